From an optimization exercise on the open Yosys and OpenROAD flow, aimed at small area and a short achievable clock period; shortcuts taken in it are not production practice. In this exercise RTL edits were held to simulation tests only and were not proved equivalent to the original. Order is by start time. A run may have started before the one above it ended, and the first run may already hold edits. Not every run is shown, and edits may drop behaviour that the tests do not exercise. Power is estimated from default activity; no workload was simulated.

==> flow/design.v <==
module TwistPE #(
     parameter INPUT_WIDTH_p  = 8
    ,parameter WEIGHT_WIDTH_p = 8
    ,parameter OUTPUT_WIDTH_p = 32      
)(
     input  logic                              clk_i
    ,input  logic                              reset_i
    ,input  logic signed [WEIGHT_WIDTH_p-1:0]  in_weight_i
    ,output logic signed [WEIGHT_WIDTH_p-1:0]  out_weight_o
    ,input  logic                              in_lock_i
    ,output logic                              out_lock_o
    ,input  logic signed [INPUT_WIDTH_p-1:0]   in_ifmap_i
    ,output logic signed [INPUT_WIDTH_p-1:0]   out_ifmap_o
    ,input  logic signed [OUTPUT_WIDTH_p-1:0]  in_psum_i
    ,output logic signed [OUTPUT_WIDTH_p-1:0]  out_psum_o
    ,input  logic                              in_propagate_i
    ,output logic                              out_propagate_o
    ,input  logic                              in_valid_i
);
    logic signed [INPUT_WIDTH_p-1:0]  buffer1_r;
    logic signed [INPUT_WIDTH_p-1:0]  buffer2_r;
    logic signed [WEIGHT_WIDTH_p-1:0] pass_reg_r;
    logic                             lock_delayed_r;
    logic                             prop_delayed_r;
    logic lock_rise;
    assign lock_rise = in_lock_i & ~lock_delayed_r;
    logic signed [INPUT_WIDTH_p-1:0] weight_sel;
    assign weight_sel = (in_propagate_i == 1'b0) ? buffer1_r
                                                 : buffer2_r;
    logic signed [OUTPUT_WIDTH_p:0] mac_full;
    assign mac_full = in_psum_i + (in_ifmap_i * weight_sel);
    logic signed [OUTPUT_WIDTH_p-1:0] mac_result;
    always_comb begin
        if (mac_full < $signed({2'b11, {(OUTPUT_WIDTH_p-1){1'b0}}}))       
            mac_result = {1'b1, {(OUTPUT_WIDTH_p-1){1'b0}}};       
        else if (mac_full > $signed({2'b00, {(OUTPUT_WIDTH_p-1){1'b1}}}))  
            mac_result = {1'b0, {(OUTPUT_WIDTH_p-1){1'b1}}};       
        else
            mac_result = mac_full[OUTPUT_WIDTH_p-1:0];
    end
    assign out_ifmap_o     = in_ifmap_i;                                   
    assign out_psum_o      = in_valid_i ? mac_result : in_psum_i;          
    assign out_weight_o    = pass_reg_r;                                   
    assign out_lock_o      = lock_delayed_r;                               
    assign out_propagate_o = prop_delayed_r;                               
    always_ff @(posedge clk_i) begin
        if (reset_i) begin
            buffer1_r      <= '0;
            buffer2_r      <= '0;
            pass_reg_r     <= '0;
            lock_delayed_r <= 1'b0;
            prop_delayed_r <= 1'b0;
        end
        else if (in_valid_i) begin
            pass_reg_r <= in_weight_i;
            lock_delayed_r <= in_lock_i;
            prop_delayed_r <= in_propagate_i;
            if (lock_rise) begin
                if (in_propagate_i == 1'b0)
                    buffer2_r <= in_weight_i;                              
                else
                    buffer1_r <= in_weight_i;                              
            end
        end
    end
endmodule
module TwistMesh #(
     parameter N_p            = 4                                          
    ,parameter INPUT_WIDTH_p  = 8
    ,parameter WEIGHT_WIDTH_p = 8
    ,parameter OUTPUT_WIDTH_p = 32      
)(
     input  logic                              clk_i
    ,input  logic                              reset_i
    ,input  logic [N_p-1:0][WEIGHT_WIDTH_p-1:0] in_weight_i
    ,input  logic [N_p-1:0]                     in_lock_i
    ,input  logic [N_p-1:0][INPUT_WIDTH_p-1:0]  in_ifmap_i
    ,input  logic [N_p-1:0][OUTPUT_WIDTH_p-1:0] in_psum_i
    ,input  logic                              in_propagate_i
    ,input  logic                              in_valid_i
    ,input  logic                              in_last_i
    ,output logic [N_p-1:0][OUTPUT_WIDTH_p-1:0] out_psum_o
    ,output logic                              out_valid_o
    ,output logic                              out_last_o
);
    logic [N_p-1:0][N_p-1:0][WEIGHT_WIDTH_p-1:0] pe_in_weight;
    logic [N_p-1:0][N_p-1:0][WEIGHT_WIDTH_p-1:0] pe_out_weight;
    logic [N_p-1:0][N_p-1:0] pe_in_lock;
    logic [N_p-1:0][N_p-1:0] pe_out_lock;
    logic [N_p-1:0][N_p-1:0][INPUT_WIDTH_p-1:0] pe_in_ifmap;
    logic [N_p-1:0][N_p-1:0][INPUT_WIDTH_p-1:0] pe_out_ifmap;
    logic [N_p-1:0][N_p-1:0][OUTPUT_WIDTH_p-1:0] pe_in_psum;
    logic [N_p-1:0][N_p-1:0][OUTPUT_WIDTH_p-1:0] pe_out_psum;
    logic [N_p-1:0][N_p-1:0] pe_in_prop;
    logic [N_p-1:0][N_p-1:0] pe_out_prop;
    logic [N_p-1:0] col_valid_r;
    assign col_valid_r[0] = in_valid_i;
    for (genvar c = 1; c < N_p; c++) begin : gen_valid_pipe
        always_ff @(posedge clk_i) begin
            if (reset_i)
                col_valid_r[c] <= 1'b0;
            else
                col_valid_r[c] <= col_valid_r[c-1];
        end
    end
    logic [N_p-1:0] col_last_r;
    assign col_last_r[0] = in_last_i;
    for (genvar c = 1; c < N_p; c++) begin : gen_last_pipe
        always_ff @(posedge clk_i) begin
            if (reset_i)
                col_last_r[c] <= 1'b0;
            else
                col_last_r[c] <= col_last_r[c-1];
        end
    end
    for (genvar r = 0; r < N_p; r++) begin : gen_row
        for (genvar c = 0; c < N_p; c++) begin : gen_col
            TwistPE #(
                 .INPUT_WIDTH_p  (INPUT_WIDTH_p)
                ,.WEIGHT_WIDTH_p (WEIGHT_WIDTH_p)
                ,.OUTPUT_WIDTH_p (OUTPUT_WIDTH_p)
            ) u_pe (
                 .clk_i           (clk_i)
                ,.reset_i         (reset_i)
                ,.in_weight_i     (pe_in_weight [r][c])
                ,.out_weight_o    (pe_out_weight[r][c])
                ,.in_lock_i       (pe_in_lock   [r][c])
                ,.out_lock_o      (pe_out_lock  [r][c])
                ,.in_ifmap_i      (pe_in_ifmap  [r][c])
                ,.out_ifmap_o     (pe_out_ifmap [r][c])
                ,.in_psum_i       (pe_in_psum   [r][c])
                ,.out_psum_o      (pe_out_psum  [r][c])
                ,.in_propagate_i  (pe_in_prop   [r][c])
                ,.out_propagate_o (pe_out_prop  [r][c])
                ,.in_valid_i      (col_valid_r[c])                         
            );
        end
    end
    for (genvar r = 0; r < N_p; r++) begin : gen_weight_col0
        assign pe_in_weight[r][0] = in_weight_i[r];                        
    end
    for (genvar r = 0; r < N_p; r++) begin : gen_weight_horiz
        for (genvar c = 1; c < N_p; c++) begin : gen_weight_c
            assign pe_in_weight[r][c] = pe_out_weight[r][c-1];             
        end
    end
    for (genvar r = 0; r < N_p; r++) begin : gen_lock_col0
        assign pe_in_lock[r][0] = in_lock_i[r];                            
    end
    for (genvar r = 0; r < N_p; r++) begin : gen_lock_diag
        for (genvar c = 1; c < N_p; c++) begin : gen_lock_c
            assign pe_in_lock[r][c] = pe_out_lock[(r+1)%N_p][c-1];         
        end
    end
    for (genvar r = 0; r < N_p; r++) begin : gen_ifmap_col0
        assign pe_in_ifmap[r][0] = in_ifmap_i[r];                          
    end
    for (genvar r = 0; r < N_p; r++) begin : gen_ifmap_diag
        for (genvar c = 1; c < N_p; c++) begin : gen_ifmap_c
            always_ff @(posedge clk_i) begin
                if (col_valid_r[c-1])                                      
                    pe_in_ifmap[r][c] <= pe_out_ifmap[(r+1)%N_p][c-1];     
            end
        end
    end
    for (genvar r = 0; r < N_p; r++) begin : gen_psum_col0
        assign pe_in_psum[r][0] = in_psum_i[r];                            
    end
    for (genvar r = 0; r < N_p; r++) begin : gen_psum_horiz
        for (genvar c = 1; c < N_p; c++) begin : gen_psum_c
            always_ff @(posedge clk_i) begin
                if (col_valid_r[c-1])                                      
                    pe_in_psum[r][c] <= pe_out_psum[r][c-1];               
            end
        end
    end
    for (genvar r = 0; r < N_p; r++) begin : gen_prop_col0
        assign pe_in_prop[r][0] = in_propagate_i;                          
    end
    for (genvar r = 0; r < N_p; r++) begin : gen_prop_chain
        for (genvar c = 1; c < N_p; c++) begin : gen_prop_c
            assign pe_in_prop[r][c] = pe_out_prop[r][c-1];                 
        end
    end
    for (genvar r = 0; r < N_p; r++) begin : gen_output
        assign out_psum_o[r] = pe_out_psum[r][N_p-1];
    end
    assign out_valid_o = col_valid_r[N_p-1];
    assign out_last_o  = col_last_r[N_p-1];
endmodule
module twist_mesh_top #(
     parameter N_p = 4
)(
     input  logic                clk_i
    ,input  logic                reset_i
    ,input  logic [N_p*8-1:0]    in_weight_i
    ,input  logic [N_p-1:0]      in_lock_i
    ,input  logic [N_p*8-1:0]    in_ifmap_i
    ,input  logic [N_p*32-1:0]   in_psum_i
    ,input  logic                in_propagate_i
    ,input  logic                in_valid_i
    ,input  logic                in_last_i
    ,output logic [N_p*32-1:0]   out_psum_o
    ,output logic                out_valid_o
    ,output logic                out_last_o
);
    TwistMesh #(
         .N_p           (N_p)
        ,.INPUT_WIDTH_p (8)
        ,.WEIGHT_WIDTH_p(8)
        ,.OUTPUT_WIDTH_p(32)
    ) u_mesh (
         .clk_i          (clk_i)
        ,.reset_i        (reset_i)
        ,.in_weight_i    (in_weight_i)
        ,.in_lock_i      (in_lock_i)
        ,.in_ifmap_i     (in_ifmap_i)
        ,.in_psum_i      (in_psum_i)
        ,.in_propagate_i (in_propagate_i)
        ,.in_valid_i     (in_valid_i)
        ,.in_last_i      (in_last_i)
        ,.out_psum_o     (out_psum_o)
        ,.out_valid_o    (out_valid_o)
        ,.out_last_o     (out_last_o)
    );
endmodule
==> flow/run.sh <==
#!/bin/bash
# synth_recipe.tcl (not shown) runs the flow's synth.tcl, then flattens the netlist and writes it again
# the make line also repeats each setting of config.mk as NAME=value (left out here)
make -C /OpenROAD-flow-scripts/flow DESIGN_CONFIG=/design/flow/config.mk WORK_HOME=/design/flow/orfs CLKGATE_MAP_FILE= SYNTH_SCRIPT=/design/flow/synth_recipe.tcl finish
==> flow/config.mk <==
export PLATFORM = sky130hd
export DESIGN_NAME = twist_mesh_top
export DESIGN_NICKNAME = twist_mesh_top
export VERILOG_FILES = /design/flow/design.v
export SDC_FILE = /design/flow/constraint.sdc
export NUM_CORES = 4
export LEC_CHECK = 0
export CAP_MARGIN = 20
export CORE_MARGIN = 2
export CORE_UTILIZATION = 40
export SLEW_MARGIN = 20
==> flow/constraint.sdc <==
create_clock -name core_clock -period 11.0 [get_ports {clk_i}]
set_input_delay 2.2000 -clock core_clock [delete_from_list [all_inputs] [get_ports {clk_i}]]
set_output_delay 2.2000 -clock core_clock [all_outputs]
set_load 0.01 [all_outputs]
==> results of run 1 <==
==> critical path: stages (launching register included) <==
cell and delay (ns):
dfxtp_4 0.48, buf_6 0.27, mux2i_1 0.23, buf_4 0.20, nand2b_1 0.24, fa_1 0.55, fa_2 0.77, clkinvlp_4 0.14
buf_4 0.21, fa_1 0.52, fa_1 0.43, ha_1 0.29, ha_1 0.41, nand4_1 0.27, nor4_1 0.33, o2bb2ai_1 0.24
o221ai_1 0.24, a31o_2 0.26, xnor2_2 0.14, buf_4 0.24, maj3_1 0.34, mux2_2 0.28, clkdlybuf4s50_1 0.48
==> cell usage after synthesis, types with 171 or more instances <==
library cell | number | area, µm²
fa_1 | 2240 | 44840
inv_1 | 1935 | 7263
ha_1 | 1152 | 14410
nand2_1 | 1021 | 3832
a21oi_1 | 791 | 3959
nor2_1 | 490 | 1839
edfxtp_1 | 480 | 14410
nor2b_1 | 469 | 2934
o21ai_0 | 378 | 1892
dfxtp_1 | 377 | 7547
xnor2_1 | 312 | 2733
a21o_1 | 231 | 1734
mux2i_1 | 225 | 2252
clkbuf_1 | 218 | 818.3
xor2_1 | 171 | 1498
==> metrics by stage <==
step / cell area [µm²] / hold WS [ns] / setup WS, ns / utilization, %
detailed placement: 130800 / 0.4297 / 0.5879 / 43.13
CTS: 134500 / 0.4417 / 0.01581 / 44.35
floorplan: 122200 / 0.4138 / 1.178 / -
global placement: 130800 / 0.4205 / 0.6377 / 43.13
finish: 134600 / 0.4391 / 0.4742 / 44.39
global route: 134600 / 0.4607 / 0.01879 / 44.39
==> worst paths after layout <==
kind	slack, ns	end	depth (start not counted)	startpoint
setup / recovery	0.47	out_psum_o[12]	22	flop
hold / removal	0.44	u_mesh.col_last_r[2]	1	u_mesh.col_last_r[1]
setup reg to reg	1.72	u_mesh.pe_in_psum[106]	21	flop
hold reg to reg	0.44	u_mesh.col_last_r[2]	1	u_mesh.col_last_r[1]
==> logic make-up after synthesis <==
family | Yosys count | share of synthesized area, %
muxes | 281 | 2.359
adders and majority gates | 3498 | 49.40
buffers and inverters | 2179 | 6.722
xor gates and xnor gates | 484 | 3.476
AOI/OAI and AO/OA | 2005 | 9.952
DFF | 857 | 17.97
and+or+nand+nor | 2599 | 10.12
==> state kept, by name, summed over array words and instances (netlist names) <==
signal	count
u_mesh.pe_in_psum	384
u_mesh.gen_row.gen_col.u_pe.buffer1_r	128
u_mesh.gen_row.gen_col.u_pe.buffer2_r	128
u_mesh.gen_row.gen_col.u_pe.pass_reg_r	96
u_mesh.pe_in_ifmap	96
u_mesh.gen_row.gen_col.u_pe.lock_delayed_r	16
u_mesh.col_last_r	3
u_mesh.col_valid_r	3
u_mesh.gen_row.gen_col.u_pe.prop_delayed_r	3
==> what timing repair did <==
item                                   CTS  global route
gates resized for setup                 11            19
pin swaps                                0             2
endpoints found under the hold margin    0             0
setup endpoints to repair               74           114
buffers inserted                        15             1
gates cloned                             0             2
==> cell type report <==
cell class | instances | area (µm²)
tap | 3978 | 4977
inverter | 1936 | 7293
fill | 28850 | 168700
multi-input combinational | 8869 | 92180
sequential | 857 | 21980
clock inverter | 58 | 744.5
antenna | 17 | 42.54
timing repair buffer | 502 | 4639
clock buffer | 130 | 2784
==> layout by cell type (no fill, tap or decap), types with 225 or more instances in the layout <==
master           netlist  layout
o21ai_0              378     377
mux2i_1              225     225
a21oi_1              791     791
inv_1               1935    1928
ha_1                1152    1152
clkdlybuf4s50_1        0     327
xnor2_1              312     305
dfxtp_1              377     371
nand2_1             1021    1021
nor2b_1              469     469
nor2_1               490     490
fa_1                2240    2237
a21o_1               231     231
edfxtp_1             480     480
==> power breakdown <==
part	switching (µW)	internal (µW)	leakage, µW
clock	1460	2070	0.00173
combinational	3120	2220	0.0544
sequential	384	3970	0.00756
total	4960	8260	0.0637
==> metal layers <==
layer	wire length [µm]	vias to the layer above	share of wire, %	track usage, %
met3	18470	290	6.0	2.724
li1	-	39510	-	-
met1	150900	41570	49	30.75
met4	6790	34	2.2	4.246
met2	133400	1887	43	30.59
met5	202	-	0.065	0
==> impl_results.md, run 1 <==
- Yosys warns: 2
- Core Area: 303300 µm²
- TNS Setup: 0 ns
- Total Die Area: 309900 µm²
- Tmin final: 10.53 ns
- Initial antenna violation count: 45
- Cells after Synth: 11.90k
- Top Ports: 331
- First-pass DRT Iterations: 5
- Worst-margin pin slew: 1.242 ns
- Hold_buf cts: 0
- Max Fclk: 0.09500 GHz
- Share of layout cells above drive strength 1: 4.347%
- Leak: 0.06366 µW
- # nets final: 15.86k
- RSZ-0062 raised after global routing: false
- Avg WL per Cell: 18.95 µm
- GRT overflow: 0
- Final Max Tran Viols: 0
- Post-Place Cells: 16.12k
- Worst setup EP type: primary output
- Crit path kind: reg -> out
- Vias in the first global route: 85.04k
- Post-synth top flop: edfxtp_1
- Seq/Total Area, Yosys: 17.97%
- Post-Syn Area: 122200 µm²
- Req. time, crit path: 8.80 ns
- Vias post-DR: 83.29k
- Worst setup SP type: flop
- Final Skew: 0.05513 ns
- PortBufs: 330
- DRC Markers: 0
- Synth async-reset ratio: 0%
- First-pass GRT wire length: 491.9 mm
- Tot GR Track Use: 20.24%
- DRT Wirelength: 309.7 mm
- Num CTS Buffers: 99
- Outcome: finished clean
- Synth unique cells: 86
- CP arrival: 8.33 ns
- PD cells: 98.17 nW/µm²
- Root Buffer: clkbuf_16
- Die height: 556.7 µm
- Hpwl dp: 262.2 mm
- Hold Vio Cnt, Final: 0
- Synth Area per Inst: 10.26 µm²
- Finished Layout Cells: 16.35k
- Max FO, Critical Path: 31
- Total chip power: 13220 µW
- Post-DRT Antenna Nets: 0
- Largest net degree at the start of global routing: 177
- Initial DRC Count: 5734
- Vias per cell: 5.095
- Maximum vdd ir drop: 0.0001349 V
- EDFF count, synth: 480
- CTS tree: yes
- Initial core utilization: 40.29%
- # H-tree levels: 3
- Syn Nets: 15.50k
- Placement row count: 202
- Gpl congestion: 0.9288
- Max transition margin: 17.23%
- Clock Latency Late Sink: 0.76 ns
- Deepest clock path buffer count: 3
- CTS sink count: 857
- Fin crit share: 95.69%
- Count of state elements after synthesis: 857
- Area Growth Syn to Fin: 10.20%
- Die Width: 556.7 µm
- Final number of setup-violating endpoints: 0
- Clock slew seen by the registers of the worst setup and hold paths: 0.06 ns
- HP Class: reg -> reg
- Max-cap viol count: 0
==> inputs of run 2 (changes only) <==
==> flow/design.v (replaced) <==
module TwistPE (
     input  logic               clk_i
    ,input  logic               reset_i
    ,input  logic signed [7:0]  in_weight_i
    ,input  logic               in_rise_i       
    ,input  logic signed [7:0]  in_ifmap_i
    ,input  logic        [31:0] in_psum_i
    ,output logic        [31:0] out_psum_o
    ,input  logic               in_propagate_i
    ,input  logic               in_valid_i
);
    logic signed [7:0] buffer1_r, buffer2_r;
    always_ff @(posedge clk_i) begin
        if (reset_i) begin
            buffer1_r <= '0;
            buffer2_r <= '0;
        end else if (in_valid_i & in_rise_i) begin
            if (in_propagate_i) buffer1_r <= in_weight_i;
            else                buffer2_r <= in_weight_i;
        end
    end
    logic signed [7:0] weight_sel;
    assign weight_sel = in_propagate_i ? buffer2_r : buffer1_r;
    TwistMac u_mac (
         .a_i (in_ifmap_i)
        ,.w_i (weight_sel)
        ,.s_i (in_psum_i)
        ,.o_o (out_psum_o)
    );
endmodule
module TwistMac (
    input  logic [7:0]  a_i
   ,input  logic [7:0]  w_i
   ,input  logic [31:0] s_i
   ,output logic [31:0] o_o
);
    wire n0, n1, n2, n3, n4, n5, n6, n7, n8, n9, n10, n11, n12, n13, n14, n15;
    wire n16, n17, n18, n19, n20, n21, n22, n23, n24, n25, n26, n27, n28, n29, n30, n31;
    wire n32, n33, n34, n35, n36, n37, n38, n39, n40, n41, n42, n43, n44, n45, n46, n47;
    wire n48, n49, n50, n51, n52, n53, n54, n55, n56, n57, n58, n59, n60, n61, n62, n63;
    wire n64, n65, n66, n67, n68, n69, n70, n71, n72, n73, n74, n75, n76, n77, n78, n79;
    wire n80, n81, n82, n83, n84, n85, n86, n87, n88, n89, n90, n91, n92, n93, n94, n95;
    wire n96, n97, n98, n99, n100, n101, n102, n103, n104, n105, n106, n107, n108, n109, n110, n111;
    wire n112, n113, n114, n115, n116, n117, n118, n119, n120, n121, n122, n123, n124, n125, n126, n127;
    wire n128, n129, n130, n131, n132, n133, n134, n135, n136, n137, n138, n139, n140, n141, n142, n143;
    wire n144, n145, n146, n147, n148, n149, n150, n151, n152, n153, n154, n155, n156, n157, n158, n159;
    wire n160, n161, n162, n163, n164, n165, n166, n167, n168, n169, n170, n171, n172, n173, n174, n175;
    wire n176, n177, n178, n179, n180, n181, n182, n183, n184, n185, n186, n187, n188, n189, n190, n191;
    wire n192, n193, n194, n195, n196, n197, n198, n199, n200, n201, n202, n203, n204, n205, n206, n207;
    wire n208, n209, n210, n211, n212, n213, n214, n215, n216, n217, n218, n219, n220, n221, n222, n223;
    wire n224, n225, n226, n227, n228, n229, n230, n231, n232, n233, n234, n235, n236, n237, n238, n239;
    wire n240, n241, n242, n243, n244, n245, n246, n247, n248, n249, n250, n251, n252, n253, n254, n255;
    wire n256, n257, n258, n259, n260, n261, n262, n263, n264, n265, n266, n267, n268, n269, n270, n271;
    wire n272, n273, n274, n275, n276, n277, n278, n279, n280, n281, n282, n283, n284;
    assign n0 = (a_i[0] & w_i[5]) ^ (a_i[1] & w_i[4]);
    assign n1 = (a_i[0] & w_i[5]) & (a_i[1] & w_i[4]);
    assign n2 = (a_i[0] & w_i[6]) ^ (a_i[1] & w_i[5]) ^ (a_i[2] & w_i[4]);
    assign n3 = ((a_i[0] & w_i[6]) & (a_i[1] & w_i[5])) | ((a_i[0] & w_i[6]) & (a_i[2] & w_i[4])) | ((a_i[1] & w_i[5]) & (a_i[2] & w_i[4]));
    assign n4 = (a_i[3] & w_i[3]) ^ (a_i[4] & w_i[2]);
    assign n5 = (a_i[3] & w_i[3]) & (a_i[4] & w_i[2]);
    assign n6 = ~(a_i[0] & w_i[7]) ^ (a_i[1] & w_i[6]) ^ (a_i[2] & w_i[5]);
    assign n7 = (~(a_i[0] & w_i[7]) & (a_i[1] & w_i[6])) | (~(a_i[0] & w_i[7]) & (a_i[2] & w_i[5])) | ((a_i[1] & w_i[6]) & (a_i[2] & w_i[5]));
    assign n8 = (a_i[3] & w_i[4]) ^ (a_i[4] & w_i[3]) ^ (a_i[5] & w_i[2]);
    assign n9 = ((a_i[3] & w_i[4]) & (a_i[4] & w_i[3])) | ((a_i[3] & w_i[4]) & (a_i[5] & w_i[2])) | ((a_i[4] & w_i[3]) & (a_i[5] & w_i[2]));
    assign n10 = (a_i[6] & w_i[1]) ^ ~(a_i[7] & w_i[0]);
    assign n11 = (a_i[6] & w_i[1]) & ~(a_i[7] & w_i[0]);
    assign n12 = ~(a_i[1] & w_i[7]) ^ (a_i[2] & w_i[6]) ^ (a_i[3] & w_i[5]);
    assign n13 = (~(a_i[1] & w_i[7]) & (a_i[2] & w_i[6])) | (~(a_i[1] & w_i[7]) & (a_i[3] & w_i[5])) | ((a_i[2] & w_i[6]) & (a_i[3] & w_i[5]));
    assign n14 = (a_i[4] & w_i[4]) ^ (a_i[5] & w_i[3]) ^ (a_i[6] & w_i[2]);
    assign n15 = ((a_i[4] & w_i[4]) & (a_i[5] & w_i[3])) | ((a_i[4] & w_i[4]) & (a_i[6] & w_i[2])) | ((a_i[5] & w_i[3]) & (a_i[6] & w_i[2]));
    assign n16 = ~(a_i[7] & w_i[1]) ^ s_i[8] ^ 1'b1;
    assign n17 = (~(a_i[7] & w_i[1]) & s_i[8]) | (~(a_i[7] & w_i[1]) & 1'b1) | (s_i[8] & 1'b1);
    assign n18 = ~(a_i[2] & w_i[7]) ^ (a_i[3] & w_i[6]) ^ (a_i[4] & w_i[5]);
    assign n19 = (~(a_i[2] & w_i[7]) & (a_i[3] & w_i[6])) | (~(a_i[2] & w_i[7]) & (a_i[4] & w_i[5])) | ((a_i[3] & w_i[6]) & (a_i[4] & w_i[5]));
    assign n20 = (a_i[5] & w_i[4]) ^ (a_i[6] & w_i[3]) ^ ~(a_i[7] & w_i[2]);
    assign n21 = ((a_i[5] & w_i[4]) & (a_i[6] & w_i[3])) | ((a_i[5] & w_i[4]) & ~(a_i[7] & w_i[2])) | ((a_i[6] & w_i[3]) & ~(a_i[7] & w_i[2]));
    assign n22 = ~(a_i[3] & w_i[7]) ^ (a_i[4] & w_i[6]) ^ (a_i[5] & w_i[5]);
    assign n23 = (~(a_i[3] & w_i[7]) & (a_i[4] & w_i[6])) | (~(a_i[3] & w_i[7]) & (a_i[5] & w_i[5])) | ((a_i[4] & w_i[6]) & (a_i[5] & w_i[5]));
    assign n24 = (a_i[0] & w_i[3]) ^ (a_i[1] & w_i[2]);
    assign n25 = (a_i[0] & w_i[3]) & (a_i[1] & w_i[2]);
    assign n26 = (a_i[0] & w_i[4]) ^ (a_i[1] & w_i[3]) ^ (a_i[2] & w_i[2]);
    assign n27 = ((a_i[0] & w_i[4]) & (a_i[1] & w_i[3])) | ((a_i[0] & w_i[4]) & (a_i[2] & w_i[2])) | ((a_i[1] & w_i[3]) & (a_i[2] & w_i[2]));
    assign n28 = (a_i[3] & w_i[1]) ^ (a_i[4] & w_i[0]);
    assign n29 = (a_i[3] & w_i[1]) & (a_i[4] & w_i[0]);
    assign n30 = (a_i[2] & w_i[3]) ^ (a_i[3] & w_i[2]) ^ (a_i[4] & w_i[1]);
    assign n31 = ((a_i[2] & w_i[3]) & (a_i[3] & w_i[2])) | ((a_i[2] & w_i[3]) & (a_i[4] & w_i[1])) | ((a_i[3] & w_i[2]) & (a_i[4] & w_i[1]));
    assign n32 = (a_i[5] & w_i[0]) ^ s_i[5] ^ n0;
    assign n33 = ((a_i[5] & w_i[0]) & s_i[5]) | ((a_i[5] & w_i[0]) & n0) | (s_i[5] & n0);
    assign n34 = (a_i[5] & w_i[1]) ^ (a_i[6] & w_i[0]) ^ s_i[6];
    assign n35 = ((a_i[5] & w_i[1]) & (a_i[6] & w_i[0])) | ((a_i[5] & w_i[1]) & s_i[6]) | ((a_i[6] & w_i[0]) & s_i[6]);
    assign n36 = n1 ^ n2 ^ n4;
    assign n37 = (n1 & n2) | (n1 & n4) | (n2 & n4);
    assign n38 = s_i[7] ^ n3 ^ n5;
    assign n39 = (s_i[7] & n3) | (s_i[7] & n5) | (n3 & n5);
    assign n40 = n6 ^ n8 ^ n10;
    assign n41 = (n6 & n8) | (n6 & n10) | (n8 & n10);
    assign n42 = n7 ^ n9 ^ n11;
    assign n43 = (n7 & n9) | (n7 & n11) | (n9 & n11);
    assign n44 = n12 ^ n14 ^ n16;
    assign n45 = (n12 & n14) | (n12 & n16) | (n14 & n16);
    assign n46 = s_i[9] ^ n13 ^ n15;
    assign n47 = (s_i[9] & n13) | (s_i[9] & n15) | (n13 & n15);
    assign n48 = n17 ^ n18 ^ n20;
    assign n49 = (n17 & n18) | (n17 & n20) | (n18 & n20);
    assign n50 = (a_i[6] & w_i[4]) ^ ~(a_i[7] & w_i[3]) ^ s_i[10];
    assign n51 = ((a_i[6] & w_i[4]) & ~(a_i[7] & w_i[3])) | ((a_i[6] & w_i[4]) & s_i[10]) | (~(a_i[7] & w_i[3]) & s_i[10]);
    assign n52 = n19 ^ n21 ^ n22;
    assign n53 = (n19 & n21) | (n19 & n22) | (n21 & n22);
    assign n54 = ~(a_i[4] & w_i[7]) ^ (a_i[5] & w_i[6]) ^ (a_i[6] & w_i[5]);
    assign n55 = (~(a_i[4] & w_i[7]) & (a_i[5] & w_i[6])) | (~(a_i[4] & w_i[7]) & (a_i[6] & w_i[5])) | ((a_i[5] & w_i[6]) & (a_i[6] & w_i[5]));
    assign n56 = ~(a_i[7] & w_i[4]) ^ s_i[11] ^ n23;
    assign n57 = (~(a_i[7] & w_i[4]) & s_i[11]) | (~(a_i[7] & w_i[4]) & n23) | (s_i[11] & n23);
    assign n58 = ~(a_i[5] & w_i[7]) ^ (a_i[6] & w_i[6]) ^ ~(a_i[7] & w_i[5]);
    assign n59 = (~(a_i[5] & w_i[7]) & (a_i[6] & w_i[6])) | (~(a_i[5] & w_i[7]) & ~(a_i[7] & w_i[5])) | ((a_i[6] & w_i[6]) & ~(a_i[7] & w_i[5]));
    assign n60 = (a_i[0] & w_i[2]) ^ (a_i[1] & w_i[1]);
    assign n61 = (a_i[0] & w_i[2]) & (a_i[1] & w_i[1]);
    assign n62 = (a_i[2] & w_i[1]) ^ (a_i[3] & w_i[0]) ^ s_i[3];
    assign n63 = ((a_i[2] & w_i[1]) & (a_i[3] & w_i[0])) | ((a_i[2] & w_i[1]) & s_i[3]) | ((a_i[3] & w_i[0]) & s_i[3]);
    assign n64 = s_i[4] ^ n25 ^ n26;
    assign n65 = (s_i[4] & n25) | (s_i[4] & n26) | (n25 & n26);
    assign n66 = n27 ^ n29 ^ n30;
    assign n67 = (n27 & n29) | (n27 & n30) | (n29 & n30);
    assign n68 = n31 ^ n33 ^ n34;
    assign n69 = (n31 & n33) | (n31 & n34) | (n33 & n34);
    assign n70 = n35 ^ n37 ^ n38;
    assign n71 = (n35 & n37) | (n35 & n38) | (n37 & n38);
    assign n72 = n39 ^ n41 ^ n42;
    assign n73 = (n39 & n41) | (n39 & n42) | (n41 & n42);
    assign n74 = n43 ^ n45 ^ n46;
    assign n75 = (n43 & n45) | (n43 & n46) | (n45 & n46);
    assign n76 = n47 ^ n49 ^ n50;
    assign n77 = (n47 & n49) | (n47 & n50) | (n49 & n50);
    assign n78 = n51 ^ n53 ^ n54;
    assign n79 = (n51 & n53) | (n51 & n54) | (n53 & n54);
    assign n80 = s_i[12] ^ n55 ^ n57;
    assign n81 = (s_i[12] & n55) | (s_i[12] & n57) | (n55 & n57);
    assign n82 = ~(a_i[6] & w_i[7]) ^ ~(a_i[7] & w_i[6]) ^ s_i[13];
    assign n83 = (~(a_i[6] & w_i[7]) & ~(a_i[7] & w_i[6])) | (~(a_i[6] & w_i[7]) & s_i[13]) | (~(a_i[7] & w_i[6]) & s_i[13]);
    assign n84 = (a_i[0] & w_i[1]) ^ (a_i[1] & w_i[0]);
    assign n85 = (a_i[0] & w_i[1]) & (a_i[1] & w_i[0]);
    assign n86 = (a_i[2] & w_i[0]) ^ s_i[2] ^ n60;
    assign n87 = ((a_i[2] & w_i[0]) & s_i[2]) | ((a_i[2] & w_i[0]) & n60) | (s_i[2] & n60);
    assign n88 = n24 ^ n61 ^ n62;
    assign n89 = (n24 & n61) | (n24 & n62) | (n61 & n62);
    assign n90 = n28 ^ n63 ^ n64;
    assign n91 = (n28 & n63) | (n28 & n64) | (n63 & n64);
    assign n92 = n32 ^ n65 ^ n66;
    assign n93 = (n32 & n65) | (n32 & n66) | (n65 & n66);
    assign n94 = n36 ^ n67 ^ n68;
    assign n95 = (n36 & n67) | (n36 & n68) | (n67 & n68);
    assign n96 = n40 ^ n69 ^ n70;
    assign n97 = (n40 & n69) | (n40 & n70) | (n69 & n70);
    assign n98 = n44 ^ n71 ^ n72;
    assign n99 = (n44 & n71) | (n44 & n72) | (n71 & n72);
    assign n100 = n48 ^ n73 ^ n74;
    assign n101 = (n48 & n73) | (n48 & n74) | (n73 & n74);
    assign n102 = n52 ^ n75 ^ n76;
    assign n103 = (n52 & n75) | (n52 & n76) | (n75 & n76);
    assign n104 = n56 ^ n77 ^ n78;
    assign n105 = (n56 & n77) | (n56 & n78) | (n77 & n78);
    assign n106 = n58 ^ n79 ^ n80;
    assign n107 = (n58 & n79) | (n58 & n80) | (n79 & n80);
    assign n108 = n59 ^ n81 ^ n82;
    assign n109 = (n59 & n81) | (n59 & n82) | (n81 & n82);
    assign n110 = (a_i[7] & w_i[7]) ^ s_i[14] ^ n83;
    assign n111 = ((a_i[7] & w_i[7]) & s_i[14]) | ((a_i[7] & w_i[7]) & n83) | (s_i[14] & n83);
    assign n112 = s_i[15] ^ 1'b1;
    assign n113 = s_i[15] & 1'b1;
    assign n114 = (a_i[0] & w_i[0]) & s_i[0];
    assign n115 = s_i[1] & n84;
    assign n116 = n85 & n86;
    assign n117 = n87 & n88;
    assign n118 = n89 & n90;
    assign n119 = n91 & n92;
    assign n120 = n93 & n94;
    assign n121 = n95 & n96;
    assign n122 = n97 & n98;
    assign n123 = n99 & n100;
    assign n124 = n101 & n102;
    assign n125 = n103 & n104;
    assign n126 = n105 & n106;
    assign n127 = n107 & n108;
    assign n128 = n109 & n110;
    assign n129 = n111 & n112;
    assign n130 = n113 & 1'b0;
    assign n131 = 1'b0 & 1'b0;
    assign n132 = (a_i[0] & w_i[0]) ^ s_i[0];
    assign n133 = s_i[1] ^ n84;
    assign n134 = n85 ^ n86;
    assign n135 = n87 ^ n88;
    assign n136 = n89 ^ n90;
    assign n137 = n91 ^ n92;
    assign n138 = n93 ^ n94;
    assign n139 = n95 ^ n96;
    assign n140 = n97 ^ n98;
    assign n141 = n99 ^ n100;
    assign n142 = n101 ^ n102;
    assign n143 = n103 ^ n104;
    assign n144 = n105 ^ n106;
    assign n145 = n107 ^ n108;
    assign n146 = n109 ^ n110;
    assign n147 = n111 ^ n112;
    assign n148 = n113 ^ 1'b0;
    assign n149 = 1'b0 ^ 1'b0;
    assign n150 = n115 | (n133 & n114);
    assign n151 = n133 & n132;
    assign n152 = n116 | (n134 & n115);
    assign n153 = n134 & n133;
    assign n154 = n117 | (n135 & n116);
    assign n155 = n135 & n134;
    assign n156 = n118 | (n136 & n117);
    assign n157 = n136 & n135;
    assign n158 = n119 | (n137 & n118);
    assign n159 = n137 & n136;
    assign n160 = n120 | (n138 & n119);
    assign n161 = n138 & n137;
    assign n162 = n121 | (n139 & n120);
    assign n163 = n139 & n138;
    assign n164 = n122 | (n140 & n121);
    assign n165 = n140 & n139;
    assign n166 = n123 | (n141 & n122);
    assign n167 = n141 & n140;
    assign n168 = n124 | (n142 & n123);
    assign n169 = n142 & n141;
    assign n170 = n125 | (n143 & n124);
    assign n171 = n143 & n142;
    assign n172 = n126 | (n144 & n125);
    assign n173 = n144 & n143;
    assign n174 = n127 | (n145 & n126);
    assign n175 = n145 & n144;
    assign n176 = n128 | (n146 & n127);
    assign n177 = n146 & n145;
    assign n178 = n129 | (n147 & n128);
    assign n179 = n147 & n146;
    assign n180 = n130 | (n148 & n129);
    assign n181 = n148 & n147;
    assign n182 = n131 | (n149 & n130);
    assign n183 = n149 & n148;
    assign n184 = n152 | (n153 & n114);
    assign n185 = n153 & n132;
    assign n186 = n154 | (n155 & n150);
    assign n187 = n155 & n151;
    assign n188 = n156 | (n157 & n152);
    assign n189 = n157 & n153;
    assign n190 = n158 | (n159 & n154);
    assign n191 = n159 & n155;
    assign n192 = n160 | (n161 & n156);
    assign n193 = n161 & n157;
    assign n194 = n162 | (n163 & n158);
    assign n195 = n163 & n159;
    assign n196 = n164 | (n165 & n160);
    assign n197 = n165 & n161;
    assign n198 = n166 | (n167 & n162);
    assign n199 = n167 & n163;
    assign n200 = n168 | (n169 & n164);
    assign n201 = n169 & n165;
    assign n202 = n170 | (n171 & n166);
    assign n203 = n171 & n167;
    assign n204 = n172 | (n173 & n168);
    assign n205 = n173 & n169;
    assign n206 = n174 | (n175 & n170);
    assign n207 = n175 & n171;
    assign n208 = n176 | (n177 & n172);
    assign n209 = n177 & n173;
    assign n210 = n178 | (n179 & n174);
    assign n211 = n179 & n175;
    assign n212 = n180 | (n181 & n176);
    assign n213 = n181 & n177;
    assign n214 = n182 | (n183 & n178);
    assign n215 = n183 & n179;
    assign n216 = n188 | (n189 & n114);
    assign n217 = n189 & n132;
    assign n218 = n190 | (n191 & n150);
    assign n219 = n191 & n151;
    assign n220 = n192 | (n193 & n184);
    assign n221 = n193 & n185;
    assign n222 = n194 | (n195 & n186);
    assign n223 = n195 & n187;
    assign n224 = n196 | (n197 & n188);
    assign n225 = n197 & n189;
    assign n226 = n198 | (n199 & n190);
    assign n227 = n199 & n191;
    assign n228 = n200 | (n201 & n192);
    assign n229 = n201 & n193;
    assign n230 = n202 | (n203 & n194);
    assign n231 = n203 & n195;
    assign n232 = n204 | (n205 & n196);
    assign n233 = n205 & n197;
    assign n234 = n206 | (n207 & n198);
    assign n235 = n207 & n199;
    assign n236 = n208 | (n209 & n200);
    assign n237 = n209 & n201;
    assign n238 = n210 | (n211 & n202);
    assign n239 = n211 & n203;
    assign n240 = n212 | (n213 & n204);
    assign n241 = n213 & n205;
    assign n242 = n214 | (n215 & n206);
    assign n243 = n215 & n207;
    assign n244 = n224 | (n225 & n114);
    assign n245 = n225 & n132;
    assign n246 = n226 | (n227 & n150);
    assign n247 = n227 & n151;
    assign n248 = n228 | (n229 & n184);
    assign n249 = n229 & n185;
    assign n250 = n230 | (n231 & n186);
    assign n251 = n231 & n187;
    assign n252 = n232 | (n233 & n216);
    assign n253 = n233 & n217;
    assign n254 = n234 | (n235 & n218);
    assign n255 = n235 & n219;
    assign n256 = n236 | (n237 & n220);
    assign n257 = n237 & n221;
    assign n258 = n238 | (n239 & n222);
    assign n259 = n239 & n223;
    assign n260 = n240 | (n241 & n224);
    assign n261 = n241 & n225;
    assign n262 = n242 | (n243 & n226);
    assign n263 = n243 & n227;
    assign n264 = n260 | (n261 & n114);
    assign n265 = n261 & n132;
    assign n266 = n262 | (n263 & n150);
    assign n267 = n263 & n151;
    assign n268 = n133 ^ n114;
    assign n269 = n134 ^ n150;
    assign n270 = n135 ^ n184;
    assign n271 = n136 ^ n186;
    assign n272 = n137 ^ n216;
    assign n273 = n138 ^ n218;
    assign n274 = n139 ^ n220;
    assign n275 = n140 ^ n222;
    assign n276 = n141 ^ n244;
    assign n277 = n142 ^ n246;
    assign n278 = n143 ^ n248;
    assign n279 = n144 ^ n250;
    assign n280 = n145 ^ n252;
    assign n281 = n146 ^ n254;
    assign n282 = n147 ^ n256;
    assign n283 = n148 ^ n258;
    assign n284 = n149 ^ n264;
    wire [17:0] t = {n284, n283, n282, n281, n280, n279, n278, n277, n276, n275, n274, n273, n272, n271, n270, n269, n268, n132};
    wire inc = t[17];
    wire dec = ~t[17] & ~t[16];
    wire [15:0] ones, zeros;
    assign ones[0] = 1'b1;
    assign zeros[0] = 1'b1;
    assign ones[1] = ones[0] & s_i[16];
    assign zeros[1] = zeros[0] & ~s_i[16];
    assign ones[2] = ones[1] & s_i[17];
    assign zeros[2] = zeros[1] & ~s_i[17];
    assign ones[3] = ones[2] & s_i[18];
    assign zeros[3] = zeros[2] & ~s_i[18];
    assign ones[4] = ones[3] & s_i[19];
    assign zeros[4] = zeros[3] & ~s_i[19];
    assign ones[5] = ones[4] & s_i[20];
    assign zeros[5] = zeros[4] & ~s_i[20];
    assign ones[6] = ones[5] & s_i[21];
    assign zeros[6] = zeros[5] & ~s_i[21];
    assign ones[7] = ones[6] & s_i[22];
    assign zeros[7] = zeros[6] & ~s_i[22];
    assign ones[8] = ones[7] & s_i[23];
    assign zeros[8] = zeros[7] & ~s_i[23];
    assign ones[9] = ones[8] & s_i[24];
    assign zeros[9] = zeros[8] & ~s_i[24];
    assign ones[10] = ones[9] & s_i[25];
    assign zeros[10] = zeros[9] & ~s_i[25];
    assign ones[11] = ones[10] & s_i[26];
    assign zeros[11] = zeros[10] & ~s_i[26];
    assign ones[12] = ones[11] & s_i[27];
    assign zeros[12] = zeros[11] & ~s_i[27];
    assign ones[13] = ones[12] & s_i[28];
    assign zeros[13] = zeros[12] & ~s_i[28];
    assign ones[14] = ones[13] & s_i[29];
    assign zeros[14] = zeros[13] & ~s_i[29];
    assign ones[15] = ones[14] & s_i[30];
    assign zeros[15] = zeros[14] & ~s_i[30];
    wire [15:0] hi = s_i[31:16] ^ (({16{inc}} & ones) | ({16{dec}} & zeros));
    wire pos_ovf = inc & ones[15] & ~s_i[31];
    wire neg_ovf = dec & zeros[15] & s_i[31];
    assign o_o = pos_ovf ? 32'h7fff_ffff : neg_ovf ? 32'h8000_0000 : {hi, t[15:0]};
endmodule
module TwistMesh #(
     parameter N_p = 4
)(
     input  logic                    clk_i
    ,input  logic                    reset_i
    ,input  logic [N_p-1:0][7:0]     in_weight_i
    ,input  logic [N_p-1:0]          in_lock_i
    ,input  logic [N_p-1:0][7:0]     in_ifmap_i
    ,input  logic [N_p-1:0][31:0]    in_psum_i
    ,input  logic                    in_propagate_i
    ,input  logic                    in_valid_i
    ,input  logic                    in_last_i
    ,output logic [N_p-1:0][31:0]    out_psum_o
    ,output logic                    out_valid_o
    ,output logic                    out_last_o
);
    logic [N_p-1:1] valid_r, last_r;
    always_ff @(posedge clk_i) begin
        if (reset_i) begin
            valid_r <= '0;
            last_r  <= '0;
        end else begin
            valid_r <= {valid_r[N_p-2:1], in_valid_i};
            last_r  <= {last_r[N_p-2:1],  in_last_i};
        end
    end
    logic [N_p-1:0] col_valid;
    assign col_valid = {valid_r, in_valid_i};
    logic [N_p-1:0] lock_hist_r;
    always_ff @(posedge clk_i) begin
        if (reset_i)         lock_hist_r <= '0;
        else if (in_valid_i) lock_hist_r <= in_lock_i;
    end
    logic [N_p-1:1][N_p-1:0] rise_r;     
    logic [N_p-1:0][N_p-1:0] rise;
    assign rise = {rise_r, in_lock_i & ~lock_hist_r};
    always_ff @(posedge clk_i) rise_r <= rise[N_p-2:0];
    logic [N_p-1:1] prop_r;
    logic [N_p-1:0] prop;
    assign prop = {prop_r, in_propagate_i};
    always_ff @(posedge clk_i) prop_r <= prop[N_p-2:0];
    logic [N_p-1:0][N_p-1:1][7:0]  weight_r;    
    logic [N_p-1:0][N_p-1:1][7:0]  ifmap_r;
    logic [N_p-1:0][N_p-1:1][31:0] psum_r;
    logic [N_p-1:0][N_p-1:0][7:0]  weight;
    logic [N_p-1:0][N_p-1:0][7:0]  ifmap;
    logic [N_p-1:0][N_p-1:0][31:0] psum_in;
    logic [N_p-1:0][N_p-1:0][31:0] psum_out;
    for (genvar r = 0; r < N_p; r++) begin : g_row
        assign weight[r]  = {weight_r[r], in_weight_i[r]};
        assign ifmap[r]   = {ifmap_r[r],  in_ifmap_i[r]};
        assign psum_in[r] = {psum_r[r],   in_psum_i[r]};
        for (genvar c = 1; c < N_p; c++) begin : g_pipe
            always_ff @(posedge clk_i) begin
                weight_r[r][c] <= weight[r][c-1];
                ifmap_r[r][c]  <= ifmap[(r+1)%N_p][c-1];
                psum_r[r][c]   <= psum_out[r][c-1];
            end
        end
        for (genvar c = 0; c < N_p; c++) begin : g_col
            TwistPE u_pe (
                 .clk_i          (clk_i)
                ,.reset_i        (reset_i)
                ,.in_weight_i    (weight[r][c])
                ,.in_rise_i      (rise[c][(r+c)%N_p])
                ,.in_ifmap_i     (ifmap[r][c])
                ,.in_psum_i      (psum_in[r][c])
                ,.out_psum_o     (psum_out[r][c])
                ,.in_propagate_i (prop[c])
                ,.in_valid_i     (col_valid[c])
            );
        end
        assign out_psum_o[r] = psum_out[r][N_p-1];
    end
    assign out_valid_o = valid_r[N_p-1];
    assign out_last_o  = last_r[N_p-1];
endmodule
module twist_mesh_top #(
     parameter N_p = 4
)(
     input  logic                clk_i
    ,input  logic                reset_i
    ,input  logic [N_p*8-1:0]    in_weight_i
    ,input  logic [N_p-1:0]      in_lock_i
    ,input  logic [N_p*8-1:0]    in_ifmap_i
    ,input  logic [N_p*32-1:0]   in_psum_i
    ,input  logic                in_propagate_i
    ,input  logic                in_valid_i
    ,input  logic                in_last_i
    ,output logic [N_p*32-1:0]   out_psum_o
    ,output logic                out_valid_o
    ,output logic                out_last_o
);
    TwistMesh #(.N_p(N_p)) u_mesh (
         .clk_i          (clk_i)
        ,.reset_i        (reset_i)
        ,.in_weight_i    (in_weight_i)
        ,.in_lock_i      (in_lock_i)
        ,.in_ifmap_i     (in_ifmap_i)
        ,.in_psum_i      (in_psum_i)
        ,.in_propagate_i (in_propagate_i)
        ,.in_valid_i     (in_valid_i)
        ,.in_last_i      (in_last_i)
        ,.out_psum_o     (out_psum_o)
        ,.out_valid_o    (out_valid_o)
        ,.out_last_o     (out_last_o)
    );
endmodule
==> run 2 against run 1 <==
Still clean on timing, DRC and antenna. Sequential power down 2%. Combinational power up 110%. Via count down 31%. Critical path type unchanged. Critical endpoint is now out_psum_o[18]. Largest cell class unchanged. Largest power group unchanged.
==> impl_results.md, run 2 <==
- Outcome: finished clean
- CTS tree: yes
- Post-DRT Antenna Nets: 0 (unchanged)
- Cell internal pwr: 10730 µW (+30%)
- Most frequent cells in the layout: nand2_1 (1039), inv_1 (899), dfxtp_1 (855)
- Synth Area per Inst: 8.773 µm² (-15%)
- Gpl congestion: 0.8869 (-4.5%)
- Filler Cells Inserted: 17.15k (-41%)
- Max FO, Critical Path: 28 (-9.7%)
- Clock Latency Late Sink: 0.71 ns (-0.05 ns)
- Share of layout cells above drive strength 1: 4.438% (+0.091 points)
- Initial core utilization: 40.38% (+0.097 points)
- DP Area: 76850 µm² (-41%)
- CP max-delay cell: dfxtp_2
- Avg WL per Cell: 18.88 µm (-0.34%)
- Synth async-reset ratio: 0% (unchanged)
- Max Fclk: 0.09741 GHz (+2.5%)
- Worst reg-to-reg setup slack: 3.22 ns (+1.50 ns)
- Worst path most repeated cell: fa_1
- Hold_buf cts: 0 (unchanged)
- Num CTS Buffers: 95 (-4.0%)
- DRC Markers: 0 (unchanged)
- Cell area after layout: 80230 µm² (-40%)
- Req. time, crit path: 8.80 ns (about the same)
- Metal3 WL: 12.77 mm (-31%)
- Post-synth top flop: dfxtp_1
- WL met2: 90.45 mm (-32%)
- Hold Vio Cnt, Final: 0 (unchanged)
- Root Buffer: clkbuf_16
- Dominant cells by area after synthesis: dfxtp_1 (24%), fa_1 (22%), ha_1 (7.0%)
- Synth top cells by count: nand2_1 (1039), inv_1 (899), dfxtp_1 (857), fa_1 (784), o21ai_0 (452)
- Initial DRC Count: 3862 (-33%)
- TNS Setup: 0 ns (unchanged)
- Placement row count: 154 (-24%)
- Maximum vdd ir drop: 0.0002666 V (+98%)
- # nets final: 9735 (-39%)
- Clock slew seen by the registers of the worst setup and hold paths: 0.06 ns (about the same)
- Yosys top cell area share: 24.07% (-13 points)
- Worst-margin pin slew: 1.114 ns (-0.1280 ns)
- Vias post-DR: 57.36k (-31%)
- # resized after CTS: 0 (-11)
- PD cells: 237.7 nW/µm² (+140%)
- RSZ-0062 raised after global routing: false
- Vias per cell: 5.323 (+4.5%)
- EDFF count, synth: 0 (-100%)
- Leak: 0.03540 µW (-44%)
- Largest Register: u_mesh.psum_r
- Highest metal used: met4
- Syn Nets: 9509 (-39%)
- Reg power frac: 22.3% (-11 points)
- Crit path kind: reg -> out
- Area Growth Syn to Fin: 12.57%
- Fin crit share: 93.33% (-2.4 points)
- Reg-to-reg endpoint: u_mesh.psum_r[87]
- WHS Path Cells: 0 (-1)
- Commonest non-fill, non-tap cell in the layout: nand2_1
- Count of state elements after synthesis: 857 (unchanged)
- Clock power frac: 17.7% (-9.0 points)
- Most numerous cell in the Yosys netlist: nand2_1
- Largest net degree at the start of global routing: 102 (-42%)
- Deepest clock path buffer count: 3 (unchanged)
- Seq/Total Area, Yosys: 24.07% (+6.1 points)
- Post-Place Cells: 10.59k (-34%)
- Combinational group share of total power: 60.0% (+20 points)
- Die Width: 426.1 µm (-23%)
- Post-Syn Area: 71270 µm² (-42%)
- Final number of setup-violating endpoints: 0 (unchanged)
- Yosys warns: 2 (unchanged)
- Die height: 426.1 µm (-23%)
- Finished Layout Cells: 10.78k (-34%)
- Max incr delay on CP: 0.90 ns (+0.13 ns)
- Initial antenna violation count: 34 (-24%)
- Cells after Synth: 8124 (-32%)
- First-pass DRT Iterations: 5 (unchanged)
- Max reg flops: 384 (unchanged)
- Sw power: 8339 µW (+68%)
- Tot GR Track Use: 22.23% (+2.0 points)
- Total Die Area: 181600 µm² (-41%)
- Worst Hold End: u_mesh.weight_r[81]
- R2r worst-path depth: 18 (-14%)
- DRT Wirelength: 203.5 mm (-34%)
- HP Class: reg -> reg
- Largest regs: u_mesh.psum_r: 384 flops, u_mesh.g_row.g_col.u_pe.buffer1_r: 128 flops, u_mesh.g_row.g_col.u_pe.buffer2_r: 128 flops
- Core Area: 176500 µm² (-42%)
- Vias in the first global route: 56.96k (-33%)
- CTS sink count: 857 (unchanged)
- Metal-1 WL: 95.41 mm (-37%)
- Worst setup EP type: primary output
- CP cell instances: mux2_2, and2_1, fa_1, inv_1, fa_1, fa_1, fa_1, ha_1, nand2_1, o21ai_0, nor2_1, a21oi_1, a41o_1, nor4b_1, and3_1, nand2_1, and3_1, o21ai_0, clkdlybuf4s50_1
- Max-cap viol count: 0 (unchanged)
- First-pass GRT wire length: 320.8 mm (-35%)
- Yosys top cell by area: dfxtp_1
- Final Max Tran Viols: 0 (unchanged)
- Post-Route Utilization: 45.46% (+1.1 points)
- Worst setup SP type: flop
- CP arrival: 8.07 ns (-0.26 ns)
- Post-CTS Setup Inserts: 0 (-15)
- Critical R2R Launch: u_mesh.prop_r[2]
- Hpwl dp: 165.0 mm (-37%)
- Min-delay src: u_mesh.weight_r[73]
- Synth unique cells: 92 (+7.0%)
- GRT overflow: 0 (unchanged)
- Top Ports: 331 (unchanged)
- Switch share: 43.73% (+6.2 points)
- Final Skew: 0.02345 ns (-0.03169 ns)
- # H-tree levels: 3 (unchanged)
- Tmin final: 10.27 ns (-0.2600 ns)
- Max transition margin: 25.66% (+8.4 points)
- PortBufs: 330 (unchanged)
- Crit. Startpoint: u_mesh.prop_r[3]
==> run 2: changes by cell type after synthesis, moves of 297 or more <==
| cell | delta |
|---|---|
| inv_1 | -1036 |
| fa_1 | -1456 |
| a21oi_1 | -368 |
| dfxtp_1 | +480 |
| ha_1 | -752 |
| edfxtp_1 | -480 |
| nor2b_1 | -297 |
==> run 2: layout make-up <==
| cell class | instances | area [µm²] | area share (%) |
|---|---|---|---|
| Multi-Input combinational cell | 6140 | 49910 | 62.21 |
| Sequential cell | 857 | 17160 | 21.39 |
| Timing Repair Buffer | 357 | 3518 | 4.385 |
| Inverter | 899 | 3374 | 4.206 |
| Tap cell | 2340 | 2928 | 3.649 |
| Clock buffer | 120 | 2623 | 3.269 |
| Clock inverter | 54 | 694.4 | 0.8655 |
| Antenna cell | 10 | 25.02 | 0.03119 |
==> run 2: worst max-delay path by stage <==
stage,to,cells after the start
after global routing,out_psum_o[18],19
after floorplan,out_psum_o[122],21
final,out_psum_o[18],19
after CTS,out_psum_o[99],18
after detailed placement,out_psum_o[99],19
after global placement,out_psum_o[104],19
==> run 2: per-stage QoR <==
step | worst slack [ns] | total power (µW) | hold WS [ns]
floorplan | 2.569 | 11820 | 0.3290
detailed placement | 1.212 | 15700 | 0.3869
finish | 0.7342 | 19070 | 0.4124
CTS | 0.4399 | 19140 | 0.3896
global route | 0.1164 | 20670 | 0.4019
global placement | 1.463 | 15550 | 0.3762
==> run 2: power by group through the flow <==
stage / clock [µW] / sequential, µW / combinational [µW]
3_3_place_gp: 0 / 4290 / 11300
4_1_cts: 3450 / 4240 / 11500
3_5_place_dp: 0 / 4310 / 11400
6_report: 3380 / 4250 / 11400
5_1_grt: 3560 / 4310 / 12800
2_1_floorplan: 0 / 4000 / 7820
==> run 2: cells by family (layout without fill, tap and decap cells) <==
logic type / count (synthesis) / in the layout / synth area share (%)
AO/OA/AOI/OAI: 1418 / 1418 / 12.08
XOR/XNOR: 335 / 335 / 4.117
adder cells (fa/ha/maj): 1184 / 1184 / 29.04
buffers and inverters: 1127 / 1430 / 5.981
flip-flops: 857 / 857 / 24.07
multiplexers: 358 / 358 / 5.251
other: 0 / 10 / 0
AND/OR/NAND/NOR: 2845 / 2845 / 19.46
==> run 2: worst max-delay path, delay by kind of cell, from the launching register on <==
kind | cells | cell delay, ns
adder cells (fa/ha/maj) | 5 | 2.30
AO/OA/AOI/OAI | 4 | 1.05
flip-flops | 1 | 0.90
AND/OR/NAND/NOR | 7 | 1.97
multiplexers | 1 | 0.50
buffers and inverters | 2 | 0.62
==> run 2: metal layers <==
metal / track usage [%] / vias to the layer above
met3: 2.798 / 224
met2: 34.82 / 1564
li1: - / 27370
met4: 6.042 / 0
met5: 0 / -
met1: 32.16 / 28210
==> inputs of run 3 (changes only) <==
==> flow/design.v (replaced) <==
module TwistPE (
     input  logic       clk_i
    ,input  logic       reset_i
    ,input  logic [7:0] in_weight_i
    ,input  logic       in_load_i         
    ,input  logic       in_prop_i         
    ,input  logic       in_prop_next_i    
    ,output logic [7:0] weight_o          
    ,output logic [7:0] weight_next_o     
);
    logic [7:0] a_r, b_r, b_load;
    logic       swap;
    assign b_load = in_load_i ? in_weight_i : b_r;
    assign swap   = in_prop_i ^ in_prop_next_i;
    assign weight_o      = a_r;
    assign weight_next_o = swap ? b_load : a_r;
    always_ff @(posedge clk_i) begin
        if (reset_i) begin
            a_r <= '0;
            b_r <= '0;
        end else begin
            a_r <= swap ? b_load : a_r;
            b_r <= swap ? a_r    : b_load;
        end
    end
endmodule
module TwTree0 (
     input  logic [7:0]  a_i
    ,input  logic [7:0]  w_i
    ,input  logic [15:0] s_i
    ,output logic [17:0] x_o
    ,output logic [17:0] y_o
);
    wire n0, n1, n2, n3, n4, n5, n6, n7, n8, n9, n10, n11, n12, n13, n14, n15;
    wire n16, n17, n18, n19, n20, n21, n22, n23, n24, n25, n26, n27, n28, n29, n30, n31;
    wire n32, n33, n34, n35, n36, n37, n38, n39, n40, n41, n42, n43, n44, n45, n46, n47;
    wire n48, n49, n50, n51, n52, n53, n54, n55, n56, n57, n58, n59, n60, n61, n62, n63;
    wire n64, n65, n66, n67, n68, n69, n70, n71, n72, n73, n74, n75, n76, n77, n78, n79;
    wire n80, n81, n82, n83, n84, n85, n86, n87, n88, n89, n90, n91, n92, n93, n94, n95;
    wire n96, n97, n98, n99, n100, n101, n102, n103, n104, n105, n106, n107, n108, n109, n110, n111;
    wire n112, n113;
    assign n0 = s_i[1] ^ (a_i[0] & w_i[1]);
    assign n1 = s_i[1] & (a_i[0] & w_i[1]);
    assign n2 = s_i[2] ^ (a_i[0] & w_i[2]) ^ (a_i[1] & w_i[1]);
    assign n3 = (s_i[2] & (a_i[0] & w_i[2])) | (s_i[2] & (a_i[1] & w_i[1])) | ((a_i[0] & w_i[2]) & (a_i[1] & w_i[1]));
    assign n4 = (a_i[2] & w_i[0]) ^ n1;
    assign n5 = (a_i[2] & w_i[0]) & n1;
    assign n6 = s_i[3] ^ (a_i[0] & w_i[3]) ^ (a_i[1] & w_i[2]);
    assign n7 = (s_i[3] & (a_i[0] & w_i[3])) | (s_i[3] & (a_i[1] & w_i[2])) | ((a_i[0] & w_i[3]) & (a_i[1] & w_i[2]));
    assign n8 = (a_i[2] & w_i[1]) ^ (a_i[3] & w_i[0]) ^ n5;
    assign n9 = ((a_i[2] & w_i[1]) & (a_i[3] & w_i[0])) | ((a_i[2] & w_i[1]) & n5) | ((a_i[3] & w_i[0]) & n5);
    assign n10 = n3 ^ n6;
    assign n11 = n3 & n6;
    assign n12 = s_i[4] ^ (a_i[0] & w_i[4]) ^ (a_i[1] & w_i[3]);
    assign n13 = (s_i[4] & (a_i[0] & w_i[4])) | (s_i[4] & (a_i[1] & w_i[3])) | ((a_i[0] & w_i[4]) & (a_i[1] & w_i[3]));
    assign n14 = (a_i[2] & w_i[2]) ^ (a_i[3] & w_i[1]) ^ (a_i[4] & w_i[0]);
    assign n15 = ((a_i[2] & w_i[2]) & (a_i[3] & w_i[1])) | ((a_i[2] & w_i[2]) & (a_i[4] & w_i[0])) | ((a_i[3] & w_i[1]) & (a_i[4] & w_i[0]));
    assign n16 = n7 ^ n12 ^ n14;
    assign n17 = (n7 & n12) | (n7 & n14) | (n12 & n14);
    assign n18 = n11 ^ n9;
    assign n19 = n11 & n9;
    assign n20 = s_i[5] ^ (a_i[0] & w_i[5]) ^ (a_i[1] & w_i[4]);
    assign n21 = (s_i[5] & (a_i[0] & w_i[5])) | (s_i[5] & (a_i[1] & w_i[4])) | ((a_i[0] & w_i[5]) & (a_i[1] & w_i[4]));
    assign n22 = (a_i[2] & w_i[3]) ^ (a_i[3] & w_i[2]) ^ (a_i[4] & w_i[1]);
    assign n23 = ((a_i[2] & w_i[3]) & (a_i[3] & w_i[2])) | ((a_i[2] & w_i[3]) & (a_i[4] & w_i[1])) | ((a_i[3] & w_i[2]) & (a_i[4] & w_i[1]));
    assign n24 = (a_i[5] & w_i[0]) ^ n13 ^ n15;
    assign n25 = ((a_i[5] & w_i[0]) & n13) | ((a_i[5] & w_i[0]) & n15) | (n13 & n15);
    assign n26 = n20 ^ n22 ^ n17;
    assign n27 = (n20 & n22) | (n20 & n17) | (n22 & n17);
    assign n28 = n24 ^ n19;
    assign n29 = n24 & n19;
    assign n30 = s_i[6] ^ (a_i[0] & w_i[6]) ^ (a_i[1] & w_i[5]);
    assign n31 = (s_i[6] & (a_i[0] & w_i[6])) | (s_i[6] & (a_i[1] & w_i[5])) | ((a_i[0] & w_i[6]) & (a_i[1] & w_i[5]));
    assign n32 = (a_i[2] & w_i[4]) ^ (a_i[3] & w_i[3]) ^ (a_i[4] & w_i[2]);
    assign n33 = ((a_i[2] & w_i[4]) & (a_i[3] & w_i[3])) | ((a_i[2] & w_i[4]) & (a_i[4] & w_i[2])) | ((a_i[3] & w_i[3]) & (a_i[4] & w_i[2]));
    assign n34 = (a_i[5] & w_i[1]) ^ (a_i[6] & w_i[0]) ^ n21;
    assign n35 = ((a_i[5] & w_i[1]) & (a_i[6] & w_i[0])) | ((a_i[5] & w_i[1]) & n21) | ((a_i[6] & w_i[0]) & n21);
    assign n36 = n23 ^ n30 ^ n32;
    assign n37 = (n23 & n30) | (n23 & n32) | (n30 & n32);
    assign n38 = n25 ^ n34 ^ n36;
    assign n39 = (n25 & n34) | (n25 & n36) | (n34 & n36);
    assign n40 = n29 ^ n27;
    assign n41 = n29 & n27;
    assign n42 = s_i[7] ^ (a_i[1] & w_i[6]) ^ (a_i[2] & w_i[5]);
    assign n43 = (s_i[7] & (a_i[1] & w_i[6])) | (s_i[7] & (a_i[2] & w_i[5])) | ((a_i[1] & w_i[6]) & (a_i[2] & w_i[5]));
    assign n44 = (a_i[3] & w_i[4]) ^ (a_i[4] & w_i[3]) ^ (a_i[5] & w_i[2]);
    assign n45 = ((a_i[3] & w_i[4]) & (a_i[4] & w_i[3])) | ((a_i[3] & w_i[4]) & (a_i[5] & w_i[2])) | ((a_i[4] & w_i[3]) & (a_i[5] & w_i[2]));
    assign n46 = (a_i[6] & w_i[1]) ^ ~(a_i[0] & w_i[7]) ^ ~(a_i[7] & w_i[0]);
    assign n47 = ((a_i[6] & w_i[1]) & ~(a_i[0] & w_i[7])) | ((a_i[6] & w_i[1]) & ~(a_i[7] & w_i[0])) | (~(a_i[0] & w_i[7]) & ~(a_i[7] & w_i[0]));
    assign n48 = n31 ^ n33 ^ n42;
    assign n49 = (n31 & n33) | (n31 & n42) | (n33 & n42);
    assign n50 = n44 ^ n46 ^ n35;
    assign n51 = (n44 & n46) | (n44 & n35) | (n46 & n35);
    assign n52 = n37 ^ n48 ^ n50;
    assign n53 = (n37 & n48) | (n37 & n50) | (n48 & n50);
    assign n54 = n39 ^ n41;
    assign n55 = n39 & n41;
    assign n56 = 1'b1 ^ s_i[8] ^ (a_i[2] & w_i[6]);
    assign n57 = (1'b1 & s_i[8]) | (1'b1 & (a_i[2] & w_i[6])) | (s_i[8] & (a_i[2] & w_i[6]));
    assign n58 = (a_i[3] & w_i[5]) ^ (a_i[4] & w_i[4]) ^ (a_i[5] & w_i[3]);
    assign n59 = ((a_i[3] & w_i[5]) & (a_i[4] & w_i[4])) | ((a_i[3] & w_i[5]) & (a_i[5] & w_i[3])) | ((a_i[4] & w_i[4]) & (a_i[5] & w_i[3]));
    assign n60 = (a_i[6] & w_i[2]) ^ ~(a_i[1] & w_i[7]) ^ ~(a_i[7] & w_i[1]);
    assign n61 = ((a_i[6] & w_i[2]) & ~(a_i[1] & w_i[7])) | ((a_i[6] & w_i[2]) & ~(a_i[7] & w_i[1])) | (~(a_i[1] & w_i[7]) & ~(a_i[7] & w_i[1]));
    assign n62 = n43 ^ n45 ^ n47;
    assign n63 = (n43 & n45) | (n43 & n47) | (n45 & n47);
    assign n64 = n56 ^ n58 ^ n60;
    assign n65 = (n56 & n58) | (n56 & n60) | (n58 & n60);
    assign n66 = n49 ^ n62 ^ n64;
    assign n67 = (n49 & n62) | (n49 & n64) | (n62 & n64);
    assign n68 = n51 ^ n66 ^ n53;
    assign n69 = (n51 & n66) | (n51 & n53) | (n66 & n53);
    assign n70 = s_i[9] ^ (a_i[3] & w_i[6]) ^ (a_i[4] & w_i[5]);
    assign n71 = (s_i[9] & (a_i[3] & w_i[6])) | (s_i[9] & (a_i[4] & w_i[5])) | ((a_i[3] & w_i[6]) & (a_i[4] & w_i[5]));
    assign n72 = (a_i[5] & w_i[4]) ^ (a_i[6] & w_i[3]) ^ ~(a_i[2] & w_i[7]);
    assign n73 = ((a_i[5] & w_i[4]) & (a_i[6] & w_i[3])) | ((a_i[5] & w_i[4]) & ~(a_i[2] & w_i[7])) | ((a_i[6] & w_i[3]) & ~(a_i[2] & w_i[7]));
    assign n74 = ~(a_i[7] & w_i[2]) ^ n57 ^ n59;
    assign n75 = (~(a_i[7] & w_i[2]) & n57) | (~(a_i[7] & w_i[2]) & n59) | (n57 & n59);
    assign n76 = n61 ^ n70 ^ n72;
    assign n77 = (n61 & n70) | (n61 & n72) | (n70 & n72);
    assign n78 = n63 ^ n65 ^ n74;
    assign n79 = (n63 & n65) | (n63 & n74) | (n65 & n74);
    assign n80 = n76 ^ n67 ^ n78;
    assign n81 = (n76 & n67) | (n76 & n78) | (n67 & n78);
    assign n82 = s_i[10] ^ (a_i[4] & w_i[6]) ^ (a_i[5] & w_i[5]);
    assign n83 = (s_i[10] & (a_i[4] & w_i[6])) | (s_i[10] & (a_i[5] & w_i[5])) | ((a_i[4] & w_i[6]) & (a_i[5] & w_i[5]));
    assign n84 = (a_i[6] & w_i[4]) ^ ~(a_i[3] & w_i[7]) ^ ~(a_i[7] & w_i[3]);
    assign n85 = ((a_i[6] & w_i[4]) & ~(a_i[3] & w_i[7])) | ((a_i[6] & w_i[4]) & ~(a_i[7] & w_i[3])) | (~(a_i[3] & w_i[7]) & ~(a_i[7] & w_i[3]));
    assign n86 = n71 ^ n73 ^ n82;
    assign n87 = (n71 & n73) | (n71 & n82) | (n73 & n82);
    assign n88 = n84 ^ n75 ^ n77;
    assign n89 = (n84 & n75) | (n84 & n77) | (n75 & n77);
    assign n90 = n86 ^ n79 ^ n88;
    assign n91 = (n86 & n79) | (n86 & n88) | (n79 & n88);
    assign n92 = s_i[11] ^ (a_i[5] & w_i[6]) ^ (a_i[6] & w_i[5]);
    assign n93 = (s_i[11] & (a_i[5] & w_i[6])) | (s_i[11] & (a_i[6] & w_i[5])) | ((a_i[5] & w_i[6]) & (a_i[6] & w_i[5]));
    assign n94 = ~(a_i[4] & w_i[7]) ^ ~(a_i[7] & w_i[4]) ^ n83;
    assign n95 = (~(a_i[4] & w_i[7]) & ~(a_i[7] & w_i[4])) | (~(a_i[4] & w_i[7]) & n83) | (~(a_i[7] & w_i[4]) & n83);
    assign n96 = n85 ^ n92 ^ n87;
    assign n97 = (n85 & n92) | (n85 & n87) | (n92 & n87);
    assign n98 = n94 ^ n89 ^ n96;
    assign n99 = (n94 & n89) | (n94 & n96) | (n89 & n96);
    assign n100 = s_i[12] ^ (a_i[6] & w_i[6]) ^ ~(a_i[5] & w_i[7]);
    assign n101 = (s_i[12] & (a_i[6] & w_i[6])) | (s_i[12] & ~(a_i[5] & w_i[7])) | ((a_i[6] & w_i[6]) & ~(a_i[5] & w_i[7]));
    assign n102 = ~(a_i[7] & w_i[5]) ^ n93 ^ n100;
    assign n103 = (~(a_i[7] & w_i[5]) & n93) | (~(a_i[7] & w_i[5]) & n100) | (n93 & n100);
    assign n104 = n95 ^ n102 ^ n97;
    assign n105 = (n95 & n102) | (n95 & n97) | (n102 & n97);
    assign n106 = s_i[13] ^ ~(a_i[6] & w_i[7]) ^ ~(a_i[7] & w_i[6]);
    assign n107 = (s_i[13] & ~(a_i[6] & w_i[7])) | (s_i[13] & ~(a_i[7] & w_i[6])) | (~(a_i[6] & w_i[7]) & ~(a_i[7] & w_i[6]));
    assign n108 = n101 ^ n106 ^ n103;
    assign n109 = (n101 & n106) | (n101 & n103) | (n106 & n103);
    assign n110 = s_i[14] ^ (a_i[7] & w_i[7]) ^ n107;
    assign n111 = (s_i[14] & (a_i[7] & w_i[7])) | (s_i[14] & n107) | ((a_i[7] & w_i[7]) & n107);
    assign n112 = 1'b1 ^ s_i[15] ^ n111;
    assign n113 = (1'b1 & s_i[15]) | (1'b1 & n111) | (s_i[15] & n111);
    assign x_o = {1'b0, n113, n112, n110, n108, n104, n91, n81, n80, n55, n52, n38, n28, n16, n10, n2, (a_i[1] & w_i[0]), s_i[0]};
    assign y_o = {1'b0, 1'b0, 1'b0, n109, n105, n99, n98, n90, n69, n68, n54, n40, n26, n18, n8, n4, n0, (a_i[0] & w_i[0])};
endmodule
module TwMerge (
     input  logic [7:0]  a_i
    ,input  logic [7:0]  w_i
    ,input  logic [17:0] xi_i
    ,input  logic [17:0] yi_i
    ,input  logic [15:0] hi_i
    ,output logic [17:0] x_o
    ,output logic [17:0] y_o
);
    wire pos, neg, sat;
    wire [17:0] xs, ys;
    wire n0, n1, n2, n3, n4, n5, n6, n7, n8, n9, n10, n11, n12, n13, n14, n15;
    wire n16, n17, n18, n19, n20, n21, n22, n23, n24, n25, n26, n27, n28, n29, n30, n31;
    wire n32, n33, n34, n35, n36, n37, n38, n39, n40, n41, n42, n43, n44, n45, n46, n47;
    wire n48, n49, n50, n51, n52, n53, n54, n55, n56, n57, n58, n59, n60, n61, n62, n63;
    wire n64, n65, n66, n67, n68, n69, n70, n71, n72, n73, n74, n75, n76, n77, n78, n79;
    wire n80, n81, n82, n83, n84, n85, n86, n87, n88, n89, n90, n91, n92, n93, n94, n95;
    wire n96, n97, n98, n99, n100, n101, n102, n103, n104, n105, n106, n107, n108, n109, n110, n111;
    wire n112, n113, n114, n115, n116, n117, n118, n119, n120, n121, n122, n123, n124, n125, n126, n127;
    wire n128, n129, n130, n131, n132, n133, n134, n135, n136, n137, n138, n139, n140, n141, n142, n143;
    wire n144, n145, n146, n147, n148, n149, n150, n151, n152, n153, n154, n155, n156, n157, n158, n159;
    wire n160, n161, n162, n163, n164, n165, n166, n167, n168, n169, n170, n171, n172, n173, n174, n175;
    wire n176, n177, n178, n179, n180, n181, n182, n183, n184, n185, n186, n187, n188, n189, n190, n191;
    wire n192, n193, n194, n195, n196, n197, n198, n199, n200, n201, n202, n203, n204, n205, n206, n207;
    wire n208, n209, n210, n211, n212, n213, n214, n215, n216, n217, n218, n219, n220, n221, n222, n223;
    wire n224, n225, n226, n227, n228, n229, n230, n231, n232, n233, n234, n235, n236, n237, n238, n239;
    wire n240, n241, n242, n243, n244, n245, n246, n247, n248, n249, n250, n251, n252, n253, n254, n255;
    wire n256, n257, n258, n259, n260, n261, n262, n263, n264, n265, n266, n267, n268, n269, n270, n271;
    wire n272, n273, n274, n275, n276, n277, n278, n279, n280, n281, n282, n283, n284, n285, n286, n287;
    wire n288, n289, n290, n291, n292, n293, n294, n295, n296, n297, n298, n299, n300, n301, n302, n303;
    wire n304, n305, n306, n307, n308, n309, n310, n311, n312, n313, n314, n315, n316, n317, n318, n319;
    wire n320;
    assign n0 = xi_i[0] & yi_i[0];
    assign n1 = xi_i[1] & yi_i[1];
    assign n2 = xi_i[2] & yi_i[2];
    assign n3 = xi_i[3] & yi_i[3];
    assign n4 = xi_i[4] & yi_i[4];
    assign n5 = xi_i[5] & yi_i[5];
    assign n6 = xi_i[6] & yi_i[6];
    assign n7 = xi_i[7] & yi_i[7];
    assign n8 = xi_i[8] & yi_i[8];
    assign n9 = xi_i[9] & yi_i[9];
    assign n10 = xi_i[10] & yi_i[10];
    assign n11 = xi_i[11] & yi_i[11];
    assign n12 = xi_i[12] & yi_i[12];
    assign n13 = xi_i[13] & yi_i[13];
    assign n14 = xi_i[14] & yi_i[14];
    assign n15 = xi_i[15] & yi_i[15];
    assign n16 = xi_i[16] & yi_i[16];
    assign n17 = xi_i[17] & yi_i[17];
    assign n18 = xi_i[0] ^ yi_i[0];
    assign n19 = xi_i[1] ^ yi_i[1];
    assign n20 = xi_i[2] ^ yi_i[2];
    assign n21 = xi_i[3] ^ yi_i[3];
    assign n22 = xi_i[4] ^ yi_i[4];
    assign n23 = xi_i[5] ^ yi_i[5];
    assign n24 = xi_i[6] ^ yi_i[6];
    assign n25 = xi_i[7] ^ yi_i[7];
    assign n26 = xi_i[8] ^ yi_i[8];
    assign n27 = xi_i[9] ^ yi_i[9];
    assign n28 = xi_i[10] ^ yi_i[10];
    assign n29 = xi_i[11] ^ yi_i[11];
    assign n30 = xi_i[12] ^ yi_i[12];
    assign n31 = xi_i[13] ^ yi_i[13];
    assign n32 = xi_i[14] ^ yi_i[14];
    assign n33 = xi_i[15] ^ yi_i[15];
    assign n34 = xi_i[16] ^ yi_i[16];
    assign n35 = xi_i[17] ^ yi_i[17];
    assign n36 = n1 | (n19 & n0);
    assign n37 = n19 & n18;
    assign n38 = n2 | (n20 & n1);
    assign n39 = n20 & n19;
    assign n40 = n3 | (n21 & n2);
    assign n41 = n21 & n20;
    assign n42 = n4 | (n22 & n3);
    assign n43 = n22 & n21;
    assign n44 = n5 | (n23 & n4);
    assign n45 = n23 & n22;
    assign n46 = n6 | (n24 & n5);
    assign n47 = n24 & n23;
    assign n48 = n7 | (n25 & n6);
    assign n49 = n25 & n24;
    assign n50 = n8 | (n26 & n7);
    assign n51 = n26 & n25;
    assign n52 = n9 | (n27 & n8);
    assign n53 = n27 & n26;
    assign n54 = n10 | (n28 & n9);
    assign n55 = n28 & n27;
    assign n56 = n11 | (n29 & n10);
    assign n57 = n29 & n28;
    assign n58 = n12 | (n30 & n11);
    assign n59 = n30 & n29;
    assign n60 = n13 | (n31 & n12);
    assign n61 = n31 & n30;
    assign n62 = n14 | (n32 & n13);
    assign n63 = n32 & n31;
    assign n64 = n15 | (n33 & n14);
    assign n65 = n33 & n32;
    assign n66 = n16 | (n34 & n15);
    assign n67 = n34 & n33;
    assign n68 = n17 | (n35 & n16);
    assign n69 = n35 & n34;
    assign n70 = n38 | (n39 & n0);
    assign n71 = n39 & n18;
    assign n72 = n40 | (n41 & n36);
    assign n73 = n41 & n37;
    assign n74 = n42 | (n43 & n38);
    assign n75 = n43 & n39;
    assign n76 = n44 | (n45 & n40);
    assign n77 = n45 & n41;
    assign n78 = n46 | (n47 & n42);
    assign n79 = n47 & n43;
    assign n80 = n48 | (n49 & n44);
    assign n81 = n49 & n45;
    assign n82 = n50 | (n51 & n46);
    assign n83 = n51 & n47;
    assign n84 = n52 | (n53 & n48);
    assign n85 = n53 & n49;
    assign n86 = n54 | (n55 & n50);
    assign n87 = n55 & n51;
    assign n88 = n56 | (n57 & n52);
    assign n89 = n57 & n53;
    assign n90 = n58 | (n59 & n54);
    assign n91 = n59 & n55;
    assign n92 = n60 | (n61 & n56);
    assign n93 = n61 & n57;
    assign n94 = n62 | (n63 & n58);
    assign n95 = n63 & n59;
    assign n96 = n64 | (n65 & n60);
    assign n97 = n65 & n61;
    assign n98 = n66 | (n67 & n62);
    assign n99 = n67 & n63;
    assign n100 = n68 | (n69 & n64);
    assign n101 = n69 & n65;
    assign n102 = n74 | (n75 & n0);
    assign n103 = n75 & n18;
    assign n104 = n76 | (n77 & n36);
    assign n105 = n77 & n37;
    assign n106 = n78 | (n79 & n70);
    assign n107 = n79 & n71;
    assign n108 = n80 | (n81 & n72);
    assign n109 = n81 & n73;
    assign n110 = n82 | (n83 & n74);
    assign n111 = n83 & n75;
    assign n112 = n84 | (n85 & n76);
    assign n113 = n85 & n77;
    assign n114 = n86 | (n87 & n78);
    assign n115 = n87 & n79;
    assign n116 = n88 | (n89 & n80);
    assign n117 = n89 & n81;
    assign n118 = n90 | (n91 & n82);
    assign n119 = n91 & n83;
    assign n120 = n92 | (n93 & n84);
    assign n121 = n93 & n85;
    assign n122 = n94 | (n95 & n86);
    assign n123 = n95 & n87;
    assign n124 = n96 | (n97 & n88);
    assign n125 = n97 & n89;
    assign n126 = n98 | (n99 & n90);
    assign n127 = n99 & n91;
    assign n128 = n100 | (n101 & n92);
    assign n129 = n101 & n93;
    assign n130 = n110 | (n111 & n0);
    assign n131 = n111 & n18;
    assign n132 = n112 | (n113 & n36);
    assign n133 = n113 & n37;
    assign n134 = n114 | (n115 & n70);
    assign n135 = n115 & n71;
    assign n136 = n116 | (n117 & n72);
    assign n137 = n117 & n73;
    assign n138 = n118 | (n119 & n102);
    assign n139 = n119 & n103;
    assign n140 = n120 | (n121 & n104);
    assign n141 = n121 & n105;
    assign n142 = n122 | (n123 & n106);
    assign n143 = n123 & n107;
    assign n144 = n124 | (n125 & n108);
    assign n145 = n125 & n109;
    assign n146 = n126 | (n127 & n110);
    assign n147 = n127 & n111;
    assign n148 = n128 | (n129 & n112);
    assign n149 = n129 & n113;
    assign n150 = n146 | (n147 & n0);
    assign n151 = n147 & n18;
    assign n152 = n148 | (n149 & n36);
    assign n153 = n149 & n37;
    assign n154 = n19 ^ n0;
    assign n155 = n20 ^ n36;
    assign n156 = n21 ^ n70;
    assign n157 = n22 ^ n72;
    assign n158 = n23 ^ n102;
    assign n159 = n24 ^ n104;
    assign n160 = n25 ^ n106;
    assign n161 = n26 ^ n108;
    assign n162 = n27 ^ n130;
    assign n163 = n28 ^ n132;
    assign n164 = n29 ^ n134;
    assign n165 = n30 ^ n136;
    assign n166 = n31 ^ n138;
    assign n167 = n32 ^ n140;
    assign n168 = n33 ^ n142;
    assign n169 = n34 ^ n144;
    assign n170 = n35 ^ n150;
    assign pos = n170 & (hi_i == 16'h7fff);
    assign neg = ~n170 & ~n169 & (hi_i == 16'h8000);
    assign sat = pos | neg;
    assign xs = sat ? {1'b0, 1'b1, {16{pos}}} : xi_i;
    assign ys = sat ? 18'd0 : yi_i;
    assign n171 = (a_i[0] & w_i[0]) ^ xs[0];
    assign n172 = (a_i[0] & w_i[0]) & xs[0];
    assign n173 = (a_i[0] & w_i[1]) ^ (a_i[1] & w_i[0]) ^ xs[1];
    assign n174 = ((a_i[0] & w_i[1]) & (a_i[1] & w_i[0])) | ((a_i[0] & w_i[1]) & xs[1]) | ((a_i[1] & w_i[0]) & xs[1]);
    assign n175 = ys[1] ^ n172;
    assign n176 = ys[1] & n172;
    assign n177 = (a_i[0] & w_i[2]) ^ (a_i[1] & w_i[1]) ^ (a_i[2] & w_i[0]);
    assign n178 = ((a_i[0] & w_i[2]) & (a_i[1] & w_i[1])) | ((a_i[0] & w_i[2]) & (a_i[2] & w_i[0])) | ((a_i[1] & w_i[1]) & (a_i[2] & w_i[0]));
    assign n179 = n177 ^ xs[2] ^ ys[2];
    assign n180 = (n177 & xs[2]) | (n177 & ys[2]) | (xs[2] & ys[2]);
    assign n181 = n174 ^ n176;
    assign n182 = n174 & n176;
    assign n183 = (a_i[0] & w_i[3]) ^ (a_i[1] & w_i[2]) ^ (a_i[2] & w_i[1]);
    assign n184 = ((a_i[0] & w_i[3]) & (a_i[1] & w_i[2])) | ((a_i[0] & w_i[3]) & (a_i[2] & w_i[1])) | ((a_i[1] & w_i[2]) & (a_i[2] & w_i[1]));
    assign n185 = (a_i[3] & w_i[0]) ^ n178 ^ n183;
    assign n186 = ((a_i[3] & w_i[0]) & n178) | ((a_i[3] & w_i[0]) & n183) | (n178 & n183);
    assign n187 = n185 ^ xs[3] ^ ys[3];
    assign n188 = (n185 & xs[3]) | (n185 & ys[3]) | (xs[3] & ys[3]);
    assign n189 = n180 ^ n187;
    assign n190 = n180 & n187;
    assign n191 = (a_i[0] & w_i[4]) ^ (a_i[1] & w_i[3]) ^ (a_i[2] & w_i[2]);
    assign n192 = ((a_i[0] & w_i[4]) & (a_i[1] & w_i[3])) | ((a_i[0] & w_i[4]) & (a_i[2] & w_i[2])) | ((a_i[1] & w_i[3]) & (a_i[2] & w_i[2]));
    assign n193 = (a_i[3] & w_i[1]) ^ (a_i[4] & w_i[0]) ^ n184;
    assign n194 = ((a_i[3] & w_i[1]) & (a_i[4] & w_i[0])) | ((a_i[3] & w_i[1]) & n184) | ((a_i[4] & w_i[0]) & n184);
    assign n195 = n191 ^ n186 ^ n193;
    assign n196 = (n191 & n186) | (n191 & n193) | (n186 & n193);
    assign n197 = n195 ^ xs[4] ^ ys[4];
    assign n198 = (n195 & xs[4]) | (n195 & ys[4]) | (xs[4] & ys[4]);
    assign n199 = n188 ^ n197;
    assign n200 = n188 & n197;
    assign n201 = (a_i[0] & w_i[5]) ^ (a_i[1] & w_i[4]) ^ (a_i[2] & w_i[3]);
    assign n202 = ((a_i[0] & w_i[5]) & (a_i[1] & w_i[4])) | ((a_i[0] & w_i[5]) & (a_i[2] & w_i[3])) | ((a_i[1] & w_i[4]) & (a_i[2] & w_i[3]));
    assign n203 = (a_i[3] & w_i[2]) ^ (a_i[4] & w_i[1]) ^ (a_i[5] & w_i[0]);
    assign n204 = ((a_i[3] & w_i[2]) & (a_i[4] & w_i[1])) | ((a_i[3] & w_i[2]) & (a_i[5] & w_i[0])) | ((a_i[4] & w_i[1]) & (a_i[5] & w_i[0]));
    assign n205 = n192 ^ n201 ^ n203;
    assign n206 = (n192 & n201) | (n192 & n203) | (n201 & n203);
    assign n207 = n194 ^ n205 ^ n196;
    assign n208 = (n194 & n205) | (n194 & n196) | (n205 & n196);
    assign n209 = n207 ^ xs[5] ^ ys[5];
    assign n210 = (n207 & xs[5]) | (n207 & ys[5]) | (xs[5] & ys[5]);
    assign n211 = n198 ^ n209;
    assign n212 = n198 & n209;
    assign n213 = (a_i[0] & w_i[6]) ^ (a_i[1] & w_i[5]) ^ (a_i[2] & w_i[4]);
    assign n214 = ((a_i[0] & w_i[6]) & (a_i[1] & w_i[5])) | ((a_i[0] & w_i[6]) & (a_i[2] & w_i[4])) | ((a_i[1] & w_i[5]) & (a_i[2] & w_i[4]));
    assign n215 = (a_i[3] & w_i[3]) ^ (a_i[4] & w_i[2]) ^ (a_i[5] & w_i[1]);
    assign n216 = ((a_i[3] & w_i[3]) & (a_i[4] & w_i[2])) | ((a_i[3] & w_i[3]) & (a_i[5] & w_i[1])) | ((a_i[4] & w_i[2]) & (a_i[5] & w_i[1]));
    assign n217 = (a_i[6] & w_i[0]) ^ n202 ^ n204;
    assign n218 = ((a_i[6] & w_i[0]) & n202) | ((a_i[6] & w_i[0]) & n204) | (n202 & n204);
    assign n219 = n213 ^ n215 ^ n206;
    assign n220 = (n213 & n215) | (n213 & n206) | (n215 & n206);
    assign n221 = n217 ^ n219 ^ n208;
    assign n222 = (n217 & n219) | (n217 & n208) | (n219 & n208);
    assign n223 = xs[6] ^ ys[6] ^ n221;
    assign n224 = (xs[6] & ys[6]) | (xs[6] & n221) | (ys[6] & n221);
    assign n225 = n210 ^ n212;
    assign n226 = n210 & n212;
    assign n227 = (a_i[1] & w_i[6]) ^ (a_i[2] & w_i[5]) ^ (a_i[3] & w_i[4]);
    assign n228 = ((a_i[1] & w_i[6]) & (a_i[2] & w_i[5])) | ((a_i[1] & w_i[6]) & (a_i[3] & w_i[4])) | ((a_i[2] & w_i[5]) & (a_i[3] & w_i[4]));
    assign n229 = (a_i[4] & w_i[3]) ^ (a_i[5] & w_i[2]) ^ (a_i[6] & w_i[1]);
    assign n230 = ((a_i[4] & w_i[3]) & (a_i[5] & w_i[2])) | ((a_i[4] & w_i[3]) & (a_i[6] & w_i[1])) | ((a_i[5] & w_i[2]) & (a_i[6] & w_i[1]));
    assign n231 = ~(a_i[0] & w_i[7]) ^ ~(a_i[7] & w_i[0]) ^ n214;
    assign n232 = (~(a_i[0] & w_i[7]) & ~(a_i[7] & w_i[0])) | (~(a_i[0] & w_i[7]) & n214) | (~(a_i[7] & w_i[0]) & n214);
    assign n233 = n216 ^ n227 ^ n229;
    assign n234 = (n216 & n227) | (n216 & n229) | (n227 & n229);
    assign n235 = n218 ^ n231 ^ n233;
    assign n236 = (n218 & n231) | (n218 & n233) | (n231 & n233);
    assign n237 = n220 ^ n235 ^ xs[7];
    assign n238 = (n220 & n235) | (n220 & xs[7]) | (n235 & xs[7]);
    assign n239 = ys[7] ^ n222 ^ n237;
    assign n240 = (ys[7] & n222) | (ys[7] & n237) | (n222 & n237);
    assign n241 = n224 ^ n226;
    assign n242 = n224 & n226;
    assign n243 = 1'b1 ^ (a_i[2] & w_i[6]) ^ (a_i[3] & w_i[5]);
    assign n244 = (1'b1 & (a_i[2] & w_i[6])) | (1'b1 & (a_i[3] & w_i[5])) | ((a_i[2] & w_i[6]) & (a_i[3] & w_i[5]));
    assign n245 = (a_i[4] & w_i[4]) ^ (a_i[5] & w_i[3]) ^ (a_i[6] & w_i[2]);
    assign n246 = ((a_i[4] & w_i[4]) & (a_i[5] & w_i[3])) | ((a_i[4] & w_i[4]) & (a_i[6] & w_i[2])) | ((a_i[5] & w_i[3]) & (a_i[6] & w_i[2]));
    assign n247 = ~(a_i[1] & w_i[7]) ^ ~(a_i[7] & w_i[1]) ^ n228;
    assign n248 = (~(a_i[1] & w_i[7]) & ~(a_i[7] & w_i[1])) | (~(a_i[1] & w_i[7]) & n228) | (~(a_i[7] & w_i[1]) & n228);
    assign n249 = n230 ^ n243 ^ n245;
    assign n250 = (n230 & n243) | (n230 & n245) | (n243 & n245);
    assign n251 = n232 ^ n234 ^ n247;
    assign n252 = (n232 & n234) | (n232 & n247) | (n234 & n247);
    assign n253 = n249 ^ n236 ^ n251;
    assign n254 = (n249 & n236) | (n249 & n251) | (n236 & n251);
    assign n255 = n253 ^ xs[8] ^ ys[8];
    assign n256 = (n253 & xs[8]) | (n253 & ys[8]) | (xs[8] & ys[8]);
    assign n257 = n238 ^ n255 ^ n240;
    assign n258 = (n238 & n255) | (n238 & n240) | (n255 & n240);
    assign n259 = (a_i[3] & w_i[6]) ^ (a_i[4] & w_i[5]) ^ (a_i[5] & w_i[4]);
    assign n260 = ((a_i[3] & w_i[6]) & (a_i[4] & w_i[5])) | ((a_i[3] & w_i[6]) & (a_i[5] & w_i[4])) | ((a_i[4] & w_i[5]) & (a_i[5] & w_i[4]));
    assign n261 = (a_i[6] & w_i[3]) ^ ~(a_i[2] & w_i[7]) ^ ~(a_i[7] & w_i[2]);
    assign n262 = ((a_i[6] & w_i[3]) & ~(a_i[2] & w_i[7])) | ((a_i[6] & w_i[3]) & ~(a_i[7] & w_i[2])) | (~(a_i[2] & w_i[7]) & ~(a_i[7] & w_i[2]));
    assign n263 = n244 ^ n246 ^ n259;
    assign n264 = (n244 & n246) | (n244 & n259) | (n246 & n259);
    assign n265 = n261 ^ n248 ^ n250;
    assign n266 = (n261 & n248) | (n261 & n250) | (n248 & n250);
    assign n267 = n263 ^ n252 ^ n265;
    assign n268 = (n263 & n252) | (n263 & n265) | (n252 & n265);
    assign n269 = n254 ^ n267 ^ xs[9];
    assign n270 = (n254 & n267) | (n254 & xs[9]) | (n267 & xs[9]);
    assign n271 = ys[9] ^ n256 ^ n269;
    assign n272 = (ys[9] & n256) | (ys[9] & n269) | (n256 & n269);
    assign n273 = (a_i[4] & w_i[6]) ^ (a_i[5] & w_i[5]) ^ (a_i[6] & w_i[4]);
    assign n274 = ((a_i[4] & w_i[6]) & (a_i[5] & w_i[5])) | ((a_i[4] & w_i[6]) & (a_i[6] & w_i[4])) | ((a_i[5] & w_i[5]) & (a_i[6] & w_i[4]));
    assign n275 = ~(a_i[3] & w_i[7]) ^ ~(a_i[7] & w_i[3]) ^ n260;
    assign n276 = (~(a_i[3] & w_i[7]) & ~(a_i[7] & w_i[3])) | (~(a_i[3] & w_i[7]) & n260) | (~(a_i[7] & w_i[3]) & n260);
    assign n277 = n262 ^ n273 ^ n264;
    assign n278 = (n262 & n273) | (n262 & n264) | (n273 & n264);
    assign n279 = n275 ^ n266 ^ n277;
    assign n280 = (n275 & n266) | (n275 & n277) | (n266 & n277);
    assign n281 = n268 ^ n279 ^ xs[10];
    assign n282 = (n268 & n279) | (n268 & xs[10]) | (n279 & xs[10]);
    assign n283 = ys[10] ^ n270 ^ n281;
    assign n284 = (ys[10] & n270) | (ys[10] & n281) | (n270 & n281);
    assign n285 = (a_i[5] & w_i[6]) ^ (a_i[6] & w_i[5]) ^ ~(a_i[4] & w_i[7]);
    assign n286 = ((a_i[5] & w_i[6]) & (a_i[6] & w_i[5])) | ((a_i[5] & w_i[6]) & ~(a_i[4] & w_i[7])) | ((a_i[6] & w_i[5]) & ~(a_i[4] & w_i[7]));
    assign n287 = ~(a_i[7] & w_i[4]) ^ n274 ^ n285;
    assign n288 = (~(a_i[7] & w_i[4]) & n274) | (~(a_i[7] & w_i[4]) & n285) | (n274 & n285);
    assign n289 = n276 ^ n287 ^ n278;
    assign n290 = (n276 & n287) | (n276 & n278) | (n287 & n278);
    assign n291 = n289 ^ n280 ^ xs[11];
    assign n292 = (n289 & n280) | (n289 & xs[11]) | (n280 & xs[11]);
    assign n293 = ys[11] ^ n282 ^ n291;
    assign n294 = (ys[11] & n282) | (ys[11] & n291) | (n282 & n291);
    assign n295 = (a_i[6] & w_i[6]) ^ ~(a_i[5] & w_i[7]) ^ ~(a_i[7] & w_i[5]);
    assign n296 = ((a_i[6] & w_i[6]) & ~(a_i[5] & w_i[7])) | ((a_i[6] & w_i[6]) & ~(a_i[7] & w_i[5])) | (~(a_i[5] & w_i[7]) & ~(a_i[7] & w_i[5]));
    assign n297 = n286 ^ n295 ^ n288;
    assign n298 = (n286 & n295) | (n286 & n288) | (n295 & n288);
    assign n299 = n297 ^ n290 ^ xs[12];
    assign n300 = (n297 & n290) | (n297 & xs[12]) | (n290 & xs[12]);
    assign n301 = ys[12] ^ n292 ^ n299;
    assign n302 = (ys[12] & n292) | (ys[12] & n299) | (n292 & n299);
    assign n303 = ~(a_i[6] & w_i[7]) ^ ~(a_i[7] & w_i[6]) ^ n296;
    assign n304 = (~(a_i[6] & w_i[7]) & ~(a_i[7] & w_i[6])) | (~(a_i[6] & w_i[7]) & n296) | (~(a_i[7] & w_i[6]) & n296);
    assign n305 = n303 ^ n298 ^ xs[13];
    assign n306 = (n303 & n298) | (n303 & xs[13]) | (n298 & xs[13]);
    assign n307 = ys[13] ^ n300 ^ n305;
    assign n308 = (ys[13] & n300) | (ys[13] & n305) | (n300 & n305);
    assign n309 = (a_i[7] & w_i[7]) ^ n304 ^ xs[14];
    assign n310 = ((a_i[7] & w_i[7]) & n304) | ((a_i[7] & w_i[7]) & xs[14]) | (n304 & xs[14]);
    assign n311 = ys[14] ^ n306 ^ n309;
    assign n312 = (ys[14] & n306) | (ys[14] & n309) | (n306 & n309);
    assign n313 = 1'b1 ^ xs[15] ^ ys[15];
    assign n314 = (1'b1 & xs[15]) | (1'b1 & ys[15]) | (xs[15] & ys[15]);
    assign n315 = n310 ^ n313;
    assign n316 = n310 & n313;
    assign n317 = xs[16] ^ ys[16] ^ n314;
    assign n318 = (xs[16] & ys[16]) | (xs[16] & n314) | (ys[16] & n314);
    assign n319 = xs[17] ^ ys[17];
    assign n320 = xs[17] & ys[17];
    assign x_o = {n319, n316, n315, n308, n302, n294, n284, n272, n271, n242, n239, n223, n200, n190, n182, n179, n173, ys[0]};
    assign y_o = {n318, n317, n312, n311, n307, n301, n293, n283, n258, n257, n241, n225, n211, n199, n189, n181, n175, n171};
endmodule
module TwFin (
     input  logic [17:0] x_i
    ,input  logic [17:0] y_i
    ,input  logic [15:0] hi_i
    ,output logic [31:0] o_o
);
    wire n0, n1, n2, n3, n4, n5, n6, n7, n8, n9, n10, n11, n12, n13, n14, n15;
    wire n16, n17, n18, n19, n20, n21, n22, n23, n24, n25, n26, n27, n28, n29, n30, n31;
    wire n32, n33, n34, n35, n36, n37, n38, n39, n40, n41, n42, n43, n44, n45, n46, n47;
    wire n48, n49, n50, n51, n52, n53, n54, n55, n56, n57, n58, n59, n60, n61, n62, n63;
    wire n64, n65, n66, n67, n68, n69, n70, n71, n72, n73, n74, n75, n76, n77, n78, n79;
    wire n80, n81, n82, n83, n84, n85, n86, n87, n88, n89, n90, n91, n92, n93, n94, n95;
    wire n96, n97, n98, n99, n100, n101, n102, n103, n104, n105, n106, n107, n108, n109, n110, n111;
    wire n112, n113, n114, n115, n116, n117, n118, n119, n120, n121, n122, n123, n124, n125, n126, n127;
    wire n128, n129, n130, n131, n132, n133, n134, n135, n136, n137, n138, n139, n140, n141, n142, n143;
    wire n144, n145, n146, n147, n148, n149, n150, n151, n152, n153, n154, n155, n156, n157, n158, n159;
    wire n160, n161, n162, n163, n164, n165, n166, n167, n168, n169, n170;
    assign n0 = x_i[0] & y_i[0];
    assign n1 = x_i[1] & y_i[1];
    assign n2 = x_i[2] & y_i[2];
    assign n3 = x_i[3] & y_i[3];
    assign n4 = x_i[4] & y_i[4];
    assign n5 = x_i[5] & y_i[5];
    assign n6 = x_i[6] & y_i[6];
    assign n7 = x_i[7] & y_i[7];
    assign n8 = x_i[8] & y_i[8];
    assign n9 = x_i[9] & y_i[9];
    assign n10 = x_i[10] & y_i[10];
    assign n11 = x_i[11] & y_i[11];
    assign n12 = x_i[12] & y_i[12];
    assign n13 = x_i[13] & y_i[13];
    assign n14 = x_i[14] & y_i[14];
    assign n15 = x_i[15] & y_i[15];
    assign n16 = x_i[16] & y_i[16];
    assign n17 = x_i[17] & y_i[17];
    assign n18 = x_i[0] ^ y_i[0];
    assign n19 = x_i[1] ^ y_i[1];
    assign n20 = x_i[2] ^ y_i[2];
    assign n21 = x_i[3] ^ y_i[3];
    assign n22 = x_i[4] ^ y_i[4];
    assign n23 = x_i[5] ^ y_i[5];
    assign n24 = x_i[6] ^ y_i[6];
    assign n25 = x_i[7] ^ y_i[7];
    assign n26 = x_i[8] ^ y_i[8];
    assign n27 = x_i[9] ^ y_i[9];
    assign n28 = x_i[10] ^ y_i[10];
    assign n29 = x_i[11] ^ y_i[11];
    assign n30 = x_i[12] ^ y_i[12];
    assign n31 = x_i[13] ^ y_i[13];
    assign n32 = x_i[14] ^ y_i[14];
    assign n33 = x_i[15] ^ y_i[15];
    assign n34 = x_i[16] ^ y_i[16];
    assign n35 = x_i[17] ^ y_i[17];
    assign n36 = n1 | (n19 & n0);
    assign n37 = n19 & n18;
    assign n38 = n2 | (n20 & n1);
    assign n39 = n20 & n19;
    assign n40 = n3 | (n21 & n2);
    assign n41 = n21 & n20;
    assign n42 = n4 | (n22 & n3);
    assign n43 = n22 & n21;
    assign n44 = n5 | (n23 & n4);
    assign n45 = n23 & n22;
    assign n46 = n6 | (n24 & n5);
    assign n47 = n24 & n23;
    assign n48 = n7 | (n25 & n6);
    assign n49 = n25 & n24;
    assign n50 = n8 | (n26 & n7);
    assign n51 = n26 & n25;
    assign n52 = n9 | (n27 & n8);
    assign n53 = n27 & n26;
    assign n54 = n10 | (n28 & n9);
    assign n55 = n28 & n27;
    assign n56 = n11 | (n29 & n10);
    assign n57 = n29 & n28;
    assign n58 = n12 | (n30 & n11);
    assign n59 = n30 & n29;
    assign n60 = n13 | (n31 & n12);
    assign n61 = n31 & n30;
    assign n62 = n14 | (n32 & n13);
    assign n63 = n32 & n31;
    assign n64 = n15 | (n33 & n14);
    assign n65 = n33 & n32;
    assign n66 = n16 | (n34 & n15);
    assign n67 = n34 & n33;
    assign n68 = n17 | (n35 & n16);
    assign n69 = n35 & n34;
    assign n70 = n38 | (n39 & n0);
    assign n71 = n39 & n18;
    assign n72 = n40 | (n41 & n36);
    assign n73 = n41 & n37;
    assign n74 = n42 | (n43 & n38);
    assign n75 = n43 & n39;
    assign n76 = n44 | (n45 & n40);
    assign n77 = n45 & n41;
    assign n78 = n46 | (n47 & n42);
    assign n79 = n47 & n43;
    assign n80 = n48 | (n49 & n44);
    assign n81 = n49 & n45;
    assign n82 = n50 | (n51 & n46);
    assign n83 = n51 & n47;
    assign n84 = n52 | (n53 & n48);
    assign n85 = n53 & n49;
    assign n86 = n54 | (n55 & n50);
    assign n87 = n55 & n51;
    assign n88 = n56 | (n57 & n52);
    assign n89 = n57 & n53;
    assign n90 = n58 | (n59 & n54);
    assign n91 = n59 & n55;
    assign n92 = n60 | (n61 & n56);
    assign n93 = n61 & n57;
    assign n94 = n62 | (n63 & n58);
    assign n95 = n63 & n59;
    assign n96 = n64 | (n65 & n60);
    assign n97 = n65 & n61;
    assign n98 = n66 | (n67 & n62);
    assign n99 = n67 & n63;
    assign n100 = n68 | (n69 & n64);
    assign n101 = n69 & n65;
    assign n102 = n74 | (n75 & n0);
    assign n103 = n75 & n18;
    assign n104 = n76 | (n77 & n36);
    assign n105 = n77 & n37;
    assign n106 = n78 | (n79 & n70);
    assign n107 = n79 & n71;
    assign n108 = n80 | (n81 & n72);
    assign n109 = n81 & n73;
    assign n110 = n82 | (n83 & n74);
    assign n111 = n83 & n75;
    assign n112 = n84 | (n85 & n76);
    assign n113 = n85 & n77;
    assign n114 = n86 | (n87 & n78);
    assign n115 = n87 & n79;
    assign n116 = n88 | (n89 & n80);
    assign n117 = n89 & n81;
    assign n118 = n90 | (n91 & n82);
    assign n119 = n91 & n83;
    assign n120 = n92 | (n93 & n84);
    assign n121 = n93 & n85;
    assign n122 = n94 | (n95 & n86);
    assign n123 = n95 & n87;
    assign n124 = n96 | (n97 & n88);
    assign n125 = n97 & n89;
    assign n126 = n98 | (n99 & n90);
    assign n127 = n99 & n91;
    assign n128 = n100 | (n101 & n92);
    assign n129 = n101 & n93;
    assign n130 = n110 | (n111 & n0);
    assign n131 = n111 & n18;
    assign n132 = n112 | (n113 & n36);
    assign n133 = n113 & n37;
    assign n134 = n114 | (n115 & n70);
    assign n135 = n115 & n71;
    assign n136 = n116 | (n117 & n72);
    assign n137 = n117 & n73;
    assign n138 = n118 | (n119 & n102);
    assign n139 = n119 & n103;
    assign n140 = n120 | (n121 & n104);
    assign n141 = n121 & n105;
    assign n142 = n122 | (n123 & n106);
    assign n143 = n123 & n107;
    assign n144 = n124 | (n125 & n108);
    assign n145 = n125 & n109;
    assign n146 = n126 | (n127 & n110);
    assign n147 = n127 & n111;
    assign n148 = n128 | (n129 & n112);
    assign n149 = n129 & n113;
    assign n150 = n146 | (n147 & n0);
    assign n151 = n147 & n18;
    assign n152 = n148 | (n149 & n36);
    assign n153 = n149 & n37;
    assign n154 = n19 ^ n0;
    assign n155 = n20 ^ n36;
    assign n156 = n21 ^ n70;
    assign n157 = n22 ^ n72;
    assign n158 = n23 ^ n102;
    assign n159 = n24 ^ n104;
    assign n160 = n25 ^ n106;
    assign n161 = n26 ^ n108;
    assign n162 = n27 ^ n130;
    assign n163 = n28 ^ n132;
    assign n164 = n29 ^ n134;
    assign n165 = n30 ^ n136;
    assign n166 = n31 ^ n138;
    assign n167 = n32 ^ n140;
    assign n168 = n33 ^ n142;
    assign n169 = n34 ^ n144;
    assign n170 = n35 ^ n150;
    wire [17:0] t = {n170, n169, n168, n167, n166, n165, n164, n163, n162, n161, n160, n159, n158, n157, n156, n155, n154, n18};
    wire inc = t[17] & t[16];
    wire dec = ~t[17];
    wire [15:0] ones, zeros;
    assign ones[0] = 1'b1;
    assign zeros[0] = 1'b1;
    assign ones[1] = ones[0] & hi_i[0];
    assign zeros[1] = zeros[0] & ~hi_i[0];
    assign ones[2] = ones[1] & hi_i[1];
    assign zeros[2] = zeros[1] & ~hi_i[1];
    assign ones[3] = ones[2] & hi_i[2];
    assign zeros[3] = zeros[2] & ~hi_i[2];
    assign ones[4] = ones[3] & hi_i[3];
    assign zeros[4] = zeros[3] & ~hi_i[3];
    assign ones[5] = ones[4] & hi_i[4];
    assign zeros[5] = zeros[4] & ~hi_i[4];
    assign ones[6] = ones[5] & hi_i[5];
    assign zeros[6] = zeros[5] & ~hi_i[5];
    assign ones[7] = ones[6] & hi_i[6];
    assign zeros[7] = zeros[6] & ~hi_i[6];
    assign ones[8] = ones[7] & hi_i[7];
    assign zeros[8] = zeros[7] & ~hi_i[7];
    assign ones[9] = ones[8] & hi_i[8];
    assign zeros[9] = zeros[8] & ~hi_i[8];
    assign ones[10] = ones[9] & hi_i[9];
    assign zeros[10] = zeros[9] & ~hi_i[9];
    assign ones[11] = ones[10] & hi_i[10];
    assign zeros[11] = zeros[10] & ~hi_i[10];
    assign ones[12] = ones[11] & hi_i[11];
    assign zeros[12] = zeros[11] & ~hi_i[11];
    assign ones[13] = ones[12] & hi_i[12];
    assign zeros[13] = zeros[12] & ~hi_i[12];
    assign ones[14] = ones[13] & hi_i[13];
    assign zeros[14] = zeros[13] & ~hi_i[13];
    assign ones[15] = ones[14] & hi_i[14];
    assign zeros[15] = zeros[14] & ~hi_i[14];
    wire [15:0] hi = hi_i ^ (({16{inc}} & ones) | ({16{dec}} & zeros));
    wire pos_ovf = inc & ones[15] & ~hi_i[15];
    wire neg_ovf = dec & zeros[15] & hi_i[15];
    assign o_o = pos_ovf ? 32'h7fff_ffff : neg_ovf ? 32'h8000_0000 : {hi, t[15:0]};
endmodule
module TwistMesh #(
     parameter N_p = 4
)(
     input  logic                    clk_i
    ,input  logic                    reset_i
    ,input  logic [N_p-1:0][7:0]     in_weight_i
    ,input  logic [N_p-1:0]          in_lock_i
    ,input  logic [N_p-1:0][7:0]     in_ifmap_i
    ,input  logic [N_p-1:0][31:0]    in_psum_i
    ,input  logic                    in_propagate_i
    ,input  logic                    in_valid_i
    ,input  logic                    in_last_i
    ,output logic [N_p-1:0][31:0]    out_psum_o
    ,output logic                    out_valid_o
    ,output logic                    out_last_o
);
    logic [N_p-1:1] valid_r, last_r;
    always_ff @(posedge clk_i) begin
        if (reset_i) begin
            valid_r <= '0;
            last_r  <= '0;
        end else begin
            valid_r <= {valid_r[N_p-2:1], in_valid_i};
            last_r  <= {last_r[N_p-2:1],  in_last_i};
        end
    end
    logic [N_p-1:0] col_valid;
    assign col_valid = {valid_r, in_valid_i};
    logic [N_p-1:0] lock_hist_r;
    always_ff @(posedge clk_i) begin
        if (reset_i)         lock_hist_r <= '0;
        else if (in_valid_i) lock_hist_r <= in_lock_i;
    end
    logic [N_p-1:1][N_p-1:0] rise_r;     
    logic [N_p-1:0][N_p-1:0] rise;
    assign rise = {rise_r, in_lock_i & ~lock_hist_r};
    always_ff @(posedge clk_i) rise_r <= rise[N_p-2:0];
    logic [N_p-1:1] prop_r;
    logic [N_p-1:0] prop;
    assign prop = {prop_r, in_propagate_i};
    always_ff @(posedge clk_i) prop_r <= prop[N_p-2:0];
    logic [N_p-1:0][N_p-1:1][7:0] weight_r;    
    logic [N_p-1:0][N_p-1:0][7:0] weight;
    logic [N_p-1:0][2:1][7:0]     ifmap_r;     
    for (genvar r = 0; r < N_p; r++) begin : g_pipe
        assign weight[r] = {weight_r[r], in_weight_i[r]};
        always_ff @(posedge clk_i) begin
            weight_r[r]   <= weight[r][N_p-2:0];
            ifmap_r[r][1] <= in_ifmap_i[(r+1)%N_p];
            ifmap_r[r][2] <= ifmap_r[(r+1)%N_p][1];
        end
    end
    logic [N_p-1:0][7:0] buf1_r, buf2_r, w0;
    for (genvar r = 0; r < N_p; r++) begin : g_col0
        always_ff @(posedge clk_i) begin
            if (reset_i) begin
                buf1_r[r] <= '0;
                buf2_r[r] <= '0;
            end else if (in_valid_i & rise[0][r]) begin
                if (in_propagate_i) buf1_r[r] <= in_weight_i[r];
                else                buf2_r[r] <= in_weight_i[r];
            end
        end
        assign w0[r] = in_propagate_i ? buf2_r[r] : buf1_r[r];
    end
    logic [N_p-1:0][N_p-1:1][7:0] w_act, w_nxt;
    for (genvar r = 0; r < N_p; r++) begin : g_row
        for (genvar c = 1; c < N_p; c++) begin : g_col
            TwistPE u_pe (
                 .clk_i          (clk_i)
                ,.reset_i        (reset_i)
                ,.in_weight_i    (weight[r][c])
                ,.in_load_i      (col_valid[c] & rise[c][(r+c)%N_p])
                ,.in_prop_i      (prop[c])
                ,.in_prop_next_i (prop[c-1])
                ,.weight_o       (w_act[r][c])
                ,.weight_next_o  (w_nxt[r][c])
            );
        end
    end
    for (genvar r = 0; r < N_p; r++) begin : g_psum
        logic [17:0] x0, y0, x0_r, y0_r;
        logic [15:0] h0_r;
        TwTree0 u_t0 (.a_i(in_ifmap_i[r]), .w_i(w0[r]), .s_i(in_psum_i[r][15:0]), .x_o(x0), .y_o(y0));
        always_ff @(posedge clk_i) begin
            x0_r <= x0;
            y0_r <= y0;
            h0_r <= in_psum_i[r][31:16];
        end
        logic [17:0] x1, y1;
        logic [31:0] o1, o1_r;
        TwMerge u_m1 (.a_i(ifmap_r[r][1]), .w_i(w_act[r][1]), .xi_i(x0_r), .yi_i(y0_r), .hi_i(h0_r), .x_o(x1), .y_o(y1));
        TwFin   u_f1 (.x_i(x1), .y_i(y1), .hi_i(h0_r), .o_o(o1));
        always_ff @(posedge clk_i) o1_r <= o1;
        logic [17:0] x2, y2, x3, y3, x3_r, y3_r;
        logic [15:0] h3_r;
        TwTree0 u_t2 (.a_i(ifmap_r[r][2]), .w_i(w_act[r][2]), .s_i(o1_r[15:0]), .x_o(x2), .y_o(y2));
        TwMerge u_m3 (.a_i(ifmap_r[(r+1)%N_p][2]), .w_i(w_nxt[r][3]), .xi_i(x2), .yi_i(y2), .hi_i(o1_r[31:16]), .x_o(x3), .y_o(y3));
        always_ff @(posedge clk_i) begin
            x3_r <= x3;
            y3_r <= y3;
            h3_r <= o1_r[31:16];
        end
        TwFin   u_f3 (.x_i(x3_r), .y_i(y3_r), .hi_i(h3_r), .o_o(out_psum_o[r]));
    end
    assign out_valid_o = valid_r[N_p-1];
    assign out_last_o  = last_r[N_p-1];
endmodule
module twist_mesh_top #(
     parameter N_p = 4
)(
     input  logic                clk_i
    ,input  logic                reset_i
    ,input  logic [N_p*8-1:0]    in_weight_i
    ,input  logic [N_p-1:0]      in_lock_i
    ,input  logic [N_p*8-1:0]    in_ifmap_i
    ,input  logic [N_p*32-1:0]   in_psum_i
    ,input  logic                in_propagate_i
    ,input  logic                in_valid_i
    ,input  logic                in_last_i
    ,output logic [N_p*32-1:0]   out_psum_o
    ,output logic                out_valid_o
    ,output logic                out_last_o
);
    TwistMesh #(.N_p(N_p)) u_mesh (
         .clk_i          (clk_i)
        ,.reset_i        (reset_i)
        ,.in_weight_i    (in_weight_i)
        ,.in_lock_i      (in_lock_i)
        ,.in_ifmap_i     (in_ifmap_i)
        ,.in_psum_i      (in_psum_i)
        ,.in_propagate_i (in_propagate_i)
        ,.in_valid_i     (in_valid_i)
        ,.in_last_i      (in_last_i)
        ,.out_psum_o     (out_psum_o)
        ,.out_valid_o    (out_valid_o)
        ,.out_last_o     (out_last_o)
    );
endmodule
==> run 3 against run 2 <==
Combinational power up 14%. Non-clock buffer count up 12. Critical path type is now reg -> reg. Count of clock-buffer cells in the layout up 16. Final cell count down 6.0%. Worst setup slack better by 2.4 ns. Clock power up 11%. First-iteration DRC count down 15%. Sequential power up 14%. Hold slack worse by 0.062 ns.
==> impl_results.md, run 3 <==
- Hold_buf cts: 0 (unchanged)
- Clock slew seen by the registers of the worst setup and hold paths: 0.06 ns (about the same)
- # H-tree levels: 3 (unchanged)
- Dominant cells by area after synthesis: dfxtp_1 (28%), fa_1 (25%), ha_1 (7.3%)
- Final Skew: 0.05239 ns (+0.02894 ns)
- Filler Cells Inserted: 16.86k (-1.7%)
- Post-synth top flop: dfxtp_1
- Crit path max-delay family: simple AND/OR/NAND/NOR gates
- Tot GR Track Use: 21.75% (-0.48 points)
- CTS tree: yes
- Reg-to-reg endpoint: u_mesh.g_psum[2].o1_r[21]
- Yosys warns: 2 (unchanged)
- Crit. Startpoint: u_mesh.g_psum[2].h0_r[0]
- Sw power: 9455 µW (+13%)
- HP Class: reg -> reg
- Outcome: finished clean
- Max incr delay on CP: 0.78 ns (-0.12 ns)
- Combinational group share of total power: 60.2% (+0.2 points)
- Vias per cell: 5.168 (-2.9%)
- Hpwl dp: 157.6 mm (-4.5%)
- Synth Area per Inst: 9.345 µm² (+6.5%)
- Share of layout cells above drive strength 1: 3.895% (-0.54 points)
- Initial core utilization: 40.31% (-0.067 points)
- First-pass DRT Iterations: 6 (+1)
- Worst Setup EP: u_mesh.g_psum[2].o1_r[21]
- Cells after Synth: 7515 (-7.5%)
- Leak: 0.03580 µW (+1.1%)
- Most frequent cells in the layout: inv_1 (983), dfxtp_1 (965), fa_1 (888)
- Count of state elements after synthesis: 965 (+13%)
- Pre-CTS WS: 2.954 ns (+1.742 ns)
- Root Buffer: clkbuf_16
- Fin crit share: 71.15% (-22 points)
- Initial DRC Count: 3266 (-15%)
- Largest net degree at the start of global routing: 98 (-3.9%)
- Max reg flops: 128 (-67%)
- PortBufs: 330 (unchanged)
- Final number of setup-violating endpoints: 0 (unchanged)
- Deepest clock path buffer count: 3 (unchanged)
- PD cells: 272.2 nW/µm² (+15%)
- Die height: 423.0 µm (-0.73%)
- Req. time, crit path: 11.57 ns (+2.77 ns)
- EDFF count, synth: 0 (unchanged)
- # nets final: 9217 (-5.3%)
- RSZ-0062 raised after global routing: false
- Top Ports: 331 (unchanged)
- Reg power frac: 22.4% (about the same)
- CP max-delay cell: or3_1
- TNS Setup: 0 ns (unchanged)
- Stages on the worst setup path: 22 (+3)
- Yosys top cell by area: dfxtp_1
- Tmin final: 7.827 ns (-2.439 ns)
- GRT overflow: 0 (unchanged)
- First-pass GRT wire length: 307.4 mm (-4.2%)
- Placement row count: 153 (-0.65%)
- Max-cap viol count: 0 (unchanged)
- Synth top cells by count: inv_1 (983), dfxtp_1 (965), fa_1 (888), nand2_1 (786), and2_1 (562)
- Clock power frac: 17.3% (-0.4 points)
- Hold Vio Cnt, Final: 0 (unchanged)
- Synth async-reset ratio: 0% (unchanged)
- Area Growth Syn to Fin: 13.27%
- Initial antenna violation count: 15 (-56%)
- Cell area after layout: 79550 µm² (-0.86%)
- DRC Markers: 0 (unchanged)
- Critical R2R Launch: u_mesh.g_psum[2].h0_r[0]
- Avg WL per Cell: 19.31 µm (+2.3%)
- Seq/Total Area, Yosys: 27.51% (+3.4 points)
- CP bufs+invs: 1 (-1)
- Post-Syn Area: 70230 µm² (-1.5%)
- Core Area: 174200 µm² (-1.3%)
- CP cell instances: or3_4, or3_4, or3_1, or3_4, nor4_4, nand4b_4, or3_1, a21oi_1, fa_1, inv_1, fa_1, fa_1, ha_1, and3_1, a31oi_1, o21ai_0, a41o_1, a311o_1, xnor2_1, nor2_1, nand2_1, o21ai_0
- Worst setup EP type: flop
- Num CTS Buffers: 105 (+11%)
- Maximum vdd ir drop: 0.0001947 V (-27%)
- Cell internal pwr: 12200 µW (+14%)
- Syn Nets: 9016 (-5.2%)
- Vias post-DR: 52.36k (-8.7%)
- Crit path kind: reg -> reg
- Gpl congestion: 0.9058 (+2.1%)
- Commonest non-fill, non-tap cell in the layout: inv_1
- Max Fclk: 0.1278 GHz (+31%)
- DRT Wirelength: 195.7 mm (-3.8%)
- CTS sink count: 965 (+13%)
- Worst-margin pin slew: 1.210 ns (+0.09689 ns)
- Clock Latency Late Sink: 0.76 ns (+0.05 ns)
- Die Width: 423.0 µm (-0.73%)
- R2r worst-path depth: 22 (+4)
- Post-DRT Antenna Nets: 0 (unchanged)
- Final Max Tran Viols: 0 (unchanged)
- Synth unique cells: 80 (-13%)
- Worst reg-to-reg setup slack: 3.17 ns (-0.05 ns)
- # resized after CTS: 0 (unchanged)
- Post-CTS Setup Inserts: 0 (unchanged)
- Largest Register: u_mesh.g_psum.o1_r
- Total Die Area: 178900 µm² (-1.4%)
- Post-Place Cells: 9933 (-6.2%)
- Yosys top cell area share: 27.51% (+3.4 points)
- Worst setup SP type: flop
- Setup ws final: 3.173 ns (+2.439 ns)
- Most numerous cell in the Yosys netlist: inv_1
- DP Area: 75800 µm² (-1.4%)
- CP arrival: 8.40 ns (+0.33 ns)
- Switch share: 43.66% (-0.070 points)
- Finished Layout Cells: 10.13k (-6.0%)
- Max transition margin: 16.99% (-8.7 points)
- Max FO, Critical Path: 33 (+18%)
- Vias in the first global route: 53.82k (-5.5%)
run 3: cell families (layout without fill, tap and decap cells):
kind of cell | Yosys count | after routing | synth area share [%]
flops | 965 | 965 | 27.51
other cells | 0 | 3 | 0
compound gates | 1205 | 1205 | 11.03
fa+ha+maj | 1300 | 1300 | 32.65
simple gates | 2472 | 2472 | 17.78
mux | 163 | 163 | 2.371
xor+xnor | 152 | 152 | 1.896
buf+inv | 1258 | 1547 | 6.759
run 3: how the worst min path moves through the flow:
stage / startpoint / endpoint / slack [ns] / cells past startpoint
finish: u_mesh.weight_r[56] / u_mesh.weight_r[64] / 0.35 / 0
global route: u_mesh.weight_r[58] / u_mesh.weight_r[66] / 0.36 / 0
CTS: u_mesh.weight_r[56] / u_mesh.weight_r[64] / 0.35 / 0
detailed placement: u_mesh.weight_r[56] / u_mesh.weight_r[64] / 0.34 / 0
global placement: u_mesh.weight_r[29] / u_mesh.weight_r[37] / 0.33 / 0
floorplan: u_mesh.ifmap_r[19] / u_mesh.ifmap_r[11] / 0.33 / 0
run 3: worst reg2reg max path: cells and delay by family (launching register included):
kind | cells | cell delay, ns
adders and majority gates | 4 | 1.32
AOI/OAI and AO/OA | 6 | 1.44
xor gates and xnor gates | 1 | 0.59
buffers and inverters | 1 | 0.05
DFF | 1 | 0.40
and+or+nand+nor | 10 | 3.88
run 3: per-stage QoR:
| step | total power, µW | hold WS [ns] | util (%) |
|---|---|---|---|
| after CTS | 21860 | 0.3518 | 45.64 |
| final | 21660 | 0.3507 | 45.66 |
| after global placement | 17790 | 0.3334 | 43.51 |
| after detailed placement | 18000 | 0.3392 | 43.51 |
| after floorplan | 13730 | 0.3290 | - |
| after global routing | 23820 | 0.3620 | 45.66 |
run 3: cell type report:
class                   count  area, µm²  share of cell area, %
repair buffers            369       3598                  4.524
diodes                      3      7.507               0.009438
well taps                2325       2909                  3.657
inverters                 983       3690                  4.639
flip-flops and latches    965      19320                  24.29
multi-input cells        5292      46310                  58.22
clock inverters            59      850.8                  1.070
clock buffers             136       2864                  3.600
run 3: power groups by stage:
| stage | Sequential [µW] | Combinational [µW] | Clock, µW |
|---|---|---|---|
| 2_1_floorplan | 4610 | 9120 | 0 |
| 3_3_place_gp | 4910 | 12900 | 0 |
| 3_5_place_dp | 4920 | 13100 | 0 |
| 4_1_cts | 4850 | 13200 | 3850 |
| 5_1_grt | 4920 | 14900 | 3990 |
| 6_report | 4860 | 13000 | 3760 |
run 3: per-layer routing:
metal	vias to the layer above	global-route usage, %	share of wire (%)
li1	24920	-	-
met2	1198	36.62	48
met4	14	6.109	2.5
met3	234	2.662	4.9
met5	-	0	0.044
met1	26000	29.38	45
==> inputs of run 4 (changes only) <==
==> flow/design.v (replaced) <==
module TwistPE (
     input  logic       clk_i
    ,input  logic       reset_i
    ,input  logic [7:0] in_weight_i
    ,input  logic       in_load_i         
    ,input  logic       in_prop_i         
    ,input  logic       in_prop_next_i    
    ,output logic [7:0] weight_o          
    ,output logic [7:0] weight_next_o     
);
    logic [7:0] a_r, b_r, b_load;
    logic       swap;
    assign b_load = in_load_i ? in_weight_i : b_r;
    assign swap   = in_prop_i ^ in_prop_next_i;
    assign weight_o      = a_r;
    assign weight_next_o = swap ? b_load : a_r;
    always_ff @(posedge clk_i) begin
        if (reset_i) begin
            a_r <= '0;
            b_r <= '0;
        end else begin
            a_r <= swap ? b_load : a_r;
            b_r <= swap ? a_r    : b_load;
        end
    end
endmodule
module TwTree0 (
     input  logic [7:0]  a_i
    ,input  logic [7:0]  w_i
    ,input  logic [15:0] s_i
    ,output logic [17:0] x_o
    ,output logic [17:0] y_o
);
    wire n0, n1, n2, n3, n4, n5, n6, n7, n8, n9, n10, n11, n12, n13, n14, n15;
    wire n16, n17, n18, n19, n20, n21, n22, n23, n24, n25, n26, n27, n28, n29, n30, n31;
    wire n32, n33, n34, n35, n36, n37, n38, n39, n40, n41, n42, n43, n44, n45, n46, n47;
    wire n48, n49, n50, n51, n52, n53, n54, n55, n56, n57, n58, n59, n60, n61, n62, n63;
    wire n64, n65, n66, n67, n68, n69, n70, n71, n72, n73, n74, n75, n76, n77, n78, n79;
    wire n80, n81, n82, n83, n84, n85, n86, n87, n88, n89, n90, n91, n92, n93, n94, n95;
    wire n96, n97, n98, n99, n100, n101, n102, n103, n104, n105, n106, n107, n108, n109, n110, n111;
    wire n112, n113;
    assign n0 = s_i[5] ^ (a_i[0] & w_i[5]);
    assign n1 = s_i[5] & (a_i[0] & w_i[5]);
    assign n2 = s_i[6] ^ (a_i[0] & w_i[6]) ^ (a_i[1] & w_i[5]);
    assign n3 = (s_i[6] & (a_i[0] & w_i[6])) | (s_i[6] & (a_i[1] & w_i[5])) | ((a_i[0] & w_i[6]) & (a_i[1] & w_i[5]));
    assign n4 = (a_i[2] & w_i[4]) ^ (a_i[3] & w_i[3]);
    assign n5 = (a_i[2] & w_i[4]) & (a_i[3] & w_i[3]);
    assign n6 = s_i[7] ^ ~(a_i[0] & w_i[7]) ^ (a_i[1] & w_i[6]);
    assign n7 = (s_i[7] & ~(a_i[0] & w_i[7])) | (s_i[7] & (a_i[1] & w_i[6])) | (~(a_i[0] & w_i[7]) & (a_i[1] & w_i[6]));
    assign n8 = (a_i[2] & w_i[5]) ^ (a_i[3] & w_i[4]) ^ (a_i[4] & w_i[3]);
    assign n9 = ((a_i[2] & w_i[5]) & (a_i[3] & w_i[4])) | ((a_i[2] & w_i[5]) & (a_i[4] & w_i[3])) | ((a_i[3] & w_i[4]) & (a_i[4] & w_i[3]));
    assign n10 = (a_i[5] & w_i[2]) ^ (a_i[6] & w_i[1]);
    assign n11 = (a_i[5] & w_i[2]) & (a_i[6] & w_i[1]);
    assign n12 = 1'b1 ^ s_i[8] ^ ~(a_i[1] & w_i[7]);
    assign n13 = (1'b1 & s_i[8]) | (1'b1 & ~(a_i[1] & w_i[7])) | (s_i[8] & ~(a_i[1] & w_i[7]));
    assign n14 = (a_i[2] & w_i[6]) ^ (a_i[3] & w_i[5]) ^ (a_i[4] & w_i[4]);
    assign n15 = ((a_i[2] & w_i[6]) & (a_i[3] & w_i[5])) | ((a_i[2] & w_i[6]) & (a_i[4] & w_i[4])) | ((a_i[3] & w_i[5]) & (a_i[4] & w_i[4]));
    assign n16 = (a_i[5] & w_i[3]) ^ (a_i[6] & w_i[2]) ^ ~(a_i[7] & w_i[1]);
    assign n17 = ((a_i[5] & w_i[3]) & (a_i[6] & w_i[2])) | ((a_i[5] & w_i[3]) & ~(a_i[7] & w_i[1])) | ((a_i[6] & w_i[2]) & ~(a_i[7] & w_i[1]));
    assign n18 = s_i[9] ^ ~(a_i[2] & w_i[7]) ^ (a_i[3] & w_i[6]);
    assign n19 = (s_i[9] & ~(a_i[2] & w_i[7])) | (s_i[9] & (a_i[3] & w_i[6])) | (~(a_i[2] & w_i[7]) & (a_i[3] & w_i[6]));
    assign n20 = (a_i[4] & w_i[5]) ^ (a_i[5] & w_i[4]) ^ (a_i[6] & w_i[3]);
    assign n21 = ((a_i[4] & w_i[5]) & (a_i[5] & w_i[4])) | ((a_i[4] & w_i[5]) & (a_i[6] & w_i[3])) | ((a_i[5] & w_i[4]) & (a_i[6] & w_i[3]));
    assign n22 = s_i[10] ^ ~(a_i[3] & w_i[7]) ^ (a_i[4] & w_i[6]);
    assign n23 = (s_i[10] & ~(a_i[3] & w_i[7])) | (s_i[10] & (a_i[4] & w_i[6])) | (~(a_i[3] & w_i[7]) & (a_i[4] & w_i[6]));
    assign n24 = s_i[3] ^ (a_i[0] & w_i[3]);
    assign n25 = s_i[3] & (a_i[0] & w_i[3]);
    assign n26 = s_i[4] ^ (a_i[0] & w_i[4]) ^ (a_i[1] & w_i[3]);
    assign n27 = (s_i[4] & (a_i[0] & w_i[4])) | (s_i[4] & (a_i[1] & w_i[3])) | ((a_i[0] & w_i[4]) & (a_i[1] & w_i[3]));
    assign n28 = (a_i[2] & w_i[2]) ^ (a_i[3] & w_i[1]);
    assign n29 = (a_i[2] & w_i[2]) & (a_i[3] & w_i[1]);
    assign n30 = (a_i[1] & w_i[4]) ^ (a_i[2] & w_i[3]) ^ (a_i[3] & w_i[2]);
    assign n31 = ((a_i[1] & w_i[4]) & (a_i[2] & w_i[3])) | ((a_i[1] & w_i[4]) & (a_i[3] & w_i[2])) | ((a_i[2] & w_i[3]) & (a_i[3] & w_i[2]));
    assign n32 = (a_i[4] & w_i[1]) ^ (a_i[5] & w_i[0]) ^ n0;
    assign n33 = ((a_i[4] & w_i[1]) & (a_i[5] & w_i[0])) | ((a_i[4] & w_i[1]) & n0) | ((a_i[5] & w_i[0]) & n0);
    assign n34 = (a_i[4] & w_i[2]) ^ (a_i[5] & w_i[1]) ^ (a_i[6] & w_i[0]);
    assign n35 = ((a_i[4] & w_i[2]) & (a_i[5] & w_i[1])) | ((a_i[4] & w_i[2]) & (a_i[6] & w_i[0])) | ((a_i[5] & w_i[1]) & (a_i[6] & w_i[0]));
    assign n36 = n1 ^ n2 ^ n4;
    assign n37 = (n1 & n2) | (n1 & n4) | (n2 & n4);
    assign n38 = ~(a_i[7] & w_i[0]) ^ n3 ^ n5;
    assign n39 = (~(a_i[7] & w_i[0]) & n3) | (~(a_i[7] & w_i[0]) & n5) | (n3 & n5);
    assign n40 = n6 ^ n8 ^ n10;
    assign n41 = (n6 & n8) | (n6 & n10) | (n8 & n10);
    assign n42 = n7 ^ n9 ^ n11;
    assign n43 = (n7 & n9) | (n7 & n11) | (n9 & n11);
    assign n44 = n12 ^ n14 ^ n16;
    assign n45 = (n12 & n14) | (n12 & n16) | (n14 & n16);
    assign n46 = ~(a_i[7] & w_i[2]) ^ n13 ^ n15;
    assign n47 = (~(a_i[7] & w_i[2]) & n13) | (~(a_i[7] & w_i[2]) & n15) | (n13 & n15);
    assign n48 = n17 ^ n18 ^ n20;
    assign n49 = (n17 & n18) | (n17 & n20) | (n18 & n20);
    assign n50 = (a_i[5] & w_i[5]) ^ (a_i[6] & w_i[4]) ^ ~(a_i[7] & w_i[3]);
    assign n51 = ((a_i[5] & w_i[5]) & (a_i[6] & w_i[4])) | ((a_i[5] & w_i[5]) & ~(a_i[7] & w_i[3])) | ((a_i[6] & w_i[4]) & ~(a_i[7] & w_i[3]));
    assign n52 = n19 ^ n21 ^ n22;
    assign n53 = (n19 & n21) | (n19 & n22) | (n21 & n22);
    assign n54 = s_i[11] ^ ~(a_i[4] & w_i[7]) ^ (a_i[5] & w_i[6]);
    assign n55 = (s_i[11] & ~(a_i[4] & w_i[7])) | (s_i[11] & (a_i[5] & w_i[6])) | (~(a_i[4] & w_i[7]) & (a_i[5] & w_i[6]));
    assign n56 = (a_i[6] & w_i[5]) ^ ~(a_i[7] & w_i[4]) ^ n23;
    assign n57 = ((a_i[6] & w_i[5]) & ~(a_i[7] & w_i[4])) | ((a_i[6] & w_i[5]) & n23) | (~(a_i[7] & w_i[4]) & n23);
    assign n58 = s_i[12] ^ ~(a_i[5] & w_i[7]) ^ (a_i[6] & w_i[6]);
    assign n59 = (s_i[12] & ~(a_i[5] & w_i[7])) | (s_i[12] & (a_i[6] & w_i[6])) | (~(a_i[5] & w_i[7]) & (a_i[6] & w_i[6]));
    assign n60 = s_i[2] ^ (a_i[0] & w_i[2]);
    assign n61 = s_i[2] & (a_i[0] & w_i[2]);
    assign n62 = (a_i[1] & w_i[2]) ^ (a_i[2] & w_i[1]) ^ (a_i[3] & w_i[0]);
    assign n63 = ((a_i[1] & w_i[2]) & (a_i[2] & w_i[1])) | ((a_i[1] & w_i[2]) & (a_i[3] & w_i[0])) | ((a_i[2] & w_i[1]) & (a_i[3] & w_i[0]));
    assign n64 = (a_i[4] & w_i[0]) ^ n25 ^ n26;
    assign n65 = ((a_i[4] & w_i[0]) & n25) | ((a_i[4] & w_i[0]) & n26) | (n25 & n26);
    assign n66 = n27 ^ n29 ^ n30;
    assign n67 = (n27 & n29) | (n27 & n30) | (n29 & n30);
    assign n68 = n31 ^ n33 ^ n34;
    assign n69 = (n31 & n33) | (n31 & n34) | (n33 & n34);
    assign n70 = n35 ^ n37 ^ n38;
    assign n71 = (n35 & n37) | (n35 & n38) | (n37 & n38);
    assign n72 = n39 ^ n41 ^ n42;
    assign n73 = (n39 & n41) | (n39 & n42) | (n41 & n42);
    assign n74 = n43 ^ n45 ^ n46;
    assign n75 = (n43 & n45) | (n43 & n46) | (n45 & n46);
    assign n76 = n47 ^ n49 ^ n50;
    assign n77 = (n47 & n49) | (n47 & n50) | (n49 & n50);
    assign n78 = n51 ^ n53 ^ n54;
    assign n79 = (n51 & n53) | (n51 & n54) | (n53 & n54);
    assign n80 = ~(a_i[7] & w_i[5]) ^ n55 ^ n57;
    assign n81 = (~(a_i[7] & w_i[5]) & n55) | (~(a_i[7] & w_i[5]) & n57) | (n55 & n57);
    assign n82 = s_i[13] ^ ~(a_i[6] & w_i[7]) ^ ~(a_i[7] & w_i[6]);
    assign n83 = (s_i[13] & ~(a_i[6] & w_i[7])) | (s_i[13] & ~(a_i[7] & w_i[6])) | (~(a_i[6] & w_i[7]) & ~(a_i[7] & w_i[6]));
    assign n84 = s_i[1] ^ (a_i[0] & w_i[1]);
    assign n85 = s_i[1] & (a_i[0] & w_i[1]);
    assign n86 = (a_i[1] & w_i[1]) ^ (a_i[2] & w_i[0]) ^ n60;
    assign n87 = ((a_i[1] & w_i[1]) & (a_i[2] & w_i[0])) | ((a_i[1] & w_i[1]) & n60) | ((a_i[2] & w_i[0]) & n60);
    assign n88 = n24 ^ n61 ^ n62;
    assign n89 = (n24 & n61) | (n24 & n62) | (n61 & n62);
    assign n90 = n28 ^ n63 ^ n64;
    assign n91 = (n28 & n63) | (n28 & n64) | (n63 & n64);
    assign n92 = n32 ^ n65 ^ n66;
    assign n93 = (n32 & n65) | (n32 & n66) | (n65 & n66);
    assign n94 = n36 ^ n67 ^ n68;
    assign n95 = (n36 & n67) | (n36 & n68) | (n67 & n68);
    assign n96 = n40 ^ n69 ^ n70;
    assign n97 = (n40 & n69) | (n40 & n70) | (n69 & n70);
    assign n98 = n44 ^ n71 ^ n72;
    assign n99 = (n44 & n71) | (n44 & n72) | (n71 & n72);
    assign n100 = n48 ^ n73 ^ n74;
    assign n101 = (n48 & n73) | (n48 & n74) | (n73 & n74);
    assign n102 = n52 ^ n75 ^ n76;
    assign n103 = (n52 & n75) | (n52 & n76) | (n75 & n76);
    assign n104 = n56 ^ n77 ^ n78;
    assign n105 = (n56 & n77) | (n56 & n78) | (n77 & n78);
    assign n106 = n58 ^ n79 ^ n80;
    assign n107 = (n58 & n79) | (n58 & n80) | (n79 & n80);
    assign n108 = n59 ^ n81 ^ n82;
    assign n109 = (n59 & n81) | (n59 & n82) | (n81 & n82);
    assign n110 = s_i[14] ^ (a_i[7] & w_i[7]) ^ n83;
    assign n111 = (s_i[14] & (a_i[7] & w_i[7])) | (s_i[14] & n83) | ((a_i[7] & w_i[7]) & n83);
    assign n112 = 1'b1 ^ s_i[15];
    assign n113 = 1'b1 & s_i[15];
    assign x_o = {1'b0, n113, n111, n109, n107, n105, n103, n101, n99, n97, n95, n93, n91, n89, n87, n85, (a_i[1] & w_i[0]), s_i[0]};
    assign y_o = {1'b0, 1'b0, n112, n110, n108, n106, n104, n102, n100, n98, n96, n94, n92, n90, n88, n86, n84, (a_i[0] & w_i[0])};
endmodule
module TwTree2 (
     input  logic [7:0]  a_i
    ,input  logic [7:0]  w_i
    ,input  logic [17:0] xi_i
    ,input  logic [17:0] yi_i
    ,output logic [17:0] x_o
    ,output logic [17:0] y_o
);
    wire n0, n1, n2, n3, n4, n5, n6, n7, n8, n9, n10, n11, n12, n13, n14, n15;
    wire n16, n17, n18, n19, n20, n21, n22, n23, n24, n25, n26, n27, n28, n29, n30, n31;
    wire n32, n33, n34, n35, n36, n37, n38, n39, n40, n41, n42, n43, n44, n45, n46, n47;
    wire n48, n49, n50, n51, n52, n53, n54, n55, n56, n57, n58, n59, n60, n61, n62, n63;
    wire n64, n65, n66, n67, n68, n69, n70, n71, n72, n73, n74, n75, n76, n77, n78, n79;
    wire n80, n81, n82, n83, n84, n85, n86, n87, n88, n89, n90, n91, n92, n93, n94, n95;
    wire n96, n97, n98, n99, n100, n101, n102, n103, n104, n105, n106, n107, n108, n109, n110, n111;
    wire n112, n113, n114, n115, n116, n117, n118, n119, n120, n121, n122, n123, n124, n125, n126, n127;
    wire n128, n129, n130, n131, n132, n133, n134, n135, n136, n137, n138, n139, n140, n141, n142, n143;
    wire n144, n145, n146, n147, n148, n149;
    assign n0 = ~(a_i[0] & w_i[7]) ^ (a_i[1] & w_i[6]);
    assign n1 = ~(a_i[0] & w_i[7]) & (a_i[1] & w_i[6]);
    assign n2 = 1'b1 ^ ~(a_i[1] & w_i[7]) ^ (a_i[2] & w_i[6]);
    assign n3 = (1'b1 & ~(a_i[1] & w_i[7])) | (1'b1 & (a_i[2] & w_i[6])) | (~(a_i[1] & w_i[7]) & (a_i[2] & w_i[6]));
    assign n4 = (a_i[0] & w_i[4]) ^ (a_i[1] & w_i[3]);
    assign n5 = (a_i[0] & w_i[4]) & (a_i[1] & w_i[3]);
    assign n6 = (a_i[0] & w_i[5]) ^ (a_i[1] & w_i[4]) ^ (a_i[2] & w_i[3]);
    assign n7 = ((a_i[0] & w_i[5]) & (a_i[1] & w_i[4])) | ((a_i[0] & w_i[5]) & (a_i[2] & w_i[3])) | ((a_i[1] & w_i[4]) & (a_i[2] & w_i[3]));
    assign n8 = (a_i[3] & w_i[2]) ^ (a_i[4] & w_i[1]);
    assign n9 = (a_i[3] & w_i[2]) & (a_i[4] & w_i[1]);
    assign n10 = (a_i[0] & w_i[6]) ^ (a_i[1] & w_i[5]) ^ (a_i[2] & w_i[4]);
    assign n11 = ((a_i[0] & w_i[6]) & (a_i[1] & w_i[5])) | ((a_i[0] & w_i[6]) & (a_i[2] & w_i[4])) | ((a_i[1] & w_i[5]) & (a_i[2] & w_i[4]));
    assign n12 = (a_i[3] & w_i[3]) ^ (a_i[4] & w_i[2]) ^ (a_i[5] & w_i[1]);
    assign n13 = ((a_i[3] & w_i[3]) & (a_i[4] & w_i[2])) | ((a_i[3] & w_i[3]) & (a_i[5] & w_i[1])) | ((a_i[4] & w_i[2]) & (a_i[5] & w_i[1]));
    assign n14 = (a_i[6] & w_i[0]) ^ xi_i[6];
    assign n15 = (a_i[6] & w_i[0]) & xi_i[6];
    assign n16 = (a_i[2] & w_i[5]) ^ (a_i[3] & w_i[4]) ^ (a_i[4] & w_i[3]);
    assign n17 = ((a_i[2] & w_i[5]) & (a_i[3] & w_i[4])) | ((a_i[2] & w_i[5]) & (a_i[4] & w_i[3])) | ((a_i[3] & w_i[4]) & (a_i[4] & w_i[3]));
    assign n18 = (a_i[5] & w_i[2]) ^ (a_i[6] & w_i[1]) ^ ~(a_i[7] & w_i[0]);
    assign n19 = ((a_i[5] & w_i[2]) & (a_i[6] & w_i[1])) | ((a_i[5] & w_i[2]) & ~(a_i[7] & w_i[0])) | ((a_i[6] & w_i[1]) & ~(a_i[7] & w_i[0]));
    assign n20 = xi_i[7] ^ yi_i[7] ^ n0;
    assign n21 = (xi_i[7] & yi_i[7]) | (xi_i[7] & n0) | (yi_i[7] & n0);
    assign n22 = (a_i[3] & w_i[5]) ^ (a_i[4] & w_i[4]) ^ (a_i[5] & w_i[3]);
    assign n23 = ((a_i[3] & w_i[5]) & (a_i[4] & w_i[4])) | ((a_i[3] & w_i[5]) & (a_i[5] & w_i[3])) | ((a_i[4] & w_i[4]) & (a_i[5] & w_i[3]));
    assign n24 = (a_i[6] & w_i[2]) ^ ~(a_i[7] & w_i[1]) ^ xi_i[8];
    assign n25 = ((a_i[6] & w_i[2]) & ~(a_i[7] & w_i[1])) | ((a_i[6] & w_i[2]) & xi_i[8]) | (~(a_i[7] & w_i[1]) & xi_i[8]);
    assign n26 = yi_i[8] ^ n1 ^ n2;
    assign n27 = (yi_i[8] & n1) | (yi_i[8] & n2) | (n1 & n2);
    assign n28 = ~(a_i[2] & w_i[7]) ^ (a_i[3] & w_i[6]) ^ (a_i[4] & w_i[5]);
    assign n29 = (~(a_i[2] & w_i[7]) & (a_i[3] & w_i[6])) | (~(a_i[2] & w_i[7]) & (a_i[4] & w_i[5])) | ((a_i[3] & w_i[6]) & (a_i[4] & w_i[5]));
    assign n30 = (a_i[5] & w_i[4]) ^ (a_i[6] & w_i[3]) ^ ~(a_i[7] & w_i[2]);
    assign n31 = ((a_i[5] & w_i[4]) & (a_i[6] & w_i[3])) | ((a_i[5] & w_i[4]) & ~(a_i[7] & w_i[2])) | ((a_i[6] & w_i[3]) & ~(a_i[7] & w_i[2]));
    assign n32 = xi_i[9] ^ yi_i[9] ^ n3;
    assign n33 = (xi_i[9] & yi_i[9]) | (xi_i[9] & n3) | (yi_i[9] & n3);
    assign n34 = ~(a_i[3] & w_i[7]) ^ (a_i[4] & w_i[6]) ^ (a_i[5] & w_i[5]);
    assign n35 = (~(a_i[3] & w_i[7]) & (a_i[4] & w_i[6])) | (~(a_i[3] & w_i[7]) & (a_i[5] & w_i[5])) | ((a_i[4] & w_i[6]) & (a_i[5] & w_i[5]));
    assign n36 = (a_i[6] & w_i[4]) ^ ~(a_i[7] & w_i[3]) ^ xi_i[10];
    assign n37 = ((a_i[6] & w_i[4]) & ~(a_i[7] & w_i[3])) | ((a_i[6] & w_i[4]) & xi_i[10]) | (~(a_i[7] & w_i[3]) & xi_i[10]);
    assign n38 = ~(a_i[4] & w_i[7]) ^ (a_i[5] & w_i[6]) ^ (a_i[6] & w_i[5]);
    assign n39 = (~(a_i[4] & w_i[7]) & (a_i[5] & w_i[6])) | (~(a_i[4] & w_i[7]) & (a_i[6] & w_i[5])) | ((a_i[5] & w_i[6]) & (a_i[6] & w_i[5]));
    assign n40 = (a_i[0] & w_i[2]) ^ (a_i[1] & w_i[1]);
    assign n41 = (a_i[0] & w_i[2]) & (a_i[1] & w_i[1]);
    assign n42 = (a_i[0] & w_i[3]) ^ (a_i[1] & w_i[2]) ^ (a_i[2] & w_i[1]);
    assign n43 = ((a_i[0] & w_i[3]) & (a_i[1] & w_i[2])) | ((a_i[0] & w_i[3]) & (a_i[2] & w_i[1])) | ((a_i[1] & w_i[2]) & (a_i[2] & w_i[1]));
    assign n44 = (a_i[3] & w_i[0]) ^ xi_i[3];
    assign n45 = (a_i[3] & w_i[0]) & xi_i[3];
    assign n46 = (a_i[2] & w_i[2]) ^ (a_i[3] & w_i[1]) ^ (a_i[4] & w_i[0]);
    assign n47 = ((a_i[2] & w_i[2]) & (a_i[3] & w_i[1])) | ((a_i[2] & w_i[2]) & (a_i[4] & w_i[0])) | ((a_i[3] & w_i[1]) & (a_i[4] & w_i[0]));
    assign n48 = xi_i[4] ^ yi_i[4] ^ n4;
    assign n49 = (xi_i[4] & yi_i[4]) | (xi_i[4] & n4) | (yi_i[4] & n4);
    assign n50 = (a_i[5] & w_i[0]) ^ xi_i[5] ^ yi_i[5];
    assign n51 = ((a_i[5] & w_i[0]) & xi_i[5]) | ((a_i[5] & w_i[0]) & yi_i[5]) | (xi_i[5] & yi_i[5]);
    assign n52 = n5 ^ n6 ^ n8;
    assign n53 = (n5 & n6) | (n5 & n8) | (n6 & n8);
    assign n54 = yi_i[6] ^ n7 ^ n9;
    assign n55 = (yi_i[6] & n7) | (yi_i[6] & n9) | (n7 & n9);
    assign n56 = n10 ^ n12 ^ n14;
    assign n57 = (n10 & n12) | (n10 & n14) | (n12 & n14);
    assign n58 = n11 ^ n13 ^ n15;
    assign n59 = (n11 & n13) | (n11 & n15) | (n13 & n15);
    assign n60 = n16 ^ n18 ^ n20;
    assign n61 = (n16 & n18) | (n16 & n20) | (n18 & n20);
    assign n62 = n17 ^ n19 ^ n21;
    assign n63 = (n17 & n19) | (n17 & n21) | (n19 & n21);
    assign n64 = n22 ^ n24 ^ n26;
    assign n65 = (n22 & n24) | (n22 & n26) | (n24 & n26);
    assign n66 = n23 ^ n25 ^ n27;
    assign n67 = (n23 & n25) | (n23 & n27) | (n25 & n27);
    assign n68 = n28 ^ n30 ^ n32;
    assign n69 = (n28 & n30) | (n28 & n32) | (n30 & n32);
    assign n70 = yi_i[10] ^ n29 ^ n31;
    assign n71 = (yi_i[10] & n29) | (yi_i[10] & n31) | (n29 & n31);
    assign n72 = n33 ^ n34 ^ n36;
    assign n73 = (n33 & n34) | (n33 & n36) | (n34 & n36);
    assign n74 = ~(a_i[7] & w_i[4]) ^ xi_i[11] ^ yi_i[11];
    assign n75 = (~(a_i[7] & w_i[4]) & xi_i[11]) | (~(a_i[7] & w_i[4]) & yi_i[11]) | (xi_i[11] & yi_i[11]);
    assign n76 = n35 ^ n37 ^ n38;
    assign n77 = (n35 & n37) | (n35 & n38) | (n37 & n38);
    assign n78 = ~(a_i[5] & w_i[7]) ^ (a_i[6] & w_i[6]) ^ ~(a_i[7] & w_i[5]);
    assign n79 = (~(a_i[5] & w_i[7]) & (a_i[6] & w_i[6])) | (~(a_i[5] & w_i[7]) & ~(a_i[7] & w_i[5])) | ((a_i[6] & w_i[6]) & ~(a_i[7] & w_i[5]));
    assign n80 = xi_i[12] ^ yi_i[12] ^ n39;
    assign n81 = (xi_i[12] & yi_i[12]) | (xi_i[12] & n39) | (yi_i[12] & n39);
    assign n82 = ~(a_i[6] & w_i[7]) ^ ~(a_i[7] & w_i[6]) ^ xi_i[13];
    assign n83 = (~(a_i[6] & w_i[7]) & ~(a_i[7] & w_i[6])) | (~(a_i[6] & w_i[7]) & xi_i[13]) | (~(a_i[7] & w_i[6]) & xi_i[13]);
    assign n84 = (a_i[0] & w_i[1]) ^ (a_i[1] & w_i[0]);
    assign n85 = (a_i[0] & w_i[1]) & (a_i[1] & w_i[0]);
    assign n86 = (a_i[2] & w_i[0]) ^ xi_i[2] ^ yi_i[2];
    assign n87 = ((a_i[2] & w_i[0]) & xi_i[2]) | ((a_i[2] & w_i[0]) & yi_i[2]) | (xi_i[2] & yi_i[2]);
    assign n88 = yi_i[3] ^ n41 ^ n42;
    assign n89 = (yi_i[3] & n41) | (yi_i[3] & n42) | (n41 & n42);
    assign n90 = n43 ^ n45 ^ n46;
    assign n91 = (n43 & n45) | (n43 & n46) | (n45 & n46);
    assign n92 = n47 ^ n49 ^ n50;
    assign n93 = (n47 & n49) | (n47 & n50) | (n49 & n50);
    assign n94 = n51 ^ n53 ^ n54;
    assign n95 = (n51 & n53) | (n51 & n54) | (n53 & n54);
    assign n96 = n55 ^ n57 ^ n58;
    assign n97 = (n55 & n57) | (n55 & n58) | (n57 & n58);
    assign n98 = n59 ^ n61 ^ n62;
    assign n99 = (n59 & n61) | (n59 & n62) | (n61 & n62);
    assign n100 = n63 ^ n65 ^ n66;
    assign n101 = (n63 & n65) | (n63 & n66) | (n65 & n66);
    assign n102 = n67 ^ n69 ^ n70;
    assign n103 = (n67 & n69) | (n67 & n70) | (n69 & n70);
    assign n104 = n71 ^ n73 ^ n74;
    assign n105 = (n71 & n73) | (n71 & n74) | (n73 & n74);
    assign n106 = n75 ^ n77 ^ n78;
    assign n107 = (n75 & n77) | (n75 & n78) | (n77 & n78);
    assign n108 = yi_i[13] ^ n79 ^ n81;
    assign n109 = (yi_i[13] & n79) | (yi_i[13] & n81) | (n79 & n81);
    assign n110 = (a_i[7] & w_i[7]) ^ xi_i[14] ^ yi_i[14];
    assign n111 = ((a_i[7] & w_i[7]) & xi_i[14]) | ((a_i[7] & w_i[7]) & yi_i[14]) | (xi_i[14] & yi_i[14]);
    assign n112 = 1'b1 ^ xi_i[15];
    assign n113 = 1'b1 & xi_i[15];
    assign n114 = (a_i[0] & w_i[0]) ^ xi_i[0];
    assign n115 = (a_i[0] & w_i[0]) & xi_i[0];
    assign n116 = xi_i[1] ^ yi_i[1] ^ n84;
    assign n117 = (xi_i[1] & yi_i[1]) | (xi_i[1] & n84) | (yi_i[1] & n84);
    assign n118 = n40 ^ n85 ^ n86;
    assign n119 = (n40 & n85) | (n40 & n86) | (n85 & n86);
    assign n120 = n44 ^ n87 ^ n88;
    assign n121 = (n44 & n87) | (n44 & n88) | (n87 & n88);
    assign n122 = n48 ^ n89 ^ n90;
    assign n123 = (n48 & n89) | (n48 & n90) | (n89 & n90);
    assign n124 = n52 ^ n91 ^ n92;
    assign n125 = (n52 & n91) | (n52 & n92) | (n91 & n92);
    assign n126 = n56 ^ n93 ^ n94;
    assign n127 = (n56 & n93) | (n56 & n94) | (n93 & n94);
    assign n128 = n60 ^ n95 ^ n96;
    assign n129 = (n60 & n95) | (n60 & n96) | (n95 & n96);
    assign n130 = n64 ^ n97 ^ n98;
    assign n131 = (n64 & n97) | (n64 & n98) | (n97 & n98);
    assign n132 = n68 ^ n99 ^ n100;
    assign n133 = (n68 & n99) | (n68 & n100) | (n99 & n100);
    assign n134 = n72 ^ n101 ^ n102;
    assign n135 = (n72 & n101) | (n72 & n102) | (n101 & n102);
    assign n136 = n76 ^ n103 ^ n104;
    assign n137 = (n76 & n103) | (n76 & n104) | (n103 & n104);
    assign n138 = n80 ^ n105 ^ n106;
    assign n139 = (n80 & n105) | (n80 & n106) | (n105 & n106);
    assign n140 = n82 ^ n107 ^ n108;
    assign n141 = (n82 & n107) | (n82 & n108) | (n107 & n108);
    assign n142 = n83 ^ n109 ^ n110;
    assign n143 = (n83 & n109) | (n83 & n110) | (n109 & n110);
    assign n144 = yi_i[15] ^ n111 ^ n112;
    assign n145 = (yi_i[15] & n111) | (yi_i[15] & n112) | (n111 & n112);
    assign n146 = xi_i[16] ^ yi_i[16] ^ n113;
    assign n147 = (xi_i[16] & yi_i[16]) | (xi_i[16] & n113) | (yi_i[16] & n113);
    assign n148 = xi_i[17] ^ yi_i[17];
    assign n149 = xi_i[17] & yi_i[17];
    assign x_o = {n147, n145, n143, n141, n139, n137, n135, n133, n131, n129, n127, n125, n123, n121, n119, n117, n115, yi_i[0]};
    assign y_o = {n148, n146, n144, n142, n140, n138, n136, n134, n132, n130, n128, n126, n124, n122, n120, n118, n116, n114};
endmodule
module TwTreeL (
     input  logic [7:0]  a_i
    ,input  logic [7:0]  w_i
    ,input  logic [17:0] xi_i
    ,input  logic [17:0] yi_i
    ,output logic [17:0] x_o
    ,output logic [17:0] y_o
);
    wire n0, n1, n2, n3, n4, n5, n6, n7, n8, n9, n10, n11, n12, n13, n14, n15;
    wire n16, n17, n18, n19, n20, n21, n22, n23, n24, n25, n26, n27, n28, n29, n30, n31;
    wire n32, n33, n34, n35, n36, n37, n38, n39, n40, n41, n42, n43, n44, n45, n46, n47;
    wire n48, n49, n50, n51, n52, n53, n54, n55, n56, n57, n58, n59, n60, n61, n62, n63;
    wire n64, n65, n66, n67, n68, n69, n70, n71, n72, n73, n74, n75, n76, n77, n78, n79;
    wire n80, n81, n82, n83, n84, n85, n86, n87, n88, n89, n90, n91, n92, n93, n94, n95;
    wire n96, n97, n98, n99, n100, n101, n102, n103, n104, n105, n106, n107, n108, n109, n110, n111;
    wire n112, n113, n114, n115, n116, n117, n118, n119, n120, n121, n122, n123, n124, n125, n126, n127;
    wire n128, n129, n130, n131, n132, n133, n134, n135, n136, n137, n138, n139, n140, n141, n142, n143;
    wire n144, n145, n146, n147, n148, n149;
    assign n0 = (a_i[0] & w_i[6]) ^ (a_i[1] & w_i[5]);
    assign n1 = (a_i[0] & w_i[6]) & (a_i[1] & w_i[5]);
    assign n2 = ~(a_i[0] & w_i[7]) ^ (a_i[1] & w_i[6]) ^ (a_i[2] & w_i[5]);
    assign n3 = (~(a_i[0] & w_i[7]) & (a_i[1] & w_i[6])) | (~(a_i[0] & w_i[7]) & (a_i[2] & w_i[5])) | ((a_i[1] & w_i[6]) & (a_i[2] & w_i[5]));
    assign n4 = (a_i[3] & w_i[4]) ^ (a_i[4] & w_i[3]);
    assign n5 = (a_i[3] & w_i[4]) & (a_i[4] & w_i[3]);
    assign n6 = 1'b1 ^ ~(a_i[1] & w_i[7]) ^ (a_i[2] & w_i[6]);
    assign n7 = (1'b1 & ~(a_i[1] & w_i[7])) | (1'b1 & (a_i[2] & w_i[6])) | (~(a_i[1] & w_i[7]) & (a_i[2] & w_i[6]));
    assign n8 = (a_i[3] & w_i[5]) ^ (a_i[4] & w_i[4]) ^ (a_i[5] & w_i[3]);
    assign n9 = ((a_i[3] & w_i[5]) & (a_i[4] & w_i[4])) | ((a_i[3] & w_i[5]) & (a_i[5] & w_i[3])) | ((a_i[4] & w_i[4]) & (a_i[5] & w_i[3]));
    assign n10 = ~(a_i[2] & w_i[7]) ^ (a_i[3] & w_i[6]) ^ (a_i[4] & w_i[5]);
    assign n11 = (~(a_i[2] & w_i[7]) & (a_i[3] & w_i[6])) | (~(a_i[2] & w_i[7]) & (a_i[4] & w_i[5])) | ((a_i[3] & w_i[6]) & (a_i[4] & w_i[5]));
    assign n12 = (a_i[0] & w_i[4]) ^ (a_i[1] & w_i[3]);
    assign n13 = (a_i[0] & w_i[4]) & (a_i[1] & w_i[3]);
    assign n14 = (a_i[0] & w_i[5]) ^ (a_i[1] & w_i[4]) ^ (a_i[2] & w_i[3]);
    assign n15 = ((a_i[0] & w_i[5]) & (a_i[1] & w_i[4])) | ((a_i[0] & w_i[5]) & (a_i[2] & w_i[3])) | ((a_i[1] & w_i[4]) & (a_i[2] & w_i[3]));
    assign n16 = (a_i[3] & w_i[2]) ^ (a_i[4] & w_i[1]);
    assign n17 = (a_i[3] & w_i[2]) & (a_i[4] & w_i[1]);
    assign n18 = (a_i[2] & w_i[4]) ^ (a_i[3] & w_i[3]) ^ (a_i[4] & w_i[2]);
    assign n19 = ((a_i[2] & w_i[4]) & (a_i[3] & w_i[3])) | ((a_i[2] & w_i[4]) & (a_i[4] & w_i[2])) | ((a_i[3] & w_i[3]) & (a_i[4] & w_i[2]));
    assign n20 = (a_i[5] & w_i[1]) ^ (a_i[6] & w_i[0]) ^ n0;
    assign n21 = ((a_i[5] & w_i[1]) & (a_i[6] & w_i[0])) | ((a_i[5] & w_i[1]) & n0) | ((a_i[6] & w_i[0]) & n0);
    assign n22 = (a_i[5] & w_i[2]) ^ (a_i[6] & w_i[1]) ^ ~(a_i[7] & w_i[0]);
    assign n23 = ((a_i[5] & w_i[2]) & (a_i[6] & w_i[1])) | ((a_i[5] & w_i[2]) & ~(a_i[7] & w_i[0])) | ((a_i[6] & w_i[1]) & ~(a_i[7] & w_i[0]));
    assign n24 = n1 ^ n2 ^ n4;
    assign n25 = (n1 & n2) | (n1 & n4) | (n2 & n4);
    assign n26 = (a_i[6] & w_i[2]) ^ ~(a_i[7] & w_i[1]) ^ n3;
    assign n27 = ((a_i[6] & w_i[2]) & ~(a_i[7] & w_i[1])) | ((a_i[6] & w_i[2]) & n3) | (~(a_i[7] & w_i[1]) & n3);
    assign n28 = n5 ^ n6 ^ n8;
    assign n29 = (n5 & n6) | (n5 & n8) | (n6 & n8);
    assign n30 = (a_i[5] & w_i[4]) ^ (a_i[6] & w_i[3]) ^ ~(a_i[7] & w_i[2]);
    assign n31 = ((a_i[5] & w_i[4]) & (a_i[6] & w_i[3])) | ((a_i[5] & w_i[4]) & ~(a_i[7] & w_i[2])) | ((a_i[6] & w_i[3]) & ~(a_i[7] & w_i[2]));
    assign n32 = n7 ^ n9 ^ n10;
    assign n33 = (n7 & n9) | (n7 & n10) | (n9 & n10);
    assign n34 = ~(a_i[3] & w_i[7]) ^ (a_i[4] & w_i[6]) ^ (a_i[5] & w_i[5]);
    assign n35 = (~(a_i[3] & w_i[7]) & (a_i[4] & w_i[6])) | (~(a_i[3] & w_i[7]) & (a_i[5] & w_i[5])) | ((a_i[4] & w_i[6]) & (a_i[5] & w_i[5]));
    assign n36 = (a_i[6] & w_i[4]) ^ ~(a_i[7] & w_i[3]) ^ n11;
    assign n37 = ((a_i[6] & w_i[4]) & ~(a_i[7] & w_i[3])) | ((a_i[6] & w_i[4]) & n11) | (~(a_i[7] & w_i[3]) & n11);
    assign n38 = ~(a_i[4] & w_i[7]) ^ (a_i[5] & w_i[6]) ^ (a_i[6] & w_i[5]);
    assign n39 = (~(a_i[4] & w_i[7]) & (a_i[5] & w_i[6])) | (~(a_i[4] & w_i[7]) & (a_i[6] & w_i[5])) | ((a_i[5] & w_i[6]) & (a_i[6] & w_i[5]));
    assign n40 = (a_i[0] & w_i[3]) ^ (a_i[1] & w_i[2]);
    assign n41 = (a_i[0] & w_i[3]) & (a_i[1] & w_i[2]);
    assign n42 = (a_i[2] & w_i[2]) ^ (a_i[3] & w_i[1]) ^ (a_i[4] & w_i[0]);
    assign n43 = ((a_i[2] & w_i[2]) & (a_i[3] & w_i[1])) | ((a_i[2] & w_i[2]) & (a_i[4] & w_i[0])) | ((a_i[3] & w_i[1]) & (a_i[4] & w_i[0]));
    assign n44 = (a_i[5] & w_i[0]) ^ n13 ^ n14;
    assign n45 = ((a_i[5] & w_i[0]) & n13) | ((a_i[5] & w_i[0]) & n14) | (n13 & n14);
    assign n46 = n15 ^ n17 ^ n18;
    assign n47 = (n15 & n17) | (n15 & n18) | (n17 & n18);
    assign n48 = n19 ^ n21 ^ n22;
    assign n49 = (n19 & n21) | (n19 & n22) | (n21 & n22);
    assign n50 = n23 ^ n25 ^ n26;
    assign n51 = (n23 & n25) | (n23 & n26) | (n25 & n26);
    assign n52 = n27 ^ n29 ^ n30;
    assign n53 = (n27 & n29) | (n27 & n30) | (n29 & n30);
    assign n54 = n31 ^ n33 ^ n34;
    assign n55 = (n31 & n33) | (n31 & n34) | (n33 & n34);
    assign n56 = ~(a_i[7] & w_i[4]) ^ n35 ^ n37;
    assign n57 = (~(a_i[7] & w_i[4]) & n35) | (~(a_i[7] & w_i[4]) & n37) | (n35 & n37);
    assign n58 = ~(a_i[5] & w_i[7]) ^ (a_i[6] & w_i[6]) ^ ~(a_i[7] & w_i[5]);
    assign n59 = (~(a_i[5] & w_i[7]) & (a_i[6] & w_i[6])) | (~(a_i[5] & w_i[7]) & ~(a_i[7] & w_i[5])) | ((a_i[6] & w_i[6]) & ~(a_i[7] & w_i[5]));
    assign n60 = (a_i[0] & w_i[2]) ^ (a_i[1] & w_i[1]);
    assign n61 = (a_i[0] & w_i[2]) & (a_i[1] & w_i[1]);
    assign n62 = (a_i[2] & w_i[1]) ^ (a_i[3] & w_i[0]) ^ n40;
    assign n63 = ((a_i[2] & w_i[1]) & (a_i[3] & w_i[0])) | ((a_i[2] & w_i[1]) & n40) | ((a_i[3] & w_i[0]) & n40);
    assign n64 = n12 ^ n41 ^ n42;
    assign n65 = (n12 & n41) | (n12 & n42) | (n41 & n42);
    assign n66 = n16 ^ n43 ^ n44;
    assign n67 = (n16 & n43) | (n16 & n44) | (n43 & n44);
    assign n68 = n20 ^ n45 ^ n46;
    assign n69 = (n20 & n45) | (n20 & n46) | (n45 & n46);
    assign n70 = n24 ^ n47 ^ n48;
    assign n71 = (n24 & n47) | (n24 & n48) | (n47 & n48);
    assign n72 = n28 ^ n49 ^ n50;
    assign n73 = (n28 & n49) | (n28 & n50) | (n49 & n50);
    assign n74 = n32 ^ n51 ^ n52;
    assign n75 = (n32 & n51) | (n32 & n52) | (n51 & n52);
    assign n76 = n36 ^ n53 ^ n54;
    assign n77 = (n36 & n53) | (n36 & n54) | (n53 & n54);
    assign n78 = n38 ^ n55 ^ n56;
    assign n79 = (n38 & n55) | (n38 & n56) | (n55 & n56);
    assign n80 = n39 ^ n57 ^ n58;
    assign n81 = (n39 & n57) | (n39 & n58) | (n57 & n58);
    assign n82 = ~(a_i[6] & w_i[7]) ^ ~(a_i[7] & w_i[6]) ^ n59;
    assign n83 = (~(a_i[6] & w_i[7]) & ~(a_i[7] & w_i[6])) | (~(a_i[6] & w_i[7]) & n59) | (~(a_i[7] & w_i[6]) & n59);
    assign n84 = (a_i[0] & w_i[1]) ^ (a_i[1] & w_i[0]);
    assign n85 = (a_i[0] & w_i[1]) & (a_i[1] & w_i[0]);
    assign n86 = (a_i[2] & w_i[0]) ^ n60 ^ xi_i[2];
    assign n87 = ((a_i[2] & w_i[0]) & n60) | ((a_i[2] & w_i[0]) & xi_i[2]) | (n60 & xi_i[2]);
    assign n88 = n61 ^ n62 ^ xi_i[3];
    assign n89 = (n61 & n62) | (n61 & xi_i[3]) | (n62 & xi_i[3]);
    assign n90 = n63 ^ n64 ^ xi_i[4];
    assign n91 = (n63 & n64) | (n63 & xi_i[4]) | (n64 & xi_i[4]);
    assign n92 = n65 ^ n66 ^ xi_i[5];
    assign n93 = (n65 & n66) | (n65 & xi_i[5]) | (n66 & xi_i[5]);
    assign n94 = n67 ^ n68 ^ xi_i[6];
    assign n95 = (n67 & n68) | (n67 & xi_i[6]) | (n68 & xi_i[6]);
    assign n96 = n69 ^ n70 ^ xi_i[7];
    assign n97 = (n69 & n70) | (n69 & xi_i[7]) | (n70 & xi_i[7]);
    assign n98 = n71 ^ n72 ^ xi_i[8];
    assign n99 = (n71 & n72) | (n71 & xi_i[8]) | (n72 & xi_i[8]);
    assign n100 = n73 ^ n74 ^ xi_i[9];
    assign n101 = (n73 & n74) | (n73 & xi_i[9]) | (n74 & xi_i[9]);
    assign n102 = n75 ^ n76 ^ xi_i[10];
    assign n103 = (n75 & n76) | (n75 & xi_i[10]) | (n76 & xi_i[10]);
    assign n104 = n77 ^ n78 ^ xi_i[11];
    assign n105 = (n77 & n78) | (n77 & xi_i[11]) | (n78 & xi_i[11]);
    assign n106 = n79 ^ n80 ^ xi_i[12];
    assign n107 = (n79 & n80) | (n79 & xi_i[12]) | (n80 & xi_i[12]);
    assign n108 = n81 ^ n82 ^ xi_i[13];
    assign n109 = (n81 & n82) | (n81 & xi_i[13]) | (n82 & xi_i[13]);
    assign n110 = (a_i[7] & w_i[7]) ^ n83 ^ xi_i[14];
    assign n111 = ((a_i[7] & w_i[7]) & n83) | ((a_i[7] & w_i[7]) & xi_i[14]) | (n83 & xi_i[14]);
    assign n112 = 1'b1 ^ xi_i[15];
    assign n113 = 1'b1 & xi_i[15];
    assign n114 = (a_i[0] & w_i[0]) ^ xi_i[0];
    assign n115 = (a_i[0] & w_i[0]) & xi_i[0];
    assign n116 = xi_i[1] ^ yi_i[1] ^ n84;
    assign n117 = (xi_i[1] & yi_i[1]) | (xi_i[1] & n84) | (yi_i[1] & n84);
    assign n118 = yi_i[2] ^ n85 ^ n86;
    assign n119 = (yi_i[2] & n85) | (yi_i[2] & n86) | (n85 & n86);
    assign n120 = yi_i[3] ^ n87 ^ n88;
    assign n121 = (yi_i[3] & n87) | (yi_i[3] & n88) | (n87 & n88);
    assign n122 = yi_i[4] ^ n89 ^ n90;
    assign n123 = (yi_i[4] & n89) | (yi_i[4] & n90) | (n89 & n90);
    assign n124 = yi_i[5] ^ n91 ^ n92;
    assign n125 = (yi_i[5] & n91) | (yi_i[5] & n92) | (n91 & n92);
    assign n126 = yi_i[6] ^ n93 ^ n94;
    assign n127 = (yi_i[6] & n93) | (yi_i[6] & n94) | (n93 & n94);
    assign n128 = yi_i[7] ^ n95 ^ n96;
    assign n129 = (yi_i[7] & n95) | (yi_i[7] & n96) | (n95 & n96);
    assign n130 = yi_i[8] ^ n97 ^ n98;
    assign n131 = (yi_i[8] & n97) | (yi_i[8] & n98) | (n97 & n98);
    assign n132 = yi_i[9] ^ n99 ^ n100;
    assign n133 = (yi_i[9] & n99) | (yi_i[9] & n100) | (n99 & n100);
    assign n134 = yi_i[10] ^ n101 ^ n102;
    assign n135 = (yi_i[10] & n101) | (yi_i[10] & n102) | (n101 & n102);
    assign n136 = yi_i[11] ^ n103 ^ n104;
    assign n137 = (yi_i[11] & n103) | (yi_i[11] & n104) | (n103 & n104);
    assign n138 = yi_i[12] ^ n105 ^ n106;
    assign n139 = (yi_i[12] & n105) | (yi_i[12] & n106) | (n105 & n106);
    assign n140 = yi_i[13] ^ n107 ^ n108;
    assign n141 = (yi_i[13] & n107) | (yi_i[13] & n108) | (n107 & n108);
    assign n142 = yi_i[14] ^ n109 ^ n110;
    assign n143 = (yi_i[14] & n109) | (yi_i[14] & n110) | (n109 & n110);
    assign n144 = yi_i[15] ^ n111 ^ n112;
    assign n145 = (yi_i[15] & n111) | (yi_i[15] & n112) | (n111 & n112);
    assign n146 = xi_i[16] ^ yi_i[16] ^ n113;
    assign n147 = (xi_i[16] & yi_i[16]) | (xi_i[16] & n113) | (yi_i[16] & n113);
    assign n148 = xi_i[17] ^ yi_i[17];
    assign n149 = xi_i[17] & yi_i[17];
    assign x_o = {n147, n145, n143, n141, n139, n137, n135, n133, n131, n129, n127, n125, n123, n121, n119, n117, n115, yi_i[0]};
    assign y_o = {n148, n146, n144, n142, n140, n138, n136, n134, n132, n130, n128, n126, n124, n122, n120, n118, n116, n114};
endmodule
module TwDet (
     input  logic [17:0] x_i
    ,input  logic [17:0] y_i
    ,input  logic        hp_i
    ,input  logic        hn_i
    ,output logic        pos_o
    ,output logic        neg_o
);
    wire n0, n1, n2, n3, n4, n5, n6, n7, n8, n9, n10, n11, n12, n13, n14, n15;
    wire n16, n17, n18, n19, n20, n21, n22, n23, n24, n25, n26, n27, n28, n29, n30, n31;
    wire n32, n33, n34, n35, n36, n37, n38, n39, n40, n41, n42, n43, n44, n45, n46, n47;
    wire n48, n49, n50, n51, n52, n53, n54, n55, n56, n57, n58, n59, n60, n61, n62, n63;
    wire n64, n65, n66, n67, n68, n69, n70, n71, n72, n73, n74, n75, n76, n77, n78, n79;
    wire n80, n81, n82, n83, n84, n85, n86, n87, n88, n89, n90, n91, n92, n93, n94, n95;
    wire n96, n97, n98, n99, n100, n101, n102, n103, n104, n105, n106, n107, n108, n109, n110, n111;
    wire n112, n113, n114, n115, n116, n117, n118, n119, n120, n121, n122, n123, n124, n125, n126, n127;
    wire n128, n129, n130, n131, n132, n133, n134, n135, n136, n137, n138, n139, n140, n141, n142, n143;
    wire n144, n145, n146, n147, n148, n149, n150, n151, n152, n153, n154, n155, n156, n157, n158, n159;
    wire n160, n161, n162, n163, n164, n165, n166, n167, n168, n169, n170;
    assign n0 = x_i[0] & y_i[0];
    assign n1 = x_i[1] & y_i[1];
    assign n2 = x_i[2] & y_i[2];
    assign n3 = x_i[3] & y_i[3];
    assign n4 = x_i[4] & y_i[4];
    assign n5 = x_i[5] & y_i[5];
    assign n6 = x_i[6] & y_i[6];
    assign n7 = x_i[7] & y_i[7];
    assign n8 = x_i[8] & y_i[8];
    assign n9 = x_i[9] & y_i[9];
    assign n10 = x_i[10] & y_i[10];
    assign n11 = x_i[11] & y_i[11];
    assign n12 = x_i[12] & y_i[12];
    assign n13 = x_i[13] & y_i[13];
    assign n14 = x_i[14] & y_i[14];
    assign n15 = x_i[15] & y_i[15];
    assign n16 = x_i[16] & y_i[16];
    assign n17 = x_i[17] & y_i[17];
    assign n18 = x_i[0] ^ y_i[0];
    assign n19 = x_i[1] ^ y_i[1];
    assign n20 = x_i[2] ^ y_i[2];
    assign n21 = x_i[3] ^ y_i[3];
    assign n22 = x_i[4] ^ y_i[4];
    assign n23 = x_i[5] ^ y_i[5];
    assign n24 = x_i[6] ^ y_i[6];
    assign n25 = x_i[7] ^ y_i[7];
    assign n26 = x_i[8] ^ y_i[8];
    assign n27 = x_i[9] ^ y_i[9];
    assign n28 = x_i[10] ^ y_i[10];
    assign n29 = x_i[11] ^ y_i[11];
    assign n30 = x_i[12] ^ y_i[12];
    assign n31 = x_i[13] ^ y_i[13];
    assign n32 = x_i[14] ^ y_i[14];
    assign n33 = x_i[15] ^ y_i[15];
    assign n34 = x_i[16] ^ y_i[16];
    assign n35 = x_i[17] ^ y_i[17];
    assign n36 = n1 | (n19 & n0);
    assign n37 = n19 & n18;
    assign n38 = n2 | (n20 & n1);
    assign n39 = n20 & n19;
    assign n40 = n3 | (n21 & n2);
    assign n41 = n21 & n20;
    assign n42 = n4 | (n22 & n3);
    assign n43 = n22 & n21;
    assign n44 = n5 | (n23 & n4);
    assign n45 = n23 & n22;
    assign n46 = n6 | (n24 & n5);
    assign n47 = n24 & n23;
    assign n48 = n7 | (n25 & n6);
    assign n49 = n25 & n24;
    assign n50 = n8 | (n26 & n7);
    assign n51 = n26 & n25;
    assign n52 = n9 | (n27 & n8);
    assign n53 = n27 & n26;
    assign n54 = n10 | (n28 & n9);
    assign n55 = n28 & n27;
    assign n56 = n11 | (n29 & n10);
    assign n57 = n29 & n28;
    assign n58 = n12 | (n30 & n11);
    assign n59 = n30 & n29;
    assign n60 = n13 | (n31 & n12);
    assign n61 = n31 & n30;
    assign n62 = n14 | (n32 & n13);
    assign n63 = n32 & n31;
    assign n64 = n15 | (n33 & n14);
    assign n65 = n33 & n32;
    assign n66 = n16 | (n34 & n15);
    assign n67 = n34 & n33;
    assign n68 = n17 | (n35 & n16);
    assign n69 = n35 & n34;
    assign n70 = n38 | (n39 & n0);
    assign n71 = n39 & n18;
    assign n72 = n40 | (n41 & n36);
    assign n73 = n41 & n37;
    assign n74 = n42 | (n43 & n38);
    assign n75 = n43 & n39;
    assign n76 = n44 | (n45 & n40);
    assign n77 = n45 & n41;
    assign n78 = n46 | (n47 & n42);
    assign n79 = n47 & n43;
    assign n80 = n48 | (n49 & n44);
    assign n81 = n49 & n45;
    assign n82 = n50 | (n51 & n46);
    assign n83 = n51 & n47;
    assign n84 = n52 | (n53 & n48);
    assign n85 = n53 & n49;
    assign n86 = n54 | (n55 & n50);
    assign n87 = n55 & n51;
    assign n88 = n56 | (n57 & n52);
    assign n89 = n57 & n53;
    assign n90 = n58 | (n59 & n54);
    assign n91 = n59 & n55;
    assign n92 = n60 | (n61 & n56);
    assign n93 = n61 & n57;
    assign n94 = n62 | (n63 & n58);
    assign n95 = n63 & n59;
    assign n96 = n64 | (n65 & n60);
    assign n97 = n65 & n61;
    assign n98 = n66 | (n67 & n62);
    assign n99 = n67 & n63;
    assign n100 = n68 | (n69 & n64);
    assign n101 = n69 & n65;
    assign n102 = n74 | (n75 & n0);
    assign n103 = n75 & n18;
    assign n104 = n76 | (n77 & n36);
    assign n105 = n77 & n37;
    assign n106 = n78 | (n79 & n70);
    assign n107 = n79 & n71;
    assign n108 = n80 | (n81 & n72);
    assign n109 = n81 & n73;
    assign n110 = n82 | (n83 & n74);
    assign n111 = n83 & n75;
    assign n112 = n84 | (n85 & n76);
    assign n113 = n85 & n77;
    assign n114 = n86 | (n87 & n78);
    assign n115 = n87 & n79;
    assign n116 = n88 | (n89 & n80);
    assign n117 = n89 & n81;
    assign n118 = n90 | (n91 & n82);
    assign n119 = n91 & n83;
    assign n120 = n92 | (n93 & n84);
    assign n121 = n93 & n85;
    assign n122 = n94 | (n95 & n86);
    assign n123 = n95 & n87;
    assign n124 = n96 | (n97 & n88);
    assign n125 = n97 & n89;
    assign n126 = n98 | (n99 & n90);
    assign n127 = n99 & n91;
    assign n128 = n100 | (n101 & n92);
    assign n129 = n101 & n93;
    assign n130 = n110 | (n111 & n0);
    assign n131 = n111 & n18;
    assign n132 = n112 | (n113 & n36);
    assign n133 = n113 & n37;
    assign n134 = n114 | (n115 & n70);
    assign n135 = n115 & n71;
    assign n136 = n116 | (n117 & n72);
    assign n137 = n117 & n73;
    assign n138 = n118 | (n119 & n102);
    assign n139 = n119 & n103;
    assign n140 = n120 | (n121 & n104);
    assign n141 = n121 & n105;
    assign n142 = n122 | (n123 & n106);
    assign n143 = n123 & n107;
    assign n144 = n124 | (n125 & n108);
    assign n145 = n125 & n109;
    assign n146 = n126 | (n127 & n110);
    assign n147 = n127 & n111;
    assign n148 = n128 | (n129 & n112);
    assign n149 = n129 & n113;
    assign n150 = n146 | (n147 & n0);
    assign n151 = n147 & n18;
    assign n152 = n148 | (n149 & n36);
    assign n153 = n149 & n37;
    assign n154 = n19 ^ n0;
    assign n155 = n20 ^ n36;
    assign n156 = n21 ^ n70;
    assign n157 = n22 ^ n72;
    assign n158 = n23 ^ n102;
    assign n159 = n24 ^ n104;
    assign n160 = n25 ^ n106;
    assign n161 = n26 ^ n108;
    assign n162 = n27 ^ n130;
    assign n163 = n28 ^ n132;
    assign n164 = n29 ^ n134;
    assign n165 = n30 ^ n136;
    assign n166 = n31 ^ n138;
    assign n167 = n32 ^ n140;
    assign n168 = n33 ^ n142;
    assign n169 = n34 ^ n144;
    assign n170 = n35 ^ n150;
    assign pos_o = n170 & hp_i;
    assign neg_o = ~n170 & ~n169 & hn_i;
endmodule
module TwSel (
     input  logic [17:0] x_i
    ,input  logic [17:0] y_i
    ,input  logic        pos_i
    ,input  logic        neg_i
    ,output logic [17:0] x_o
    ,output logic [17:0] y_o
);
    wire sat = pos_i | neg_i;
    assign x_o = sat ? {2'b01, {16{pos_i}}} : x_i;
    assign y_o = sat ? 18'd0 : y_i;
endmodule
module TwFin (
     input  logic [17:0] x_i
    ,input  logic [17:0] y_i
    ,input  logic [15:0] hi_i
    ,input  logic        f7ffe_i   
    ,input  logic        f7fff_i   
    ,input  logic        f8000_i   
    ,input  logic        f8001_i   
    ,output logic [31:0] o_o
    ,output logic        o7fff_o   
    ,output logic        o8000_o   
);
    wire n0, n1, n2, n3, n4, n5, n6, n7, n8, n9, n10, n11, n12, n13, n14, n15;
    wire n16, n17, n18, n19, n20, n21, n22, n23, n24, n25, n26, n27, n28, n29, n30, n31;
    wire n32, n33, n34, n35, n36, n37, n38, n39, n40, n41, n42, n43, n44, n45, n46, n47;
    wire n48, n49, n50, n51, n52, n53, n54, n55, n56, n57, n58, n59, n60, n61, n62, n63;
    wire n64, n65, n66, n67, n68, n69, n70, n71, n72, n73, n74, n75, n76, n77, n78, n79;
    wire n80, n81, n82, n83, n84, n85, n86, n87, n88, n89, n90, n91, n92, n93, n94, n95;
    wire n96, n97, n98, n99, n100, n101, n102, n103, n104, n105, n106, n107, n108, n109, n110, n111;
    wire n112, n113, n114, n115, n116, n117, n118, n119, n120, n121, n122, n123, n124, n125, n126, n127;
    wire n128, n129, n130, n131, n132, n133, n134, n135, n136, n137, n138, n139, n140, n141, n142, n143;
    wire n144, n145, n146, n147, n148, n149, n150, n151, n152, n153, n154, n155, n156, n157, n158, n159;
    wire n160, n161, n162, n163, n164, n165, n166, n167, n168, n169, n170;
    assign n0 = x_i[0] & y_i[0];
    assign n1 = x_i[1] & y_i[1];
    assign n2 = x_i[2] & y_i[2];
    assign n3 = x_i[3] & y_i[3];
    assign n4 = x_i[4] & y_i[4];
    assign n5 = x_i[5] & y_i[5];
    assign n6 = x_i[6] & y_i[6];
    assign n7 = x_i[7] & y_i[7];
    assign n8 = x_i[8] & y_i[8];
    assign n9 = x_i[9] & y_i[9];
    assign n10 = x_i[10] & y_i[10];
    assign n11 = x_i[11] & y_i[11];
    assign n12 = x_i[12] & y_i[12];
    assign n13 = x_i[13] & y_i[13];
    assign n14 = x_i[14] & y_i[14];
    assign n15 = x_i[15] & y_i[15];
    assign n16 = x_i[16] & y_i[16];
    assign n17 = x_i[17] & y_i[17];
    assign n18 = x_i[0] ^ y_i[0];
    assign n19 = x_i[1] ^ y_i[1];
    assign n20 = x_i[2] ^ y_i[2];
    assign n21 = x_i[3] ^ y_i[3];
    assign n22 = x_i[4] ^ y_i[4];
    assign n23 = x_i[5] ^ y_i[5];
    assign n24 = x_i[6] ^ y_i[6];
    assign n25 = x_i[7] ^ y_i[7];
    assign n26 = x_i[8] ^ y_i[8];
    assign n27 = x_i[9] ^ y_i[9];
    assign n28 = x_i[10] ^ y_i[10];
    assign n29 = x_i[11] ^ y_i[11];
    assign n30 = x_i[12] ^ y_i[12];
    assign n31 = x_i[13] ^ y_i[13];
    assign n32 = x_i[14] ^ y_i[14];
    assign n33 = x_i[15] ^ y_i[15];
    assign n34 = x_i[16] ^ y_i[16];
    assign n35 = x_i[17] ^ y_i[17];
    assign n36 = n1 | (n19 & n0);
    assign n37 = n19 & n18;
    assign n38 = n2 | (n20 & n1);
    assign n39 = n20 & n19;
    assign n40 = n3 | (n21 & n2);
    assign n41 = n21 & n20;
    assign n42 = n4 | (n22 & n3);
    assign n43 = n22 & n21;
    assign n44 = n5 | (n23 & n4);
    assign n45 = n23 & n22;
    assign n46 = n6 | (n24 & n5);
    assign n47 = n24 & n23;
    assign n48 = n7 | (n25 & n6);
    assign n49 = n25 & n24;
    assign n50 = n8 | (n26 & n7);
    assign n51 = n26 & n25;
    assign n52 = n9 | (n27 & n8);
    assign n53 = n27 & n26;
    assign n54 = n10 | (n28 & n9);
    assign n55 = n28 & n27;
    assign n56 = n11 | (n29 & n10);
    assign n57 = n29 & n28;
    assign n58 = n12 | (n30 & n11);
    assign n59 = n30 & n29;
    assign n60 = n13 | (n31 & n12);
    assign n61 = n31 & n30;
    assign n62 = n14 | (n32 & n13);
    assign n63 = n32 & n31;
    assign n64 = n15 | (n33 & n14);
    assign n65 = n33 & n32;
    assign n66 = n16 | (n34 & n15);
    assign n67 = n34 & n33;
    assign n68 = n17 | (n35 & n16);
    assign n69 = n35 & n34;
    assign n70 = n38 | (n39 & n0);
    assign n71 = n39 & n18;
    assign n72 = n40 | (n41 & n36);
    assign n73 = n41 & n37;
    assign n74 = n42 | (n43 & n38);
    assign n75 = n43 & n39;
    assign n76 = n44 | (n45 & n40);
    assign n77 = n45 & n41;
    assign n78 = n46 | (n47 & n42);
    assign n79 = n47 & n43;
    assign n80 = n48 | (n49 & n44);
    assign n81 = n49 & n45;
    assign n82 = n50 | (n51 & n46);
    assign n83 = n51 & n47;
    assign n84 = n52 | (n53 & n48);
    assign n85 = n53 & n49;
    assign n86 = n54 | (n55 & n50);
    assign n87 = n55 & n51;
    assign n88 = n56 | (n57 & n52);
    assign n89 = n57 & n53;
    assign n90 = n58 | (n59 & n54);
    assign n91 = n59 & n55;
    assign n92 = n60 | (n61 & n56);
    assign n93 = n61 & n57;
    assign n94 = n62 | (n63 & n58);
    assign n95 = n63 & n59;
    assign n96 = n64 | (n65 & n60);
    assign n97 = n65 & n61;
    assign n98 = n66 | (n67 & n62);
    assign n99 = n67 & n63;
    assign n100 = n68 | (n69 & n64);
    assign n101 = n69 & n65;
    assign n102 = n74 | (n75 & n0);
    assign n103 = n75 & n18;
    assign n104 = n76 | (n77 & n36);
    assign n105 = n77 & n37;
    assign n106 = n78 | (n79 & n70);
    assign n107 = n79 & n71;
    assign n108 = n80 | (n81 & n72);
    assign n109 = n81 & n73;
    assign n110 = n82 | (n83 & n74);
    assign n111 = n83 & n75;
    assign n112 = n84 | (n85 & n76);
    assign n113 = n85 & n77;
    assign n114 = n86 | (n87 & n78);
    assign n115 = n87 & n79;
    assign n116 = n88 | (n89 & n80);
    assign n117 = n89 & n81;
    assign n118 = n90 | (n91 & n82);
    assign n119 = n91 & n83;
    assign n120 = n92 | (n93 & n84);
    assign n121 = n93 & n85;
    assign n122 = n94 | (n95 & n86);
    assign n123 = n95 & n87;
    assign n124 = n96 | (n97 & n88);
    assign n125 = n97 & n89;
    assign n126 = n98 | (n99 & n90);
    assign n127 = n99 & n91;
    assign n128 = n100 | (n101 & n92);
    assign n129 = n101 & n93;
    assign n130 = n110 | (n111 & n0);
    assign n131 = n111 & n18;
    assign n132 = n112 | (n113 & n36);
    assign n133 = n113 & n37;
    assign n134 = n114 | (n115 & n70);
    assign n135 = n115 & n71;
    assign n136 = n116 | (n117 & n72);
    assign n137 = n117 & n73;
    assign n138 = n118 | (n119 & n102);
    assign n139 = n119 & n103;
    assign n140 = n120 | (n121 & n104);
    assign n141 = n121 & n105;
    assign n142 = n122 | (n123 & n106);
    assign n143 = n123 & n107;
    assign n144 = n124 | (n125 & n108);
    assign n145 = n125 & n109;
    assign n146 = n126 | (n127 & n110);
    assign n147 = n127 & n111;
    assign n148 = n128 | (n129 & n112);
    assign n149 = n129 & n113;
    assign n150 = n146 | (n147 & n0);
    assign n151 = n147 & n18;
    assign n152 = n148 | (n149 & n36);
    assign n153 = n149 & n37;
    assign n154 = n19 ^ n0;
    assign n155 = n20 ^ n36;
    assign n156 = n21 ^ n70;
    assign n157 = n22 ^ n72;
    assign n158 = n23 ^ n102;
    assign n159 = n24 ^ n104;
    assign n160 = n25 ^ n106;
    assign n161 = n26 ^ n108;
    assign n162 = n27 ^ n130;
    assign n163 = n28 ^ n132;
    assign n164 = n29 ^ n134;
    assign n165 = n30 ^ n136;
    assign n166 = n31 ^ n138;
    assign n167 = n32 ^ n140;
    assign n168 = n33 ^ n142;
    assign n169 = n34 ^ n144;
    assign n170 = n35 ^ n150;
    wire [17:0] t = {n170, n169, n168, n167, n166, n165, n164, n163, n162, n161, n160, n159, n158, n157, n156, n155, n154, n18};
    wire inc = t[17] & t[16];
    wire dec = ~t[17];
    wire [15:0] ones, zeros;
    assign ones[0] = 1'b1;
    assign zeros[0] = 1'b1;
    assign ones[1] = ones[0] & hi_i[0];
    assign zeros[1] = zeros[0] & ~hi_i[0];
    assign ones[2] = ones[1] & hi_i[1];
    assign zeros[2] = zeros[1] & ~hi_i[1];
    assign ones[3] = ones[2] & hi_i[2];
    assign zeros[3] = zeros[2] & ~hi_i[2];
    assign ones[4] = ones[3] & hi_i[3];
    assign zeros[4] = zeros[3] & ~hi_i[3];
    assign ones[5] = ones[4] & hi_i[4];
    assign zeros[5] = zeros[4] & ~hi_i[4];
    assign ones[6] = ones[5] & hi_i[5];
    assign zeros[6] = zeros[5] & ~hi_i[5];
    assign ones[7] = ones[6] & hi_i[6];
    assign zeros[7] = zeros[6] & ~hi_i[6];
    assign ones[8] = ones[7] & hi_i[7];
    assign zeros[8] = zeros[7] & ~hi_i[7];
    assign ones[9] = ones[8] & hi_i[8];
    assign zeros[9] = zeros[8] & ~hi_i[8];
    assign ones[10] = ones[9] & hi_i[9];
    assign zeros[10] = zeros[9] & ~hi_i[9];
    assign ones[11] = ones[10] & hi_i[10];
    assign zeros[11] = zeros[10] & ~hi_i[10];
    assign ones[12] = ones[11] & hi_i[11];
    assign zeros[12] = zeros[11] & ~hi_i[11];
    assign ones[13] = ones[12] & hi_i[12];
    assign zeros[13] = zeros[12] & ~hi_i[12];
    assign ones[14] = ones[13] & hi_i[13];
    assign zeros[14] = zeros[13] & ~hi_i[13];
    assign ones[15] = ones[14] & hi_i[14];
    assign zeros[15] = zeros[14] & ~hi_i[14];
    wire [15:0] hi = hi_i ^ (({16{inc}} & ones) | ({16{dec}} & zeros));
    wire pos_ovf = inc & f7fff_i;
    wire neg_ovf = dec & f8000_i;
    assign o_o = pos_ovf ? 32'h7fff_ffff : neg_ovf ? 32'h8000_0000 : {hi, t[15:0]};
    assign o7fff_o = (f7fff_i & ~dec) | (f7ffe_i & inc);
    assign o8000_o = (f8000_i & ~inc) | (f8001_i & dec);
endmodule
module TwistMesh #(
     parameter N_p = 4
)(
     input  logic                    clk_i
    ,input  logic                    reset_i
    ,input  logic [N_p-1:0][7:0]     in_weight_i
    ,input  logic [N_p-1:0]          in_lock_i
    ,input  logic [N_p-1:0][7:0]     in_ifmap_i
    ,input  logic [N_p-1:0][31:0]    in_psum_i
    ,input  logic                    in_propagate_i
    ,input  logic                    in_valid_i
    ,input  logic                    in_last_i
    ,output logic [N_p-1:0][31:0]    out_psum_o
    ,output logic                    out_valid_o
    ,output logic                    out_last_o
);
    logic [N_p-1:1] valid_r, last_r;
    always_ff @(posedge clk_i) begin
        if (reset_i) begin
            valid_r <= '0;
            last_r  <= '0;
        end else begin
            valid_r <= {valid_r[N_p-2:1], in_valid_i};
            last_r  <= {last_r[N_p-2:1],  in_last_i};
        end
    end
    logic [N_p-1:0] col_valid;
    assign col_valid = {valid_r, in_valid_i};
    logic [N_p-1:0] lock_hist_r;
    always_ff @(posedge clk_i) begin
        if (reset_i)         lock_hist_r <= '0;
        else if (in_valid_i) lock_hist_r <= in_lock_i;
    end
    logic [N_p-1:1][N_p-1:0] rise_r;     
    logic [N_p-1:0][N_p-1:0] rise;
    assign rise = {rise_r, in_lock_i & ~lock_hist_r};
    always_ff @(posedge clk_i) rise_r <= rise[N_p-2:0];
    logic [N_p-1:1] prop_r;
    logic [N_p-1:0] prop;
    assign prop = {prop_r, in_propagate_i};
    always_ff @(posedge clk_i) prop_r <= prop[N_p-2:0];
    logic [N_p-1:0][N_p-1:1][7:0] weight_r;    
    logic [N_p-1:0][N_p-1:0][7:0] weight;
    logic [N_p-1:0][2:1][7:0]     ifmap_r;     
    for (genvar r = 0; r < N_p; r++) begin : g_pipe
        assign weight[r] = {weight_r[r], in_weight_i[r]};
        always_ff @(posedge clk_i) begin
            weight_r[r]   <= weight[r][N_p-2:0];
            ifmap_r[r][1] <= in_ifmap_i[(r+1)%N_p];
            ifmap_r[r][2] <= ifmap_r[(r+1)%N_p][1];
        end
    end
    logic [N_p-1:0][7:0] buf1_r, buf2_r, w0;
    for (genvar r = 0; r < N_p; r++) begin : g_col0
        always_ff @(posedge clk_i) begin
            if (reset_i) begin
                buf1_r[r] <= '0;
                buf2_r[r] <= '0;
            end else if (in_valid_i & rise[0][r]) begin
                if (in_propagate_i) buf1_r[r] <= in_weight_i[r];
                else                buf2_r[r] <= in_weight_i[r];
            end
        end
        assign w0[r] = in_propagate_i ? buf2_r[r] : buf1_r[r];
    end
    logic [N_p-1:0][N_p-1:1][7:0] w_act, w_nxt;
    for (genvar r = 0; r < N_p; r++) begin : g_row
        for (genvar c = 1; c < N_p; c++) begin : g_col
            TwistPE u_pe (
                 .clk_i          (clk_i)
                ,.reset_i        (reset_i)
                ,.in_weight_i    (weight[r][c])
                ,.in_load_i      (col_valid[c] & rise[c][(r+c)%N_p])
                ,.in_prop_i      (prop[c])
                ,.in_prop_next_i (prop[c-1])
                ,.weight_o       (w_act[r][c])
                ,.weight_next_o  (w_nxt[r][c])
            );
        end
    end
    for (genvar r = 0; r < N_p; r++) begin : g_psum
        logic [17:0] x0, y0, x0_r, y0_r;
        logic [15:0] h0_r;
        logic [3:0]  f0_r;       
        logic        pos0, neg0, pos0_r, neg0_r;
        TwTree0 u_t0 (.a_i(in_ifmap_i[r]), .w_i(w0[r]), .s_i(in_psum_i[r][15:0]), .x_o(x0), .y_o(y0));
        TwDet   u_d0 (.x_i(x0), .y_i(y0), .hp_i(in_psum_i[r][31:16] == 16'h7fff),
                      .hn_i(in_psum_i[r][31:16] == 16'h8000), .pos_o(pos0), .neg_o(neg0));
        always_ff @(posedge clk_i) begin
            x0_r   <= x0;
            y0_r   <= y0;
            pos0_r <= pos0;
            neg0_r <= neg0;
            h0_r   <= in_psum_i[r][31:16];
            f0_r   <= {in_psum_i[r][31:16] == 16'h8001, in_psum_i[r][31:16] == 16'h8000,
                       in_psum_i[r][31:16] == 16'h7fff, in_psum_i[r][31:16] == 16'h7ffe};
        end
        logic [17:0] xs0, ys0, x1, y1;
        logic [31:0] o1, o1_r;
        logic        p1, n1, p1_r, n1_r;
        TwSel   u_s0 (.x_i(x0_r), .y_i(y0_r), .pos_i(pos0_r), .neg_i(neg0_r), .x_o(xs0), .y_o(ys0));
        TwTree2 u_t1 (.a_i(ifmap_r[r][1]), .w_i(w_act[r][1]), .xi_i(xs0), .yi_i(ys0), .x_o(x1), .y_o(y1));
        TwFin   u_f1 (.x_i(x1), .y_i(y1), .hi_i(h0_r),
                      .f7ffe_i(f0_r[0]), .f7fff_i(f0_r[1]), .f8000_i(f0_r[2]), .f8001_i(f0_r[3]),
                      .o_o(o1), .o7fff_o(p1), .o8000_o(n1));
        always_ff @(posedge clk_i) begin
            o1_r <= o1;
            p1_r <= p1;
            n1_r <= n1;
        end
        logic [17:0] x2, y2, xs2, ys2, x3, y3, x3_r, y3_r;
        logic [15:0] h3_r;
        logic        pos2, neg2, p3_r, n3_r;
        TwTree0 u_t2 (.a_i(ifmap_r[r][2]), .w_i(w_act[r][2]), .s_i(o1_r[15:0]), .x_o(x2), .y_o(y2));
        TwDet   u_d2 (.x_i(x2), .y_i(y2), .hp_i(p1_r), .hn_i(n1_r), .pos_o(pos2), .neg_o(neg2));
        TwSel   u_s2 (.x_i(x2), .y_i(y2), .pos_i(pos2), .neg_i(neg2), .x_o(xs2), .y_o(ys2));
        TwTreeL u_t3 (.a_i(ifmap_r[(r+1)%N_p][2]), .w_i(w_nxt[r][3]), .xi_i(xs2), .yi_i(ys2), .x_o(x3), .y_o(y3));
        always_ff @(posedge clk_i) begin
            x3_r <= x3;
            y3_r <= y3;
            h3_r <= o1_r[31:16];
            p3_r <= p1_r;
            n3_r <= n1_r;
        end
        TwFin   u_f3 (.x_i(x3_r), .y_i(y3_r), .hi_i(h3_r),
                      .f7ffe_i(1'b0), .f7fff_i(p3_r), .f8000_i(n3_r), .f8001_i(1'b0),
                      .o_o(out_psum_o[r]), .o7fff_o(), .o8000_o());
    end
    assign out_valid_o = valid_r[N_p-1];
    assign out_last_o  = last_r[N_p-1];
endmodule
module twist_mesh_top #(
     parameter N_p = 4
)(
     input  logic                clk_i
    ,input  logic                reset_i
    ,input  logic [N_p*8-1:0]    in_weight_i
    ,input  logic [N_p-1:0]      in_lock_i
    ,input  logic [N_p*8-1:0]    in_ifmap_i
    ,input  logic [N_p*32-1:0]   in_psum_i
    ,input  logic                in_propagate_i
    ,input  logic                in_valid_i
    ,input  logic                in_last_i
    ,output logic [N_p*32-1:0]   out_psum_o
    ,output logic                out_valid_o
    ,output logic                out_last_o
);
    TwistMesh #(.N_p(N_p)) u_mesh (
         .clk_i          (clk_i)
        ,.reset_i        (reset_i)
        ,.in_weight_i    (in_weight_i)
        ,.in_lock_i      (in_lock_i)
        ,.in_ifmap_i     (in_ifmap_i)
        ,.in_psum_i      (in_psum_i)
        ,.in_propagate_i (in_propagate_i)
        ,.in_valid_i     (in_valid_i)
        ,.in_last_i      (in_last_i)
        ,.out_psum_o     (out_psum_o)
        ,.out_valid_o    (out_valid_o)
        ,.out_last_o     (out_last_o)
    );
endmodule
--- a/flow/config.mk
+++ b/flow/config.mk
@@ -10,2 +10,3 @@
 export CORE_UTILIZATION = 40
+export SETUP_SLACK_MARGIN = 3.5
 export SLEW_MARGIN = 20
==> run 4 against run 3 <==
Count of clock-buffer cells in the layout grew 12. Flip-flop and latch count increased by 44. First-iteration DRC count fell by 2.0%. Hold slack lost 0.032 ns. Final cell count is 1.2% lower. Clock power is 2% higher. Total power rose by 4.7%. Combinational power rose by 6%. Critical path type is now reg -> out. Critical endpoint is now out_psum_o[63]. Largest cell class unchanged. Largest power group unchanged.
==> impl_results.md, run 4 <==
- Largest Register: u_mesh.g_psum.o1_r
- Avg WL per Cell: 19.28 µm (-0.20%)
- Die height: 424.6 µm (+0.37%)
- Pre-CTS WS: 3.180 ns (+0.2260 ns)
- Post-Route Utilization: 45.51% (-0.15 points)
- CP cell instances: ha_1, inv_1, fa_1, nor2b_1, o2111ai_1, a311oi_1, a221o_1, a221o_1, xor2_2, nand2_2, o31ai_1, xnor2_1, a21boi_0, clkdlybuf4s50_1
- Leak: 0.03609 µW (+0.80%)
- Max reg flops: 128 (unchanged)
- DRT Wirelength: 193.0 mm (-1.4%)
- # nets final: 9085 (-1.4%)
- PD cells: 283.3 nW/µm² (+4.1%)
- Crit path kind: reg -> out
- Synth top cells by count: dfxtp_1 (1009), fa_1 (896), inv_1 (887), nand2_1 (734), and2_1 (552)
- Outcome: finished clean
- Area Growth Syn to Fin: 13.17% (about the same)
- Cells after Synth: 7406 (-1.5%)
- Register area: 20200 µm² (+4.6%)
- Die Width: 424.6 µm (+0.37%)
- Initial antenna violation count: 16 (+1)
- Total Die Area: 180300 µm² (+0.73%)
- HP Class: reg -> reg
- Synth Area per Inst: 9.553 µm² (+2.2%)
- Max FO, Critical Path: 12 (-64%)
- CP arrival: 4.98 ns (-3.42 ns)
- Vias post-DR: 51.42k (-1.8%)
- CTS sink count: 1009 (+4.6%)
- Syn Nets: 8911 (-1.2%)
- Root Buffer: clkbuf_16
- Maximum vdd ir drop: 0.0002373 V (+22%)
- Initial core utilization: 40.22% (-0.099 points)
- Num CTS Buffers: 107 (+1.9%)
- Hold Slack: 0.3191 ns (-0.03159 ns)
- Most frequent cells in the layout: dfxtp_1 (1009), fa_1 (896), inv_1 (887)
- Setup ws final: 3.821 ns (+0.6476 ns)
- Final Max Tran Viols: 0 (unchanged)
- CP max-delay cell: clkdlybuf4s50_1
- CTS tree: yes
- Commonest non-fill, non-tap cell in the layout: dfxtp_1
- Fin crit share: 65.26% (-5.9 points)
- Clock slew seen by the registers of the worst setup and hold paths: 0.07 ns (about the same)
- Hold Vio Cnt, Final: 0 (unchanged)
- Final Skew: 0.04251 ns (-0.009882 ns)
- Core Area: 175900 µm² (+0.99%)
- PortBufs: 330 (unchanged)
- Max transition margin: 31.16% (+14 points)
- EDFF count, synth: 0 (unchanged)
- GRT overflow: 0 (unchanged)
- Post-Syn Area: 70750 µm² (+0.74%)
- DRC Markers: 0 (unchanged)
- Max-cap viol count: 0 (unchanged)
- Filler Cells Inserted: 16.74k (-0.66%)
- Total chip power: 22680 µW (+4.7%)
- Hpwl dp: 154.9 mm (-1.7%)
- Dominant cells by area after synthesis: dfxtp_1 (29%), fa_1 (25%), ha_1 (7.2%)
- Count of state elements after synthesis: 1009 (+4.6%)
- Vias in the first global route: 53.12k (-1.3%)
- Gpl congestion: 0.8748 (-3.4%)
- Tmin final: 7.179 ns (-0.6476 ns)
- Largest net degree at the start of global routing: 111 (+13%)
- # H-tree levels: 3 (unchanged)
- Worst path most repeated cell: a221o_1
- First-pass DRT Iterations: 7 (+1)
- Final number of setup-violating endpoints: 0 (unchanged)
- Multi-input gate area: 46240 µm² (-0.15%)
- Top Ports: 331 (unchanged)
- Crit path max-delay family: compound AO/OA/AOI/OAI gates
- Post-DRT Antenna Nets: 0 (unchanged)
- Yosys top cell by area: dfxtp_1
- Placement row count: 154 (+0.65%)
- Worst setup SP type: flop
- Worst-margin pin slew: 1.018 ns (-0.1922 ns)
- Share of layout cells above drive strength 1: 3.794% (-0.10 points)
- Hold_buf cts: 0 (unchanged)
- Synth async-reset ratio: 0% (unchanged)
- Max Fclk: 0.1393 GHz (+9.0%)
- Seq/Total Area, Yosys: 28.55% (+1.0 points)
- RSZ-0062 raised after global routing: true
- Deepest clock path buffer count: 3 (unchanged)
- First-pass GRT wire length: 304.5 mm (-0.93%)
- Max incr delay on CP: 0.58 ns (-0.20 ns)
- Req. time, crit path: 8.80 ns (-2.77 ns)
- Yosys top cell area share: 28.55% (+1.0 points)
- Synth unique cells: 92 (+15%)
- Most numerous cell in the Yosys netlist: dfxtp_1
- Tot GR Track Use: 21.42% (-0.33 points)
- Post-synth top flop: dfxtp_1
- Yosys warns: 2 (unchanged)
- Initial DRC Count: 3202 (-2.0%)
- Clock Latency Late Sink: 0.74 ns (-0.02 ns)
- Vias per cell: 5.135 (-0.64%)
- Worst setup EP type: primary output
- TNS Setup: 0 ns (unchanged)
- CP bufs+invs: 2 (+1)
run 4: metrics by stage:
| stage | cells | cell area [µm²] |
|---|---|---|
| global route | 10010 | 80060 |
| global placement | 9810 | 76190 |
| detailed placement | 9810 | 76190 |
| CTS | 10010 | 80000 |
| finish | 10010 | 80060 |
| floorplan | 7406 | 70750 |
run 4: layout make-up:
type / instances / share of cell area, %
Sequential cell: 1009 / 25.23
Antenna cell: 4 / 0.01250
Clock buffer: 148 / 3.865
Tap cell: 2340 / 3.657
Multi-Input combinational cell: 5212 / 57.75
Clock inverter: 51 / 0.8908
Inverter: 887 / 4.158
Timing Repair Buffer: 363 / 4.438
run 4: layer usage:
| metal | track usage, % | vias up | part of all wire [%] |
|---|---|---|---|
| met2 | 34.32 | 1217 | 45 |
| met4 | 5.670 | 6 | 2.5 |
| met1 | 30.63 | 25500 | 48 |
| met5 | 0 | - | 0.021 |
| li1 | - | 24470 | - |
| met3 | 2.471 | 229 | 4.7 |
run 4: logic make-up after synthesis:
| kind of cell | after synthesis | synth area share, % |
|---|---|---|
| AO/OA/AOI/OAI | 1255 | 11.35 |
| XOR/XNOR | 206 | 2.550 |
| adder cells (fa/ha/maj) | 1304 | 32.57 |
| buffers and inverters | 1185 | 6.312 |
| flip-flops | 1009 | 28.55 |
| multiplexers | 152 | 2.177 |
| AND/OR/NAND/NOR | 2295 | 16.49 |
run 4: power breakdown:
group / total (µW) / internal, µW / switching [µW]
sequential: 4980 / 4480 / 498
clock: 3850 / 2280 / 1570
combinational: 13800 / 6140 / 7710
total: 22700 / 12900 / 9780
run 4: final timing paths:
kind | endpoint | startpoint | cells past startpoint | slack (ns)
setup / recovery | out_psum_o[63] | u_mesh.g_psum[1].x3_r[0] | 14 | 3.82
hold / removal | u_mesh.g_psum[3].h3_r[15] | u_mesh.g_psum[3].o1_r[31] | 0 | 0.32
setup reg to reg | u_mesh.g_psum[1].o1_r[18] | u_mesh.g_psum[1].pos0_r | 17 | 4.08
hold reg to reg | u_mesh.g_psum[3].h3_r[15] | u_mesh.g_psum[3].o1_r[31] | 0 | 0.32
run 4: timing repair:
action                                 in CTS  in global routing
setup buffers                               0                  0
setup endpoints to repair                  28                120
gates resized for setup                     2                 13
endpoints found under the hold margin       0                  0
==> inputs of run 5 (changes only) <==
--- a/flow/design.v
+++ b/flow/design.v
@@ -77,10 +77,10 @@
     assign n35 = ((a_i[4] & w_i[2]) & (a_i[5] & w_i[1])) | ((a_i[4] & w_i[2]) & (a_i[6] & w_i[0])) | ((a_i[5] & w_i[1]) & (a_i[6] & w_i[0]));
-    assign n36 = n1 ^ n2 ^ n4;
-    assign n37 = (n1 & n2) | (n1 & n4) | (n2 & n4);
-    assign n38 = ~(a_i[7] & w_i[0]) ^ n3 ^ n5;
-    assign n39 = (~(a_i[7] & w_i[0]) & n3) | (~(a_i[7] & w_i[0]) & n5) | (n3 & n5);
-    assign n40 = n6 ^ n8 ^ n10;
-    assign n41 = (n6 & n8) | (n6 & n10) | (n8 & n10);
-    assign n42 = n7 ^ n9 ^ n11;
-    assign n43 = (n7 & n9) | (n7 & n11) | (n9 & n11);
+    assign n36 = n1 ^ n4 ^ n2;
+    assign n37 = (n1 & n4) | (n1 & n2) | (n4 & n2);
+    assign n38 = ~(a_i[7] & w_i[0]) ^ n5 ^ n10;
+    assign n39 = (~(a_i[7] & w_i[0]) & n5) | (~(a_i[7] & w_i[0]) & n10) | (n5 & n10);
+    assign n40 = n3 ^ n6 ^ n8;
+    assign n41 = (n3 & n6) | (n3 & n8) | (n6 & n8);
+    assign n42 = n11 ^ n7 ^ n9;
+    assign n43 = (n11 & n7) | (n11 & n9) | (n7 & n9);
     assign n44 = n12 ^ n14 ^ n16;
@@ -105,10 +105,10 @@
     assign n63 = ((a_i[1] & w_i[2]) & (a_i[2] & w_i[1])) | ((a_i[1] & w_i[2]) & (a_i[3] & w_i[0])) | ((a_i[2] & w_i[1]) & (a_i[3] & w_i[0]));
-    assign n64 = (a_i[4] & w_i[0]) ^ n25 ^ n26;
-    assign n65 = ((a_i[4] & w_i[0]) & n25) | ((a_i[4] & w_i[0]) & n26) | (n25 & n26);
-    assign n66 = n27 ^ n29 ^ n30;
-    assign n67 = (n27 & n29) | (n27 & n30) | (n29 & n30);
-    assign n68 = n31 ^ n33 ^ n34;
-    assign n69 = (n31 & n33) | (n31 & n34) | (n33 & n34);
-    assign n70 = n35 ^ n37 ^ n38;
-    assign n71 = (n35 & n37) | (n35 & n38) | (n37 & n38);
+    assign n64 = (a_i[4] & w_i[0]) ^ n25 ^ n28;
+    assign n65 = ((a_i[4] & w_i[0]) & n25) | ((a_i[4] & w_i[0]) & n28) | (n25 & n28);
+    assign n66 = n29 ^ n27 ^ n30;
+    assign n67 = (n29 & n27) | (n29 & n30) | (n27 & n30);
+    assign n68 = n31 ^ n34 ^ n33;
+    assign n69 = (n31 & n34) | (n31 & n33) | (n34 & n33);
+    assign n70 = n35 ^ n38 ^ n37;
+    assign n71 = (n35 & n38) | (n35 & n37) | (n38 & n37);
     assign n72 = n39 ^ n41 ^ n42;
@@ -117,8 +117,8 @@
     assign n75 = (n43 & n45) | (n43 & n46) | (n45 & n46);
-    assign n76 = n47 ^ n49 ^ n50;
-    assign n77 = (n47 & n49) | (n47 & n50) | (n49 & n50);
-    assign n78 = n51 ^ n53 ^ n54;
-    assign n79 = (n51 & n53) | (n51 & n54) | (n53 & n54);
-    assign n80 = ~(a_i[7] & w_i[5]) ^ n55 ^ n57;
-    assign n81 = (~(a_i[7] & w_i[5]) & n55) | (~(a_i[7] & w_i[5]) & n57) | (n55 & n57);
+    assign n76 = n50 ^ n47 ^ n49;
+    assign n77 = (n50 & n47) | (n50 & n49) | (n47 & n49);
+    assign n78 = n51 ^ n54 ^ n53;
+    assign n79 = (n51 & n54) | (n51 & n53) | (n54 & n53);
+    assign n80 = ~(a_i[7] & w_i[5]) ^ n55 ^ n58;
+    assign n81 = (~(a_i[7] & w_i[5]) & n55) | (~(a_i[7] & w_i[5]) & n58) | (n55 & n58);
     assign n82 = s_i[13] ^ ~(a_i[6] & w_i[7]) ^ ~(a_i[7] & w_i[6]);
@@ -129,10 +129,10 @@
     assign n87 = ((a_i[1] & w_i[1]) & (a_i[2] & w_i[0])) | ((a_i[1] & w_i[1]) & n60) | ((a_i[2] & w_i[0]) & n60);
-    assign n88 = n24 ^ n61 ^ n62;
-    assign n89 = (n24 & n61) | (n24 & n62) | (n61 & n62);
-    assign n90 = n28 ^ n63 ^ n64;
-    assign n91 = (n28 & n63) | (n28 & n64) | (n63 & n64);
-    assign n92 = n32 ^ n65 ^ n66;
-    assign n93 = (n32 & n65) | (n32 & n66) | (n65 & n66);
-    assign n94 = n36 ^ n67 ^ n68;
-    assign n95 = (n36 & n67) | (n36 & n68) | (n67 & n68);
+    assign n88 = n61 ^ n24 ^ n62;
+    assign n89 = (n61 & n24) | (n61 & n62) | (n24 & n62);
+    assign n90 = n63 ^ n26 ^ n64;
+    assign n91 = (n63 & n26) | (n63 & n64) | (n26 & n64);
+    assign n92 = n65 ^ n32 ^ n66;
+    assign n93 = (n65 & n32) | (n65 & n66) | (n32 & n66);
+    assign n94 = n67 ^ n36 ^ n68;
+    assign n95 = (n67 & n36) | (n67 & n68) | (n36 & n68);
     assign n96 = n40 ^ n69 ^ n70;
@@ -147,6 +147,6 @@
     assign n105 = (n56 & n77) | (n56 & n78) | (n77 & n78);
-    assign n106 = n58 ^ n79 ^ n80;
-    assign n107 = (n58 & n79) | (n58 & n80) | (n79 & n80);
-    assign n108 = n59 ^ n81 ^ n82;
-    assign n109 = (n59 & n81) | (n59 & n82) | (n81 & n82);
+    assign n106 = n57 ^ n80 ^ n79;
+    assign n107 = (n57 & n80) | (n57 & n79) | (n80 & n79);
+    assign n108 = n59 ^ n82 ^ n81;
+    assign n109 = (n59 & n82) | (n59 & n81) | (n82 & n81);
     assign n110 = s_i[14] ^ (a_i[7] & w_i[7]) ^ n83;
@@ -228,24 +228,24 @@
     assign n51 = ((a_i[5] & w_i[0]) & xi_i[5]) | ((a_i[5] & w_i[0]) & yi_i[5]) | (xi_i[5] & yi_i[5]);
-    assign n52 = n5 ^ n6 ^ n8;
-    assign n53 = (n5 & n6) | (n5 & n8) | (n6 & n8);
-    assign n54 = yi_i[6] ^ n7 ^ n9;
-    assign n55 = (yi_i[6] & n7) | (yi_i[6] & n9) | (n7 & n9);
-    assign n56 = n10 ^ n12 ^ n14;
-    assign n57 = (n10 & n12) | (n10 & n14) | (n12 & n14);
-    assign n58 = n11 ^ n13 ^ n15;
-    assign n59 = (n11 & n13) | (n11 & n15) | (n13 & n15);
+    assign n52 = n5 ^ n8 ^ n6;
+    assign n53 = (n5 & n8) | (n5 & n6) | (n8 & n6);
+    assign n54 = yi_i[6] ^ n9 ^ n14;
+    assign n55 = (yi_i[6] & n9) | (yi_i[6] & n14) | (n9 & n14);
+    assign n56 = n7 ^ n10 ^ n12;
+    assign n57 = (n7 & n10) | (n7 & n12) | (n10 & n12);
+    assign n58 = n15 ^ n11 ^ n13;
+    assign n59 = (n15 & n11) | (n15 & n13) | (n11 & n13);
     assign n60 = n16 ^ n18 ^ n20;
     assign n61 = (n16 & n18) | (n16 & n20) | (n18 & n20);
-    assign n62 = n17 ^ n19 ^ n21;
-    assign n63 = (n17 & n19) | (n17 & n21) | (n19 & n21);
-    assign n64 = n22 ^ n24 ^ n26;
-    assign n65 = (n22 & n24) | (n22 & n26) | (n24 & n26);
-    assign n66 = n23 ^ n25 ^ n27;
-    assign n67 = (n23 & n25) | (n23 & n27) | (n25 & n27);
-    assign n68 = n28 ^ n30 ^ n32;
-    assign n69 = (n28 & n30) | (n28 & n32) | (n30 & n32);
+    assign n62 = n17 ^ n19 ^ n22;
+    assign n63 = (n17 & n19) | (n17 & n22) | (n19 & n22);
+    assign n64 = n24 ^ n21 ^ n26;
+    assign n65 = (n24 & n21) | (n24 & n26) | (n21 & n26);
+    assign n66 = n23 ^ n25 ^ n28;
+    assign n67 = (n23 & n25) | (n23 & n28) | (n25 & n28);
+    assign n68 = n30 ^ n27 ^ n32;
+    assign n69 = (n30 & n27) | (n30 & n32) | (n27 & n32);
     assign n70 = yi_i[10] ^ n29 ^ n31;
     assign n71 = (yi_i[10] & n29) | (yi_i[10] & n31) | (n29 & n31);
-    assign n72 = n33 ^ n34 ^ n36;
-    assign n73 = (n33 & n34) | (n33 & n36) | (n34 & n36);
+    assign n72 = n34 ^ n36 ^ n33;
+    assign n73 = (n34 & n36) | (n34 & n33) | (n36 & n33);
     assign n74 = ~(a_i[7] & w_i[4]) ^ xi_i[11] ^ yi_i[11];
@@ -264,24 +264,24 @@
     assign n87 = ((a_i[2] & w_i[0]) & xi_i[2]) | ((a_i[2] & w_i[0]) & yi_i[2]) | (xi_i[2] & yi_i[2]);
-    assign n88 = yi_i[3] ^ n41 ^ n42;
-    assign n89 = (yi_i[3] & n41) | (yi_i[3] & n42) | (n41 & n42);
-    assign n90 = n43 ^ n45 ^ n46;
-    assign n91 = (n43 & n45) | (n43 & n46) | (n45 & n46);
-    assign n92 = n47 ^ n49 ^ n50;
-    assign n93 = (n47 & n49) | (n47 & n50) | (n49 & n50);
-    assign n94 = n51 ^ n53 ^ n54;
-    assign n95 = (n51 & n53) | (n51 & n54) | (n53 & n54);
+    assign n88 = yi_i[3] ^ n41 ^ n44;
+    assign n89 = (yi_i[3] & n41) | (yi_i[3] & n44) | (n41 & n44);
+    assign n90 = n45 ^ n43 ^ n46;
+    assign n91 = (n45 & n43) | (n45 & n46) | (n43 & n46);
+    assign n92 = n47 ^ n50 ^ n49;
+    assign n93 = (n47 & n50) | (n47 & n49) | (n50 & n49);
+    assign n94 = n51 ^ n54 ^ n53;
+    assign n95 = (n51 & n54) | (n51 & n53) | (n54 & n53);
     assign n96 = n55 ^ n57 ^ n58;
     assign n97 = (n55 & n57) | (n55 & n58) | (n57 & n58);
-    assign n98 = n59 ^ n61 ^ n62;
-    assign n99 = (n59 & n61) | (n59 & n62) | (n61 & n62);
-    assign n100 = n63 ^ n65 ^ n66;
-    assign n101 = (n63 & n65) | (n63 & n66) | (n65 & n66);
-    assign n102 = n67 ^ n69 ^ n70;
-    assign n103 = (n67 & n69) | (n67 & n70) | (n69 & n70);
-    assign n104 = n71 ^ n73 ^ n74;
-    assign n105 = (n71 & n73) | (n71 & n74) | (n73 & n74);
-    assign n106 = n75 ^ n77 ^ n78;
-    assign n107 = (n75 & n77) | (n75 & n78) | (n77 & n78);
-    assign n108 = yi_i[13] ^ n79 ^ n81;
-    assign n109 = (yi_i[13] & n79) | (yi_i[13] & n81) | (n79 & n81);
+    assign n98 = n59 ^ n62 ^ n61;
+    assign n99 = (n59 & n62) | (n59 & n61) | (n62 & n61);
+    assign n100 = n63 ^ n66 ^ n65;
+    assign n101 = (n63 & n66) | (n63 & n65) | (n66 & n65);
+    assign n102 = n67 ^ n70 ^ n69;
+    assign n103 = (n67 & n70) | (n67 & n69) | (n70 & n69);
+    assign n104 = n74 ^ n71 ^ n76;
+    assign n105 = (n74 & n71) | (n74 & n76) | (n71 & n76);
+    assign n106 = n75 ^ n78 ^ n77;
+    assign n107 = (n75 & n78) | (n75 & n77) | (n78 & n77);
+    assign n108 = yi_i[13] ^ n79 ^ n82;
+    assign n109 = (yi_i[13] & n79) | (yi_i[13] & n82) | (n79 & n82);
     assign n110 = (a_i[7] & w_i[7]) ^ xi_i[14] ^ yi_i[14];
@@ -294,10 +294,10 @@
     assign n117 = (xi_i[1] & yi_i[1]) | (xi_i[1] & n84) | (yi_i[1] & n84);
-    assign n118 = n40 ^ n85 ^ n86;
-    assign n119 = (n40 & n85) | (n40 & n86) | (n85 & n86);
-    assign n120 = n44 ^ n87 ^ n88;
-    assign n121 = (n44 & n87) | (n44 & n88) | (n87 & n88);
-    assign n122 = n48 ^ n89 ^ n90;
-    assign n123 = (n48 & n89) | (n48 & n90) | (n89 & n90);
-    assign n124 = n52 ^ n91 ^ n92;
-    assign n125 = (n52 & n91) | (n52 & n92) | (n91 & n92);
+    assign n118 = n85 ^ n40 ^ n86;
+    assign n119 = (n85 & n40) | (n85 & n86) | (n40 & n86);
+    assign n120 = n87 ^ n42 ^ n88;
+    assign n121 = (n87 & n42) | (n87 & n88) | (n42 & n88);
+    assign n122 = n89 ^ n48 ^ n90;
+    assign n123 = (n89 & n48) | (n89 & n90) | (n48 & n90);
+    assign n124 = n91 ^ n52 ^ n92;
+    assign n125 = (n91 & n52) | (n91 & n92) | (n52 & n92);
     assign n126 = n56 ^ n93 ^ n94;
@@ -306,18 +306,18 @@
     assign n129 = (n60 & n95) | (n60 & n96) | (n95 & n96);
-    assign n130 = n64 ^ n97 ^ n98;
-    assign n131 = (n64 & n97) | (n64 & n98) | (n97 & n98);
+    assign n130 = n97 ^ n64 ^ n98;
+    assign n131 = (n97 & n64) | (n97 & n98) | (n64 & n98);
     assign n132 = n68 ^ n99 ^ n100;
     assign n133 = (n68 & n99) | (n68 & n100) | (n99 & n100);
-    assign n134 = n72 ^ n101 ^ n102;
-    assign n135 = (n72 & n101) | (n72 & n102) | (n101 & n102);
-    assign n136 = n76 ^ n103 ^ n104;
-    assign n137 = (n76 & n103) | (n76 & n104) | (n103 & n104);
+    assign n134 = n72 ^ n102 ^ n101;
+    assign n135 = (n72 & n102) | (n72 & n101) | (n102 & n101);
+    assign n136 = n73 ^ n104 ^ n103;
+    assign n137 = (n73 & n104) | (n73 & n103) | (n104 & n103);
     assign n138 = n80 ^ n105 ^ n106;
     assign n139 = (n80 & n105) | (n80 & n106) | (n105 & n106);
-    assign n140 = n82 ^ n107 ^ n108;
-    assign n141 = (n82 & n107) | (n82 & n108) | (n107 & n108);
-    assign n142 = n83 ^ n109 ^ n110;
-    assign n143 = (n83 & n109) | (n83 & n110) | (n109 & n110);
-    assign n144 = yi_i[15] ^ n111 ^ n112;
-    assign n145 = (yi_i[15] & n111) | (yi_i[15] & n112) | (n111 & n112);
+    assign n140 = n81 ^ n108 ^ n107;
+    assign n141 = (n81 & n108) | (n81 & n107) | (n108 & n107);
+    assign n142 = n83 ^ n110 ^ n109;
+    assign n143 = (n83 & n110) | (n83 & n109) | (n110 & n109);
+    assign n144 = yi_i[15] ^ n112 ^ n111;
+    assign n145 = (yi_i[15] & n112) | (yi_i[15] & n111) | (n112 & n111);
     assign n146 = xi_i[16] ^ yi_i[16] ^ n113;
@@ -371,8 +371,8 @@
     assign n23 = ((a_i[5] & w_i[2]) & (a_i[6] & w_i[1])) | ((a_i[5] & w_i[2]) & ~(a_i[7] & w_i[0])) | ((a_i[6] & w_i[1]) & ~(a_i[7] & w_i[0]));
-    assign n24 = n1 ^ n2 ^ n4;
-    assign n25 = (n1 & n2) | (n1 & n4) | (n2 & n4);
-    assign n26 = (a_i[6] & w_i[2]) ^ ~(a_i[7] & w_i[1]) ^ n3;
-    assign n27 = ((a_i[6] & w_i[2]) & ~(a_i[7] & w_i[1])) | ((a_i[6] & w_i[2]) & n3) | (~(a_i[7] & w_i[1]) & n3);
-    assign n28 = n5 ^ n6 ^ n8;
-    assign n29 = (n5 & n6) | (n5 & n8) | (n6 & n8);
+    assign n24 = n1 ^ n4 ^ n2;
+    assign n25 = (n1 & n4) | (n1 & n2) | (n4 & n2);
+    assign n26 = (a_i[6] & w_i[2]) ^ ~(a_i[7] & w_i[1]) ^ n5;
+    assign n27 = ((a_i[6] & w_i[2]) & ~(a_i[7] & w_i[1])) | ((a_i[6] & w_i[2]) & n5) | (~(a_i[7] & w_i[1]) & n5);
+    assign n28 = n3 ^ n6 ^ n8;
+    assign n29 = (n3 & n6) | (n3 & n8) | (n6 & n8);
     assign n30 = (a_i[5] & w_i[4]) ^ (a_i[6] & w_i[3]) ^ ~(a_i[7] & w_i[2]);
@@ -391,16 +391,16 @@
     assign n43 = ((a_i[2] & w_i[2]) & (a_i[3] & w_i[1])) | ((a_i[2] & w_i[2]) & (a_i[4] & w_i[0])) | ((a_i[3] & w_i[1]) & (a_i[4] & w_i[0]));
-    assign n44 = (a_i[5] & w_i[0]) ^ n13 ^ n14;
-    assign n45 = ((a_i[5] & w_i[0]) & n13) | ((a_i[5] & w_i[0]) & n14) | (n13 & n14);
-    assign n46 = n15 ^ n17 ^ n18;
-    assign n47 = (n15 & n17) | (n15 & n18) | (n17 & n18);
-    assign n48 = n19 ^ n21 ^ n22;
-    assign n49 = (n19 & n21) | (n19 & n22) | (n21 & n22);
-    assign n50 = n23 ^ n25 ^ n26;
-    assign n51 = (n23 & n25) | (n23 & n26) | (n25 & n26);
-    assign n52 = n27 ^ n29 ^ n30;
-    assign n53 = (n27 & n29) | (n27 & n30) | (n29 & n30);
-    assign n54 = n31 ^ n33 ^ n34;
-    assign n55 = (n31 & n33) | (n31 & n34) | (n33 & n34);
-    assign n56 = ~(a_i[7] & w_i[4]) ^ n35 ^ n37;
-    assign n57 = (~(a_i[7] & w_i[4]) & n35) | (~(a_i[7] & w_i[4]) & n37) | (n35 & n37);
+    assign n44 = (a_i[5] & w_i[0]) ^ n13 ^ n16;
+    assign n45 = ((a_i[5] & w_i[0]) & n13) | ((a_i[5] & w_i[0]) & n16) | (n13 & n16);
+    assign n46 = n17 ^ n15 ^ n18;
+    assign n47 = (n17 & n15) | (n17 & n18) | (n15 & n18);
+    assign n48 = n19 ^ n22 ^ n21;
+    assign n49 = (n19 & n22) | (n19 & n21) | (n22 & n21);
+    assign n50 = n23 ^ n26 ^ n25;
+    assign n51 = (n23 & n26) | (n23 & n25) | (n26 & n25);
+    assign n52 = n30 ^ n27 ^ n29;
+    assign n53 = (n30 & n27) | (n30 & n29) | (n27 & n29);
+    assign n54 = n31 ^ n34 ^ n33;
+    assign n55 = (n31 & n34) | (n31 & n33) | (n34 & n33);
+    assign n56 = ~(a_i[7] & w_i[4]) ^ n35 ^ n38;
+    assign n57 = (~(a_i[7] & w_i[4]) & n35) | (~(a_i[7] & w_i[4]) & n38) | (n35 & n38);
     assign n58 = ~(a_i[5] & w_i[7]) ^ (a_i[6] & w_i[6]) ^ ~(a_i[7] & w_i[5]);
@@ -411,10 +411,10 @@
     assign n63 = ((a_i[2] & w_i[1]) & (a_i[3] & w_i[0])) | ((a_i[2] & w_i[1]) & n40) | ((a_i[3] & w_i[0]) & n40);
-    assign n64 = n12 ^ n41 ^ n42;
-    assign n65 = (n12 & n41) | (n12 & n42) | (n41 & n42);
-    assign n66 = n16 ^ n43 ^ n44;
-    assign n67 = (n16 & n43) | (n16 & n44) | (n43 & n44);
-    assign n68 = n20 ^ n45 ^ n46;
-    assign n69 = (n20 & n45) | (n20 & n46) | (n45 & n46);
-    assign n70 = n24 ^ n47 ^ n48;
-    assign n71 = (n24 & n47) | (n24 & n48) | (n47 & n48);
+    assign n64 = n41 ^ n12 ^ n42;
+    assign n65 = (n41 & n12) | (n41 & n42) | (n12 & n42);
+    assign n66 = n43 ^ n14 ^ n44;
+    assign n67 = (n43 & n14) | (n43 & n44) | (n14 & n44);
+    assign n68 = n45 ^ n20 ^ n46;
+    assign n69 = (n45 & n20) | (n45 & n46) | (n20 & n46);
+    assign n70 = n47 ^ n24 ^ n48;
+    assign n71 = (n47 & n24) | (n47 & n48) | (n24 & n48);
     assign n72 = n28 ^ n49 ^ n50;
@@ -425,6 +425,6 @@
     assign n77 = (n36 & n53) | (n36 & n54) | (n53 & n54);
-    assign n78 = n38 ^ n55 ^ n56;
-    assign n79 = (n38 & n55) | (n38 & n56) | (n55 & n56);
-    assign n80 = n39 ^ n57 ^ n58;
-    assign n81 = (n39 & n57) | (n39 & n58) | (n57 & n58);
+    assign n78 = n37 ^ n56 ^ n55;
+    assign n79 = (n37 & n56) | (n37 & n55) | (n56 & n55);
+    assign n80 = n39 ^ n58 ^ n57;
+    assign n81 = (n39 & n58) | (n39 & n57) | (n58 & n57);
     assign n82 = ~(a_i[6] & w_i[7]) ^ ~(a_i[7] & w_i[6]) ^ n59;
@@ -451,8 +451,8 @@
     assign n103 = (n75 & n76) | (n75 & xi_i[10]) | (n76 & xi_i[10]);
-    assign n104 = n77 ^ n78 ^ xi_i[11];
-    assign n105 = (n77 & n78) | (n77 & xi_i[11]) | (n78 & xi_i[11]);
-    assign n106 = n79 ^ n80 ^ xi_i[12];
-    assign n107 = (n79 & n80) | (n79 & xi_i[12]) | (n80 & xi_i[12]);
-    assign n108 = n81 ^ n82 ^ xi_i[13];
-    assign n109 = (n81 & n82) | (n81 & xi_i[13]) | (n82 & xi_i[13]);
+    assign n104 = n78 ^ n77 ^ xi_i[11];
+    assign n105 = (n78 & n77) | (n78 & xi_i[11]) | (n77 & xi_i[11]);
+    assign n106 = n80 ^ n79 ^ xi_i[12];
+    assign n107 = (n80 & n79) | (n80 & xi_i[12]) | (n79 & xi_i[12]);
+    assign n108 = n82 ^ n81 ^ xi_i[13];
+    assign n109 = (n82 & n81) | (n82 & xi_i[13]) | (n81 & xi_i[13]);
     assign n110 = (a_i[7] & w_i[7]) ^ n83 ^ xi_i[14];
@@ -463,6 +463,6 @@
     assign n115 = (a_i[0] & w_i[0]) & xi_i[0];
-    assign n116 = xi_i[1] ^ yi_i[1] ^ n84;
-    assign n117 = (xi_i[1] & yi_i[1]) | (xi_i[1] & n84) | (yi_i[1] & n84);
-    assign n118 = yi_i[2] ^ n85 ^ n86;
-    assign n119 = (yi_i[2] & n85) | (yi_i[2] & n86) | (n85 & n86);
+    assign n116 = n84 ^ xi_i[1] ^ yi_i[1];
+    assign n117 = (n84 & xi_i[1]) | (n84 & yi_i[1]) | (xi_i[1] & yi_i[1]);
+    assign n118 = n85 ^ yi_i[2] ^ n86;
+    assign n119 = (n85 & yi_i[2]) | (n85 & n86) | (yi_i[2] & n86);
     assign n120 = yi_i[3] ^ n87 ^ n88;
@@ -491,4 +491,4 @@
     assign n143 = (yi_i[14] & n109) | (yi_i[14] & n110) | (n109 & n110);
-    assign n144 = yi_i[15] ^ n111 ^ n112;
-    assign n145 = (yi_i[15] & n111) | (yi_i[15] & n112) | (n111 & n112);
+    assign n144 = yi_i[15] ^ n112 ^ n111;
+    assign n145 = (yi_i[15] & n112) | (yi_i[15] & n111) | (n112 & n111);
     assign n146 = xi_i[16] ^ yi_i[16] ^ n113;
@@ -705,14 +705,15 @@
 endmodule
-module TwFin (
-     input  logic [17:0] x_i
-    ,input  logic [17:0] y_i
-    ,input  logic [15:0] hi_i
-    ,input  logic        f7ffe_i   
-    ,input  logic        f7fff_i   
-    ,input  logic        f8000_i   
-    ,input  logic        f8001_i   
-    ,output logic [31:0] o_o
-    ,output logic        o7fff_o   
-    ,output logic        o8000_o   
+module TwCorr (
+     input  logic [17:0] xi_i   
+    ,input  logic [17:0] yi_i
+    ,input  logic        hp_i
+    ,input  logic        hn_i
+    ,input  logic [17:0] x3_i   
+    ,input  logic [17:0] y3_i
+    ,output logic [17:0] x_o
+    ,output logic [17:0] y_o
+    ,output logic        cin_o
 );
+    wire pos, neg, sat;
+    wire [17:0] c;
     wire n0, n1, n2, n3, n4, n5, n6, n7, n8, n9, n10, n11, n12, n13, n14, n15;
@@ -727,39 +728,41 @@
     wire n144, n145, n146, n147, n148, n149, n150, n151, n152, n153, n154, n155, n156, n157, n158, n159;
-    wire n160, n161, n162, n163, n164, n165, n166, n167, n168, n169, n170;
-    assign n0 = x_i[0] & y_i[0];
-    assign n1 = x_i[1] & y_i[1];
-    assign n2 = x_i[2] & y_i[2];
-    assign n3 = x_i[3] & y_i[3];
-    assign n4 = x_i[4] & y_i[4];
-    assign n5 = x_i[5] & y_i[5];
-    assign n6 = x_i[6] & y_i[6];
-    assign n7 = x_i[7] & y_i[7];
-    assign n8 = x_i[8] & y_i[8];
-    assign n9 = x_i[9] & y_i[9];
-    assign n10 = x_i[10] & y_i[10];
-    assign n11 = x_i[11] & y_i[11];
-    assign n12 = x_i[12] & y_i[12];
-    assign n13 = x_i[13] & y_i[13];
-    assign n14 = x_i[14] & y_i[14];
-    assign n15 = x_i[15] & y_i[15];
-    assign n16 = x_i[16] & y_i[16];
-    assign n17 = x_i[17] & y_i[17];
-    assign n18 = x_i[0] ^ y_i[0];
-    assign n19 = x_i[1] ^ y_i[1];
-    assign n20 = x_i[2] ^ y_i[2];
-    assign n21 = x_i[3] ^ y_i[3];
-    assign n22 = x_i[4] ^ y_i[4];
-    assign n23 = x_i[5] ^ y_i[5];
-    assign n24 = x_i[6] ^ y_i[6];
-    assign n25 = x_i[7] ^ y_i[7];
-    assign n26 = x_i[8] ^ y_i[8];
-    assign n27 = x_i[9] ^ y_i[9];
-    assign n28 = x_i[10] ^ y_i[10];
-    assign n29 = x_i[11] ^ y_i[11];
-    assign n30 = x_i[12] ^ y_i[12];
-    assign n31 = x_i[13] ^ y_i[13];
-    assign n32 = x_i[14] ^ y_i[14];
-    assign n33 = x_i[15] ^ y_i[15];
-    assign n34 = x_i[16] ^ y_i[16];
-    assign n35 = x_i[17] ^ y_i[17];
+    wire n160, n161, n162, n163, n164, n165, n166, n167, n168, n169, n170, n171, n172, n173, n174, n175;
+    wire n176, n177, n178, n179, n180, n181, n182, n183, n184, n185, n186, n187, n188, n189, n190, n191;
+    wire n192, n193, n194, n195, n196, n197, n198, n199, n200, n201, n202, n203, n204, n205, n206;
+    assign n0 = xi_i[0] & yi_i[0];
+    assign n1 = xi_i[1] & yi_i[1];
+    assign n2 = xi_i[2] & yi_i[2];
+    assign n3 = xi_i[3] & yi_i[3];
+    assign n4 = xi_i[4] & yi_i[4];
+    assign n5 = xi_i[5] & yi_i[5];
+    assign n6 = xi_i[6] & yi_i[6];
+    assign n7 = xi_i[7] & yi_i[7];
+    assign n8 = xi_i[8] & yi_i[8];
+    assign n9 = xi_i[9] & yi_i[9];
+    assign n10 = xi_i[10] & yi_i[10];
+    assign n11 = xi_i[11] & yi_i[11];
+    assign n12 = xi_i[12] & yi_i[12];
+    assign n13 = xi_i[13] & yi_i[13];
+    assign n14 = xi_i[14] & yi_i[14];
+    assign n15 = xi_i[15] & yi_i[15];
+    assign n16 = xi_i[16] & yi_i[16];
+    assign n17 = xi_i[17] & yi_i[17];
+    assign n18 = xi_i[0] ^ yi_i[0];
+    assign n19 = xi_i[1] ^ yi_i[1];
+    assign n20 = xi_i[2] ^ yi_i[2];
+    assign n21 = xi_i[3] ^ yi_i[3];
+    assign n22 = xi_i[4] ^ yi_i[4];
+    assign n23 = xi_i[5] ^ yi_i[5];
+    assign n24 = xi_i[6] ^ yi_i[6];
+    assign n25 = xi_i[7] ^ yi_i[7];
+    assign n26 = xi_i[8] ^ yi_i[8];
+    assign n27 = xi_i[9] ^ yi_i[9];
+    assign n28 = xi_i[10] ^ yi_i[10];
+    assign n29 = xi_i[11] ^ yi_i[11];
+    assign n30 = xi_i[12] ^ yi_i[12];
+    assign n31 = xi_i[13] ^ yi_i[13];
+    assign n32 = xi_i[14] ^ yi_i[14];
+    assign n33 = xi_i[15] ^ yi_i[15];
+    assign n34 = xi_i[16] ^ yi_i[16];
+    assign n35 = xi_i[17] ^ yi_i[17];
     assign n36 = n1 | (n19 & n0);
@@ -899,42 +902,282 @@
     assign n170 = n35 ^ n150;
-    wire [17:0] t = {n170, n169, n168, n167, n166, n165, n164, n163, n162, n161, n160, n159, n158, n157, n156, n155, n154, n18};
+    assign pos = n170 & hp_i;
+    assign neg = ~n170 & ~n169 & hn_i;
+    assign sat = pos | neg;
+    assign c[0] = sat & ~n18;
+    assign c[1] = sat & ~n154;
+    assign c[2] = sat & ~n155;
+    assign c[3] = sat & ~n156;
+    assign c[4] = sat & ~n157;
+    assign c[5] = sat & ~n158;
+    assign c[6] = sat & ~n159;
+    assign c[7] = sat & ~n160;
+    assign c[8] = sat & ~n161;
+    assign c[9] = sat & ~n162;
+    assign c[10] = sat & ~n163;
+    assign c[11] = sat & ~n164;
+    assign c[12] = sat & ~n165;
+    assign c[13] = sat & ~n166;
+    assign c[14] = sat & ~n167;
+    assign c[15] = sat & ~n168;
+    assign c[16] = pos & ~n169;
+    assign c[17] = pos & n170;
+    assign cin_o = neg;
+    assign n171 = x3_i[0] ^ y3_i[0];
+    assign n172 = x3_i[0] & y3_i[0];
+    assign n173 = x3_i[1] ^ y3_i[1] ^ c[1];
+    assign n174 = (x3_i[1] & y3_i[1]) | (x3_i[1] & c[1]) | (y3_i[1] & c[1]);
+    assign n175 = x3_i[2] ^ y3_i[2] ^ c[2];
+    assign n176 = (x3_i[2] & y3_i[2]) | (x3_i[2] & c[2]) | (y3_i[2] & c[2]);
+    assign n177 = x3_i[3] ^ y3_i[3] ^ c[3];
+    assign n178 = (x3_i[3] & y3_i[3]) | (x3_i[3] & c[3]) | (y3_i[3] & c[3]);
+    assign n179 = x3_i[4] ^ y3_i[4] ^ c[4];
+    assign n180 = (x3_i[4] & y3_i[4]) | (x3_i[4] & c[4]) | (y3_i[4] & c[4]);
+    assign n181 = x3_i[5] ^ y3_i[5] ^ c[5];
+    assign n182 = (x3_i[5] & y3_i[5]) | (x3_i[5] & c[5]) | (y3_i[5] & c[5]);
+    assign n183 = x3_i[6] ^ y3_i[6] ^ c[6];
+    assign n184 = (x3_i[6] & y3_i[6]) | (x3_i[6] & c[6]) | (y3_i[6] & c[6]);
+    assign n185 = x3_i[7] ^ y3_i[7] ^ c[7];
+    assign n186 = (x3_i[7] & y3_i[7]) | (x3_i[7] & c[7]) | (y3_i[7] & c[7]);
+    assign n187 = x3_i[8] ^ y3_i[8] ^ c[8];
+    assign n188 = (x3_i[8] & y3_i[8]) | (x3_i[8] & c[8]) | (y3_i[8] & c[8]);
+    assign n189 = x3_i[9] ^ y3_i[9] ^ c[9];
+    assign n190 = (x3_i[9] & y3_i[9]) | (x3_i[9] & c[9]) | (y3_i[9] & c[9]);
+    assign n191 = x3_i[10] ^ y3_i[10] ^ c[10];
+    assign n192 = (x3_i[10] & y3_i[10]) | (x3_i[10] & c[10]) | (y3_i[10] & c[10]);
+    assign n193 = x3_i[11] ^ y3_i[11] ^ c[11];
+    assign n194 = (x3_i[11] & y3_i[11]) | (x3_i[11] & c[11]) | (y3_i[11] & c[11]);
+    assign n195 = x3_i[12] ^ y3_i[12] ^ c[12];
+    assign n196 = (x3_i[12] & y3_i[12]) | (x3_i[12] & c[12]) | (y3_i[12] & c[12]);
+    assign n197 = x3_i[13] ^ y3_i[13] ^ c[13];
+    assign n198 = (x3_i[13] & y3_i[13]) | (x3_i[13] & c[13]) | (y3_i[13] & c[13]);
+    assign n199 = x3_i[14] ^ y3_i[14] ^ c[14];
+    assign n200 = (x3_i[14] & y3_i[14]) | (x3_i[14] & c[14]) | (y3_i[14] & c[14]);
+    assign n201 = x3_i[15] ^ y3_i[15] ^ c[15];
+    assign n202 = (x3_i[15] & y3_i[15]) | (x3_i[15] & c[15]) | (y3_i[15] & c[15]);
+    assign n203 = x3_i[16] ^ y3_i[16] ^ c[16];
+    assign n204 = (x3_i[16] & y3_i[16]) | (x3_i[16] & c[16]) | (y3_i[16] & c[16]);
+    assign n205 = x3_i[17] ^ y3_i[17] ^ c[17];
+    assign n206 = (x3_i[17] & y3_i[17]) | (x3_i[17] & c[17]) | (y3_i[17] & c[17]);
+    assign x_o = {n204, n202, n200, n198, n196, n194, n192, n190, n188, n186, n184, n182, n180, n178, n176, n174, n172, c[0]};
+    assign y_o = {n205, n203, n201, n199, n197, n195, n193, n191, n189, n187, n185, n183, n181, n179, n177, n175, n173, n171};
+endmodule
+module TwFin (
+     input  logic [17:0] x_i
+    ,input  logic [17:0] y_i
+    ,input  logic        cin_i
+    ,input  logic [15:0] hi_i
+    ,input  logic        f7ffe_i   
+    ,input  logic        f7fff_i   
+    ,input  logic        f8000_i   
+    ,input  logic        f8001_i   
+    ,output logic [31:0] o_o
+    ,output logic        o7fff_o   
+    ,output logic        o8000_o   
+);
+    wire n0, n1, n2, n3, n4, n5, n6, n7, n8, n9, n10, n11, n12, n13, n14, n15;
+    wire n16, n17, n18, n19, n20, n21, n22, n23, n24, n25, n26, n27, n28, n29, n30, n31;
+    wire n32, n33, n34, n35, n36, n37, n38, n39, n40, n41, n42, n43, n44, n45, n46, n47;
+    wire n48, n49, n50, n51, n52, n53, n54, n55, n56, n57, n58, n59, n60, n61, n62, n63;
+    wire n64, n65, n66, n67, n68, n69, n70, n71, n72, n73, n74, n75, n76, n77, n78, n79;
+    wire n80, n81, n82, n83, n84, n85, n86, n87, n88, n89, n90, n91, n92, n93, n94, n95;
+    wire n96, n97, n98, n99, n100, n101, n102, n103, n104, n105, n106, n107, n108, n109, n110, n111;
+    wire n112, n113, n114, n115, n116, n117, n118, n119, n120, n121, n122, n123, n124, n125, n126, n127;
+    wire n128, n129, n130, n131, n132, n133, n134, n135, n136, n137, n138, n139, n140, n141, n142, n143;
+    wire n144, n145, n146, n147, n148, n149, n150, n151, n152, n153, n154, n155, n156, n157, n158, n159;
+    wire n160, n161, n162, n163, n164, n165, n166, n167, n168, n169, n170, n171, n172, n173, n174, n175;
+    wire n176, n177, n178, n179, n180, n181, n182, n183;
+    assign n0 = cin_i & cin_i;
+    assign n1 = x_i[0] & y_i[0];
+    assign n2 = x_i[1] & y_i[1];
+    assign n3 = x_i[2] & y_i[2];
+    assign n4 = x_i[3] & y_i[3];
+    assign n5 = x_i[4] & y_i[4];
+    assign n6 = x_i[5] & y_i[5];
+    assign n7 = x_i[6] & y_i[6];
+    assign n8 = x_i[7] & y_i[7];
+    assign n9 = x_i[8] & y_i[8];
+    assign n10 = x_i[9] & y_i[9];
+    assign n11 = x_i[10] & y_i[10];
+    assign n12 = x_i[11] & y_i[11];
+    assign n13 = x_i[12] & y_i[12];
+    assign n14 = x_i[13] & y_i[13];
+    assign n15 = x_i[14] & y_i[14];
+    assign n16 = x_i[15] & y_i[15];
+    assign n17 = x_i[16] & y_i[16];
+    assign n18 = x_i[17] & y_i[17];
+    assign n19 = cin_i ^ cin_i;
+    assign n20 = x_i[0] ^ y_i[0];
+    assign n21 = x_i[1] ^ y_i[1];
+    assign n22 = x_i[2] ^ y_i[2];
+    assign n23 = x_i[3] ^ y_i[3];
+    assign n24 = x_i[4] ^ y_i[4];
+    assign n25 = x_i[5] ^ y_i[5];
+    assign n26 = x_i[6] ^ y_i[6];
+    assign n27 = x_i[7] ^ y_i[7];
+    assign n28 = x_i[8] ^ y_i[8];
+    assign n29 = x_i[9] ^ y_i[9];
+    assign n30 = x_i[10] ^ y_i[10];
+    assign n31 = x_i[11] ^ y_i[11];
+    assign n32 = x_i[12] ^ y_i[12];
+    assign n33 = x_i[13] ^ y_i[13];
+    assign n34 = x_i[14] ^ y_i[14];
+    assign n35 = x_i[15] ^ y_i[15];
+    assign n36 = x_i[16] ^ y_i[16];
+    assign n37 = x_i[17] ^ y_i[17];
+    assign n38 = n1 | (n20 & n0);
+    assign n39 = n20 & n19;
+    assign n40 = n2 | (n21 & n1);
+    assign n41 = n21 & n20;
+    assign n42 = n3 | (n22 & n2);
+    assign n43 = n22 & n21;
+    assign n44 = n4 | (n23 & n3);
+    assign n45 = n23 & n22;
+    assign n46 = n5 | (n24 & n4);
+    assign n47 = n24 & n23;
+    assign n48 = n6 | (n25 & n5);
+    assign n49 = n25 & n24;
+    assign n50 = n7 | (n26 & n6);
+    assign n51 = n26 & n25;
+    assign n52 = n8 | (n27 & n7);
+    assign n53 = n27 & n26;
+    assign n54 = n9 | (n28 & n8);
+    assign n55 = n28 & n27;
+    assign n56 = n10 | (n29 & n9);
+    assign n57 = n29 & n28;
+    assign n58 = n11 | (n30 & n10);
+    assign n59 = n30 & n29;
+    assign n60 = n12 | (n31 & n11);
+    assign n61 = n31 & n30;
+    assign n62 = n13 | (n32 & n12);
+    assign n63 = n32 & n31;
+    assign n64 = n14 | (n33 & n13);
+    assign n65 = n33 & n32;
+    assign n66 = n15 | (n34 & n14);
+    assign n67 = n34 & n33;
+    assign n68 = n16 | (n35 & n15);
+    assign n69 = n35 & n34;
+    assign n70 = n17 | (n36 & n16);
+    assign n71 = n36 & n35;
+    assign n72 = n18 | (n37 & n17);
+    assign n73 = n37 & n36;
+    assign n74 = n40 | (n41 & n0);
+    assign n75 = n41 & n19;
+    assign n76 = n42 | (n43 & n38);
+    assign n77 = n43 & n39;
+    assign n78 = n44 | (n45 & n40);
+    assign n79 = n45 & n41;
+    assign n80 = n46 | (n47 & n42);
+    assign n81 = n47 & n43;
+    assign n82 = n48 | (n49 & n44);
+    assign n83 = n49 & n45;
+    assign n84 = n50 | (n51 & n46);
+    assign n85 = n51 & n47;
+    assign n86 = n52 | (n53 & n48);
+    assign n87 = n53 & n49;
+    assign n88 = n54 | (n55 & n50);
+    assign n89 = n55 & n51;
+    assign n90 = n56 | (n57 & n52);
+    assign n91 = n57 & n53;
+    assign n92 = n58 | (n59 & n54);
+    assign n93 = n59 & n55;
+    assign n94 = n60 | (n61 & n56);
+    assign n95 = n61 & n57;
+    assign n96 = n62 | (n63 & n58);
+    assign n97 = n63 & n59;
+    assign n98 = n64 | (n65 & n60);
+    assign n99 = n65 & n61;
+    assign n100 = n66 | (n67 & n62);
+    assign n101 = n67 & n63;
+    assign n102 = n68 | (n69 & n64);
+    assign n103 = n69 & n65;
+    assign n104 = n70 | (n71 & n66);
+    assign n105 = n71 & n67;
+    assign n106 = n72 | (n73 & n68);
+    assign n107 = n73 & n69;
+    assign n108 = n78 | (n79 & n0);
+    assign n109 = n79 & n19;
+    assign n110 = n80 | (n81 & n38);
+    assign n111 = n81 & n39;
+    assign n112 = n82 | (n83 & n74);
+    assign n113 = n83 & n75;
+    assign n114 = n84 | (n85 & n76);
+    assign n115 = n85 & n77;
+    assign n116 = n86 | (n87 & n78);
+    assign n117 = n87 & n79;
+    assign n118 = n88 | (n89 & n80);
+    assign n119 = n89 & n81;
+    assign n120 = n90 | (n91 & n82);
+    assign n121 = n91 & n83;
+    assign n122 = n92 | (n93 & n84);
+    assign n123 = n93 & n85;
+    assign n124 = n94 | (n95 & n86);
+    assign n125 = n95 & n87;
+    assign n126 = n96 | (n97 & n88);
+    assign n127 = n97 & n89;
+    assign n128 = n98 | (n99 & n90);
+    assign n129 = n99 & n91;
+    assign n130 = n100 | (n101 & n92);
+    assign n131 = n101 & n93;
+    assign n132 = n102 | (n103 & n94);
+    assign n133 = n103 & n95;
+    assign n134 = n104 | (n105 & n96);
+    assign n135 = n105 & n97;
+    assign n136 = n106 | (n107 & n98);
+    assign n137 = n107 & n99;
+    assign n138 = n116 | (n117 & n0);
+    assign n139 = n117 & n19;
+    assign n140 = n118 | (n119 & n38);
+    assign n141 = n119 & n39;
+    assign n142 = n120 | (n121 & n74);
+    assign n143 = n121 & n75;
+    assign n144 = n122 | (n123 & n76);
+    assign n145 = n123 & n77;
+    assign n146 = n124 | (n125 & n108);
+    assign n147 = n125 & n109;
+    assign n148 = n126 | (n127 & n110);
+    assign n149 = n127 & n111;
+    assign n150 = n128 | (n129 & n112);
+    assign n151 = n129 & n113;
+    assign n152 = n130 | (n131 & n114);
+    assign n153 = n131 & n115;
+    assign n154 = n132 | (n133 & n116);
+    assign n155 = n133 & n117;
+    assign n156 = n134 | (n135 & n118);
+    assign n157 = n135 & n119;
+    assign n158 = n136 | (n137 & n120);
+    assign n159 = n137 & n121;
+    assign n160 = n154 | (n155 & n0);
+    assign n161 = n155 & n19;
+    assign n162 = n156 | (n157 & n38);
+    assign n163 = n157 & n39;
+    assign n164 = n158 | (n159 & n74);
+    assign n165 = n159 & n75;
+    assign n166 = n20 ^ n0;
+    assign n167 = n21 ^ n38;
+    assign n168 = n22 ^ n74;
+    assign n169 = n23 ^ n76;
+    assign n170 = n24 ^ n108;
+    assign n171 = n25 ^ n110;
+    assign n172 = n26 ^ n112;
+    assign n173 = n27 ^ n114;
+    assign n174 = n28 ^ n138;
+    assign n175 = n29 ^ n140;
+    assign n176 = n30 ^ n142;
+    assign n177 = n31 ^ n144;
+    assign n178 = n32 ^ n146;
+    assign n179 = n33 ^ n148;
+    assign n180 = n34 ^ n150;
+    assign n181 = n35 ^ n152;
+    assign n182 = n36 ^ n160;
+    assign n183 = n37 ^ n162;
+    wire [17:0] t = {n183, n182, n181, n180, n179, n178, n177, n176, n175, n174, n173, n172, n171, n170, n169, n168, n167, n166};
     wire inc = t[17] & t[16];
     wire dec = ~t[17];
-    wire [15:0] ones, zeros;
-    assign ones[0] = 1'b1;
-    assign zeros[0] = 1'b1;
-    assign ones[1] = ones[0] & hi_i[0];
-    assign zeros[1] = zeros[0] & ~hi_i[0];
-    assign ones[2] = ones[1] & hi_i[1];
-    assign zeros[2] = zeros[1] & ~hi_i[1];
-    assign ones[3] = ones[2] & hi_i[2];
-    assign zeros[3] = zeros[2] & ~hi_i[2];
-    assign ones[4] = ones[3] & hi_i[3];
-    assign zeros[4] = zeros[3] & ~hi_i[3];
-    assign ones[5] = ones[4] & hi_i[4];
-    assign zeros[5] = zeros[4] & ~hi_i[4];
-    assign ones[6] = ones[5] & hi_i[5];
-    assign zeros[6] = zeros[5] & ~hi_i[5];
-    assign ones[7] = ones[6] & hi_i[6];
-    assign zeros[7] = zeros[6] & ~hi_i[6];
-    assign ones[8] = ones[7] & hi_i[7];
-    assign zeros[8] = zeros[7] & ~hi_i[7];
-    assign ones[9] = ones[8] & hi_i[8];
-    assign zeros[9] = zeros[8] & ~hi_i[8];
-    assign ones[10] = ones[9] & hi_i[9];
-    assign zeros[10] = zeros[9] & ~hi_i[9];
-    assign ones[11] = ones[10] & hi_i[10];
-    assign zeros[11] = zeros[10] & ~hi_i[10];
-    assign ones[12] = ones[11] & hi_i[11];
-    assign zeros[12] = zeros[11] & ~hi_i[11];
-    assign ones[13] = ones[12] & hi_i[12];
-    assign zeros[13] = zeros[12] & ~hi_i[12];
-    assign ones[14] = ones[13] & hi_i[13];
-    assign zeros[14] = zeros[13] & ~hi_i[13];
-    assign ones[15] = ones[14] & hi_i[14];
-    assign zeros[15] = zeros[14] & ~hi_i[14];
-    wire [15:0] hi = hi_i ^ (({16{inc}} & ones) | ({16{dec}} & zeros));
+    wire [15:0] hi_inc = hi_i + 16'd1;
+    wire [15:0] hi_dec = hi_i - 16'd1;
     wire pos_ovf = inc & f7fff_i;
     wire neg_ovf = dec & f8000_i;
-    assign o_o = pos_ovf ? 32'h7fff_ffff : neg_ovf ? 32'h8000_0000 : {hi, t[15:0]};
+    wire [15:0] hi = inc ? hi_inc : dec ? hi_dec : hi_i;
+    assign o_o[15:0]  = (t[15:0] | {16{pos_ovf}}) & ~{16{neg_ovf}};
+    assign o_o[31:16] = pos_ovf ? 16'h7fff : neg_ovf ? 16'h8000 : hi;
     assign o7fff_o = (f7fff_i & ~dec) | (f7ffe_i & inc);
@@ -1026,21 +1269,17 @@
         logic [3:0]  f0_r;       
-        logic        pos0, neg0, pos0_r, neg0_r;
         TwTree0 u_t0 (.a_i(in_ifmap_i[r]), .w_i(w0[r]), .s_i(in_psum_i[r][15:0]), .x_o(x0), .y_o(y0));
-        TwDet   u_d0 (.x_i(x0), .y_i(y0), .hp_i(in_psum_i[r][31:16] == 16'h7fff),
-                      .hn_i(in_psum_i[r][31:16] == 16'h8000), .pos_o(pos0), .neg_o(neg0));
         always_ff @(posedge clk_i) begin
-            x0_r   <= x0;
-            y0_r   <= y0;
-            pos0_r <= pos0;
-            neg0_r <= neg0;
-            h0_r   <= in_psum_i[r][31:16];
-            f0_r   <= {in_psum_i[r][31:16] == 16'h8001, in_psum_i[r][31:16] == 16'h8000,
-                       in_psum_i[r][31:16] == 16'h7fff, in_psum_i[r][31:16] == 16'h7ffe};
+            x0_r <= x0;
+            y0_r <= y0;
+            h0_r <= in_psum_i[r][31:16];
+            f0_r <= {in_psum_i[r][31:16] == 16'h8001, in_psum_i[r][31:16] == 16'h8000,
+                     in_psum_i[r][31:16] == 16'h7fff, in_psum_i[r][31:16] == 16'h7ffe};
         end
-        logic [17:0] xs0, ys0, x1, y1;
+        logic [17:0] x1u, y1u, x1, y1;
         logic [31:0] o1, o1_r;
-        logic        p1, n1, p1_r, n1_r;
-        TwSel   u_s0 (.x_i(x0_r), .y_i(y0_r), .pos_i(pos0_r), .neg_i(neg0_r), .x_o(xs0), .y_o(ys0));
-        TwTree2 u_t1 (.a_i(ifmap_r[r][1]), .w_i(w_act[r][1]), .xi_i(xs0), .yi_i(ys0), .x_o(x1), .y_o(y1));
-        TwFin   u_f1 (.x_i(x1), .y_i(y1), .hi_i(h0_r),
+        logic        cin1, p1, n1, p1_r, n1_r;
+        TwTree2 u_t1 (.a_i(ifmap_r[r][1]), .w_i(w_act[r][1]), .xi_i(x0_r), .yi_i(y0_r), .x_o(x1u), .y_o(y1u));
+        TwCorr  u_c1 (.xi_i(x0_r), .yi_i(y0_r), .hp_i(f0_r[1]), .hn_i(f0_r[2]), .x3_i(x1u), .y3_i(y1u),
+                      .x_o(x1), .y_o(y1), .cin_o(cin1));
+        TwFin   u_f1 (.x_i(x1), .y_i(y1), .cin_i(cin1), .hi_i(h0_r),
                       .f7ffe_i(f0_r[0]), .f7fff_i(f0_r[1]), .f8000_i(f0_r[2]), .f8001_i(f0_r[3]),
@@ -1052,17 +1291,18 @@
         end
-        logic [17:0] x2, y2, xs2, ys2, x3, y3, x3_r, y3_r;
+        logic [17:0] x2, y2, x3u, y3u, x3, y3, x3_r, y3_r;
         logic [15:0] h3_r;
-        logic        pos2, neg2, p3_r, n3_r;
+        logic        cin3, cin3_r, p3_r, n3_r;
         TwTree0 u_t2 (.a_i(ifmap_r[r][2]), .w_i(w_act[r][2]), .s_i(o1_r[15:0]), .x_o(x2), .y_o(y2));
-        TwDet   u_d2 (.x_i(x2), .y_i(y2), .hp_i(p1_r), .hn_i(n1_r), .pos_o(pos2), .neg_o(neg2));
-        TwSel   u_s2 (.x_i(x2), .y_i(y2), .pos_i(pos2), .neg_i(neg2), .x_o(xs2), .y_o(ys2));
-        TwTreeL u_t3 (.a_i(ifmap_r[(r+1)%N_p][2]), .w_i(w_nxt[r][3]), .xi_i(xs2), .yi_i(ys2), .x_o(x3), .y_o(y3));
+        TwTreeL u_t3 (.a_i(ifmap_r[(r+1)%N_p][2]), .w_i(w_nxt[r][3]), .xi_i(x2), .yi_i(y2), .x_o(x3u), .y_o(y3u));
+        TwCorr  u_c3 (.xi_i(x2), .yi_i(y2), .hp_i(p1_r), .hn_i(n1_r), .x3_i(x3u), .y3_i(y3u),
+                      .x_o(x3), .y_o(y3), .cin_o(cin3));
         always_ff @(posedge clk_i) begin
-            x3_r <= x3;
-            y3_r <= y3;
-            h3_r <= o1_r[31:16];
-            p3_r <= p1_r;
-            n3_r <= n1_r;
+            x3_r   <= x3;
+            y3_r   <= y3;
+            cin3_r <= cin3;
+            h3_r   <= o1_r[31:16];
+            p3_r   <= p1_r;
+            n3_r   <= n1_r;
         end
-        TwFin   u_f3 (.x_i(x3_r), .y_i(y3_r), .hi_i(h3_r),
+        TwFin   u_f3 (.x_i(x3_r), .y_i(y3_r), .cin_i(cin3_r), .hi_i(h3_r),
                       .f7ffe_i(1'b0), .f7fff_i(p3_r), .f8000_i(n3_r), .f8001_i(1'b0),
--- a/flow/config.mk
+++ b/flow/config.mk
@@ -10,3 +10,2 @@
 export CORE_UTILIZATION = 40
-export SETUP_SLACK_MARGIN = 3.5
 export SLEW_MARGIN = 20
==> run 5 against run 4 <==
Critical path depth down 2. Core utilization down 0.11 points. Non-clock buffer count up 5. Count of clock-buffer cells in the layout down 1. Fmax down 8.9%. Routed wire length up 13%. Final area up 11%. Flip-flop and latch count unchanged. Global-route usage up 0.37 points. Critical path type unchanged.
==> impl_results.md, run 5 <==
- Outcome: finished clean
- Largest Register: u_mesh.g_psum.o1_r
- Post-CTS Setup Inserts: 0 (unchanged)
- Vias post-DR: 58.79k (+14%)
- EDFF count, synth: 0 (unchanged)
- CTS tree: yes
- Vias per cell: 5.125 (-0.19%)
- Most frequent cells in the layout: inv_1 (1376), fa_1 (1036), dfxtp_1 (1008)
- Cells after Synth: 8547 (+15%)
- Synth async-reset ratio: 0% (unchanged)
- Largest net degree at the start of global routing: 105 (-5.4%)
- # H-tree levels: 3 (unchanged)
- Synth unique cells: 89 (-3.3%)
- Worst setup EP type: primary output
- Syn Nets: 10.22k (+15%)
- Synth top cells by count: inv_1 (1376), fa_1 (1036), dfxtp_1 (1009), nand2_1 (712), and2_1 (555)
- Vias in the first global route: 60.66k (+14%)
- Dominant cells by area after synthesis: fa_1 (26%), dfxtp_1 (26%), ha_1 (6.9%)
- Crit path max-delay family: compound AO/OA/AOI/OAI gates
- Yosys warns: 2 (unchanged)
- Max Fclk: 0.1269 GHz (-8.9%)
- Filler Cells Inserted: 18.91k (+13%)
- Num CTS Buffers: 111 (+3.7%)
- Avg WL per Cell: 19.03 µm (-1.3%)
- HP Class: reg -> reg
- Initial core utilization: 40.31% (+0.097 points)
- PortBufs: 330 (unchanged)
- Final Max Tran Viols: 0 (unchanged)
- Worst setup SP type: flop
- Most numerous cell in the Yosys netlist: inv_1
- Max-cap viol count: 0 (unchanged)
- Top Ports: 331 (unchanged)
- Max FO, Critical Path: 26 (+14)
- CP cell instances: fa_1, a21oi_1, o21bai_1, a2111oi_0, o211ai_1, a41oi_1, o21ai_0, a21oi_1, xnor2_1, nand3_2, a21oi_1, clkdlybuf4s50_1
- Yosys top cell area share: 26.33% (-2.2 points)
- CP bufs+invs: 1 (-1)
- Share of layout cells above drive strength 1: 3.622% (-0.17 points)
- Count of state elements after synthesis: 1009 (unchanged)
- Total Die Area: 200500 µm² (+11%)
- GRT overflow: 0 (unchanged)
- Req. time, crit path: 8.80 ns (about the same)
- DRC Markers: 0 (unchanged)
- Root Buffer: clkbuf_16
- Tmin final: 7.878 ns (+0.6988 ns)
- DRT Wirelength: 218.3 mm (+13%)
- Synth Area per Inst: 9.216 µm² (-3.5%)
- First-pass DRT Iterations: 6 (-1)
- Placement row count: 162 (+5.2%)
- Hold Vio Cnt, Final: 0 (unchanged)
- Fin crit share: 71.62% (+6.4 points)
- Deepest clock path buffer count: 3 (unchanged)
- Clock Latency Late Sink: 0.77 ns (+0.03 ns)
- Die Width: 447.8 µm (+5.5%)
- RSZ-0062 raised after global routing: false
- CTS sink count: 1009 (unchanged)
- Tot GR Track Use: 21.79% (+0.37 points)
- Worst-margin pin slew: 1.220 ns (+0.2022 ns)
- Die height: 447.8 µm (+5.5%)
- Crit path kind: reg -> out
- First-pass GRT wire length: 342.9 mm (+13%)
- Seq/Total Area, Yosys: 25.64% (-2.9 points)
- Final number of setup-violating endpoints: 0 (unchanged)
- Post-DRT Antenna Nets: 0 (unchanged)
- # nets final: 10.42k (+15%)
- Commonest non-fill, non-tap cell in the layout: inv_1
- # resized after CTS: 0 (-2)
- Worst path most repeated cell: a21oi_1
- Hpwl dp: 176.8 mm (+14%)
- Initial antenna violation count: 24 (+8)
- Core Area: 195400 µm² (+11%)
- Hold_buf cts: 0 (unchanged)
- Clock slew seen by the registers of the worst setup and hold paths: 0.06 ns (about the same)
- Max reg flops: 128 (unchanged)
- Yosys top cell by area: fa_1
- Post-synth top flop: dfxtp_1
- Max transition margin: 18.53% (-13 points)
- Gpl congestion: 0.9184 (+5.0%)
- TNS Setup: 0 ns (unchanged)
- Area Growth Syn to Fin: 12.61%
- Initial DRC Count: 3574 (+12%)
- Max incr delay on CP: 0.85 ns (+0.27 ns)
- Final Skew: 0.05532 ns (+0.01281 ns)
- CP arrival: 5.68 ns (+0.70 ns)
- Post-Syn Area: 78770 µm² (+11%)
- CP max-delay cell: a2111oi_0
-- run 5: cell types whose count changed after synthesis, sizes merged, moves of 27 or more --
cell / previous run / this run
nand3: 68 / 95
nor3: 65 / 100
xnor2: 90 / 190
a21oi: 285 / 466
fa: 896 / 1036
inv: 887 / 1376
o21a: 69 / 39
nor2b: 203 / 174
ha: 408 / 436
clkbuf: 291 / 263
nor2: 342 / 518
o21ai: 328 / 212
a21o: 147 / 107
nand2b: 48 / 84
-- run 5: layer usage --
metal | track usage [%] | wire, µm
met1 | 28.92 | 96600
met2 | 35.91 | 102100
met3 | 2.836 | 10430
met4 | 8.824 | 9055
met5 | 0 | 73
-- run 5: cell type report --
type / count / area, µm² / area share [%]
diodes: 10 / 25.02 / 0.02821
clock buffers: 147 / 3134 / 3.533
clock inverters: 57 / 857.1 / 0.9662
inverters: 1376 / 5165 / 5.823
multi-input cells: 5879 / 52450 / 59.12
flip-flops and latches: 1009 / 20200 / 22.77
well taps: 2624 / 3283 / 3.701
repair buffers: 368 / 3595 / 4.052
-- run 5: kinds of logic after synthesis --
logic type,count (synthesis),share of synthesized area (%)
mux,150,1.935
fa+ha+maj,1472,33.25
xor+xnor,330,3.706
flops,1009,25.64
simple gates,2560,16.32
compound gates,1367,11.19
buf+inv,1659,7.945
-- run 5: final timing paths --
| kind | startpoint | to | slack, ns | cells after the start |
|---|---|---|---|---|
| max reg2reg | u_mesh.g_psum[3].x0_r[0] | u_mesh.g_psum[3].o1_r[1] | 3.14 | 22 |
| min | u_mesh.g_psum[1].o1_r[18] | u_mesh.g_psum[1].h3_r[2] | 0.33 | 0 |
| max | u_mesh.g_psum[2].x3_r[0] | out_psum_o[64] | 3.12 | 12 |
| min reg2reg | u_mesh.g_psum[1].o1_r[18] | u_mesh.g_psum[1].h3_r[2] | 0.33 | 0 |
-- run 5: per-stage QoR --
step                      utilization (%)  instance area [µm²]  worst slack, ns  hold slack, ns  instances
final                               45.40                88710            3.122          0.3256      11470
after global routing                45.40                88700            2.556          0.3271      11470
after global placement              43.33                84660            3.332          0.3114      11250
after floorplan                         -                78770            4.931          0.3096       8547
after CTS                           45.37                88660            2.940          0.3258      11460
after detailed placement            43.33                84660            3.105          0.3121      11260
Power of run 5 is not shown: the default activity estimate is doubtful for this run.
==> inputs of run 6 (changes only) <==
--- a/flow/config.mk
+++ b/flow/config.mk
@@ -10,2 +10,3 @@
 export CORE_UTILIZATION = 40
+export SETUP_SLACK_MARGIN = 5
 export SLEW_MARGIN = 20
==> run 6 against run 5 <==
Still clean. Hold slack worse by 0.0013 ns. First-iteration DRC count up 4.8%. Fmax up 30%. Highest routed layer unchanged.
==> impl_results.md, run 6 <==
- Clock Latency Late Sink: 0.76 ns (about the same)
- Tmin final: 6.064 ns (-1.813 ns)
- Max-cap viol count: 0 (unchanged)
- Max FO, Critical Path: 5 (-81%)
- Syn Nets: 10.22k (unchanged)
- Num CTS Buffers: 110 (-0.90%)
- Largest net degree at the start of global routing: 99 (-5.7%)
- Max reg flops: 128 (unchanged)
- Seq/Total Area, Yosys: 25.64% (unchanged)
- Highest metal used: met5
- CP arrival: 6.76 ns (+1.08 ns)
- Fin crit share: 55.13% (-16 points)
- Area Growth Syn to Fin: 20.39%
- Vias post-DR: 60.74k (+3.3%)
- Vias in the first global route: 62.37k (+2.8%)
- DRT Wirelength: 232.0 mm (+6.3%)
- Post-Place Cells: 11.26k (+0.044%)
- EDFF count, synth: 0 (unchanged)
- PortBufs: 330 (unchanged)
- Metal-1 WL: 104.1 mm (+7.7%)
- Filler Cells Inserted: 18.23k (-3.6%)
- Yosys top cell area share: 26.33% (unchanged)
- HP Class: reg -> reg
- Final Skew: 0.03669 ns (-0.01863 ns)
- First-pass GRT wire length: 355.6 mm (+3.7%)
- Initial core utilization: 40.31% (unchanged)
- Multi-input gate area: 56270 µm² (+7.3%)
- Final number of setup-violating endpoints: 0 (unchanged)
- Hpwl dp: 177.5 mm (+0.38%)
- Root Buffer: clkbuf_16
- Metal3 WL: 12.22 mm (+17%)
- Finished Layout Cells: 11.77k (+2.6%)
- Max transition margin: 29.88% (+11 points)
- CTS tree: yes
- Initial antenna violation count: 25 (+4.2%)
- Clock slew seen by the registers of the worst setup and hold paths: 0.06 ns (about the same)
- Tot GR Track Use: 22.65% (+0.85 points)
- Synth Area per Inst: 9.216 µm² (unchanged)
- DRC Markers: 0 (unchanged)
- Largest Register: u_mesh.g_psum.o1_r
- Dominant cells by area after synthesis: fa_1 (26%), dfxtp_1 (26%), ha_1 (6.9%)
- CTS sink count: 1009 (unchanged)
- Hold Slack: 0.3243 ns (-0.001282 ns)
- Worst setup EP type: flop
- Commonest non-fill, non-tap cell in the layout: inv_1
- Hold Vio Cnt, Final: 0 (unchanged)
- Synth unique cells: 89 (unchanged)
- Count of state elements after synthesis: 1009 (unchanged)
- Synth async-reset ratio: 0% (unchanged)
- Initial DRC Count: 3747 (+4.8%)
- Core Area: 195400 µm² (unchanged)
- Yosys top cell by area: fa_1
- Worst setup SP type: flop
- Most frequent cells in the layout: inv_1 (1369), fa_1 (1016), dfxtp_1 (910)
- Yosys warns: 2 (unchanged)
- Placement row count: 162 (unchanged)
- # H-tree levels: 3 (unchanged)
- Synth top cells by count: inv_1 (1376), fa_1 (1036), dfxtp_1 (1009), nand2_1 (712), and2_1 (555)
- RSZ-0062 raised after global routing: true
- Register area: 20440 µm² (+1.2%)
- Deepest clock path buffer count: 3 (unchanged)
- CP cell instances: buf_4, and2_1, fa_1, inv_1, fa_1, fa_1, inv_1, fa_1, inv_2, fa_2, ha_4, and3_4, a311o_1, a2111o_1, a21oi_4, buf_6, buf_6, nor2_4, buf_6, or3_4, a211o_1, nand3_1
- Vias per cell: 5.163 (+0.73%)
- Post-synth top flop: dfxtp_1
- Post-DRT Antenna Nets: 0 (unchanged)
- Share of layout cells above drive strength 1: 14.06% (+10 points)
- WL met2: 108.6 mm (+6.4%)
- Post-Syn Area: 78770 µm² (unchanged)
- GRT overflow: 0 (unchanged)
- Die Width: 447.8 µm (unchanged)
- Gpl congestion: 0.8902 (-3.1%)
- TNS Setup: 0 ns (unchanged)
- Hold_buf cts: 0 (unchanged)
- Most numerous cell in the Yosys netlist: inv_1
- Die height: 447.8 µm (unchanged)
- First-pass DRT Iterations: 6 (unchanged)
- Total Die Area: 200500 µm² (unchanged)
- CP max-delay cell: fa_2
- Req. time, crit path: 11.69 ns (+2.89 ns)
- Final Max Tran Viols: 0 (unchanged)
- Post-Route Utilization: 48.53% (+3.1 points)
- Max incr delay on CP: 0.60 ns (-0.25 ns)
- Crit path kind: reg -> reg
- Top Ports: 331 (unchanged)
- Worst path most repeated cell: fa_1
- Cells after Synth: 8547 (unchanged)
- Worst-margin pin slew: 1.022 ns (-0.1979 ns)
- Avg WL per Cell: 19.72 µm (+3.6%)
- Max Fclk: 0.1649 GHz (+30%)
- # nets final: 10.72k (+2.9%)
- Outcome: finished clean
[run 6: cell count changes in the layout (fill, tap and decap cells not counted), sizes merged, moves of 6 or more]
cell	delta
buf	+330
clkbuf	+23
clkdlybuf4s15	+7
clkdlybuf4s50	-128
clkinvlp	+7
diode	-6
dlygate4sd2	+14
dlymetal6s2s	+19
nand2	+6
nand3	+8
[run 6: worst paths after layout]
check             depth (start not counted)                        end                                  from  slack, ns
setup / recovery                         22  u_mesh.g_psum[1].o1_r[30]  u_mesh.g_row[1].g_col[1].u_pe.a_r[7]       4.94
hold / removal                            0   u_mesh.g_psum[1].h3_r[4]             u_mesh.g_psum[1].o1_r[20]       0.32
setup reg to reg                         22  u_mesh.g_psum[1].o1_r[30]  u_mesh.g_row[1].g_col[1].u_pe.a_r[7]       4.94
hold reg to reg                           0   u_mesh.g_psum[1].h3_r[4]             u_mesh.g_psum[1].o1_r[20]       0.32
[run 6: final cells by class]
| type | instances | area share [%] |
|---|---|---|
| Tap cell | 2624 | 3.462 |
| Clock inverter | 63 | 0.8616 |
| Inverter | 1376 | 5.452 |
| Multi-Input combinational cell | 5909 | 59.34 |
| Sequential cell | 1009 | 21.55 |
| Timing Repair Buffer | 641 | 6.088 |
| Clock buffer | 140 | 3.234 |
| Antenna cell | 4 | 0.01056 |
[run 6: logic make-up (layout without fill, tap and decap cells)]
family          after synthesis  after routing  share of synthesized area, %
simple gates               2560           2582                         16.32
other cells                   0              4                             0
compound gates             1367           1369                         11.19
fa+ha+maj                  1472           1472                         33.25
mux                         150            150                         1.935
flops                      1009           1009                         25.64
xor+xnor                    330            336                         3.706
buf+inv                    1659           2220                         7.945
[run 6: critical path: cells and delay by family, from the launching register on]
family | cells | cell delay, ns
compound gates | 4 | 1.39
fa+ha+maj | 6 | 2.82
buf+inv | 7 | 0.63
flops | 1 | 0.37
simple gates | 5 | 0.78
[run 6: metrics by stage]
stage / cell area, µm² / worst slack, ns
after floorplan: 78790 / 4.997
after global placement: 84700 / 3.199
after detailed placement: 84700 / 3.039
after CTS: 91730 / 4.823
after global routing: 94830 / 4.756
final: 94830 / 4.936
[run 6: per-layer routing]
| metal | up-vias | global-route usage [%] |
|---|---|---|
| li1 | 28560 | - |
| met4 | 10 | 7.236 |
| met3 | 301 | 3.091 |
| met2 | 1536 | 37.33 |
| met1 | 30340 | 30.70 |
| met5 | - | 0 |
[run 6: repair_timing]
| action | CTS | global route |
|---|---|---|
| cloned | 29 | 9 |
| endpoints found under the setup margin | 387 | 375 |
| buffers inserted | 116 | 145 |
| hold endpoints to repair | 0 | 0 |
| pin swaps | 94 | 241 |
| resized for setup | 731 | 599 |
Power of run 6 is not shown: the default activity estimate is doubtful for this run.
==> inputs of run 7 (changes only) <==
==> flow/design.v: back to that of run 3 <==
==> run 7 against run 6 <==
Still clean on timing, DRC and antenna. Area after synthesis decreased by 11%. Fmax is 8.3% lower. Non-clock buffer count grew 146. Sequential share of layout area increased by 0.86 points. First-iteration DRC count increased by 7.0%. Die area down 11%. Synthesized cell count shrank 12%. Count of clock-buffer cells in the layout shrank 2. Critical path depth decreased by 1. Clock skew up 0.046 ns. Critical path type unchanged.
==> impl_results.md, run 7 <==
- Largest Register: u_mesh.g_psum.o1_r
- Min-delay src: u_mesh.weight_r[35]
- GRT overflow: 0 (unchanged)
- Maximum vdd ir drop: 0.0002552 V
- Most numerous cell in the Yosys netlist: inv_1
- Worst setup EP type: flop
- Placement row count: 153 (-5.6%)
- Yosys top cell area share: 27.51% (+1.2 points)
- Max transition margin: 33.50% (+3.6 points)
- Synth top cells by count: inv_1 (983), dfxtp_1 (965), fa_1 (888), nand2_1 (786), and2_1 (562)
- Vias in the first global route: 56.39k (-9.6%)
- Outcome: finished clean
- Area Growth Syn to Fin: 24.87%
- Yosys warns: 2 (unchanged)
- Max FO, Critical Path: 6 (+1)
- # H-tree levels: 3 (unchanged)
- Final Max Tran Viols: 0 (unchanged)
- CP arrival: 7.30 ns (+0.54 ns)
- Count of state elements after synthesis: 965 (-4.4%)
- RSZ-0062 raised after global routing: true
- Hold Slack: 0.3346 ns (+0.01035 ns)
- Leak: 0.03904 µW
- First-pass DRT Iterations: 6 (unchanged)
- # nets final: 9662 (-9.9%)
- Core Area: 174200 µm² (-11%)
- Dominant cells by area after synthesis: dfxtp_1 (28%), fa_1 (25%), ha_1 (7.3%)
- CP cell instances: or3_4, or3_4, or3_4, or3_4, nor4_4, nand4b_4, or3_4, buf_12, a21oi_4, fa_1, inv_2, fa_2, fa_2, ha_4, and3_4, a211o_1, a311o_2, a211o_4, or4_4, a211o_1, nand3_1
- Final number of setup-violating endpoints: 0 (unchanged)
- EDFF count, synth: 0 (unchanged)
- CTS tree: yes
- Syn Nets: 9016 (-12%)
- Total Die Area: 178900 µm² (-11%)
- Tot GR Track Use: 23.49% (+0.84 points)
- Synth async-reset ratio: 0% (unchanged)
- Top Ports: 331 (unchanged)
- Critical R2R Launch: u_mesh.g_psum[2].h0_r[1]
- Hold Vio Cnt, Final: 0 (unchanged)
- HP Class: reg -> reg
- Max Fclk: 0.1512 GHz (-8.3%)
- First-pass GRT wire length: 329.8 mm (-7.2%)
- Hpwl dp: 160.1 mm (-9.8%)
- Initial antenna violation count: 17 (-32%)
- CTS sink count: 965 (-4.4%)
- Synth unique cells: 80 (-10%)
- PortBufs: 330 (unchanged)
- Avg WL per Cell: 20.42 µm (+3.6%)
- Most frequent cells in the layout: inv_1 (967), dfxtp_1 (849), fa_1 (834)
- Commonest non-fill, non-tap cell in the layout: inv_1
- Root Buffer: clkbuf_16
- Fin crit share: 60.12% (+5.0 points)
- Num CTS Buffers: 107 (-2.7%)
- Yosys top cell by area: dfxtp_1
- Tmin final: 6.614 ns (+0.5491 ns)
- Share of layout cells above drive strength 1: 18.83% (+4.8 points)
- CP max-delay cell: or3_4
- DRC Markers: 0 (unchanged)
- Synth Area per Inst: 9.345 µm² (+1.4%)
- Initial DRC Count: 4011 (+7.0%)
- Max reg flops: 128 (unchanged)
- Largest net degree at the start of global routing: 107 (+8.1%)
- Vias post-DR: 55.58k (-8.5%)
- CP bufs+invs: 2 (-5)
- Crit path max-delay family: simple AND/OR/NAND/NOR gates
- Post-Syn Area: 70230 µm² (-11%)
- Clock Latency Late Sink: 0.78 ns (+0.02 ns)
- Worst setup SP type: flop
- Worst-margin pin slew: 0.9975 ns (-0.02505 ns)
- Cells after Synth: 7515 (-12%)
- Clock slew seen by the registers of the worst setup and hold paths: 0.06 ns (about the same)
- Worst path most repeated cell: or3_4
- Die Width: 423.0 µm (-5.5%)
- Max-cap viol count: 0 (unchanged)
- Crit path kind: reg -> reg
- TNS Setup: 0 ns (unchanged)
- Post-synth top flop: dfxtp_1
- Seq/Total Area, Yosys: 27.51% (+1.9 points)
- Deepest clock path buffer count: 3 (unchanged)
- Total chip power: 25660 µW
- Die height: 423.0 µm (-5.5%)
- Vias per cell: 5.250 (+1.7%)
- DRT Wirelength: 216.2 mm (-6.8%)
- Filler Cells Inserted: 15.97k (-12%)
- Initial core utilization: 40.31% (about the same)
- Max incr delay on CP: 0.49 ns (-0.11 ns)
- PD cells: 292.6 nW/µm²
- Req. time, crit path: 11.69 ns (about the same)
- Final Skew: 0.08249 ns (+0.04580 ns)
- Crit. Startpoint: u_mesh.g_psum[2].h0_r[1]
- Post-DRT Antenna Nets: 0 (unchanged)
- Gpl congestion: 0.9220 (+3.6%)
[run 7: changes by cell type in the layout (fill, tap and decap cells not counted), sizes merged, moves of 118 or more]
cell and delta:
buf +190, inv -400, xnor2 -118, nor2 -120
a21oi -155, fa -148
[run 7: worst paths after layout]
path	depth (start not counted)	end	slack (ns)
min	0	u_mesh.weight_r[43]	0.33
max	21	u_mesh.g_psum[2].o1_r[27]	4.39
max reg2reg	21	u_mesh.g_psum[2].o1_r[27]	4.39
min reg2reg	0	u_mesh.weight_r[43]	0.33
[run 7: power breakdown]
| part | internal [µW] | total, µW | switching [µW] |
|---|---|---|---|
| clock | 2330 | 3970 | 1640 |
| combinational | 7500 | 16800 | 9280 |
| sequential | 4320 | 4920 | 599 |
[run 7: worst register-to-register path, cell delays in order (launching register included)]
cell and delay [ns]:
dfxtp_4 0.34, or3_4 0.38, or3_4 0.34, or3_4 0.33, or3_4 0.36, nor4_4 0.23, nand4b_4 0.21, or3_4 0.49
buf_12 0.17, a21oi_4 0.13, fa_1 0.44, inv_2 0.08, fa_2 0.20, fa_2 0.47, ha_4 0.28, and3_4 0.14
a211o_1 0.28, a311o_2 0.44, a211o_4 0.42, or4_4 0.45, a211o_1 0.30, nand3_1 0.07
[run 7: stage by stage]
step	util, %	std cells	setup slack [ns]	cell area (µm²)
5_1_grt	50.33	10580	4.231	87680
3_3_place_gp	43.63	9941	3.502	76010
6_report	50.34	10590	4.387	87700
2_1_floorplan	-	7515	4.605	70520
3_5_place_dp	43.64	9941	3.331	76020
4_1_cts	48.08	10380	4.191	83760
[run 7: layout make-up]
class | count | area (µm²) | area share, %
Clock inverter | 64 | 949.7 | 1.083
Inverter | 983 | 3692 | 4.210
Multi-Input combinational cell | 5317 | 50320 | 57.38
Antenna cell | 8 | 20.02 | 0.02283
Sequential cell | 965 | 19660 | 22.41
Clock buffer | 138 | 3034 | 3.460
Timing Repair Buffer | 787 | 7116 | 8.114
Tap cell | 2325 | 2909 | 3.317
[run 7: cells by family (layout without fill, tap and decap cells)]
family / Yosys count / in the layout / share of synthesized area (%)
xor gates and xnor gates: 152 / 153 / 1.896
DFF: 965 / 965 / 27.51
muxes: 163 / 163 / 2.371
and+or+nand+nor: 2472 / 2493 / 17.78
other: 0 / 8 / 0
adders and majority gates: 1300 / 1300 / 32.65
buffers and inverters: 1258 / 1972 / 6.759
AOI/OAI and AO/OA: 1205 / 1208 / 11.03
[run 7: what timing repair did]
action | 4_1_cts | 5_1_grt
gates resized for setup | 1021 | 680
setup buffers | 218 | 183
gates cloned | 20 | 15
endpoints found under the setup margin | 367 | 295
hold buffers | 0 | 0
pin swaps | 139 | 268
[run 7: per-layer routing]
layer  routed length (µm)  part of all wire, %  up-vias  track usage, %
li1                     -                    -    25840               -
met1                96160                   44    27820           32.30
met2               101400                   47     1568           38.25
met3                11430                  5.3      343           3.057
met4                 7067                  3.3       12           7.610
met5                   80                0.037        -               0
==> inputs of run 8 (changes only) <==
==> flow/design.v: back to that of run 4 <==
==> run 8 against run 7 <==
Register-to-register slack better by 0.74 ns. Critical path type is now reg -> out. Fmax is 7.9% higher. Largest cell class unchanged. Clock power is 5% lower. Worst setup slack better by 0.48 ns. Still clean on timing, DRC and antenna. Final area is 5.0% lower. Hold slack worse by 0.0098 ns. Synthesized cell count is 1.5% lower.
==> impl_results.md, run 8 <==
- Commonest non-fill, non-tap cell in the layout: dfxtp_1
- Worst setup EP type: primary output
- Clock Latency Late Sink: 0.75 ns (-0.03 ns)
- Syn Nets: 8911 (-1.2%)
- Reg-to-reg endpoint: u_mesh.g_psum[2].y3_r[4]
- Core Area: 175900 µm² (+0.99%)
- Max transition margin: 24.74% (-8.8 points)
- Hpwl dp: 155.8 mm (-2.7%)
- HP Class: reg -> reg
- Grt met3 use: 2.700% (-0.36 points)
- Avg WL per Cell: 19.65 µm (-3.8%)
- Num CTS Buffers: 107 (unchanged)
- TNS Setup: 0 ns (unchanged)
- Most numerous cell in the Yosys netlist: dfxtp_1
- Yosys top cell area share: 28.55% (+1.0 points)
- Worst setup SP type: flop
- Grt met2 use: 35.14% (-3.1 points)
- Yosys warns: 2 (unchanged)
- DRC Markers: 0 (unchanged)
- Count of state elements after synthesis: 1009 (+4.6%)
- PD cells: 289.0 nW/µm² (-1.3%)
- Initial DRC Count: 3549 (-12%)
- Req. time, crit path: 8.80 ns (-2.89 ns)
- Maximum vdd ir drop: 0.0002058 V (-19%)
- Synth async-reset ratio: 0% (unchanged)
- # nets final: 9275 (-4.0%)
- Hold Vio Cnt, Final: 0 (unchanged)
- CP arrival: 3.93 ns (-3.37 ns)
- Vias in the first global route: 54.44k (-3.5%)
- Top Ports: 331 (unchanged)
- Root Buffer: clkbuf_16
- Placement row count: 154 (+0.65%)
- Worst reg-to-reg setup slack: 5.13 ns (+0.74 ns)
- Critical R2R Launch: u_mesh.g_row[2].g_col[2].u_pe.a_r[5]
- Die Width: 424.6 µm (+0.37%)
- GR Layer Usage met1: 31.29% (-1.0 points)
- Post-Syn Area: 70750 µm² (+0.74%)
- Post-synth top flop: dfxtp_1
- First-pass GRT wire length: 313.9 mm (-4.8%)
- Post-DRT Antenna Nets: 0 (unchanged)
- Vias post-DR: 52.84k (-4.9%)
- Initial core utilization: 40.22% (-0.099 points)
- Initial antenna violation count: 13 (-4)
- Clock slew seen by the registers of the worst setup and hold paths: 0.06 ns (about the same)
- Max FO, Critical Path: 4 (-2)
- Crit path kind: reg -> out
- Register area: 20350 µm² (+3.5%)
- Dominant cells by area after synthesis: dfxtp_1 (29%), fa_1 (25%), ha_1 (7.2%)
- Die height: 424.6 µm (+0.37%)
- GRT overflow: 0 (unchanged)
- Cells after Synth: 7406 (-1.5%)
- Final Skew: 0.03573 ns (-0.04676 ns)
- Max Fclk: 0.1631 GHz (+7.9%)
- Gr busiest metal: met2
- Total chip power: 24080 µW (-6.2%)
- EDFF count, synth: 0 (unchanged)
- First-pass DRT Iterations: 6 (unchanged)
- Crit. Startpoint: u_mesh.g_psum[1].y3_r[0]
- Yosys top cell by area: dfxtp_1
- CTS tree: yes
- PortBufs: 330 (unchanged)
- Fin crit share: 55.73% (-4.4 points)
- Share of layout cells above drive strength 1: 11.55% (-7.3 points)
- Final Max Tran Viols: 0 (unchanged)
- RSZ-0062 raised after global routing: true
- Deepest clock path buffer count: 3 (unchanged)
- Total Die Area: 180300 µm² (+0.73%)
- Synth unique cells: 92 (+15%)
- Filler Cells Inserted: 16.39k (+2.7%)
- # H-tree levels: 3 (unchanged)
- Seq/Total Area, Yosys: 28.55% (+1.0 points)
- DRT Wirelength: 200.7 mm (-7.2%)
- Post-Route Utilization: 47.36% (-3.0 points)
- Multi-input gate area: 48130 µm² (-4.3%)
- Leak: 0.03770 µW (-3.4%)
- Most frequent cells in the layout: dfxtp_1 (927), fa_1 (888), inv_1 (881)
- Gpl congestion: 0.8923 (-3.2%)
- Worst-margin pin slew: 1.127 ns (+0.1299 ns)
- Outcome: finished clean
- Largest net degree at the start of global routing: 76 (-29%)
- Final number of setup-violating endpoints: 0 (unchanged)
- Tot GR Track Use: 22.08% (-1.4 points)
- Tmin final: 6.130 ns (-0.4831 ns)
- Area Growth Syn to Fin: 17.76%
- R2r worst-path depth: 19 (-9.5%)
- Worst Setup EP: out_psum_o[54]
- Synth Area per Inst: 9.553 µm² (+2.2%)
- Synth top cells by count: dfxtp_1 (1009), fa_1 (896), inv_1 (887), nand2_1 (734), and2_1 (552)
- Max-cap viol count: 0 (unchanged)
- Max reg flops: 128 (unchanged)
- Vias per cell: 5.174 (-1.4%)
- CTS sink count: 1009 (+4.6%)
- Largest Register: u_mesh.g_psum.o1_r
[run 8: changes by cell type in the layout (fill, tap and decap cells not counted), sizes merged, moves of 39 or more]
cell   change
dfxtp     +44
buf      -282
nand3     -52
nand2     -48
nor2b     +66
o21ai     +50
a21o      +39
nor2      -56
inv       -90
[run 8: cell families after synthesis]
logic type	Yosys count	share of synthesized area (%)
adder cells (fa/ha/maj)	1304	32.57
buffers and inverters	1185	6.312
multiplexers	152	2.177
XOR/XNOR	206	2.550
AO/OA/AOI/OAI	1255	11.35
AND/OR/NAND/NOR	2295	16.49
flip-flops	1009	28.55
[run 8: critical path, stage by stage, from the launching register on]
cell and delay (ns):
dfxtp_2 0.34, ha_4 0.14, inv_2 0.03, fa_2 0.35, nor2b_4 0.15, o2111ai_4 0.15
a311oi_2 0.33, a221o_1 0.24, a221o_1 0.25, xor2_4 0.23, buf_6 0.13, buf_6 0.10
buf_6 0.09, buf_6 0.08, nand4_1 0.10, a31oi_1 0.20, nand4b_1 0.12, buf_2 0.15
[run 8: worst min path at each step]
stage	slack, ns	from	endpoint	cells past startpoint
6_report	0.32	u_mesh.g_psum[1].o1_r[20]	u_mesh.g_psum[1].h3_r[4]	0
2_1_floorplan	0.31	u_mesh.g_psum[0].o1_r[16]	u_mesh.g_psum[0].h3_r[0]	0
3_5_place_dp	0.31	u_mesh.g_psum[1].o1_r[28]	u_mesh.g_psum[1].h3_r[12]	0
4_1_cts	0.32	u_mesh.g_psum[2].o1_r[17]	u_mesh.g_psum[2].h3_r[1]	0
5_1_grt	0.33	u_mesh.g_psum[2].o1_r[31]	u_mesh.g_psum[2].h3_r[15]	0
3_3_place_gp	0.31	u_mesh.g_psum[2].o1_r[31]	u_mesh.g_psum[2].h3_r[15]	0
[run 8: what timing repair did]
action / 4_1_cts / 5_1_grt
hold buffers: 0 / 0
cloned: 16 / 4
resized for setup: 655 / 331
setup buffers: 102 / 66
hold endpoints to repair: 0 / 0
setup endpoints to repair: 382 / 341
pin swaps: 90 / 121
[run 8: through the flow]
step	cell area, µm²	hold slack [ns]	instances	setup slack [ns]
2_1_floorplan	71030	0.3096	7406	4.762
3_5_place_dp	76420	0.3121	9813	3.642
6_report	83320	0.3248	10210	4.870
4_1_cts	81870	0.3237	10130	4.759
5_1_grt	83300	0.3274	10210	4.692
3_3_place_gp	76410	0.3111	9813	3.852
[run 8: power by group]
group | internal, µW | total [µW] | switching [µW] | leakage, µW
Sequential | 4490 | 5020 | 532 | 0.00844
Combinational | 6800 | 15300 | 8480 | 0.0275
Clock | 2170 | 3770 | 1600 | 0.00179
Total | 13500 | 24100 | 10600 | 0.0377
[run 8: metal layers]
| layer | vias up | wire length [µm] |
|---|---|---|
| li1 | 24920 | - |
| met2 | 1416 | 91120 |
| met1 | 26230 | 93250 |
| met3 | 271 | 10600 |
| met4 | 2 | 5742 |
| met5 | - | 13 |
[run 8: cell type report]
class | count | share of cell area (%)
clock buffer | 144 | 3.633
clock inverter | 58 | 0.8275
multi-input combinational | 5224 | 57.77
inverter | 887 | 4.008
sequential | 1009 | 24.43
tap | 2340 | 3.514
timing repair buffer | 541 | 5.791
antenna | 10 | 0.03003
==> inputs of run 9 (changes only) <==
--- a/flow/config.mk
+++ b/flow/config.mk
@@ -9,3 +9,3 @@
 export CORE_MARGIN = 2
-export CORE_UTILIZATION = 40
+export CORE_UTILIZATION = 60
 export SETUP_SLACK_MARGIN = 5
==> run 9 against run 8 <==
Count of clock-buffer cells in the layout decreased by 6. Sequential share of layout area increased by 0.29 points. Die area decreased by 33%. Critical path depth decreased by 1. Critical path type unchanged. Largest cell class unchanged.
==> impl_results.md, run 9 <==
- Hold_buf cts: 0 (unchanged)
- Reg-to-reg endpoint: u_mesh.g_psum[2].y3_r[14]
- Req. time, crit path: 8.80 ns (about the same)
- Most frequent cells in the layout: dfxtp_1 (931), fa_1 (883), inv_1 (876)
- Maximum vdd ir drop: 0.0002225 V (+8.1%)
- TNS Setup: 0 ns (unchanged)
- Num CTS Buffers: 107 (unchanged)
- Worst-margin pin slew: 1.076 ns (-0.05177 ns)
- Max incr delay on CP: 0.36 ns (about the same)
- Reg power frac: 20.6% (-0.3 points)
- R2r worst-path depth: 22 (+3)
- Worst Hold End: u_mesh.g_psum[2].h3_r[2]
- CTS sink count: 1009 (unchanged)
- CTS tree: yes
- Hpwl dp: 144.9 mm (-7.0%)
- Largest net degree at the start of global routing: 108 (+42%)
- Worst setup EP type: primary output
- Placement row count: 125 (-19%)
- Clock Latency Late Sink: 0.70 ns (-0.05 ns)
- Most numerous cell in the Yosys netlist: dfxtp_1
- Max FO, Critical Path: 6 (+2)
- Synth Area per Inst: 9.553 µm² (unchanged)
- Fin crit share: 55.21% (-0.52 points)
- WHS Path Cells: 0 (unchanged)
- Initial antenna violation count: 12 (-1)
- Max reg flops: 128 (unchanged)
- First-pass GRT wire length: 296.1 mm (-5.7%)
- Total Die Area: 120700 µm² (-33%)
- Max Fclk: 0.1647 GHz (+0.94%)
- Initial DRC Count: 4046 (+14%)
- Min-delay src: u_mesh.g_psum[2].o1_r[18]
- Register area: 20340 µm² (about the same)
- Deepest clock path buffer count: 3 (unchanged)
- RSZ-0062 raised after global routing: true
- Die height: 347.4 µm (-18%)
- Synth top cells by count: dfxtp_1 (1009), fa_1 (896), inv_1 (887), nand2_1 (734), and2_1 (552)
- Dominant cells by area after synthesis: dfxtp_1 (29%), fa_1 (25%), ha_1 (7.2%)
- Share of layout cells above drive strength 1: 10.93% (-0.62 points)
- Max transition margin: 28.20% (+3.5 points)
- Seq/Total Area, Yosys: 28.55% (unchanged)
- Combinational group share of total power: 63.5% (about the same)
- Hold Vio Cnt, Final: 0 (unchanged)
- CP arrival: 3.87 ns (-0.06 ns)
- Commonest non-fill, non-tap cell in the layout: dfxtp_1
- Yosys warns: 2 (unchanged)
- Post-synth top flop: dfxtp_1
- Synth async-reset ratio: 0% (unchanged)
- Filler Cells Inserted: 9047 (-45%)
- Final Max Tran Viols: 0 (unchanged)
- PD cells: 296.1 nW/µm² (+2.5%)
- EDFF count, synth: 0 (unchanged)
- Worst reg-to-reg setup slack: 5.10 ns (-0.03 ns)
- Switch share: 44.33% (+0.25 points)
- Clock power frac: 16.0% (+0.3 points)
- Clock slew seen by the registers of the worst setup and hold paths: 0.07 ns (about the same)
- # H-tree levels: 3 (unchanged)
- Largest Register: u_mesh.g_psum.o1_r
- Critical R2R Launch: u_mesh.ifmap_r[45]
- Vias in the first global route: 53.76k (-1.2%)
- Outcome: finished clean
- Worst setup SP type: flop
- Initial core utilization: 60.72% (+21 points)
- Gpl congestion: 0.9186 (+2.9%)
- Sw power: 10800 µW (+1.7%)
- Cells after Synth: 7406 (unchanged)
- CP max-delay cell: fa_2
- Tmin final: 6.073 ns (-0.05705 ns)
- DRT Wirelength: 189.7 mm (-5.5%)
- Root Buffer: clkbuf_16
- Crit path kind: reg -> out
- Final number of setup-violating endpoints: 0 (unchanged)
- Post-DRT Antenna Nets: 0 (unchanged)
- Tot GR Track Use: 30.94% (+8.9 points)
- Synth unique cells: 92 (unchanged)
- GRT overflow: 0 (unchanged)
- DRC Markers: 0 (unchanged)
- Avg WL per Cell: 20.26 µm (+3.1%)
- Die Width: 347.4 µm (-18%)
- Post-Route Utilization: 70.61% (+23 points)
- Leak: 0.03763 µW (-0.19%)
- HP Class: reg -> reg
- Yosys top cell area share: 28.55% (unchanged)
- Post-Syn Area: 70750 µm² (unchanged)
- First-pass DRT Iterations: 6 (unchanged)
- Syn Nets: 8911 (unchanged)
- Cell internal pwr: 13560 µW (+0.73%)
- PortBufs: 330 (unchanged)
- Max-cap viol count: 0 (unchanged)
- Area Growth Syn to Fin: 16.29%
- # nets final: 9256 (-0.20%)
- Yosys top cell by area: dfxtp_1
- Vias post-DR: 53.42k (+1.1%)
- Count of state elements after synthesis: 1009 (unchanged)
- CP cell instances: ha_4, inv_2, fa_2, nor2b_2, o2111ai_2, a311oi_2, a221o_1, a221o_1, xor2_4, buf_6, buf_6, nand2_8, nor3_1, a31oi_1, nand4b_1, buf_2
- Core Area: 116500 µm² (-34%)
- Top Ports: 331 (unchanged)
- Vias per cell: 5.702 (+10%)
- Multi-input gate area: 48130 µm² (about the same)
- Final Skew: 0.02849 ns (-0.007237 ns)
-- run 9: cell type report --
cell class | count | area share (%)
diodes | 2 | 0.006083
clock buffers | 138 | 3.619
clock inverters | 61 | 1.051
inverters | 887 | 4.064
multi-input cells | 5226 | 58.51
flip-flops and latches | 1009 | 24.72
well taps | 1524 | 2.318
repair buffers | 520 | 5.717
-- run 9: critical path, delay by kind of cell, from the launching register on --
kind	cells	cell delay (ns)
AO/OA/AOI/OAI	5	1.04
XOR/XNOR	1	0.28
adder cells (fa/ha/maj)	2	0.50
buffers and inverters	4	0.44
flip-flops	1	0.35
AND/OR/NAND/NOR	4	0.57
-- run 9: routing by layer --
| metal | global-route usage [%] | wire [µm] |
|---|---|---|
| met3 | 4.392 | 13630 |
| met1 | 44.56 | 84470 |
| met5 | 0 | 36 |
| met4 | 8.137 | 4758 |
| met2 | 49.19 | 86860 |
-- run 9: through the flow --
stage / worst slack (ns) / instance area, µm² / hold WS [ns] / instances / total power (µW)
finish: 4.927 / 82270 / 0.3231 / 9367 / 24360
CTS: 4.830 / 80470 / 0.3244 / 9273 / 23450
floorplan: 4.762 / 71030 / 0.3096 / 7406 / 14150
global route: 4.761 / 82270 / 0.3284 / 9365 / 26240
global placement: 3.687 / 75360 / 0.3101 / 8993 / 18610
detailed placement: 3.577 / 75360 / 0.3121 / 8993 / 18910
-- run 9: cells by family after synthesis --
| logic type | Yosys count | synth area share [%] |
|---|---|---|
| DFF | 1009 | 28.55 |
| muxes | 152 | 2.177 |
| AOI/OAI and AO/OA | 1255 | 11.35 |
| buffers and inverters | 1185 | 6.312 |
| and+or+nand+nor | 2295 | 16.49 |
| xor gates and xnor gates | 206 | 2.550 |
| adders and majority gates | 1304 | 32.57 |
-- run 9: power by group through the flow --
stage	combinational [µW]	sequential, µW	clock, µW
CTS	14600	4970	3930
finish	15500	5010	3890
global route	17100	5060	4090
detailed placement	13900	5040	0
global placement	13600	5030	0
floorplan	9400	4750	0
-- run 9: repair_timing --
| item | 4_1_cts | 5_1_grt |
|---|---|---|
| endpoints found under the setup margin | 383 | 342 |
| buffers inserted | 71 | 81 |
| pin swaps | 67 | 120 |
| cloned | 10 | 11 |
| gates resized for setup | 532 | 346 |
-- run 9: worst max path at each step --
stage / startpoint / endpoint / cells after the start
5_1_grt: u_mesh.g_psum[1].y3_r[0] / out_psum_o[59] / 15
3_3_place_gp: in_propagate_i / u_mesh.g_psum[0].neg0_r / 18
6_report: u_mesh.g_psum[1].y3_r[0] / out_psum_o[54] / 16
3_5_place_dp: in_propagate_i / u_mesh.g_psum[0].pos0_r / 18
2_1_floorplan: in_propagate_i / u_mesh.g_psum[0].pos0_r / 18
4_1_cts: u_mesh.g_psum[1].x3_r[0] / out_psum_o[63] / 14
==> inputs of run 10 (changes only) <==
==> flow/flow/run.sh (new file) <==
#!/bin/bash
cp standard.sh standard_sh.log
export SETUP_SLACK_MARGIN=6.5
bash standard.sh > standard_run.log 2>&1
==> flow/standard.sh (new file) <==
#!/bin/bash
# synth_recipe.tcl (not shown) runs the flow's synth.tcl, then flattens the netlist and writes it again
# the make line also repeats each setting of config.mk as NAME=value (left out here)
make -C /OpenROAD-flow-scripts/flow DESIGN_CONFIG=/design/flow/config.mk WORK_HOME=/design/flow/orfs CLKGATE_MAP_FILE= SYNTH_SCRIPT=/design/flow/synth_recipe.tcl "${@:-finish}"
--- a/flow/config.mk
+++ b/flow/config.mk
@@ -9,4 +9,3 @@
 export CORE_MARGIN = 2
-export CORE_UTILIZATION = 60
-export SETUP_SLACK_MARGIN = 5
+export CORE_UTILIZATION = 40
 export SLEW_MARGIN = 20
removed: flow/run.sh
==> run 10 against run 9 <==
Clock power is 2% higher. Combinational power is 34% higher. Final area is 14% higher. First-iteration DRC count is 4.5% lower. Synthesized cell count stayed put. Critical endpoint is now out_psum_o[34]. Fmax is 0.27% higher. Hold slack worse by 0.0028 ns. Register-to-register slack better by 0.15 ns. Sequential share of layout area is 2.7 points lower. Die area is 49% higher. Largest power group unchanged.
==> impl_results.md, run 10 <==
- Crit path kind: reg -> out
- Gpl congestion: 0.8790 (-4.3%)
- Multi-input gate area: 53150 µm² (+10%)
- Largest family of logic cells by synthesized area: adder cells
- Req. time, crit path: 8.80 ns (about the same)
- Num CTS Buffers: 109 (+1.9%)
- Vias in the first global route: 57.69k (+7.3%)
- Worst-margin pin slew: 1.083 ns (+0.007526 ns)
- Max FO, Critical Path: 6 (unchanged)
- Worst reg-to-reg setup slack: 5.25 ns (+0.15 ns)
- Max Fclk: 0.1651 GHz (+0.27%)
- Register area: 20660 µm² (+1.6%)
- Synth top cells by count: dfxtp_1 (1009), fa_1 (896), inv_1 (887), nand2_1 (734), and2_1 (552)
- Largest net degree at the start of global routing: 100 (-7.4%)
- Min-delay src: u_mesh.g_psum[0].o1_r[28]
- Critical R2R Launch: u_mesh.ifmap_r[46]
- Yosys top cell by area: dfxtp_1
- Core Area: 175900 µm² (+51%)
- Share of layout cells above drive strength 1: 26.78% (+16 points)
- Die Width: 424.6 µm (+22%)
- Fin crit share: 55.06% (-0.15 points)
- DRT Wirelength: 215.4 mm (+14%)
- TNS Setup: 0 ns (unchanged)
- Synth Area in Simple Gates: 16.49% (unchanged)
- Worst setup SP type: flop
- Max-cap viol count: 0 (unchanged)
- Tot GR Track Use: 23.41% (-7.5 points)
- Seq/Total Area, Yosys: 28.55% (unchanged)
- Pre-CTS WS: 3.690 ns (+0.1130 ns)
- Reg-to-reg endpoint: u_mesh.g_psum[2].y3_r[4]
- Synth async-reset ratio: 0% (unchanged)
- Max reg flops: 128 (unchanged)
- Mux contribution to synthesized area: 2.177% (unchanged)
- Placement row count: 154 (+23%)
- RSZ-0062 raised after global routing: true
- Post-DRT Antenna Nets: 0 (unchanged)
- Final Skew: 0.03917 ns (+0.01068 ns)
- Initial antenna violation count: 31 (+19)
- Setup ws final: 4.943 ns (+0.01643 ns)
- Synth Area per Inst: 9.553 µm² (unchanged)
- Area Growth Syn to Fin: 32.38%
- Initial DRC Count: 3864 (-4.5%)
- Yosys warns: 2 (unchanged)
- Worst Hold End: u_mesh.g_psum[0].h3_r[12]
- Post-synth top flop: dfxtp_1
- PD cells: 316.6 nW/µm² (+6.9%)
- EDFF count, synth: 0 (unchanged)
- PortBufs: 330 (unchanged)
- Worst setup EP type: primary output
- Clock slew seen by the registers of the worst setup and hold paths: 0.06 ns (about the same)
- CTS tree: yes
- Vias post-DR: 55.94k (+4.7%)
- Commonest non-fill, non-tap cell in the layout: dfxtp_1
- Root Buffer: clkbuf_16
- Most frequent cells in the layout: dfxtp_1 (857), inv_1 (829), fa_1 (712)
- Cells after Synth: 7406 (unchanged)
- Clock Latency Late Sink: 0.75 ns (+0.05 ns)
- Synth Area in Adders: 32.57% (unchanged)
- Hold Vio Cnt, Final: 0 (unchanged)
- Vias per cell: 5.243 (-8.1%)
- Deepest clock path buffer count: 3 (unchanged)
- Tmin final: 6.057 ns (-0.01643 ns)
- Largest Register: u_mesh.g_psum.o1_r
- # nets final: 9731 (+5.1%)
- GRT overflow: 0 (unchanged)
- DRC Markers: 0 (unchanged)
- Dominant cells by area after synthesis: dfxtp_1 (29%), fa_1 (25%), ha_1 (7.2%)
- CP arrival: 3.86 ns (about the same)
- Filler Cells Inserted: 15.33k (+69%)
- # H-tree levels: 3 (unchanged)
- HP Class: reg -> reg
- First-pass DRT Iterations: 5 (-1)
- Syn Nets: 8911 (unchanged)
- Synth unique cells: 92 (unchanged)
- Count of state elements after synthesis: 1009 (unchanged)
- Final number of setup-violating endpoints: 0 (unchanged)
- Total Die Area: 180300 µm² (+49%)
- Outcome: finished clean
- Most numerous cell in the Yosys netlist: dfxtp_1
- First-pass GRT wire length: 332.2 mm (+12%)
- Max transition margin: 27.79% (-0.40 points)
- CTS sink count: 1009 (unchanged)
- Initial core utilization: 40.22% (-21 points)
- Post-Syn Area: 70750 µm² (unchanged)
- Leak: 0.04092 µW (+8.8%)
- Top Ports: 331 (unchanged)
- Die height: 424.6 µm (+22%)
- Maximum vdd ir drop: 0.0002338 V (+5.1%)
- WHS Path Cells: 0 (unchanged)
- R2r worst-path depth: 21 (-4.5%)
- Final Max Tran Viols: 0 (unchanged)
- Xor-xnor portion of the synthesized cell area: 2.550% (unchanged)
- Compound-Gate Fraction of Synth Area: 11.35% (unchanged)
- Hpwl dp: 154.5 mm (+6.6%)
- Yosys top cell area share: 28.55% (unchanged)
- Avg WL per Cell: 20.19 µm (-0.35%)
run 10: metal layers:
layer  vias up  track usage [%]  wire [µm]
met5         -                0        100
met4        14            7.657       6594
met3       346            2.911      11670
met2      1610            37.29      98310
met1     28050            32.96      98710
li1      25920                -          -
run 10: layout make-up:
cell class                 instances  area share [%]
inverter                         887           3.587
sequential                      1009           22.06
tap                             2340           3.126
multi-input combinational       5249           56.75
clock buffer                     146           3.330
clock inverter                    55          0.8496
antenna                           14         0.03741
timing repair buffer             970           10.25
run 10: repair_timing:
| action | 4_1_cts | 5_1_grt |
|---|---|---|
| cloned | 54 | 5 |
| setup endpoints to repair | 475 | 412 |
| pin swaps | 345 | 305 |
| hold buffers | 0 | 0 |
| setup buffers | 441 | 154 |
| resized for setup | 1488 | 495 |
run 10: cells by family (layout without fill, tap and decap cells):
logic type      count (synthesis)  count (layout)
buf+inv                      1185            2058
xor+xnor                      206             207
flops                        1009            1009
mux                           152             152
compound gates               1255            1256
other cells                     0              14
fa+ha+maj                    1304            1304
simple gates                 2295            2330
run 10: power breakdown:
part / switching [µW] / internal (µW)
Sequential: 510 / 4490
Combinational: 10700 / 10000
Clock: 1590 / 2350
Total: 12800 / 16900
run 10: per-stage QoR:
stage	cell area (µm²)	power [µW]	util, %	hold WS (ns)	cells
floorplan	74750	15950	-	0.3096	7406
global placement	78890	20360	44.84	0.3119	9799
detailed placement	78900	20640	44.85	0.3121	9800
CTS	90470	27690	51.43	0.3240	10500
global route	93650	31840	53.23	0.3303	10670
finish	93660	29650	53.24	0.3203	10670
run 10: how the worst max path moves through the flow:
stage	from	to	depth (start not counted)
after floorplan	in_propagate_i	u_mesh.g_psum[0].pos0_r	18
after global placement	in_propagate_i	u_mesh.g_psum[0].neg0_r	17
after detailed placement	in_propagate_i	u_mesh.g_psum[0].neg0_r	17
after CTS	u_mesh.g_psum[0].x3_r[1]	out_psum_o[28]	12
after global routing	u_mesh.g_psum[2].x3_r[0]	out_psum_o[88]	16
final	u_mesh.g_psum[1].y3_r[0]	out_psum_o[34]	17
run 10: worst max-delay path, stage by stage, from the launching register on:
cell,delay (ns)
dfxtp_2,0.34
ha_4,0.13
inv_2,0.03
fa_2,0.37
nor2b_4,0.16
o2111ai_4,0.15
a311oi_2,0.38
a221o_1,0.25
a221o_1,0.17
xor2_1,0.17
buf_6,0.17
and2_4,0.17
buf_12,0.13
nand2_8,0.07
buf_12,0.17
buf_8,0.12
o21ai_4,0.05
buf_6,0.12
==> inputs of run 11 (changes only) <==
--- a/flow/design.v
+++ b/flow/design.v
@@ -77,10 +77,10 @@
     assign n35 = ((a_i[4] & w_i[2]) & (a_i[5] & w_i[1])) | ((a_i[4] & w_i[2]) & (a_i[6] & w_i[0])) | ((a_i[5] & w_i[1]) & (a_i[6] & w_i[0]));
-    assign n36 = n1 ^ n2 ^ n4;
-    assign n37 = (n1 & n2) | (n1 & n4) | (n2 & n4);
-    assign n38 = ~(a_i[7] & w_i[0]) ^ n3 ^ n5;
-    assign n39 = (~(a_i[7] & w_i[0]) & n3) | (~(a_i[7] & w_i[0]) & n5) | (n3 & n5);
-    assign n40 = n6 ^ n8 ^ n10;
-    assign n41 = (n6 & n8) | (n6 & n10) | (n8 & n10);
-    assign n42 = n7 ^ n9 ^ n11;
-    assign n43 = (n7 & n9) | (n7 & n11) | (n9 & n11);
+    assign n36 = n1 ^ n4 ^ n2;
+    assign n37 = (n1 & n4) | (n1 & n2) | (n4 & n2);
+    assign n38 = ~(a_i[7] & w_i[0]) ^ n5 ^ n10;
+    assign n39 = (~(a_i[7] & w_i[0]) & n5) | (~(a_i[7] & w_i[0]) & n10) | (n5 & n10);
+    assign n40 = n3 ^ n6 ^ n8;
+    assign n41 = (n3 & n6) | (n3 & n8) | (n6 & n8);
+    assign n42 = n11 ^ n7 ^ n9;
+    assign n43 = (n11 & n7) | (n11 & n9) | (n7 & n9);
     assign n44 = n12 ^ n14 ^ n16;
@@ -105,10 +105,10 @@
     assign n63 = ((a_i[1] & w_i[2]) & (a_i[2] & w_i[1])) | ((a_i[1] & w_i[2]) & (a_i[3] & w_i[0])) | ((a_i[2] & w_i[1]) & (a_i[3] & w_i[0]));
-    assign n64 = (a_i[4] & w_i[0]) ^ n25 ^ n26;
-    assign n65 = ((a_i[4] & w_i[0]) & n25) | ((a_i[4] & w_i[0]) & n26) | (n25 & n26);
-    assign n66 = n27 ^ n29 ^ n30;
-    assign n67 = (n27 & n29) | (n27 & n30) | (n29 & n30);
-    assign n68 = n31 ^ n33 ^ n34;
-    assign n69 = (n31 & n33) | (n31 & n34) | (n33 & n34);
-    assign n70 = n35 ^ n37 ^ n38;
-    assign n71 = (n35 & n37) | (n35 & n38) | (n37 & n38);
+    assign n64 = (a_i[4] & w_i[0]) ^ n25 ^ n28;
+    assign n65 = ((a_i[4] & w_i[0]) & n25) | ((a_i[4] & w_i[0]) & n28) | (n25 & n28);
+    assign n66 = n29 ^ n27 ^ n30;
+    assign n67 = (n29 & n27) | (n29 & n30) | (n27 & n30);
+    assign n68 = n31 ^ n34 ^ n33;
+    assign n69 = (n31 & n34) | (n31 & n33) | (n34 & n33);
+    assign n70 = n35 ^ n38 ^ n37;
+    assign n71 = (n35 & n38) | (n35 & n37) | (n38 & n37);
     assign n72 = n39 ^ n41 ^ n42;
@@ -117,8 +117,8 @@
     assign n75 = (n43 & n45) | (n43 & n46) | (n45 & n46);
-    assign n76 = n47 ^ n49 ^ n50;
-    assign n77 = (n47 & n49) | (n47 & n50) | (n49 & n50);
-    assign n78 = n51 ^ n53 ^ n54;
-    assign n79 = (n51 & n53) | (n51 & n54) | (n53 & n54);
-    assign n80 = ~(a_i[7] & w_i[5]) ^ n55 ^ n57;
-    assign n81 = (~(a_i[7] & w_i[5]) & n55) | (~(a_i[7] & w_i[5]) & n57) | (n55 & n57);
+    assign n76 = n50 ^ n47 ^ n49;
+    assign n77 = (n50 & n47) | (n50 & n49) | (n47 & n49);
+    assign n78 = n51 ^ n54 ^ n53;
+    assign n79 = (n51 & n54) | (n51 & n53) | (n54 & n53);
+    assign n80 = ~(a_i[7] & w_i[5]) ^ n55 ^ n58;
+    assign n81 = (~(a_i[7] & w_i[5]) & n55) | (~(a_i[7] & w_i[5]) & n58) | (n55 & n58);
     assign n82 = s_i[13] ^ ~(a_i[6] & w_i[7]) ^ ~(a_i[7] & w_i[6]);
@@ -129,10 +129,10 @@
     assign n87 = ((a_i[1] & w_i[1]) & (a_i[2] & w_i[0])) | ((a_i[1] & w_i[1]) & n60) | ((a_i[2] & w_i[0]) & n60);
-    assign n88 = n24 ^ n61 ^ n62;
-    assign n89 = (n24 & n61) | (n24 & n62) | (n61 & n62);
-    assign n90 = n28 ^ n63 ^ n64;
-    assign n91 = (n28 & n63) | (n28 & n64) | (n63 & n64);
-    assign n92 = n32 ^ n65 ^ n66;
-    assign n93 = (n32 & n65) | (n32 & n66) | (n65 & n66);
-    assign n94 = n36 ^ n67 ^ n68;
-    assign n95 = (n36 & n67) | (n36 & n68) | (n67 & n68);
+    assign n88 = n61 ^ n24 ^ n62;
+    assign n89 = (n61 & n24) | (n61 & n62) | (n24 & n62);
+    assign n90 = n63 ^ n26 ^ n64;
+    assign n91 = (n63 & n26) | (n63 & n64) | (n26 & n64);
+    assign n92 = n65 ^ n32 ^ n66;
+    assign n93 = (n65 & n32) | (n65 & n66) | (n32 & n66);
+    assign n94 = n67 ^ n36 ^ n68;
+    assign n95 = (n67 & n36) | (n67 & n68) | (n36 & n68);
     assign n96 = n40 ^ n69 ^ n70;
@@ -147,6 +147,6 @@
     assign n105 = (n56 & n77) | (n56 & n78) | (n77 & n78);
-    assign n106 = n58 ^ n79 ^ n80;
-    assign n107 = (n58 & n79) | (n58 & n80) | (n79 & n80);
-    assign n108 = n59 ^ n81 ^ n82;
-    assign n109 = (n59 & n81) | (n59 & n82) | (n81 & n82);
+    assign n106 = n57 ^ n80 ^ n79;
+    assign n107 = (n57 & n80) | (n57 & n79) | (n80 & n79);
+    assign n108 = n59 ^ n82 ^ n81;
+    assign n109 = (n59 & n82) | (n59 & n81) | (n82 & n81);
     assign n110 = s_i[14] ^ (a_i[7] & w_i[7]) ^ n83;
@@ -228,24 +228,24 @@
     assign n51 = ((a_i[5] & w_i[0]) & xi_i[5]) | ((a_i[5] & w_i[0]) & yi_i[5]) | (xi_i[5] & yi_i[5]);
-    assign n52 = n5 ^ n6 ^ n8;
-    assign n53 = (n5 & n6) | (n5 & n8) | (n6 & n8);
-    assign n54 = yi_i[6] ^ n7 ^ n9;
-    assign n55 = (yi_i[6] & n7) | (yi_i[6] & n9) | (n7 & n9);
-    assign n56 = n10 ^ n12 ^ n14;
-    assign n57 = (n10 & n12) | (n10 & n14) | (n12 & n14);
-    assign n58 = n11 ^ n13 ^ n15;
-    assign n59 = (n11 & n13) | (n11 & n15) | (n13 & n15);
+    assign n52 = n5 ^ n8 ^ n6;
+    assign n53 = (n5 & n8) | (n5 & n6) | (n8 & n6);
+    assign n54 = yi_i[6] ^ n9 ^ n14;
+    assign n55 = (yi_i[6] & n9) | (yi_i[6] & n14) | (n9 & n14);
+    assign n56 = n7 ^ n10 ^ n12;
+    assign n57 = (n7 & n10) | (n7 & n12) | (n10 & n12);
+    assign n58 = n15 ^ n11 ^ n13;
+    assign n59 = (n15 & n11) | (n15 & n13) | (n11 & n13);
     assign n60 = n16 ^ n18 ^ n20;
     assign n61 = (n16 & n18) | (n16 & n20) | (n18 & n20);
-    assign n62 = n17 ^ n19 ^ n21;
-    assign n63 = (n17 & n19) | (n17 & n21) | (n19 & n21);
-    assign n64 = n22 ^ n24 ^ n26;
-    assign n65 = (n22 & n24) | (n22 & n26) | (n24 & n26);
-    assign n66 = n23 ^ n25 ^ n27;
-    assign n67 = (n23 & n25) | (n23 & n27) | (n25 & n27);
-    assign n68 = n28 ^ n30 ^ n32;
-    assign n69 = (n28 & n30) | (n28 & n32) | (n30 & n32);
+    assign n62 = n17 ^ n19 ^ n22;
+    assign n63 = (n17 & n19) | (n17 & n22) | (n19 & n22);
+    assign n64 = n24 ^ n21 ^ n26;
+    assign n65 = (n24 & n21) | (n24 & n26) | (n21 & n26);
+    assign n66 = n23 ^ n25 ^ n28;
+    assign n67 = (n23 & n25) | (n23 & n28) | (n25 & n28);
+    assign n68 = n30 ^ n27 ^ n32;
+    assign n69 = (n30 & n27) | (n30 & n32) | (n27 & n32);
     assign n70 = yi_i[10] ^ n29 ^ n31;
     assign n71 = (yi_i[10] & n29) | (yi_i[10] & n31) | (n29 & n31);
-    assign n72 = n33 ^ n34 ^ n36;
-    assign n73 = (n33 & n34) | (n33 & n36) | (n34 & n36);
+    assign n72 = n34 ^ n36 ^ n33;
+    assign n73 = (n34 & n36) | (n34 & n33) | (n36 & n33);
     assign n74 = ~(a_i[7] & w_i[4]) ^ xi_i[11] ^ yi_i[11];
@@ -264,24 +264,24 @@
     assign n87 = ((a_i[2] & w_i[0]) & xi_i[2]) | ((a_i[2] & w_i[0]) & yi_i[2]) | (xi_i[2] & yi_i[2]);
-    assign n88 = yi_i[3] ^ n41 ^ n42;
-    assign n89 = (yi_i[3] & n41) | (yi_i[3] & n42) | (n41 & n42);
-    assign n90 = n43 ^ n45 ^ n46;
-    assign n91 = (n43 & n45) | (n43 & n46) | (n45 & n46);
-    assign n92 = n47 ^ n49 ^ n50;
-    assign n93 = (n47 & n49) | (n47 & n50) | (n49 & n50);
-    assign n94 = n51 ^ n53 ^ n54;
-    assign n95 = (n51 & n53) | (n51 & n54) | (n53 & n54);
+    assign n88 = yi_i[3] ^ n41 ^ n44;
+    assign n89 = (yi_i[3] & n41) | (yi_i[3] & n44) | (n41 & n44);
+    assign n90 = n45 ^ n43 ^ n46;
+    assign n91 = (n45 & n43) | (n45 & n46) | (n43 & n46);
+    assign n92 = n47 ^ n50 ^ n49;
+    assign n93 = (n47 & n50) | (n47 & n49) | (n50 & n49);
+    assign n94 = n51 ^ n54 ^ n53;
+    assign n95 = (n51 & n54) | (n51 & n53) | (n54 & n53);
     assign n96 = n55 ^ n57 ^ n58;
     assign n97 = (n55 & n57) | (n55 & n58) | (n57 & n58);
-    assign n98 = n59 ^ n61 ^ n62;
-    assign n99 = (n59 & n61) | (n59 & n62) | (n61 & n62);
-    assign n100 = n63 ^ n65 ^ n66;
-    assign n101 = (n63 & n65) | (n63 & n66) | (n65 & n66);
-    assign n102 = n67 ^ n69 ^ n70;
-    assign n103 = (n67 & n69) | (n67 & n70) | (n69 & n70);
-    assign n104 = n71 ^ n73 ^ n74;
-    assign n105 = (n71 & n73) | (n71 & n74) | (n73 & n74);
-    assign n106 = n75 ^ n77 ^ n78;
-    assign n107 = (n75 & n77) | (n75 & n78) | (n77 & n78);
-    assign n108 = yi_i[13] ^ n79 ^ n81;
-    assign n109 = (yi_i[13] & n79) | (yi_i[13] & n81) | (n79 & n81);
+    assign n98 = n59 ^ n62 ^ n61;
+    assign n99 = (n59 & n62) | (n59 & n61) | (n62 & n61);
+    assign n100 = n63 ^ n66 ^ n65;
+    assign n101 = (n63 & n66) | (n63 & n65) | (n66 & n65);
+    assign n102 = n67 ^ n70 ^ n69;
+    assign n103 = (n67 & n70) | (n67 & n69) | (n70 & n69);
+    assign n104 = n74 ^ n71 ^ n76;
+    assign n105 = (n74 & n71) | (n74 & n76) | (n71 & n76);
+    assign n106 = n75 ^ n78 ^ n77;
+    assign n107 = (n75 & n78) | (n75 & n77) | (n78 & n77);
+    assign n108 = yi_i[13] ^ n79 ^ n82;
+    assign n109 = (yi_i[13] & n79) | (yi_i[13] & n82) | (n79 & n82);
     assign n110 = (a_i[7] & w_i[7]) ^ xi_i[14] ^ yi_i[14];
@@ -294,10 +294,10 @@
     assign n117 = (xi_i[1] & yi_i[1]) | (xi_i[1] & n84) | (yi_i[1] & n84);
-    assign n118 = n40 ^ n85 ^ n86;
-    assign n119 = (n40 & n85) | (n40 & n86) | (n85 & n86);
-    assign n120 = n44 ^ n87 ^ n88;
-    assign n121 = (n44 & n87) | (n44 & n88) | (n87 & n88);
-    assign n122 = n48 ^ n89 ^ n90;
-    assign n123 = (n48 & n89) | (n48 & n90) | (n89 & n90);
-    assign n124 = n52 ^ n91 ^ n92;
-    assign n125 = (n52 & n91) | (n52 & n92) | (n91 & n92);
+    assign n118 = n85 ^ n40 ^ n86;
+    assign n119 = (n85 & n40) | (n85 & n86) | (n40 & n86);
+    assign n120 = n87 ^ n42 ^ n88;
+    assign n121 = (n87 & n42) | (n87 & n88) | (n42 & n88);
+    assign n122 = n89 ^ n48 ^ n90;
+    assign n123 = (n89 & n48) | (n89 & n90) | (n48 & n90);
+    assign n124 = n91 ^ n52 ^ n92;
+    assign n125 = (n91 & n52) | (n91 & n92) | (n52 & n92);
     assign n126 = n56 ^ n93 ^ n94;
@@ -306,18 +306,18 @@
     assign n129 = (n60 & n95) | (n60 & n96) | (n95 & n96);
-    assign n130 = n64 ^ n97 ^ n98;
-    assign n131 = (n64 & n97) | (n64 & n98) | (n97 & n98);
+    assign n130 = n97 ^ n64 ^ n98;
+    assign n131 = (n97 & n64) | (n97 & n98) | (n64 & n98);
     assign n132 = n68 ^ n99 ^ n100;
     assign n133 = (n68 & n99) | (n68 & n100) | (n99 & n100);
-    assign n134 = n72 ^ n101 ^ n102;
-    assign n135 = (n72 & n101) | (n72 & n102) | (n101 & n102);
-    assign n136 = n76 ^ n103 ^ n104;
-    assign n137 = (n76 & n103) | (n76 & n104) | (n103 & n104);
+    assign n134 = n72 ^ n102 ^ n101;
+    assign n135 = (n72 & n102) | (n72 & n101) | (n102 & n101);
+    assign n136 = n73 ^ n104 ^ n103;
+    assign n137 = (n73 & n104) | (n73 & n103) | (n104 & n103);
     assign n138 = n80 ^ n105 ^ n106;
     assign n139 = (n80 & n105) | (n80 & n106) | (n105 & n106);
-    assign n140 = n82 ^ n107 ^ n108;
-    assign n141 = (n82 & n107) | (n82 & n108) | (n107 & n108);
-    assign n142 = n83 ^ n109 ^ n110;
-    assign n143 = (n83 & n109) | (n83 & n110) | (n109 & n110);
-    assign n144 = yi_i[15] ^ n111 ^ n112;
-    assign n145 = (yi_i[15] & n111) | (yi_i[15] & n112) | (n111 & n112);
+    assign n140 = n81 ^ n108 ^ n107;
+    assign n141 = (n81 & n108) | (n81 & n107) | (n108 & n107);
+    assign n142 = n83 ^ n110 ^ n109;
+    assign n143 = (n83 & n110) | (n83 & n109) | (n110 & n109);
+    assign n144 = yi_i[15] ^ n112 ^ n111;
+    assign n145 = (yi_i[15] & n112) | (yi_i[15] & n111) | (n112 & n111);
     assign n146 = xi_i[16] ^ yi_i[16] ^ n113;
@@ -371,8 +371,8 @@
     assign n23 = ((a_i[5] & w_i[2]) & (a_i[6] & w_i[1])) | ((a_i[5] & w_i[2]) & ~(a_i[7] & w_i[0])) | ((a_i[6] & w_i[1]) & ~(a_i[7] & w_i[0]));
-    assign n24 = n1 ^ n2 ^ n4;
-    assign n25 = (n1 & n2) | (n1 & n4) | (n2 & n4);
-    assign n26 = (a_i[6] & w_i[2]) ^ ~(a_i[7] & w_i[1]) ^ n3;
-    assign n27 = ((a_i[6] & w_i[2]) & ~(a_i[7] & w_i[1])) | ((a_i[6] & w_i[2]) & n3) | (~(a_i[7] & w_i[1]) & n3);
-    assign n28 = n5 ^ n6 ^ n8;
-    assign n29 = (n5 & n6) | (n5 & n8) | (n6 & n8);
+    assign n24 = n1 ^ n4 ^ n2;
+    assign n25 = (n1 & n4) | (n1 & n2) | (n4 & n2);
+    assign n26 = (a_i[6] & w_i[2]) ^ ~(a_i[7] & w_i[1]) ^ n5;
+    assign n27 = ((a_i[6] & w_i[2]) & ~(a_i[7] & w_i[1])) | ((a_i[6] & w_i[2]) & n5) | (~(a_i[7] & w_i[1]) & n5);
+    assign n28 = n3 ^ n6 ^ n8;
+    assign n29 = (n3 & n6) | (n3 & n8) | (n6 & n8);
     assign n30 = (a_i[5] & w_i[4]) ^ (a_i[6] & w_i[3]) ^ ~(a_i[7] & w_i[2]);
@@ -391,16 +391,16 @@
     assign n43 = ((a_i[2] & w_i[2]) & (a_i[3] & w_i[1])) | ((a_i[2] & w_i[2]) & (a_i[4] & w_i[0])) | ((a_i[3] & w_i[1]) & (a_i[4] & w_i[0]));
-    assign n44 = (a_i[5] & w_i[0]) ^ n13 ^ n14;
-    assign n45 = ((a_i[5] & w_i[0]) & n13) | ((a_i[5] & w_i[0]) & n14) | (n13 & n14);
-    assign n46 = n15 ^ n17 ^ n18;
-    assign n47 = (n15 & n17) | (n15 & n18) | (n17 & n18);
-    assign n48 = n19 ^ n21 ^ n22;
-    assign n49 = (n19 & n21) | (n19 & n22) | (n21 & n22);
-    assign n50 = n23 ^ n25 ^ n26;
-    assign n51 = (n23 & n25) | (n23 & n26) | (n25 & n26);
-    assign n52 = n27 ^ n29 ^ n30;
-    assign n53 = (n27 & n29) | (n27 & n30) | (n29 & n30);
-    assign n54 = n31 ^ n33 ^ n34;
-    assign n55 = (n31 & n33) | (n31 & n34) | (n33 & n34);
-    assign n56 = ~(a_i[7] & w_i[4]) ^ n35 ^ n37;
-    assign n57 = (~(a_i[7] & w_i[4]) & n35) | (~(a_i[7] & w_i[4]) & n37) | (n35 & n37);
+    assign n44 = (a_i[5] & w_i[0]) ^ n13 ^ n16;
+    assign n45 = ((a_i[5] & w_i[0]) & n13) | ((a_i[5] & w_i[0]) & n16) | (n13 & n16);
+    assign n46 = n17 ^ n15 ^ n18;
+    assign n47 = (n17 & n15) | (n17 & n18) | (n15 & n18);
+    assign n48 = n19 ^ n22 ^ n21;
+    assign n49 = (n19 & n22) | (n19 & n21) | (n22 & n21);
+    assign n50 = n23 ^ n26 ^ n25;
+    assign n51 = (n23 & n26) | (n23 & n25) | (n26 & n25);
+    assign n52 = n30 ^ n27 ^ n29;
+    assign n53 = (n30 & n27) | (n30 & n29) | (n27 & n29);
+    assign n54 = n31 ^ n34 ^ n33;
+    assign n55 = (n31 & n34) | (n31 & n33) | (n34 & n33);
+    assign n56 = ~(a_i[7] & w_i[4]) ^ n35 ^ n38;
+    assign n57 = (~(a_i[7] & w_i[4]) & n35) | (~(a_i[7] & w_i[4]) & n38) | (n35 & n38);
     assign n58 = ~(a_i[5] & w_i[7]) ^ (a_i[6] & w_i[6]) ^ ~(a_i[7] & w_i[5]);
@@ -411,10 +411,10 @@
     assign n63 = ((a_i[2] & w_i[1]) & (a_i[3] & w_i[0])) | ((a_i[2] & w_i[1]) & n40) | ((a_i[3] & w_i[0]) & n40);
-    assign n64 = n12 ^ n41 ^ n42;
-    assign n65 = (n12 & n41) | (n12 & n42) | (n41 & n42);
-    assign n66 = n16 ^ n43 ^ n44;
-    assign n67 = (n16 & n43) | (n16 & n44) | (n43 & n44);
-    assign n68 = n20 ^ n45 ^ n46;
-    assign n69 = (n20 & n45) | (n20 & n46) | (n45 & n46);
-    assign n70 = n24 ^ n47 ^ n48;
-    assign n71 = (n24 & n47) | (n24 & n48) | (n47 & n48);
+    assign n64 = n41 ^ n12 ^ n42;
+    assign n65 = (n41 & n12) | (n41 & n42) | (n12 & n42);
+    assign n66 = n43 ^ n14 ^ n44;
+    assign n67 = (n43 & n14) | (n43 & n44) | (n14 & n44);
+    assign n68 = n45 ^ n20 ^ n46;
+    assign n69 = (n45 & n20) | (n45 & n46) | (n20 & n46);
+    assign n70 = n47 ^ n24 ^ n48;
+    assign n71 = (n47 & n24) | (n47 & n48) | (n24 & n48);
     assign n72 = n28 ^ n49 ^ n50;
@@ -425,6 +425,6 @@
     assign n77 = (n36 & n53) | (n36 & n54) | (n53 & n54);
-    assign n78 = n38 ^ n55 ^ n56;
-    assign n79 = (n38 & n55) | (n38 & n56) | (n55 & n56);
-    assign n80 = n39 ^ n57 ^ n58;
-    assign n81 = (n39 & n57) | (n39 & n58) | (n57 & n58);
+    assign n78 = n37 ^ n56 ^ n55;
+    assign n79 = (n37 & n56) | (n37 & n55) | (n56 & n55);
+    assign n80 = n39 ^ n58 ^ n57;
+    assign n81 = (n39 & n58) | (n39 & n57) | (n58 & n57);
     assign n82 = ~(a_i[6] & w_i[7]) ^ ~(a_i[7] & w_i[6]) ^ n59;
@@ -451,8 +451,8 @@
     assign n103 = (n75 & n76) | (n75 & xi_i[10]) | (n76 & xi_i[10]);
-    assign n104 = n77 ^ n78 ^ xi_i[11];
-    assign n105 = (n77 & n78) | (n77 & xi_i[11]) | (n78 & xi_i[11]);
-    assign n106 = n79 ^ n80 ^ xi_i[12];
-    assign n107 = (n79 & n80) | (n79 & xi_i[12]) | (n80 & xi_i[12]);
-    assign n108 = n81 ^ n82 ^ xi_i[13];
-    assign n109 = (n81 & n82) | (n81 & xi_i[13]) | (n82 & xi_i[13]);
+    assign n104 = n78 ^ n77 ^ xi_i[11];
+    assign n105 = (n78 & n77) | (n78 & xi_i[11]) | (n77 & xi_i[11]);
+    assign n106 = n80 ^ n79 ^ xi_i[12];
+    assign n107 = (n80 & n79) | (n80 & xi_i[12]) | (n79 & xi_i[12]);
+    assign n108 = n82 ^ n81 ^ xi_i[13];
+    assign n109 = (n82 & n81) | (n82 & xi_i[13]) | (n81 & xi_i[13]);
     assign n110 = (a_i[7] & w_i[7]) ^ n83 ^ xi_i[14];
@@ -463,6 +463,6 @@
     assign n115 = (a_i[0] & w_i[0]) & xi_i[0];
-    assign n116 = xi_i[1] ^ yi_i[1] ^ n84;
-    assign n117 = (xi_i[1] & yi_i[1]) | (xi_i[1] & n84) | (yi_i[1] & n84);
-    assign n118 = yi_i[2] ^ n85 ^ n86;
-    assign n119 = (yi_i[2] & n85) | (yi_i[2] & n86) | (n85 & n86);
+    assign n116 = n84 ^ xi_i[1] ^ yi_i[1];
+    assign n117 = (n84 & xi_i[1]) | (n84 & yi_i[1]) | (xi_i[1] & yi_i[1]);
+    assign n118 = n85 ^ yi_i[2] ^ n86;
+    assign n119 = (n85 & yi_i[2]) | (n85 & n86) | (yi_i[2] & n86);
     assign n120 = yi_i[3] ^ n87 ^ n88;
@@ -491,4 +491,4 @@
     assign n143 = (yi_i[14] & n109) | (yi_i[14] & n110) | (n109 & n110);
-    assign n144 = yi_i[15] ^ n111 ^ n112;
-    assign n145 = (yi_i[15] & n111) | (yi_i[15] & n112) | (n111 & n112);
+    assign n144 = yi_i[15] ^ n112 ^ n111;
+    assign n145 = (yi_i[15] & n112) | (yi_i[15] & n111) | (n112 & n111);
     assign n146 = xi_i[16] ^ yi_i[16] ^ n113;
@@ -705,14 +705,15 @@
 endmodule
-module TwFin (
-     input  logic [17:0] x_i
-    ,input  logic [17:0] y_i
-    ,input  logic [15:0] hi_i
-    ,input  logic        f7ffe_i   
-    ,input  logic        f7fff_i   
-    ,input  logic        f8000_i   
-    ,input  logic        f8001_i   
-    ,output logic [31:0] o_o
-    ,output logic        o7fff_o   
-    ,output logic        o8000_o   
+module TwCorr (
+     input  logic [17:0] xi_i   
+    ,input  logic [17:0] yi_i
+    ,input  logic        hp_i
+    ,input  logic        hn_i
+    ,input  logic [17:0] x3_i   
+    ,input  logic [17:0] y3_i
+    ,output logic [17:0] x_o
+    ,output logic [17:0] y_o
+    ,output logic        cin_o
 );
+    wire pos, neg, sat;
+    wire [17:0] c;
     wire n0, n1, n2, n3, n4, n5, n6, n7, n8, n9, n10, n11, n12, n13, n14, n15;
@@ -727,39 +728,41 @@
     wire n144, n145, n146, n147, n148, n149, n150, n151, n152, n153, n154, n155, n156, n157, n158, n159;
-    wire n160, n161, n162, n163, n164, n165, n166, n167, n168, n169, n170;
-    assign n0 = x_i[0] & y_i[0];
-    assign n1 = x_i[1] & y_i[1];
-    assign n2 = x_i[2] & y_i[2];
-    assign n3 = x_i[3] & y_i[3];
-    assign n4 = x_i[4] & y_i[4];
-    assign n5 = x_i[5] & y_i[5];
-    assign n6 = x_i[6] & y_i[6];
-    assign n7 = x_i[7] & y_i[7];
-    assign n8 = x_i[8] & y_i[8];
-    assign n9 = x_i[9] & y_i[9];
-    assign n10 = x_i[10] & y_i[10];
-    assign n11 = x_i[11] & y_i[11];
-    assign n12 = x_i[12] & y_i[12];
-    assign n13 = x_i[13] & y_i[13];
-    assign n14 = x_i[14] & y_i[14];
-    assign n15 = x_i[15] & y_i[15];
-    assign n16 = x_i[16] & y_i[16];
-    assign n17 = x_i[17] & y_i[17];
-    assign n18 = x_i[0] ^ y_i[0];
-    assign n19 = x_i[1] ^ y_i[1];
-    assign n20 = x_i[2] ^ y_i[2];
-    assign n21 = x_i[3] ^ y_i[3];
-    assign n22 = x_i[4] ^ y_i[4];
-    assign n23 = x_i[5] ^ y_i[5];
-    assign n24 = x_i[6] ^ y_i[6];
-    assign n25 = x_i[7] ^ y_i[7];
-    assign n26 = x_i[8] ^ y_i[8];
-    assign n27 = x_i[9] ^ y_i[9];
-    assign n28 = x_i[10] ^ y_i[10];
-    assign n29 = x_i[11] ^ y_i[11];
-    assign n30 = x_i[12] ^ y_i[12];
-    assign n31 = x_i[13] ^ y_i[13];
-    assign n32 = x_i[14] ^ y_i[14];
-    assign n33 = x_i[15] ^ y_i[15];
-    assign n34 = x_i[16] ^ y_i[16];
-    assign n35 = x_i[17] ^ y_i[17];
+    wire n160, n161, n162, n163, n164, n165, n166, n167, n168, n169, n170, n171, n172, n173, n174, n175;
+    wire n176, n177, n178, n179, n180, n181, n182, n183, n184, n185, n186, n187, n188, n189, n190, n191;
+    wire n192, n193, n194, n195, n196, n197, n198, n199, n200, n201, n202, n203, n204, n205, n206;
+    assign n0 = xi_i[0] & yi_i[0];
+    assign n1 = xi_i[1] & yi_i[1];
+    assign n2 = xi_i[2] & yi_i[2];
+    assign n3 = xi_i[3] & yi_i[3];
+    assign n4 = xi_i[4] & yi_i[4];
+    assign n5 = xi_i[5] & yi_i[5];
+    assign n6 = xi_i[6] & yi_i[6];
+    assign n7 = xi_i[7] & yi_i[7];
+    assign n8 = xi_i[8] & yi_i[8];
+    assign n9 = xi_i[9] & yi_i[9];
+    assign n10 = xi_i[10] & yi_i[10];
+    assign n11 = xi_i[11] & yi_i[11];
+    assign n12 = xi_i[12] & yi_i[12];
+    assign n13 = xi_i[13] & yi_i[13];
+    assign n14 = xi_i[14] & yi_i[14];
+    assign n15 = xi_i[15] & yi_i[15];
+    assign n16 = xi_i[16] & yi_i[16];
+    assign n17 = xi_i[17] & yi_i[17];
+    assign n18 = xi_i[0] ^ yi_i[0];
+    assign n19 = xi_i[1] ^ yi_i[1];
+    assign n20 = xi_i[2] ^ yi_i[2];
+    assign n21 = xi_i[3] ^ yi_i[3];
+    assign n22 = xi_i[4] ^ yi_i[4];
+    assign n23 = xi_i[5] ^ yi_i[5];
+    assign n24 = xi_i[6] ^ yi_i[6];
+    assign n25 = xi_i[7] ^ yi_i[7];
+    assign n26 = xi_i[8] ^ yi_i[8];
+    assign n27 = xi_i[9] ^ yi_i[9];
+    assign n28 = xi_i[10] ^ yi_i[10];
+    assign n29 = xi_i[11] ^ yi_i[11];
+    assign n30 = xi_i[12] ^ yi_i[12];
+    assign n31 = xi_i[13] ^ yi_i[13];
+    assign n32 = xi_i[14] ^ yi_i[14];
+    assign n33 = xi_i[15] ^ yi_i[15];
+    assign n34 = xi_i[16] ^ yi_i[16];
+    assign n35 = xi_i[17] ^ yi_i[17];
     assign n36 = n1 | (n19 & n0);
@@ -899,42 +902,282 @@
     assign n170 = n35 ^ n150;
-    wire [17:0] t = {n170, n169, n168, n167, n166, n165, n164, n163, n162, n161, n160, n159, n158, n157, n156, n155, n154, n18};
+    assign pos = n170 & hp_i;
+    assign neg = ~n170 & ~n169 & hn_i;
+    assign sat = pos | neg;
+    assign c[0] = sat & ~n18;
+    assign c[1] = sat & ~n154;
+    assign c[2] = sat & ~n155;
+    assign c[3] = sat & ~n156;
+    assign c[4] = sat & ~n157;
+    assign c[5] = sat & ~n158;
+    assign c[6] = sat & ~n159;
+    assign c[7] = sat & ~n160;
+    assign c[8] = sat & ~n161;
+    assign c[9] = sat & ~n162;
+    assign c[10] = sat & ~n163;
+    assign c[11] = sat & ~n164;
+    assign c[12] = sat & ~n165;
+    assign c[13] = sat & ~n166;
+    assign c[14] = sat & ~n167;
+    assign c[15] = sat & ~n168;
+    assign c[16] = pos & ~n169;
+    assign c[17] = pos & n170;
+    assign cin_o = neg;
+    assign n171 = x3_i[0] ^ y3_i[0];
+    assign n172 = x3_i[0] & y3_i[0];
+    assign n173 = x3_i[1] ^ y3_i[1] ^ c[1];
+    assign n174 = (x3_i[1] & y3_i[1]) | (x3_i[1] & c[1]) | (y3_i[1] & c[1]);
+    assign n175 = x3_i[2] ^ y3_i[2] ^ c[2];
+    assign n176 = (x3_i[2] & y3_i[2]) | (x3_i[2] & c[2]) | (y3_i[2] & c[2]);
+    assign n177 = x3_i[3] ^ y3_i[3] ^ c[3];
+    assign n178 = (x3_i[3] & y3_i[3]) | (x3_i[3] & c[3]) | (y3_i[3] & c[3]);
+    assign n179 = x3_i[4] ^ y3_i[4] ^ c[4];
+    assign n180 = (x3_i[4] & y3_i[4]) | (x3_i[4] & c[4]) | (y3_i[4] & c[4]);
+    assign n181 = x3_i[5] ^ y3_i[5] ^ c[5];
+    assign n182 = (x3_i[5] & y3_i[5]) | (x3_i[5] & c[5]) | (y3_i[5] & c[5]);
+    assign n183 = x3_i[6] ^ y3_i[6] ^ c[6];
+    assign n184 = (x3_i[6] & y3_i[6]) | (x3_i[6] & c[6]) | (y3_i[6] & c[6]);
+    assign n185 = x3_i[7] ^ y3_i[7] ^ c[7];
+    assign n186 = (x3_i[7] & y3_i[7]) | (x3_i[7] & c[7]) | (y3_i[7] & c[7]);
+    assign n187 = x3_i[8] ^ y3_i[8] ^ c[8];
+    assign n188 = (x3_i[8] & y3_i[8]) | (x3_i[8] & c[8]) | (y3_i[8] & c[8]);
+    assign n189 = x3_i[9] ^ y3_i[9] ^ c[9];
+    assign n190 = (x3_i[9] & y3_i[9]) | (x3_i[9] & c[9]) | (y3_i[9] & c[9]);
+    assign n191 = x3_i[10] ^ y3_i[10] ^ c[10];
+    assign n192 = (x3_i[10] & y3_i[10]) | (x3_i[10] & c[10]) | (y3_i[10] & c[10]);
+    assign n193 = x3_i[11] ^ y3_i[11] ^ c[11];
+    assign n194 = (x3_i[11] & y3_i[11]) | (x3_i[11] & c[11]) | (y3_i[11] & c[11]);
+    assign n195 = x3_i[12] ^ y3_i[12] ^ c[12];
+    assign n196 = (x3_i[12] & y3_i[12]) | (x3_i[12] & c[12]) | (y3_i[12] & c[12]);
+    assign n197 = x3_i[13] ^ y3_i[13] ^ c[13];
+    assign n198 = (x3_i[13] & y3_i[13]) | (x3_i[13] & c[13]) | (y3_i[13] & c[13]);
+    assign n199 = x3_i[14] ^ y3_i[14] ^ c[14];
+    assign n200 = (x3_i[14] & y3_i[14]) | (x3_i[14] & c[14]) | (y3_i[14] & c[14]);
+    assign n201 = x3_i[15] ^ y3_i[15] ^ c[15];
+    assign n202 = (x3_i[15] & y3_i[15]) | (x3_i[15] & c[15]) | (y3_i[15] & c[15]);
+    assign n203 = x3_i[16] ^ y3_i[16] ^ c[16];
+    assign n204 = (x3_i[16] & y3_i[16]) | (x3_i[16] & c[16]) | (y3_i[16] & c[16]);
+    assign n205 = x3_i[17] ^ y3_i[17] ^ c[17];
+    assign n206 = (x3_i[17] & y3_i[17]) | (x3_i[17] & c[17]) | (y3_i[17] & c[17]);
+    assign x_o = {n204, n202, n200, n198, n196, n194, n192, n190, n188, n186, n184, n182, n180, n178, n176, n174, n172, c[0]};
+    assign y_o = {n205, n203, n201, n199, n197, n195, n193, n191, n189, n187, n185, n183, n181, n179, n177, n175, n173, n171};
+endmodule
+module TwFin (
+     input  logic [17:0] x_i
+    ,input  logic [17:0] y_i
+    ,input  logic        cin_i
+    ,input  logic [15:0] hi_i
+    ,input  logic        f7ffe_i   
+    ,input  logic        f7fff_i   
+    ,input  logic        f8000_i   
+    ,input  logic        f8001_i   
+    ,output logic [31:0] o_o
+    ,output logic        o7fff_o   
+    ,output logic        o8000_o   
+);
+    wire n0, n1, n2, n3, n4, n5, n6, n7, n8, n9, n10, n11, n12, n13, n14, n15;
+    wire n16, n17, n18, n19, n20, n21, n22, n23, n24, n25, n26, n27, n28, n29, n30, n31;
+    wire n32, n33, n34, n35, n36, n37, n38, n39, n40, n41, n42, n43, n44, n45, n46, n47;
+    wire n48, n49, n50, n51, n52, n53, n54, n55, n56, n57, n58, n59, n60, n61, n62, n63;
+    wire n64, n65, n66, n67, n68, n69, n70, n71, n72, n73, n74, n75, n76, n77, n78, n79;
+    wire n80, n81, n82, n83, n84, n85, n86, n87, n88, n89, n90, n91, n92, n93, n94, n95;
+    wire n96, n97, n98, n99, n100, n101, n102, n103, n104, n105, n106, n107, n108, n109, n110, n111;
+    wire n112, n113, n114, n115, n116, n117, n118, n119, n120, n121, n122, n123, n124, n125, n126, n127;
+    wire n128, n129, n130, n131, n132, n133, n134, n135, n136, n137, n138, n139, n140, n141, n142, n143;
+    wire n144, n145, n146, n147, n148, n149, n150, n151, n152, n153, n154, n155, n156, n157, n158, n159;
+    wire n160, n161, n162, n163, n164, n165, n166, n167, n168, n169, n170, n171, n172, n173, n174, n175;
+    wire n176, n177, n178, n179, n180, n181, n182, n183;
+    assign n0 = cin_i & cin_i;
+    assign n1 = x_i[0] & y_i[0];
+    assign n2 = x_i[1] & y_i[1];
+    assign n3 = x_i[2] & y_i[2];
+    assign n4 = x_i[3] & y_i[3];
+    assign n5 = x_i[4] & y_i[4];
+    assign n6 = x_i[5] & y_i[5];
+    assign n7 = x_i[6] & y_i[6];
+    assign n8 = x_i[7] & y_i[7];
+    assign n9 = x_i[8] & y_i[8];
+    assign n10 = x_i[9] & y_i[9];
+    assign n11 = x_i[10] & y_i[10];
+    assign n12 = x_i[11] & y_i[11];
+    assign n13 = x_i[12] & y_i[12];
+    assign n14 = x_i[13] & y_i[13];
+    assign n15 = x_i[14] & y_i[14];
+    assign n16 = x_i[15] & y_i[15];
+    assign n17 = x_i[16] & y_i[16];
+    assign n18 = x_i[17] & y_i[17];
+    assign n19 = cin_i ^ cin_i;
+    assign n20 = x_i[0] ^ y_i[0];
+    assign n21 = x_i[1] ^ y_i[1];
+    assign n22 = x_i[2] ^ y_i[2];
+    assign n23 = x_i[3] ^ y_i[3];
+    assign n24 = x_i[4] ^ y_i[4];
+    assign n25 = x_i[5] ^ y_i[5];
+    assign n26 = x_i[6] ^ y_i[6];
+    assign n27 = x_i[7] ^ y_i[7];
+    assign n28 = x_i[8] ^ y_i[8];
+    assign n29 = x_i[9] ^ y_i[9];
+    assign n30 = x_i[10] ^ y_i[10];
+    assign n31 = x_i[11] ^ y_i[11];
+    assign n32 = x_i[12] ^ y_i[12];
+    assign n33 = x_i[13] ^ y_i[13];
+    assign n34 = x_i[14] ^ y_i[14];
+    assign n35 = x_i[15] ^ y_i[15];
+    assign n36 = x_i[16] ^ y_i[16];
+    assign n37 = x_i[17] ^ y_i[17];
+    assign n38 = n1 | (n20 & n0);
+    assign n39 = n20 & n19;
+    assign n40 = n2 | (n21 & n1);
+    assign n41 = n21 & n20;
+    assign n42 = n3 | (n22 & n2);
+    assign n43 = n22 & n21;
+    assign n44 = n4 | (n23 & n3);
+    assign n45 = n23 & n22;
+    assign n46 = n5 | (n24 & n4);
+    assign n47 = n24 & n23;
+    assign n48 = n6 | (n25 & n5);
+    assign n49 = n25 & n24;
+    assign n50 = n7 | (n26 & n6);
+    assign n51 = n26 & n25;
+    assign n52 = n8 | (n27 & n7);
+    assign n53 = n27 & n26;
+    assign n54 = n9 | (n28 & n8);
+    assign n55 = n28 & n27;
+    assign n56 = n10 | (n29 & n9);
+    assign n57 = n29 & n28;
+    assign n58 = n11 | (n30 & n10);
+    assign n59 = n30 & n29;
+    assign n60 = n12 | (n31 & n11);
+    assign n61 = n31 & n30;
+    assign n62 = n13 | (n32 & n12);
+    assign n63 = n32 & n31;
+    assign n64 = n14 | (n33 & n13);
+    assign n65 = n33 & n32;
+    assign n66 = n15 | (n34 & n14);
+    assign n67 = n34 & n33;
+    assign n68 = n16 | (n35 & n15);
+    assign n69 = n35 & n34;
+    assign n70 = n17 | (n36 & n16);
+    assign n71 = n36 & n35;
+    assign n72 = n18 | (n37 & n17);
+    assign n73 = n37 & n36;
+    assign n74 = n40 | (n41 & n0);
+    assign n75 = n41 & n19;
+    assign n76 = n42 | (n43 & n38);
+    assign n77 = n43 & n39;
+    assign n78 = n44 | (n45 & n40);
+    assign n79 = n45 & n41;
+    assign n80 = n46 | (n47 & n42);
+    assign n81 = n47 & n43;
+    assign n82 = n48 | (n49 & n44);
+    assign n83 = n49 & n45;
+    assign n84 = n50 | (n51 & n46);
+    assign n85 = n51 & n47;
+    assign n86 = n52 | (n53 & n48);
+    assign n87 = n53 & n49;
+    assign n88 = n54 | (n55 & n50);
+    assign n89 = n55 & n51;
+    assign n90 = n56 | (n57 & n52);
+    assign n91 = n57 & n53;
+    assign n92 = n58 | (n59 & n54);
+    assign n93 = n59 & n55;
+    assign n94 = n60 | (n61 & n56);
+    assign n95 = n61 & n57;
+    assign n96 = n62 | (n63 & n58);
+    assign n97 = n63 & n59;
+    assign n98 = n64 | (n65 & n60);
+    assign n99 = n65 & n61;
+    assign n100 = n66 | (n67 & n62);
+    assign n101 = n67 & n63;
+    assign n102 = n68 | (n69 & n64);
+    assign n103 = n69 & n65;
+    assign n104 = n70 | (n71 & n66);
+    assign n105 = n71 & n67;
+    assign n106 = n72 | (n73 & n68);
+    assign n107 = n73 & n69;
+    assign n108 = n78 | (n79 & n0);
+    assign n109 = n79 & n19;
+    assign n110 = n80 | (n81 & n38);
+    assign n111 = n81 & n39;
+    assign n112 = n82 | (n83 & n74);
+    assign n113 = n83 & n75;
+    assign n114 = n84 | (n85 & n76);
+    assign n115 = n85 & n77;
+    assign n116 = n86 | (n87 & n78);
+    assign n117 = n87 & n79;
+    assign n118 = n88 | (n89 & n80);
+    assign n119 = n89 & n81;
+    assign n120 = n90 | (n91 & n82);
+    assign n121 = n91 & n83;
+    assign n122 = n92 | (n93 & n84);
+    assign n123 = n93 & n85;
+    assign n124 = n94 | (n95 & n86);
+    assign n125 = n95 & n87;
+    assign n126 = n96 | (n97 & n88);
+    assign n127 = n97 & n89;
+    assign n128 = n98 | (n99 & n90);
+    assign n129 = n99 & n91;
+    assign n130 = n100 | (n101 & n92);
+    assign n131 = n101 & n93;
+    assign n132 = n102 | (n103 & n94);
+    assign n133 = n103 & n95;
+    assign n134 = n104 | (n105 & n96);
+    assign n135 = n105 & n97;
+    assign n136 = n106 | (n107 & n98);
+    assign n137 = n107 & n99;
+    assign n138 = n116 | (n117 & n0);
+    assign n139 = n117 & n19;
+    assign n140 = n118 | (n119 & n38);
+    assign n141 = n119 & n39;
+    assign n142 = n120 | (n121 & n74);
+    assign n143 = n121 & n75;
+    assign n144 = n122 | (n123 & n76);
+    assign n145 = n123 & n77;
+    assign n146 = n124 | (n125 & n108);
+    assign n147 = n125 & n109;
+    assign n148 = n126 | (n127 & n110);
+    assign n149 = n127 & n111;
+    assign n150 = n128 | (n129 & n112);
+    assign n151 = n129 & n113;
+    assign n152 = n130 | (n131 & n114);
+    assign n153 = n131 & n115;
+    assign n154 = n132 | (n133 & n116);
+    assign n155 = n133 & n117;
+    assign n156 = n134 | (n135 & n118);
+    assign n157 = n135 & n119;
+    assign n158 = n136 | (n137 & n120);
+    assign n159 = n137 & n121;
+    assign n160 = n154 | (n155 & n0);
+    assign n161 = n155 & n19;
+    assign n162 = n156 | (n157 & n38);
+    assign n163 = n157 & n39;
+    assign n164 = n158 | (n159 & n74);
+    assign n165 = n159 & n75;
+    assign n166 = n20 ^ n0;
+    assign n167 = n21 ^ n38;
+    assign n168 = n22 ^ n74;
+    assign n169 = n23 ^ n76;
+    assign n170 = n24 ^ n108;
+    assign n171 = n25 ^ n110;
+    assign n172 = n26 ^ n112;
+    assign n173 = n27 ^ n114;
+    assign n174 = n28 ^ n138;
+    assign n175 = n29 ^ n140;
+    assign n176 = n30 ^ n142;
+    assign n177 = n31 ^ n144;
+    assign n178 = n32 ^ n146;
+    assign n179 = n33 ^ n148;
+    assign n180 = n34 ^ n150;
+    assign n181 = n35 ^ n152;
+    assign n182 = n36 ^ n160;
+    assign n183 = n37 ^ n162;
+    wire [17:0] t = {n183, n182, n181, n180, n179, n178, n177, n176, n175, n174, n173, n172, n171, n170, n169, n168, n167, n166};
     wire inc = t[17] & t[16];
     wire dec = ~t[17];
-    wire [15:0] ones, zeros;
-    assign ones[0] = 1'b1;
-    assign zeros[0] = 1'b1;
-    assign ones[1] = ones[0] & hi_i[0];
-    assign zeros[1] = zeros[0] & ~hi_i[0];
-    assign ones[2] = ones[1] & hi_i[1];
-    assign zeros[2] = zeros[1] & ~hi_i[1];
-    assign ones[3] = ones[2] & hi_i[2];
-    assign zeros[3] = zeros[2] & ~hi_i[2];
-    assign ones[4] = ones[3] & hi_i[3];
-    assign zeros[4] = zeros[3] & ~hi_i[3];
-    assign ones[5] = ones[4] & hi_i[4];
-    assign zeros[5] = zeros[4] & ~hi_i[4];
-    assign ones[6] = ones[5] & hi_i[5];
-    assign zeros[6] = zeros[5] & ~hi_i[5];
-    assign ones[7] = ones[6] & hi_i[6];
-    assign zeros[7] = zeros[6] & ~hi_i[6];
-    assign ones[8] = ones[7] & hi_i[7];
-    assign zeros[8] = zeros[7] & ~hi_i[7];
-    assign ones[9] = ones[8] & hi_i[8];
-    assign zeros[9] = zeros[8] & ~hi_i[8];
-    assign ones[10] = ones[9] & hi_i[9];
-    assign zeros[10] = zeros[9] & ~hi_i[9];
-    assign ones[11] = ones[10] & hi_i[10];
-    assign zeros[11] = zeros[10] & ~hi_i[10];
-    assign ones[12] = ones[11] & hi_i[11];
-    assign zeros[12] = zeros[11] & ~hi_i[11];
-    assign ones[13] = ones[12] & hi_i[12];
-    assign zeros[13] = zeros[12] & ~hi_i[12];
-    assign ones[14] = ones[13] & hi_i[13];
-    assign zeros[14] = zeros[13] & ~hi_i[13];
-    assign ones[15] = ones[14] & hi_i[14];
-    assign zeros[15] = zeros[14] & ~hi_i[14];
-    wire [15:0] hi = hi_i ^ (({16{inc}} & ones) | ({16{dec}} & zeros));
+    wire [15:0] hi_inc = hi_i + 16'd1;
+    wire [15:0] hi_dec = hi_i - 16'd1;
     wire pos_ovf = inc & f7fff_i;
     wire neg_ovf = dec & f8000_i;
-    assign o_o = pos_ovf ? 32'h7fff_ffff : neg_ovf ? 32'h8000_0000 : {hi, t[15:0]};
+    wire [15:0] hi = inc ? hi_inc : dec ? hi_dec : hi_i;
+    assign o_o[15:0]  = (t[15:0] | {16{pos_ovf}}) & ~{16{neg_ovf}};
+    assign o_o[31:16] = pos_ovf ? 16'h7fff : neg_ovf ? 16'h8000 : hi;
     assign o7fff_o = (f7fff_i & ~dec) | (f7ffe_i & inc);
@@ -1044,3 +1287,3 @@
         TwTree2 u_t1 (.a_i(ifmap_r[r][1]), .w_i(w_act[r][1]), .xi_i(xs0), .yi_i(ys0), .x_o(x1), .y_o(y1));
-        TwFin   u_f1 (.x_i(x1), .y_i(y1), .hi_i(h0_r),
+        TwFin   u_f1 (.x_i(x1), .y_i(y1), .cin_i(1'b0), .hi_i(h0_r),
                       .f7ffe_i(f0_r[0]), .f7fff_i(f0_r[1]), .f8000_i(f0_r[2]), .f8001_i(f0_r[3]),
@@ -1066,3 +1309,3 @@
         end
-        TwFin   u_f3 (.x_i(x3_r), .y_i(y3_r), .hi_i(h3_r),
+        TwFin   u_f3 (.x_i(x3_r), .y_i(y3_r), .cin_i(1'b0), .hi_i(h3_r),
                       .f7ffe_i(1'b0), .f7fff_i(p3_r), .f8000_i(n3_r), .f8001_i(1'b0),
==> flow/run.sh (new file) <==
#!/bin/bash
# synth_recipe.tcl (not shown) runs the flow's synth.tcl, then flattens the netlist and writes it again
# the make line also repeats each setting of config.mk as NAME=value (left out here)
make -C /OpenROAD-flow-scripts/flow DESIGN_CONFIG=/design/flow/config.mk WORK_HOME=/design/flow/orfs CLKGATE_MAP_FILE= SYNTH_SCRIPT=/design/flow/synth_recipe.tcl finish
--- a/flow/config.mk
+++ b/flow/config.mk
@@ -9,3 +9,4 @@
 export CORE_MARGIN = 2
-export CORE_UTILIZATION = 40
+export CORE_UTILIZATION = 60
+export SETUP_SLACK_MARGIN = 5
 export SLEW_MARGIN = 20
removed: flow/flow/run.sh
removed: flow/standard.sh
==> run 11 against run 10 <==
Largest power group unchanged. Flip-flop and latch count unchanged. Via count is 3.0% lower. Clock power is 5.3% lower. Routed wire length fell by 11%. Critical path type is now in -> reg. Area after synthesis grew 1.5%. Largest cell class unchanged. Combinational power shrank 25%. Fmax shrank 0.67%. Still clean on timing, DRC and antenna. Sequential power increased by 1%. Die area decreased by 32%. Clock skew decreased by 0.010 ns.
==> impl_results.md, run 11 <==
- Clock slew seen by the registers of the worst setup and hold paths: 0.06 ns (about the same)
- EDFF count, synth: 0 (unchanged)
- DRC Markers: 0 (unchanged)
- PortBufs: 330 (unchanged)
- Seq/Total Area, Yosys: 28.13% (-0.42 points)
- Synth Area per Inst: 9.542 µm² (-0.11%)
- Max-cap viol count: 0 (unchanged)
- CP arrival: 6.72 ns (+2.86 ns)
- Count of state elements after synthesis: 1009 (unchanged)
- # nets final: 9393 (-3.5%)
- CTS sink count: 1009 (unchanged)
- Final number of setup-violating endpoints: 0 (unchanged)
- Vias in the first global route: 55.03k (-4.6%)
- GRT overflow: 0 (unchanged)
- Register area: 20350 µm² (-1.5%)
- Final Skew: 0.02919 ns (-0.009980 ns)
- Yosys top cell area share: 28.13% (-0.42 points)
- Initial antenna violation count: 17 (-45%)
- Max transition margin: 25.75% (-2.0 points)
- Multi-input gate area: 49030 µm² (-7.8%)
- Clock Latency Late Sink: 0.71 ns (-0.04 ns)
- Root Buffer: clkbuf_16
- Hold_buf cts: 0 (unchanged)
- DRT Wirelength: 191.0 mm (-11%)
- Post-Syn Area: 71800 µm² (+1.5%)
- Filler Cells Inserted: 9166 (-40%)
- Die Width: 349.9 µm (-18%)
- RSZ-0062 raised after global routing: true
- Fin crit share: 55.44% (+0.37 points)
- Top Ports: 331 (unchanged)
- Crit path kind: in -> reg
- Worst setup SP type: primary input
- Syn Nets: 9046 (+1.5%)
- Synth unique cells: 82 (-11%)
- CTS tree: yes
- Max FO, Critical Path: 6 (unchanged)
- Most frequent cells in the layout: dfxtp_1 (934), inv_1 (912), fa_1 (880)
- First-pass DRT Iterations: 7 (+2)
- Gpl congestion: 0.9073 (+3.2%)
- Initial core utilization: 60.65% (+20 points)
- TNS Setup: 0 ns (unchanged)
- Post-DRT Antenna Nets: 0 (unchanged)
- Tot GR Track Use: 31.19% (+7.8 points)
- Worst setup EP type: flop
- Largest net degree at the start of global routing: 111 (+11%)
- Yosys warns: 2 (unchanged)
- Deepest clock path buffer count: 3 (unchanged)
- Share of layout cells above drive strength 1: 10.38% (-16 points)
- Die height: 349.9 µm (-18%)
- Synth top cells by count: dfxtp_1 (1009), inv_1 (921), fa_1 (896), nand2_1 (658), and2_1 (575)
- Num CTS Buffers: 105 (-3.7%)
- Maximum vdd ir drop: 0.0002742 V (+17%)
- Synth async-reset ratio: 0% (unchanged)
- Yosys top cell by area: dfxtp_1
- PD cells: 291.9 nW/µm² (-7.8%)
- Max reg flops: 128 (unchanged)
- Largest Register: u_mesh.g_psum.o1_r
- Max Fclk: 0.1640 GHz (-0.67%)
- Commonest non-fill, non-tap cell in the layout: dfxtp_1
- Dominant cells by area after synthesis: dfxtp_1 (28%), fa_1 (25%), ha_1 (7.4%)
- Placement row count: 126 (-18%)
- Initial DRC Count: 3592 (-7.0%)
- Hold Vio Cnt, Final: 0 (unchanged)
- Leak: 0.03775 µW (-7.8%)
- # H-tree levels: 3 (unchanged)
- Vias per cell: 5.676 (+8.3%)
- Avg WL per Cell: 19.99 µm (-0.98%)
- Core Area: 118400 µm² (-33%)
- Final Max Tran Viols: 0 (unchanged)
- Tmin final: 6.098 ns (+0.04105 ns)
- Req. time, crit path: 11.62 ns (+2.82 ns)
- First-pass GRT wire length: 301.4 mm (-9.3%)
- Hpwl dp: 143.9 mm (-6.9%)
- Most numerous cell in the Yosys netlist: dfxtp_1
- Cells after Synth: 7525 (+1.6%)
- Area Growth Syn to Fin: 15.93%
- HP Class: reg -> reg
- Post-synth top flop: dfxtp_1
- Worst-margin pin slew: 1.110 ns (+0.02651 ns)
- Hold Slack: 0.3219 ns (+0.001649 ns)
- Vias post-DR: 54.24k (-3.0%)
- Outcome: finished clean
- Total Die Area: 122500 µm² (-32%)
-- run 11: area by class of cell --
cell class	count	share of cell area, %
antenna	2	0.006013
clock buffer	145	3.618
clock inverter	44	0.7471
inverter	921	4.162
multi-input combinational	5311	58.90
sequential	1009	24.45
tap	1600	2.405
timing repair buffer	524	5.713
-- run 11: kinds of logic after synthesis --
family | Yosys count | share of synthesized area [%]
flip-flops | 1009 | 28.13
XOR/XNOR | 227 | 2.769
adder cells (fa/ha/maj) | 1320 | 32.37
AND/OR/NAND/NOR | 2375 | 16.92
multiplexers | 181 | 2.558
AO/OA/AOI/OAI | 1194 | 10.85
buffers and inverters | 1219 | 6.407
-- run 11: critical path, stage by stage --
cell and delay (ns):
buf_16 0.14, buf_16 0.17, mux2_4 0.35, and2_4 0.17, fa_1 0.49, inv_1 0.05
fa_1 0.35, inv_1 0.07, fa_1 0.41, inv_1 0.08, fa_2 0.47, ha_4 0.30
nand4_1 0.17, nor2_2 0.15, buf_4 0.12, a221oi_2 0.05, o221ai_2 0.06, a21o_1 0.15
a21oi_2 0.07, or3_4 0.35, a2111oi_4 0.33
-- run 11: final timing paths --
| path | endpoint | slack [ns] | startpoint | cells past startpoint |
|---|---|---|---|---|
| max reg2reg | u_mesh.g_psum[2].o1_r[27] | 5.08 | u_mesh.ifmap_r[33] | 17 |
| min | u_mesh.g_psum[3].h3_r[11] | 0.32 | u_mesh.g_psum[3].o1_r[27] | 0 |
| max | u_mesh.g_psum[0].neg0_r | 4.90 | in_propagate_i | 21 |
| min reg2reg | u_mesh.g_psum[3].h3_r[11] | 0.32 | u_mesh.g_psum[3].o1_r[27] | 0 |
-- run 11: what timing repair did --
action / in CTS / in global routing
pin swaps: 72 / 97
cloned: 20 / 4
gates resized for setup: 457 / 347
endpoints found under the setup margin: 344 / 311
setup buffers: 73 / 82
-- run 11: stage by stage --
stage          worst slack [ns]  area (µm²)  util (%)  instances  total power, µW
5_1_grt                   4.705       83230     70.30       9554            26360
2_1_floorplan             4.522       71960         -       7525            14870
6_report                  4.902       83240     70.31       9556            24300
4_1_cts                   4.840       81740     69.04       9468            23860
3_3_place_gp              3.578       76400     64.53       9186            19120
3_5_place_dp              3.485       76400     64.53       9186            19380
-- run 11: routing by layer --
layer / vias up / global-route usage, % / wire, µm
met5: - / 0 / 132
met3: 334 / 5.268 / 12500
met2: 1500 / 51.29 / 90350
li1: 25320 / - / -
met4: 20 / 9.008 / 5452
met1: 27060 / 42.48 / 82570
-- run 11: power breakdown --
part / switching [µW] / internal, µW / leakage [µW]
registers: 535 / 4520 / 0.00844
clock network: 1500 / 2240 / 0.00177
logic: 8520 / 6990 / 0.0275
==> inputs of run 12 (changes only) <==
==> flow/design.v: back to that of run 4 <==
--- a/flow/config.mk
+++ b/flow/config.mk
@@ -7,3 +7,3 @@
 export LEC_CHECK = 0
-export CAP_MARGIN = 20
+export CAP_MARGIN = 10
 export CORE_MARGIN = 2
@@ -11,2 +11,2 @@
 export SETUP_SLACK_MARGIN = 5
-export SLEW_MARGIN = 20
+export SLEW_MARGIN = 10
==> run 12 against run 11 <==
Die area decreased by 1.5%. Via count decreased by 1.7%. Total power fell by 0.37%. Critical endpoint is now out_psum_o[54]. Largest power group unchanged.
==> impl_results.md, run 12 <==
- GRT overflow: 0 (unchanged)
- Max incr delay on CP: 0.36 ns (-0.13 ns)
- Largest net degree at the start of global routing: 108 (-2.7%)
- Initial antenna violation count: 13 (-4)
- CP arrival: 3.92 ns (-2.80 ns)
- Mux contribution to synthesized area: 2.177% (-0.38 points)
- Leak: 0.03745 µW (-0.78%)
- DP Area: 75360 µm² (-1.4%)
- Area Growth Syn to Fin: 16.13%
- Post-Syn Area: 70750 µm² (-1.5%)
- Max reg flops: 128 (unchanged)
- Share of layout cells above drive strength 1: 10.68% (+0.30 points)
- Max FO, Critical Path: 4 (-2)
- First-pass GRT wire length: 297.2 mm (-1.4%)
- DRT Wirelength: 189.3 mm (-0.88%)
- Pre-CTS WS: 3.551 ns (+0.06526 ns)
- DRC Markers: 0 (unchanged)
- Yosys warns: 2 (unchanged)
- Tmin final: 6.125 ns (+0.02656 ns)
- Synth Area in Simple Gates: 16.49% (-0.43 points)
- CP max-delay cell: fa_2
- CTS sink count: 1009 (unchanged)
- CTS tree: yes
- PortBufs: 330 (unchanged)
- Crit path kind: reg -> out
- Final Max Tran Viols: 0 (unchanged)
- Synth top cells by count: dfxtp_1 (1009), fa_1 (896), inv_1 (887), nand2_1 (734), and2_1 (552)
- Most numerous cell in the Yosys netlist: dfxtp_1
- Worst setup EP type: primary output
- Synth unique cells: 92 (+12%)
- Hold Vio Cnt, Final: 0 (unchanged)
- Largest Register: u_mesh.g_psum.o1_r
- Final number of setup-violating endpoints: 0 (unchanged)
- CP bufs+invs: 5 (-1)
- Gr busiest metal: met2
- Seq/Total Area, Yosys: 28.55% (+0.42 points)
- Compound-Gate Fraction of Synth Area: 11.35% (+0.51 points)
- Synth Area in Adders: 32.57% (+0.20 points)
- Die Width: 347.4 µm (-0.73%)
- Vias per cell: 5.692 (+0.27%)
- Total Die Area: 120700 µm² (-1.5%)
- Max transition margin: 33.60% (+7.8 points)
- Total chip power: 24210 µW (-0.37%)
- CP cell instances: ha_4, inv_2, fa_2, nor2b_2, o2111ai_2, a311oi_2, a221o_1, a221o_1, xor2_4, buf_6, buf_6, buf_6, nand4_1, a31oi_1, nand4b_1, buf_2
- Num CTS Buffers: 107 (+1.9%)
- Commonest non-fill, non-tap cell in the layout: dfxtp_1
- Dominant cells by area after synthesis: dfxtp_1 (29%), fa_1 (25%), ha_1 (7.2%)
- Clock Latency Late Sink: 0.70 ns (about the same)
- Vias in the first global route: 54.09k (-1.7%)
- Fin crit share: 55.68% (+0.24 points)
- Most frequent cells in the layout: dfxtp_1 (934), fa_1 (884), inv_1 (876)
- Grt met3 use: 5.087% (-0.18 points)
- Core Area: 116500 µm² (-1.6%)
- Cell area after layout: 82160 µm² (-1.3%)
- Largest family of logic cells by synthesized area: adder cells
- Top Ports: 331 (unchanged)
- # nets final: 9251 (-1.5%)
- Worst setup SP type: flop
- PD cells: 294.7 nW/µm² (+0.94%)
- Vias post-DR: 53.32k (-1.7%)
- GR Layer Usage met1: 43.92% (+1.4 points)
- Xor-xnor portion of the synthesized cell area: 2.550% (-0.22 points)
- First-pass DRT Iterations: 7 (unchanged)
- Max Fclk: 0.1633 GHz (-0.43%)
- Cells after Synth: 7406 (-1.6%)
- Outcome: finished clean
- Deepest clock path buffer count: 3 (unchanged)
- Crit path max-delay family: compound AO/OA/AOI/OAI gates
- # H-tree levels: 3 (unchanged)
- TNS Setup: 0 ns (unchanged)
- Worst-margin pin slew: 0.9960 ns (-0.1136 ns)
- Root Buffer: clkbuf_16
- Filler Cells Inserted: 8947 (-2.4%)
- Req. time, crit path: 8.80 ns (-2.82 ns)
- Placement row count: 125 (-0.79%)
- Synth async-reset ratio: 0% (unchanged)
- Worst path most repeated cell: buf_6
- Maximum vdd ir drop: 0.0002232 V (-19%)
- Gpl congestion: 0.9186 (+1.2%)
- Final Skew: 0.02845 ns (-0.0007377 ns)
- RSZ-0062 raised after global routing: true
- Yosys top cell area share: 28.55% (+0.42 points)
- Clock slew seen by the registers of the worst setup and hold paths: 0.06 ns (about the same)
- Count of state elements after synthesis: 1009 (unchanged)
- Avg WL per Cell: 20.21 µm (+1.1%)
- Tot GR Track Use: 31.02% (-0.17 points)
- Initial DRC Count: 3669 (+2.1%)
- Initial core utilization: 60.72% (+0.072 points)
- Hpwl dp: 144.9 mm (+0.69%)
- Max-cap viol count: 0 (unchanged)
- Synth Area per Inst: 9.553 µm² (+0.11%)
- Grt met2 use: 49.51% (-1.8 points)
- Post-DRT Antenna Nets: 0 (unchanged)
- Setup ws final: 4.875 ns (-0.02656 ns)
- EDFF count, synth: 0 (unchanged)
- HP Class: reg -> reg
- Hold_buf cts: 0 (unchanged)
- Die height: 347.4 µm (-0.73%)
- Yosys top cell by area: dfxtp_1
- Syn Nets: 8911 (-1.5%)
- Post-synth top flop: dfxtp_1
[run 12: area by class of cell]
cell class	instances	area [µm²]	area share [%]
diodes	7	17.52	0.02132
clock buffers	143	3077	3.745
clock inverters	57	777.0	0.9457
inverters	887	3344	4.071
multi-input cells	5223	48080	58.52
flip-flops and latches	1009	20320	24.74
well taps	1524	1907	2.321
repair buffers	518	4633	5.639
[run 12: metrics by stage]
step | hold WS, ns | utilization, % | std cells
finish | 0.3234 | 70.51 | 9368
floorplan | 0.3096 | - | 7406
global route | 0.3269 | 70.50 | 9362
CTS | 0.3228 | 69.17 | 9275
detailed placement | 0.3121 | 64.68 | 8993
global placement | 0.3101 | 64.68 | 8993
[run 12: repair_timing]
action	4_1_cts	5_1_grt
gates resized for setup	543	292
pin swaps	68	126
buffers inserted	73	77
setup endpoints to repair	383	335
cloned	9	9
[run 12: final timing paths]
check / cells past startpoint / end / slack (ns) / start
setup / recovery: 16 / out_psum_o[54] / 4.88 / u_mesh.g_psum[1].y3_r[0]
hold reg to reg: 0 / u_mesh.g_psum[3].h3_r[7] / 0.32 / u_mesh.g_psum[3].o1_r[23]
hold / removal: 0 / u_mesh.g_psum[3].h3_r[7] / 0.32 / u_mesh.g_psum[3].o1_r[23]
setup reg to reg: 23 / u_mesh.g_psum[1].y3_r[2] / 5.14 / u_mesh.ifmap_r[28]
[run 12: cells by family after synthesis]
group,after synthesis
AO/OA/AOI/OAI,1255
XOR/XNOR,206
multiplexers,152
buffers and inverters,1185
AND/OR/NAND/NOR,2295
flip-flops,1009
adder cells (fa/ha/maj),1304
[run 12: power by group]
group          internal, µW  switching (µW)  total [µW]
clock                  2310            1570        3880
combinational          6670            8650       15300
sequential             4490             512        5000
total                 13500           10700       24200
[run 12: routing by layer]
layer / part of all wire [%] / up-vias
met5: 0.052 / -
met4: 2.7 / 8
met3: 7.3 / 301
met2: 46 / 1777
met1: 44 / 26400
li1: - / 24830
[run 12: worst reg2reg max path, cell delays in order, from the launching register on]
cell and delay, ns:
dfxtp_1 0.33, buf_12 0.17, and2_1 0.18, fa_1 0.53, inv_1 0.05, fa_1 0.37
inv_2 0.07, fa_1 0.42, fa_1 0.59, ha_4 0.23, a21oi_4 0.14, or3b_4 0.39
a21oi_2 0.12, o21ai_2 0.10, a31oi_4 0.23, o31ai_4 0.11, a21oi_2 0.20, xnor2_2 0.16
nand3_4 0.11, buf_12 0.16, o21ai_1 0.11, fa_1 0.45, fa_1 0.49, inv_1 0.04
--- run 13: outline of the changes from run 12 ---
flow/design.v: 1104 -> 1718 lines; modules unchanged: 4
  TwTree0: edited, 132 -> 132 lines
  TwTree2: edited, 171 -> 171 lines
  TwTreeL: edited, 171 -> 171 lines
  TwCorr: new, 258 lines, shown in part
  TwFin: edited, 237 -> 222 lines, not shown
  TwAdd: new, 204 lines, not shown
  TwSat: new, 17 lines
  TwTreeP: new, 99 lines, not shown
  TwAdd3: new, 49 lines
  TwistMesh: edited, 131 -> 133 lines
==> module TwTree0, changes in run 13 <==
@@ -51,10 +51,10 @@
     assign n35 = ((a_i[4] & w_i[2]) & (a_i[5] & w_i[1])) | ((a_i[4] & w_i[2]) & (a_i[6] & w_i[0])) | ((a_i[5] & w_i[1]) & (a_i[6] & w_i[0]));
-    assign n36 = n1 ^ n2 ^ n4;
-    assign n37 = (n1 & n2) | (n1 & n4) | (n2 & n4);
-    assign n38 = ~(a_i[7] & w_i[0]) ^ n3 ^ n5;
-    assign n39 = (~(a_i[7] & w_i[0]) & n3) | (~(a_i[7] & w_i[0]) & n5) | (n3 & n5);
-    assign n40 = n6 ^ n8 ^ n10;
-    assign n41 = (n6 & n8) | (n6 & n10) | (n8 & n10);
-    assign n42 = n7 ^ n9 ^ n11;
-    assign n43 = (n7 & n9) | (n7 & n11) | (n9 & n11);
+    assign n36 = n1 ^ n4 ^ n2;
+    assign n37 = (n1 & n4) | (n1 & n2) | (n4 & n2);
+    assign n38 = ~(a_i[7] & w_i[0]) ^ n5 ^ n10;
+    assign n39 = (~(a_i[7] & w_i[0]) & n5) | (~(a_i[7] & w_i[0]) & n10) | (n5 & n10);
+    assign n40 = n3 ^ n6 ^ n8;
+    assign n41 = (n3 & n6) | (n3 & n8) | (n6 & n8);
+    assign n42 = n11 ^ n7 ^ n9;
+    assign n43 = (n11 & n7) | (n11 & n9) | (n7 & n9);
     assign n44 = n12 ^ n14 ^ n16;
@@ -79,10 +79,10 @@
     assign n63 = ((a_i[1] & w_i[2]) & (a_i[2] & w_i[1])) | ((a_i[1] & w_i[2]) & (a_i[3] & w_i[0])) | ((a_i[2] & w_i[1]) & (a_i[3] & w_i[0]));
-    assign n64 = (a_i[4] & w_i[0]) ^ n25 ^ n26;
-    assign n65 = ((a_i[4] & w_i[0]) & n25) | ((a_i[4] & w_i[0]) & n26) | (n25 & n26);
-    assign n66 = n27 ^ n29 ^ n30;
-    assign n67 = (n27 & n29) | (n27 & n30) | (n29 & n30);
-    assign n68 = n31 ^ n33 ^ n34;
-    assign n69 = (n31 & n33) | (n31 & n34) | (n33 & n34);
-    assign n70 = n35 ^ n37 ^ n38;
-    assign n71 = (n35 & n37) | (n35 & n38) | (n37 & n38);
+    assign n64 = (a_i[4] & w_i[0]) ^ n25 ^ n28;
+    assign n65 = ((a_i[4] & w_i[0]) & n25) | ((a_i[4] & w_i[0]) & n28) | (n25 & n28);
+    assign n66 = n29 ^ n27 ^ n30;
+    assign n67 = (n29 & n27) | (n29 & n30) | (n27 & n30);
+    assign n68 = n31 ^ n34 ^ n33;
+    assign n69 = (n31 & n34) | (n31 & n33) | (n34 & n33);
+    assign n70 = n35 ^ n38 ^ n37;
+    assign n71 = (n35 & n38) | (n35 & n37) | (n38 & n37);
     assign n72 = n39 ^ n41 ^ n42;
@@ -91,8 +91,8 @@
     assign n75 = (n43 & n45) | (n43 & n46) | (n45 & n46);
-    assign n76 = n47 ^ n49 ^ n50;
-    assign n77 = (n47 & n49) | (n47 & n50) | (n49 & n50);
-    assign n78 = n51 ^ n53 ^ n54;
-    assign n79 = (n51 & n53) | (n51 & n54) | (n53 & n54);
-    assign n80 = ~(a_i[7] & w_i[5]) ^ n55 ^ n57;
-    assign n81 = (~(a_i[7] & w_i[5]) & n55) | (~(a_i[7] & w_i[5]) & n57) | (n55 & n57);
+    assign n76 = n50 ^ n47 ^ n49;
+    assign n77 = (n50 & n47) | (n50 & n49) | (n47 & n49);
+    assign n78 = n51 ^ n54 ^ n53;
+    assign n79 = (n51 & n54) | (n51 & n53) | (n54 & n53);
+    assign n80 = ~(a_i[7] & w_i[5]) ^ n55 ^ n58;
+    assign n81 = (~(a_i[7] & w_i[5]) & n55) | (~(a_i[7] & w_i[5]) & n58) | (n55 & n58);
     assign n82 = s_i[13] ^ ~(a_i[6] & w_i[7]) ^ ~(a_i[7] & w_i[6]);
@@ -103,10 +103,10 @@
     assign n87 = ((a_i[1] & w_i[1]) & (a_i[2] & w_i[0])) | ((a_i[1] & w_i[1]) & n60) | ((a_i[2] & w_i[0]) & n60);
-    assign n88 = n24 ^ n61 ^ n62;
-    assign n89 = (n24 & n61) | (n24 & n62) | (n61 & n62);
-    assign n90 = n28 ^ n63 ^ n64;
-    assign n91 = (n28 & n63) | (n28 & n64) | (n63 & n64);
-    assign n92 = n32 ^ n65 ^ n66;
-    assign n93 = (n32 & n65) | (n32 & n66) | (n65 & n66);
-    assign n94 = n36 ^ n67 ^ n68;
-    assign n95 = (n36 & n67) | (n36 & n68) | (n67 & n68);
+    assign n88 = n61 ^ n24 ^ n62;
+    assign n89 = (n61 & n24) | (n61 & n62) | (n24 & n62);
+    assign n90 = n63 ^ n26 ^ n64;
+    assign n91 = (n63 & n26) | (n63 & n64) | (n26 & n64);
+    assign n92 = n65 ^ n32 ^ n66;
+    assign n93 = (n65 & n32) | (n65 & n66) | (n32 & n66);
+    assign n94 = n67 ^ n36 ^ n68;
+    assign n95 = (n67 & n36) | (n67 & n68) | (n36 & n68);
     assign n96 = n40 ^ n69 ^ n70;
@@ -121,6 +121,6 @@
     assign n105 = (n56 & n77) | (n56 & n78) | (n77 & n78);
-    assign n106 = n58 ^ n79 ^ n80;
-    assign n107 = (n58 & n79) | (n58 & n80) | (n79 & n80);
-    assign n108 = n59 ^ n81 ^ n82;
-    assign n109 = (n59 & n81) | (n59 & n82) | (n81 & n82);
+    assign n106 = n57 ^ n80 ^ n79;
+    assign n107 = (n57 & n80) | (n57 & n79) | (n80 & n79);
+    assign n108 = n59 ^ n82 ^ n81;
+    assign n109 = (n59 & n82) | (n59 & n81) | (n82 & n81);
     assign n110 = s_i[14] ^ (a_i[7] & w_i[7]) ^ n83;
==> module TwTree2, changes in run 13 <==
@@ -70,24 +70,24 @@
     assign n51 = ((a_i[5] & w_i[0]) & xi_i[5]) | ((a_i[5] & w_i[0]) & yi_i[5]) | (xi_i[5] & yi_i[5]);
-    assign n52 = n5 ^ n6 ^ n8;
-    assign n53 = (n5 & n6) | (n5 & n8) | (n6 & n8);
-    assign n54 = yi_i[6] ^ n7 ^ n9;
-    assign n55 = (yi_i[6] & n7) | (yi_i[6] & n9) | (n7 & n9);
-    assign n56 = n10 ^ n12 ^ n14;
-    assign n57 = (n10 & n12) | (n10 & n14) | (n12 & n14);
-    assign n58 = n11 ^ n13 ^ n15;
-    assign n59 = (n11 & n13) | (n11 & n15) | (n13 & n15);
+    assign n52 = n5 ^ n8 ^ n6;
+    assign n53 = (n5 & n8) | (n5 & n6) | (n8 & n6);
+    assign n54 = yi_i[6] ^ n9 ^ n14;
+    assign n55 = (yi_i[6] & n9) | (yi_i[6] & n14) | (n9 & n14);
+    assign n56 = n7 ^ n10 ^ n12;
+    assign n57 = (n7 & n10) | (n7 & n12) | (n10 & n12);
+    assign n58 = n15 ^ n11 ^ n13;
+    assign n59 = (n15 & n11) | (n15 & n13) | (n11 & n13);
     assign n60 = n16 ^ n18 ^ n20;
     assign n61 = (n16 & n18) | (n16 & n20) | (n18 & n20);
-    assign n62 = n17 ^ n19 ^ n21;
-    assign n63 = (n17 & n19) | (n17 & n21) | (n19 & n21);
-    assign n64 = n22 ^ n24 ^ n26;
-    assign n65 = (n22 & n24) | (n22 & n26) | (n24 & n26);
-    assign n66 = n23 ^ n25 ^ n27;
-    assign n67 = (n23 & n25) | (n23 & n27) | (n25 & n27);
-    assign n68 = n28 ^ n30 ^ n32;
-    assign n69 = (n28 & n30) | (n28 & n32) | (n30 & n32);
+    assign n62 = n17 ^ n19 ^ n22;
+    assign n63 = (n17 & n19) | (n17 & n22) | (n19 & n22);
+    assign n64 = n24 ^ n21 ^ n26;
+    assign n65 = (n24 & n21) | (n24 & n26) | (n21 & n26);
+    assign n66 = n23 ^ n25 ^ n28;
+    assign n67 = (n23 & n25) | (n23 & n28) | (n25 & n28);
+    assign n68 = n30 ^ n27 ^ n32;
+    assign n69 = (n30 & n27) | (n30 & n32) | (n27 & n32);
     assign n70 = yi_i[10] ^ n29 ^ n31;
     assign n71 = (yi_i[10] & n29) | (yi_i[10] & n31) | (n29 & n31);
-    assign n72 = n33 ^ n34 ^ n36;
-    assign n73 = (n33 & n34) | (n33 & n36) | (n34 & n36);
+    assign n72 = n34 ^ n36 ^ n33;
+    assign n73 = (n34 & n36) | (n34 & n33) | (n36 & n33);
     assign n74 = ~(a_i[7] & w_i[4]) ^ xi_i[11] ^ yi_i[11];
@@ -106,24 +106,24 @@
     assign n87 = ((a_i[2] & w_i[0]) & xi_i[2]) | ((a_i[2] & w_i[0]) & yi_i[2]) | (xi_i[2] & yi_i[2]);
-    assign n88 = yi_i[3] ^ n41 ^ n42;
-    assign n89 = (yi_i[3] & n41) | (yi_i[3] & n42) | (n41 & n42);
-    assign n90 = n43 ^ n45 ^ n46;
-    assign n91 = (n43 & n45) | (n43 & n46) | (n45 & n46);
-    assign n92 = n47 ^ n49 ^ n50;
-    assign n93 = (n47 & n49) | (n47 & n50) | (n49 & n50);
-    assign n94 = n51 ^ n53 ^ n54;
-    assign n95 = (n51 & n53) | (n51 & n54) | (n53 & n54);
+    assign n88 = yi_i[3] ^ n41 ^ n44;
+    assign n89 = (yi_i[3] & n41) | (yi_i[3] & n44) | (n41 & n44);
+    assign n90 = n45 ^ n43 ^ n46;
+    assign n91 = (n45 & n43) | (n45 & n46) | (n43 & n46);
+    assign n92 = n47 ^ n50 ^ n49;
+    assign n93 = (n47 & n50) | (n47 & n49) | (n50 & n49);
+    assign n94 = n51 ^ n54 ^ n53;
+    assign n95 = (n51 & n54) | (n51 & n53) | (n54 & n53);
     assign n96 = n55 ^ n57 ^ n58;
     assign n97 = (n55 & n57) | (n55 & n58) | (n57 & n58);
-    assign n98 = n59 ^ n61 ^ n62;
-    assign n99 = (n59 & n61) | (n59 & n62) | (n61 & n62);
-    assign n100 = n63 ^ n65 ^ n66;
-    assign n101 = (n63 & n65) | (n63 & n66) | (n65 & n66);
-    assign n102 = n67 ^ n69 ^ n70;
-    assign n103 = (n67 & n69) | (n67 & n70) | (n69 & n70);
-    assign n104 = n71 ^ n73 ^ n74;
-    assign n105 = (n71 & n73) | (n71 & n74) | (n73 & n74);
-    assign n106 = n75 ^ n77 ^ n78;
-    assign n107 = (n75 & n77) | (n75 & n78) | (n77 & n78);
-    assign n108 = yi_i[13] ^ n79 ^ n81;
-    assign n109 = (yi_i[13] & n79) | (yi_i[13] & n81) | (n79 & n81);
+    assign n98 = n59 ^ n62 ^ n61;
+    assign n99 = (n59 & n62) | (n59 & n61) | (n62 & n61);
+    assign n100 = n63 ^ n66 ^ n65;
+    assign n101 = (n63 & n66) | (n63 & n65) | (n66 & n65);
+    assign n102 = n67 ^ n70 ^ n69;
+    assign n103 = (n67 & n70) | (n67 & n69) | (n70 & n69);
+    assign n104 = n74 ^ n71 ^ n76;
+    assign n105 = (n74 & n71) | (n74 & n76) | (n71 & n76);
+    assign n106 = n75 ^ n78 ^ n77;
+    assign n107 = (n75 & n78) | (n75 & n77) | (n78 & n77);
+    assign n108 = yi_i[13] ^ n79 ^ n82;
+    assign n109 = (yi_i[13] & n79) | (yi_i[13] & n82) | (n79 & n82);
     assign n110 = (a_i[7] & w_i[7]) ^ xi_i[14] ^ yi_i[14];
@@ -136,10 +136,10 @@
     assign n117 = (xi_i[1] & yi_i[1]) | (xi_i[1] & n84) | (yi_i[1] & n84);
-    assign n118 = n40 ^ n85 ^ n86;
-    assign n119 = (n40 & n85) | (n40 & n86) | (n85 & n86);
-    assign n120 = n44 ^ n87 ^ n88;
-    assign n121 = (n44 & n87) | (n44 & n88) | (n87 & n88);
-    assign n122 = n48 ^ n89 ^ n90;
-    assign n123 = (n48 & n89) | (n48 & n90) | (n89 & n90);
-    assign n124 = n52 ^ n91 ^ n92;
-    assign n125 = (n52 & n91) | (n52 & n92) | (n91 & n92);
+    assign n118 = n85 ^ n40 ^ n86;
+    assign n119 = (n85 & n40) | (n85 & n86) | (n40 & n86);
+    assign n120 = n87 ^ n42 ^ n88;
+    assign n121 = (n87 & n42) | (n87 & n88) | (n42 & n88);
+    assign n122 = n89 ^ n48 ^ n90;
+    assign n123 = (n89 & n48) | (n89 & n90) | (n48 & n90);
+    assign n124 = n91 ^ n52 ^ n92;
+    assign n125 = (n91 & n52) | (n91 & n92) | (n52 & n92);
     assign n126 = n56 ^ n93 ^ n94;
@@ -148,18 +148,18 @@
     assign n129 = (n60 & n95) | (n60 & n96) | (n95 & n96);
-    assign n130 = n64 ^ n97 ^ n98;
-    assign n131 = (n64 & n97) | (n64 & n98) | (n97 & n98);
+    assign n130 = n97 ^ n64 ^ n98;
+    assign n131 = (n97 & n64) | (n97 & n98) | (n64 & n98);
     assign n132 = n68 ^ n99 ^ n100;
     assign n133 = (n68 & n99) | (n68 & n100) | (n99 & n100);
-    assign n134 = n72 ^ n101 ^ n102;
-    assign n135 = (n72 & n101) | (n72 & n102) | (n101 & n102);
-    assign n136 = n76 ^ n103 ^ n104;
-    assign n137 = (n76 & n103) | (n76 & n104) | (n103 & n104);
+    assign n134 = n72 ^ n102 ^ n101;
+    assign n135 = (n72 & n102) | (n72 & n101) | (n102 & n101);
+    assign n136 = n73 ^ n104 ^ n103;
+    assign n137 = (n73 & n104) | (n73 & n103) | (n104 & n103);
     assign n138 = n80 ^ n105 ^ n106;
     assign n139 = (n80 & n105) | (n80 & n106) | (n105 & n106);
-    assign n140 = n82 ^ n107 ^ n108;
-    assign n141 = (n82 & n107) | (n82 & n108) | (n107 & n108);
-    assign n142 = n83 ^ n109 ^ n110;
-    assign n143 = (n83 & n109) | (n83 & n110) | (n109 & n110);
-    assign n144 = yi_i[15] ^ n111 ^ n112;
-    assign n145 = (yi_i[15] & n111) | (yi_i[15] & n112) | (n111 & n112);
+    assign n140 = n81 ^ n108 ^ n107;
+    assign n141 = (n81 & n108) | (n81 & n107) | (n108 & n107);
+    assign n142 = n83 ^ n110 ^ n109;
+    assign n143 = (n83 & n110) | (n83 & n109) | (n110 & n109);
+    assign n144 = yi_i[15] ^ n112 ^ n111;
+    assign n145 = (yi_i[15] & n112) | (yi_i[15] & n111) | (n112 & n111);
     assign n146 = xi_i[16] ^ yi_i[16] ^ n113;
==> module TwTreeL, changes in run 13 <==
@@ -42,8 +42,8 @@
     assign n23 = ((a_i[5] & w_i[2]) & (a_i[6] & w_i[1])) | ((a_i[5] & w_i[2]) & ~(a_i[7] & w_i[0])) | ((a_i[6] & w_i[1]) & ~(a_i[7] & w_i[0]));
-    assign n24 = n1 ^ n2 ^ n4;
-    assign n25 = (n1 & n2) | (n1 & n4) | (n2 & n4);
-    assign n26 = (a_i[6] & w_i[2]) ^ ~(a_i[7] & w_i[1]) ^ n3;
-    assign n27 = ((a_i[6] & w_i[2]) & ~(a_i[7] & w_i[1])) | ((a_i[6] & w_i[2]) & n3) | (~(a_i[7] & w_i[1]) & n3);
-    assign n28 = n5 ^ n6 ^ n8;
-    assign n29 = (n5 & n6) | (n5 & n8) | (n6 & n8);
+    assign n24 = n1 ^ n4 ^ n2;
+    assign n25 = (n1 & n4) | (n1 & n2) | (n4 & n2);
+    assign n26 = (a_i[6] & w_i[2]) ^ ~(a_i[7] & w_i[1]) ^ n5;
+    assign n27 = ((a_i[6] & w_i[2]) & ~(a_i[7] & w_i[1])) | ((a_i[6] & w_i[2]) & n5) | (~(a_i[7] & w_i[1]) & n5);
+    assign n28 = n3 ^ n6 ^ n8;
+    assign n29 = (n3 & n6) | (n3 & n8) | (n6 & n8);
     assign n30 = (a_i[5] & w_i[4]) ^ (a_i[6] & w_i[3]) ^ ~(a_i[7] & w_i[2]);
@@ -62,16 +62,16 @@
     assign n43 = ((a_i[2] & w_i[2]) & (a_i[3] & w_i[1])) | ((a_i[2] & w_i[2]) & (a_i[4] & w_i[0])) | ((a_i[3] & w_i[1]) & (a_i[4] & w_i[0]));
-    assign n44 = (a_i[5] & w_i[0]) ^ n13 ^ n14;
-    assign n45 = ((a_i[5] & w_i[0]) & n13) | ((a_i[5] & w_i[0]) & n14) | (n13 & n14);
-    assign n46 = n15 ^ n17 ^ n18;
-    assign n47 = (n15 & n17) | (n15 & n18) | (n17 & n18);
-    assign n48 = n19 ^ n21 ^ n22;
-    assign n49 = (n19 & n21) | (n19 & n22) | (n21 & n22);
-    assign n50 = n23 ^ n25 ^ n26;
-    assign n51 = (n23 & n25) | (n23 & n26) | (n25 & n26);
-    assign n52 = n27 ^ n29 ^ n30;
-    assign n53 = (n27 & n29) | (n27 & n30) | (n29 & n30);
-    assign n54 = n31 ^ n33 ^ n34;
-    assign n55 = (n31 & n33) | (n31 & n34) | (n33 & n34);
-    assign n56 = ~(a_i[7] & w_i[4]) ^ n35 ^ n37;
-    assign n57 = (~(a_i[7] & w_i[4]) & n35) | (~(a_i[7] & w_i[4]) & n37) | (n35 & n37);
+    assign n44 = (a_i[5] & w_i[0]) ^ n13 ^ n16;
+    assign n45 = ((a_i[5] & w_i[0]) & n13) | ((a_i[5] & w_i[0]) & n16) | (n13 & n16);
+    assign n46 = n17 ^ n15 ^ n18;
+    assign n47 = (n17 & n15) | (n17 & n18) | (n15 & n18);
+    assign n48 = n19 ^ n22 ^ n21;
+    assign n49 = (n19 & n22) | (n19 & n21) | (n22 & n21);
+    assign n50 = n23 ^ n26 ^ n25;
+    assign n51 = (n23 & n26) | (n23 & n25) | (n26 & n25);
+    assign n52 = n30 ^ n27 ^ n29;
+    assign n53 = (n30 & n27) | (n30 & n29) | (n27 & n29);
+    assign n54 = n31 ^ n34 ^ n33;
+    assign n55 = (n31 & n34) | (n31 & n33) | (n34 & n33);
+    assign n56 = ~(a_i[7] & w_i[4]) ^ n35 ^ n38;
+    assign n57 = (~(a_i[7] & w_i[4]) & n35) | (~(a_i[7] & w_i[4]) & n38) | (n35 & n38);
     assign n58 = ~(a_i[5] & w_i[7]) ^ (a_i[6] & w_i[6]) ^ ~(a_i[7] & w_i[5]);
@@ -82,10 +82,10 @@
     assign n63 = ((a_i[2] & w_i[1]) & (a_i[3] & w_i[0])) | ((a_i[2] & w_i[1]) & n40) | ((a_i[3] & w_i[0]) & n40);
-    assign n64 = n12 ^ n41 ^ n42;
-    assign n65 = (n12 & n41) | (n12 & n42) | (n41 & n42);
-    assign n66 = n16 ^ n43 ^ n44;
-    assign n67 = (n16 & n43) | (n16 & n44) | (n43 & n44);
-    assign n68 = n20 ^ n45 ^ n46;
-    assign n69 = (n20 & n45) | (n20 & n46) | (n45 & n46);
-    assign n70 = n24 ^ n47 ^ n48;
-    assign n71 = (n24 & n47) | (n24 & n48) | (n47 & n48);
+    assign n64 = n41 ^ n12 ^ n42;
+    assign n65 = (n41 & n12) | (n41 & n42) | (n12 & n42);
+    assign n66 = n43 ^ n14 ^ n44;
+    assign n67 = (n43 & n14) | (n43 & n44) | (n14 & n44);
+    assign n68 = n45 ^ n20 ^ n46;
+    assign n69 = (n45 & n20) | (n45 & n46) | (n20 & n46);
+    assign n70 = n47 ^ n24 ^ n48;
+    assign n71 = (n47 & n24) | (n47 & n48) | (n24 & n48);
     assign n72 = n28 ^ n49 ^ n50;
@@ -96,6 +96,6 @@
     assign n77 = (n36 & n53) | (n36 & n54) | (n53 & n54);
-    assign n78 = n38 ^ n55 ^ n56;
-    assign n79 = (n38 & n55) | (n38 & n56) | (n55 & n56);
-    assign n80 = n39 ^ n57 ^ n58;
-    assign n81 = (n39 & n57) | (n39 & n58) | (n57 & n58);
+    assign n78 = n37 ^ n56 ^ n55;
+    assign n79 = (n37 & n56) | (n37 & n55) | (n56 & n55);
+    assign n80 = n39 ^ n58 ^ n57;
+    assign n81 = (n39 & n58) | (n39 & n57) | (n58 & n57);
     assign n82 = ~(a_i[6] & w_i[7]) ^ ~(a_i[7] & w_i[6]) ^ n59;
@@ -122,8 +122,8 @@
     assign n103 = (n75 & n76) | (n75 & xi_i[10]) | (n76 & xi_i[10]);
-    assign n104 = n77 ^ n78 ^ xi_i[11];
-    assign n105 = (n77 & n78) | (n77 & xi_i[11]) | (n78 & xi_i[11]);
-    assign n106 = n79 ^ n80 ^ xi_i[12];
-    assign n107 = (n79 & n80) | (n79 & xi_i[12]) | (n80 & xi_i[12]);
-    assign n108 = n81 ^ n82 ^ xi_i[13];
-    assign n109 = (n81 & n82) | (n81 & xi_i[13]) | (n82 & xi_i[13]);
+    assign n104 = n78 ^ n77 ^ xi_i[11];
+    assign n105 = (n78 & n77) | (n78 & xi_i[11]) | (n77 & xi_i[11]);
+    assign n106 = n80 ^ n79 ^ xi_i[12];
+    assign n107 = (n80 & n79) | (n80 & xi_i[12]) | (n79 & xi_i[12]);
+    assign n108 = n82 ^ n81 ^ xi_i[13];
+    assign n109 = (n82 & n81) | (n82 & xi_i[13]) | (n81 & xi_i[13]);
     assign n110 = (a_i[7] & w_i[7]) ^ n83 ^ xi_i[14];
@@ -134,6 +134,6 @@
     assign n115 = (a_i[0] & w_i[0]) & xi_i[0];
-    assign n116 = xi_i[1] ^ yi_i[1] ^ n84;
-    assign n117 = (xi_i[1] & yi_i[1]) | (xi_i[1] & n84) | (yi_i[1] & n84);
-    assign n118 = yi_i[2] ^ n85 ^ n86;
-    assign n119 = (yi_i[2] & n85) | (yi_i[2] & n86) | (n85 & n86);
+    assign n116 = n84 ^ xi_i[1] ^ yi_i[1];
+    assign n117 = (n84 & xi_i[1]) | (n84 & yi_i[1]) | (xi_i[1] & yi_i[1]);
+    assign n118 = n85 ^ yi_i[2] ^ n86;
+    assign n119 = (n85 & yi_i[2]) | (n85 & n86) | (yi_i[2] & n86);
     assign n120 = yi_i[3] ^ n87 ^ n88;
@@ -162,4 +162,4 @@
     assign n143 = (yi_i[14] & n109) | (yi_i[14] & n110) | (n109 & n110);
-    assign n144 = yi_i[15] ^ n111 ^ n112;
-    assign n145 = (yi_i[15] & n111) | (yi_i[15] & n112) | (n111 & n112);
+    assign n144 = yi_i[15] ^ n112 ^ n111;
+    assign n145 = (yi_i[15] & n112) | (yi_i[15] & n111) | (n112 & n111);
     assign n146 = xi_i[16] ^ yi_i[16] ^ n113;
==> module TwCorr as of run 13, first 32 of 258 lines <==
module TwCorr (
     input  logic [17:0] xi_i   
    ,input  logic [17:0] yi_i
    ,input  logic        hp_i
    ,input  logic        hn_i
    ,input  logic [17:0] x3_i   
    ,input  logic [17:0] y3_i
    ,output logic [17:0] x_o
    ,output logic [17:0] y_o
    ,output logic        cin_o
);
    wire pos, neg, sat;
    wire [17:0] c;
    wire n0, n1, n2, n3, n4, n5, n6, n7, n8, n9, n10, n11, n12, n13, n14, n15;
    wire n16, n17, n18, n19, n20, n21, n22, n23, n24, n25, n26, n27, n28, n29, n30, n31;
    wire n32, n33, n34, n35, n36, n37, n38, n39, n40, n41, n42, n43, n44, n45, n46, n47;
    wire n48, n49, n50, n51, n52, n53, n54, n55, n56, n57, n58, n59, n60, n61, n62, n63;
    wire n64, n65, n66, n67, n68, n69, n70, n71, n72, n73, n74, n75, n76, n77, n78, n79;
    wire n80, n81, n82, n83, n84, n85, n86, n87, n88, n89, n90, n91, n92, n93, n94, n95;
    wire n96, n97, n98, n99, n100, n101, n102, n103, n104, n105, n106, n107, n108, n109, n110, n111;
    wire n112, n113, n114, n115, n116, n117, n118, n119, n120, n121, n122, n123, n124, n125, n126, n127;
    wire n128, n129, n130, n131, n132, n133, n134, n135, n136, n137, n138, n139, n140, n141, n142, n143;
    wire n144, n145, n146, n147, n148, n149, n150, n151, n152, n153, n154, n155, n156, n157, n158, n159;
    wire n160, n161, n162, n163, n164, n165, n166, n167, n168, n169, n170, n171, n172, n173, n174, n175;
    wire n176, n177, n178, n179, n180, n181, n182, n183, n184, n185, n186, n187, n188, n189, n190, n191;
    wire n192, n193, n194, n195, n196, n197, n198, n199, n200, n201, n202, n203, n204, n205, n206;
    assign n0 = xi_i[0] & yi_i[0];
    assign n1 = xi_i[1] & yi_i[1];
    assign n2 = xi_i[2] & yi_i[2];
    assign n3 = xi_i[3] & yi_i[3];
    assign n4 = xi_i[4] & yi_i[4];
    assign n5 = xi_i[5] & yi_i[5];
==> module TwSat as of run 13 <==
module TwSat (
     input  logic [17:0] t_i
    ,input  logic [15:0] hi_i
    ,input  logic        f7fff_i
    ,input  logic        f8000_i
    ,output logic [31:0] o_o
);
    wire inc = t_i[17] & t_i[16];
    wire dec = ~t_i[17];
    wire [15:0] hi_inc = hi_i + 16'd1;
    wire [15:0] hi_dec = hi_i - 16'd1;
    wire pos_ovf = inc & f7fff_i;
    wire neg_ovf = dec & f8000_i;
    wire [15:0] hi = inc ? hi_inc : dec ? hi_dec : hi_i;
    assign o_o[15:0]  = (t_i[15:0] | {16{pos_ovf}}) & ~{16{neg_ovf}};
    assign o_o[31:16] = pos_ovf ? 16'h7fff : neg_ovf ? 16'h8000 : hi;
endmodule
==> module TwAdd3 as of run 13 <==
module TwAdd3 (
     input  logic [15:0] s_i
    ,input  logic [17:0] xi_i
    ,input  logic [17:0] yi_i
    ,output logic [17:0] x_o
    ,output logic [17:0] y_o
);
    wire n0, n1, n2, n3, n4, n5, n6, n7, n8, n9, n10, n11, n12, n13, n14, n15;
    wire n16, n17, n18, n19, n20, n21, n22, n23, n24, n25, n26, n27, n28, n29, n30, n31;
    wire n32, n33, n34, n35;
    assign n0 = s_i[0] ^ xi_i[0];
    assign n1 = s_i[0] & xi_i[0];
    assign n2 = s_i[1] ^ xi_i[1] ^ yi_i[1];
    assign n3 = (s_i[1] & xi_i[1]) | (s_i[1] & yi_i[1]) | (xi_i[1] & yi_i[1]);
    assign n4 = s_i[2] ^ xi_i[2] ^ yi_i[2];
    assign n5 = (s_i[2] & xi_i[2]) | (s_i[2] & yi_i[2]) | (xi_i[2] & yi_i[2]);
    assign n6 = s_i[3] ^ xi_i[3] ^ yi_i[3];
    assign n7 = (s_i[3] & xi_i[3]) | (s_i[3] & yi_i[3]) | (xi_i[3] & yi_i[3]);
    assign n8 = s_i[4] ^ xi_i[4] ^ yi_i[4];
    assign n9 = (s_i[4] & xi_i[4]) | (s_i[4] & yi_i[4]) | (xi_i[4] & yi_i[4]);
    assign n10 = s_i[5] ^ xi_i[5] ^ yi_i[5];
    assign n11 = (s_i[5] & xi_i[5]) | (s_i[5] & yi_i[5]) | (xi_i[5] & yi_i[5]);
    assign n12 = s_i[6] ^ xi_i[6] ^ yi_i[6];
    assign n13 = (s_i[6] & xi_i[6]) | (s_i[6] & yi_i[6]) | (xi_i[6] & yi_i[6]);
    assign n14 = s_i[7] ^ xi_i[7] ^ yi_i[7];
    assign n15 = (s_i[7] & xi_i[7]) | (s_i[7] & yi_i[7]) | (xi_i[7] & yi_i[7]);
    assign n16 = s_i[8] ^ xi_i[8] ^ yi_i[8];
    assign n17 = (s_i[8] & xi_i[8]) | (s_i[8] & yi_i[8]) | (xi_i[8] & yi_i[8]);
    assign n18 = s_i[9] ^ xi_i[9] ^ yi_i[9];
    assign n19 = (s_i[9] & xi_i[9]) | (s_i[9] & yi_i[9]) | (xi_i[9] & yi_i[9]);
    assign n20 = s_i[10] ^ xi_i[10] ^ yi_i[10];
    assign n21 = (s_i[10] & xi_i[10]) | (s_i[10] & yi_i[10]) | (xi_i[10] & yi_i[10]);
    assign n22 = s_i[11] ^ xi_i[11] ^ yi_i[11];
    assign n23 = (s_i[11] & xi_i[11]) | (s_i[11] & yi_i[11]) | (xi_i[11] & yi_i[11]);
    assign n24 = s_i[12] ^ xi_i[12] ^ yi_i[12];
    assign n25 = (s_i[12] & xi_i[12]) | (s_i[12] & yi_i[12]) | (xi_i[12] & yi_i[12]);
    assign n26 = s_i[13] ^ xi_i[13] ^ yi_i[13];
    assign n27 = (s_i[13] & xi_i[13]) | (s_i[13] & yi_i[13]) | (xi_i[13] & yi_i[13]);
    assign n28 = s_i[14] ^ xi_i[14] ^ yi_i[14];
    assign n29 = (s_i[14] & xi_i[14]) | (s_i[14] & yi_i[14]) | (xi_i[14] & yi_i[14]);
    assign n30 = s_i[15] ^ xi_i[15] ^ yi_i[15];
    assign n31 = (s_i[15] & xi_i[15]) | (s_i[15] & yi_i[15]) | (xi_i[15] & yi_i[15]);
    assign n32 = xi_i[16] ^ yi_i[16];
    assign n33 = xi_i[16] & yi_i[16];
    assign n34 = xi_i[17] ^ yi_i[17];
    assign n35 = xi_i[17] & yi_i[17];
    assign x_o = {n33, n31, n29, n27, n25, n23, n21, n19, n17, n15, n13, n11, n9, n7, n5, n3, n1, yi_i[0]};
    assign y_o = {n34, n32, n30, n28, n26, n24, n22, n20, n18, n16, n14, n12, n10, n8, n6, n4, n2, n0};
endmodule
==> module TwistMesh, changes in run 13 <==
@@ -102,6 +102,10 @@
         TwTree2 u_t1 (.a_i(ifmap_r[r][1]), .w_i(w_act[r][1]), .xi_i(xs0), .yi_i(ys0), .x_o(x1), .y_o(y1));
-        TwFin   u_f1 (.x_i(x1), .y_i(y1), .hi_i(h0_r),
+        TwFin   u_f1 (.x_i(x1), .y_i(y1), .cin_i(1'b0), .hi_i(h0_r),
                       .f7ffe_i(f0_r[0]), .f7fff_i(f0_r[1]), .f8000_i(f0_r[2]), .f8001_i(f0_r[3]),
                       .o_o(o1), .o7fff_o(p1), .o8000_o(n1));
+        logic [17:0] xp2, yp2, xp2_r, yp2_r;
+        TwTreeP u_p2 (.a_i(ifmap_r[(r+1)%N_p][1]), .w_i(w_nxt[r][2]), .x_o(xp2), .y_o(yp2));
         always_ff @(posedge clk_i) begin
+            xp2_r <= xp2;
+            yp2_r <= yp2;
             o1_r <= o1;
@@ -110,12 +114,12 @@
         end
-        logic [17:0] x2, y2, xs2, ys2, x3, y3, x3_r, y3_r;
+        logic [17:0] x2, y2, x3u, y3u, x3, y3, t3, t3_r;
         logic [15:0] h3_r;
-        logic        pos2, neg2, p3_r, n3_r;
-        TwTree0 u_t2 (.a_i(ifmap_r[r][2]), .w_i(w_act[r][2]), .s_i(o1_r[15:0]), .x_o(x2), .y_o(y2));
-        TwDet   u_d2 (.x_i(x2), .y_i(y2), .hp_i(p1_r), .hn_i(n1_r), .pos_o(pos2), .neg_o(neg2));
-        TwSel   u_s2 (.x_i(x2), .y_i(y2), .pos_i(pos2), .neg_i(neg2), .x_o(xs2), .y_o(ys2));
-        TwTreeL u_t3 (.a_i(ifmap_r[(r+1)%N_p][2]), .w_i(w_nxt[r][3]), .xi_i(xs2), .yi_i(ys2), .x_o(x3), .y_o(y3));
+        logic        cin3, p3_r, n3_r;
+        TwAdd3  u_t2 (.s_i(o1_r[15:0]), .xi_i(xp2_r), .yi_i(yp2_r), .x_o(x2), .y_o(y2));
+        TwTreeL u_t3 (.a_i(ifmap_r[(r+1)%N_p][2]), .w_i(w_nxt[r][3]), .xi_i(x2), .yi_i(y2), .x_o(x3u), .y_o(y3u));
+        TwCorr  u_c3 (.xi_i(x2), .yi_i(y2), .hp_i(p1_r), .hn_i(n1_r), .x3_i(x3u), .y3_i(y3u),
+                      .x_o(x3), .y_o(y3), .cin_o(cin3));
+        TwAdd   u_a3 (.x_i(x3), .y_i(y3), .cin_i(cin3), .t_o(t3));
         always_ff @(posedge clk_i) begin
-            x3_r <= x3;
-            y3_r <= y3;
+            t3_r <= t3;
             h3_r <= o1_r[31:16];
@@ -124,5 +128,3 @@
         end
-        TwFin   u_f3 (.x_i(x3_r), .y_i(y3_r), .hi_i(h3_r),
-                      .f7ffe_i(1'b0), .f7fff_i(p3_r), .f8000_i(n3_r), .f8001_i(1'b0),
-                      .o_o(out_psum_o[r]), .o7fff_o(), .o8000_o());
+        TwSat   u_s3 (.t_i(t3_r), .hi_i(h3_r), .f7fff_i(p3_r), .f8000_i(n3_r), .o_o(out_psum_o[r]));
     end
--- a/flow/config.mk
+++ b/flow/config.mk
@@ -7,3 +7,3 @@
 export LEC_CHECK = 0
-export CAP_MARGIN = 10
+export CAP_MARGIN = 20
 export CORE_MARGIN = 2
@@ -11,2 +11,2 @@
 export SETUP_SLACK_MARGIN = 5
-export SLEW_MARGIN = 10
+export SLEW_MARGIN = 20
==> run 13 against run 12 <==
Final area is 8.1% higher. Critical path type is now reg -> reg. Final cell count rose by 9.1%. Critical path depth up 14. First-iteration DRC count increased by 13%. Hold slack got worse by 0.00087 ns. Global-route usage grew 0.26 points. Register-to-register slack got worse by 0.63 ns. Highest routed layer unchanged. Critical endpoint is now u_mesh.g_psum[0].t3_r[14]. Sequential share of layout area is 0.86 points lower. Core utilization rose by 0.48 points. Non-clock buffer count grew 47.
==> impl_results.md, run 13 <==
- First-pass GRT wire length: 313.0 mm (+5.3%)
- Cells after Synth: 8039 (+8.5%)
- Final Skew: 0.03254 ns (+0.004090 ns)
- Initial DRC Count: 4164 (+13%)
- Crit path kind: reg -> reg
- Deepest clock path buffer count: 3 (unchanged)
- CP bufs+invs: 10 (+5)
- Yosys top cell area share: 28.07% (-0.48 points)
- Worst setup SP type: flop
- Top Ports: 331 (unchanged)
- Vias per cell: 5.535 (-2.7%)
- Syn Nets: 9636 (+8.1%)
- Max transition margin: 25.23% (-8.4 points)
- Total Die Area: 128500 µm² (+6.5%)
- Commonest non-fill, non-tap cell in the layout: inv_1
- Largest net degree at the start of global routing: 106 (-1.9%)
- Clock Latency Late Sink: 0.76 ns (+0.06 ns)
- Hpwl dp: 152.5 mm (+5.2%)
- Most frequent cells in the layout: inv_1 (1111), dfxtp_1 (1038), fa_1 (922)
- Gpl congestion: 0.9165 (-0.23%)
- Post-Syn Area: 75380 µm² (+6.5%)
- Vias in the first global route: 57.04k (+5.5%)
- Initial core utilization: 60.26% (-0.45 points)
- Vias post-DR: 56.60k (+6.2%)
- Pre-CTS WS: 3.353 ns (-0.1980 ns)
- Final number of setup-violating endpoints: 0 (unchanged)
- DRC Markers: 0 (unchanged)
- PortBufs: 330 (unchanged)
- Setup ws final: 4.508 ns (-0.3670 ns)
- Hold_buf cts: 0 (unchanged)
- TNS Setup: 0 ns (unchanged)
- # H-tree levels: 3 (unchanged)
- First-pass DRT Iterations: 6 (-1)
- CP max-delay cell: fa_1
- DRT Wirelength: 202.4 mm (+6.9%)
- EDFF count, synth: 0 (unchanged)
- Worst path most repeated cell: fa_1
- Largest Register: u_mesh.g_psum.o1_r
- Worst-margin pin slew: 1.122 ns (+0.1256 ns)
- Max incr delay on CP: 0.55 ns (+0.19 ns)
- Post-synth top flop: dfxtp_1
- Num CTS Buffers: 114 (+6.5%)
- Outcome: finished clean
- Core Area: 125100 µm² (+7.3%)
- Die height: 358.4 µm (+3.2%)
- Clock slew seen by the registers of the worst setup and hold paths: 0.07 ns (about the same)
- Worst setup EP type: flop
- Tmin final: 6.492 ns (+0.3670 ns)
- Initial antenna violation count: 24 (+11)
- # nets final: 10.07k (+8.8%)
- CP arrival: 7.16 ns (+3.24 ns)
- Dominant cells by area after synthesis: dfxtp_1 (28%), fa_1 (26%), ha_1 (7.1%)
- GRT overflow: 0 (unchanged)
- Req. time, crit path: 11.67 ns (+2.87 ns)
- Yosys top cell by area: dfxtp_1
- Synth async-reset ratio: 0% (unchanged)
- Hold Vio Cnt, Final: 0 (unchanged)
- Fin crit share: 59.01% (+3.3 points)
- Die Width: 358.4 µm (+3.2%)
- Hold Slack: 0.3226 ns (-0.0008650 ns)
- CTS sink count: 1057 (+4.8%)
- Seq/Total Area, Yosys: 28.07% (-0.48 points)
- Tot GR Track Use: 31.28% (+0.26 points)
- HP Class: reg -> reg
- Area Growth Syn to Fin: 17.79%
- Post-DRT Antenna Nets: 0 (unchanged)
- Crit path max-delay family: adder cells
- Most numerous cell in the Yosys netlist: inv_1
- RSZ-0062 raised after global routing: true
- Synth top cells by count: inv_1 (1164), dfxtp_1 (1057), fa_1 (968), nand2_1 (796), and2_1 (565)
- Max-cap viol count: 0 (unchanged)
- Yosys warns: 2 (unchanged)
- Count of state elements after synthesis: 1057 (+4.8%)
- Root Buffer: clkbuf_16
- Synth unique cells: 86 (-6.5%)
- Share of layout cells above drive strength 1: 10.65% (-0.027 points)
- Placement row count: 130 (+4.0%)
- Synth Area per Inst: 9.377 µm² (-1.8%)
- Avg WL per Cell: 19.80 µm (-2.0%)
- Max FO, Critical Path: 6 (+2)
- Max reg flops: 128 (unchanged)
- Final Max Tran Viols: 0 (unchanged)
- Max Fclk: 0.1540 GHz (-5.7%)
- CTS tree: yes
[run 13: final cells by class]
cell class,instances,area (µm²)
Multi-Input combinational cell,5570,51370
Fill cell,9666,36290
Sequential cell,1057,21200
Timing Repair Buffer,565,5600
Inverter,1164,4382
Clock buffer,156,3377
Tap cell,1650,2064
Clock inverter,58,788.3
Antenna cell,5,12.51
[run 13: kinds of logic (layout without fill, tap and decap cells)]
logic type / count (synthesis) / count (layout) / synth area share (%)
other: 0 / 5 / 0
and+or+nand+nor: 2586 / 2586 / 17.04
DFF: 1057 / 1057 / 28.07
muxes: 143 / 143 / 1.932
xor gates and xnor gates: 299 / 299 / 3.474
buffers and inverters: 1416 / 1943 / 7.073
AOI/OAI and AO/OA: 1142 / 1146 / 9.601
adders and majority gates: 1396 / 1396 / 32.81
[run 13: worst paths after layout]
| kind | slack [ns] | cells past startpoint | endpoint | start |
|---|---|---|---|---|
| max | 4.51 | 30 | u_mesh.g_psum[0].t3_r[14] | u_mesh.prop_r[2] |
| min reg2reg | 0.32 | 0 | u_mesh.g_psum[1].h3_r[13] | u_mesh.g_psum[1].o1_r[29] |
| max reg2reg | 4.51 | 30 | u_mesh.g_psum[0].t3_r[14] | u_mesh.prop_r[2] |
| min | 0.32 | 0 | u_mesh.g_psum[1].h3_r[13] | u_mesh.g_psum[1].o1_r[29] |
[run 13: through the flow]
stage / std cells / area [µm²] / util (%)
floorplan: 8039 / 75950 / -
global placement: 9817 / 80690 / 64.51
detailed placement: 9817 / 80700 / 64.51
CTS: 10130 / 86820 / 69.41
global route: 10220 / 88780 / 70.98
finish: 10230 / 88790 / 70.99
[run 13: worst reg2reg max path: cells and delay by family, from the launching register on]
kind | cells | cell delay [ns]
adder cells (fa/ha/maj) | 8 | 3.56
AO/OA/AOI/OAI | 6 | 1.00
AND/OR/NAND/NOR | 4 | 0.29
flip-flops | 1 | 0.36
buffers and inverters | 10 | 0.82
XOR/XNOR | 2 | 0.39
[run 13: what timing repair did]
action,4_1_cts,5_1_grt
gates resized for setup,234,292
endpoints found under the setup margin,179,166
pin swaps,67,143
setup buffers,86,87
cloned,10,5
[run 13: per-layer routing]
layer | track usage (%) | wire length, µm | vias to the layer above
met4 | 9.833 | 6506 | 18
met2 | 52.17 | 96860 | 1630
met1 | 41.78 | 86470 | 28030
li1 | - | - | 26550
met5 | 0 | 131 | -
met3 | 5.168 | 12460 | 369
Power of run 13 is left out: the tool's default activity adds up to more than one toggle a clock period on the data nets, which glitch-free logic cannot reach.
==> inputs of run 14 (changes only) <==
==> flow/design.v: back to that of run 4 <==
--- a/flow/config.mk
+++ b/flow/config.mk
@@ -10,2 +10,5 @@
 export CORE_UTILIZATION = 60
+export CTS_BUF_LIST = sky130_fd_sc_hd__clkbuf_8
+export CTS_CLUSTER_DIAMETER = 50
+export CTS_CLUSTER_SIZE = 16
 export SETUP_SLACK_MARGIN = 5
==> run 14 against run 13 <==
Routed wire length down 6.0%. Register-to-register slack better by 0.60 ns. Hold slack better by 0.0068 ns. Flip-flop and latch count down 48. Worst setup slack better by 0.28 ns. Critical path depth down 16. Area after synthesis down 6.1%. Sequential share of layout area up 1.1 points. Global-route usage down 0.089 points. Critical endpoint is now out_psum_o[60]. Highest routed layer unchanged.
==> impl_results.md, run 14 <==
- Outcome: finished clean
- Yosys top cell by area: dfxtp_1
- Largest Register: u_mesh.g_psum.o1_r
- R2r worst-path depth: 22 (-27%)
- CTS tree: yes
- Critical R2R Launch: u_mesh.ifmap_r[45]
- Setup ws final: 4.793 ns (+0.2842 ns)
- Post-Syn Area: 70750 µm² (-6.1%)
- # nets final: 9290 (-7.7%)
- First-pass DRT Iterations: 9 (+3)
- RSZ-0062 raised after global routing: true
- Fin crit share: 56.43% (-2.6 points)
- Vias post-DR: 53.57k (-5.4%)
- Dominant cells by area after synthesis: dfxtp_1 (29%), fa_1 (25%), ha_1 (7.2%)
- Largest net degree at the start of global routing: 108 (+1.9%)
- DRT Wirelength: 190.3 mm (-6.0%)
- Deepest clock path buffer count: 3 (unchanged)
- Leak: 0.03697 µW
- Commonest non-fill, non-tap cell in the layout: dfxtp_1
- Area Growth Syn to Fin: 15.19%
- PortBufs: 330 (unchanged)
- Worst setup EP type: primary output
- Pre-CTS WS: 3.577 ns (+0.2239 ns)
- Total Die Area: 120700 µm² (-6.1%)
- TNS Setup: 0 ns (unchanged)
- Final Max Tran Viols: 0 (unchanged)
- Yosys warns: 2 (unchanged)
- GRT overflow: 0 (unchanged)
- Worst reg-to-reg setup slack: 5.11 ns (+0.60 ns)
- Final number of setup-violating endpoints: 0 (unchanged)
- Max Fclk: 0.1611 GHz (+4.6%)
- Maximum vdd ir drop: 0.0002703 V
- Max transition margin: 25.30% (+0.072 points)
- Share of layout cells above drive strength 1: 12.76% (+2.1 points)
- Num CTS Buffers: 108 (-5.3%)
- Avg WL per Cell: 20.26 µm (+2.3%)
- Hpwl dp: 144.9 mm (-5.0%)
- CP arrival: 4.01 ns (-3.15 ns)
- Synth async-reset ratio: 0% (unchanged)
- Most frequent cells in the layout: dfxtp_1 (906), fa_1 (884), inv_1 (878)
- Count of state elements after synthesis: 1009 (-4.5%)
- Synth Area per Inst: 9.553 µm² (+1.9%)
- Post-synth top flop: dfxtp_1
- # H-tree levels: 3 (unchanged)
- Cells after Synth: 7406 (-7.9%)
- HP Class: reg -> reg
- Most numerous cell in the Yosys netlist: dfxtp_1
- Initial DRC Count: 3938 (-5.4%)
- Initial core utilization: 60.72% (+0.45 points)
- WHS Path Cells: 0 (unchanged)
- Tot GR Track Use: 31.19% (-0.089 points)
- Max-cap viol count: 0 (unchanged)
- Initial antenna violation count: 12 (-50%)
- Worst-margin pin slew: 1.119 ns (-0.002618 ns)
- Die Width: 347.4 µm (-3.1%)
- Worst setup SP type: flop
- Post-DRT Antenna Nets: 0 (unchanged)
- Synth unique cells: 92 (+7.0%)
- Max reg flops: 128 (unchanged)
- Tmin final: 6.207 ns (-0.2842 ns)
- Top Ports: 331 (unchanged)
- Worst Hold End: u_mesh.weight_r[47]
- Clock Latency Late Sink: 0.87 ns (+0.11 ns)
- Yosys top cell area share: 28.55% (+0.48 points)
- Max FO, Critical Path: 6 (unchanged)
- CTS sink count: 1009 (-4.5%)
- Die height: 347.4 µm (-3.1%)
- EDFF count, synth: 0 (unchanged)
- Root Buffer: clkbuf_8
- Clock slew seen by the registers of the worst setup and hold paths: 0.09 ns (+0.02 ns)
- Reg-to-reg endpoint: u_mesh.g_psum[2].x3_r[8]
- First-pass GRT wire length: 298.5 mm (-4.6%)
- Vias per cell: 5.701 (+3.0%)
- DRC Markers: 0 (unchanged)
- Synth top cells by count: dfxtp_1 (1009), fa_1 (896), inv_1 (887), nand2_1 (734), and2_1 (552)
- Hold_buf cts: 0 (unchanged)
- Final Skew: 0.08748 ns (+0.05493 ns)
- Min-delay src: u_mesh.weight_r[39]
- Core Area: 116500 µm² (-6.8%)
- Syn Nets: 8911 (-7.5%)
- Vias in the first global route: 54.09k (-5.2%)
- Crit path kind: reg -> out
- Hold Vio Cnt, Final: 0 (unchanged)
- Seq/Total Area, Yosys: 28.55% (+0.48 points)
- Gpl congestion: 0.9186 (+0.23%)
- PD cells: 288.6 nW/µm²
- Req. time, crit path: 8.80 ns (-2.87 ns)
- Placement row count: 125 (-3.8%)
-- run 14: worst max-delay path by stage --
stage | slack (ns) | startpoint | end
global placement | 3.69 | in_propagate_i | u_mesh.g_psum[0].neg0_r
floorplan | 4.76 | in_propagate_i | u_mesh.g_psum[0].pos0_r
detailed placement | 3.58 | in_propagate_i | u_mesh.g_psum[0].pos0_r
global route | 4.65 | u_mesh.g_psum[1].y3_r[0] | out_psum_o[43]
finish | 4.79 | u_mesh.g_psum[1].y3_r[0] | out_psum_o[60]
CTS | 4.75 | u_mesh.g_psum[1].y3_r[0] | out_psum_o[59]
-- run 14: repair_timing --
| item | in CTS | in global routing |
|---|---|---|
| resized for setup | 699 | 374 |
| buffers inserted | 99 | 84 |
| setup endpoints to repair | 384 | 352 |
| cloned | 17 | 6 |
| endpoints found under the hold margin | 0 | 0 |
| pin swaps | 99 | 134 |
-- run 14: where the power goes --
part | switching (µW) | internal [µW]
clock network | 1570 | 1220
logic | 8840 | 6880
registers | 527 | 4490
-- run 14: worst max-delay path, stage by stage, from the launching register on --
cell       delay, ns
dfxtp_2         0.34
ha_4            0.14
inv_2           0.03
fa_2            0.35
nor2b_2         0.15
o2111ai_2       0.16
a311oi_2        0.34
a221o_1         0.23
a221o_1         0.26
xor2_4          0.31
and2_4          0.25
buf_12          0.16
nand2_8         0.08
o211ai_1        0.22
buf_2           0.20
-- run 14: cells by family after synthesis --
| kind of cell | synth area share, % |
|---|---|
| and+or+nand+nor | 16.49 |
| muxes | 2.177 |
| DFF | 28.55 |
| AOI/OAI and AO/OA | 11.35 |
| adders and majority gates | 32.57 |
| xor gates and xnor gates | 2.550 |
| buffers and inverters | 6.312 |
-- run 14: metal layers --
metal	vias up	track usage, %	part of all wire (%)
li1	24910	-	-
met1	26550	44.97	45
met2	1792	49.29	46
met3	308	4.478	7.2
met4	6	8.607	2.5
met5	-	0	0.023
-- run 14: cell type report --
cell class,instances,area [µm²]
antenna,3,7.507
tap,1524,1907
multi-input combinational,5226,48500
clock buffer,114,1569
sequential,1009,20370
inverter,887,3349
fill,9120,35020
clock inverter,80,949.7
timing repair buffer,553,4845
-- run 14: per-stage QoR --
step | hold WS, ns | std cells | utilization [%] | area, µm² | power, µW
detailed placement | 0.3121 | 8993 | 64.68 | 75360 | 18910
global route | 0.3375 | 9395 | 69.94 | 81490 | 25440
CTS | 0.3328 | 9303 | 68.41 | 79710 | 22570
floorplan | 0.3096 | 7406 | - | 71030 | 14150
finish | 0.3293 | 9396 | 69.94 | 81490 | 23520
global placement | 0.3101 | 8993 | 64.68 | 75360 | 18610
==> inputs of run 15 (changes only) <==
--- a/flow/design.v
+++ b/flow/design.v
@@ -942,2 +942,201 @@
 endmodule
+module TwFinGP (
+     input  logic [17:0] x_i
+    ,input  logic [17:0] y_i
+    ,input  logic [15:0] hi_i
+    ,input  logic        f7ffe_i   
+    ,input  logic        f7fff_i   
+    ,input  logic        f8000_i   
+    ,input  logic        f8001_i   
+    ,output logic [31:0] o_o
+    ,output logic        o7fff_o   
+    ,output logic        o8000_o   
+);
+    wire n0, n1, n2, n3, n4, n5, n6, n7, n8, n9, n10, n11, n12, n13, n14, n15;
+    wire n16, n17, n18, n19, n20, n21, n22, n23, n24, n25, n26, n27, n28, n29, n30, n31;
+    wire n32, n33, n34, n35, n36, n37, n38, n39, n40, n41, n42, n43, n44, n45, n46, n47;
+    wire n48, n49, n50, n51, n52, n53, n54, n55, n56, n57, n58, n59, n60, n61, n62, n63;
+    wire n64, n65, n66, n67, n68, n69, n70, n71, n72, n73, n74, n75, n76, n77, n78, n79;
+    wire n80, n81, n82, n83, n84, n85, n86, n87, n88, n89, n90, n91, n92, n93, n94, n95;
+    wire n96, n97, n98, n99, n100, n101, n102, n103, n104, n105, n106, n107, n108, n109, n110, n111;
+    wire n112, n113, n114, n115, n116, n117, n118, n119, n120, n121, n122, n123, n124, n125, n126, n127;
+    wire n128, n129, n130, n131, n132, n133, n134;
+    assign n0 = x_i[1] | (y_i[1] & x_i[0]);
+    assign n1 = y_i[1] & y_i[0];
+    assign n2 = x_i[2] | (y_i[2] & x_i[1]);
+    assign n3 = y_i[2] & y_i[1];
+    assign n4 = x_i[3] | (y_i[3] & x_i[2]);
+    assign n5 = y_i[3] & y_i[2];
+    assign n6 = x_i[4] | (y_i[4] & x_i[3]);
+    assign n7 = y_i[4] & y_i[3];
+    assign n8 = x_i[5] | (y_i[5] & x_i[4]);
+    assign n9 = y_i[5] & y_i[4];
+    assign n10 = x_i[6] | (y_i[6] & x_i[5]);
+    assign n11 = y_i[6] & y_i[5];
+    assign n12 = x_i[7] | (y_i[7] & x_i[6]);
+    assign n13 = y_i[7] & y_i[6];
+    assign n14 = x_i[8] | (y_i[8] & x_i[7]);
+    assign n15 = y_i[8] & y_i[7];
+    assign n16 = x_i[9] | (y_i[9] & x_i[8]);
+    assign n17 = y_i[9] & y_i[8];
+    assign n18 = x_i[10] | (y_i[10] & x_i[9]);
+    assign n19 = y_i[10] & y_i[9];
+    assign n20 = x_i[11] | (y_i[11] & x_i[10]);
+    assign n21 = y_i[11] & y_i[10];
+    assign n22 = x_i[12] | (y_i[12] & x_i[11]);
+    assign n23 = y_i[12] & y_i[11];
+    assign n24 = x_i[13] | (y_i[13] & x_i[12]);
+    assign n25 = y_i[13] & y_i[12];
+    assign n26 = x_i[14] | (y_i[14] & x_i[13]);
+    assign n27 = y_i[14] & y_i[13];
+    assign n28 = x_i[15] | (y_i[15] & x_i[14]);
+    assign n29 = y_i[15] & y_i[14];
+    assign n30 = x_i[16] | (y_i[16] & x_i[15]);
+    assign n31 = y_i[16] & y_i[15];
+    assign n32 = x_i[17] | (y_i[17] & x_i[16]);
+    assign n33 = y_i[17] & y_i[16];
+    assign n34 = n2 | (n3 & x_i[0]);
+    assign n35 = n3 & y_i[0];
+    assign n36 = n4 | (n5 & n0);
+    assign n37 = n5 & n1;
+    assign n38 = n6 | (n7 & n2);
+    assign n39 = n7 & n3;
+    assign n40 = n8 | (n9 & n4);
+    assign n41 = n9 & n5;
+    assign n42 = n10 | (n11 & n6);
+    assign n43 = n11 & n7;
+    assign n44 = n12 | (n13 & n8);
+    assign n45 = n13 & n9;
+    assign n46 = n14 | (n15 & n10);
+    assign n47 = n15 & n11;
+    assign n48 = n16 | (n17 & n12);
+    assign n49 = n17 & n13;
+    assign n50 = n18 | (n19 & n14);
+    assign n51 = n19 & n15;
+    assign n52 = n20 | (n21 & n16);
+    assign n53 = n21 & n17;
+    assign n54 = n22 | (n23 & n18);
+    assign n55 = n23 & n19;
+    assign n56 = n24 | (n25 & n20);
+    assign n57 = n25 & n21;
+    assign n58 = n26 | (n27 & n22);
+    assign n59 = n27 & n23;
+    assign n60 = n28 | (n29 & n24);
+    assign n61 = n29 & n25;
+    assign n62 = n30 | (n31 & n26);
+    assign n63 = n31 & n27;
+    assign n64 = n32 | (n33 & n28);
+    assign n65 = n33 & n29;
+    assign n66 = n38 | (n39 & x_i[0]);
+    assign n67 = n39 & y_i[0];
+    assign n68 = n40 | (n41 & n0);
+    assign n69 = n41 & n1;
+    assign n70 = n42 | (n43 & n34);
+    assign n71 = n43 & n35;
+    assign n72 = n44 | (n45 & n36);
+    assign n73 = n45 & n37;
+    assign n74 = n46 | (n47 & n38);
+    assign n75 = n47 & n39;
+    assign n76 = n48 | (n49 & n40);
+    assign n77 = n49 & n41;
+    assign n78 = n50 | (n51 & n42);
+    assign n79 = n51 & n43;
+    assign n80 = n52 | (n53 & n44);
+    assign n81 = n53 & n45;
+    assign n82 = n54 | (n55 & n46);
+    assign n83 = n55 & n47;
+    assign n84 = n56 | (n57 & n48);
+    assign n85 = n57 & n49;
+    assign n86 = n58 | (n59 & n50);
+    assign n87 = n59 & n51;
+    assign n88 = n60 | (n61 & n52);
+    assign n89 = n61 & n53;
+    assign n90 = n62 | (n63 & n54);
+    assign n91 = n63 & n55;
+    assign n92 = n64 | (n65 & n56);
+    assign n93 = n65 & n57;
+    assign n94 = n74 | (n75 & x_i[0]);
+    assign n95 = n75 & y_i[0];
+    assign n96 = n76 | (n77 & n0);
+    assign n97 = n77 & n1;
+    assign n98 = n78 | (n79 & n34);
+    assign n99 = n79 & n35;
+    assign n100 = n80 | (n81 & n36);
+    assign n101 = n81 & n37;
+    assign n102 = n82 | (n83 & n66);
+    assign n103 = n83 & n67;
+    assign n104 = n84 | (n85 & n68);
+    assign n105 = n85 & n69;
+    assign n106 = n86 | (n87 & n70);
+    assign n107 = n87 & n71;
+    assign n108 = n88 | (n89 & n72);
+    assign n109 = n89 & n73;
+    assign n110 = n90 | (n91 & n74);
+    assign n111 = n91 & n75;
+    assign n112 = n92 | (n93 & n76);
+    assign n113 = n93 & n77;
+    assign n114 = n110 | (n111 & x_i[0]);
+    assign n115 = n111 & y_i[0];
+    assign n116 = n112 | (n113 & n0);
+    assign n117 = n113 & n1;
+    assign n118 = y_i[1] ^ x_i[0];
+    assign n119 = y_i[2] ^ n0;
+    assign n120 = y_i[3] ^ n34;
+    assign n121 = y_i[4] ^ n36;
+    assign n122 = y_i[5] ^ n66;
+    assign n123 = y_i[6] ^ n68;
+    assign n124 = y_i[7] ^ n70;
+    assign n125 = y_i[8] ^ n72;
+    assign n126 = y_i[9] ^ n94;
+    assign n127 = y_i[10] ^ n96;
+    assign n128 = y_i[11] ^ n98;
+    assign n129 = y_i[12] ^ n100;
+    assign n130 = y_i[13] ^ n102;
+    assign n131 = y_i[14] ^ n104;
+    assign n132 = y_i[15] ^ n106;
+    assign n133 = y_i[16] ^ n108;
+    assign n134 = y_i[17] ^ n114;
+    wire [17:0] t = {n134, n133, n132, n131, n130, n129, n128, n127, n126, n125, n124, n123, n122, n121, n120, n119, n118, y_i[0]};
+    wire inc = t[17] & t[16];
+    wire dec = ~t[17];
+    wire [15:0] ones, zeros;
+    assign ones[0] = 1'b1;
+    assign zeros[0] = 1'b1;
+    assign ones[1] = ones[0] & hi_i[0];
+    assign zeros[1] = zeros[0] & ~hi_i[0];
+    assign ones[2] = ones[1] & hi_i[1];
+    assign zeros[2] = zeros[1] & ~hi_i[1];
+    assign ones[3] = ones[2] & hi_i[2];
+    assign zeros[3] = zeros[2] & ~hi_i[2];
+    assign ones[4] = ones[3] & hi_i[3];
+    assign zeros[4] = zeros[3] & ~hi_i[3];
+    assign ones[5] = ones[4] & hi_i[4];
+    assign zeros[5] = zeros[4] & ~hi_i[4];
+    assign ones[6] = ones[5] & hi_i[5];
+    assign zeros[6] = zeros[5] & ~hi_i[5];
+    assign ones[7] = ones[6] & hi_i[6];
+    assign zeros[7] = zeros[6] & ~hi_i[6];
+    assign ones[8] = ones[7] & hi_i[7];
+    assign zeros[8] = zeros[7] & ~hi_i[7];
+    assign ones[9] = ones[8] & hi_i[8];
+    assign zeros[9] = zeros[8] & ~hi_i[8];
+    assign ones[10] = ones[9] & hi_i[9];
+    assign zeros[10] = zeros[9] & ~hi_i[9];
+    assign ones[11] = ones[10] & hi_i[10];
+    assign zeros[11] = zeros[10] & ~hi_i[10];
+    assign ones[12] = ones[11] & hi_i[11];
+    assign zeros[12] = zeros[11] & ~hi_i[11];
+    assign ones[13] = ones[12] & hi_i[12];
+    assign zeros[13] = zeros[12] & ~hi_i[12];
+    assign ones[14] = ones[13] & hi_i[13];
+    assign zeros[14] = zeros[13] & ~hi_i[13];
+    assign ones[15] = ones[14] & hi_i[14];
+    assign zeros[15] = zeros[14] & ~hi_i[14];
+    wire [15:0] hi = hi_i ^ (({16{inc}} & ones) | ({16{dec}} & zeros));
+    wire pos_ovf = inc & f7fff_i;
+    wire neg_ovf = dec & f8000_i;
+    assign o_o = pos_ovf ? 32'h7fff_ffff : neg_ovf ? 32'h8000_0000 : {hi, t[15:0]};
+    assign o7fff_o = (f7fff_i & ~dec) | (f7ffe_i & inc);
+    assign o8000_o = (f8000_i & ~inc) | (f8001_i & dec);
+endmodule
 module TwistMesh #(
@@ -1060,4 +1259,4 @@
         always_ff @(posedge clk_i) begin
-            x3_r <= x3;
-            y3_r <= y3;
+            x3_r <= x3 & y3;
+            y3_r <= x3 ^ y3;
             h3_r <= o1_r[31:16];
@@ -1066,3 +1265,3 @@
         end
-        TwFin   u_f3 (.x_i(x3_r), .y_i(y3_r), .hi_i(h3_r),
+        TwFinGP u_f3 (.x_i(x3_r), .y_i(y3_r), .hi_i(h3_r),
                       .f7ffe_i(1'b0), .f7fff_i(p3_r), .f8000_i(n3_r), .f8001_i(1'b0),
--- a/flow/config.mk
+++ b/flow/config.mk
@@ -10,5 +10,2 @@
 export CORE_UTILIZATION = 60
-export CTS_BUF_LIST = sky130_fd_sc_hd__clkbuf_8
-export CTS_CLUSTER_DIAMETER = 50
-export CTS_CLUSTER_SIZE = 16
 export SETUP_SLACK_MARGIN = 5
==> run 15 against run 14 <==
Sequential power increased by 4.4%. First-iteration DRC count fell by 2.2%. Core utilization is 0.53 points higher. Final area up 3.3%. Global-route usage decreased by 0.25 points. Worst setup slack improved by 0.10 ns. Routed wire length is 1.0% higher. Count of clock-buffer cells in the layout grew 20. Clock skew is 0.050 ns lower. Via count is 3.2% higher. Fmax increased by 1.7%.
==> impl_results.md, run 15 <==
- Synth Area in Adders: 32.10% (-0.47 points)
- Vias per cell: 5.679 (-0.38%)
- Gpl congestion: 0.9186 (unchanged)
- Die Width: 350.6 µm (+0.93%)
- Post-synth top flop: dfxtp_1
- Hold_buf cts: 0 (unchanged)
- Req. time, crit path: 11.59 ns (+2.79 ns)
- Initial core utilization: 60.33% (-0.39 points)
- Top Ports: 331 (unchanged)
- Dominant cells by area after synthesis: dfxtp_1 (28%), fa_1 (25%), ha_1 (7.2%)
- Vias post-DR: 55.27k (+3.2%)
- Largest family of logic cells by synthesized area: adder cells
- Commonest non-fill, non-tap cell in the layout: inv_1
- Synth top cells by count: dfxtp_1 (1009), inv_1 (984), fa_1 (896), nand2_1 (741), and2_1 (595)
- Hold Vio Cnt, Final: 0 (unchanged)
- Avg WL per Cell: 19.75 µm (-2.5%)
- Clock slew seen by the registers of the worst setup and hold paths: 0.06 ns (-0.03 ns)
- # H-tree levels: 3 (unchanged)
- Worst-margin pin slew: 1.067 ns (-0.05170 ns)
- CP arrival: 6.70 ns (+2.69 ns)
- Max reg flops: 128 (unchanged)
- Most frequent cells in the layout: inv_1 (970), dfxtp_1 (928), fa_1 (867)
- Seq/Total Area, Yosys: 28.02% (-0.53 points)
- Initial antenna violation count: 16 (+4)
- Post-DRT Antenna Nets: 0 (unchanged)
- Count of state elements after synthesis: 1009 (unchanged)
- Synth unique cells: 106 (+15%)
- Tmin final: 6.104 ns (-0.1031 ns)
- Hold Slack: 0.3218 ns (-0.007582 ns)
- CTS tree: yes
- Synth async-reset ratio: 0% (unchanged)
- RSZ-0062 raised after global routing: true
- WHS Path Cells: 0 (unchanged)
- DRC Markers: 0 (unchanged)
- Cells after Synth: 7642 (+3.2%)
- Total Die Area: 122900 µm² (+1.9%)
- TNS Setup: 0 ns (unchanged)
- Vias in the first global route: 55.21k (+2.1%)
- Final Max Tran Viols: 0 (unchanged)
- Die height: 350.6 µm (+0.93%)
- First-pass DRT Iterations: 5 (-4)
- Largest net degree at the start of global routing: 100 (-7.4%)
- Tot GR Track Use: 30.93% (-0.25 points)
- Synth Area per Inst: 9.433 µm² (-1.3%)
- # nets final: 9532 (+2.6%)
- Placement row count: 127 (+1.6%)
- Final number of setup-violating endpoints: 0 (unchanged)
- Deepest clock path buffer count: 3 (unchanged)
- Hpwl dp: 146.0 mm (+0.73%)
- Yosys top cell by area: dfxtp_1
- Area Growth Syn to Fin: 16.81%
- Clock Latency Late Sink: 0.73 ns (-0.14 ns)
- CTS sink count: 1009 (unchanged)
- Max FO, Critical Path: 11 (+5)
- Largest Register: u_mesh.g_psum.o1_r
- Finished Layout Cells: 9732 (+3.6%)
- PD cells: 281.5 nW/µm² (-2.5%)
- Outcome: finished clean
- Yosys top cell area share: 28.02% (-0.53 points)
- Fin crit share: 55.49% (-0.94 points)
- Share of layout cells above drive strength 1: 10.43% (-2.3 points)
- Yosys warns: 2 (unchanged)
- PortBufs: 330 (unchanged)
- Syn Nets: 9155 (+2.7%)
- Max transition margin: 28.37% (+3.1 points)
- Filler Cells Inserted: 9261 (+1.5%)
- Crit path kind: in -> reg
- Xor-xnor portion of the synthesized cell area: 1.895% (-0.65 points)
- Max-cap viol count: 0 (unchanged)
- Root Buffer: clkbuf_16
- Post-Place Cells: 9327 (+3.7%)
- Final Skew: 0.03699 ns (-0.05049 ns)
- Initial DRC Count: 3851 (-2.2%)
- EDFF count, synth: 0 (unchanged)
- GRT overflow: 0 (unchanged)
- DRT Wirelength: 192.3 mm (+1.0%)
- Worst setup EP type: flop
- Num CTS Buffers: 108 (unchanged)
- Core Area: 119500 µm² (+2.6%)
- First-pass GRT wire length: 300.1 mm (+0.55%)
- HP Class: reg -> reg
- Worst setup SP type: primary input
- Synth Area in Simple Gates: 17.38% (+0.90 points)
- Worst reg-to-reg setup slack: 4.96 ns (-0.15 ns)
- R2r worst-path depth: 22 (unchanged)
- Post-Syn Area: 72090 µm² (+1.9%)
- Most numerous cell in the Yosys netlist: dfxtp_1
- Leak: 0.03867 µW (+4.6%)
- Maximum vdd ir drop: 0.0002226 V (-18%)
- Compound-Gate Fraction of Synth Area: 11.79% (+0.44 points)
- Max Fclk: 0.1638 GHz (+1.7%)
- Mux contribution to synthesized area: 2.085% (-0.092 points)
[run 15: timing repair]
action                                  CTS  global route
setup buffers                            61           120
resized for setup                       268           324
endpoints found under the setup margin  389           355
pin swaps                                55            94
cloned                                    6             7
[run 15: report_power, final]
group | total, µW | internal, µW | switching (µW)
clock network | 3870 | 2260 | 1600
logic | 14600 | 6610 | 7980
registers | 5240 | 4570 | 678
[run 15: metal layers]
layer	wire length, µm	up-vias	GRT usage, %
li1	-	25770	-
met1	82910	27440	41.70
met2	90970	1684	50.94
met3	11850	360	4.899
met4	6438	12	10.43
met5	82	-	0
[run 15: cells by family after synthesis]
logic type | Yosys count
compound gates | 1294
xor+xnor | 156
fa+ha+maj | 1312
buf+inv | 1271
flops | 1009
mux | 147
simple gates | 2453
[run 15: worst paths after layout]
kind / from / end
worst max-delay path: in_propagate_i / u_mesh.g_psum[2].neg0_r
worst min-delay path: u_mesh.g_psum[0].o1_r[26] / u_mesh.g_psum[0].h3_r[10]
worst max register to register: u_mesh.g_row[0].g_col[2].u_pe.a_r[5] / u_mesh.g_psum[0].y3_r[9]
worst min register to register: u_mesh.g_psum[0].o1_r[26] / u_mesh.g_psum[0].h3_r[10]
[run 15: worst max-delay path, stage by stage]
cell and delay (ns):
buf_12 0.13, buf_16 0.15, buf_12 0.15, buf_4 0.14, mux2_4 0.32, and2_4 0.15, fa_1 0.49, inv_1 0.05
fa_2 0.34, fa_1 0.51, inv_1 0.06, fa_1 0.48, ha_1 0.31, nand4_1 0.11, or3_1 0.31, a31oi_1 0.26
o22ai_2 0.16, o21bai_4 0.19, a21oi_2 0.13, nor4_1 0.05
[run 15: per-stage QoR]
stage / area (µm²) / worst slack [ns] / power, µW / utilization [%]
floorplan: 72270 / 4.691 / 14380 / -
global placement: 76670 / 3.566 / 18300 / 64.16
detailed placement: 76670 / 3.436 / 18610 / 64.16
CTS: 82030 / 4.908 / 23090 / 68.65
global route: 84190 / 4.766 / 25860 / 70.46
finish: 84210 / 4.896 / 23710 / 70.47
[run 15: layout make-up]
cell class | instances | area, µm² | share of cell area, %
Antenna cell | 7 | 17.52 | 0.02080
Clock buffer | 134 | 3023 | 3.590
Clock inverter | 70 | 809.5 | 0.9614
Inverter | 984 | 3704 | 4.398
Multi-Input combinational cell | 5368 | 48840 | 58.00
Sequential cell | 1009 | 20390 | 24.21
Tap cell | 1612 | 2017 | 2.395
Timing Repair Buffer | 548 | 5411 | 6.426
==> inputs of run 16 (changes only) <==
==> flow/flow/run.sh (new file) <==
#!/bin/bash
cp standard.sh standard_sh.log
export SETUP_SLACK_MARGIN=5.5
bash standard.sh > standard_run.log 2>&1
==> flow/standard.sh (new file) <==
#!/bin/bash
# synth_recipe.tcl (not shown) runs the flow's synth.tcl, then flattens the netlist and writes it again
# the make line also repeats each setting of config.mk as NAME=value (left out here)
make -C /OpenROAD-flow-scripts/flow DESIGN_CONFIG=/design/flow/config.mk WORK_HOME=/design/flow/orfs CLKGATE_MAP_FILE= SYNTH_SCRIPT=/design/flow/synth_recipe.tcl "${@:-finish}"
--- a/flow/config.mk
+++ b/flow/config.mk
@@ -10,3 +10,2 @@
 export CORE_UTILIZATION = 60
-export SETUP_SLACK_MARGIN = 5
 export SLEW_MARGIN = 20
removed: flow/run.sh
==> run 16 against run 15 <==
Core utilization grew 3.7 points. Final cell count grew 2.8%. Via count grew 3.4%. Fmax grew 2.0%. Worst setup slack gained 0.12 ns. Combinational power grew 17%. Flip-flop and latch count is the same. Critical path type is now reg -> reg.
==> impl_results.md, run 16 <==
- Outcome: finished clean
- Finished Layout Cells: 10.00k (+2.8%)
- Tot GR Track Use: 32.79% (+1.9 points)
- Critical R2R Launch: u_mesh.ifmap_r[10]
- PD cells: 293.6 nW/µm² (+4.3%)
- Top Ports: 331 (unchanged)
- Hpwl dp: 147.4 mm (+0.98%)
- CP cell instances: buf_6, nand2_1, fa_1, inv_1, fa_2, fa_2, fa_2, ha_1, a21o_1, a21o_1, a21o_1, a21o_1, a221o_1, and4b_1, o311ai_4, buf_6, buf_16, o21ai_4, fa_1, inv_2, fa_2, ha_1
- Synth unique cells: 106 (unchanged)
- Most numerous cell in the Yosys netlist: dfxtp_1
- Deepest clock path buffer count: 3 (unchanged)
- TNS Setup: 0 ns (unchanged)
- # H-tree levels: 3 (unchanged)
- Xor-xnor portion of the synthesized cell area: 1.895% (unchanged)
- Max reg flops: 128 (unchanged)
- Switch share: 43.99% (+0.69 points)
- Die height: 350.6 µm (unchanged)
- Initial core utilization: 60.33% (unchanged)
- Maximum vdd ir drop: 0.0002445 V (+9.9%)
- Post-synth top flop: dfxtp_1
- Final Max Tran Viols: 0 (unchanged)
- Sw power: 11450 µW (+12%)
- Clock Latency Late Sink: 0.72 ns (about the same)
- Synth top cells by count: dfxtp_1 (1009), inv_1 (984), fa_1 (896), nand2_1 (741), and2_1 (595)
- Final number of setup-violating endpoints: 0 (unchanged)
- # nets final: 9808 (+2.9%)
- GRT overflow: 0 (unchanged)
- Total Die Area: 122900 µm² (unchanged)
- Leak: 0.03977 µW (+2.9%)
- First-pass GRT wire length: 317.0 mm (+5.6%)
- Vias in the first global route: 57.88k (+4.8%)
- CP arrival: 6.58 ns (-0.12 ns)
- Most frequent cells in the layout: inv_1 (926), dfxtp_1 (857), fa_1 (810)
- PortBufs: 330 (unchanged)
- Seq/Total Area, Yosys: 28.02% (unchanged)
- Vias per cell: 5.716 (+0.65%)
- Initial antenna violation count: 13 (-3)
- Hold Vio Cnt, Final: 0 (unchanged)
- Clock power frac: 14.0% (-2.3 points)
- DRT Wirelength: 206.5 mm (+7.4%)
- Share of layout cells above drive strength 1: 20.50% (+10 points)
- Synth Area in Adders: 32.10% (unchanged)
- Fin crit share: 54.41% (-1.1 points)
- Post-DRT Antenna Nets: 0 (unchanged)
- Mux contribution to synthesized area: 2.085% (unchanged)
- WHS Path Cells: 0 (unchanged)
- Worst-margin pin slew: 1.078 ns (+0.01099 ns)
- Clock slew seen by the registers of the worst setup and hold paths: 0.07 ns (about the same)
- Tmin final: 5.985 ns (-0.1190 ns)
- Synth Area per Inst: 9.433 µm² (unchanged)
- Root Buffer: clkbuf_16
- Commonest non-fill, non-tap cell in the layout: inv_1
- Die Width: 350.6 µm (unchanged)
- Combinational group share of total power: 65.8% (+4.2 points)
- CP max-delay cell: fa_2
- Max-cap viol count: 0 (unchanged)
- Worst Hold End: u_mesh.g_psum[0].h3_r[3]
- Num CTS Buffers: 105 (-2.8%)
- Hold_buf cts: 0 (unchanged)
- R2r worst-path depth: 22 (unchanged)
- Post-Place Cells: 9323 (-0.043%)
- CTS tree: yes
- Cell internal pwr: 14580 µW (+8.5%)
- Crit path kind: reg -> reg
- Reg power frac: 20.2% (-1.9 points)
- Max FO, Critical Path: 7 (-4)
- RSZ-0062 raised after global routing: true
- Post-Syn Area: 72090 µm² (unchanged)
- Avg WL per Cell: 20.65 µm (+4.6%)
- DRC Markers: 0 (unchanged)
- Req. time, crit path: 11.60 ns (about the same)
- First-pass DRT Iterations: 6 (+1)
- Max Fclk: 0.1671 GHz (+2.0%)
- Yosys top cell by area: dfxtp_1
- Largest Register: u_mesh.g_psum.o1_r
- Max incr delay on CP: 0.55 ns (+0.04 ns)
- Initial DRC Count: 4178 (+8.5%)
- Synth Area in Simple Gates: 17.38% (unchanged)
- CTS sink count: 1009 (unchanged)
- Gpl congestion: 0.9204 (+0.20%)
- Worst reg-to-reg setup slack: 5.01 ns (+0.05 ns)
- Min-delay src: u_mesh.g_psum[0].o1_r[19]
- Largest net degree at the start of global routing: 98 (-2.0%)
- Synth async-reset ratio: 0% (unchanged)
- HP Class: reg -> reg
- Vias post-DR: 57.16k (+3.4%)
- Count of state elements after synthesis: 1009 (unchanged)
- EDFF count, synth: 0 (unchanged)
- Reg-to-reg endpoint: u_mesh.g_psum[0].y3_r[11]
- Compound-Gate Fraction of Synth Area: 11.79% (unchanged)
- Worst setup EP type: flop
- Core Area: 119500 µm² (unchanged)
- Yosys warns: 2 (unchanged)
- Dominant cells by area after synthesis: dfxtp_1 (28%), fa_1 (25%), ha_1 (7.2%)
- Final Skew: 0.03155 ns (-0.005432 ns)
- Cells after Synth: 7642 (unchanged)
- Syn Nets: 9155 (unchanged)
- Largest family of logic cells by synthesized area: adder cells
- Area Growth Syn to Fin: 23.02%
- Placement row count: 127 (unchanged)
- Worst setup SP type: flop
- Max transition margin: 28.12% (-0.25 points)
- Yosys top cell area share: 28.02% (unchanged)
==> run 16: kinds of logic after synthesis <==
kind of cell	after synthesis
AND/OR/NAND/NOR	2453
AO/OA/AOI/OAI	1294
flip-flops	1009
XOR/XNOR	156
multiplexers	147
adder cells (fa/ha/maj)	1312
buffers and inverters	1271
==> run 16: cell type report <==
cell class                 instances  area (µm²)
multi-input combinational       5383       51490
fill                            8678       30820
sequential                      1009       20580
timing repair buffer             812        7278
inverter                         984        3711
clock buffer                     144        3017
tap                             1612        2017
clock inverter                    53       568.0
antenna                            3       7.507
==> run 16: metal layers <==
| layer | part of all wire [%] | vias up | wire, µm | global-route usage, % |
|---|---|---|---|---|
| li1 | - | 26340 | - | - |
| met1 | 42 | 28440 | 87710 | 44.08 |
| met3 | 6.7 | 397 | 13890 | 5.450 |
| met2 | 47 | 1987 | 97420 | 53.49 |
| met4 | 3.6 | 8 | 7454 | 12.05 |
| met5 | 0.028 | - | 57 | 0 |
==> run 16: through the flow <==
| stage | hold slack (ns) | instance area, µm² | utilization (%) | total power [µW] | worst slack, ns |
|---|---|---|---|---|---|
| after floorplan | 0.3096 | 72560 | - | 14480 | 4.691 |
| after global placement | 0.3106 | 76800 | 64.27 | 18430 | 3.676 |
| after detailed placement | 0.3121 | 76800 | 64.27 | 18800 | 3.564 |
| after CTS | 0.3248 | 85700 | 71.72 | 24330 | 5.007 |
| after global routing | 0.3285 | 88670 | 74.21 | 28210 | 4.866 |
| final | 0.3220 | 88680 | 74.21 | 26040 | 5.015 |
==> run 16: repair_timing <==
| item | in CTS | in global routing |
|---|---|---|
| endpoints found under the setup margin | 411 | 359 |
| gates cloned | 24 | 9 |
| buffers inserted | 308 | 136 |
| endpoints found under the hold margin | 0 | 0 |
| pin swaps | 202 | 291 |
| resized for setup | 1086 | 691 |
==> run 16: worst max path at each step <==
stage	start	to	slack, ns	cells past startpoint
2_1_floorplan	in_propagate_i	u_mesh.g_psum[1].neg0_r	4.69	20
3_3_place_gp	in_propagate_i	u_mesh.g_psum[2].neg0_r	3.68	18
3_5_place_dp	in_propagate_i	u_mesh.g_psum[2].neg0_r	3.56	18
4_1_cts	u_mesh.ifmap_r[8]	u_mesh.g_psum[0].y3_r[11]	5.01	21
5_1_grt	u_mesh.ifmap_r[10]	u_mesh.g_psum[0].y3_r[11]	4.87	22
6_report	u_mesh.ifmap_r[10]	u_mesh.g_psum[0].y3_r[11]	5.01	22
==> run 16: power groups by stage <==
stage	registers, µW	logic [µW]	clock network (µW)
floorplan	4960	9520	0
global placement	5270	13200	0
detailed placement	5280	13500	0
CTS	5220	15400	3690
global route	5340	19000	3840
finish	5270	17100	3640
==> run 16: critical path: cells and delay by family (launching register included) <==
family                   cells  cell delay (ns)
flip-flops                   1             0.37
buffers and inverters        5             0.54
AND/OR/NAND/NOR              2             0.32
AO/OA/AOI/OAI                7             1.30
adder cells (fa/ha/maj)      8             3.33
==> inputs of run 17 (changes only) <==
==> flow/flow/run.sh (replaced) <==
#!/bin/bash
cp standard.sh standard_sh.log
export SETUP_SLACK_MARGIN=6
bash standard.sh > standard_run.log 2>&1
==> run 17 against run 16 <==
Sequential power is essentially flat. Critical path depth unchanged. Core utilization rose by 4.7 points. First-iteration DRC count rose by 9.5%. Count of clock-buffer cells in the layout is 6 lower. Final area increased by 6.3%. Hold slack got worse by 0.0037 ns. Fmax barely moved. Die area did not move. Area after synthesis unchanged. Critical endpoint is now u_mesh.g_psum[0].y3_r[14]. Clock skew decreased by 0.0050 ns.
==> impl_results.md, run 17 <==
- Pre-CTS WS: 3.637 ns (+0.07352 ns)
- First-pass DRT Iterations: 8 (+2)
- DRC Markers: 0 (unchanged)
- Post-DRT Antenna Nets: 0 (unchanged)
- Hold_buf cts: 0 (unchanged)
- Cell area after layout: 94290 µm² (+6.3%)
- HP Class: reg -> reg
- PD cells: 310.6 nW/µm² (+5.8%)
- Critical R2R Launch: u_mesh.ifmap_r[14]
- Syn Nets: 9155 (unchanged)
- CP max-delay cell: fa_2
- Outcome: finished clean
- Initial antenna violation count: 22 (+9)
- Top Ports: 331 (unchanged)
- Max-cap viol count: 0 (unchanged)
- # nets final: 10.08k (+2.8%)
- Max FO, Critical Path: 8 (+1)
- RSZ-0062 raised after global routing: true
- Core Area: 119500 µm² (unchanged)
- Yosys top cell by area: dfxtp_1
- Final number of setup-violating endpoints: 0 (unchanged)
- Post-synth top flop: dfxtp_1
- Hpwl dp: 141.9 mm (-3.7%)
- Vias per cell: 5.859 (+2.5%)
- Req. time, crit path: 11.63 ns (+0.03 ns)
- Post-Syn Area: 72090 µm² (unchanged)
- TNS Setup: 0 ns (unchanged)
- Area Growth Syn to Fin: 30.80%
- Yosys warns: 2 (unchanged)
- Synth unique cells: 106 (unchanged)
- Min-delay src: u_mesh.g_psum[3].o1_r[20]
- Hold Vio Cnt, Final: 0 (unchanged)
- Crit path kind: reg -> reg
- Most numerous cell in the Yosys netlist: dfxtp_1
- Crit. Startpoint: u_mesh.ifmap_r[14]
- Final Skew: 0.02659 ns (-0.004959 ns)
- PortBufs: 330 (unchanged)
- Worst path most repeated cell: fa_1
- Setup ws final: 5.019 ns (+0.004060 ns)
- Vias post-DR: 60.21k (+5.3%)
- Synth async-reset ratio: 0% (unchanged)
- Final Max Tran Viols: 0 (unchanged)
- Dominant cells by area after synthesis: dfxtp_1 (28%), fa_1 (25%), ha_1 (7.2%)
- Leak: 0.04184 µW (+5.2%)
- Die Width: 350.6 µm (unchanged)
- CP arrival: 6.61 ns (+0.03 ns)
- Max reg flops: 128 (unchanged)
- Vias in the first global route: 59.56k (+2.9%)
- Most frequent cells in the layout: inv_1 (919), dfxtp_1 (854), fa_1 (752)
- Num CTS Buffers: 106 (+0.95%)
- Initial core utilization: 60.33% (unchanged)
- Seq/Total Area, Yosys: 28.02% (unchanged)
- Worst-margin pin slew: 0.9570 ns (-0.1212 ns)
- Maximum vdd ir drop: 0.0003220 V (+32%)
- Placement row count: 127 (unchanged)
- Largest net degree at the start of global routing: 103 (+5.1%)
- Clock slew seen by the registers of the worst setup and hold paths: 0.06 ns (about the same)
- CTS tree: yes
- Total Die Area: 122900 µm² (unchanged)
- Synth top cells by count: dfxtp_1 (1009), inv_1 (984), fa_1 (896), nand2_1 (741), and2_1 (595)
- Worst setup EP type: flop
- Cells after Synth: 7642 (unchanged)
- EDFF count, synth: 0 (unchanged)
- CP cell instances: buf_4, and2_1, ha_1, inv_1, fa_1, inv_1, fa_1, fa_1, ha_1, and4_1, a221oi_2, o21ai_1, a221o_1, and4b_1, o311ai_4, buf_6, buf_12, o21ai_4, fa_2, inv_2, fa_2, ha_4
- Max Fclk: 0.1672 GHz (about the same)
- Deepest clock path buffer count: 3 (unchanged)
- Max incr delay on CP: 0.57 ns (+0.02 ns)
- Commonest non-fill, non-tap cell in the layout: inv_1
- DRT Wirelength: 223.7 mm (+8.3%)
- CTS sink count: 1009 (unchanged)
- Avg WL per Cell: 21.77 µm (+5.4%)
- Count of state elements after synthesis: 1009 (unchanged)
- Root Buffer: clkbuf_16
- Worst setup SP type: flop
- Yosys top cell area share: 28.02% (unchanged)
- Tot GR Track Use: 33.81% (+1.0 points)
- Synth Area per Inst: 9.433 µm² (unchanged)
- Crit path max-delay family: adder cells
- Largest Register: u_mesh.g_psum.o1_r
- GRT overflow: 0 (unchanged)
- Initial DRC Count: 4576 (+9.5%)
- Max transition margin: 36.20% (+8.1 points)
- DP Area: 77300 µm² (+0.65%)
- Tmin final: 5.981 ns (-0.004060 ns)
- First-pass GRT wire length: 326.2 mm (+2.9%)
- Clock Latency Late Sink: 0.74 ns (+0.02 ns)
- CP bufs+invs: 6 (+1)
- Fin crit share: 54.37% (about the same)
- # H-tree levels: 3 (unchanged)
- Die height: 350.6 µm (unchanged)
- Gpl congestion: 0.9119 (-0.92%)
- Share of layout cells above drive strength 1: 27.16% (+6.7 points)
[run 17: cell counts after synthesis]
Identical to the previous run, type by type.
[run 17: stage by stage]
step           instances  hold slack (ns)  total power (µW)  utilization [%]
2_1_floorplan       7642           0.3096             14750                -
3_3_place_gp        9326           0.3099             18430            64.67
3_5_place_dp        9328           0.3121             18730            64.69
4_1_cts            10050           0.3222             25910            74.49
5_1_grt            10280           0.3224             31450            78.91
6_report           10280           0.3183             29290            78.91
[run 17: routing by layer]
layer,vias to the layer above,part of all wire [%],GRT usage [%]
met5,-,0.034,0
met1,30150,41,45.12
met3,613,7.4,5.699
met2,2483,48,55.51
met4,12,4.0,12.39
li1,26950,-,-
[run 17: repair_timing]
action / CTS / global route
setup buffers: 480 / 210
setup endpoints to repair: 423 / 407
resized for setup: 1653 / 858
gates cloned: 45 / 12
pin swaps: 392 / 461
[run 17: area by class of cell]
class / count / area [µm²]
inverter: 984 / 3716
fill: 7653 / 25200
sequential: 1009 / 20650
timing repair buffer: 1073 / 10160
clock inverter: 58 / 750.7
tap: 1612 / 2017
clock buffer: 138 / 3035
antenna: 5 / 12.51
multi-input combinational: 5397 / 53940
[run 17: final timing paths]
kind / end / slack (ns) / cells after the start
max: u_mesh.g_psum[0].y3_r[14] / 5.02 / 22
min: u_mesh.g_psum[3].h3_r[4] / 0.32 / 0
max reg2reg: u_mesh.g_psum[0].y3_r[14] / 5.02 / 22
min reg2reg: u_mesh.g_psum[3].h3_r[4] / 0.32 / 0
[run 17: where the power goes]
| group | total, µW | internal, µW | switching, µW |
|---|---|---|---|
| sequential | 5260 | 4580 | 683 |
| combinational | 20100 | 9810 | 10300 |
| clock | 3880 | 2260 | 1620 |
[run 17: cells by family (layout without fill, tap and decap cells)]
group,count (synthesis),count (layout),share of synthesized area [%]
AND/OR/NAND/NOR,2453,2485,17.38
adder cells (fa/ha/maj),1312,1312,32.10
AO/OA/AOI/OAI,1294,1295,11.79
buffers and inverters,1271,2253,6.722
flip-flops,1009,1009,28.02
XOR/XNOR,156,158,1.895
multiplexers,147,147,2.085
other,0,5,0
==> inputs of run 18 (changes only) <==
==> flow/design.v: back to that of run 4 <==
==> flow/run.sh (new file) <==
#!/bin/bash
# synth_recipe.tcl (not shown) runs the flow's synth.tcl, then flattens the netlist and writes it again
# the make line also repeats each setting of config.mk as NAME=value (left out here)
make -C /OpenROAD-flow-scripts/flow DESIGN_CONFIG=/design/flow/config.mk WORK_HOME=/design/flow/orfs CLKGATE_MAP_FILE= SYNTH_SCRIPT=/design/flow/synth_recipe.tcl finish
--- a/flow/config.mk
+++ b/flow/config.mk
@@ -10,2 +10,4 @@
 export CORE_UTILIZATION = 60
+export SETUP_SLACK_MARGIN = 5
 export SLEW_MARGIN = 20
+export TNS_END_PERCENT = 30
removed: flow/flow/run.sh
removed: flow/standard.sh
==> run 18 against run 17 <==
Area after synthesis fell by 1.9%. Clock skew rose by 0.0038 ns. First-iteration DRC count fell by 15%. Hold slack improved by 0.0033 ns. Synthesized cell count fell by 3.1%. Worst setup slack got worse by 0.20 ns. Total power fell by 19%. Fmax fell by 3.2%. Global-route usage fell by 2.9 points. Final area fell by 14%. Largest cell class unchanged.
==> impl_results.md, run 18 <==
- Outcome: finished clean
- Register area: 20310 µm² (-1.7%)
- CP bufs+invs: 3 (-3)
- Tmin final: 6.177 ns (+0.1955 ns)
- Root Buffer: clkbuf_16
- Maximum vdd ir drop: 0.0002826 V (-12%)
- PortBufs: 330 (unchanged)
- Req. time, crit path: 8.80 ns (-2.83 ns)
- Deepest clock path buffer count: 3 (unchanged)
- Top Ports: 331 (unchanged)
- DRC Markers: 0 (unchanged)
- Crit. Startpoint: u_mesh.g_psum[1].y3_r[0]
- Clock slew seen by the registers of the worst setup and hold paths: 0.07 ns (about the same)
- Dominant cells by area after synthesis: dfxtp_1 (29%), fa_1 (25%), ha_1 (7.2%)
- Worst path most repeated cell: a221o_1
- Most numerous cell in the Yosys netlist: dfxtp_1
- Vias in the first global route: 53.68k (-9.9%)
- Area Growth Syn to Fin: 14.71%
- Placement row count: 125 (-1.6%)
- Stages on the worst setup path: 15 (-32%)
- Final number of setup-violating endpoints: 0 (unchanged)
- Vias post-DR: 52.82k (-12%)
- CP arrival: 3.98 ns (-2.63 ns)
- Crit path max-delay family: compound AO/OA/AOI/OAI gates
- Clock Latency Late Sink: 0.70 ns (-0.04 ns)
- Count of state elements after synthesis: 1009 (unchanged)
- Reg power frac: 21.0% (+3.0 points)
- Avg WL per Cell: 19.96 µm (-8.3%)
- Fin crit share: 56.15% (+1.8 points)
- Max transition margin: 28.82% (-7.4 points)
- TNS Setup: 0 ns (unchanged)
- Num CTS Buffers: 105 (-0.94%)
- R2r worst-path depth: 22 (unchanged)
- Share of layout cells above drive strength 1: 8.610% (-19 points)
- HP Class: reg -> reg
- Critical R2R Launch: u_mesh.ifmap_r[28]
- Worst setup SP type: flop
- Hpwl dp: 143.7 mm (+1.3%)
- Synth unique cells: 92 (-13%)
- Post-Route Utilization: 69.65% (-9.3 points)
- Worst Setup EP: out_psum_o[52]
- Die height: 347.4 µm (-0.92%)
- CTS tree: yes
- Most frequent cells in the layout: dfxtp_1 (947), fa_1 (888), inv_1 (881)
- Synth Area per Inst: 9.553 µm² (+1.3%)
- Seq/Total Area, Yosys: 28.55% (+0.53 points)
- Max-cap viol count: 0 (unchanged)
- Final Max Tran Viols: 0 (unchanged)
- RSZ-0062 raised after global routing: true
- Initial core utilization: 60.72% (+0.39 points)
- Reg-to-reg endpoint: u_mesh.g_psum[1].y3_r[12]
- Die Width: 347.4 µm (-0.92%)
- Largest Register: u_mesh.g_psum.o1_r
- Max incr delay on CP: 0.36 ns (-0.21 ns)
- Post-synth top flop: dfxtp_1
- # H-tree levels: 3 (unchanged)
- First-pass DRT Iterations: 6 (-2)
- Worst reg-to-reg setup slack: 4.84 ns (-0.18 ns)
- Max FO, Critical Path: 5 (-3)
- Yosys top cell by area: dfxtp_1
- Vias per cell: 5.674 (-3.2%)
- Final Skew: 0.03039 ns (+0.003798 ns)
- CP max-delay cell: a311oi_2
- Commonest non-fill, non-tap cell in the layout: dfxtp_1
- Synth top cells by count: dfxtp_1 (1009), fa_1 (896), inv_1 (887), nand2_1 (734), and2_1 (552)
- Post-Syn Area: 70750 µm² (-1.9%)
- Gpl congestion: 0.9009 (-1.2%)
- Max reg flops: 128 (unchanged)
- Tot GR Track Use: 30.91% (-2.9 points)
- Initial DRC Count: 3873 (-15%)
- Worst-margin pin slew: 1.066 ns (+0.1092 ns)
- Worst setup EP type: primary output
- Yosys warns: 2 (unchanged)
- Hold Vio Cnt, Final: 0 (unchanged)
- Post-DRT Antenna Nets: 0 (unchanged)
- Cells after Synth: 7406 (-3.1%)
- Switch share: 43.92% (+0.77 points)
- Synth async-reset ratio: 0% (unchanged)
- CTS sink count: 1009 (unchanged)
- Yosys top cell area share: 28.55% (+0.53 points)
- Largest net degree at the start of global routing: 113 (+9.7%)
- Max Fclk: 0.1619 GHz (-3.2%)
- Filler Cells Inserted: 9102 (+19%)
- Clock power frac: 16.3% (+3.1 points)
- Crit path kind: reg -> out
- Cell internal pwr: 13350 µW (-20%)
- First-pass GRT wire length: 295.8 mm (-9.3%)
- # nets final: 9197 (-8.8%)
- Total Die Area: 120700 µm² (-1.8%)
- CP cell instances: ha_2, inv_2, fa_2, nor2b_2, o2111ai_2, a311oi_2, a221o_1, a221o_1, xor2_4, nand2_4, buf_4, o21ai_1, nor2_1, a211oi_1, buf_2
- Sw power: 10450 µW (-17%)
- DRT Wirelength: 185.8 mm (-17%)
- GRT overflow: 0 (unchanged)
- Initial antenna violation count: 9 (-59%)
- Combinational group share of total power: 62.8% (-6.0 points)
- PD cells: 293.3 nW/µm² (-5.6%)
- Hold_buf cts: 0 (unchanged)
- Syn Nets: 8911 (-2.7%)
- Core Area: 116500 µm² (-2.5%)
- Leak: 0.03708 µW (-11%)
- EDFF count, synth: 0 (unchanged)
- Multi-input gate area: 47480 µm² (-12%)
## run 18: power groups by stage
stage                     logic [µW]  clock network, µW  registers (µW)
final                          14900               3870            4990
after global routing           16600               4080            5040
after CTS                      14700               3930            4970
after detailed placement       13800                  0            5040
after global placement         13600                  0            5030
after floorplan                 9400                  0            4750
## run 18: worst min-delay path by stage
stage	start	end	slack [ns]	cells past startpoint
floorplan	u_mesh.g_psum[0].o1_r[16]	u_mesh.g_psum[0].h3_r[0]	0.31	0
global placement	u_mesh.g_psum[0].o1_r[28]	u_mesh.g_psum[0].h3_r[12]	0.31	0
detailed placement	u_mesh.g_psum[0].o1_r[21]	u_mesh.g_psum[0].h3_r[5]	0.31	0
CTS	u_mesh.g_psum[0].o1_r[17]	u_mesh.g_psum[0].h3_r[1]	0.32	0
global route	u_mesh.g_psum[0].o1_r[17]	u_mesh.g_psum[0].h3_r[1]	0.32	0
finish	u_mesh.g_psum[0].o1_r[17]	u_mesh.g_psum[0].h3_r[1]	0.32	0
## run 18: area by class of cell
cell class                 count  area share, %
multi-input combinational   5221          58.51
clock buffer                 135          3.692
inverter                     887          4.119
tap                         1524          2.350
sequential                  1009          25.03
timing repair buffer         468          5.273
antenna                        4        0.01233
clock inverter                62          1.019
## run 18: cell families (layout without fill, tap and decap cells)
kind of cell             count (synthesis)  in the layout  synth area share (%)
adder cells (fa/ha/maj)               1304           1304                 32.57
XOR/XNOR                               206            207                 2.550
flip-flops                            1009           1009                 28.55
other                                    0              4                     0
buffers and inverters                 1185           1552                 6.312
AO/OA/AOI/OAI                         1255           1255                 11.35
AND/OR/NAND/NOR                       2295           2303                 16.49
multiplexers                           152            152                 2.177
## run 18: repair_timing
item                                    in CTS  in global routing
gates resized for setup                    454                123
gates cloned                                 8                  3
pin swaps                                   70                 12
endpoints found under the setup margin     386                382
setup buffers                               90                 15
## run 18: routing by layer
| metal | up-vias | GRT usage (%) | routed length, µm |
|---|---|---|---|
| met2 | 1707 | 48.57 | 83550 |
| met1 | 26070 | 44.25 | 83900 |
| met5 | - | 0 | 61 |
| met4 | 8 | 8.412 | 4549 |
| li1 | 24760 | - | - |
| met3 | 285 | 5.365 | 13740 |
## run 18: per-stage QoR
stage | hold WS [ns] | total power [µW] | setup slack [ns] | area [µm²] | instances
after global placement | 0.3110 | 18580 | 3.890 | 75360 | 8993
after detailed placement | 0.3121 | 18860 | 3.789 | 75360 | 8993
after CTS | 0.3165 | 23620 | 4.785 | 80610 | 9288
final | 0.3216 | 23800 | 4.823 | 81160 | 9310
after global routing | 0.3233 | 25720 | 4.646 | 81150 | 9307
after floorplan | 0.3096 | 14150 | 4.762 | 71030 | 7406
## run 18: worst reg2reg max path, delay by kind of cell, from the launching register on
family | cells | cell delay, ns
AO/OA/AOI/OAI | 7 | 1.16
XOR/XNOR | 1 | 0.17
adder cells (fa/ha/maj) | 7 | 3.05
AND/OR/NAND/NOR | 3 | 0.84
flip-flops | 1 | 0.30
buffers and inverters | 4 | 0.53
==> inputs of run 19 (changes only) <==
--- a/flow/config.mk
+++ b/flow/config.mk
@@ -12,2 +12,2 @@
 export SLEW_MARGIN = 20
-export TNS_END_PERCENT = 30
+export TNS_END_PERCENT = 0
==> run 19 against run 18 <==
Critical endpoint is now out_psum_o[127]. Core utilization shrank 0.72 points. Highest routed layer unchanged. Hold slack gained 0.0036 ns. Area after synthesis stayed put. Global-route usage down 0.27 points. Routed wire length down 1.3%. Sequential share of layout area rose by 0.18 points.
==> impl_results.md, run 19 <==
- CP bufs+invs: 2 (-1)
- # nets final: 9138 (-0.64%)
- Synth Area per Inst: 9.553 µm² (unchanged)
- Synth Area in Simple Gates: 16.49% (unchanged)
- Placement row count: 125 (unchanged)
- Area Growth Syn to Fin: 13.52%
- Total chip power: 23320 µW (-2.0%)
- CP cell instances: ha_2, inv_1, fa_2, nor2b_1, o21ai_1, a21boi_2, o21ai_2, and3_4, a211o_4, and2_4, and4_1, a2111o_1, and4_1, clkdlybuf4s15_1
- Max reg flops: 128 (unchanged)
- Largest family of logic cells by synthesized area: adder cells
- Post-Syn Area: 70750 µm² (unchanged)
- Num CTS Buffers: 106 (+0.95%)
- Tot GR Track Use: 30.64% (-0.27 points)
- Clock Latency Late Sink: 0.71 ns (about the same)
- Largest Register: u_mesh.g_psum.o1_r
- First-pass DRT Iterations: 6 (unchanged)
- Vias per cell: 5.651 (-0.40%)
- Syn Nets: 8911 (unchanged)
- Worst-margin pin slew: 1.009 ns (-0.05724 ns)
- Count of state elements after synthesis: 1009 (unchanged)
- Xor-xnor portion of the synthesized cell area: 2.550% (unchanged)
- Worst setup EP type: primary output
- CTS tree: yes
- Tmin final: 6.275 ns (+0.09868 ns)
- Dominant cells by area after synthesis: dfxtp_1 (29%), fa_1 (25%), ha_1 (7.2%)
- TNS Setup: 0 ns (unchanged)
- CTS sink count: 1009 (unchanged)
- PD cells: 290.3 nW/µm² (-0.99%)
- Maximum vdd ir drop: 0.0002402 V (-15%)
- Worst setup SP type: flop
- Yosys top cell area share: 28.55% (unchanged)
- Mux contribution to synthesized area: 2.177% (unchanged)
- Max Fclk: 0.1594 GHz (-1.6%)
- Share of layout cells above drive strength 1: 6.528% (-2.1 points)
- Yosys top cell by area: dfxtp_1
- Max-cap viol count: 0 (unchanged)
- Die Width: 347.4 µm (unchanged)
- Core Area: 116500 µm² (unchanged)
- Yosys warns: 2 (unchanged)
- # H-tree levels: 3 (unchanged)
- Req. time, crit path: 8.80 ns (about the same)
- Compound-Gate Fraction of Synth Area: 11.35% (unchanged)
- Vias post-DR: 52.26k (-1.1%)
- Initial antenna violation count: 12 (+3)
- Leak: 0.03661 µW (-1.2%)
- Crit path max-delay family: compound AO/OA/AOI/OAI gates
- Max transition margin: 32.73% (+3.9 points)
- Gpl congestion: 0.9206 (+2.2%)
- HP Class: reg -> reg
- Crit path kind: reg -> out
- Largest net degree at the start of global routing: 105 (-7.1%)
- Post-synth top flop: dfxtp_1
- Vias in the first global route: 52.66k (-1.9%)
- Cell area after layout: 80310 µm² (-1.0%)
- Avg WL per Cell: 19.83 µm (-0.64%)
- Hold Vio Cnt, Final: 0 (unchanged)
- DRT Wirelength: 183.4 mm (-1.3%)
- Initial DRC Count: 3591 (-7.3%)
- Synth async-reset ratio: 0% (unchanged)
- GRT overflow: 0 (unchanged)
- Final number of setup-violating endpoints: 0 (unchanged)
- Worst path most repeated cell: and4_1
- EDFF count, synth: 0 (unchanged)
- Top Ports: 331 (unchanged)
- Fin crit share: 57.05% (+0.90 points)
- Synth unique cells: 92 (unchanged)
- Final Skew: 0.02948 ns (-0.0009064 ns)
- Outcome: finished clean
- Final Max Tran Viols: 0 (unchanged)
- Most numerous cell in the Yosys netlist: dfxtp_1
- Most frequent cells in the layout: dfxtp_1 (973), fa_1 (891), inv_1 (887)
- Max FO, Critical Path: 6 (+1)
- CP arrival: 4.08 ns (+0.10 ns)
- Commonest non-fill, non-tap cell in the layout: dfxtp_1
- Max incr delay on CP: 0.40 ns (+0.04 ns)
- Seq/Total Area, Yosys: 28.55% (unchanged)
- Hpwl dp: 143.9 mm (about the same)
- Synth top cells by count: dfxtp_1 (1009), fa_1 (896), inv_1 (887), nand2_1 (734), and2_1 (552)
- DP Area: 75370 µm² (about the same)
- Root Buffer: clkbuf_16
- Hold_buf cts: 0 (unchanged)
- Cells after Synth: 7406 (unchanged)
- Post-DRT Antenna Nets: 0 (unchanged)
- Synth Area in Adders: 32.57% (unchanged)
- PortBufs: 330 (unchanged)
- First-pass GRT wire length: 292.4 mm (-1.1%)
- Clock slew seen by the registers of the worst setup and hold paths: 0.06 ns (about the same)
- Initial core utilization: 60.72% (unchanged)
- RSZ-0062 raised after global routing: true
- Die height: 347.4 µm (unchanged)
- DRC Markers: 0 (unchanged)
- Total Die Area: 120700 µm² (unchanged)
- Deepest clock path buffer count: 3 (unchanged)
- CP max-delay cell: fa_2
-- run 19: cell counts after synthesis --
Identical to the previous run, type by type.
-- run 19: routing by layer --
metal	vias up	GRT usage [%]	wire length, µm
met2	1567	48.20	82720
met1	25810	44.19	83410
li1	24620	-	-
met5	-	0	27
met3	260	5.317	12970
met4	4	7.400	4237
-- run 19: worst reg2reg max path, stage by stage (launching register included) --
cell and delay [ns]:
dfxtp_1 0.30, buf_4 0.22, and2_1 0.21, fa_1 0.54, inv_1 0.05, fa_1 0.37, inv_1 0.08, fa_1 0.44
fa_1 0.46, ha_1 0.33, a21oi_2 0.16, or3b_2 0.45, a21oi_1 0.12, o21ai_0 0.15, a31oi_1 0.27, o31ai_2 0.14
a21oi_2 0.20, xnor2_2 0.17, nand3_4 0.11, buf_12 0.17, o21ai_0 0.10, fa_1 0.47, fa_1 0.50, inv_1 0.04
-- run 19: power by group --
| part | total (µW) | switching, µW | leakage, µW | internal [µW] |
|---|---|---|---|---|
| Clock | 3900 | 1560 | 0.00187 | 2340 |
| Combinational | 14400 | 8100 | 0.0263 | 6320 |
| Sequential | 4990 | 504 | 0.00843 | 4490 |
| Total | 23300 | 10200 | 0.0366 | 13200 |
-- run 19: logic make-up (layout without fill, tap and decap cells) --
family | count (synthesis) | count (layout)
simple gates | 2295 | 2299
fa+ha+maj | 1304 | 1304
compound gates | 1255 | 1255
buf+inv | 1185 | 1495
flops | 1009 | 1009
xor+xnor | 206 | 207
mux | 152 | 152
other cells | 0 | 3
-- run 19: what timing repair did --
| item | 4_1_cts | 5_1_grt |
|---|---|---|
| gates cloned | 5 | 1 |
| resized for setup | 241 | 76 |
| endpoints found under the setup margin | 392 | 388 |
| pin swaps | 27 | 25 |
| setup buffers | 27 | 19 |
-- run 19: area by class of cell --
class	instances	area, µm²
Antenna cell	3	7.507
Clock buffer	131	2918
Fill cell	9246	36200
Timing Repair Buffer	412	3839
Inverter	887	3329
Tap cell	1524	1907
Clock inverter	65	927.1
Sequential cell	1009	20250
Multi-Input combinational cell	5217	47140
-- run 19: per-stage QoR --
| stage | instances | hold WS [ns] | setup WS, ns | utilization, % |
|---|---|---|---|---|
| 2_1_floorplan | 7406 | 0.3096 | 4.755 | - |
| 3_3_place_gp | 8997 | 0.3097 | 3.933 | 64.68 |
| 3_5_place_dp | 8997 | 0.3121 | 3.830 | 64.68 |
| 4_1_cts | 9225 | 0.3244 | 4.743 | 68.61 |
| 5_1_grt | 9245 | 0.3285 | 4.588 | 68.92 |
| 6_report | 9248 | 0.3252 | 4.725 | 68.93 |
-- run 19: final timing paths --
| path | from | to | slack [ns] | cells after the start |
|---|---|---|---|---|
| worst min-delay path | u_mesh.g_psum[2].o1_r[19] | u_mesh.g_psum[2].h3_r[3] | 0.33 | 0 |
| worst min register to register | u_mesh.g_psum[2].o1_r[19] | u_mesh.g_psum[2].h3_r[3] | 0.33 | 0 |
| worst max register to register | u_mesh.ifmap_r[28] | u_mesh.g_psum[1].y3_r[2] | 4.85 | 23 |
| worst max-delay path | u_mesh.g_psum[3].y3_r[0] | out_psum_o[127] | 4.72 | 14 |

afterwards: timing with drivers on the ports:
Ports are ideal in the flow. The routed layouts listed here were re-timed in OpenROAD. Step 1 (the two cells are an assumption about what drives the block):
set clk [get_ports {clk_i}]
set_driving_cell -lib_cell sky130_fd_sc_hd__clkbuf_16 $clk
set_driving_cell -lib_cell sky130_fd_sc_hd__buf_2 [delete_from_list [all_inputs] $clk]
Step 2 adds t to the input delays and takes it off the output delays; t is the mean of the earliest and latest rising clock arrival at the registers after step 1. Input paths then give back, and output paths get back, about the clock's delay inside the block. a / b / c = no drivers / after step 1 / after step 2; a / b = the first two.
run | shift t [ns] | setup WS [ns] | slew at the worst register clock pin (ns) | cell pins on the clock port's net
run 1 | 0.827 | 0.474 / 0.379 / 0.570 | 0.07 / 0.07 | 1
run 2 | 0.774 | 0.734 / 0.660 / 1.434 | 0.07 / 0.07 | 1
run 3 | 0.808 | 3.173 / 3.109 / 3.173 | 0.07 / 0.07 | 1
run 4 | 0.799 | 3.821 / 3.745 / 3.129 | 0.08 / 0.08 | 1
run 5 | 0.826 | 3.122 / 3.039 / 3.136 | 0.07 / 0.07 | 1
run 6 | 0.830 | 4.936 / 4.867 / 4.853 | 0.07 / 0.07 | 1
run 7 | 0.807 | 4.387 / 4.387 / 4.387 | 0.07 / 0.07 | 1
run 8 | 0.806 | 4.870 / 4.796 / 4.288 | 0.07 / 0.07 | 1
run 9 | 0.770 | 4.927 / 4.847 / 4.327 | 0.07 / 0.07 | 1
run 10 | 0.808 | 4.943 / 4.864 / 4.330 | 0.07 / 0.07 | 1
run 11 | 0.786 | 4.902 / 4.825 / 4.111 | 0.07 / 0.07 | 1
run 12 | 0.770 | 4.875 / 4.793 / 4.187 | 0.07 / 0.07 | 1
run 13 | 0.831 | 4.508 / 4.508 / 4.075 | 0.07 / 0.07 | 1
run 14 | 0.900 | 4.793 / 4.717 / 4.309 | 0.10 / 0.10 | 1
run 15 | 0.794 | 4.896 / 4.928 / 4.134 | 0.07 / 0.07 | 1
run 16 | 0.786 | 5.015 / 5.015 / 4.255 | 0.07 / 0.07 | 1
run 17 | 0.806 | 5.019 / 4.845 / 4.038 | 0.07 / 0.07 | 1
run 18 | 0.766 | 4.823 / 4.739 / 4.334 | 0.07 / 0.07 | 1
run 19 | 0.775 | 4.725 / 4.645 / 4.246 | 0.07 / 0.07 | 1
After both steps every run listed still meets setup and hold. The setup slack of run 17, which loses most, moves by -0.174 ns with the drivers and by -0.981 ns with both steps.
